What follows belongs to an exercise in optimizing a design on an open flow for small area; a production flow would make more cautious choices.
At most, simulation tests tie the RTL to the original design; equivalence was not proved.
Order is by start time. A run may have started before the one above it ended, and the first run may already hold edits.
The series may have gaps, and a smaller design here may also do less where the tests do not look.
No functional check of the RTL was part of runs 2, 4 and 5.
Power figures rest on the tool's default switching activity, not on a simulated workload.

## design/flow/design.v

```verilog
`timescale 1ns / 1ps
module game6#(
    MAXSCORE = 110
)
(
    input wire mode,
    input wire CLK,  
    input wire rst,  
    input wire [1:0] BTN_LR,  
    input wire [9:0] i_x,  
    input wire [8:0] i_y,  
    input wire i_animate,  
    output reg [3:0] VGA_R,  
    output reg [3:0] VGA_G,  
    output reg [3:0] VGA_B,  
    output wire endgame,  
    output wire [8:0] score,
    output wire win
    );
    localparam PW = 60;  
    localparam PH = 5;  
    localparam PY = 480 - 2*PH;  
    localparam PX = 320;  
    localparam BX = 104;
    localparam BY = 150;
    localparam BW = 30;  
    localparam BH = 10;  
    localparam IX = 320;  
    localparam IY = 470 - PH - PH - 30;  
    localparam B_SIZE = 5;  
    localparam speed_x = 5;
    localparam speed_y = 5;
    wire pix_stb = 1'b1;  
    wire [9:0] x = i_x;   
    wire [8:0] y = i_y;   
    wire animate = i_animate;   
    wire collide;  
    wire [43:0] hit_block;
    wire [21:0] col_detected;
    reg sq_a, sq_b;  
    reg sq_b1, sq_b2, sq_b3, sq_b4, sq_b5, sq_b6, sq_b7, sq_b8, sq_b9, sq_b10, sq_b11, sq_b12, sq_b13;
    reg sq_b14, sq_b15, sq_b16, sq_b17, sq_b18, sq_b19, sq_b20, sq_b21, sq_b22;
    wire [11:0] s_x, s_y;  
    wire [11:0] sq_a_x1, sq_a_x2, sq_a_y1, sq_a_y2;  
    wire [11:0] sq_b_x1, sq_b_x2, sq_b_y1, sq_b_y2;  
    wire [11:0] sq_b1_x1, sq_b1_x2, sq_b1_y1, sq_b1_y2;
    wire [11:0] sq_b2_x1, sq_b2_x2, sq_b2_y1, sq_b2_y2;
    wire [11:0] sq_b3_x1, sq_b3_x2, sq_b3_y1, sq_b3_y2;
    wire [11:0] sq_b4_x1, sq_b4_x2, sq_b4_y1, sq_b4_y2;
    wire [11:0] sq_b5_x1, sq_b5_x2, sq_b5_y1, sq_b5_y2;
    wire [11:0] sq_b6_x1, sq_b6_x2, sq_b6_y1, sq_b6_y2;
    wire [11:0] sq_b7_x1, sq_b7_x2, sq_b7_y1, sq_b7_y2;
    wire [11:0] sq_b8_x1, sq_b8_x2, sq_b8_y1, sq_b8_y2;
    wire [11:0] sq_b9_x1, sq_b9_x2, sq_b9_y1, sq_b9_y2;
    wire [11:0] sq_b10_x1, sq_b10_x2, sq_b10_y1, sq_b10_y2;
    wire [11:0] sq_b11_x1, sq_b11_x2, sq_b11_y1, sq_b11_y2;
    wire [11:0] sq_b12_x1, sq_b12_x2, sq_b12_y1, sq_b12_y2;
    wire [11:0] sq_b13_x1, sq_b13_x2, sq_b13_y1, sq_b13_y2;
    wire [11:0] sq_b14_x1, sq_b14_x2, sq_b14_y1, sq_b14_y2;
    wire [11:0] sq_b15_x1, sq_b15_x2, sq_b15_y1, sq_b15_y2;
    wire [11:0] sq_b16_x1, sq_b16_x2, sq_b16_y1, sq_b16_y2;
    wire [11:0] sq_b17_x1, sq_b17_x2, sq_b17_y1, sq_b17_y2;
    wire [11:0] sq_b18_x1, sq_b18_x2, sq_b18_y1, sq_b18_y2;
    wire [11:0] sq_b19_x1, sq_b19_x2, sq_b19_y1, sq_b19_y2;
    wire [11:0] sq_b20_x1, sq_b20_x2, sq_b20_y1, sq_b20_y2;
    wire [11:0] sq_b21_x1, sq_b21_x2, sq_b21_y1, sq_b21_y2;
    wire [11:0] sq_b22_x1, sq_b22_x2, sq_b22_y1, sq_b22_y2;
    wire active;  
    wire [1:0] com;  
    paddle #(.P_WIDTH(PW), .P_HEIGHT(PH), .IX(PX), .IY(PY)) p(
        .endgame(endgame|!mode),
        .i_clk(CLK),
        .rst(rst), 
        .i_ani_stb(pix_stb),
        .i_animate(animate),
        .BTN_LR(BTN_LR),
        .o_x1(sq_b_x1),
        .o_x2(sq_b_x2),
        .o_y1(sq_b_y1),
        .o_y2(sq_b_y2),
        .active(active),
        .com(com)
        );  
    square #(.PY(PY), .PH(PH), .IX(IX), .IY(IY), .H_SIZE(B_SIZE), .speed_x(speed_x), .speed_y(speed_y),.MAXSCORE(MAXSCORE)) b0 (
        .toggle(1),
        .com(com),
        .mode(mode),
        .start(active),
        .i_x1(sq_b_x1),
        .i_x2(sq_b_x2),
        .i_clk(CLK),
        .rst(rst), 
        .i_ani_stb(pix_stb),
        .i_animate(animate),
        .hit_block(hit_block),
        .o_x1(sq_a_x1),
        .o_x2(sq_a_x2),
        .o_y1(sq_a_y1),
        .o_y2(sq_a_y2),
        .s_x(s_x),
        .s_y(s_y),
        .endgame(endgame),
        .score(score),
        .col_detected(col_detected),
        .win_game(win)
    );  
    block #(.B_WIDTH(BW), .B_HEIGHT(BH), .IX(BX), .IY(BY)) b1(
        .i_clk(CLK),
        .rst(rst), 
        .i_ani_stb(pix_stb),
        .i_animate(animate),
        .mode(mode),
        .s_x(s_x),
        .s_y(s_y),
        .col_detected(col_detected[21]),
        .o_x1(sq_b1_x1),
        .o_x2(sq_b1_x2),
        .o_y1(sq_b1_y1),
        .o_y2(sq_b1_y2),
        .com(com),
        .hit_block(hit_block[43:42])
    );
    block #(.B_WIDTH(BW), .B_HEIGHT(BH), .IX(BX+216), .IY(BY)) b2(
        .i_clk(CLK),
        .rst(rst), 
        .i_ani_stb(pix_stb),
        .i_animate(animate),
        .mode(mode),
        .s_x(s_x),
        .s_y(s_y),
        .col_detected(col_detected[20]),
        .o_x1(sq_b2_x1),
        .o_x2(sq_b2_x2),
        .o_y1(sq_b2_y1),
        .o_y2(sq_b2_y2),
        .com(com),
        .hit_block(hit_block[41:40])
    );
    block #(.B_WIDTH(BW), .B_HEIGHT(BH), .IX(BX + 432), .IY(BY)) b3(
        .i_clk(CLK),
        .rst(rst), 
        .i_ani_stb(pix_stb),
        .i_animate(animate),
        .mode(mode),
        .s_x(s_x),
        .s_y(s_y),
        .col_detected(col_detected[19]),
        .o_x1(sq_b3_x1),
        .o_x2(sq_b3_x2),
        .o_y1(sq_b3_y1),
        .o_y2(sq_b3_y2),
        .com(com),
        .hit_block(hit_block[39:38])
    );
    block #(.B_WIDTH(BW), .B_HEIGHT(BH), .IX(BX + 216), .IY(BY + 150)) b4(
        .i_clk(CLK),
        .rst(rst), 
        .i_ani_stb(pix_stb),
        .i_animate(animate),
        .mode(mode),
        .s_x(s_x),
        .s_y(s_y),
        .col_detected(col_detected[18]),
        .o_x1(sq_b4_x1),
        .o_x2(sq_b4_x2),
        .o_y1(sq_b4_y1),
        .o_y2(sq_b4_y2),
        .com(com),
        .hit_block(hit_block[37:36])
    );
    block #(.B_WIDTH(BW), .B_HEIGHT(BH), .IX(BX + 36), .IY(BY - 25)) b5(
        .i_clk(CLK),
        .rst(rst), 
        .i_ani_stb(pix_stb),
        .i_animate(animate),
        .mode(mode),
        .s_x(s_x),
        .s_y(s_y),
        .col_detected(col_detected[17]),
        .o_x1(sq_b5_x1),
        .o_x2(sq_b5_x2),
        .o_y1(sq_b5_y1),
        .o_y2(sq_b5_y2),
        .com(com),
        .hit_block(hit_block[35:34])
    );
    block #(.B_WIDTH(BW), .B_HEIGHT(BH), .IX(BX + 36), .IY(BY + 25)) b6(
        .i_clk(CLK),
        .rst(rst), 
        .i_ani_stb(pix_stb),
        .i_animate(animate),
        .mode(mode),
        .s_x(s_x),
        .s_y(s_y),
        .col_detected(col_detected[16]),
        .o_x1(sq_b6_x1),
        .o_x2(sq_b6_x2),
        .o_y1(sq_b6_y1),
        .o_y2(sq_b6_y2),
        .com(com),
        .hit_block(hit_block[33:32])
    );
    block #(.B_WIDTH(BW), .B_HEIGHT(BH), .IX(BX + 72), .IY(BY - 50)) b7(
        .i_clk(CLK),
        .rst(rst), 
        .i_ani_stb(pix_stb),
        .i_animate(animate),
        .mode(mode),
        .s_x(s_x),
        .s_y(s_y),
        .col_detected(col_detected[15]),
        .o_x1(sq_b7_x1),
        .o_x2(sq_b7_x2),
        .o_y1(sq_b7_y1),
        .o_y2(sq_b7_y2),
        .com(com),
        .hit_block(hit_block[31:30])
    );
    block #(.B_WIDTH(BW), .B_HEIGHT(BH), .IX(BX + 72), .IY(BY + 50)) b8(
        .i_clk(CLK),
        .rst(rst), 
        .i_ani_stb(pix_stb),
        .i_animate(animate),
        .mode(mode),
        .s_x(s_x),
        .s_y(s_y),
        .col_detected(col_detected[14]),
        .o_x1(sq_b8_x1),
        .o_x2(sq_b8_x2),
        .o_y1(sq_b8_y1),
        .o_y2(sq_b8_y2),
        .com(com),
        .hit_block(hit_block[29:28])
    );
    block #(.B_WIDTH(BW), .B_HEIGHT(BH), .IX(BX + 144), .IY(BY - 50)) b9(
        .i_clk(CLK),
        .rst(rst), 
        .i_ani_stb(pix_stb),
        .i_animate(animate),
        .mode(mode),
        .s_x(s_x),
        .s_y(s_y),
        .col_detected(col_detected[13]),
        .o_x1(sq_b9_x1),
        .o_x2(sq_b9_x2),
        .o_y1(sq_b9_y1),
        .o_y2(sq_b9_y2),
        .com(com),
        .hit_block(hit_block[27:26])
    );
    block #(.B_WIDTH(BW), .B_HEIGHT(BH), .IX(BX + 144), .IY(BY + 100)) b10(
        .i_clk(CLK),
        .rst(rst), 
        .i_ani_stb(pix_stb),
        .i_animate(animate),
         .mode(mode),
        .s_x(s_x),
        .s_y(s_y),
        .col_detected(col_detected[12]),
        .o_x1(sq_b10_x1),
        .o_x2(sq_b10_x2),
        .o_y1(sq_b10_y1),
        .o_y2(sq_b10_y2),
        .com(com),
        .hit_block(hit_block[25:24])
    );
    block #(.B_WIDTH(BW), .B_HEIGHT(BH), .IX(BX + 180), .IY(BY - 25)) b11(
        .i_clk(CLK),
        .rst(rst), 
        .i_ani_stb(pix_stb),
        .i_animate(animate),
        .mode(mode),
        .s_x(s_x),
        .s_y(s_y),
        .col_detected(col_detected[11]),
        .o_x1(sq_b11_x1),
        .o_x2(sq_b11_x2),
        .o_y1(sq_b11_y1),
        .o_y2(sq_b11_y2),
        .com(com),
        .hit_block(hit_block[23:22])
    );
     block #(.B_WIDTH(BW), .B_HEIGHT(BH), .IX(BX + 180), .IY(BY + 125)) b12(
        .i_clk(CLK),
        .rst(rst), 
        .i_ani_stb(pix_stb),
        .i_animate(animate),
        .mode(mode),
        .s_x(s_x),
        .s_y(s_y),
        .col_detected(col_detected[10]),
        .o_x1(sq_b12_x1),
        .o_x2(sq_b12_x2),
        .o_y1(sq_b12_y1),
        .o_y2(sq_b12_y2),
        .com(com),
        .hit_block(hit_block[21:20])
    );
     block #(.B_WIDTH(BW), .B_HEIGHT(BH), .IX(BX + 252), .IY(BY - 25)) b13(
        .i_clk(CLK),
        .rst(rst), 
        .i_ani_stb(pix_stb),
        .i_animate(animate),
        .mode(mode),
        .s_x(s_x),
        .s_y(s_y),
        .col_detected(col_detected[9]),
        .o_x1(sq_b13_x1),
        .o_x2(sq_b13_x2),
        .o_y1(sq_b13_y1),
        .o_y2(sq_b13_y2),
        .com(com),
        .hit_block(hit_block[19:18])
    );
    block #(.B_WIDTH(BW), .B_HEIGHT(BH), .IX(BX + 252), .IY(BY + 125)) b14(
        .i_clk(CLK),
        .rst(rst), 
        .i_ani_stb(pix_stb),
        .i_animate(animate),
        .mode(mode),
        .s_x(s_x),
        .s_y(s_y),
        .col_detected(col_detected[8]),
        .o_x1(sq_b14_x1),
        .o_x2(sq_b14_x2),
        .o_y1(sq_b14_y1),
        .o_y2(sq_b14_y2),
        .com(com),
        .hit_block(hit_block[17:16])
    );
    block #(.B_WIDTH(BW), .B_HEIGHT(BH), .IX(BX + 288), .IY(BY - 50)) b15(
        .i_clk(CLK),
        .rst(rst), 
        .i_ani_stb(pix_stb),
        .i_animate(animate),
        .mode(mode),
        .s_x(s_x),
        .s_y(s_y),
        .col_detected(col_detected[7]),
        .o_x1(sq_b15_x1),
        .o_x2(sq_b15_x2),
        .o_y1(sq_b15_y1),
        .o_y2(sq_b15_y2),
        .com(com),
        .hit_block(hit_block[15:14])
    );
    block #(.B_WIDTH(BW), .B_HEIGHT(BH), .IX(BX + 288), .IY(BY + 100)) b16(
        .i_clk(CLK),
        .rst(rst), 
        .i_ani_stb(pix_stb),
        .i_animate(animate),
        .mode(mode),
        .s_x(s_x),
        .s_y(s_y),
        .col_detected(col_detected[6]),
        .o_x1(sq_b16_x1),
        .o_x2(sq_b16_x2),
        .o_y1(sq_b16_y1),
        .o_y2(sq_b16_y2),
        .com(com),
        .hit_block(hit_block[13:12])
    );
    block #(.B_WIDTH(BW), .B_HEIGHT(BH), .IX(BX + 360), .IY(BY - 50)) b17(
        .i_clk(CLK),
        .rst(rst), 
        .i_ani_stb(pix_stb),
        .i_animate(animate),
        .mode(mode),
        .s_x(s_x),
        .s_y(s_y),
        .col_detected(col_detected[5]),
        .o_x1(sq_b17_x1),
        .o_x2(sq_b17_x2),
        .o_y1(sq_b17_y1),
        .o_y2(sq_b17_y2),
        .com(com),
        .hit_block(hit_block[11:10])
    );
    block #(.B_WIDTH(BW), .B_HEIGHT(BH), .IX(BX + 360), .IY(BY + 50)) b18(
        .i_clk(CLK),
        .rst(rst), 
        .i_ani_stb(pix_stb),
        .i_animate(animate),
        .mode(mode),
        .s_x(s_x),
        .s_y(s_y),
        .col_detected(col_detected[4]),
        .o_x1(sq_b18_x1),
        .o_x2(sq_b18_x2),
        .o_y1(sq_b18_y1),
        .o_y2(sq_b18_y2),
        .com(com),
        .hit_block(hit_block[9:8])
    );
    block #(.B_WIDTH(BW), .B_HEIGHT(BH), .IX(BX + 396), .IY(BY - 25)) b19(
        .i_clk(CLK),
        .rst(rst), 
        .i_ani_stb(pix_stb),
        .i_animate(animate),
        .mode(mode),
        .s_x(s_x),
        .s_y(s_y),
        .col_detected(col_detected[3]),
        .o_x1(sq_b19_x1),
        .o_x2(sq_b19_x2),
        .o_y1(sq_b19_y1),
        .o_y2(sq_b19_y2),
        .com(com),
        .hit_block(hit_block[7:6])
    );
    block #(.B_WIDTH(BW), .B_HEIGHT(BH), .IX(BX + 396), .IY(BY + 25)) b20(
        .i_clk(CLK),
        .rst(rst), 
        .i_ani_stb(pix_stb),
        .i_animate(animate),
        .mode(mode),
        .s_x(s_x),
        .s_y(s_y),
        .col_detected(col_detected[2]),
        .o_x1(sq_b20_x1),
        .o_x2(sq_b20_x2),
        .o_y1(sq_b20_y1),
        .o_y2(sq_b20_y2),
        .com(com),
        .hit_block(hit_block[5:4])
    );
    block #(.B_WIDTH(BW), .B_HEIGHT(BH), .IX(BX + 108), .IY(BY + 75)) b21(
        .i_clk(CLK),
        .rst(rst), 
        .i_ani_stb(pix_stb),
        .i_animate(animate),
        .mode(mode),
        .s_x(s_x),
        .s_y(s_y),
        .col_detected(col_detected[1]),
        .o_x1(sq_b21_x1),
        .o_x2(sq_b21_x2),
        .o_y1(sq_b21_y1),
        .o_y2(sq_b21_y2),
        .com(com),
        .hit_block(hit_block[3:2])
    );
    block #(.B_WIDTH(BW), .B_HEIGHT(BH), .IX(BX + 324), .IY(BY + 75)) b22(
        .i_clk(CLK),
        .rst(rst), 
        .i_ani_stb(pix_stb),
        .i_animate(animate),
        .mode(mode),
        .s_x(s_x),
        .s_y(s_y),
        .col_detected(col_detected[0]),
        .o_x1(sq_b22_x1),
        .o_x2(sq_b22_x2),
        .o_y1(sq_b22_y1),
        .o_y2(sq_b22_y2),
        .com(com),
        .hit_block(hit_block[1:0])
    );
    always @ (*)
    begin
            sq_a = ((x > sq_a_x1) & (y > sq_a_y1) & (x < sq_a_x2) & (y < sq_a_y2)) ? 1 : 0;  
            sq_b = ((x > sq_b_x1) & (y > sq_b_y1) & (x < sq_b_x2) & (y < sq_b_y2)) ? 1 : 0;  
            sq_b1 = ((x > sq_b1_x1) & (y > sq_b1_y1) & (x < sq_b1_x2) & (y < sq_b1_y2)) ? 1 : 0; 
            sq_b2 = ((x > sq_b2_x1) & (y > sq_b2_y1) & (x < sq_b2_x2) & (y < sq_b2_y2)) ? 1 : 0; 
            sq_b3 = ((x > sq_b3_x1) & (y > sq_b3_y1) & (x < sq_b3_x2) & (y < sq_b3_y2)) ? 1 : 0; 
            sq_b4 = ((x > sq_b4_x1) & (y > sq_b4_y1) & (x < sq_b4_x2) & (y < sq_b4_y2)) ? 1 : 0; 
            sq_b5 = ((x > sq_b5_x1) & (y > sq_b5_y1) & (x < sq_b5_x2) & (y < sq_b5_y2)) ? 1 : 0; 
            sq_b6 = ((x > sq_b6_x1) & (y > sq_b6_y1) & (x < sq_b6_x2) & (y < sq_b6_y2)) ? 1 : 0; 
            sq_b7 = ((x > sq_b7_x1) & (y > sq_b7_y1) & (x < sq_b7_x2) & (y < sq_b7_y2)) ? 1 : 0; 
            sq_b8 = ((x > sq_b8_x1) & (y > sq_b8_y1) & (x < sq_b8_x2) & (y < sq_b8_y2)) ? 1 : 0; 
            sq_b9 = ((x > sq_b9_x1) & (y > sq_b9_y1) & (x < sq_b9_x2) & (y < sq_b9_y2)) ? 1 : 0;
            sq_b10 = ((x > sq_b10_x1) & (y > sq_b10_y1) & (x < sq_b10_x2) & (y < sq_b10_y2)) ? 1 : 0;   
            sq_b11 = ((x > sq_b11_x1) & (y > sq_b11_y1) & (x < sq_b11_x2) & (y < sq_b11_y2)) ? 1 : 0;   
            sq_b12 = ((x > sq_b12_x1) & (y > sq_b12_y1) & (x < sq_b12_x2) & (y < sq_b12_y2)) ? 1 : 0;   
            sq_b13 = ((x > sq_b13_x1) & (y > sq_b13_y1) & (x < sq_b13_x2) & (y < sq_b13_y2)) ? 1 : 0;   
            sq_b14 = ((x > sq_b14_x1) & (y > sq_b14_y1) & (x < sq_b14_x2) & (y < sq_b14_y2)) ? 1 : 0;   
            sq_b15 = ((x > sq_b15_x1) & (y > sq_b15_y1) & (x < sq_b15_x2) & (y < sq_b15_y2)) ? 1 : 0; 
            sq_b16 = ((x > sq_b16_x1) & (y > sq_b16_y1) & (x < sq_b16_x2) & (y < sq_b16_y2)) ? 1 : 0;   
            sq_b17 = ((x > sq_b17_x1) & (y > sq_b17_y1) & (x < sq_b17_x2) & (y < sq_b17_y2)) ? 1 : 0;
            sq_b18 = ((x > sq_b18_x1) & (y > sq_b18_y1) & (x < sq_b18_x2) & (y < sq_b18_y2)) ? 1 : 0;
            sq_b19 = ((x > sq_b19_x1) & (y > sq_b19_y1) & (x < sq_b19_x2) & (y < sq_b19_y2)) ? 1 : 0;
            sq_b20 = ((x > sq_b20_x1) & (y > sq_b20_y1) & (x < sq_b20_x2) & (y < sq_b20_y2)) ? 1 : 0;
            sq_b21 = ((x > sq_b21_x1) & (y > sq_b21_y1) & (x < sq_b21_x2) & (y < sq_b21_y2)) ? 1 : 0;
            sq_b22 = ((x > sq_b22_x1) & (y > sq_b22_y1) & (x < sq_b22_x2) & (y < sq_b22_y2)) ? 1 : 0;   
    end
    always @(posedge CLK)
    if (rst) begin
        VGA_R <= 4'd0;
        VGA_G <= 4'd0;
        VGA_B <= 4'd0;
    end
    else begin
        VGA_R[3] <= (sq_a | sq_b | sq_b1 |  sq_b2 |  sq_b3 |  sq_b4 |  sq_b5 |  sq_b6 |  sq_b7 |  sq_b8 |  sq_b9  | sq_b10 |  sq_b11 |  sq_b12 |  sq_b13 |  sq_b14 |  sq_b15 |  sq_b16 |  sq_b17 |  sq_b18 |  sq_b19 |  sq_b20 |  sq_b21 |  sq_b22 ); 
        VGA_G[3] <= (sq_a | sq_b | sq_b1 |  sq_b2 |  sq_b3 |  sq_b4 |  sq_b5 |  sq_b6 |  sq_b7 |  sq_b8 |  sq_b9  | sq_b10 |  sq_b11 |  sq_b12 |  sq_b13 |  sq_b14 |  sq_b15 |  sq_b16 |  sq_b17 |  sq_b18 |  sq_b19 |  sq_b20 |  sq_b21 |  sq_b22 ); 
        VGA_B[3] <= (sq_a | sq_b | sq_b1 |  sq_b2 |  sq_b3 |  sq_b4 |  sq_b5 |  sq_b6 |  sq_b7 |  sq_b8 |  sq_b9  | sq_b10 |  sq_b11 |  sq_b12 |  sq_b13 |  sq_b14 |  sq_b15 |  sq_b16 |  sq_b17 |  sq_b18 |  sq_b19 |  sq_b20 |  sq_b21 |  sq_b22 ); 
        VGA_R[2] <= (sq_a | sq_b | sq_b1 |  sq_b2 |  sq_b3 |  sq_b4 |  sq_b5 |  sq_b6 |  sq_b7 |  sq_b8 |  sq_b9  | sq_b10 |  sq_b11 |  sq_b12 |  sq_b13 |  sq_b14 |  sq_b15 |  sq_b16 |  sq_b17 |  sq_b18 |  sq_b19 |  sq_b20 |  sq_b21 |  sq_b22 ); 
        VGA_G[2] <= (sq_a | sq_b | sq_b1 |  sq_b2 |  sq_b3 |  sq_b4 |  sq_b5 |  sq_b6 |  sq_b7 |  sq_b8 |  sq_b9  | sq_b10 |  sq_b11 |  sq_b12 |  sq_b13 |  sq_b14 |  sq_b15 |  sq_b16 |  sq_b17 |  sq_b18 |  sq_b19 |  sq_b20 |  sq_b21 |  sq_b22 ); 
        VGA_B[2] <= (sq_a | sq_b | sq_b1 |  sq_b2 |  sq_b3 |  sq_b4 |  sq_b5 |  sq_b6 |  sq_b7 |  sq_b8 |  sq_b9  | sq_b10 |  sq_b11 |  sq_b12 |  sq_b13 |  sq_b14 |  sq_b15 |  sq_b16 |  sq_b17 |  sq_b18 |  sq_b19 |  sq_b20 |  sq_b21 |  sq_b22 ); 
        VGA_R[1] <= (sq_a | sq_b | sq_b1 |  sq_b2 |  sq_b3 |  sq_b4 |  sq_b5 |  sq_b6 |  sq_b7 |  sq_b8 |  sq_b9  | sq_b10 |  sq_b11 |  sq_b12 |  sq_b13 |  sq_b14 |  sq_b15 |  sq_b16 |  sq_b17 |  sq_b18 |  sq_b19 |  sq_b20 |  sq_b21 |  sq_b22 ); 
        VGA_G[1] <= (sq_a | sq_b | sq_b1 |  sq_b2 |  sq_b3 |  sq_b4 |  sq_b5 |  sq_b6 |  sq_b7 |  sq_b8 |  sq_b9  | sq_b10 |  sq_b11 |  sq_b12 |  sq_b13 |  sq_b14 |  sq_b15 |  sq_b16 |  sq_b17 |  sq_b18 |  sq_b19 |  sq_b20 |  sq_b21 |  sq_b22 ); 
        VGA_B[1] <= (sq_a | sq_b | sq_b1 |  sq_b2 |  sq_b3 |  sq_b4 |  sq_b5 |  sq_b6 |  sq_b7 |  sq_b8 |  sq_b9  | sq_b10 |  sq_b11 |  sq_b12 |  sq_b13 |  sq_b14 |  sq_b15 |  sq_b16 |  sq_b17 |  sq_b18 |  sq_b19 |  sq_b20 |  sq_b21 |  sq_b22 ); 
        VGA_R[0] <= (sq_a | sq_b | sq_b1 |  sq_b2 |  sq_b3 |  sq_b4 |  sq_b5 |  sq_b6 |  sq_b7 |  sq_b8 |  sq_b9  | sq_b10 |  sq_b11 |  sq_b12 |  sq_b13 |  sq_b14 |  sq_b15 |  sq_b16 |  sq_b17 |  sq_b18 |  sq_b19 |  sq_b20 |  sq_b21 |  sq_b22 ); 
        VGA_G[0] <= (sq_a | sq_b | sq_b1 |  sq_b2 |  sq_b3 |  sq_b4 |  sq_b5 |  sq_b6 |  sq_b7 |  sq_b8 |  sq_b9  | sq_b10 |  sq_b11 |  sq_b12 |  sq_b13 |  sq_b14 |  sq_b15 |  sq_b16 |  sq_b17 |  sq_b18 |  sq_b19 |  sq_b20 |  sq_b21 |  sq_b22 ); 
        VGA_B[0] <= (sq_a | sq_b | sq_b1 |  sq_b2 |  sq_b3 |  sq_b4 |  sq_b5 |  sq_b6 |  sq_b7 |  sq_b8 |  sq_b9  | sq_b10 |  sq_b11 |  sq_b12 |  sq_b13 |  sq_b14 |  sq_b15 |  sq_b16 |  sq_b17 |  sq_b18 |  sq_b19 |  sq_b20 |  sq_b21 |  sq_b22 ); 
    end
endmodule
`timescale 1ns / 1ps
module square #(
    PY=10,           
    PH=10,           
    H_SIZE=80,       
    IX=320,          
    IY=240,          
    IY_DIR=0,        
    D_WIDTH=640,     
    D_HEIGHT=480,     
    MAXSCORE=20,
    speed_x = 1,
    speed_y = 1
    )
    (
    input wire toggle,
    input wire [1:0] com,
    input wire mode,         
    input wire start,        
    input wire [11:0] i_x1,  
    input wire [11:0] i_x2,  
    input wire i_clk,          
    input wire rst,            
    input wire i_ani_stb,      
    input wire i_animate,      
    input wire [43:0] hit_block,
    output wire [11:0] o_x1,   
    output wire [11:0] o_x2,   
    output wire [11:0] o_y1,   
    output wire [11:0] o_y2,    
    output wire [11:0] s_x,   
    output wire [11:0] s_y,   
    output reg [13:0] score,
    output reg endgame,
    output reg [21:0] col_detected,
    output reg win_game
    );
    reg [13:0] s;
    reg [11:0] x;         
    reg [11:0] y;         
    reg y_dir;            
    reg x_dir;            
    wire [3:0] incx = speed_x, incy = speed_y;  
    assign s_x = x;
    assign s_y = y;
    assign o_x1 = x - H_SIZE;   
    assign o_x2 = x + H_SIZE;   
    assign o_y1 = y - H_SIZE;   
    assign o_y2 = y + H_SIZE;   
    reg [28:0] ctr;  
    wire [28:0] ctr_inc = ctr + 1;
    wire [28:0] ctr_nxt = (ctr_inc == 500000000) ? 29'd0 : ctr_inc;  
    integer i;
    reg hx_dir, hy_dir;
    reg [13:0] hs;
    reg [21:0] hcol;
    always @(*)
    begin
        hx_dir = x_dir;
        hy_dir = y_dir;
        hs = s;
        hcol = col_detected;
        for (i = 44; i > 1; i = i-2) begin
            if (hit_block[(i-1) -: 2] == 2'b01) begin
                hy_dir = ~hy_dir;
                hs = hs + 5;
                hcol[((i/2) -1)] = 1'b1;  end
            else if (hit_block[(i-1) -: 2] == 2'b10) begin
                hx_dir = ~hx_dir;
                hs = hs + 5;
                hcol[((i/2) - 1)] = 1'b1; end
            else if (hit_block[(i-1) -: 2] == 2'b11) begin
                hx_dir = ~hx_dir;
                hy_dir = ~hy_dir;
                hs = hs + 5;
                hcol[((i/2) - 1)] = 1'b1; end
        end
    end
    wire bottom = (y >= D_HEIGHT - H_SIZE - 1) & toggle;  
    always @ (posedge i_clk)
    if (rst) begin
        ctr <= 0;
        x <= IX;
        y <= IY;
        x_dir <= 1'b0;
        y_dir <= IY_DIR;
        col_detected <= 0;
        endgame <= 1'b0;
        s <= 0;
    end
    else begin
        ctr <= ctr_nxt;
        if (mode & endgame) begin
            x <= IX;  
            y <= IY;  
            x_dir <= ctr_nxt[0];  
            y_dir <= IY_DIR;  
        end
        if (bottom)   
        begin
            endgame <= 1;  
            x <= IX;  
            y <= IY;  
            x_dir <= ctr_nxt[0];  
            y_dir <= IY_DIR;  
        end
        if (!mode) begin  
            x <= IX;  
            y <= IY;  
            x_dir <= ctr_nxt[0];  
            y_dir <= IY_DIR;  
            col_detected <= 0;
            endgame <= 0;
            s <= 0;
        end
        if (i_animate & i_ani_stb & !endgame & mode)
        begin
            if (!bottom) begin
                x_dir <= hx_dir;
                y_dir <= hy_dir;
            end
            s <= hs;
            col_detected <= hcol;
            x <= (x_dir) ? x + incx : x - incx;   
            y <= (y_dir) ? y + incy : y - incy;   
            if (x <= H_SIZE + 1) begin   
                x_dir <= 1;   
            end
            if (x >= (D_WIDTH - H_SIZE - 1)) begin   
                x_dir <= 0;   
            end
            if (y <= H_SIZE + 1) begin  
                y_dir <= 1;   
            end
            if (y >= (D_HEIGHT - H_SIZE - 1) | ((o_y2 >= PY - PH) & (o_y2 > 0) & (o_x1 <= i_x2) & (o_x2 >= i_x1))) begin  
                y_dir <= 0;   
                if (com[1] & !com[0])
                    x_dir <= 0;
                else if (com[0] & !com[1])
                    x_dir <= 1;
            end
       end
    end
 always @(s) begin
        if (s == MAXSCORE) 
        win_game = 1;
        else 
        win_game = 0;
 end
    always @(*)
    begin
        if(!mode)begin
        score = 0;
        end
        else
        score = s;  
    end    
endmodule
`timescale 1ns / 1ps
module block
     #(
    B_WIDTH=30,  
    B_HEIGHT=5, 
    IX=20,          
    IY=20,          
    IX_DIR=0,        
    D_WIDTH=640,     
    D_HEIGHT=480,     
    S_SIZE = 5,
    BUFF = 2
    )
    (
    input wire toggle,
    input wire [1:0] com,
    input wire mode,          
    input wire start,         
    input wire [11:0] i_x1,   
    input wire [11:0] i_x2,   
    input wire i_clk,         
    input wire rst,           
    input wire i_ani_stb,     
    input wire i_animate,     
    input wire col_detected,  
    input wire [11:0] s_x,    
    input wire [11:0] s_y,    
    output reg [11:0] o_x1,   
    output reg [11:0] o_x2,   
    output reg [11:0] o_y1,   
    output reg [11:0] o_y2,   
    output reg [8:0] score,
    output reg [1:0] hit_block
    );
    reg [11:0] x;    
    reg [11:0] y;    
    always @(*)
    begin
        o_x1 = x - B_WIDTH;   
        o_x2 = x + B_WIDTH;   
        o_y1 = y - B_HEIGHT;   
        o_y2 = y + B_HEIGHT;   
    end
    reg [11:0] nx, ny;
    reg [1:0] nh;
    always @ (posedge i_clk) begin
       nx = x;
       ny = y;
       nh = hit_block;
       if (rst) begin
            nx = IX;
            ny = IY;
            nh = 2'b00;
       end
       else begin
       if(!mode)begin
            nx = IX;    
            ny = IY;    
       end
        if( (s_x <= nx + B_WIDTH + S_SIZE) && (s_x >= nx + B_WIDTH + S_SIZE - BUFF) && 
            (s_y <= ny + B_HEIGHT + S_SIZE) && (s_y >= ny - B_HEIGHT - S_SIZE) ) begin
            nh = 2'b10;
            nx = 3000;
            ny = 3000;
            end
        else if( (s_x >= nx - B_WIDTH - S_SIZE) && (s_x <= nx - B_WIDTH - S_SIZE + BUFF) &&
            (s_y <= ny + B_HEIGHT + S_SIZE) && (s_y >= ny - B_HEIGHT - S_SIZE) ) begin
           nh = 2'b10;
           nx = 3000;
           ny = 3000;
           end
        else if( (s_y <= ny + B_HEIGHT + S_SIZE) && (s_y >=ny + B_HEIGHT + S_SIZE - BUFF) &&
            (s_x <= nx + B_WIDTH + S_SIZE) && (s_x >= nx - B_WIDTH - S_SIZE) ) begin
            nh = 2'b01;
            nx = 3000;
            ny = 3000;
            end
        else if( (s_y >= ny - B_HEIGHT - S_SIZE) && (s_y <= ny - B_HEIGHT - S_SIZE + BUFF) &&
            (s_x <= nx + B_WIDTH + S_SIZE) && (s_x >= nx - B_WIDTH - S_SIZE) ) begin
           nh = 2'b01;       
           nx = 3000;
           ny = 3000;
           end
        else if( (s_x == nx - B_WIDTH - S_SIZE && (s_y == ny - B_HEIGHT - S_SIZE)) ||
                  (s_x == nx + B_WIDTH + S_SIZE && (s_y == ny - B_HEIGHT - S_SIZE)) ||
                  (s_x == nx - B_WIDTH - S_SIZE && (s_y == ny + B_HEIGHT + S_SIZE)) ||
                  (s_x == nx + B_WIDTH + S_SIZE && (s_y == ny + B_HEIGHT + S_SIZE)) ) begin
            nh = 2'b11;
            nx = 3000;
            ny = 3000;
            end
          else if(col_detected == 1) nh = 2'b00;
       end
       x <= nx;
       y <= ny;
       hit_block <= nh;
    end
endmodule
`timescale 1ns / 1ps
module paddle
    #(
    P_WIDTH=30,  
    P_HEIGHT=5, 
    IX=320,          
    IY=480,          
    IX_DIR=0,        
    D_WIDTH=640,     
    D_HEIGHT=480     
    )
    (
    input wire endgame,        
    input wire i_clk,          
    input wire rst,            
    input wire i_ani_stb,      
    input wire i_animate,      
    input wire [1:0] BTN_LR,      
    output reg [11:0] o_x1,   
    output reg [11:0] o_x2,   
    output reg [11:0] o_y1,   
    output reg [11:0] o_y2,    
    output wire active,      
    output wire [1:0] com   
    );
    assign com = BTN_LR;  
    assign active = BTN_LR[0] | BTN_LR[1];  
    reg [11:0] x;    
    reg [11:0] y;    
    always @ (posedge i_clk)
    if (rst) begin
        x <= IX;
        y <= IY;
    end
    else begin
        if (endgame)   
        begin
            x <= IX;  
            y <= IY;  
        end
        if (i_animate & i_ani_stb & !endgame)
        begin
            if (BTN_LR[0] & ! BTN_LR[1] & o_x2<=D_WIDTH)  
                x <= x + 10;  
            if (BTN_LR[1] & ! BTN_LR[0] & o_x1>=2)  
                x <= x - 10;  
        end
    end
    always @(*)
    begin
        o_x1 = x - P_WIDTH;   
        o_x2 = x + P_WIDTH;   
        o_y1 = y - P_HEIGHT;   
        o_y2 = y + P_HEIGHT;   
    end
endmodule
```

## design/flow/run.sh

```bash
#!/bin/bash
# synth_recipe.tcl (not shown) runs the flow's synth.tcl, then flattens the netlist and writes it again
# the make line also repeats each setting of config.mk as NAME=value (left out here)
make -C /OpenROAD-flow-scripts/flow DESIGN_CONFIG=/design/flow/config.mk WORK_HOME=/design/flow/orfs CLKGATE_MAP_FILE= SYNTH_SCRIPT=/design/flow/synth_recipe.tcl finish
```

## design/flow/config.mk

```make
export PLATFORM = sky130hd
export DESIGN_NAME = game6
export DESIGN_NICKNAME = game6
export VERILOG_FILES = /design/flow/design.v
export SDC_FILE = /design/flow/constraint.sdc
export NUM_CORES = 4
export LEC_CHECK = 0
export CAP_MARGIN = 20
export CORE_MARGIN = 2
export CORE_UTILIZATION = 40
export SLEW_MARGIN = 20
```

## design/flow/constraint.sdc

```tcl
create_clock -name core_clock -period 16.0 [get_ports {CLK}]
set_input_delay 3.2000 -clock core_clock [delete_from_list [all_inputs] [get_ports {CLK}]]
set_output_delay 3.2000 -clock core_clock [all_outputs]
set_load 0.01 [all_outputs]
```

==> summary.md, run 1 <==
| Metric | Value |
|---|---|
| Run status | no timing/DRC/antenna violations |
| CTS tree | yes |
| Top cell type's share of synthesized area | 0.272 |
| Standard-cell rows | 238 |
| Async SR Flop Fraction | 0 |
| Cell area power density | approximately 48 mW/mm^2 |
| Max Root-Sink Buffers | 4 |
| Core area | 0.420 sq mm |
| H-tree lvl count | 3 |
| Largest net degree at the start of global routing | 130 |
| Initial Utilization | 0.402 |
| Pins over their slew limit | 0 |
| Post-Route WL | 546000 um |
| Initial antenna violation count | 31 |
| Setup_tns | 0 ns |
| Synth Area per Inst | ~7.4 sq um |
| Crit path arrival time | 15.56 ns |
| Drc violations | 0 |
| Post-synth top flop | dfxtp_1 |
| Maximum clock rate | 0.0672 GHz |
| Tightest Pin Transition | ~1.2 ns |
| Crit path required time | 16.67 ns |
| Top cells by area, synth | ha_1 27%, xnor2_1 8.7%, dfxtp_1 8.0% |
| Crit start category | register |
| Area Overhead vs Synth | 5.82% |
| Die width | 653 um |
| Final nets | approximately 26000 |
| Hold_buf cts | 0 |
| Final hold vios | 0 |
| First-pass GRT wire length | 853000 um |
| Yosys reg bits | 677 |
| Vias per cell | around 5.7 |
| Via Count | 160685 |
| RSZ-0062 raised after global routing | false |
| Fill cells | 43526 |
| Pre-antenna DRT Iters | 6 |
| Vias in the first global route | about 150k |
| Unique masters post-synth | roughly 120 |
| CTS buffer count | 99 |
| Slowest CP cell | or4_1 |
| Worst r2r path cells | 70 |
| Critical path type | register to register |
| Cell taking the most area after synthesis | ha_1 |
| Die Area | between 0.4 and 0.5 sq mm |
| Worst-path clk slew | around 0.06 ns |
| Tmin final | 14.89 ns |
| Overall routing resource usage | 0.246 |
| Maxcap violations | 0 |
| Post-synth EDFFs | 0 |
| CTS sink cnt | 677 |
| Initial DRC Count | ~11000 |
| Final HPWL DP | 412000 um |
| Leakage | 75.9 nW |
| Synthesized area | 0.169 sq mm |
| Routability Congestion | between 0.9 and 1 |
| Wirelength per Cell | 19.3 um |
| Clk_skew | 0.0680 ns |
| Post-DRT Antenna Nets | 0 |
| Worst min path class | register to register |
| CTS root buf | clkbuf_16 |
| Sequential area share after synthesis | 0.0803 |
| Worst Setup End Kind | register |
| Layout cells sized above 1 | 0.0276 |
| Synthesis warning total | 27 |
| VDD IR max | 69.8 uV |
| Placed cell count | roughly 28000 |
| Buffers on Ports | 47 |
| Hold Crit Depth | 2 |
| Ports | 48 |
| Chip height | 653 um |
| GRT overflow | 0 |
| Max FFs per register | 29 |
| Slew headroom | 0.200 |
| Largest register by flop count | b0.ctr |
| Mapped Cells | 22936 |
| Most common cell on crit path | ha_1 |
| CP peak stage delay | 0.55 ns |
| Fin cells | roughly 28000 |
| Final setup fails | 0 |
| Crit share post-route | 0.931 |
| Clk latency of the worst-skew pair | between 0.8 and 0.9 ns |
| Worst-path maximum fanout | 10 |
| Biggest regs | b0.ctr x29, b0.col_detected x22, b0.s x14 |
[report_power, final]
| group | internal (mW) | switching (mW) |
|---|---|---|
| sequential | 1.75 | 0.201 |
| combinational | 1.66 | 2.54 |
| clock | 1.36 | 0.989 |
| total | 4.78 | 3.73 |
[synth_stat cells, drive strengths merged (159+ instances only)]
library cell,instances
xnor2,1697
nor4,254
and2,166
xor2,1361
nand2b,853
o21a,159
inv,1128
nand4,631
and3,318
nor2b,611
nor2,1693
clkbuf,600
nand2,1929
o21ai,1276
a21oi,1592
nand3,769
nor3,790
ha,3668
a21o,533
dfxtp,677
or3,273
[layer usage]
metal  wire length (um)  vias to the layer above  track usage
met5                 80                        -            0
met3              27900                      653       0.0181
met2             244000                     3806        0.410
met4              15700                       12       0.0663
li1                   -                    80930            -
met1             258000                    75284        0.339
[area by class of cell]
type,count,area [sq um],share of cell area
multi-input cells,20421,148000,0.831
repair buffers,218,1940,0.0109
clock buffers,139,2880,0.0161
diodes,18,45.0,0.000252
flip-flops and latches,677,13600,0.0764
inverters,1131,4260,0.0239
clock inverters,38,409,0.00229
well taps,5640,7060,0.0395
[logic make-up after synthesis]
family,count (synthesis),share of synthesized area
simple gates,9071,0.279
compound gates,4487,0.160
flops,677,0.0803
xor+xnor,3067,0.161
mux,81,0.00494
other cells,1,0.0000222
buf+inv,1880,0.0422
fa+ha+maj,3672,0.272
[placed cells by master (no fill, tap or decap), types with 318 or more instances in the layout]
cell and n:
nor2b_1 611, nand2_1 1929, nor3_1 779, nand2b_1 852
xnor2_1 1678, nor2_1 1689, o21ai_0 1259, ha_1 3668
nand3_1 769, inv_1 1122, nand4_1 631, and3_1 318
a21o_1 533, dfxtp_1 655, a21oi_1 1587, xor2_1 1351
[worst max-delay path, delay by kind of cell (launching register included)]
family,cells,cell delay (ns)
AOI/OAI and AO/OA,19,3.57
DFF,1,0.45
xor gates and xnor gates,6,1.10
adders and majority gates,15,4.66
buffers and inverters,5,0.40
and+or+nand+nor,24,4.26
muxes,1,0.30
[stage by stage]
step	util	hold WS (ns)	worst slack [ns]	total power, mW	area [sq um]
CTS	0.425	0.474	1.12	8.51	178000
floorplan	-	0.443	2.12	4.99	169000
global placement	0.417	0.462	0.968	6.07	175000
finish	0.425	0.469	1.11	8.50	179000
detailed placement	0.417	0.464	1.17	6.12	175000
global route	0.425	0.496	0.0121	9.13	178000
[repair_timing]
item | 4_1_cts | 5_1_grt
endpoints found under the setup margin | 0 | 2
gates resized for setup | 0 | 1
hold endpoints to repair | 0 | 0
buffers inserted | 0 | 1
[worst paths after layout]
kind	start	endpoint	slack [ns]
min	b0.col_detected[10]	b0.col_detected[10]	0.47
max	b1.hit_block[1]	b0.s[13]	1.11
min reg2reg	b0.col_detected[10]	b0.col_detected[10]	0.47
max reg2reg	b1.hit_block[1]	b0.s[13]	1.11
==> run 2, diff against run 1 <==
==> design/flow/design.v (replaced) <==
module game6 (
    input wire mode,
    input wire CLK,
    input wire rst,
    input wire [1:0] BTN_LR,
    input wire [9:0] i_x,
    input wire [8:0] i_y,
    input wire i_animate,
    output wire [3:0] VGA_R,
    output wire [3:0] VGA_G,
    output wire [3:0] VGA_B,
    output wire endgame,
    output wire [8:0] score,
    output wire win
    );
    reg [9:0] bx;
    reg [8:0] by;
    reg xd, yd;          
    reg par;             
    reg eg;              
    reg [4:0] n;         
    reg [9:0] px;        
    reg [21:0] a;        
    reg [21:0] pend;     
    reg [21:0] cnt;      
    reg hx, hy;          
    reg lit;
    wire run = i_animate & ~eg & mode;
    wire bottom = (by >= 9'd474);
    wire restart = ~mode | bottom | eg;
    wire cx104 = (bx >= 10'd69) & (bx <= 10'd139);
    wire sx104 = (bx == 10'd70);
    wire cx140 = (bx >= 10'd105) & (bx <= 10'd175);
    wire sx140 = (bx == 10'd105) | (bx == 10'd175);
    wire cx176 = (bx >= 10'd141) & (bx <= 10'd211);
    wire sx176 = (bx == 10'd210);
    wire cx212 = (bx >= 10'd177) & (bx <= 10'd247);
    wire sx212 = (bx == 10'd245);
    wire cx248 = (bx >= 10'd213) & (bx <= 10'd283);
    wire sx248 = (bx == 10'd215);
    wire cx284 = (bx >= 10'd249) & (bx <= 10'd319);
    wire sx284 = (bx == 10'd250);
    wire cx320 = (bx >= 10'd285) & (bx <= 10'd355);
    wire sx320 = (bx == 10'd285) | (bx == 10'd355);
    wire cx356 = (bx >= 10'd321) & (bx <= 10'd391);
    wire sx356 = (bx == 10'd390);
    wire cx392 = (bx >= 10'd357) & (bx <= 10'd427);
    wire sx392 = (bx == 10'd425);
    wire cx428 = (bx >= 10'd393) & (bx <= 10'd463);
    wire sx428 = (bx == 10'd395);
    wire cx464 = (bx >= 10'd429) & (bx <= 10'd499);
    wire sx464 = (bx == 10'd430);
    wire cx500 = (bx >= 10'd465) & (bx <= 10'd535);
    wire sx500 = (bx == 10'd465) | (bx == 10'd535);
    wire cx536 = (bx >= 10'd501) & (bx <= 10'd571);
    wire sx536 = (bx == 10'd570);
    wire ry100 = (by >= 9'd85) & (by <= 9'd115);
    wire ey100 = (by == 9'd85) | (by == 9'd115);
    wire ry125 = (by >= 9'd110) & (by <= 9'd140);
    wire ey125 = (by == 9'd110) | (by == 9'd140);
    wire ry150 = (by >= 9'd135) & (by <= 9'd165);
    wire ey150 = (by == 9'd135) | (by == 9'd165);
    wire ry175 = (by >= 9'd160) & (by <= 9'd190);
    wire ey175 = (by == 9'd160) | (by == 9'd190);
    wire ry200 = (by >= 9'd185) & (by <= 9'd215);
    wire ey200 = (by == 9'd185) | (by == 9'd215);
    wire ry225 = (by >= 9'd210) & (by <= 9'd240);
    wire ey225 = (by == 9'd210) | (by == 9'd240);
    wire ry250 = (by >= 9'd235) & (by <= 9'd265);
    wire ey250 = (by == 9'd235) | (by == 9'd265);
    wire ry275 = (by >= 9'd260) & (by <= 9'd290);
    wire ey275 = (by == 9'd260) | (by == 9'd290);
    wire ry300 = (by >= 9'd285) & (by <= 9'd315);
    wire ey300 = (by == 9'd285) | (by == 9'd315);
    wire [21:0] zs, ze;
    assign zs[0] = sx104 & ry150;
    assign ze[0] = cx104 & ey150;
    assign zs[1] = sx320 & ry150;
    assign ze[1] = cx320 & ey150;
    assign zs[2] = sx536 & ry150;
    assign ze[2] = cx536 & ey150;
    assign zs[3] = sx320 & ry300;
    assign ze[3] = cx320 & ey300;
    assign zs[4] = sx140 & ry125;
    assign ze[4] = cx140 & ey125;
    assign zs[5] = sx140 & ry175;
    assign ze[5] = cx140 & ey175;
    assign zs[6] = sx176 & ry100;
    assign ze[6] = cx176 & ey100;
    assign zs[7] = sx176 & ry200;
    assign ze[7] = cx176 & ey200;
    assign zs[8] = sx248 & ry100;
    assign ze[8] = cx248 & ey100;
    assign zs[9] = sx248 & ry250;
    assign ze[9] = cx248 & ey250;
    assign zs[10] = sx284 & ry125;
    assign ze[10] = cx284 & ey125;
    assign zs[11] = sx284 & ry275;
    assign ze[11] = cx284 & ey275;
    assign zs[12] = sx356 & ry125;
    assign ze[12] = cx356 & ey125;
    assign zs[13] = sx356 & ry275;
    assign ze[13] = cx356 & ey275;
    assign zs[14] = sx392 & ry100;
    assign ze[14] = cx392 & ey100;
    assign zs[15] = sx392 & ry250;
    assign ze[15] = cx392 & ey250;
    assign zs[16] = sx464 & ry100;
    assign ze[16] = cx464 & ey100;
    assign zs[17] = sx464 & ry200;
    assign ze[17] = cx464 & ey200;
    assign zs[18] = sx500 & ry125;
    assign ze[18] = cx500 & ey125;
    assign zs[19] = sx500 & ry175;
    assign ze[19] = cx500 & ey175;
    assign zs[20] = sx212 & ry225;
    assign ze[20] = cx212 & ey225;
    assign zs[21] = sx428 & ry225;
    assign ze[21] = cx428 & ey225;
    wire [21:0] z = zs | ze;
    wire [21:0] hit = (a | {22{~mode}}) & z;
    wire [21:0] t10 = zs;              
    always @(posedge CLK)
    if (rst) begin
        a <= {22{1'b1}};
        pend <= 0;
        cnt <= 0;
        hx <= 1'b0;
        hy <= 1'b0;
    end else begin
        a <= (a | {22{~mode}}) & ~z;
        if (~mode) begin
            pend <= pend | hit;
            cnt <= 0;
            hx <= hx | (|(hit & t10));
            hy <= hy | (|(hit & ~t10));
        end else if (run) begin
            pend <= hit & ~pend & ~cnt;
            cnt <= cnt | pend;
            hx <= |(hit & t10 & ~pend & ~cnt);
            hy <= |(hit & ~t10 & ~pend & ~cnt);
        end else begin
            pend <= pend | (hit & ~cnt);
            hx <= hx | (|(hit & t10 & ~cnt));
            hy <= hy | (|(hit & ~t10 & ~cnt));
        end
    end
    wire pad_x = (bx != 10'd0) & (bx != 10'd1019) & (bx <= px + 10'd65) & (bx + 10'd65 >= px);
    wire pad_hit = bottom | ((by >= 9'd460) & pad_x);
    wire lwall = (bx <= 10'd6);
    wire rwall = (bx >= 10'd634);
    wire top = (by <= 9'd6);
    wire btn_l = BTN_LR[1] & ~BTN_LR[0];
    wire btn_r = BTN_LR[0] & ~BTN_LR[1];
    always @(posedge CLK)
    if (rst) begin
        par <= 1'b0;
        bx <= 10'd320;
        by <= 9'd430;
        xd <= 1'b0;
        yd <= 1'b0;
        eg <= 1'b0;
        n <= 5'd0;
    end else begin
        par <= ~par;
        eg <= mode & (eg | bottom);
        if (~mode) n <= 5'd0;
        else if (run) n <= n + {4'd0, hx} + {4'd0, hy};
        if (run) begin
            bx <= xd ? bx + 10'd5 : bx - 10'd5;
            by <= yd ? by + 9'd5 : by - 9'd5;
            if (pad_hit & (btn_l | btn_r)) xd <= btn_r;
            else if (rwall) xd <= 1'b0;
            else if (lwall) xd <= 1'b1;
            else if (bottom) xd <= ~par;
            else xd <= xd ^ hx;
            if (pad_hit) yd <= 1'b0;
            else if (top) yd <= 1'b1;
            else if (bottom) yd <= 1'b0;
            else yd <= yd ^ hy;
        end else if (restart) begin
            bx <= 10'd320;
            by <= 9'd430;
            xd <= ~par;
            yd <= 1'b0;
        end
    end
    always @(posedge CLK)
    if (rst) px <= 10'd320;
    else if (eg | ~mode) px <= 10'd320;
    else if (run & btn_r & (px <= 10'd580)) px <= px + 10'd10;
    else if (run & btn_l & (px >= 10'd62)) px <= px - 10'd10;
    wire dx104 = (i_x >= 10'd75) & (i_x <= 10'd133);
    wire dx140 = (i_x >= 10'd111) & (i_x <= 10'd169);
    wire dx176 = (i_x >= 10'd147) & (i_x <= 10'd205);
    wire dx212 = (i_x >= 10'd183) & (i_x <= 10'd241);
    wire dx248 = (i_x >= 10'd219) & (i_x <= 10'd277);
    wire dx284 = (i_x >= 10'd255) & (i_x <= 10'd313);
    wire dx320 = (i_x >= 10'd291) & (i_x <= 10'd349);
    wire dx356 = (i_x >= 10'd327) & (i_x <= 10'd385);
    wire dx392 = (i_x >= 10'd363) & (i_x <= 10'd421);
    wire dx428 = (i_x >= 10'd399) & (i_x <= 10'd457);
    wire dx464 = (i_x >= 10'd435) & (i_x <= 10'd493);
    wire dx500 = (i_x >= 10'd471) & (i_x <= 10'd529);
    wire dx536 = (i_x >= 10'd507) & (i_x <= 10'd565);
    wire dy100 = (i_y >= 9'd91) & (i_y <= 9'd109);
    wire dy125 = (i_y >= 9'd116) & (i_y <= 9'd134);
    wire dy150 = (i_y >= 9'd141) & (i_y <= 9'd159);
    wire dy175 = (i_y >= 9'd166) & (i_y <= 9'd184);
    wire dy200 = (i_y >= 9'd191) & (i_y <= 9'd209);
    wire dy225 = (i_y >= 9'd216) & (i_y <= 9'd234);
    wire dy250 = (i_y >= 9'd241) & (i_y <= 9'd259);
    wire dy275 = (i_y >= 9'd266) & (i_y <= 9'd284);
    wire dy300 = (i_y >= 9'd291) & (i_y <= 9'd309);
    wire [21:0] blk_pix = a & {dx428 & dy225, dx212 & dy225, dx500 & dy175, dx500 & dy125, dx464 & dy200, dx464 & dy100, dx392 & dy250, dx392 & dy100, dx356 & dy275, dx356 & dy125, dx284 & dy275, dx284 & dy125, dx248 & dy250, dx248 & dy100, dx176 & dy200, dx176 & dy100, dx140 & dy175, dx140 & dy125, dx320 & dy300, dx536 & dy150, dx320 & dy150, dx104 & dy150};
    wire ball_pix = (bx != 10'd0) & (by != 9'd0) & (i_x + 10'd5 > bx) & (i_x < bx + 10'd5) & ({1'b0, i_y} + 10'd5 > {1'b0, by}) & (i_y < by + 9'd5);
    wire pad_pix = (i_x + 10'd60 > px) & (i_x < px + 10'd60) & (i_y > 9'd465) & (i_y < 9'd475);
    always @(posedge CLK)
    if (rst) lit <= 1'b0;
    else lit <= ball_pix | pad_pix | (|blk_pix);
    assign VGA_R = {4{lit}};
    assign VGA_G = {4{lit}};
    assign VGA_B = {4{lit}};
    assign endgame = eg;
    wire [6:0] s = {n, 2'b00} + {2'b00, n};
    assign score = mode ? {2'b00, s} : 9'd0;
    assign win = (n == 5'd22);
endmodule
==> run 2 against run 1 <==
Against the previous run:
- utilization is 0.33 points higher
- register-to-register slack better by 10 ns
- via count is 92% lower
- largest cell class unchanged
- still clean on timing, DRC and antenna
- die area is 92% lower
- first-iteration DRC count is 85% lower
- non-clock buffer count is 156 lower
- global-route usage is 4.5 points higher
- synthesized cell count is 93% lower
- worst hold slack better by 0.0035 ns
==> summary.md, run 2 <==
| Metric | Value |
|---|---|
| Run status | no timing/DRC/antenna violations (unchanged) |
| Routability Congestion | 1.03 (was 0.907) |
| Final hold vios | 0 (unchanged) |
| Sequential area share after synthesis | 0.173 (was 0.0803) |
| Vias in the first global route | 12356 (was 150548) |
| Global Route met3 Usage | 0.0558 (was 0.0181) |
| Chip height | 179 um (was 653 um) |
| Initial Utilization | 0.403 (was 0.402) |
| Maxcap violations | 0 (unchanged) |
| Biggest regs | a x22, cnt x22, pend x22 (was b0.ctr x29, b0.col_detected x22, b0.s x14) |
| Met1 usage | 0.392 (was 0.339) |
| Largest net degree at the start of global routing | 71 (was 130) |
| Crit path arrival time | 5.02 ns (was 15.56 ns) |
| Wirelength per Cell | 22.8 um (was 19.3 um) |
| Initial antenna violation count | 0 (was 31) |
| Worst-path maximum fanout | 25 (was 10) |
| RSZ-0062 raised after global routing | false (unchanged) |
| Post-Route WL | 46700 um (was 546000 um) |
| Tightest Pin Transition | 1.15 ns (was 1.19 ns) |
| Synthesis warning total | 1 (was 27) |
| Post-synth EDFFs | 0 (unchanged) |
| Core area | 0.0304 sq mm (was 0.420 sq mm) |
| Cell area power density | 51.6 mW/mm^2 (was 47.6 mW/mm^2) |
| Slew headroom | 0.234 (was 0.200) |
| Final setup fails | 0 (unchanged) |
| Post-route cell area | 0.0130 sq mm (was 0.179 sq mm) |
| Leakage | 4.97 nW (was 75.9 nW) |
| Most frequent cells in the layout | 212 x nor2_1, 138 x nand2_1, 118 x a21oi_1 (was 3668 x ha_1, 1929 x nand2_1, 1689 x nor2_1) |
| Clk latency of the worst-skew pair | 0.38 ns (was 0.88 ns) |
| Origin of the critical flop-to-flop path | by[1] (was b1.hit_block[1]) |
| WHS Endpoint | cnt[18] (was b0.col_detected[10]) |
| Synthesized area | 0.0123 sq mm (was 0.169 sq mm) |
| Hold Path Origin | cnt[18] (was b0.col_detected[10]) |
| Pins over their slew limit | 0 (unchanged) |
| Via Count | 13146 (was 160685) |
| Final nets | 1788 (was 26241) |
| Clk_skew | 0.0163 ns (was 0.0680 ns) |
| Vias per cell | 6.42 (was 5.68) |
| Reg-to-reg critical path endpoint | hx (was b0.s[13]) |
| Maximum clock rate | 0.122 GHz (was 0.0672 GHz) |
| VDD IR max | 42.7 uV (was 69.8 uV) |
| Pre-antenna DRT Iters | 6 (unchanged) |
| Layout cells sized above 1 | 0.0527 (was 0.0276) |
| First-pass GRT wire length | 72200 um (was 853000 um) |
| CTS buffer count | 9 (was 99) |
| Most common cell in the synthesized netlist | nor2_1 (was ha_1) |
| Yosys reg bits | 106 (was 677) |
| Critical path type | input pin to primary output (was register to register) |
| H-tree lvl count | 3 (unchanged) |
| Reg-to-reg slack, setup | 11.26 ns (was 1.11 ns) |
| Worst-path clk slew | 0.07 ns (was 0.06 ns) |
| Post-CTS Resized | 0 (unchanged) |
| GR peak layer | met2 (unchanged) |
| Post-DRT Antenna Nets | 0 (unchanged) |
| Most common cell after layout, fill and taps aside | nor2_1 (was ha_1) |
| Buffers on Ports | 45 (was 47) |
| Setup_tns | 0 ns (unchanged) |
| Fin util | 0.428 (was 0.425) |
| Hold_buf cts | 0 (unchanged) |
| Worst min path class | register to register (unchanged) |
| Placed instance area | 0.0128 sq mm (was 0.175 sq mm) |
| Die Area | 0.0321 sq mm (was 0.427 sq mm) |
| Die width | 179 um (was 653 um) |
| Max Root-Sink Buffers | 2 (was 4) |
| Final HPWL DP | 35500 um (was 412000 um) |
| Top cells by area, synth | dfxtp_1 17%, ha_1 11%, nor2_1 6.5% (was ha_1 27%, xnor2_1 8.7%, dfxtp_1 8.0%) |
| Top cell type's share of synthesized area | 0.173 (was 0.272) |
| Met2 global-route usage | 0.445 (was 0.410) |
| Async SR Flop Fraction | 0 (unchanged) |
| Mapped Cells | 1695 (was 22936) |
| Ports | 48 (unchanged) |
| Initial DRC Count | 1701 (was 11307) |
| Area Overhead vs Synth | 6.14% (was 5.82%) |
| Fill cells | 3212 (was 43526) |
| Worst Setup End Kind | primary output (was register) |
| Synth top cells by count | 212 x nor2_1, 138 x nand2_1, 118 x a21oi_1 (was 3668 x ha_1, 1929 x nand2_1, 1692 x nor2_1) |
| WHS | 0.473 ns (was 0.469 ns) |
| Setup Fix Bufs, Post-CTS | 0 (unchanged) |
| Crit path required time | 12.80 ns (was 16.67 ns) |
| CTS sink cnt | 106 (was 677) |
| Standard-cell rows | 64 (was 238) |
| CTS root buf | clkbuf_16 (unchanged) |
| Crit share post-route | 0.514 (was 0.931) |
| Hold Crit Depth | 2 (unchanged) |
| Cell taking the most area after synthesis | dfxtp_1 (was ha_1) |
| Tmin final | 8.22 ns (was 14.89 ns) |
| Unique masters post-synth | 105 (was 115) |
| CTS tree | yes (unchanged) |
| Post-synth top flop | dfxtp_1 (unchanged) |
| Overall routing resource usage | 0.291 (was 0.246) |
| Worst r2r path cells | 10 (was 70) |
| GRT overflow | 0 (unchanged) |
| Synth Area per Inst | 7.24 sq um (was 7.36 sq um) |
| Drc violations | 0 (unchanged) |
| Crit start category | input pin (was register) |
## run 2: changes by cell type after synthesis, sizes merged, moves of 734 or more
cell / before / now
a21oi: 1592 / 120
xnor2: 1697 / 49
nand2b: 853 / 44
inv: 1128 / 65
o21ai: 1276 / 74
nor2: 1693 / 212
xor2: 1361 / 22
nand2: 1929 / 139
nor3: 790 / 56
ha: 3668 / 112
## run 2: logic make-up after synthesis
family,Yosys count,share of synthesized area
compound gates,467,0.266
flops,106,0.173
mux,11,0.00927
buf+inv,192,0.0699
simple gates,731,0.310
xor+xnor,71,0.0507
fa+ha+maj,116,0.121
other cells,1,0.000305
## run 2: layout make-up
| type | count | area, sq um | area share |
|---|---|---|---|
| antenna | 1 | 2.50 | 0.000192 |
| multi-input combinational | 1398 | 9300 | 0.714 |
| sequential | 106 | 2120 | 0.163 |
| inverter | 70 | 263 | 0.0202 |
| timing repair buffer | 62 | 573 | 0.0440 |
| clock buffer | 10 | 229 | 0.0176 |
| clock inverter | 5 | 41.3 | 0.00317 |
| tap | 396 | 495 | 0.0380 |
## run 2: through the flow
| stage | setup WS (ns) | cells | power, mW |
|---|---|---|---|
| 2_1_floorplan | 8.47 | 1696 | 0.401 |
| 3_3_place_gp | 7.76 | 2032 | 0.448 |
| 3_5_place_dp | 7.72 | 2032 | 0.451 |
| 4_1_cts | 7.72 | 2047 | 0.673 |
| 5_1_grt | 7.70 | 2047 | 0.702 |
| 6_report | 7.78 | 2048 | 0.672 |
## run 2: worst max-delay path by stage
stage,from,endpoint,slack (ns),cells past startpoint
6_report,mode,score[0],7.78,5
5_1_grt,mode,score[0],7.70,5
4_1_cts,mode,score[0],7.72,5
3_5_place_dp,mode,score[0],7.72,5
3_3_place_gp,mode,score[0],7.76,5
2_1_floorplan,mode,score[4],8.47,5
## run 2: critical path: stages
cell             delay [ns]
clkdlybuf4s50_1        0.66
clkinv_1               0.20
buf_4                  0.27
nor2_1                 0.14
clkdlybuf4s50_1        0.54
## run 2: power by group
group          total [mW]  switching [mW]  internal, mW  leakage (nW)
Clock               0.224           0.118         0.106         0.119
Sequential          0.279          0.0124         0.267         0.858
Combinational       0.169           0.105        0.0643          3.99
Total               0.672           0.235         0.437          4.97
## run 2: routing by layer
metal  vias to the layer above  part of all wire  routed length (um)
li1                       6133                 -                   -
met1                      6273              0.44               20500
met2                       637              0.43               20000
met3                       103             0.087                4070
met4                         0             0.046                2170
met5                         -                 0                   0
==> run 3, diff against run 2 <==
==> design/flow/design.v (replaced) <==
module game6 (
    input wire mode,
    input wire CLK,
    input wire rst,
    input wire [1:0] BTN_LR,
    input wire [9:0] i_x,
    input wire [8:0] i_y,
    input wire i_animate,
    output wire [3:0] VGA_R,
    output wire [3:0] VGA_G,
    output wire [3:0] VGA_B,
    output wire endgame,
    output wire [8:0] score,
    output wire win
    );
    reg [9:0] bx;        
    reg [8:0] by;        
    reg xd, yd;          
    reg par;             
    reg eg;              
    reg [8:0] ph;        
    reg [21:0] a;        
    reg [21:0] pend;     
    reg [21:0] cnt;      
    reg hx, hy;          
    reg lit;             
    reg [4:0] n;         
    wire run = i_animate & ~eg & mode;
    wire bottom = ((by[7] & by[6] & ~by[5] & by[3] & by[1]));
    wire restart = ~mode | bottom | eg;
    wire cx104 = ((~bx[9] & ~bx[8] & ~bx[7] & bx[6] & bx[3]) | (~bx[9] & ~bx[8] & ~bx[7] & bx[6] & bx[4]) | (~bx[8] & bx[7] & ~bx[6] & ~bx[4] & ~bx[3] & bx[1]) | (~bx[9] & ~bx[8] & ~bx[7] & bx[6] & bx[5]));
    wire sx104 = ((~bx[7] & ~bx[5] & ~bx[3] & bx[2] & bx[1] & ~bx[0]));
    wire cx140 = ((~bx[9] & ~bx[8] & bx[7] & ~bx[6] & ~bx[5]) | (~bx[9] & ~bx[8] & ~bx[7] & bx[6] & bx[5] & bx[4]) | (~bx[9] & ~bx[8] & bx[7] & ~bx[6] & ~bx[4] & ~bx[0]) | (~bx[9] & ~bx[8] & bx[7] & ~bx[6] & ~bx[4] & ~bx[3]) | (~bx[8] & bx[5] & ~bx[4] & bx[3] & bx[1] & ~bx[0]));
    wire sx140 = ((~bx[7] & bx[5] & bx[3] & ~bx[2] & ~bx[1] & bx[0]) | (bx[7] & ~bx[6] & bx[5] & bx[2] & bx[1] & bx[0]));
    wire cx176 = ((~bx[8] & bx[7] & ~bx[6] & bx[5]) | (~bx[9] & ~bx[8] & bx[7] & ~bx[6] & bx[4]) | (~bx[8] & bx[7] & bx[6] & ~bx[5] & ~bx[4]));
    wire sx176 = ((bx[7] & bx[4] & ~bx[3] & ~bx[2] & bx[1] & ~bx[0]));
    wire cx212 = ((~bx[8] & bx[7] & bx[6] & ~bx[4]) | (~bx[8] & bx[7] & bx[6] & ~bx[5]) | (~bx[8] & bx[7] & ~bx[6] & bx[5] & bx[4]) | (~bx[8] & bx[7] & bx[6] & ~bx[3] & ~bx[2]));
    wire sx212 = ((bx[7] & bx[5] & bx[4] & ~bx[3] & ~bx[1] & bx[0]));
    wire cx248 = ((~bx[8] & bx[7] & bx[6] & bx[5]) | (bx[8] & ~bx[7] & ~bx[6] & ~bx[5] & ~bx[0]) | (bx[8] & ~bx[7] & ~bx[6] & ~bx[5] & ~bx[2]) | (~bx[8] & bx[7] & bx[6] & bx[4] & ~bx[1]));
    wire sx248 = ((bx[7] & bx[4] & ~bx[3] & bx[2] & bx[1] & bx[0]));
    wire cx284 = ((bx[8] & ~bx[7] & ~bx[6]) | (~bx[9] & bx[5] & bx[4] & bx[3] & bx[1] & bx[0]));
    wire sx284 = ((bx[7] & bx[5] & bx[4] & ~bx[2] & bx[1] & ~bx[0]));
    wire cx320 = ((bx[8] & ~bx[7] & bx[6] & ~bx[5]) | (bx[8] & ~bx[7] & ~bx[6] & bx[5]));
    wire sx320 = ((bx[8] & bx[6] & ~bx[4] & ~bx[2] & bx[0]) | (bx[8] & ~bx[5] & bx[3] & bx[2] & ~bx[1] & bx[0]));
    wire cx356 = ((bx[8] & ~bx[7] & bx[6] & bx[2]) | (bx[8] & ~bx[7] & bx[6] & bx[3]) | (bx[8] & ~bx[7] & bx[6] & bx[1]) | (bx[8] & ~bx[4] & ~bx[3] & ~bx[2] & bx[0]));
    wire sx356 = ((bx[7] & ~bx[5] & ~bx[4] & bx[2] & bx[1] & ~bx[0]));
    wire cx392 = ((bx[8] & bx[7] & ~bx[6] & ~bx[5]) | (bx[8] & ~bx[7] & bx[6] & bx[5] & ~bx[0]) | (bx[8] & ~bx[7] & bx[6] & bx[5] & bx[2]) | (bx[8] & bx[7] & ~bx[6] & ~bx[3] & ~bx[1]));
    wire sx392 = ((bx[7] & bx[5] & ~bx[4] & bx[3] & ~bx[1]));
    wire cx428 = ((bx[8] & bx[7] & ~bx[6] & bx[4]) | (bx[8] & bx[7] & ~bx[6] & bx[5]) | (bx[8] & bx[7] & bx[6] & ~bx[5] & ~bx[4]));
    wire sx428 = ((bx[7] & ~bx[5] & ~bx[4] & bx[3] & ~bx[2] & bx[0]));
    wire cx464 = ((bx[8] & bx[7] & bx[6] & ~bx[4]) | (bx[8] & bx[7] & bx[6] & ~bx[5]) | (bx[8] & bx[7] & ~bx[6] & bx[5] & bx[4]));
    wire sx464 = ((bx[7] & ~bx[4] & bx[3] & bx[2] & bx[1] & ~bx[0]));
    wire cx500 = ((~bx[9] & bx[8] & bx[7] & bx[6] & bx[5]) | (bx[9] & ~bx[7] & ~bx[6] & ~bx[5] & ~bx[2]) | (~bx[9] & bx[8] & bx[7] & bx[6] & bx[4] & bx[1]) | (bx[9] & ~bx[7] & ~bx[6] & ~bx[5] & ~bx[4]));
    wire sx500 = ((bx[7] & bx[6] & ~bx[5] & ~bx[3] & ~bx[1]) | (bx[9] & ~bx[5] & ~bx[3] & bx[2] & bx[1]));
    wire cx536 = ((bx[9] & ~bx[7] & ~bx[6] & ~bx[3]) | (bx[9] & ~bx[7] & ~bx[6] & ~bx[1]) | (~bx[9] & bx[8] & bx[7] & bx[6] & bx[5] & bx[4] & bx[3]) | (bx[9] & ~bx[7] & ~bx[6] & ~bx[4]));
    wire sx536 = ((bx[9] & bx[4] & bx[3] & bx[1] & ~bx[0]));
    wire ry100 = ((~by[8] & ~by[7] & by[6] & by[4] & by[1]) | (~by[8] & ~by[7] & by[6] & by[5] & ~by[4]) | (~by[7] & by[6] & ~by[5] & by[4] & by[2] & by[0]));
    wire ey100 = ((~by[8] & ~by[7] & by[6] & by[4] & ~by[3] & by[0]));
    wire ry125 = ((~by[8] & by[7] & ~by[6] & ~by[5] & ~by[4]) | (~by[8] & ~by[7] & by[6] & by[5] & by[4]) | (~by[8] & ~by[4] & by[3] & by[2] & ~by[0]));
    wire ey125 = ((~by[8] & ~by[4] & by[3] & by[2] & ~by[0]));
    wire ry150 = ((~by[8] & by[7] & ~by[6] & ~by[3] & by[0]) | (~by[8] & by[7] & ~by[6] & ~by[4] & ~by[1]) | (~by[8] & by[7] & ~by[6] & ~by[5] & by[4]));
    wire ey150 = ((by[7] & ~by[6] & ~by[4] & ~by[3] & by[2] & by[0]));
    wire ry175 = ((~by[8] & by[7] & ~by[6] & by[5]));
    wire ey175 = ((by[5] & by[4] & by[3] & by[2] & by[1] & ~by[0]) | (by[5] & ~by[4] & ~by[3] & ~by[2] & ~by[1] & ~by[0]));
    wire ry200 = ((~by[8] & by[7] & by[6] & ~by[5] & by[0]) | (~by[8] & by[7] & by[6] & ~by[5] & ~by[2]) | (~by[8] & by[7] & ~by[6] & by[5] & by[4] & by[3]));
    wire ey200 = ((~by[8] & by[7] & by[5] & by[3] & ~by[1]) | (~by[5] & by[4] & ~by[3] & by[2] & by[1] & by[0]));
    wire ry225 = ((by[7] & by[6] & by[5] & ~by[4]) | (~by[8] & by[7] & by[6] & ~by[5] & by[4]) | (~by[8] & by[7] & by[6] & ~by[3] & ~by[0]));
    wire ey225 = ((by[7] & by[6] & by[4] & ~by[3] & ~by[2] & ~by[0]));
    wire ry250 = ((by[7] & by[6] & by[5] & by[4]) | (by[8] & ~by[7] & ~by[6] & ~by[5] & ~by[4] & ~by[1]) | (by[7] & by[6] & by[5] & by[3]));
    wire ey250 = ((~by[7] & ~by[5] & ~by[4] & by[3] & ~by[1]) | (by[7] & by[6] & ~by[4] & by[3] & by[1]));
    wire ry275 = ((by[8] & ~by[7] & ~by[6] & ~by[5]) | (by[8] & ~by[7] & ~by[6] & ~by[2] & ~by[0]));
    wire ey275 = ((by[8] & ~by[7] & ~by[6] & ~by[4] & ~by[3] & ~by[0]));
    wire ry300 = ((by[8] & ~by[7] & ~by[6] & by[5]) | (by[8] & ~by[7] & ~by[6] & by[2] & by[0]));
    wire ey300 = ((by[8] & ~by[7] & ~by[6] & by[4] & by[3] & by[0]));
    wire [21:0] zs, ze;
    assign zs[0] = sx104 & ry150;
    assign ze[0] = cx104 & ey150;
    assign zs[1] = sx320 & ry150;
    assign ze[1] = cx320 & ey150;
    assign zs[2] = sx536 & ry150;
    assign ze[2] = cx536 & ey150;
    assign zs[3] = sx320 & ry300;
    assign ze[3] = cx320 & ey300;
    assign zs[4] = sx140 & ry125;
    assign ze[4] = cx140 & ey125;
    assign zs[5] = sx140 & ry175;
    assign ze[5] = cx140 & ey175;
    assign zs[6] = sx176 & ry100;
    assign ze[6] = cx176 & ey100;
    assign zs[7] = sx176 & ry200;
    assign ze[7] = cx176 & ey200;
    assign zs[8] = sx248 & ry100;
    assign ze[8] = cx248 & ey100;
    assign zs[9] = sx248 & ry250;
    assign ze[9] = cx248 & ey250;
    assign zs[10] = sx284 & ry125;
    assign ze[10] = cx284 & ey125;
    assign zs[11] = sx284 & ry275;
    assign ze[11] = cx284 & ey275;
    assign zs[12] = sx356 & ry125;
    assign ze[12] = cx356 & ey125;
    assign zs[13] = sx356 & ry275;
    assign ze[13] = cx356 & ey275;
    assign zs[14] = sx392 & ry100;
    assign ze[14] = cx392 & ey100;
    assign zs[15] = sx392 & ry250;
    assign ze[15] = cx392 & ey250;
    assign zs[16] = sx464 & ry100;
    assign ze[16] = cx464 & ey100;
    assign zs[17] = sx464 & ry200;
    assign ze[17] = cx464 & ey200;
    assign zs[18] = sx500 & ry125;
    assign ze[18] = cx500 & ey125;
    assign zs[19] = sx500 & ry175;
    assign ze[19] = cx500 & ey175;
    assign zs[20] = sx212 & ry225;
    assign ze[20] = cx212 & ey225;
    assign zs[21] = sx428 & ry225;
    assign ze[21] = cx428 & ey225;
    wire [21:0] z = zs | ze;           
    wire [21:0] hm = z & ({22{~mode}} | (a & ~cnt));
    always @(posedge CLK)
    if (rst) begin
        a <= {22{1'b1}};
        pend <= 0;
        cnt <= 0;
        hx <= 1'b0;
        hy <= 1'b0;
    end else begin
        a <= (a | {22{~mode}}) & ~z;
        pend <= run ? {22{1'b0}} : pend | hm;
        cnt <= ~mode ? {22{1'b0}} : run ? cnt | pend : cnt;
        hx <= ~run & (hx | (|(hm & zs)));
        hy <= ~run & (hy | (|(hm & ze)));
    end
    wire btn_l = BTN_LR[1] & ~BTN_LR[0];
    wire btn_r = BTN_LR[0] & ~BTN_LR[1];
    wire [8:0] dbp_s;
    wire [9:0] dbp_c;
    assign dbp_c[0] = 1'b1;
    assign dbp_s[0] = bx[1] ^ ~ph[0] ^ dbp_c[0];
    assign dbp_c[1] = (bx[1] & ~ph[0]) | (dbp_c[0] & (bx[1] ^ ~ph[0]));
    assign dbp_s[1] = bx[2] ^ ~ph[1] ^ dbp_c[1];
    assign dbp_c[2] = (bx[2] & ~ph[1]) | (dbp_c[1] & (bx[2] ^ ~ph[1]));
    assign dbp_s[2] = bx[3] ^ ~ph[2] ^ dbp_c[2];
    assign dbp_c[3] = (bx[3] & ~ph[2]) | (dbp_c[2] & (bx[3] ^ ~ph[2]));
    assign dbp_s[3] = bx[4] ^ ~ph[3] ^ dbp_c[3];
    assign dbp_c[4] = (bx[4] & ~ph[3]) | (dbp_c[3] & (bx[4] ^ ~ph[3]));
    assign dbp_s[4] = bx[5] ^ ~ph[4] ^ dbp_c[4];
    assign dbp_c[5] = (bx[5] & ~ph[4]) | (dbp_c[4] & (bx[5] ^ ~ph[4]));
    assign dbp_s[5] = bx[6] ^ ~ph[5] ^ dbp_c[5];
    assign dbp_c[6] = (bx[6] & ~ph[5]) | (dbp_c[5] & (bx[6] ^ ~ph[5]));
    assign dbp_s[6] = bx[7] ^ ~ph[6] ^ dbp_c[6];
    assign dbp_c[7] = (bx[7] & ~ph[6]) | (dbp_c[6] & (bx[7] ^ ~ph[6]));
    assign dbp_s[7] = bx[8] ^ ~ph[7] ^ dbp_c[7];
    assign dbp_c[8] = (bx[8] & ~ph[7]) | (dbp_c[7] & (bx[8] ^ ~ph[7]));
    assign dbp_s[8] = bx[9] ^ ~ph[8] ^ dbp_c[8];
    assign dbp_c[9] = (bx[9] & ~ph[8]) | (dbp_c[8] & (bx[9] ^ ~ph[8]));
    wire [9:0] dbp = {dbp_s, bx[0]};
    wire pad_x = ((bx[0]) | (bx[3]) | (bx[2]) | (bx[1]) | (bx[7]) | (bx[4]) | (bx[6])) & ((~bx[9]) | (~bx[8])) & ((dbp_c[9] & ~(dbp[9] | (dbp[8] | (dbp[7] | (dbp[6] & (dbp[5] | (dbp[4] | (dbp[3] | (dbp[2] | dbp[1]))))))))) | (~dbp_c[9] & (dbp[9] & (dbp[8] & (dbp[7] & (dbp[6] | (dbp[5] & (dbp[4] & (dbp[3] & (dbp[2] & (dbp[1] & dbp[0])))))))))));
    wire pad_hit = bottom | (((by[8] & by[7] & by[6] & by[4]) | (by[8] & by[7] & by[6] & ~by[1])) & pad_x);
    wire lwall = ((~bx[8] & ~bx[7] & ~bx[6] & ~bx[5] & ~bx[4] & ~bx[3] & ~bx[1]));
    wire rwall = ((bx[9] & bx[7]) | (bx[9] & bx[4] & bx[3] & ~bx[2] & bx[0]));
    wire top = ((~by[8] & ~by[6] & ~by[5] & ~by[4] & ~by[3] & ~by[1]));
    wire [9:0] mx_s;
    wire [10:0] mx_c;
    assign mx_c[0] = 1'b0;
    assign mx_s[0] = bx[0] ^ 1'b1 ^ mx_c[0];
    assign mx_c[1] = (bx[0] & 1'b1) | (mx_c[0] & (bx[0] ^ 1'b1));
    assign mx_s[1] = bx[1] ^ ~xd ^ mx_c[1];
    assign mx_c[2] = (bx[1] & ~xd) | (mx_c[1] & (bx[1] ^ ~xd));
    assign mx_s[2] = bx[2] ^ xd ^ mx_c[2];
    assign mx_c[3] = (bx[2] & xd) | (mx_c[2] & (bx[2] ^ xd));
    assign mx_s[3] = bx[3] ^ ~xd ^ mx_c[3];
    assign mx_c[4] = (bx[3] & ~xd) | (mx_c[3] & (bx[3] ^ ~xd));
    assign mx_s[4] = bx[4] ^ ~xd ^ mx_c[4];
    assign mx_c[5] = (bx[4] & ~xd) | (mx_c[4] & (bx[4] ^ ~xd));
    assign mx_s[5] = bx[5] ^ ~xd ^ mx_c[5];
    assign mx_c[6] = (bx[5] & ~xd) | (mx_c[5] & (bx[5] ^ ~xd));
    assign mx_s[6] = bx[6] ^ ~xd ^ mx_c[6];
    assign mx_c[7] = (bx[6] & ~xd) | (mx_c[6] & (bx[6] ^ ~xd));
    assign mx_s[7] = bx[7] ^ ~xd ^ mx_c[7];
    assign mx_c[8] = (bx[7] & ~xd) | (mx_c[7] & (bx[7] ^ ~xd));
    assign mx_s[8] = bx[8] ^ ~xd ^ mx_c[8];
    assign mx_c[9] = (bx[8] & ~xd) | (mx_c[8] & (bx[8] ^ ~xd));
    assign mx_s[9] = bx[9] ^ ~xd ^ mx_c[9];
    assign mx_c[10] = (bx[9] & ~xd) | (mx_c[9] & (bx[9] ^ ~xd));
    wire [8:0] my_s;
    wire [9:0] my_c;
    assign my_c[0] = 1'b0;
    assign my_s[0] = by[0] ^ 1'b1 ^ my_c[0];
    assign my_c[1] = (by[0] & 1'b1) | (my_c[0] & (by[0] ^ 1'b1));
    assign my_s[1] = by[1] ^ ~yd ^ my_c[1];
    assign my_c[2] = (by[1] & ~yd) | (my_c[1] & (by[1] ^ ~yd));
    assign my_s[2] = by[2] ^ yd ^ my_c[2];
    assign my_c[3] = (by[2] & yd) | (my_c[2] & (by[2] ^ yd));
    assign my_s[3] = by[3] ^ ~yd ^ my_c[3];
    assign my_c[4] = (by[3] & ~yd) | (my_c[3] & (by[3] ^ ~yd));
    assign my_s[4] = by[4] ^ ~yd ^ my_c[4];
    assign my_c[5] = (by[4] & ~yd) | (my_c[4] & (by[4] ^ ~yd));
    assign my_s[5] = by[5] ^ ~yd ^ my_c[5];
    assign my_c[6] = (by[5] & ~yd) | (my_c[5] & (by[5] ^ ~yd));
    assign my_s[6] = by[6] ^ ~yd ^ my_c[6];
    assign my_c[7] = (by[6] & ~yd) | (my_c[6] & (by[6] ^ ~yd));
    assign my_s[7] = by[7] ^ ~yd ^ my_c[7];
    assign my_c[8] = (by[7] & ~yd) | (my_c[7] & (by[7] ^ ~yd));
    assign my_s[8] = by[8] ^ ~yd ^ my_c[8];
    assign my_c[9] = (by[8] & ~yd) | (my_c[8] & (by[8] ^ ~yd));
    wire inc1 = hx ^ hy, inc2 = hx & hy;
    wire [4:0] na_s;
    wire [5:0] na_c;
    assign na_c[0] = 1'b0;
    assign na_s[0] = n[0] ^ inc1 ^ na_c[0];
    assign na_c[1] = (n[0] & inc1) | (na_c[0] & (n[0] ^ inc1));
    assign na_s[1] = n[1] ^ inc2 ^ na_c[1];
    assign na_c[2] = (n[1] & inc2) | (na_c[1] & (n[1] ^ inc2));
    assign na_s[2] = n[2] ^ 1'b0 ^ na_c[2];
    assign na_c[3] = (n[2] & 1'b0) | (na_c[2] & (n[2] ^ 1'b0));
    assign na_s[3] = n[3] ^ 1'b0 ^ na_c[3];
    assign na_c[4] = (n[3] & 1'b0) | (na_c[3] & (n[3] ^ 1'b0));
    assign na_s[4] = n[4] ^ 1'b0 ^ na_c[4];
    assign na_c[5] = (n[4] & 1'b0) | (na_c[4] & (n[4] ^ 1'b0));
    always @(posedge CLK)
    if (rst | ~mode) n <= 5'd0;
    else if (run) n <= na_s;
    always @(posedge CLK)
    if (rst) begin
        par <= 1'b0;
        bx <= 10'd320;
        by <= 9'd430;
        xd <= 1'b0;
        yd <= 1'b0;
        eg <= 1'b0;
    end else begin
        par <= ~par;
        eg <= mode & (eg | bottom);
        if (run) begin
            bx <= mx_s;
            by <= my_s;
            if (pad_hit & (btn_l | btn_r)) xd <= btn_r;
            else if (rwall) xd <= 1'b0;
            else if (lwall) xd <= 1'b1;
            else if (bottom) xd <= ~par;
            else xd <= xd ^ hx;
            if (pad_hit) yd <= 1'b0;
            else if (top) yd <= 1'b1;
            else if (bottom) yd <= 1'b0;
            else yd <= yd ^ hy;
        end else if (restart) begin
            bx <= 10'd320;
            by <= 9'd430;
            xd <= ~par;
            yd <= 1'b0;
        end
    end
    wire pm_l = run & btn_l & ((ph[5]) | (ph[0]) | (~ph[2]) | (~ph[4]) | (ph[7]));
    wire pm_r = run & btn_r & ((~ph[8]) | (~ph[5]) | (~ph[0]));
    wire pm = pm_l | pm_r;
    wire [8:0] pa_s;
    wire [9:0] pa_c;
    assign pa_c[0] = 1'b0;
    assign pa_s[0] = ph[0] ^ pm ^ pa_c[0];
    assign pa_c[1] = (ph[0] & pm) | (pa_c[0] & (ph[0] ^ pm));
    assign pa_s[1] = ph[1] ^ pm_l ^ pa_c[1];
    assign pa_c[2] = (ph[1] & pm_l) | (pa_c[1] & (ph[1] ^ pm_l));
    assign pa_s[2] = ph[2] ^ pm_r ^ pa_c[2];
    assign pa_c[3] = (ph[2] & pm_r) | (pa_c[2] & (ph[2] ^ pm_r));
    assign pa_s[3] = ph[3] ^ pm_l ^ pa_c[3];
    assign pa_c[4] = (ph[3] & pm_l) | (pa_c[3] & (ph[3] ^ pm_l));
    assign pa_s[4] = ph[4] ^ pm_l ^ pa_c[4];
    assign pa_c[5] = (ph[4] & pm_l) | (pa_c[4] & (ph[4] ^ pm_l));
    assign pa_s[5] = ph[5] ^ pm_l ^ pa_c[5];
    assign pa_c[6] = (ph[5] & pm_l) | (pa_c[5] & (ph[5] ^ pm_l));
    assign pa_s[6] = ph[6] ^ pm_l ^ pa_c[6];
    assign pa_c[7] = (ph[6] & pm_l) | (pa_c[6] & (ph[6] ^ pm_l));
    assign pa_s[7] = ph[7] ^ pm_l ^ pa_c[7];
    assign pa_c[8] = (ph[7] & pm_l) | (pa_c[7] & (ph[7] ^ pm_l));
    assign pa_s[8] = ph[8] ^ pm_l ^ pa_c[8];
    assign pa_c[9] = (ph[8] & pm_l) | (pa_c[8] & (ph[8] ^ pm_l));
    always @(posedge CLK)
    if (rst | eg | ~mode) ph <= 9'd160;
    else ph <= pa_s;
    wire dx104 = ((i_x[9] | (i_x[8] | (i_x[7] | (i_x[6] & (i_x[5] | (i_x[4] | (i_x[3] & (i_x[2] | (i_x[1] & i_x[0]))))))))) & ~(i_x[9] | (i_x[8] | (i_x[7] & (i_x[6] | (i_x[5] | (i_x[4] | (i_x[3] | (i_x[2] & i_x[1])))))))));
    wire dx140 = ((i_x[9] | (i_x[8] | (i_x[7] | (i_x[6] & (i_x[5] & (i_x[4] | (i_x[3] & (i_x[2] & (i_x[1] & i_x[0]))))))))) & ~(i_x[9] | (i_x[8] | (i_x[7] & (i_x[6] | (i_x[5] & (i_x[4] | (i_x[3] & (i_x[2] | i_x[1])))))))));
    wire dx176 = ((i_x[9] | (i_x[8] | (i_x[7] & (i_x[6] | (i_x[5] | (i_x[4] & (i_x[3] | (i_x[2] | (i_x[1] & i_x[0]))))))))) & ~(i_x[9] | (i_x[8] | (i_x[7] & (i_x[6] & (i_x[5] | (i_x[4] | (i_x[3] & (i_x[2] & i_x[1])))))))));
    wire dx212 = ((i_x[9] | (i_x[8] | (i_x[7] & (i_x[6] | (i_x[5] & (i_x[4] & (i_x[3] | (i_x[2] & (i_x[1] & i_x[0]))))))))) & ~(i_x[9] | (i_x[8] | (i_x[7] & (i_x[6] & (i_x[5] & (i_x[4] & (i_x[3] | (i_x[2] | i_x[1])))))))));
    wire dx248 = ((i_x[9] | (i_x[8] | (i_x[7] & (i_x[6] & (i_x[5] | (i_x[4] & (i_x[3] & (i_x[2] | (i_x[1] & i_x[0]))))))))) & ~(i_x[9] | (i_x[8] & (i_x[7] | (i_x[6] | (i_x[5] | (i_x[4] & (i_x[3] | (i_x[2] & i_x[1])))))))));
    wire dx284 = ((i_x[9] | (i_x[8] | (i_x[7] & (i_x[6] & (i_x[5] & (i_x[4] & (i_x[3] & (i_x[2] & (i_x[1] & i_x[0]))))))))) & ~(i_x[9] | (i_x[8] & (i_x[7] | (i_x[6] | (i_x[5] & (i_x[4] & (i_x[3] & (i_x[2] | i_x[1])))))))));
    wire dx320 = ((i_x[9] | (i_x[8] & (i_x[7] | (i_x[6] | (i_x[5] & (i_x[4] | (i_x[3] | (i_x[2] | (i_x[1] & i_x[0]))))))))) & ~(i_x[9] | (i_x[8] & (i_x[7] | (i_x[6] & (i_x[5] | (i_x[4] & (i_x[3] & (i_x[2] & i_x[1])))))))));
    wire dx356 = ((i_x[9] | (i_x[8] & (i_x[7] | (i_x[6] & (i_x[5] | (i_x[4] | (i_x[3] | (i_x[2] & (i_x[1] & i_x[0]))))))))) & ~(i_x[9] | (i_x[8] & (i_x[7] & (i_x[6] | (i_x[5] | (i_x[4] | (i_x[3] | (i_x[2] | i_x[1])))))))));
    wire dx392 = ((i_x[9] | (i_x[8] & (i_x[7] | (i_x[6] & (i_x[5] & (i_x[4] | (i_x[3] & (i_x[2] | (i_x[1] & i_x[0]))))))))) & ~(i_x[9] | (i_x[8] & (i_x[7] & (i_x[6] | (i_x[5] & (i_x[4] | (i_x[3] | (i_x[2] & i_x[1])))))))));
    wire dx428 = ((i_x[9] | (i_x[8] & (i_x[7] & (i_x[6] | (i_x[5] | (i_x[4] | (i_x[3] & (i_x[2] & (i_x[1] & i_x[0]))))))))) & ~(i_x[9] | (i_x[8] & (i_x[7] & (i_x[6] & (i_x[5] | (i_x[4] | (i_x[3] & (i_x[2] | i_x[1])))))))));
    wire dx464 = ((i_x[9] | (i_x[8] & (i_x[7] & (i_x[6] | (i_x[5] & (i_x[4] & (i_x[3] | (i_x[2] | (i_x[1] & i_x[0]))))))))) & ~(i_x[9] | (i_x[8] & (i_x[7] & (i_x[6] & (i_x[5] & (i_x[4] | (i_x[3] & (i_x[2] & i_x[1])))))))));
    wire dx500 = ((i_x[9] | (i_x[8] & (i_x[7] & (i_x[6] & (i_x[5] | (i_x[4] & (i_x[3] | (i_x[2] & (i_x[1] & i_x[0]))))))))) & ~(i_x[9] & (i_x[8] | (i_x[7] | (i_x[6] | (i_x[5] | (i_x[4] & (i_x[3] | (i_x[2] | i_x[1])))))))));
    wire dx536 = ((i_x[9] | (i_x[8] & (i_x[7] & (i_x[6] & (i_x[5] & (i_x[4] & (i_x[3] & (i_x[2] | (i_x[1] & i_x[0]))))))))) & ~(i_x[9] & (i_x[8] | (i_x[7] | (i_x[6] | (i_x[5] & (i_x[4] & (i_x[3] | (i_x[2] & i_x[1])))))))));
    wire dy100 = ((i_y[8] | (i_y[7] | (i_y[6] & (i_y[5] | (i_y[4] & (i_y[3] & (i_y[2] | (i_y[1] & i_y[0])))))))) & ~(i_y[8] | (i_y[7] | (i_y[6] & (i_y[5] & (i_y[4] | (i_y[3] & (i_y[2] & i_y[1]))))))));
    wire dy125 = ((i_y[8] | (i_y[7] | (i_y[6] & (i_y[5] & (i_y[4] & (i_y[3] | i_y[2])))))) & ~(i_y[8] | (i_y[7] & (i_y[6] | (i_y[5] | (i_y[4] | (i_y[3] | (i_y[2] & (i_y[1] & i_y[0])))))))));
    wire dy150 = ((i_y[8] | (i_y[7] & (i_y[6] | (i_y[5] | (i_y[4] | (i_y[3] & (i_y[2] & (i_y[1] | i_y[0])))))))) & ~(i_y[8] | (i_y[7] & (i_y[6] | i_y[5]))));
    wire dy175 = ((i_y[8] | (i_y[7] & (i_y[6] | (i_y[5] & (i_y[4] | (i_y[3] | (i_y[2] & i_y[1]))))))) & ~(i_y[8] | (i_y[7] & (i_y[6] | (i_y[5] & (i_y[4] & (i_y[3] & (i_y[2] | (i_y[1] | i_y[0])))))))));
    wire dy200 = ((i_y[8] | (i_y[7] & (i_y[6] | (i_y[5] & (i_y[4] & (i_y[3] & (i_y[2] & (i_y[1] & i_y[0])))))))) & ~(i_y[8] | (i_y[7] & (i_y[6] & (i_y[5] | (i_y[4] & (i_y[3] | (i_y[2] | i_y[1]))))))));
    wire dy225 = ((i_y[8] | (i_y[7] & (i_y[6] & (i_y[5] | (i_y[4] & i_y[3]))))) & ~(i_y[8] | (i_y[7] & (i_y[6] & (i_y[5] & (i_y[4] | (i_y[3] & (i_y[2] | (i_y[1] & i_y[0])))))))));
    wire dy250 = ((i_y[8] | (i_y[7] & (i_y[6] & (i_y[5] & (i_y[4] & (i_y[3] | (i_y[2] | (i_y[1] | i_y[0])))))))) & ~(i_y[8] & (i_y[7] | (i_y[6] | (i_y[5] | (i_y[4] | (i_y[3] | i_y[2])))))));
    wire dy275 = ((i_y[8] & (i_y[7] | (i_y[6] | (i_y[5] | (i_y[4] | (i_y[3] & (i_y[2] | i_y[1]))))))) & ~(i_y[8] & (i_y[7] | (i_y[6] | (i_y[5] | (i_y[4] & (i_y[3] & (i_y[2] & (i_y[1] | i_y[0])))))))));
    wire dy300 = ((i_y[8] & (i_y[7] | (i_y[6] | (i_y[5] & (i_y[4] | (i_y[3] | (i_y[2] | (i_y[1] & i_y[0])))))))) & ~(i_y[8] & (i_y[7] | (i_y[6] | (i_y[5] & (i_y[4] & (i_y[3] | (i_y[2] & i_y[1]))))))));
    wire [21:0] blk_pix = a & {dx428 & dy225, dx212 & dy225, dx500 & dy175, dx500 & dy125, dx464 & dy200, dx464 & dy100, dx392 & dy250, dx392 & dy100, dx356 & dy275, dx356 & dy125, dx284 & dy275, dx284 & dy125, dx248 & dy250, dx248 & dy100, dx176 & dy200, dx176 & dy100, dx140 & dy175, dx140 & dy125, dx320 & dy300, dx536 & dy150, dx320 & dy150, dx104 & dy150};
    wire [9:0] bpx_s;
    wire [10:0] bpx_c;
    assign bpx_c[0] = 1'b1;
    assign bpx_s[0] = i_x[0] ^ ~bx[0] ^ bpx_c[0];
    assign bpx_c[1] = (i_x[0] & ~bx[0]) | (bpx_c[0] & (i_x[0] ^ ~bx[0]));
    assign bpx_s[1] = i_x[1] ^ ~bx[1] ^ bpx_c[1];
    assign bpx_c[2] = (i_x[1] & ~bx[1]) | (bpx_c[1] & (i_x[1] ^ ~bx[1]));
    assign bpx_s[2] = i_x[2] ^ ~bx[2] ^ bpx_c[2];
    assign bpx_c[3] = (i_x[2] & ~bx[2]) | (bpx_c[2] & (i_x[2] ^ ~bx[2]));
    assign bpx_s[3] = i_x[3] ^ ~bx[3] ^ bpx_c[3];
    assign bpx_c[4] = (i_x[3] & ~bx[3]) | (bpx_c[3] & (i_x[3] ^ ~bx[3]));
    assign bpx_s[4] = i_x[4] ^ ~bx[4] ^ bpx_c[4];
    assign bpx_c[5] = (i_x[4] & ~bx[4]) | (bpx_c[4] & (i_x[4] ^ ~bx[4]));
    assign bpx_s[5] = i_x[5] ^ ~bx[5] ^ bpx_c[5];
    assign bpx_c[6] = (i_x[5] & ~bx[5]) | (bpx_c[5] & (i_x[5] ^ ~bx[5]));
    assign bpx_s[6] = i_x[6] ^ ~bx[6] ^ bpx_c[6];
    assign bpx_c[7] = (i_x[6] & ~bx[6]) | (bpx_c[6] & (i_x[6] ^ ~bx[6]));
    assign bpx_s[7] = i_x[7] ^ ~bx[7] ^ bpx_c[7];
    assign bpx_c[8] = (i_x[7] & ~bx[7]) | (bpx_c[7] & (i_x[7] ^ ~bx[7]));
    assign bpx_s[8] = i_x[8] ^ ~bx[8] ^ bpx_c[8];
    assign bpx_c[9] = (i_x[8] & ~bx[8]) | (bpx_c[8] & (i_x[8] ^ ~bx[8]));
    assign bpx_s[9] = i_x[9] ^ ~bx[9] ^ bpx_c[9];
    assign bpx_c[10] = (i_x[9] & ~bx[9]) | (bpx_c[9] & (i_x[9] ^ ~bx[9]));
    wire [8:0] bpy_s;
    wire [9:0] bpy_c;
    assign bpy_c[0] = 1'b1;
    assign bpy_s[0] = i_y[0] ^ ~by[0] ^ bpy_c[0];
    assign bpy_c[1] = (i_y[0] & ~by[0]) | (bpy_c[0] & (i_y[0] ^ ~by[0]));
    assign bpy_s[1] = i_y[1] ^ ~by[1] ^ bpy_c[1];
    assign bpy_c[2] = (i_y[1] & ~by[1]) | (bpy_c[1] & (i_y[1] ^ ~by[1]));
    assign bpy_s[2] = i_y[2] ^ ~by[2] ^ bpy_c[2];
    assign bpy_c[3] = (i_y[2] & ~by[2]) | (bpy_c[2] & (i_y[2] ^ ~by[2]));
    assign bpy_s[3] = i_y[3] ^ ~by[3] ^ bpy_c[3];
    assign bpy_c[4] = (i_y[3] & ~by[3]) | (bpy_c[3] & (i_y[3] ^ ~by[3]));
    assign bpy_s[4] = i_y[4] ^ ~by[4] ^ bpy_c[4];
    assign bpy_c[5] = (i_y[4] & ~by[4]) | (bpy_c[4] & (i_y[4] ^ ~by[4]));
    assign bpy_s[5] = i_y[5] ^ ~by[5] ^ bpy_c[5];
    assign bpy_c[6] = (i_y[5] & ~by[5]) | (bpy_c[5] & (i_y[5] ^ ~by[5]));
    assign bpy_s[6] = i_y[6] ^ ~by[6] ^ bpy_c[6];
    assign bpy_c[7] = (i_y[6] & ~by[6]) | (bpy_c[6] & (i_y[6] ^ ~by[6]));
    assign bpy_s[7] = i_y[7] ^ ~by[7] ^ bpy_c[7];
    assign bpy_c[8] = (i_y[7] & ~by[7]) | (bpy_c[7] & (i_y[7] ^ ~by[7]));
    assign bpy_s[8] = i_y[8] ^ ~by[8] ^ bpy_c[8];
    assign bpy_c[9] = (i_y[8] & ~by[8]) | (bpy_c[8] & (i_y[8] ^ ~by[8]));
    wire [8:0] ppx_s;
    wire [9:0] ppx_c;
    assign ppx_c[0] = 1'b1;
    assign ppx_s[0] = i_x[1] ^ ~ph[0] ^ ppx_c[0];
    assign ppx_c[1] = (i_x[1] & ~ph[0]) | (ppx_c[0] & (i_x[1] ^ ~ph[0]));
    assign ppx_s[1] = i_x[2] ^ ~ph[1] ^ ppx_c[1];
    assign ppx_c[2] = (i_x[2] & ~ph[1]) | (ppx_c[1] & (i_x[2] ^ ~ph[1]));
    assign ppx_s[2] = i_x[3] ^ ~ph[2] ^ ppx_c[2];
    assign ppx_c[3] = (i_x[3] & ~ph[2]) | (ppx_c[2] & (i_x[3] ^ ~ph[2]));
    assign ppx_s[3] = i_x[4] ^ ~ph[3] ^ ppx_c[3];
    assign ppx_c[4] = (i_x[4] & ~ph[3]) | (ppx_c[3] & (i_x[4] ^ ~ph[3]));
    assign ppx_s[4] = i_x[5] ^ ~ph[4] ^ ppx_c[4];
    assign ppx_c[5] = (i_x[5] & ~ph[4]) | (ppx_c[4] & (i_x[5] ^ ~ph[4]));
    assign ppx_s[5] = i_x[6] ^ ~ph[5] ^ ppx_c[5];
    assign ppx_c[6] = (i_x[6] & ~ph[5]) | (ppx_c[5] & (i_x[6] ^ ~ph[5]));
    assign ppx_s[6] = i_x[7] ^ ~ph[6] ^ ppx_c[6];
    assign ppx_c[7] = (i_x[7] & ~ph[6]) | (ppx_c[6] & (i_x[7] ^ ~ph[6]));
    assign ppx_s[7] = i_x[8] ^ ~ph[7] ^ ppx_c[7];
    assign ppx_c[8] = (i_x[8] & ~ph[7]) | (ppx_c[7] & (i_x[8] ^ ~ph[7]));
    assign ppx_s[8] = i_x[9] ^ ~ph[8] ^ ppx_c[8];
    assign ppx_c[9] = (i_x[9] & ~ph[8]) | (ppx_c[8] & (i_x[9] ^ ~ph[8]));
    wire [9:0] dpx = {ppx_s, i_x[0]};
    wire ball_x = (bpx_c[10] & ~(bpx_s[9] | (bpx_s[8] | (bpx_s[7] | (bpx_s[6] | (bpx_s[5] | (bpx_s[4] | (bpx_s[3] | (bpx_s[2] & (bpx_s[1] | bpx_s[0])))))))))) | (~bpx_c[10] & (bpx_s[9] & (bpx_s[8] & (bpx_s[7] & (bpx_s[6] & (bpx_s[5] & (bpx_s[4] & (bpx_s[3] & bpx_s[2]))))))));
    wire ball_y = (bpy_c[9] & ~(bpy_s[8] | (bpy_s[7] | (bpy_s[6] | (bpy_s[5] | (bpy_s[4] | (bpy_s[3] | (bpy_s[2] & (bpy_s[1] | bpy_s[0]))))))))) | (~bpy_c[9] & (bpy_s[8] & (bpy_s[7] & (bpy_s[6] & (bpy_s[5] & (bpy_s[4] & (bpy_s[3] & bpy_s[2])))))));
    wire ball_pix = ((bx[0]) | (bx[3]) | (bx[2]) | (bx[1]) | (bx[7]) | (bx[4]) | (bx[6])) & ((by[0]) | (by[1]) | (by[2]) | (by[3]) | (by[4]) | (by[6]) | (by[7])) & ball_x & ball_y;
    wire pad_pix = ((ppx_c[9] & ~(dpx[9] | (dpx[8] | (dpx[7] | (dpx[6] | (dpx[5] & (dpx[4] & (dpx[3] & dpx[2])))))))) | (~ppx_c[9] & (dpx[9] & (dpx[8] & (dpx[7] & (dpx[6] & (dpx[5] | (dpx[4] | (dpx[3] | (dpx[2] & (dpx[1] | dpx[0]))))))))))) & ((i_y[8] & (i_y[7] & (i_y[6] & (i_y[5] | (i_y[4] & (i_y[3] | (i_y[2] | i_y[1]))))))) & ~(i_y[8] & (i_y[7] & (i_y[6] & (i_y[5] | (i_y[4] & (i_y[3] & (i_y[2] | (i_y[1] & i_y[0])))))))));
    always @(posedge CLK)
    if (rst) lit <= 1'b0;
    else lit <= ball_pix | pad_pix | (|blk_pix);
    assign VGA_R = {4{lit}};
    assign VGA_G = {4{lit}};
    assign VGA_B = {4{lit}};
    assign endgame = eg;
    wire [4:0] s5_s;
    wire [5:0] s5_c;
    assign s5_c[0] = 1'b0;
    assign s5_s[0] = n[2] ^ n[0] ^ s5_c[0];
    assign s5_c[1] = (n[2] & n[0]) | (s5_c[0] & (n[2] ^ n[0]));
    assign s5_s[1] = n[3] ^ n[1] ^ s5_c[1];
    assign s5_c[2] = (n[3] & n[1]) | (s5_c[1] & (n[3] ^ n[1]));
    assign s5_s[2] = n[4] ^ n[2] ^ s5_c[2];
    assign s5_c[3] = (n[4] & n[2]) | (s5_c[2] & (n[4] ^ n[2]));
    assign s5_s[3] = 1'b0 ^ n[3] ^ s5_c[3];
    assign s5_c[4] = (1'b0 & n[3]) | (s5_c[3] & (1'b0 ^ n[3]));
    assign s5_s[4] = 1'b0 ^ n[4] ^ s5_c[4];
    assign s5_c[5] = (1'b0 & n[4]) | (s5_c[4] & (1'b0 ^ n[4]));
    wire [6:0] s = {s5_s, n[1:0]};
    assign score = {2'b00, s & {7{mode}}};
    assign win = ((n[4] & n[2] & n[1]));
endmodule
==> run 3 against run 2 <==
Against the previous run:
- wire length fell by 45%
- maximum frequency increased by 0.29%
- sequential share of layout area increased by 7.2 points
- sequential power is 1% lower
- clock power grew 2%
- register-to-register slack worse by 0.77 ns
- setup slack improved by 0.024 ns
- via count is 42% lower
- clock skew is 0.0059 ns lower
- critical endpoint is now score[1]
- largest cell class unchanged
- largest power group unchanged
- highest routed layer unchanged
==> summary.md, run 3 <==
| Metric | Value |
|---|---|
| Run status | no timing/DRC/antenna violations (unchanged) |
| Post-route cell area | 0.00904 sq mm (was 0.0130 sq mm) |
| Largest net degree at the start of global routing | 52 (was 71) |
| Tmin final | 8.20 ns (was 8.22 ns) |
| Top cells by area, synth | dfxtp_1 26%, fa_1 14%, nor2_1 5.0% (was dfxtp_1 17%, ha_1 11%, nor2_1 6.5%) |
| Routed wl met2 | 11100 um (was 20000 um) |
| Critical path type | input pin to primary output (unchanged) |
| Ports | 48 (unchanged) |
| Largest family of logic cells by synthesized area | simple AND/OR/NAND/NOR gates (unchanged) |
| Final hold vios | 0 (unchanged) |
| Pre-antenna DRT Iters | 5 (was 6) |
| Post-synth top flop | dfxtp_1 (unchanged) |
| Layout cells sized above 1 | 0.0559 (was 0.0527) |
| Wirelength per Cell | 20.1 um (was 22.8 um) |
| Top cell type's share of synthesized area | 0.258 (was 0.173) |
| Post-DRT Antenna Nets | 0 (unchanged) |
| Most common cell in the synthesized netlist | nor2_1 (unchanged) |
| Worst min path class | register to register (unchanged) |
| Clk latency of the worst-skew pair | 0.37 ns (was 0.38 ns) |
| Worst r2r path cells | 16 (was 10) |
| Placed instance area | 0.00876 sq mm (was 0.0128 sq mm) |
| Maximum clock rate | 0.122 GHz (about the same) |
| Clk_skew | 0.0104 ns (was 0.0163 ns) |
| Most frequent cells in the layout | 110 x nor2_1, 106 x dfxtp_1, 93 x inv_1 (was 212 x nor2_1, 138 x nand2_1, 118 x a21oi_1) |
| Crit path arrival time | 5.00 ns (was 5.02 ns) |
| Top Metal Used | met4 (unchanged) |
| XOR/XNOR Fraction of Synth Area | 0.00958 (was 0.0507) |
| Hold Crit Depth | 1 (was 2) |
| Slowest CP cell | clkdlybuf4s50_1 (unchanged) |
| Buffers on Ports | 45 (unchanged) |
| Placed cell count | 1274 (was 2032) |
| Maxcap violations | 0 (unchanged) |
| Cell taking the most area after synthesis | dfxtp_1 (unchanged) |
| Antenna Cells | 0 (was 1) |
| CTS sink cnt | 106 (unchanged) |
| Post-Synth Simple-Gate Area | 0.254 (was 0.310) |
| Cell area power density | 68.7 mW/mm^2 (was 51.6 mW/mm^2) |
| Worst Setup End Kind | primary output (unchanged) |
| Max Root-Sink Buffers | 2 (unchanged) |
| Core area | 0.0202 sq mm (was 0.0304 sq mm) |
| Chip height | 147 um (was 179 um) |
| Final HPWL DP | 19500 um (was 35500 um) |
| Vias in the first global route | 7271 (was 12356) |
| Synthesized area | 0.00823 sq mm (was 0.0123 sq mm) |
| Crit share post-route | 0.513 (was 0.514) |
| Async SR Flop Fraction | 0 (unchanged) |
| Via Count | 7634 (was 13146) |
| CTS root buf | clkbuf_16 (unchanged) |
| Synthesis warning total | 1 (unchanged) |
| VDD IR max | 41.1 uV (was 42.7 uV) |
| Yosys reg bits | 106 (unchanged) |
| Final nets | 1112 (was 1788) |
| Initial Utilization | 0.407 (was 0.403) |
| CTS tree | yes (unchanged) |
| Overall routing resource usage | 0.246 (was 0.291) |
| Sequential area share after synthesis | 0.258 (was 0.173) |
| Routability Congestion | 0.929 (was 1.03) |
| Die Area | 0.0217 sq mm (was 0.0321 sq mm) |
| Initial antenna violation count | 0 (unchanged) |
| Fin util | 0.447 (was 0.428) |
| Metal-1 WL | 11700 um (was 20500 um) |
| Setup_tns | 0 ns (unchanged) |
| Metal3 WL | 2170 um (was 4070 um) |
| RSZ-0062 raised after global routing | false (unchanged) |
| Post-Route WL | 25900 um (was 46700 um) |
| Initial DRC Count | 812 (was 1701) |
| Tightest Pin Transition | 1.12 ns (was 1.15 ns) |
| Standard-cell rows | 52 (was 64) |
| Drc violations | 0 (unchanged) |
| First-pass GRT wire length | 41400 um (was 72200 um) |
| Worst-path maximum fanout | 31 (was 25) |
| Synth Area in Adders | 0.162 (was 0.121) |
| Worst-path clk slew | 0.07 ns (about the same) |
| Hold_buf cts | 0 (unchanged) |
| Mapped Cells | 1021 (was 1695) |
| WHS | 0.436 ns (was 0.473 ns) |
| GRT overflow | 0 (unchanged) |
| Biggest regs | a x22, cnt x22, pend x22 (unchanged) |
| Crit start category | input pin (unchanged) |
| Fin cells | 1290 (was 2048) |
| Die width | 147 um (was 179 um) |
| Leakage | 3.35 nW (was 4.97 nW) |
| Slew headroom | 0.250 (was 0.234) |
| Vias per cell | 5.92 (was 6.42) |
| Pins over their slew limit | 0 (unchanged) |
| Unique masters post-synth | 88 (was 105) |
| Synth top cells by count | 110 x nor2_1, 106 x dfxtp_1, 93 x inv_1 (was 212 x nor2_1, 138 x nand2_1, 118 x a21oi_1) |
| CP peak stage delay | 0.55 ns (was 0.66 ns) |
| Worst-path cell chain | clkdlybuf4s50_1 > buf_4 > inv_1 > buf_4 > nor2_1 > clkdlybuf4s50_1 (was clkdlybuf4s50_1 > clkinv_1 > buf_4 > nor2_1 > clkdlybuf4s50_1) |
| Most common cell after layout, fill and taps aside | nor2_1 (unchanged) |
| CTS buffer count | 9 (unchanged) |
| Final setup fails | 0 (unchanged) |
| H-tree lvl count | 3 (unchanged) |
| Fill cells | 2049 (was 3212) |
| Mux share of post-synthesis cell area | 0.00259 (was 0.00927) |
| Post-CTS Resized | 0 (unchanged) |
| Crit path required time | 12.80 ns (about the same) |
| Fraction of the mapped netlist area in compound gates | 0.225 (was 0.266) |
| Synth Area per Inst | 8.06 sq um (was 7.24 sq um) |
| Area Overhead vs Synth | 9.95% (was 6.14%) |
| Post-synth EDFFs | 0 (unchanged) |
| Setup Fix Bufs, Post-CTS | 0 (unchanged) |
-- run 3: cell types whose count changed in the layout (fill, tap and decap cells not counted), sizes merged, moves of 17 or more --
cell | before | now
nand2b | 44 | 21
nand3 | 54 | 35
inv | 66 | 97
nor3 | 56 | 24
nand2 | 139 | 70
ha | 112 | 14
xnor2 | 49 | 7
nand4 | 34 | 16
xor2 | 22 | 2
o21ai | 74 | 48
a21oi | 120 | 77
nor2 | 212 | 110
a21o | 27 | 10
fa | 4 | 58
-- run 3: cell type report --
type	count	area, sq um	share of cell area
multi-input cells	744	5380	0.595
flip-flops and latches	106	2120	0.235
repair buffers	61	566	0.0625
inverters	93	349	0.0386
well taps	270	338	0.0373
clock buffers	10	229	0.0253
clock inverters	6	57.6	0.00636
-- run 3: power breakdown --
part,switching (mW),total (mW),internal (mW)
Combinational,0.0731,0.118,0.0451
Clock,0.118,0.228,0.110
Sequential,0.00863,0.275,0.267
-- run 3: final timing paths --
| check | start | end | slack [ns] |
|---|---|---|---|
| worst max register to register | bx[0] | lit | 10.49 |
| worst max-delay path | mode | score[1] | 7.80 |
| worst min-delay path | par | par | 0.44 |
| worst min register to register | par | par | 0.44 |
-- run 3: stage by stage --
stage	worst slack, ns	power [mW]
floorplan	8.40	0.360
global placement	7.82	0.397
detailed placement	7.65	0.398
CTS	7.82	0.621
global route	7.67	0.648
finish	7.80	0.621
-- run 3: worst max-delay path: cells and delay by family --
kind	cells	cell delay [ns]
buffers and inverters	5	1.66
and+or+nand+nor	1	0.13
-- run 3: cells by family after synthesis --
| group | after synthesis |
|---|---|
| AND/OR/NAND/NOR | 390 |
| AO/OA/AOI/OAI | 269 |
| buffers and inverters | 172 |
| flip-flops | 106 |
| adder cells (fa/ha/maj) | 72 |
| XOR/XNOR | 9 |
| multiplexers | 2 |
| other | 1 |
-- run 3: routing by layer --
metal,vias to the layer above,GRT usage
met2,330,0.366
met1,3657,0.352
li1,3588,-
met4,0,0.107
met5,-,0
met3,59,0.0451
==> run 4, diff against run 3 <==
--- a/design/flow/design.v
+++ b/design/flow/design.v
@@ -15,4 +15,6 @@
     );
-    reg [9:0] bx;        
-    reg [8:0] by;        
+    reg [9:0] bxn;       
+    reg [8:0] byn;       
+    wire [9:0] bx = ~bxn;
+    wire [8:0] by = ~byn;
     reg xd, yd;          
@@ -21,5 +23,4 @@
     reg [8:0] ph;        
-    reg [21:0] a;        
-    reg [21:0] pend;     
-    reg [21:0] cnt;      
+    reg [21:0] a, h;     
+    reg cs;              
     reg hx, hy;          
@@ -120,3 +121,4 @@
     wire [21:0] z = zs | ze;           
-    wire [21:0] hm = z & ({22{~mode}} | (a & ~cnt));
+    wire [21:0] hc = h & {22{cs}};
+    wire [21:0] hm = z & ({22{~mode}} | (a & ~hc));
     always @(posedge CLK)
@@ -124,4 +126,4 @@
         a <= {22{1'b1}};
-        pend <= 0;
-        cnt <= 0;
+        h <= 0;
+        cs <= 1'b0;
         hx <= 1'b0;
@@ -130,4 +132,6 @@
         a <= (a | {22{~mode}}) & ~z;
-        pend <= run ? {22{1'b0}} : pend | hm;
-        cnt <= ~mode ? {22{1'b0}} : run ? cnt | pend : cnt;
+        if (~mode) h <= z | (h & ~(a & {22{cs}}));
+        else if (run) h <= h & a;
+        else h <= (a & z & ~hc) | (~(a & z) & h);
+        cs <= mode & (cs | run);
         hx <= ~run & (hx | (|(hm & zs)));
@@ -137,25 +141,27 @@
     wire btn_r = BTN_LR[0] & ~BTN_LR[1];
-    wire [8:0] dbp_s;
-    wire [9:0] dbp_c;
+    wire [9:0] dbp_s;
+    wire [10:0] dbp_c;
     assign dbp_c[0] = 1'b1;
-    assign dbp_s[0] = bx[1] ^ ~ph[0] ^ dbp_c[0];
-    assign dbp_c[1] = (bx[1] & ~ph[0]) | (dbp_c[0] & (bx[1] ^ ~ph[0]));
-    assign dbp_s[1] = bx[2] ^ ~ph[1] ^ dbp_c[1];
-    assign dbp_c[2] = (bx[2] & ~ph[1]) | (dbp_c[1] & (bx[2] ^ ~ph[1]));
-    assign dbp_s[2] = bx[3] ^ ~ph[2] ^ dbp_c[2];
-    assign dbp_c[3] = (bx[3] & ~ph[2]) | (dbp_c[2] & (bx[3] ^ ~ph[2]));
-    assign dbp_s[3] = bx[4] ^ ~ph[3] ^ dbp_c[3];
-    assign dbp_c[4] = (bx[4] & ~ph[3]) | (dbp_c[3] & (bx[4] ^ ~ph[3]));
-    assign dbp_s[4] = bx[5] ^ ~ph[4] ^ dbp_c[4];
-    assign dbp_c[5] = (bx[5] & ~ph[4]) | (dbp_c[4] & (bx[5] ^ ~ph[4]));
-    assign dbp_s[5] = bx[6] ^ ~ph[5] ^ dbp_c[5];
-    assign dbp_c[6] = (bx[6] & ~ph[5]) | (dbp_c[5] & (bx[6] ^ ~ph[5]));
-    assign dbp_s[6] = bx[7] ^ ~ph[6] ^ dbp_c[6];
-    assign dbp_c[7] = (bx[7] & ~ph[6]) | (dbp_c[6] & (bx[7] ^ ~ph[6]));
-    assign dbp_s[7] = bx[8] ^ ~ph[7] ^ dbp_c[7];
-    assign dbp_c[8] = (bx[8] & ~ph[7]) | (dbp_c[7] & (bx[8] ^ ~ph[7]));
-    assign dbp_s[8] = bx[9] ^ ~ph[8] ^ dbp_c[8];
-    assign dbp_c[9] = (bx[9] & ~ph[8]) | (dbp_c[8] & (bx[9] ^ ~ph[8]));
-    wire [9:0] dbp = {dbp_s, bx[0]};
-    wire pad_x = ((bx[0]) | (bx[3]) | (bx[2]) | (bx[1]) | (bx[7]) | (bx[4]) | (bx[6])) & ((~bx[9]) | (~bx[8])) & ((dbp_c[9] & ~(dbp[9] | (dbp[8] | (dbp[7] | (dbp[6] & (dbp[5] | (dbp[4] | (dbp[3] | (dbp[2] | dbp[1]))))))))) | (~dbp_c[9] & (dbp[9] & (dbp[8] & (dbp[7] & (dbp[6] | (dbp[5] & (dbp[4] & (dbp[3] & (dbp[2] & (dbp[1] & dbp[0])))))))))));
+    assign dbp_s[0] = 1'b0 ^ bxn[0] ^ dbp_c[0];
+    assign dbp_c[1] = (1'b0 & bxn[0]) | (dbp_c[0] & (1'b0 ^ bxn[0]));
+    assign dbp_s[1] = ph[0] ^ bxn[1] ^ dbp_c[1];
+    assign dbp_c[2] = (ph[0] & bxn[1]) | (dbp_c[1] & (ph[0] ^ bxn[1]));
+    assign dbp_s[2] = ph[1] ^ bxn[2] ^ dbp_c[2];
+    assign dbp_c[3] = (ph[1] & bxn[2]) | (dbp_c[2] & (ph[1] ^ bxn[2]));
+    assign dbp_s[3] = ph[2] ^ bxn[3] ^ dbp_c[3];
+    assign dbp_c[4] = (ph[2] & bxn[3]) | (dbp_c[3] & (ph[2] ^ bxn[3]));
+    assign dbp_s[4] = ph[3] ^ bxn[4] ^ dbp_c[4];
+    assign dbp_c[5] = (ph[3] & bxn[4]) | (dbp_c[4] & (ph[3] ^ bxn[4]));
+    assign dbp_s[5] = ph[4] ^ bxn[5] ^ dbp_c[5];
+    assign dbp_c[6] = (ph[4] & bxn[5]) | (dbp_c[5] & (ph[4] ^ bxn[5]));
+    assign dbp_s[6] = ph[5] ^ bxn[6] ^ dbp_c[6];
+    assign dbp_c[7] = (ph[5] & bxn[6]) | (dbp_c[6] & (ph[5] ^ bxn[6]));
+    assign dbp_s[7] = ph[6] ^ bxn[7] ^ dbp_c[7];
+    assign dbp_c[8] = (ph[6] & bxn[7]) | (dbp_c[7] & (ph[6] ^ bxn[7]));
+    assign dbp_s[8] = ph[7] ^ bxn[8] ^ dbp_c[8];
+    assign dbp_c[9] = (ph[7] & bxn[8]) | (dbp_c[8] & (ph[7] ^ bxn[8]));
+    assign dbp_s[9] = ph[8] ^ bxn[9] ^ dbp_c[9];
+    assign dbp_c[10] = (ph[8] & bxn[9]) | (dbp_c[9] & (ph[8] ^ bxn[9]));
+    wire [9:0] dbp = dbp_s;
+    wire pad_x = ((bx[0]) | (bx[3]) | (bx[2]) | (bx[1]) | (bx[7]) | (bx[4]) | (bx[6])) & ((~bx[9]) | (~bx[8])) & ((dbp_c[10] & ~(dbp[9] | (dbp[8] | (dbp[7] | (dbp[6] & (dbp[5] | (dbp[4] | (dbp[3] | (dbp[2] | dbp[1]))))))))) | (~dbp_c[10] & (dbp[9] & (dbp[8] & (dbp[7] & (dbp[6] | (dbp[5] & (dbp[4] & (dbp[3] & (dbp[2] & (dbp[1] & dbp[0])))))))))));
     wire pad_hit = bottom | (((by[8] & by[7] & by[6] & by[4]) | (by[8] & by[7] & by[6] & ~by[1])) & pad_x);
@@ -167,22 +173,22 @@
     assign mx_c[0] = 1'b0;
-    assign mx_s[0] = bx[0] ^ 1'b1 ^ mx_c[0];
-    assign mx_c[1] = (bx[0] & 1'b1) | (mx_c[0] & (bx[0] ^ 1'b1));
-    assign mx_s[1] = bx[1] ^ ~xd ^ mx_c[1];
-    assign mx_c[2] = (bx[1] & ~xd) | (mx_c[1] & (bx[1] ^ ~xd));
-    assign mx_s[2] = bx[2] ^ xd ^ mx_c[2];
-    assign mx_c[3] = (bx[2] & xd) | (mx_c[2] & (bx[2] ^ xd));
-    assign mx_s[3] = bx[3] ^ ~xd ^ mx_c[3];
-    assign mx_c[4] = (bx[3] & ~xd) | (mx_c[3] & (bx[3] ^ ~xd));
-    assign mx_s[4] = bx[4] ^ ~xd ^ mx_c[4];
-    assign mx_c[5] = (bx[4] & ~xd) | (mx_c[4] & (bx[4] ^ ~xd));
-    assign mx_s[5] = bx[5] ^ ~xd ^ mx_c[5];
-    assign mx_c[6] = (bx[5] & ~xd) | (mx_c[5] & (bx[5] ^ ~xd));
-    assign mx_s[6] = bx[6] ^ ~xd ^ mx_c[6];
-    assign mx_c[7] = (bx[6] & ~xd) | (mx_c[6] & (bx[6] ^ ~xd));
-    assign mx_s[7] = bx[7] ^ ~xd ^ mx_c[7];
-    assign mx_c[8] = (bx[7] & ~xd) | (mx_c[7] & (bx[7] ^ ~xd));
-    assign mx_s[8] = bx[8] ^ ~xd ^ mx_c[8];
-    assign mx_c[9] = (bx[8] & ~xd) | (mx_c[8] & (bx[8] ^ ~xd));
-    assign mx_s[9] = bx[9] ^ ~xd ^ mx_c[9];
-    assign mx_c[10] = (bx[9] & ~xd) | (mx_c[9] & (bx[9] ^ ~xd));
+    assign mx_s[0] = bxn[0] ^ 1'b1 ^ mx_c[0];
+    assign mx_c[1] = (bxn[0] & 1'b1) | (mx_c[0] & (bxn[0] ^ 1'b1));
+    assign mx_s[1] = bxn[1] ^ xd ^ mx_c[1];
+    assign mx_c[2] = (bxn[1] & xd) | (mx_c[1] & (bxn[1] ^ xd));
+    assign mx_s[2] = bxn[2] ^ ~xd ^ mx_c[2];
+    assign mx_c[3] = (bxn[2] & ~xd) | (mx_c[2] & (bxn[2] ^ ~xd));
+    assign mx_s[3] = bxn[3] ^ xd ^ mx_c[3];
+    assign mx_c[4] = (bxn[3] & xd) | (mx_c[3] & (bxn[3] ^ xd));
+    assign mx_s[4] = bxn[4] ^ xd ^ mx_c[4];
+    assign mx_c[5] = (bxn[4] & xd) | (mx_c[4] & (bxn[4] ^ xd));
+    assign mx_s[5] = bxn[5] ^ xd ^ mx_c[5];
+    assign mx_c[6] = (bxn[5] & xd) | (mx_c[5] & (bxn[5] ^ xd));
+    assign mx_s[6] = bxn[6] ^ xd ^ mx_c[6];
+    assign mx_c[7] = (bxn[6] & xd) | (mx_c[6] & (bxn[6] ^ xd));
+    assign mx_s[7] = bxn[7] ^ xd ^ mx_c[7];
+    assign mx_c[8] = (bxn[7] & xd) | (mx_c[7] & (bxn[7] ^ xd));
+    assign mx_s[8] = bxn[8] ^ xd ^ mx_c[8];
+    assign mx_c[9] = (bxn[8] & xd) | (mx_c[8] & (bxn[8] ^ xd));
+    assign mx_s[9] = bxn[9] ^ xd ^ mx_c[9];
+    assign mx_c[10] = (bxn[9] & xd) | (mx_c[9] & (bxn[9] ^ xd));
     wire [8:0] my_s;
@@ -190,20 +196,20 @@
     assign my_c[0] = 1'b0;
-    assign my_s[0] = by[0] ^ 1'b1 ^ my_c[0];
-    assign my_c[1] = (by[0] & 1'b1) | (my_c[0] & (by[0] ^ 1'b1));
-    assign my_s[1] = by[1] ^ ~yd ^ my_c[1];
-    assign my_c[2] = (by[1] & ~yd) | (my_c[1] & (by[1] ^ ~yd));
-    assign my_s[2] = by[2] ^ yd ^ my_c[2];
-    assign my_c[3] = (by[2] & yd) | (my_c[2] & (by[2] ^ yd));
-    assign my_s[3] = by[3] ^ ~yd ^ my_c[3];
-    assign my_c[4] = (by[3] & ~yd) | (my_c[3] & (by[3] ^ ~yd));
-    assign my_s[4] = by[4] ^ ~yd ^ my_c[4];
-    assign my_c[5] = (by[4] & ~yd) | (my_c[4] & (by[4] ^ ~yd));
-    assign my_s[5] = by[5] ^ ~yd ^ my_c[5];
-    assign my_c[6] = (by[5] & ~yd) | (my_c[5] & (by[5] ^ ~yd));
-    assign my_s[6] = by[6] ^ ~yd ^ my_c[6];
-    assign my_c[7] = (by[6] & ~yd) | (my_c[6] & (by[6] ^ ~yd));
-    assign my_s[7] = by[7] ^ ~yd ^ my_c[7];
-    assign my_c[8] = (by[7] & ~yd) | (my_c[7] & (by[7] ^ ~yd));
-    assign my_s[8] = by[8] ^ ~yd ^ my_c[8];
-    assign my_c[9] = (by[8] & ~yd) | (my_c[8] & (by[8] ^ ~yd));
+    assign my_s[0] = byn[0] ^ 1'b1 ^ my_c[0];
+    assign my_c[1] = (byn[0] & 1'b1) | (my_c[0] & (byn[0] ^ 1'b1));
+    assign my_s[1] = byn[1] ^ yd ^ my_c[1];
+    assign my_c[2] = (byn[1] & yd) | (my_c[1] & (byn[1] ^ yd));
+    assign my_s[2] = byn[2] ^ ~yd ^ my_c[2];
+    assign my_c[3] = (byn[2] & ~yd) | (my_c[2] & (byn[2] ^ ~yd));
+    assign my_s[3] = byn[3] ^ yd ^ my_c[3];
+    assign my_c[4] = (byn[3] & yd) | (my_c[3] & (byn[3] ^ yd));
+    assign my_s[4] = byn[4] ^ yd ^ my_c[4];
+    assign my_c[5] = (byn[4] & yd) | (my_c[4] & (byn[4] ^ yd));
+    assign my_s[5] = byn[5] ^ yd ^ my_c[5];
+    assign my_c[6] = (byn[5] & yd) | (my_c[5] & (byn[5] ^ yd));
+    assign my_s[6] = byn[6] ^ yd ^ my_c[6];
+    assign my_c[7] = (byn[6] & yd) | (my_c[6] & (byn[6] ^ yd));
+    assign my_s[7] = byn[7] ^ yd ^ my_c[7];
+    assign my_c[8] = (byn[7] & yd) | (my_c[7] & (byn[7] ^ yd));
+    assign my_s[8] = byn[8] ^ yd ^ my_c[8];
+    assign my_c[9] = (byn[8] & yd) | (my_c[8] & (byn[8] ^ yd));
     wire inc1 = hx ^ hy, inc2 = hx & hy;
@@ -228,4 +234,4 @@
         par <= 1'b0;
-        bx <= 10'd320;
-        by <= 9'd430;
+        bxn <= ~10'd320;
+        byn <= ~9'd430;
         xd <= 1'b0;
@@ -237,4 +243,4 @@
         if (run) begin
-            bx <= mx_s;
-            by <= my_s;
+            bxn <= mx_s;
+            byn <= my_s;
             if (pad_hit & (btn_l | btn_r)) xd <= btn_r;
@@ -249,4 +255,4 @@
         end else if (restart) begin
-            bx <= 10'd320;
-            by <= 9'd430;
+            bxn <= ~10'd320;
+            byn <= ~9'd430;
             xd <= ~par;
@@ -308,22 +314,22 @@
     assign bpx_c[0] = 1'b1;
-    assign bpx_s[0] = i_x[0] ^ ~bx[0] ^ bpx_c[0];
-    assign bpx_c[1] = (i_x[0] & ~bx[0]) | (bpx_c[0] & (i_x[0] ^ ~bx[0]));
-    assign bpx_s[1] = i_x[1] ^ ~bx[1] ^ bpx_c[1];
-    assign bpx_c[2] = (i_x[1] & ~bx[1]) | (bpx_c[1] & (i_x[1] ^ ~bx[1]));
-    assign bpx_s[2] = i_x[2] ^ ~bx[2] ^ bpx_c[2];
-    assign bpx_c[3] = (i_x[2] & ~bx[2]) | (bpx_c[2] & (i_x[2] ^ ~bx[2]));
-    assign bpx_s[3] = i_x[3] ^ ~bx[3] ^ bpx_c[3];
-    assign bpx_c[4] = (i_x[3] & ~bx[3]) | (bpx_c[3] & (i_x[3] ^ ~bx[3]));
-    assign bpx_s[4] = i_x[4] ^ ~bx[4] ^ bpx_c[4];
-    assign bpx_c[5] = (i_x[4] & ~bx[4]) | (bpx_c[4] & (i_x[4] ^ ~bx[4]));
-    assign bpx_s[5] = i_x[5] ^ ~bx[5] ^ bpx_c[5];
-    assign bpx_c[6] = (i_x[5] & ~bx[5]) | (bpx_c[5] & (i_x[5] ^ ~bx[5]));
-    assign bpx_s[6] = i_x[6] ^ ~bx[6] ^ bpx_c[6];
-    assign bpx_c[7] = (i_x[6] & ~bx[6]) | (bpx_c[6] & (i_x[6] ^ ~bx[6]));
-    assign bpx_s[7] = i_x[7] ^ ~bx[7] ^ bpx_c[7];
-    assign bpx_c[8] = (i_x[7] & ~bx[7]) | (bpx_c[7] & (i_x[7] ^ ~bx[7]));
-    assign bpx_s[8] = i_x[8] ^ ~bx[8] ^ bpx_c[8];
-    assign bpx_c[9] = (i_x[8] & ~bx[8]) | (bpx_c[8] & (i_x[8] ^ ~bx[8]));
-    assign bpx_s[9] = i_x[9] ^ ~bx[9] ^ bpx_c[9];
-    assign bpx_c[10] = (i_x[9] & ~bx[9]) | (bpx_c[9] & (i_x[9] ^ ~bx[9]));
+    assign bpx_s[0] = i_x[0] ^ bxn[0] ^ bpx_c[0];
+    assign bpx_c[1] = (i_x[0] & bxn[0]) | (bpx_c[0] & (i_x[0] ^ bxn[0]));
+    assign bpx_s[1] = i_x[1] ^ bxn[1] ^ bpx_c[1];
+    assign bpx_c[2] = (i_x[1] & bxn[1]) | (bpx_c[1] & (i_x[1] ^ bxn[1]));
+    assign bpx_s[2] = i_x[2] ^ bxn[2] ^ bpx_c[2];
+    assign bpx_c[3] = (i_x[2] & bxn[2]) | (bpx_c[2] & (i_x[2] ^ bxn[2]));
+    assign bpx_s[3] = i_x[3] ^ bxn[3] ^ bpx_c[3];
+    assign bpx_c[4] = (i_x[3] & bxn[3]) | (bpx_c[3] & (i_x[3] ^ bxn[3]));
+    assign bpx_s[4] = i_x[4] ^ bxn[4] ^ bpx_c[4];
+    assign bpx_c[5] = (i_x[4] & bxn[4]) | (bpx_c[4] & (i_x[4] ^ bxn[4]));
+    assign bpx_s[5] = i_x[5] ^ bxn[5] ^ bpx_c[5];
+    assign bpx_c[6] = (i_x[5] & bxn[5]) | (bpx_c[5] & (i_x[5] ^ bxn[5]));
+    assign bpx_s[6] = i_x[6] ^ bxn[6] ^ bpx_c[6];
+    assign bpx_c[7] = (i_x[6] & bxn[6]) | (bpx_c[6] & (i_x[6] ^ bxn[6]));
+    assign bpx_s[7] = i_x[7] ^ bxn[7] ^ bpx_c[7];
+    assign bpx_c[8] = (i_x[7] & bxn[7]) | (bpx_c[7] & (i_x[7] ^ bxn[7]));
+    assign bpx_s[8] = i_x[8] ^ bxn[8] ^ bpx_c[8];
+    assign bpx_c[9] = (i_x[8] & bxn[8]) | (bpx_c[8] & (i_x[8] ^ bxn[8]));
+    assign bpx_s[9] = i_x[9] ^ bxn[9] ^ bpx_c[9];
+    assign bpx_c[10] = (i_x[9] & bxn[9]) | (bpx_c[9] & (i_x[9] ^ bxn[9]));
     wire [8:0] bpy_s;
@@ -331,20 +337,20 @@
     assign bpy_c[0] = 1'b1;
-    assign bpy_s[0] = i_y[0] ^ ~by[0] ^ bpy_c[0];
-    assign bpy_c[1] = (i_y[0] & ~by[0]) | (bpy_c[0] & (i_y[0] ^ ~by[0]));
-    assign bpy_s[1] = i_y[1] ^ ~by[1] ^ bpy_c[1];
-    assign bpy_c[2] = (i_y[1] & ~by[1]) | (bpy_c[1] & (i_y[1] ^ ~by[1]));
-    assign bpy_s[2] = i_y[2] ^ ~by[2] ^ bpy_c[2];
-    assign bpy_c[3] = (i_y[2] & ~by[2]) | (bpy_c[2] & (i_y[2] ^ ~by[2]));
-    assign bpy_s[3] = i_y[3] ^ ~by[3] ^ bpy_c[3];
-    assign bpy_c[4] = (i_y[3] & ~by[3]) | (bpy_c[3] & (i_y[3] ^ ~by[3]));
-    assign bpy_s[4] = i_y[4] ^ ~by[4] ^ bpy_c[4];
-    assign bpy_c[5] = (i_y[4] & ~by[4]) | (bpy_c[4] & (i_y[4] ^ ~by[4]));
-    assign bpy_s[5] = i_y[5] ^ ~by[5] ^ bpy_c[5];
-    assign bpy_c[6] = (i_y[5] & ~by[5]) | (bpy_c[5] & (i_y[5] ^ ~by[5]));
-    assign bpy_s[6] = i_y[6] ^ ~by[6] ^ bpy_c[6];
-    assign bpy_c[7] = (i_y[6] & ~by[6]) | (bpy_c[6] & (i_y[6] ^ ~by[6]));
-    assign bpy_s[7] = i_y[7] ^ ~by[7] ^ bpy_c[7];
-    assign bpy_c[8] = (i_y[7] & ~by[7]) | (bpy_c[7] & (i_y[7] ^ ~by[7]));
-    assign bpy_s[8] = i_y[8] ^ ~by[8] ^ bpy_c[8];
-    assign bpy_c[9] = (i_y[8] & ~by[8]) | (bpy_c[8] & (i_y[8] ^ ~by[8]));
+    assign bpy_s[0] = i_y[0] ^ byn[0] ^ bpy_c[0];
+    assign bpy_c[1] = (i_y[0] & byn[0]) | (bpy_c[0] & (i_y[0] ^ byn[0]));
+    assign bpy_s[1] = i_y[1] ^ byn[1] ^ bpy_c[1];
+    assign bpy_c[2] = (i_y[1] & byn[1]) | (bpy_c[1] & (i_y[1] ^ byn[1]));
+    assign bpy_s[2] = i_y[2] ^ byn[2] ^ bpy_c[2];
+    assign bpy_c[3] = (i_y[2] & byn[2]) | (bpy_c[2] & (i_y[2] ^ byn[2]));
+    assign bpy_s[3] = i_y[3] ^ byn[3] ^ bpy_c[3];
+    assign bpy_c[4] = (i_y[3] & byn[3]) | (bpy_c[3] & (i_y[3] ^ byn[3]));
+    assign bpy_s[4] = i_y[4] ^ byn[4] ^ bpy_c[4];
+    assign bpy_c[5] = (i_y[4] & byn[4]) | (bpy_c[4] & (i_y[4] ^ byn[4]));
+    assign bpy_s[5] = i_y[5] ^ byn[5] ^ bpy_c[5];
+    assign bpy_c[6] = (i_y[5] & byn[5]) | (bpy_c[5] & (i_y[5] ^ byn[5]));
+    assign bpy_s[6] = i_y[6] ^ byn[6] ^ bpy_c[6];
+    assign bpy_c[7] = (i_y[6] & byn[6]) | (bpy_c[6] & (i_y[6] ^ byn[6]));
+    assign bpy_s[7] = i_y[7] ^ byn[7] ^ bpy_c[7];
+    assign bpy_c[8] = (i_y[7] & byn[7]) | (bpy_c[7] & (i_y[7] ^ byn[7]));
+    assign bpy_s[8] = i_y[8] ^ byn[8] ^ bpy_c[8];
+    assign bpy_c[9] = (i_y[8] & byn[8]) | (bpy_c[8] & (i_y[8] ^ byn[8]));
     wire [8:0] ppx_s;
==> run 4 against run 3 <==
Against the previous run:
- clock power fell by 7%
- largest power group unchanged
- wire length rose by 5.7%
- synthesized area rose by 2.4%
- clock skew fell by 0.0011 ns
- still clean on timing, DRC and antenna
- utilization fell by 0.49 points
- worst hold slack improved by 0.0023 ns
==> summary.md, run 4 <==
| Metric | Value |
|---|---|
| Mapped Cells | 1087 (was 1021) |
| Clk latency of the worst-skew pair | 0.36 ns (was 0.37 ns) |
| Initial Utilization | 0.405 (was 0.407) |
| Cell area power density | 63.2 mW/mm^2 (was 68.7 mW/mm^2) |
| Run status | no timing/DRC/antenna violations (unchanged) |
| Unique masters post-synth | 90 (was 88) |
| Standard-cell rows | 53 (was 52) |
| Sequential area share after synthesis | 0.202 (was 0.258) |
| Async SR Flop Fraction | 0 (unchanged) |
| Placed cell count | 1330 (was 1274) |
| Crit path buf inv count | 5 (unchanged) |
| Die Area | 0.0222 sq mm (was 0.0217 sq mm) |
| Vias per cell | 6.10 (was 5.92) |
| Most frequent cells in the layout | 99 x nand2_1, 93 x inv_1, 92 x nor2_1 (was 110 x nor2_1, 106 x dfxtp_1, 93 x inv_1) |
| Post-synth EDFFs | 0 (unchanged) |
| Delay-heaviest family, CP | buffers and inverters (unchanged) |
| FF/Latch Area | 0.00170 sq mm (was 0.00212 sq mm) |
| Crit path arrival time | 5.20 ns (was 5.00 ns) |
| Synth Area per Inst | 7.75 sq um (was 8.06 sq um) |
| CTS buffer count | 9 (unchanged) |
| H-tree lvl count | 3 (unchanged) |
| Crit path required time | 12.80 ns (about the same) |
| Worst Setup End Kind | primary output (unchanged) |
| Top cell type's share of synthesized area | 0.202 (was 0.258) |
| Worst-path maximum fanout | 59 (was 31) |
| Maxcap violations | 0 (unchanged) |
| VDD IR max | 58.4 uV (was 41.1 uV) |
| CP Launch Point | mode (unchanged) |
| GRT overflow | 0 (unchanged) |
| Origin of the critical flop-to-flop path | bxn[0] (was bx[0]) |
| Pins over their slew limit | 0 (unchanged) |
| Synthesis warning total | 1 (unchanged) |
| Initial antenna violation count | 1 (was 0) |
| Core area | 0.0208 sq mm (was 0.0202 sq mm) |
| Setup slack at placement | 7.41 ns (was 7.65 ns) |
| Setup_tns | 0 ns (unchanged) |
| Most common cell after layout, fill and taps aside | nand2_1 (was nor2_1) |
| Worst-path cell chain | clkdlybuf4s50_1 > buf_4 > clkinv_1 > buf_4 > nor2_1 > clkdlybuf4s50_1 (was clkdlybuf4s50_1 > buf_4 > inv_1 > buf_4 > nor2_1 > clkdlybuf4s50_1) |
| Pre-antenna DRT Iters | 6 (was 5) |
| Clk_skew | 0.00932 ns (was 0.0104 ns) |
| First-pass GRT wire length | 43800 um (was 41400 um) |
| Buffers on Ports | 45 (unchanged) |
| Slowest CP cell | clkdlybuf4s50_1 (unchanged) |
| Final hold vios | 0 (unchanged) |
| Critical path type | input pin to primary output (unchanged) |
| CTS tree | yes (unchanged) |
| Tightest Pin Transition | 0.915 ns (was 1.12 ns) |
| Crit start category | input pin (unchanged) |
| Slew headroom | 0.388 (was 0.250) |
| Maximum clock rate | 0.119 GHz (was 0.122 GHz) |
| Final nets | 1165 (was 1112) |
| Synth top cells by count | 99 x nand2_1, 94 x inv_1, 92 x nor2_1 (was 110 x nor2_1, 106 x dfxtp_1, 93 x inv_1) |
| Chip height | 149 um (was 147 um) |
| Largest net degree at the start of global routing | 60 (was 52) |
| Drc violations | 0 (unchanged) |
| Tmin final | 8.40 ns (was 8.20 ns) |
| Ports | 48 (unchanged) |
| Die width | 149 um (was 147 um) |
| Max Root-Sink Buffers | 2 (unchanged) |
| Fin cells | 1347 (was 1290) |
| Vias in the first global route | 7705 (was 7271) |
| Area Overhead vs Synth | 9.28% (was 9.95%) |
| Hold Path Origin | par (unchanged) |
| Cell taking the most area after synthesis | dfxtp_1 (unchanged) |
| Post-CTS Resized | 0 (unchanged) |
| Yosys reg bits | 85 (was 106) |
| Setup Fix Bufs, Post-CTS | 0 (unchanged) |
| CTS root buf | clkbuf_16 (unchanged) |
| Final setup fails | 0 (unchanged) |
| Final HPWL DP | 20300 um (was 19500 um) |
| Area of the multi-input gates | 0.00596 sq mm (was 0.00538 sq mm) |
| Setup ws final | 7.60 ns (was 7.80 ns) |
| Routability Congestion | 0.991 (was 0.929) |
| Most common cell in the synthesized netlist | nand2_1 (was nor2_1) |
| RSZ-0062 raised after global routing | false (unchanged) |
| Synthesized area | 0.00842 sq mm (was 0.00823 sq mm) |
| Post-synth top flop | dfxtp_1 (unchanged) |
| Wirelength per Cell | 20.3 um (was 20.1 um) |
| Overall routing resource usage | 0.253 (was 0.246) |
| Via Count | 8212 (was 7634) |
| Worst-path clk slew | 0.06 ns (was 0.07 ns) |
| WHS | 0.439 ns (was 0.436 ns) |
| Hold_buf cts | 0 (unchanged) |
| CTS sink cnt | 85 (was 106) |
| Worst min path class | register to register (unchanged) |
| Design Power | 0.582 mW (was 0.621 mW) |
| Post-DRT Antenna Nets | 0 (unchanged) |
| Crit share post-route | 0.525 (was 0.513) |
| Leakage | 3.45 nW (was 3.35 nW) |
| CP peak stage delay | 0.55 ns (about the same) |
| Layout cells sized above 1 | 0.0476 (was 0.0559) |
| Post-Route WL | 27400 um (was 25900 um) |
| Initial DRC Count | 863 (was 812) |
| Fill cells | 2125 (was 2049) |
| Top cells by area, synth | dfxtp_1 20%, fa_1 14%, a21oi_1 4.5% (was dfxtp_1 26%, fa_1 14%, nor2_1 5.0%) |
==> run 4: worst paths after layout <==
kind                            slack (ns)  cells after the start        to
worst max-delay path                  7.60                      6  score[3]
worst max register to register       10.40                     17        yd
worst min-delay path                  0.44                      1       par
worst min register to register        0.44                      1       par
==> run 4: per-stage QoR <==
stage | cell area, sq um | utilization
floorplan | 8430 | -
global placement | 8890 | 0.427
detailed placement | 8890 | 0.427
CTS | 9180 | 0.441
global route | 9200 | 0.442
finish | 9210 | 0.442
==> run 4: cells by family (layout without fill, tap and decap cells) <==
logic type	count (synthesis)	count (layout)	share of synthesized area
compound gates	323	323	0.265
xor+xnor	10	10	0.0104
fa+ha+maj	84	84	0.174
buf+inv	186	169	0.0934
flops	85	85	0.202
mux	14	14	0.0168
other cells	1	3	0.000445
simple gates	384	384	0.237
==> run 4: area by class of cell <==
class                   instances  share of cell area
clock buffers                  11              0.0275
flip-flops and latches         85               0.185
diodes                          1            0.000272
well taps                     275              0.0374
inverters                      95              0.0387
multi-input cells             817               0.647
clock inverters                 5             0.00462
repair buffers                 58              0.0595
==> run 4: report_power, final <==
| group | total (mW) | leakage [nW] | internal, mW | switching, mW |
|---|---|---|---|---|
| combinational | 0.141 | 2.61 | 0.0553 | 0.0857 |
| sequential | 0.227 | 0.691 | 0.217 | 0.0105 |
| clock | 0.213 | 0.148 | 0.116 | 0.0972 |
| total | 0.582 | 3.45 | 0.388 | 0.193 |
==> run 4: routing by layer <==
layer	global-route usage	routed length [um]	up-vias	part of all wire
met2	0.386	12300	306	0.45
met1	0.348	12000	3983	0.44
met5	0	13	-	0.00048
met3	0.0630	2210	59	0.081
li1	-	-	3862	-
met4	0.0886	832	2	0.030
==> run 5, diff against run 4 <==
--- a/design/flow/design.v
+++ b/design/flow/design.v
@@ -23,4 +23,5 @@
     reg [8:0] ph;        
-    reg [21:0] a, h;     
-    reg cs;              
+    reg [21:0] a;        
+    reg [21:0] pend;     
+    reg [21:0] cnt;      
     reg hx, hy;          
@@ -121,4 +122,3 @@
     wire [21:0] z = zs | ze;           
-    wire [21:0] hc = h & {22{cs}};
-    wire [21:0] hm = z & ({22{~mode}} | (a & ~hc));
+    wire [21:0] hm = z & ({22{~mode}} | (a & ~cnt));
     always @(posedge CLK)
@@ -126,4 +126,4 @@
         a <= {22{1'b1}};
-        h <= 0;
-        cs <= 1'b0;
+        pend <= 0;
+        cnt <= 0;
         hx <= 1'b0;
@@ -132,6 +132,4 @@
         a <= (a | {22{~mode}}) & ~z;
-        if (~mode) h <= z | (h & ~(a & {22{cs}}));
-        else if (run) h <= h & a;
-        else h <= (a & z & ~hc) | (~(a & z) & h);
-        cs <= mode & (cs | run);
+        pend <= run ? {22{1'b0}} : pend | hm;
+        cnt <= ~mode ? {22{1'b0}} : run ? cnt | pend : cnt;
         hx <= ~run & (hx | (|(hm & zs)));
==> run 5 against run 4 <==
Against the previous run:
- worst hold slack worse by 0.0052 ns
- critical path depth rose by 13
- clock skew is 0.0033 ns lower
- non-clock buffer count is 2 lower
- sequential cell count is 21 higher
- sequential power rose by 22%
- total power is 7.4% higher
- sequential share of layout area increased by 5.3 points
- critical endpoint is now lit
- still clean
- critical path type is now input pin to register
- largest power group unchanged
- setup slack worse by 0.048 ns
- synthesized area fell by 3.3%
- clock-buffer cell count decreased by 1
==> summary.md, run 5 <==
| Metric | Value |
|---|---|
| GRT overflow | 0 (unchanged) |
| Slowest CP cell | clkdlybuf4s50_1 (unchanged) |
| Setup_tns | 0 ns (unchanged) |
| Chip height | 147 um (was 149 um) |
| Pins over their slew limit | 0 (unchanged) |
| Worst-path cell chain | clkdlybuf4s50_1 > inv_1 > ha_1 > inv_1 > fa_1 > inv_1 > fa_1 > fa_1 > fa_1 > fa_1 > fa_1 > fa_1 > fa_1 > fa_1 > nand4b_1 > or3_1 > a2111oi_0 > nor4_1 > a41oi_1 (was clkdlybuf4s50_1 > buf_4 > clkinv_1 > buf_4 > nor2_1 > clkdlybuf4s50_1) |
| WHS | 0.434 ns (was 0.439 ns) |
| Tightest Pin Transition | 0.912 ns (was 0.915 ns) |
| Drc violations | 0 (unchanged) |
| CTS tree | yes (unchanged) |
| Crit path required time | 16.28 ns (was 12.80 ns) |
| FF/Latch Area | 0.00212 sq mm (was 0.00170 sq mm) |
| Slew headroom | 0.387 (was 0.388) |
| RSZ-0062 raised after global routing | false (unchanged) |
| Ports | 48 (unchanged) |
| Top cells by area, synth | dfxtp_1 26%, fa_1 15%, nor2_1 4.5% (was dfxtp_1 20%, fa_1 14%, a21oi_1 4.5%) |
| Core area | 0.0201 sq mm (was 0.0208 sq mm) |
| Crit start category | input pin (unchanged) |
| Synth top cells by count | 106 x dfxtp_1, 98 x nor2_1, 92 x inv_1 (was 99 x nand2_1, 94 x inv_1, 92 x nor2_1) |
| Post-CTS Resized | 0 (unchanged) |
| Initial DRC Count | 614 (was 863) |
| Origin of the critical flop-to-flop path | bxn[0] (unchanged) |
| Async SR Flop Fraction | 0 (unchanged) |
| Tmin final | 8.45 ns (was 8.40 ns) |
| Worst-path maximum fanout | 5 (was 59) |
| Antenna Cells | 0 (was 1) |
| Final setup fails | 0 (unchanged) |
| Setup ws final | 7.55 ns (was 7.60 ns) |
| CP Launch Point | i_x[0] (was mode) |
| Worst-path clk slew | 0.08 ns (was 0.06 ns) |
| CTS root buf | clkbuf_16 (unchanged) |
| Critical path type | input pin to register (was input pin to primary output) |
| Most common cell in the synthesized netlist | dfxtp_1 (was nand2_1) |
| Post-DRT Antenna Nets | 0 (unchanged) |
| Synthesis warning total | 1 (unchanged) |
| Hold_buf cts | 0 (unchanged) |
| Final HPWL DP | 19300 um (was 20300 um) |
| Maximum clock rate | 0.118 GHz (was 0.119 GHz) |
| Run status | no timing/DRC/antenna violations (unchanged) |
| Routability Congestion | 0.998 (was 0.991) |
| Area of the multi-input gates | 0.00527 sq mm (was 0.00596 sq mm) |
| Unique masters post-synth | 85 (was 90) |
| Initial antenna violation count | 0 (was 1) |
| Max Root-Sink Buffers | 2 (unchanged) |
| First-pass GRT wire length | 40700 um (was 43800 um) |
| Die Area | 0.0215 sq mm (was 0.0222 sq mm) |
| Crit share post-route | 0.528 (was 0.525) |
| Mapped Cells | 1021 (was 1087) |
| Biggest regs | a x22, cnt x22, pend x22 |
| Cell area power density | 69.9 mW/mm^2 (was 63.2 mW/mm^2) |
| Vias in the first global route | 7332 (was 7705) |
| Top cell type's share of synthesized area | 0.261 (was 0.202) |
| Leakage | 3.38 nW (was 3.45 nW) |
| CTS sink cnt | 106 (was 85) |
| Sequential area share after synthesis | 0.261 (was 0.202) |
| Synthesized area | 0.00814 sq mm (was 0.00842 sq mm) |
| Initial Utilization | 0.405 (about the same) |
| Setup slack at placement | 7.18 ns (was 7.41 ns) |
| Most common cell after layout, fill and taps aside | dfxtp_1 (was nand2_1) |
| CP peak stage delay | 0.54 ns (was 0.55 ns) |
| Post-synth top flop | dfxtp_1 (unchanged) |
| Design Power | 0.624 mW (was 0.582 mW) |
| Wirelength per Cell | 19.6 um (was 20.3 um) |
| Fin util | 0.445 (was 0.442) |
| Overall routing resource usage | 0.240 (was 0.253) |
| Clk latency of the worst-skew pair | 0.36 ns (about the same) |
| Cell taking the most area after synthesis | dfxtp_1 (unchanged) |
| Worst Setup End Kind | register (was primary output) |
| VDD IR max | 64.2 uV (was 58.4 uV) |
| Most frequent cells in the layout | 106 x dfxtp_1, 98 x nor2_1, 92 x inv_1 (was 99 x nand2_1, 93 x inv_1, 92 x nor2_1) |
| Clk_skew | 0.00606 ns (was 0.00932 ns) |
| H-tree lvl count | 3 (unchanged) |
| Synth Area per Inst | 7.98 sq um (was 7.75 sq um) |
| Largest net degree at the start of global routing | 41 (was 60) |
| Crit path arrival time | 8.73 ns (was 5.20 ns) |
| Post-Route WL | 25300 um (was 27400 um) |
| Vias per cell | 5.91 (was 6.10) |
| Fill cells | 2045 (was 2125) |
| Layout cells sized above 1 | 0.0471 (was 0.0476) |
| Final hold vios | 0 (unchanged) |
| Pre-antenna DRT Iters | 8 (was 6) |
| Most common cell on crit path | fa_1 |
| Worst min path class | register to register (unchanged) |
| Die width | 147 um (was 149 um) |
| Area Overhead vs Synth | 9.76% (was 9.28%) |
| Setup Fix Bufs, Post-CTS | 0 (unchanged) |
| Buffers on Ports | 45 (unchanged) |
| Standard-cell rows | 52 (was 53) |
| Via Count | 7616 (was 8212) |
| Yosys reg bits | 106 (was 85) |
| Final nets | 1113 (was 1165) |
| Maxcap violations | 0 (unchanged) |
| Post-synth EDFFs | 0 (unchanged) |
| CTS buffer count | 9 (unchanged) |
| Hold Path Origin | par (unchanged) |
==> run 5: cell types whose count changed after synthesis, moves of 12 or more <==
cell      previous run  this run
and3_1               5        18
and2_1              19         7
nand4_1             27        13
o21ai_0             55        31
clkbuf_1            49        33
o21ai_1              3        31
nand2_1             99        70
nand3_1             23        41
dfxtp_1             85       106
==> run 5: per-layer routing <==
metal	vias to the layer above	wire length (um)	track usage
li1	3599	-	-
met1	3650	11600	0.344
met2	313	11200	0.375
met3	54	1740	0.0339
met4	0	727	0.0806
met5	-	0	0
==> run 5: path summary, 6_finish.rpt <==
check             cells past startpoint   to  slack (ns)
setup / recovery                     19  lit        7.55
hold reg to reg                       1  par        0.43
hold / removal                        1  par        0.43
setup reg to reg                     18  lit       10.02
==> run 5: cell type report <==
cell class,count,share of cell area
clock buffers,10,0.0256
clock inverters,6,0.00630
inverters,103,0.0433
multi-input cells,738,0.590
flip-flops and latches,106,0.237
well taps,270,0.0378
repair buffers,56,0.0596
==> run 5: logic make-up after synthesis <==
group	Yosys count	share of synthesized area
buffers and inverters	178	0.0933
adder cells (fa/ha/maj)	74	0.168
multiplexers	3	0.00384
flip-flops	106	0.261
XOR/XNOR	9	0.00968
AO/OA/AOI/OAI	266	0.213
other	1	0.000460
AND/OR/NAND/NOR	384	0.251
==> run 5: worst max-delay path: cells and delay by family <==
family,cells,cell delay [ns]
AND/OR/NAND/NOR,3,0.55
adder cells (fa/ha/maj),10,3.57
AO/OA/AOI/OAI,2,0.70
buffers and inverters,4,0.72
==> run 5: report_power, final <==
group | leakage [nW] | internal, mW | switching, mW
logic | 2.38 | 0.0483 | 0.0768
clock network | 0.138 | 0.109 | 0.112
registers | 0.858 | 0.267 | 0.0110
==> run 5: per-stage QoR <==
step,instances,cell area [sq um]
3_3_place_gp,1273,8650
6_report,1289,8940
3_5_place_dp,1273,8650
5_1_grt,1289,8940
4_1_cts,1289,8930
2_1_floorplan,1022,8150
==> run 6, diff against run 5 <==
--- a/design/flow/design.v
+++ b/design/flow/design.v
@@ -23,8 +23,6 @@
     reg [8:0] ph;        
-    reg [21:0] a;        
-    reg [21:0] pend;     
-    reg [21:0] cnt;      
+    reg cs;              
     reg hx, hy;          
-    reg lit;             
     reg [4:0] n;         
+    reg lit;             
     wire run = i_animate & ~eg & mode;
@@ -76,2 +74,26 @@
     wire ey300 = ((by[8] & ~by[7] & ~by[6] & by[4] & by[3] & by[0]));
+    wire dx104 = ((i_x[9] | (i_x[8] | (i_x[7] | (i_x[6] & (i_x[5] | (i_x[4] | (i_x[3] & (i_x[2] | (i_x[1] & i_x[0]))))))))) & ~(i_x[9] | (i_x[8] | (i_x[7] & (i_x[6] | (i_x[5] | (i_x[4] | (i_x[3] | (i_x[2] & i_x[1])))))))));
+    wire dx140 = ((i_x[9] | (i_x[8] | (i_x[7] | (i_x[6] & (i_x[5] & (i_x[4] | (i_x[3] & (i_x[2] & (i_x[1] & i_x[0]))))))))) & ~(i_x[9] | (i_x[8] | (i_x[7] & (i_x[6] | (i_x[5] & (i_x[4] | (i_x[3] & (i_x[2] | i_x[1])))))))));
+    wire dx176 = ((i_x[9] | (i_x[8] | (i_x[7] & (i_x[6] | (i_x[5] | (i_x[4] & (i_x[3] | (i_x[2] | (i_x[1] & i_x[0]))))))))) & ~(i_x[9] | (i_x[8] | (i_x[7] & (i_x[6] & (i_x[5] | (i_x[4] | (i_x[3] & (i_x[2] & i_x[1])))))))));
+    wire dx212 = ((i_x[9] | (i_x[8] | (i_x[7] & (i_x[6] | (i_x[5] & (i_x[4] & (i_x[3] | (i_x[2] & (i_x[1] & i_x[0]))))))))) & ~(i_x[9] | (i_x[8] | (i_x[7] & (i_x[6] & (i_x[5] & (i_x[4] & (i_x[3] | (i_x[2] | i_x[1])))))))));
+    wire dx248 = ((i_x[9] | (i_x[8] | (i_x[7] & (i_x[6] & (i_x[5] | (i_x[4] & (i_x[3] & (i_x[2] | (i_x[1] & i_x[0]))))))))) & ~(i_x[9] | (i_x[8] & (i_x[7] | (i_x[6] | (i_x[5] | (i_x[4] & (i_x[3] | (i_x[2] & i_x[1])))))))));
+    wire dx284 = ((i_x[9] | (i_x[8] | (i_x[7] & (i_x[6] & (i_x[5] & (i_x[4] & (i_x[3] & (i_x[2] & (i_x[1] & i_x[0]))))))))) & ~(i_x[9] | (i_x[8] & (i_x[7] | (i_x[6] | (i_x[5] & (i_x[4] & (i_x[3] & (i_x[2] | i_x[1])))))))));
+    wire dx320 = ((i_x[9] | (i_x[8] & (i_x[7] | (i_x[6] | (i_x[5] & (i_x[4] | (i_x[3] | (i_x[2] | (i_x[1] & i_x[0]))))))))) & ~(i_x[9] | (i_x[8] & (i_x[7] | (i_x[6] & (i_x[5] | (i_x[4] & (i_x[3] & (i_x[2] & i_x[1])))))))));
+    wire dx356 = ((i_x[9] | (i_x[8] & (i_x[7] | (i_x[6] & (i_x[5] | (i_x[4] | (i_x[3] | (i_x[2] & (i_x[1] & i_x[0]))))))))) & ~(i_x[9] | (i_x[8] & (i_x[7] & (i_x[6] | (i_x[5] | (i_x[4] | (i_x[3] | (i_x[2] | i_x[1])))))))));
+    wire dx392 = ((i_x[9] | (i_x[8] & (i_x[7] | (i_x[6] & (i_x[5] & (i_x[4] | (i_x[3] & (i_x[2] | (i_x[1] & i_x[0]))))))))) & ~(i_x[9] | (i_x[8] & (i_x[7] & (i_x[6] | (i_x[5] & (i_x[4] | (i_x[3] | (i_x[2] & i_x[1])))))))));
+    wire dx428 = ((i_x[9] | (i_x[8] & (i_x[7] & (i_x[6] | (i_x[5] | (i_x[4] | (i_x[3] & (i_x[2] & (i_x[1] & i_x[0]))))))))) & ~(i_x[9] | (i_x[8] & (i_x[7] & (i_x[6] & (i_x[5] | (i_x[4] | (i_x[3] & (i_x[2] | i_x[1])))))))));
+    wire dx464 = ((i_x[9] | (i_x[8] & (i_x[7] & (i_x[6] | (i_x[5] & (i_x[4] & (i_x[3] | (i_x[2] | (i_x[1] & i_x[0]))))))))) & ~(i_x[9] | (i_x[8] & (i_x[7] & (i_x[6] & (i_x[5] & (i_x[4] | (i_x[3] & (i_x[2] & i_x[1])))))))));
+    wire dx500 = ((i_x[9] | (i_x[8] & (i_x[7] & (i_x[6] & (i_x[5] | (i_x[4] & (i_x[3] | (i_x[2] & (i_x[1] & i_x[0]))))))))) & ~(i_x[9] & (i_x[8] | (i_x[7] | (i_x[6] | (i_x[5] | (i_x[4] & (i_x[3] | (i_x[2] | i_x[1])))))))));
+    wire dx536 = ((i_x[9] | (i_x[8] & (i_x[7] & (i_x[6] & (i_x[5] & (i_x[4] & (i_x[3] & (i_x[2] | (i_x[1] & i_x[0]))))))))) & ~(i_x[9] & (i_x[8] | (i_x[7] | (i_x[6] | (i_x[5] & (i_x[4] & (i_x[3] | (i_x[2] & i_x[1])))))))));
+    wire dy100 = ((i_y[8] | (i_y[7] | (i_y[6] & (i_y[5] | (i_y[4] & (i_y[3] & (i_y[2] | (i_y[1] & i_y[0])))))))) & ~(i_y[8] | (i_y[7] | (i_y[6] & (i_y[5] & (i_y[4] | (i_y[3] & (i_y[2] & i_y[1]))))))));
+    wire dy125 = ((i_y[8] | (i_y[7] | (i_y[6] & (i_y[5] & (i_y[4] & (i_y[3] | i_y[2])))))) & ~(i_y[8] | (i_y[7] & (i_y[6] | (i_y[5] | (i_y[4] | (i_y[3] | (i_y[2] & (i_y[1] & i_y[0])))))))));
+    wire dy150 = ((i_y[8] | (i_y[7] & (i_y[6] | (i_y[5] | (i_y[4] | (i_y[3] & (i_y[2] & (i_y[1] | i_y[0])))))))) & ~(i_y[8] | (i_y[7] & (i_y[6] | i_y[5]))));
+    wire dy175 = ((i_y[8] | (i_y[7] & (i_y[6] | (i_y[5] & (i_y[4] | (i_y[3] | (i_y[2] & i_y[1]))))))) & ~(i_y[8] | (i_y[7] & (i_y[6] | (i_y[5] & (i_y[4] & (i_y[3] & (i_y[2] | (i_y[1] | i_y[0])))))))));
+    wire dy200 = ((i_y[8] | (i_y[7] & (i_y[6] | (i_y[5] & (i_y[4] & (i_y[3] & (i_y[2] & (i_y[1] & i_y[0])))))))) & ~(i_y[8] | (i_y[7] & (i_y[6] & (i_y[5] | (i_y[4] & (i_y[3] | (i_y[2] | i_y[1]))))))));
+    wire dy225 = ((i_y[8] | (i_y[7] & (i_y[6] & (i_y[5] | (i_y[4] & i_y[3]))))) & ~(i_y[8] | (i_y[7] & (i_y[6] & (i_y[5] & (i_y[4] | (i_y[3] & (i_y[2] | (i_y[1] & i_y[0])))))))));
+    wire dy250 = ((i_y[8] | (i_y[7] & (i_y[6] & (i_y[5] & (i_y[4] & (i_y[3] | (i_y[2] | (i_y[1] | i_y[0])))))))) & ~(i_y[8] & (i_y[7] | (i_y[6] | (i_y[5] | (i_y[4] | (i_y[3] | i_y[2])))))));
+    wire dy275 = ((i_y[8] & (i_y[7] | (i_y[6] | (i_y[5] | (i_y[4] | (i_y[3] & (i_y[2] | i_y[1]))))))) & ~(i_y[8] & (i_y[7] | (i_y[6] | (i_y[5] | (i_y[4] & (i_y[3] & (i_y[2] & (i_y[1] | i_y[0])))))))));
+    wire dy300 = ((i_y[8] & (i_y[7] | (i_y[6] | (i_y[5] & (i_y[4] | (i_y[3] | (i_y[2] | (i_y[1] & i_y[0])))))))) & ~(i_y[8] & (i_y[7] | (i_y[6] | (i_y[5] & (i_y[4] & (i_y[3] | (i_y[2] & i_y[1]))))))));
+    wire [21:0] hxs, hys, bpix;
+    reg [21:0] a, h;
     wire [21:0] zs, ze;
@@ -79,46 +101,70 @@
     assign ze[0] = cx104 & ey150;
+    assign bpix[0] = a[0] & dx104 & dy150;
     assign zs[1] = sx320 & ry150;
     assign ze[1] = cx320 & ey150;
+    assign bpix[1] = a[1] & dx320 & dy150;
     assign zs[2] = sx536 & ry150;
     assign ze[2] = cx536 & ey150;
+    assign bpix[2] = a[2] & dx536 & dy150;
     assign zs[3] = sx320 & ry300;
     assign ze[3] = cx320 & ey300;
+    assign bpix[3] = a[3] & dx320 & dy300;
     assign zs[4] = sx140 & ry125;
     assign ze[4] = cx140 & ey125;
+    assign bpix[4] = a[4] & dx140 & dy125;
     assign zs[5] = sx140 & ry175;
     assign ze[5] = cx140 & ey175;
+    assign bpix[5] = a[5] & dx140 & dy175;
     assign zs[6] = sx176 & ry100;
     assign ze[6] = cx176 & ey100;
+    assign bpix[6] = a[6] & dx176 & dy100;
     assign zs[7] = sx176 & ry200;
     assign ze[7] = cx176 & ey200;
+    assign bpix[7] = a[7] & dx176 & dy200;
     assign zs[8] = sx248 & ry100;
     assign ze[8] = cx248 & ey100;
+    assign bpix[8] = a[8] & dx248 & dy100;
     assign zs[9] = sx248 & ry250;
     assign ze[9] = cx248 & ey250;
+    assign bpix[9] = a[9] & dx248 & dy250;
     assign zs[10] = sx284 & ry125;
     assign ze[10] = cx284 & ey125;
+    assign bpix[10] = a[10] & dx284 & dy125;
     assign zs[11] = sx284 & ry275;
     assign ze[11] = cx284 & ey275;
+    assign bpix[11] = a[11] & dx284 & dy275;
     assign zs[12] = sx356 & ry125;
     assign ze[12] = cx356 & ey125;
+    assign bpix[12] = a[12] & dx356 & dy125;
     assign zs[13] = sx356 & ry275;
     assign ze[13] = cx356 & ey275;
+    assign bpix[13] = a[13] & dx356 & dy275;
     assign zs[14] = sx392 & ry100;
     assign ze[14] = cx392 & ey100;
+    assign bpix[14] = a[14] & dx392 & dy100;
     assign zs[15] = sx392 & ry250;
     assign ze[15] = cx392 & ey250;
+    assign bpix[15] = a[15] & dx392 & dy250;
     assign zs[16] = sx464 & ry100;
     assign ze[16] = cx464 & ey100;
+    assign bpix[16] = a[16] & dx464 & dy100;
     assign zs[17] = sx464 & ry200;
     assign ze[17] = cx464 & ey200;
+    assign bpix[17] = a[17] & dx464 & dy200;
     assign zs[18] = sx500 & ry125;
     assign ze[18] = cx500 & ey125;
+    assign bpix[18] = a[18] & dx500 & dy125;
     assign zs[19] = sx500 & ry175;
     assign ze[19] = cx500 & ey175;
+    assign bpix[19] = a[19] & dx500 & dy175;
     assign zs[20] = sx212 & ry225;
     assign ze[20] = cx212 & ey225;
+    assign bpix[20] = a[20] & dx212 & dy225;
     assign zs[21] = sx428 & ry225;
     assign ze[21] = cx428 & ey225;
-    wire [21:0] z = zs | ze;           
-    wire [21:0] hm = z & ({22{~mode}} | (a & ~cnt));
+    assign bpix[21] = a[21] & dx428 & dy225;
+    wire [21:0] z = zs | ze;
+    wire [21:0] g = {22{~mode}} | (a & ~h);
+    assign hxs = zs & g;
+    assign hys = ze & g;
     always @(posedge CLK)
@@ -126,4 +172,11 @@
         a <= {22{1'b1}};
-        pend <= 0;
-        cnt <= 0;
+        h <= 0;
+    end else begin
+        a <= (a | {22{~mode}}) & ~z;
+        if (~mode) h <= ~z & ((a & h & {22{~cs}}) | (~a & ~h));
+        else h <= h | ({22{run}} & ~a);
+    end
+    always @(posedge CLK)
+    if (rst) begin
+        cs <= 1'b0;
         hx <= 1'b0;
@@ -131,7 +184,5 @@
     end else begin
-        a <= (a | {22{~mode}}) & ~z;
-        pend <= run ? {22{1'b0}} : pend | hm;
-        cnt <= ~mode ? {22{1'b0}} : run ? cnt | pend : cnt;
-        hx <= ~run & (hx | (|(hm & zs)));
-        hy <= ~run & (hy | (|(hm & ze)));
+        cs <= mode & (cs | run);
+        hx <= ~run & (hx | (|hxs));
+        hy <= ~run & (hy | (|hys));
     end
@@ -163,3 +214,3 @@
     wire [9:0] dbp = dbp_s;
-    wire pad_x = ((bx[0]) | (bx[3]) | (bx[2]) | (bx[1]) | (bx[7]) | (bx[4]) | (bx[6])) & ((~bx[9]) | (~bx[8])) & ((dbp_c[10] & ~(dbp[9] | (dbp[8] | (dbp[7] | (dbp[6] & (dbp[5] | (dbp[4] | (dbp[3] | (dbp[2] | dbp[1]))))))))) | (~dbp_c[10] & (dbp[9] & (dbp[8] & (dbp[7] & (dbp[6] | (dbp[5] & (dbp[4] & (dbp[3] & (dbp[2] & (dbp[1] & dbp[0])))))))))));
+    wire pad_x = ((bx[2]) | (~bx[9] & bx[3]) | (~bx[3] & bx[0]) | (bx[9] & ~bx[8]) | (~bx[9] & bx[6]) | (~bx[9] & bx[7]) | (~bx[9] & bx[1])) & ((dbp_c[10] & ~(dbp[9] | (dbp[8] | (dbp[7] | (dbp[6] & (dbp[5] | (dbp[4] | (dbp[3] | (dbp[2] | dbp[1]))))))))) | (~dbp_c[10] & (dbp[9] & (dbp[8] & (dbp[7] & (dbp[6] | (dbp[5] & (dbp[4] & (dbp[3] & (dbp[2] & (dbp[1] & dbp[0])))))))))));
     wire pad_hit = bottom | (((by[8] & by[7] & by[6] & by[4]) | (by[8] & by[7] & by[6] & ~by[1])) & pad_x);
@@ -286,25 +337,2 @@
     else ph <= pa_s;
-    wire dx104 = ((i_x[9] | (i_x[8] | (i_x[7] | (i_x[6] & (i_x[5] | (i_x[4] | (i_x[3] & (i_x[2] | (i_x[1] & i_x[0]))))))))) & ~(i_x[9] | (i_x[8] | (i_x[7] & (i_x[6] | (i_x[5] | (i_x[4] | (i_x[3] | (i_x[2] & i_x[1])))))))));
-    wire dx140 = ((i_x[9] | (i_x[8] | (i_x[7] | (i_x[6] & (i_x[5] & (i_x[4] | (i_x[3] & (i_x[2] & (i_x[1] & i_x[0]))))))))) & ~(i_x[9] | (i_x[8] | (i_x[7] & (i_x[6] | (i_x[5] & (i_x[4] | (i_x[3] & (i_x[2] | i_x[1])))))))));
-    wire dx176 = ((i_x[9] | (i_x[8] | (i_x[7] & (i_x[6] | (i_x[5] | (i_x[4] & (i_x[3] | (i_x[2] | (i_x[1] & i_x[0]))))))))) & ~(i_x[9] | (i_x[8] | (i_x[7] & (i_x[6] & (i_x[5] | (i_x[4] | (i_x[3] & (i_x[2] & i_x[1])))))))));
-    wire dx212 = ((i_x[9] | (i_x[8] | (i_x[7] & (i_x[6] | (i_x[5] & (i_x[4] & (i_x[3] | (i_x[2] & (i_x[1] & i_x[0]))))))))) & ~(i_x[9] | (i_x[8] | (i_x[7] & (i_x[6] & (i_x[5] & (i_x[4] & (i_x[3] | (i_x[2] | i_x[1])))))))));
-    wire dx248 = ((i_x[9] | (i_x[8] | (i_x[7] & (i_x[6] & (i_x[5] | (i_x[4] & (i_x[3] & (i_x[2] | (i_x[1] & i_x[0]))))))))) & ~(i_x[9] | (i_x[8] & (i_x[7] | (i_x[6] | (i_x[5] | (i_x[4] & (i_x[3] | (i_x[2] & i_x[1])))))))));
-    wire dx284 = ((i_x[9] | (i_x[8] | (i_x[7] & (i_x[6] & (i_x[5] & (i_x[4] & (i_x[3] & (i_x[2] & (i_x[1] & i_x[0]))))))))) & ~(i_x[9] | (i_x[8] & (i_x[7] | (i_x[6] | (i_x[5] & (i_x[4] & (i_x[3] & (i_x[2] | i_x[1])))))))));
-    wire dx320 = ((i_x[9] | (i_x[8] & (i_x[7] | (i_x[6] | (i_x[5] & (i_x[4] | (i_x[3] | (i_x[2] | (i_x[1] & i_x[0]))))))))) & ~(i_x[9] | (i_x[8] & (i_x[7] | (i_x[6] & (i_x[5] | (i_x[4] & (i_x[3] & (i_x[2] & i_x[1])))))))));
-    wire dx356 = ((i_x[9] | (i_x[8] & (i_x[7] | (i_x[6] & (i_x[5] | (i_x[4] | (i_x[3] | (i_x[2] & (i_x[1] & i_x[0]))))))))) & ~(i_x[9] | (i_x[8] & (i_x[7] & (i_x[6] | (i_x[5] | (i_x[4] | (i_x[3] | (i_x[2] | i_x[1])))))))));
-    wire dx392 = ((i_x[9] | (i_x[8] & (i_x[7] | (i_x[6] & (i_x[5] & (i_x[4] | (i_x[3] & (i_x[2] | (i_x[1] & i_x[0]))))))))) & ~(i_x[9] | (i_x[8] & (i_x[7] & (i_x[6] | (i_x[5] & (i_x[4] | (i_x[3] | (i_x[2] & i_x[1])))))))));
-    wire dx428 = ((i_x[9] | (i_x[8] & (i_x[7] & (i_x[6] | (i_x[5] | (i_x[4] | (i_x[3] & (i_x[2] & (i_x[1] & i_x[0]))))))))) & ~(i_x[9] | (i_x[8] & (i_x[7] & (i_x[6] & (i_x[5] | (i_x[4] | (i_x[3] & (i_x[2] | i_x[1])))))))));
-    wire dx464 = ((i_x[9] | (i_x[8] & (i_x[7] & (i_x[6] | (i_x[5] & (i_x[4] & (i_x[3] | (i_x[2] | (i_x[1] & i_x[0]))))))))) & ~(i_x[9] | (i_x[8] & (i_x[7] & (i_x[6] & (i_x[5] & (i_x[4] | (i_x[3] & (i_x[2] & i_x[1])))))))));
-    wire dx500 = ((i_x[9] | (i_x[8] & (i_x[7] & (i_x[6] & (i_x[5] | (i_x[4] & (i_x[3] | (i_x[2] & (i_x[1] & i_x[0]))))))))) & ~(i_x[9] & (i_x[8] | (i_x[7] | (i_x[6] | (i_x[5] | (i_x[4] & (i_x[3] | (i_x[2] | i_x[1])))))))));
-    wire dx536 = ((i_x[9] | (i_x[8] & (i_x[7] & (i_x[6] & (i_x[5] & (i_x[4] & (i_x[3] & (i_x[2] | (i_x[1] & i_x[0]))))))))) & ~(i_x[9] & (i_x[8] | (i_x[7] | (i_x[6] | (i_x[5] & (i_x[4] & (i_x[3] | (i_x[2] & i_x[1])))))))));
-    wire dy100 = ((i_y[8] | (i_y[7] | (i_y[6] & (i_y[5] | (i_y[4] & (i_y[3] & (i_y[2] | (i_y[1] & i_y[0])))))))) & ~(i_y[8] | (i_y[7] | (i_y[6] & (i_y[5] & (i_y[4] | (i_y[3] & (i_y[2] & i_y[1]))))))));
-    wire dy125 = ((i_y[8] | (i_y[7] | (i_y[6] & (i_y[5] & (i_y[4] & (i_y[3] | i_y[2])))))) & ~(i_y[8] | (i_y[7] & (i_y[6] | (i_y[5] | (i_y[4] | (i_y[3] | (i_y[2] & (i_y[1] & i_y[0])))))))));
-    wire dy150 = ((i_y[8] | (i_y[7] & (i_y[6] | (i_y[5] | (i_y[4] | (i_y[3] & (i_y[2] & (i_y[1] | i_y[0])))))))) & ~(i_y[8] | (i_y[7] & (i_y[6] | i_y[5]))));
-    wire dy175 = ((i_y[8] | (i_y[7] & (i_y[6] | (i_y[5] & (i_y[4] | (i_y[3] | (i_y[2] & i_y[1]))))))) & ~(i_y[8] | (i_y[7] & (i_y[6] | (i_y[5] & (i_y[4] & (i_y[3] & (i_y[2] | (i_y[1] | i_y[0])))))))));
-    wire dy200 = ((i_y[8] | (i_y[7] & (i_y[6] | (i_y[5] & (i_y[4] & (i_y[3] & (i_y[2] & (i_y[1] & i_y[0])))))))) & ~(i_y[8] | (i_y[7] & (i_y[6] & (i_y[5] | (i_y[4] & (i_y[3] | (i_y[2] | i_y[1]))))))));
-    wire dy225 = ((i_y[8] | (i_y[7] & (i_y[6] & (i_y[5] | (i_y[4] & i_y[3]))))) & ~(i_y[8] | (i_y[7] & (i_y[6] & (i_y[5] & (i_y[4] | (i_y[3] & (i_y[2] | (i_y[1] & i_y[0])))))))));
-    wire dy250 = ((i_y[8] | (i_y[7] & (i_y[6] & (i_y[5] & (i_y[4] & (i_y[3] | (i_y[2] | (i_y[1] | i_y[0])))))))) & ~(i_y[8] & (i_y[7] | (i_y[6] | (i_y[5] | (i_y[4] | (i_y[3] | i_y[2])))))));
-    wire dy275 = ((i_y[8] & (i_y[7] | (i_y[6] | (i_y[5] | (i_y[4] | (i_y[3] & (i_y[2] | i_y[1]))))))) & ~(i_y[8] & (i_y[7] | (i_y[6] | (i_y[5] | (i_y[4] & (i_y[3] & (i_y[2] & (i_y[1] | i_y[0])))))))));
-    wire dy300 = ((i_y[8] & (i_y[7] | (i_y[6] | (i_y[5] & (i_y[4] | (i_y[3] | (i_y[2] | (i_y[1] & i_y[0])))))))) & ~(i_y[8] & (i_y[7] | (i_y[6] | (i_y[5] & (i_y[4] & (i_y[3] | (i_y[2] & i_y[1]))))))));
-    wire [21:0] blk_pix = a & {dx428 & dy225, dx212 & dy225, dx500 & dy175, dx500 & dy125, dx464 & dy200, dx464 & dy100, dx392 & dy250, dx392 & dy100, dx356 & dy275, dx356 & dy125, dx284 & dy275, dx284 & dy125, dx248 & dy250, dx248 & dy100, dx176 & dy200, dx176 & dy100, dx140 & dy175, dx140 & dy125, dx320 & dy300, dx536 & dy150, dx320 & dy150, dx104 & dy150};
     wire [9:0] bpx_s;
@@ -381,3 +409,3 @@
     if (rst) lit <= 1'b0;
-    else lit <= ball_pix | pad_pix | (|blk_pix);
+    else lit <= ball_pix | pad_pix | (|bpix);
     assign VGA_R = {4{lit}};
--- a/design/flow/config.mk
+++ b/design/flow/config.mk
@@ -9,3 +9,6 @@
 export CORE_MARGIN = 2
-export CORE_UTILIZATION = 40
+export CORE_UTILIZATION = 60
+export CTS_BUF_LIST = sky130_fd_sc_hd__clkbuf_8
+export CTS_CLUSTER_DIAMETER = 150
+export CTS_CLUSTER_SIZE = 40
 export SLEW_MARGIN = 20
==> run 6 against run 5 <==
Against the previous run:
- sequential power shrank 19%
- critical endpoint unchanged
- clock skew rose by 0.0071 ns
- sequential cell count down 21
- register-to-register slack got worse by 0.33 ns
- largest power group unchanged
- clock power down 21%
- critical path type unchanged
- synthesized cell count is 2.5% higher
==> summary.md, run 6 <==
| Metric | Value |
|---|---|
| CTS root buf | clkbuf_8 (was clkbuf_16) |
| Ports | 48 (unchanged) |
| Worst-path clk slew | 0.09 ns (was 0.08 ns) |
| CTS sink cnt | 85 (was 106) |
| Hold_buf cts | 0 (unchanged) |
| Die Area | 0.0142 sq mm (was 0.0215 sq mm) |
| Slew headroom | 0.337 (was 0.387) |
| Cell taking the most area after synthesis | dfxtp_1 (unchanged) |
| Core area | 0.0131 sq mm (was 0.0201 sq mm) |
| Setup_tns | 0 ns (unchanged) |
| Most common cell after layout, fill and taps aside | o21ai_0 (was dfxtp_1) |
| Post-route cell area | 0.00854 sq mm (was 0.00894 sq mm) |
| Vias per cell | 6.45 (was 5.91) |
| Die width | 119 um (was 147 um) |
| Maxcap violations | 0 (unchanged) |
| Worst-path maximum fanout | 5 (unchanged) |
| Cell area power density | 61.1 mW/mm^2 (was 69.9 mW/mm^2) |
| Crit start category | input pin (unchanged) |
| RSZ-0062 raised after global routing | false (unchanged) |
| Via Count | 7835 (was 7616) |
| Unique masters post-synth | 80 (was 85) |
| Maximum clock rate | 0.122 GHz (was 0.118 GHz) |
| Fin cells | 1215 (was 1289) |
| Post-CTS Resized | 0 (unchanged) |
| Routability Congestion | 0.992 (was 0.998) |
| Setup ws final | 7.79 ns (was 7.55 ns) |
| Tightest Pin Transition | 0.985 ns (was 0.912 ns) |
| VDD IR max | 49.2 uV (was 64.2 uV) |
| Pre-antenna DRT Iters | 6 (was 8) |
| Sequential area share after synthesis | 0.214 (was 0.261) |
| Worst min path class | register to register (unchanged) |
| Most frequent cells in the layout | 97 x o21ai_0, 92 x inv_1, 88 x nor2_1 (was 106 x dfxtp_1, 98 x nor2_1, 92 x inv_1) |
| Crit share post-route | 0.513 (was 0.528) |
| Vias in the first global route | 7171 (was 7332) |
| Final HPWL DP | 18000 um (was 19300 um) |
| Leakage | 3.24 nW (was 3.38 nW) |
| Yosys reg bits | 85 (was 106) |
| Synthesized area | 0.00796 sq mm (was 0.00814 sq mm) |
| H-tree lvl count | 3 (unchanged) |
| Layout cells sized above 1 | 0.0443 (was 0.0471) |
| Chip height | 119 um (was 147 um) |
| CTS buffer count | 9 (unchanged) |
| Biggest regs | a x22, h x22, bxn x10 (was a x22, cnt x22, pend x22) |
| Initial Utilization | 0.609 (was 0.405) |
| GRT overflow | 0 (unchanged) |
| Mapped Cells | 1047 (was 1021) |
| First-pass GRT wire length | 39100 um (was 40700 um) |
| Initial antenna violation count | 0 (unchanged) |
| Run status | no timing/DRC/antenna violations (unchanged) |
| Placed cell count | 1199 (was 1273) |
| Largest net degree at the start of global routing | 67 (was 41) |
| Overall routing resource usage | 0.353 (was 0.240) |
| Async SR Flop Fraction | 0 (unchanged) |
| Post-Route WL | 24300 um (was 25300 um) |
| Area of the multi-input gates | 0.00553 sq mm (was 0.00527 sq mm) |
| Buffers on Ports | 45 (unchanged) |
| Clk latency of the worst-skew pair | 0.39 ns (was 0.36 ns) |
| FF/Latch Area | 0.00170 sq mm (was 0.00212 sq mm) |
| Pins over their slew limit | 0 (unchanged) |
| Hold Crit Depth | 1 (unchanged) |
| Final hold vios | 0 (unchanged) |
| Wirelength per Cell | 20.0 um (was 19.6 um) |
| Post-synth EDFFs | 0 (unchanged) |
| Post-synth top flop | dfxtp_1 (unchanged) |
| Top cell type's share of synthesized area | 0.214 (was 0.261) |
| Max Root-Sink Buffers | 2 (unchanged) |
| Drc violations | 0 (unchanged) |
| Top cells by area, synth | dfxtp_1 21%, fa_1 15%, o21ai_0 6.1% (was dfxtp_1 26%, fa_1 15%, nor2_1 4.5%) |
| Crit path required time | 16.31 ns (was 16.28 ns) |
| Crit path arrival time | 8.52 ns (was 8.73 ns) |
| Synthesis warning total | 1 (unchanged) |
| Critical path type | input pin to register (unchanged) |
| Synth top cells by count | 97 x o21ai_0, 91 x inv_1, 88 x nor2_1 (was 106 x dfxtp_1, 98 x nor2_1, 92 x inv_1) |
| Fill cells | 1178 (was 2045) |
| Initial DRC Count | 997 (was 614) |
| Area Overhead vs Synth | 7.23% (was 9.76%) |
| Standard-cell rows | 42 (was 52) |
| Worst r2r path cells | 19 (was 18) |
| Most common cell in the synthesized netlist | o21ai_0 (was dfxtp_1) |
| Post-DRT Antenna Nets | 0 (unchanged) |
| Final setup fails | 0 (unchanged) |
| Design Power | 0.522 mW (was 0.624 mW) |
| Antenna Cells | 0 (unchanged) |
| Synth Area per Inst | 7.61 sq um (was 7.98 sq um) |
| Setup Fix Bufs, Post-CTS | 0 (unchanged) |
| Setup slack at placement | 7.42 ns (was 7.18 ns) |
| CTS tree | yes (unchanged) |
| Clk_skew | 0.0132 ns (was 0.00606 ns) |
| Placed instance area | 0.00831 sq mm (was 0.00865 sq mm) |
| Final nets | 1133 (was 1113) |
| Worst Setup End Kind | register (unchanged) |
| Tmin final | 8.21 ns (was 8.45 ns) |
run 6: final timing paths:
kind               start   to  slack (ns)
hold / removal       par  par        0.46
setup / recovery  i_x[0]  lit        7.79
setup reg to reg  bxn[0]   xd        9.69
hold reg to reg      par  par        0.46
run 6: where the power goes:
part	switching (mW)	internal (mW)	total [mW]
Combinational	0.0760	0.0467	0.123
Clock	0.0792	0.0954	0.175
Sequential	0.0101	0.215	0.225
Total	0.165	0.357	0.522
run 6: worst max-delay path, cell delays in order:
cell and delay [ns]:
clkdlybuf4s50_1 0.55, inv_1 0.09, ha_1 0.20, inv_1 0.06, fa_1 0.16, inv_1 0.05, fa_1 0.39, fa_1 0.40
fa_1 0.39, fa_1 0.39, fa_1 0.38, fa_1 0.39, fa_1 0.42, fa_1 0.52, nand4b_1 0.09, o31ai_1 0.30
o2111ai_1 0.16, o221ai_1 0.10, a21oi_1 0.07, a41oi_1 0.21
run 6: layer usage:
layer | global-route usage | routed length (um) | vias up
li1 | - | - | 3683
met1 | 0.504 | 10700 | 3672
met2 | 0.520 | 10400 | 413
met3 | 0.0618 | 2160 | 67
met4 | 0.161 | 988 | 0
met5 | 0 | 0 | -
run 6: area by class of cell:
| type | instances | area share |
|---|---|---|
| Multi-Input combinational cell | 790 | 0.647 |
| Timing Repair Buffer | 54 | 0.0601 |
| Clock buffer | 11 | 0.0177 |
| Tap cell | 176 | 0.0258 |
| Inverter | 94 | 0.0413 |
| Sequential cell | 85 | 0.199 |
| Clock inverter | 5 | 0.00865 |
run 6: kinds of logic after synthesis:
kind of cell / share of synthesized area
and+or+nand+nor: 0.261
DFF: 0.214
xor gates and xnor gates: 0.0110
buffers and inverters: 0.0938
adders and majority gates: 0.172
other: 0.000471
AOI/OAI and AO/OA: 0.242
muxes: 0.00519
run 6: through the flow:
stage	hold slack, ns	utilization
2_1_floorplan	0.400	-
3_3_place_gp	0.416	0.635
3_5_place_dp	0.449	0.635
4_1_cts	0.461	0.652
5_1_grt	0.489	0.653
6_report	0.461	0.653
==> run 7, diff against run 6 <==
==> design/flow/flow/run.sh (new file) <==
#!/bin/bash
# Layout flow: the standard layout (standard.sh), except that the
# synthesis maps the logic with an area-oriented ABC script (abc_area.script
# here) in place of ORFS's delay-oriented abc_speed.script.  The synthesis is
# otherwise ORFS's and the standard flow's own (synth_recipe.tcl), so the registers, their
# names and cells are those of the standard synthesis.
set -euo pipefail
W=$(pwd)
rm -rf "$W/scripts_area"
cp -r "$FLOW_HOME/scripts" "$W/scripts_area"
cp "$W/flow/abc_area.script" "$W/scripts_area/abc_speed.script"
bash "$W/standard.sh" SCRIPTS_DIR="$W/scripts_area" synth > "$W/synth.log" 2>&1
bash "$W/standard.sh" > "$W/layout.log" 2>&1
==> design/flow/flow/abc_area.script (new file) <==
&get -n
&st
&syn2
&dc2
&syn2
&dch -f
&nf -R 1000 -p
&put
topo
==> design/flow/standard.sh (new file) <==
#!/bin/bash
# synth_recipe.tcl (not shown) runs the flow's synth.tcl, then flattens the netlist and writes it again
# the make line also repeats each setting of config.mk as NAME=value (left out here)
make -C /OpenROAD-flow-scripts/flow DESIGN_CONFIG=/design/flow/config.mk WORK_HOME=/design/flow/orfs CLKGATE_MAP_FILE= SYNTH_SCRIPT=/design/flow/synth_recipe.tcl "${@:-finish}"
--- a/design/flow/config.mk
+++ b/design/flow/config.mk
@@ -9,6 +9,3 @@
 export CORE_MARGIN = 2
-export CORE_UTILIZATION = 60
-export CTS_BUF_LIST = sky130_fd_sc_hd__clkbuf_8
-export CTS_CLUSTER_DIAMETER = 150
-export CTS_CLUSTER_SIZE = 40
+export CORE_UTILIZATION = 40
 export SLEW_MARGIN = 20
removed: design/flow/run.sh
==> run 7 against run 6 <==
Against the previous run:
- critical path type unchanged
- synthesized cell count shrank 13%
- clock power grew 22%
- cell count down 1.7%
- highest routed layer unchanged
- wire length fell by 3.6%
- sequential cell count stayed put
- largest power group unchanged
- combinational power fell by 6%
==> summary.md, run 7 <==
| Metric | Value |
|---|---|
| Post-CTS Resized | 0 (unchanged) |
| Wirelength per Cell | 19.6 um (was 20.0 um) |
| Post-synth top flop | dfxtp_1 (unchanged) |
| Antenna Cells | 0 (unchanged) |
| Synth Area per Inst | 7.91 sq um (was 7.61 sq um) |
| Hold_buf cts | 0 (unchanged) |
| Yosys reg bits | 85 (unchanged) |
| Critical path type | input pin to register (unchanged) |
| Placed cell count | 1178 (was 1199) |
| Routed wl met2 | 10000 um (was 10400 um) |
| Area Overhead vs Synth | 13.2% (was 7.23%) |
| Top cell type's share of synthesized area | 0.235 (was 0.214) |
| Final HPWL DP | 17800 um (was 18000 um) |
| CTS sink cnt | 85 (unchanged) |
| Routability Congestion | 0.973 (was 0.992) |
| Run status | no timing/DRC/antenna violations (unchanged) |
| Core area | 0.0178 sq mm (was 0.0131 sq mm) |
| Top cells by area, synth | dfxtp_1 24%, fa_1 16%, nor2_1 5.4% (was dfxtp_1 21%, fa_1 15%, o21ai_0 6.1%) |
| Delay-heaviest family, CP | adder cells (unchanged) |
| Maxcap violations | 0 (unchanged) |
| Final hold vios | 0 (unchanged) |
| Setup_tns | 0 ns (unchanged) |
| Unique masters post-synth | 54 (was 80) |
| Most frequent cells in the layout | 104 x nor2_1, 99 x clkinv_1, 85 x dfxtp_1 (was 97 x o21ai_0, 92 x inv_1, 88 x nor2_1) |
| Worst min path class | register to register (unchanged) |
| Layout cells sized above 1 | 0.0228 (was 0.0443) |
| Tmin final | 8.12 ns (was 8.21 ns) |
| Worst-path clk slew | 0.07 ns (was 0.09 ns) |
| Pins over their slew limit | 0 (unchanged) |
| Standard-cell rows | 49 (was 42) |
| Worst Setup End Kind | register (unchanged) |
| Sw Pwr | 0.186 mW (was 0.165 mW) |
| Pre-antenna DRT Iters | 6 (unchanged) |
| Worst-path cell chain | clkdlybuf4s50_1 > clkinv_1 > ha_1 > clkinv_1 > fa_1 > clkinv_1 > fa_1 > fa_1 > fa_1 > fa_1 > fa_1 > fa_1 > fa_1 > fa_1 > nand4b_1 > nor3_1 > a31oi_1 > nor3_1 > nor4_1 > a21oi_1 (was clkdlybuf4s50_1 > inv_1 > ha_1 > inv_1 > fa_1 > inv_1 > fa_1 > fa_1 > fa_1 > fa_1 > fa_1 > fa_1 > fa_1 > fa_1 > nand4b_1 > o31ai_1 > o2111ai_1 > o221ai_1 > a21oi_1 > a41oi_1) |
| Die width | 138 um (was 119 um) |
| Crit path buf inv count | 4 (unchanged) |
| Most common cell in the synthesized netlist | nor2_1 (was o21ai_0) |
| Synth top cells by count | 104 x nor2_1, 99 x clkinv_1, 85 x dfxtp_1 (was 97 x o21ai_0, 91 x inv_1, 88 x nor2_1) |
| H-tree lvl count | 3 (unchanged) |
| Clk_skew | 0.00808 ns (was 0.0132 ns) |
| Largest net degree at the start of global routing | 69 (was 67) |
| Fill cells | 1803 (was 1178) |
| Cell area power density | 68.0 mW/mm^2 (was 61.1 mW/mm^2) |
| Slew headroom | 0.322 (was 0.337) |
| Mapped Cells | 913 (was 1047) |
| Final setup fails | 0 (unchanged) |
| Most common cell after layout, fill and taps aside | nor2_1 (was o21ai_0) |
| Sw Ratio | 0.335 (was 0.316) |
| GRT overflow | 0 (unchanged) |
| Metal3 WL | 1820 um (was 2160 um) |
| Crit share post-route | 0.507 (was 0.513) |
| CTS root buf | clkbuf_16 (was clkbuf_8) |
| Seq pwr share | 0.408 (was 0.431) |
| RSZ-0062 raised after global routing | false (unchanged) |
| Tightest Pin Transition | 1.02 ns (was 0.985 ns) |
| Post-route cell area | 0.00818 sq mm (was 0.00854 sq mm) |
| CTS tree | yes (unchanged) |
| Crit path required time | 16.21 ns (was 16.31 ns) |
| Vias in the first global route | 6893 (was 7171) |
| Chip height | 138 um (was 119 um) |
| Post-Route WL | 23400 um (was 24300 um) |
| Fin cells | 1194 (was 1215) |
| Leakage | 2.72 nW (was 3.24 nW) |
| Overall routing resource usage | 0.246 (was 0.353) |
| Top Metal Used | met4 (unchanged) |
| Post-DRT Antenna Nets | 0 (unchanged) |
| Clock power frac | 0.384 (was 0.334) |
| Initial DRC Count | 891 (was 997) |
| Design Power | 0.556 mW (was 0.522 mW) |
| Sequential area share after synthesis | 0.235 (was 0.214) |
| Synthesized area | 0.00723 sq mm (was 0.00796 sq mm) |
| Slowest CP cell | clkdlybuf4s50_1 (unchanged) |
| Most common cell on crit path | fa_1 (unchanged) |
| Drc violations | 0 (unchanged) |
| Synthesis warning total | 1 (unchanged) |
| Max Root-Sink Buffers | 2 (unchanged) |
| Initial Utilization | 0.405 (was 0.609) |
| VDD IR max | 37.4 uV (was 49.2 uV) |
| Biggest regs | a x22, h x22, bxn x10 (unchanged) |
| Metal-1 WL | 10400 um (was 10700 um) |
| Comb pwr share | 0.208 (was 0.235) |
| Die Area | 0.0192 sq mm (was 0.0142 sq mm) |
| Setup Fix Bufs, Post-CTS | 0 (unchanged) |
| Initial antenna violation count | 0 (unchanged) |
| Ports | 48 (unchanged) |
| CTS buffer count | 9 (unchanged) |
| Worst-path maximum fanout | 5 (unchanged) |
| Maximum clock rate | 0.123 GHz (was 0.122 GHz) |
| Clk latency of the worst-skew pair | 0.36 ns (was 0.39 ns) |
| Placed instance area | 0.00788 sq mm (was 0.00831 sq mm) |
| Async SR Flop Fraction | 0 (unchanged) |
| Crit path arrival time | 8.33 ns (was 8.52 ns) |
| Vias per cell | 6.18 (was 6.45) |
| Crit start category | input pin (unchanged) |
| Cell taking the most area after synthesis | dfxtp_1 (unchanged) |
| Int Pwr | 0.370 mW (was 0.357 mW) |
| First-pass GRT wire length | 37800 um (was 39100 um) |
| Via Count | 7377 (was 7835) |
| Buffers on Ports | 45 (unchanged) |
| Final nets | 1059 (was 1133) |
| Post-synth EDFFs | 0 (unchanged) |
| CP peak stage delay | 0.55 ns (about the same) |
run 7: cells by family after synthesis:
logic type,after synthesis,synth area share
simple gates,358,0.244
compound gates,274,0.255
buf+inv,113,0.0660
flops,85,0.235
fa+ha+maj,74,0.189
xor+xnor,7,0.00849
other cells,1,0.000519
mux,1,0.00139
run 7: metal layers:
metal / GRT usage / vias up
li1: - / 3461
met1: 0.350 / 3455
met2: 0.366 / 392
met3: 0.0291 / 69
met4: 0.130 / 0
met5: 0 / -
run 7: worst paths after layout:
kind | start | endpoint | slack (ns) | depth (start not counted)
worst max register to register | bxn[0] | xd | 9.70 | 20
worst min-delay path | par | par | 0.46 | 1
worst min register to register | par | par | 0.46 | 1
worst max-delay path | i_x[0] | lit | 7.88 | 20
run 7: area by class of cell:
| cell class | instances | area [sq um] | area share |
|---|---|---|---|
| Tap cell | 229 | 287 | 0.0350 |
| Multi-Input combinational cell | 716 | 5050 | 0.617 |
| Sequential cell | 85 | 1700 | 0.208 |
| Clock buffer | 9 | 225 | 0.0275 |
| Inverter | 99 | 372 | 0.0454 |
| Clock inverter | 7 | 73.8 | 0.00902 |
| Timing Repair Buffer | 49 | 470 | 0.0575 |
run 7: power groups by stage:
stage	combinational (mW)	sequential, mW	clock [mW]
3_5_place_dp	0.114	0.231	0
3_3_place_gp	0.114	0.232	0
4_1_cts	0.115	0.226	0.217
5_1_grt	0.131	0.228	0.227
2_1_floorplan	0.0738	0.228	0
6_report	0.116	0.227	0.213
run 7: through the flow:
step	util	hold slack (ns)	setup WS, ns
5_1_grt	0.459	0.473	7.60
4_1_cts	0.459	0.461	7.89
6_report	0.459	0.455	7.88
3_3_place_gp	0.442	0.430	7.56
3_5_place_dp	0.442	0.446	7.52
2_1_floorplan	-	0.409	8.41
==> run 8, diff against run 7 <==
==> design/flow/run.sh (new file) <==
#!/bin/bash
# synth_recipe.tcl (not shown) runs the flow's synth.tcl, then flattens the netlist and writes it again
# the make line also repeats each setting of config.mk as NAME=value (left out here)
make -C /OpenROAD-flow-scripts/flow DESIGN_CONFIG=/design/flow/config.mk WORK_HOME=/design/flow/orfs CLKGATE_MAP_FILE= SYNTH_SCRIPT=/design/flow/synth_recipe.tcl finish
--- a/design/flow/config.mk
+++ b/design/flow/config.mk
@@ -7,5 +7,8 @@
 export LEC_CHECK = 0
-export CAP_MARGIN = 20
+export CAP_MARGIN = 0
 export CORE_MARGIN = 2
-export CORE_UTILIZATION = 40
-export SLEW_MARGIN = 20
+export CORE_UTILIZATION = 70
+export CTS_BUF_LIST = sky130_fd_sc_hd__clkbuf_8
+export CTS_CLUSTER_DIAMETER = 200
+export CTS_CLUSTER_SIZE = 60
+export SLEW_MARGIN = 0
removed: design/flow/flow/run.sh
removed: design/flow/flow/abc_area.script
removed: design/flow/standard.sh
==> run 8 against run 7 <==
Against the previous run:
- via count up 9.8%
- synthesized area up 10%
- die area down 36%
- final area up 3.4%
- synthesized cell count up 15%
- register-to-register slack better by 0.16 ns
- largest power group unchanged
==> summary.md, run 8 <==
| Metric | Value |
|---|---|
| Maximum clock rate | 0.120 GHz (was 0.123 GHz) |
| Crit start category | input pin (unchanged) |
| CTS root buf | clkbuf_8 (was clkbuf_16) |
| Sequential area share after synthesis | 0.214 (was 0.235) |
| Final nets | 1130 (was 1059) |
| Slew headroom | 0.225 (was 0.322) |
| Pre-antenna DRT Iters | 6 (unchanged) |
| Clk_skew | 0.0174 ns (was 0.00808 ns) |
| RSZ-0062 raised after global routing | false (unchanged) |
| Setup Fix Bufs, Post-CTS | 0 (unchanged) |
| Max Root-Sink Buffers | 2 (unchanged) |
| Core area | 0.0110 sq mm (was 0.0178 sq mm) |
| Run status | no timing/DRC/antenna violations (unchanged) |
| First-pass GRT wire length | 39000 um (was 37800 um) |
| Biggest regs | a x22, h x22, bxn x10 (unchanged) |
| Largest net degree at the start of global routing | 67 (was 69) |
| Synth Area per Inst | 7.61 sq um (was 7.91 sq um) |
| Tightest Pin Transition | 1.16 ns (was 1.02 ns) |
| Worst min path class | register to register (unchanged) |
| Synthesis warning total | 1 (unchanged) |
| Clk latency of the worst-skew pair | 0.39 ns (was 0.36 ns) |
| Synth top cells by count | 97 x o21ai_0, 91 x inv_1, 88 x nor2_1 (was 104 x nor2_1, 99 x clkinv_1, 85 x dfxtp_1) |
| Initial Utilization | 0.725 (was 0.405) |
| Post-synth EDFFs | 0 (unchanged) |
| Ports | 48 (unchanged) |
| Post-CTS Resized | 0 (unchanged) |
| Setup ws final | 7.69 ns (was 7.88 ns) |
| Crit path arrival time | 8.62 ns (was 8.33 ns) |
| Unique masters post-synth | 80 (was 54) |
| Final hold vios | 0 (unchanged) |
| VDD IR max | 66.1 uV (was 37.4 uV) |
| Most common cell after layout, fill and taps aside | o21ai_0 (was nor2_1) |
| Placed cell count | 1160 (was 1178) |
| H-tree lvl count | 3 (unchanged) |
| Die width | 111 um (was 138 um) |
| Critical path type | input pin to register (unchanged) |
| Cell area power density | 61.8 mW/mm^2 (was 68.0 mW/mm^2) |
| Hold_buf cts | 0 (unchanged) |
| Overall routing resource usage | 0.393 (was 0.246) |
| Layout cells sized above 1 | 0.0405 (was 0.0228) |
| CTS sink cnt | 85 (unchanged) |
| Yosys reg bits | 85 (unchanged) |
| Crit path required time | 16.30 ns (was 16.21 ns) |
| Area Overhead vs Synth | 6.25% (was 13.2%) |
| Final HPWL DP | 17700 um (was 17800 um) |
| Top cells by area, synth | dfxtp_1 21%, fa_1 15%, o21ai_0 6.1% (was dfxtp_1 24%, fa_1 16%, nor2_1 5.4%) |
| Cell taking the most area after synthesis | dfxtp_1 (unchanged) |
| Tmin final | 8.31 ns (was 8.12 ns) |
| Crit share post-route | 0.519 (was 0.507) |
| Worst r2r path cells | 19 (was 20) |
| Synthesized area | 0.00796 sq mm (was 0.00723 sq mm) |
| Antenna Cells | 0 (unchanged) |
| Initial DRC Count | 1349 (was 891) |
| Fin cells | 1176 (was 1194) |
| Post-synth top flop | dfxtp_1 (unchanged) |
| Mapped Cells | 1047 (was 913) |
| Vias per cell | 6.89 (was 6.18) |
| Most frequent cells in the layout | 97 x o21ai_0, 92 x inv_1, 88 x nor2_1 (was 104 x nor2_1, 99 x clkinv_1, 85 x dfxtp_1) |
| Die Area | 0.0122 sq mm (was 0.0192 sq mm) |
| Post-DRT Antenna Nets | 0 (unchanged) |
| Initial antenna violation count | 0 (unchanged) |
| Drc violations | 0 (unchanged) |
| Pins over their slew limit | 0 (unchanged) |
| Routability Congestion | 1.02 (was 0.973) |
| CTS buffer count | 9 (unchanged) |
| Most common cell in the synthesized netlist | o21ai_0 (was nor2_1) |
| Chip height | 111 um (was 138 um) |
| Hold Crit Depth | 1 (unchanged) |
| Setup_tns | 0 ns (unchanged) |
| GRT overflow | 0 (unchanged) |
| Maxcap violations | 0 (unchanged) |
| Post-Route WL | 24000 um (was 23400 um) |
| Wirelength per Cell | 20.4 um (was 19.6 um) |
| Leakage | 3.22 nW (was 2.72 nW) |
| Standard-cell rows | 38 (was 49) |
| CTS tree | yes (unchanged) |
| Via Count | 8102 (was 7377) |
| Buffers on Ports | 45 (unchanged) |
| Vias in the first global route | 7370 (was 6893) |
| Top cell type's share of synthesized area | 0.214 (was 0.235) |
| Worst-path clk slew | 0.09 ns (was 0.07 ns) |
| Worst Setup End Kind | register (unchanged) |
| Worst-path maximum fanout | 27 (was 5) |
| Final setup fails | 0 (unchanged) |
| Async SR Flop Fraction | 0 (unchanged) |
| Setup slack at placement | 7.30 ns (was 7.52 ns) |
run 8: per-layer routing:
layer,track usage,vias up,part of all wire
li1,-,3696,-
met1,0.555,3681,0.39
met2,0.587,632,0.43
met3,0.0705,93,0.13
met4,0.185,0,0.047
met5,0,-,0
run 8: stage by stage:
step | area [sq um] | hold slack, ns | power, mW | util
after floorplan | 7970 | 0.400 | 0.312 | -
after global placement | 8240 | 0.436 | 0.343 | 0.750
after detailed placement | 8240 | 0.465 | 0.348 | 0.750
after CTS | 8460 | 0.479 | 0.517 | 0.770
after global routing | 8460 | 0.493 | 0.544 | 0.770
final | 8460 | 0.493 | 0.523 | 0.770
run 8: area by class of cell:
class / count / area, sq um
inverters: 94 / 353
repair buffers: 51 / 490
clock inverters: 7 / 98.8
multi-input cells: 790 / 5520
clock buffers: 9 / 124
fillers: 849 / 2520
flip-flops and latches: 85 / 1700
well taps: 140 / 175
run 8: report_power, final:
group          internal [mW]  switching, mW  total, mW
Sequential             0.215         0.0122      0.227
Clock                 0.0887         0.0868      0.176
Combinational         0.0464         0.0743      0.121
Total                  0.350          0.173      0.523
run 8: path summary, 6_finish.rpt:
path | start | endpoint | slack [ns]
worst max-delay path | i_animate | ph[8] | 7.69
worst min-delay path | par | par | 0.49
worst max register to register | bxn[0] | xd | 9.86
worst min register to register | par | par | 0.49
run 8: cell families (layout without fill, tap and decap cells):
| group | count (synthesis) | in the layout | share of synthesized area |
|---|---|---|---|
| compound gates | 303 | 303 | 0.242 |
| xor+xnor | 10 | 10 | 0.0110 |
| fa+ha+maj | 74 | 74 | 0.172 |
| buf+inv | 173 | 161 | 0.0938 |
| flops | 85 | 85 | 0.214 |
| mux | 4 | 4 | 0.00519 |
| other cells | 1 | 2 | 0.000471 |
| simple gates | 397 | 397 | 0.261 |
run 8: worst max-delay path: stages:
cell	delay (ns)
clkdlybuf4s50_1	0.46
nand2b_1	0.09
buf_4	0.30
nor2_1	0.34
nand2_1	0.17
a41oi_1	0.20
or2_2	0.49
ha_1	0.19
fa_1	0.38
fa_1	0.38
fa_1	0.40
fa_1	0.39
fa_1	0.39
fa_1	0.39
fa_1	0.38
xor2_1	0.16
xnor2_1	0.12
nor3_1	0.14
==> run 9, diff against run 8 <==
--- a/design/flow/design.v
+++ b/design/flow/design.v
@@ -97,3 +97,5 @@
     wire [21:0] hxs, hys, bpix;
-    reg [21:0] a, h;
+    reg [21:0] an;
+    wire [21:0] a = ~an;
+    reg [21:0] h;
     wire [21:0] zs, ze;
@@ -169,10 +171,7 @@
     assign hys = ze & g;
-    always @(posedge CLK)
-    if (rst) begin
-        a <= {22{1'b1}};
-        h <= 0;
-    end else begin
-        a <= (a | {22{~mode}}) & ~z;
-        if (~mode) h <= ~z & ((a & h & {22{~cs}}) | (~a & ~h));
-        else h <= h | ({22{run}} & ~a);
+    wire [21:0] a_n = rst ? {22{1'b1}} : (a | {22{~mode}}) & ~z;
+    wire [21:0] h_n = rst ? {22{1'b0}} : ~mode ? ~z & ((a & h & {22{~cs}}) | (~a & ~h)) : h | ({22{run}} & ~a);
+    always @(posedge CLK) begin
+        an <= ~a_n;
+        h <= h_n;
     end
@@ -190,27 +189,16 @@
     wire btn_r = BTN_LR[0] & ~BTN_LR[1];
-    wire [9:0] dbp_s;
-    wire [10:0] dbp_c;
-    assign dbp_c[0] = 1'b1;
-    assign dbp_s[0] = 1'b0 ^ bxn[0] ^ dbp_c[0];
-    assign dbp_c[1] = (1'b0 & bxn[0]) | (dbp_c[0] & (1'b0 ^ bxn[0]));
-    assign dbp_s[1] = ph[0] ^ bxn[1] ^ dbp_c[1];
-    assign dbp_c[2] = (ph[0] & bxn[1]) | (dbp_c[1] & (ph[0] ^ bxn[1]));
-    assign dbp_s[2] = ph[1] ^ bxn[2] ^ dbp_c[2];
-    assign dbp_c[3] = (ph[1] & bxn[2]) | (dbp_c[2] & (ph[1] ^ bxn[2]));
-    assign dbp_s[3] = ph[2] ^ bxn[3] ^ dbp_c[3];
-    assign dbp_c[4] = (ph[2] & bxn[3]) | (dbp_c[3] & (ph[2] ^ bxn[3]));
-    assign dbp_s[4] = ph[3] ^ bxn[4] ^ dbp_c[4];
-    assign dbp_c[5] = (ph[3] & bxn[4]) | (dbp_c[4] & (ph[3] ^ bxn[4]));
-    assign dbp_s[5] = ph[4] ^ bxn[5] ^ dbp_c[5];
-    assign dbp_c[6] = (ph[4] & bxn[5]) | (dbp_c[5] & (ph[4] ^ bxn[5]));
-    assign dbp_s[6] = ph[5] ^ bxn[6] ^ dbp_c[6];
-    assign dbp_c[7] = (ph[5] & bxn[6]) | (dbp_c[6] & (ph[5] ^ bxn[6]));
-    assign dbp_s[7] = ph[6] ^ bxn[7] ^ dbp_c[7];
-    assign dbp_c[8] = (ph[6] & bxn[7]) | (dbp_c[7] & (ph[6] ^ bxn[7]));
-    assign dbp_s[8] = ph[7] ^ bxn[8] ^ dbp_c[8];
-    assign dbp_c[9] = (ph[7] & bxn[8]) | (dbp_c[8] & (ph[7] ^ bxn[8]));
-    assign dbp_s[9] = ph[8] ^ bxn[9] ^ dbp_c[9];
-    assign dbp_c[10] = (ph[8] & bxn[9]) | (dbp_c[9] & (ph[8] ^ bxn[9]));
-    wire [9:0] dbp = dbp_s;
-    wire pad_x = ((bx[2]) | (~bx[9] & bx[3]) | (~bx[3] & bx[0]) | (bx[9] & ~bx[8]) | (~bx[9] & bx[6]) | (~bx[9] & bx[7]) | (~bx[9] & bx[1])) & ((dbp_c[10] & ~(dbp[9] | (dbp[8] | (dbp[7] | (dbp[6] & (dbp[5] | (dbp[4] | (dbp[3] | (dbp[2] | dbp[1]))))))))) | (~dbp_c[10] & (dbp[9] & (dbp[8] & (dbp[7] & (dbp[6] | (dbp[5] & (dbp[4] & (dbp[3] & (dbp[2] & (dbp[1] & dbp[0])))))))))));
+    wire [8:0] dbp_s;
+    wire [9:0] dbp_c;
+    assign dbp_c[0] = bxn[0];
+    fa dbp_0 (.a(ph[0]), .b(bxn[1]), .ci(dbp_c[0]), .s(dbp_s[0]), .co(dbp_c[1]));
+    fa dbp_1 (.a(ph[1]), .b(bxn[2]), .ci(dbp_c[1]), .s(dbp_s[1]), .co(dbp_c[2]));
+    fa dbp_2 (.a(ph[2]), .b(bxn[3]), .ci(dbp_c[2]), .s(dbp_s[2]), .co(dbp_c[3]));
+    fa dbp_3 (.a(ph[3]), .b(bxn[4]), .ci(dbp_c[3]), .s(dbp_s[3]), .co(dbp_c[4]));
+    fa dbp_4 (.a(ph[4]), .b(bxn[5]), .ci(dbp_c[4]), .s(dbp_s[4]), .co(dbp_c[5]));
+    fa dbp_5 (.a(ph[5]), .b(bxn[6]), .ci(dbp_c[5]), .s(dbp_s[5]), .co(dbp_c[6]));
+    fa dbp_6 (.a(ph[6]), .b(bxn[7]), .ci(dbp_c[6]), .s(dbp_s[6]), .co(dbp_c[7]));
+    fa dbp_7 (.a(ph[7]), .b(bxn[8]), .ci(dbp_c[7]), .s(dbp_s[7]), .co(dbp_c[8]));
+    fa dbp_8 (.a(ph[8]), .b(bxn[9]), .ci(dbp_c[8]), .s(dbp_s[8]), .co(dbp_c[9]));
+    wire [9:0] dbp = {dbp_s, ~bxn[0]};
+    wire pad_x = ((bx[2]) | (~bx[9] & bx[3]) | (~bx[3] & bx[0]) | (bx[9] & ~bx[8]) | (~bx[9] & bx[6]) | (~bx[9] & bx[7]) | (~bx[9] & bx[1])) & ((dbp_c[9] & ~(dbp[9] | (dbp[8] | (dbp[7] | (dbp[6] & (dbp[5] | (dbp[4] | (dbp[3] | (dbp[2] | dbp[1]))))))))) | (~dbp_c[9] & (dbp[9] & (dbp[8] & (dbp[7] & (dbp[6] | (dbp[5] & (dbp[4] & (dbp[3] & (dbp[2] & (dbp[1] & dbp[0])))))))))));
     wire pad_hit = bottom | (((by[8] & by[7] & by[6] & by[4]) | (by[8] & by[7] & by[6] & ~by[1])) & pad_x);
@@ -219,46 +207,25 @@
     wire top = ((~by[8] & ~by[6] & ~by[5] & ~by[4] & ~by[3] & ~by[1]));
-    wire [9:0] mx_s;
-    wire [10:0] mx_c;
-    assign mx_c[0] = 1'b0;
-    assign mx_s[0] = bxn[0] ^ 1'b1 ^ mx_c[0];
-    assign mx_c[1] = (bxn[0] & 1'b1) | (mx_c[0] & (bxn[0] ^ 1'b1));
-    assign mx_s[1] = bxn[1] ^ xd ^ mx_c[1];
-    assign mx_c[2] = (bxn[1] & xd) | (mx_c[1] & (bxn[1] ^ xd));
-    assign mx_s[2] = bxn[2] ^ ~xd ^ mx_c[2];
-    assign mx_c[3] = (bxn[2] & ~xd) | (mx_c[2] & (bxn[2] ^ ~xd));
-    assign mx_s[3] = bxn[3] ^ xd ^ mx_c[3];
-    assign mx_c[4] = (bxn[3] & xd) | (mx_c[3] & (bxn[3] ^ xd));
-    assign mx_s[4] = bxn[4] ^ xd ^ mx_c[4];
-    assign mx_c[5] = (bxn[4] & xd) | (mx_c[4] & (bxn[4] ^ xd));
-    assign mx_s[5] = bxn[5] ^ xd ^ mx_c[5];
-    assign mx_c[6] = (bxn[5] & xd) | (mx_c[5] & (bxn[5] ^ xd));
-    assign mx_s[6] = bxn[6] ^ xd ^ mx_c[6];
-    assign mx_c[7] = (bxn[6] & xd) | (mx_c[6] & (bxn[6] ^ xd));
-    assign mx_s[7] = bxn[7] ^ xd ^ mx_c[7];
-    assign mx_c[8] = (bxn[7] & xd) | (mx_c[7] & (bxn[7] ^ xd));
-    assign mx_s[8] = bxn[8] ^ xd ^ mx_c[8];
-    assign mx_c[9] = (bxn[8] & xd) | (mx_c[8] & (bxn[8] ^ xd));
-    assign mx_s[9] = bxn[9] ^ xd ^ mx_c[9];
-    assign mx_c[10] = (bxn[9] & xd) | (mx_c[9] & (bxn[9] ^ xd));
-    wire [8:0] my_s;
-    wire [9:0] my_c;
-    assign my_c[0] = 1'b0;
-    assign my_s[0] = byn[0] ^ 1'b1 ^ my_c[0];
-    assign my_c[1] = (byn[0] & 1'b1) | (my_c[0] & (byn[0] ^ 1'b1));
-    assign my_s[1] = byn[1] ^ yd ^ my_c[1];
-    assign my_c[2] = (byn[1] & yd) | (my_c[1] & (byn[1] ^ yd));
-    assign my_s[2] = byn[2] ^ ~yd ^ my_c[2];
-    assign my_c[3] = (byn[2] & ~yd) | (my_c[2] & (byn[2] ^ ~yd));
-    assign my_s[3] = byn[3] ^ yd ^ my_c[3];
-    assign my_c[4] = (byn[3] & yd) | (my_c[3] & (byn[3] ^ yd));
-    assign my_s[4] = byn[4] ^ yd ^ my_c[4];
-    assign my_c[5] = (byn[4] & yd) | (my_c[4] & (byn[4] ^ yd));
-    assign my_s[5] = byn[5] ^ yd ^ my_c[5];
-    assign my_c[6] = (byn[5] & yd) | (my_c[5] & (byn[5] ^ yd));
-    assign my_s[6] = byn[6] ^ yd ^ my_c[6];
-    assign my_c[7] = (byn[6] & yd) | (my_c[6] & (byn[6] ^ yd));
-    assign my_s[7] = byn[7] ^ yd ^ my_c[7];
-    assign my_c[8] = (byn[7] & yd) | (my_c[7] & (byn[7] ^ yd));
-    assign my_s[8] = byn[8] ^ yd ^ my_c[8];
-    assign my_c[9] = (byn[8] & yd) | (my_c[8] & (byn[8] ^ yd));
+    wire [8:0] mx_s;
+    wire [9:0] mx_c;
+    assign mx_c[0] = bxn[0];
+    fa mx_0 (.a(bxn[1]), .b(xd), .ci(mx_c[0]), .s(mx_s[0]), .co(mx_c[1]));
+    fa mx_1 (.a(bxn[2]), .b(~xd), .ci(mx_c[1]), .s(mx_s[1]), .co(mx_c[2]));
+    fa mx_2 (.a(bxn[3]), .b(xd), .ci(mx_c[2]), .s(mx_s[2]), .co(mx_c[3]));
+    fa mx_3 (.a(bxn[4]), .b(xd), .ci(mx_c[3]), .s(mx_s[3]), .co(mx_c[4]));
+    fa mx_4 (.a(bxn[5]), .b(xd), .ci(mx_c[4]), .s(mx_s[4]), .co(mx_c[5]));
+    fa mx_5 (.a(bxn[6]), .b(xd), .ci(mx_c[5]), .s(mx_s[5]), .co(mx_c[6]));
+    fa mx_6 (.a(bxn[7]), .b(xd), .ci(mx_c[6]), .s(mx_s[6]), .co(mx_c[7]));
+    fa mx_7 (.a(bxn[8]), .b(xd), .ci(mx_c[7]), .s(mx_s[7]), .co(mx_c[8]));
+    fa mx_8 (.a(bxn[9]), .b(xd), .ci(mx_c[8]), .s(mx_s[8]), .co(mx_c[9]));
+    wire [7:0] my_s;
+    wire [8:0] my_c;
+    assign my_c[0] = byn[0];
+    fa my_0 (.a(byn[1]), .b(yd), .ci(my_c[0]), .s(my_s[0]), .co(my_c[1]));
+    fa my_1 (.a(byn[2]), .b(~yd), .ci(my_c[1]), .s(my_s[1]), .co(my_c[2]));
+    fa my_2 (.a(byn[3]), .b(yd), .ci(my_c[2]), .s(my_s[2]), .co(my_c[3]));
+    fa my_3 (.a(byn[4]), .b(yd), .ci(my_c[3]), .s(my_s[3]), .co(my_c[4]));
+    fa my_4 (.a(byn[5]), .b(yd), .ci(my_c[4]), .s(my_s[4]), .co(my_c[5]));
+    fa my_5 (.a(byn[6]), .b(yd), .ci(my_c[5]), .s(my_s[5]), .co(my_c[6]));
+    fa my_6 (.a(byn[7]), .b(yd), .ci(my_c[6]), .s(my_s[6]), .co(my_c[7]));
+    fa my_7 (.a(byn[8]), .b(yd), .ci(my_c[7]), .s(my_s[7]), .co(my_c[8]));
     wire inc1 = hx ^ hy, inc2 = hx & hy;
@@ -269,4 +236,3 @@
     assign na_c[1] = (n[0] & inc1) | (na_c[0] & (n[0] ^ inc1));
-    assign na_s[1] = n[1] ^ inc2 ^ na_c[1];
-    assign na_c[2] = (n[1] & inc2) | (na_c[1] & (n[1] ^ inc2));
+    fa na_1 (.a(n[1]), .b(inc2), .ci(na_c[1]), .s(na_s[1]), .co(na_c[2]));
     assign na_s[2] = n[2] ^ 1'b0 ^ na_c[2];
@@ -292,4 +258,4 @@
         if (run) begin
-            bxn <= mx_s;
-            byn <= my_s;
+            bxn <= {mx_s, ~bxn[0]};
+            byn <= {my_s, ~byn[0]};
             if (pad_hit & (btn_l | btn_r)) xd <= btn_r;
@@ -318,18 +284,10 @@
     assign pa_c[1] = (ph[0] & pm) | (pa_c[0] & (ph[0] ^ pm));
-    assign pa_s[1] = ph[1] ^ pm_l ^ pa_c[1];
-    assign pa_c[2] = (ph[1] & pm_l) | (pa_c[1] & (ph[1] ^ pm_l));
-    assign pa_s[2] = ph[2] ^ pm_r ^ pa_c[2];
-    assign pa_c[3] = (ph[2] & pm_r) | (pa_c[2] & (ph[2] ^ pm_r));
-    assign pa_s[3] = ph[3] ^ pm_l ^ pa_c[3];
-    assign pa_c[4] = (ph[3] & pm_l) | (pa_c[3] & (ph[3] ^ pm_l));
-    assign pa_s[4] = ph[4] ^ pm_l ^ pa_c[4];
-    assign pa_c[5] = (ph[4] & pm_l) | (pa_c[4] & (ph[4] ^ pm_l));
-    assign pa_s[5] = ph[5] ^ pm_l ^ pa_c[5];
-    assign pa_c[6] = (ph[5] & pm_l) | (pa_c[5] & (ph[5] ^ pm_l));
-    assign pa_s[6] = ph[6] ^ pm_l ^ pa_c[6];
-    assign pa_c[7] = (ph[6] & pm_l) | (pa_c[6] & (ph[6] ^ pm_l));
-    assign pa_s[7] = ph[7] ^ pm_l ^ pa_c[7];
-    assign pa_c[8] = (ph[7] & pm_l) | (pa_c[7] & (ph[7] ^ pm_l));
-    assign pa_s[8] = ph[8] ^ pm_l ^ pa_c[8];
-    assign pa_c[9] = (ph[8] & pm_l) | (pa_c[8] & (ph[8] ^ pm_l));
+    fa pa_1 (.a(ph[1]), .b(pm_l), .ci(pa_c[1]), .s(pa_s[1]), .co(pa_c[2]));
+    fa pa_2 (.a(ph[2]), .b(pm_r), .ci(pa_c[2]), .s(pa_s[2]), .co(pa_c[3]));
+    fa pa_3 (.a(ph[3]), .b(pm_l), .ci(pa_c[3]), .s(pa_s[3]), .co(pa_c[4]));
+    fa pa_4 (.a(ph[4]), .b(pm_l), .ci(pa_c[4]), .s(pa_s[4]), .co(pa_c[5]));
+    fa pa_5 (.a(ph[5]), .b(pm_l), .ci(pa_c[5]), .s(pa_s[5]), .co(pa_c[6]));
+    fa pa_6 (.a(ph[6]), .b(pm_l), .ci(pa_c[6]), .s(pa_s[6]), .co(pa_c[7]));
+    fa pa_7 (.a(ph[7]), .b(pm_l), .ci(pa_c[7]), .s(pa_s[7]), .co(pa_c[8]));
+    fa pa_8 (.a(ph[8]), .b(pm_l), .ci(pa_c[8]), .s(pa_s[8]), .co(pa_c[9]));
     always @(posedge CLK)
@@ -339,44 +297,27 @@
     wire [10:0] bpx_c;
-    assign bpx_c[0] = 1'b1;
+    assign bpx_c[0] = 1'b0;
     assign bpx_s[0] = i_x[0] ^ bxn[0] ^ bpx_c[0];
     assign bpx_c[1] = (i_x[0] & bxn[0]) | (bpx_c[0] & (i_x[0] ^ bxn[0]));
-    assign bpx_s[1] = i_x[1] ^ bxn[1] ^ bpx_c[1];
-    assign bpx_c[2] = (i_x[1] & bxn[1]) | (bpx_c[1] & (i_x[1] ^ bxn[1]));
-    assign bpx_s[2] = i_x[2] ^ bxn[2] ^ bpx_c[2];
-    assign bpx_c[3] = (i_x[2] & bxn[2]) | (bpx_c[2] & (i_x[2] ^ bxn[2]));
-    assign bpx_s[3] = i_x[3] ^ bxn[3] ^ bpx_c[3];
-    assign bpx_c[4] = (i_x[3] & bxn[3]) | (bpx_c[3] & (i_x[3] ^ bxn[3]));
-    assign bpx_s[4] = i_x[4] ^ bxn[4] ^ bpx_c[4];
-    assign bpx_c[5] = (i_x[4] & bxn[4]) | (bpx_c[4] & (i_x[4] ^ bxn[4]));
-    assign bpx_s[5] = i_x[5] ^ bxn[5] ^ bpx_c[5];
-    assign bpx_c[6] = (i_x[5] & bxn[5]) | (bpx_c[5] & (i_x[5] ^ bxn[5]));
-    assign bpx_s[6] = i_x[6] ^ bxn[6] ^ bpx_c[6];
-    assign bpx_c[7] = (i_x[6] & bxn[6]) | (bpx_c[6] & (i_x[6] ^ bxn[6]));
-    assign bpx_s[7] = i_x[7] ^ bxn[7] ^ bpx_c[7];
-    assign bpx_c[8] = (i_x[7] & bxn[7]) | (bpx_c[7] & (i_x[7] ^ bxn[7]));
-    assign bpx_s[8] = i_x[8] ^ bxn[8] ^ bpx_c[8];
-    assign bpx_c[9] = (i_x[8] & bxn[8]) | (bpx_c[8] & (i_x[8] ^ bxn[8]));
-    assign bpx_s[9] = i_x[9] ^ bxn[9] ^ bpx_c[9];
-    assign bpx_c[10] = (i_x[9] & bxn[9]) | (bpx_c[9] & (i_x[9] ^ bxn[9]));
+    fa bpx_1 (.a(i_x[1]), .b(bxn[1]), .ci(bpx_c[1]), .s(bpx_s[1]), .co(bpx_c[2]));
+    fa bpx_2 (.a(i_x[2]), .b(bxn[2]), .ci(bpx_c[2]), .s(bpx_s[2]), .co(bpx_c[3]));
+    fa bpx_3 (.a(i_x[3]), .b(bxn[3]), .ci(bpx_c[3]), .s(bpx_s[3]), .co(bpx_c[4]));
+    fa bpx_4 (.a(i_x[4]), .b(bxn[4]), .ci(bpx_c[4]), .s(bpx_s[4]), .co(bpx_c[5]));
+    fa bpx_5 (.a(i_x[5]), .b(bxn[5]), .ci(bpx_c[5]), .s(bpx_s[5]), .co(bpx_c[6]));
+    fa bpx_6 (.a(i_x[6]), .b(bxn[6]), .ci(bpx_c[6]), .s(bpx_s[6]), .co(bpx_c[7]));
+    fa bpx_7 (.a(i_x[7]), .b(bxn[7]), .ci(bpx_c[7]), .s(bpx_s[7]), .co(bpx_c[8]));
+    fa bpx_8 (.a(i_x[8]), .b(bxn[8]), .ci(bpx_c[8]), .s(bpx_s[8]), .co(bpx_c[9]));
+    fa bpx_9 (.a(i_x[9]), .b(bxn[9]), .ci(bpx_c[9]), .s(bpx_s[9]), .co(bpx_c[10]));
     wire [8:0] bpy_s;
     wire [9:0] bpy_c;
-    assign bpy_c[0] = 1'b1;
+    assign bpy_c[0] = 1'b0;
     assign bpy_s[0] = i_y[0] ^ byn[0] ^ bpy_c[0];
     assign bpy_c[1] = (i_y[0] & byn[0]) | (bpy_c[0] & (i_y[0] ^ byn[0]));
-    assign bpy_s[1] = i_y[1] ^ byn[1] ^ bpy_c[1];
-    assign bpy_c[2] = (i_y[1] & byn[1]) | (bpy_c[1] & (i_y[1] ^ byn[1]));
-    assign bpy_s[2] = i_y[2] ^ byn[2] ^ bpy_c[2];
-    assign bpy_c[3] = (i_y[2] & byn[2]) | (bpy_c[2] & (i_y[2] ^ byn[2]));
-    assign bpy_s[3] = i_y[3] ^ byn[3] ^ bpy_c[3];
-    assign bpy_c[4] = (i_y[3] & byn[3]) | (bpy_c[3] & (i_y[3] ^ byn[3]));
-    assign bpy_s[4] = i_y[4] ^ byn[4] ^ bpy_c[4];
-    assign bpy_c[5] = (i_y[4] & byn[4]) | (bpy_c[4] & (i_y[4] ^ byn[4]));
-    assign bpy_s[5] = i_y[5] ^ byn[5] ^ bpy_c[5];
-    assign bpy_c[6] = (i_y[5] & byn[5]) | (bpy_c[5] & (i_y[5] ^ byn[5]));
-    assign bpy_s[6] = i_y[6] ^ byn[6] ^ bpy_c[6];
-    assign bpy_c[7] = (i_y[6] & byn[6]) | (bpy_c[6] & (i_y[6] ^ byn[6]));
-    assign bpy_s[7] = i_y[7] ^ byn[7] ^ bpy_c[7];
-    assign bpy_c[8] = (i_y[7] & byn[7]) | (bpy_c[7] & (i_y[7] ^ byn[7]));
-    assign bpy_s[8] = i_y[8] ^ byn[8] ^ bpy_c[8];
-    assign bpy_c[9] = (i_y[8] & byn[8]) | (bpy_c[8] & (i_y[8] ^ byn[8]));
+    fa bpy_1 (.a(i_y[1]), .b(byn[1]), .ci(bpy_c[1]), .s(bpy_s[1]), .co(bpy_c[2]));
+    fa bpy_2 (.a(i_y[2]), .b(byn[2]), .ci(bpy_c[2]), .s(bpy_s[2]), .co(bpy_c[3]));
+    fa bpy_3 (.a(i_y[3]), .b(byn[3]), .ci(bpy_c[3]), .s(bpy_s[3]), .co(bpy_c[4]));
+    fa bpy_4 (.a(i_y[4]), .b(byn[4]), .ci(bpy_c[4]), .s(bpy_s[4]), .co(bpy_c[5]));
+    fa bpy_5 (.a(i_y[5]), .b(byn[5]), .ci(bpy_c[5]), .s(bpy_s[5]), .co(bpy_c[6]));
+    fa bpy_6 (.a(i_y[6]), .b(byn[6]), .ci(bpy_c[6]), .s(bpy_s[6]), .co(bpy_c[7]));
+    fa bpy_7 (.a(i_y[7]), .b(byn[7]), .ci(bpy_c[7]), .s(bpy_s[7]), .co(bpy_c[8]));
+    fa bpy_8 (.a(i_y[8]), .b(byn[8]), .ci(bpy_c[8]), .s(bpy_s[8]), .co(bpy_c[9]));
     wire [8:0] ppx_s;
@@ -386,21 +327,13 @@
     assign ppx_c[1] = (i_x[1] & ~ph[0]) | (ppx_c[0] & (i_x[1] ^ ~ph[0]));
-    assign ppx_s[1] = i_x[2] ^ ~ph[1] ^ ppx_c[1];
-    assign ppx_c[2] = (i_x[2] & ~ph[1]) | (ppx_c[1] & (i_x[2] ^ ~ph[1]));
-    assign ppx_s[2] = i_x[3] ^ ~ph[2] ^ ppx_c[2];
-    assign ppx_c[3] = (i_x[3] & ~ph[2]) | (ppx_c[2] & (i_x[3] ^ ~ph[2]));
-    assign ppx_s[3] = i_x[4] ^ ~ph[3] ^ ppx_c[3];
-    assign ppx_c[4] = (i_x[4] & ~ph[3]) | (ppx_c[3] & (i_x[4] ^ ~ph[3]));
-    assign ppx_s[4] = i_x[5] ^ ~ph[4] ^ ppx_c[4];
-    assign ppx_c[5] = (i_x[5] & ~ph[4]) | (ppx_c[4] & (i_x[5] ^ ~ph[4]));
-    assign ppx_s[5] = i_x[6] ^ ~ph[5] ^ ppx_c[5];
-    assign ppx_c[6] = (i_x[6] & ~ph[5]) | (ppx_c[5] & (i_x[6] ^ ~ph[5]));
-    assign ppx_s[6] = i_x[7] ^ ~ph[6] ^ ppx_c[6];
-    assign ppx_c[7] = (i_x[7] & ~ph[6]) | (ppx_c[6] & (i_x[7] ^ ~ph[6]));
-    assign ppx_s[7] = i_x[8] ^ ~ph[7] ^ ppx_c[7];
-    assign ppx_c[8] = (i_x[8] & ~ph[7]) | (ppx_c[7] & (i_x[8] ^ ~ph[7]));
-    assign ppx_s[8] = i_x[9] ^ ~ph[8] ^ ppx_c[8];
-    assign ppx_c[9] = (i_x[9] & ~ph[8]) | (ppx_c[8] & (i_x[9] ^ ~ph[8]));
+    fa ppx_1 (.a(i_x[2]), .b(~ph[1]), .ci(ppx_c[1]), .s(ppx_s[1]), .co(ppx_c[2]));
+    fa ppx_2 (.a(i_x[3]), .b(~ph[2]), .ci(ppx_c[2]), .s(ppx_s[2]), .co(ppx_c[3]));
+    fa ppx_3 (.a(i_x[4]), .b(~ph[3]), .ci(ppx_c[3]), .s(ppx_s[3]), .co(ppx_c[4]));
+    fa ppx_4 (.a(i_x[5]), .b(~ph[4]), .ci(ppx_c[4]), .s(ppx_s[4]), .co(ppx_c[5]));
+    fa ppx_5 (.a(i_x[6]), .b(~ph[5]), .ci(ppx_c[5]), .s(ppx_s[5]), .co(ppx_c[6]));
+    fa ppx_6 (.a(i_x[7]), .b(~ph[6]), .ci(ppx_c[6]), .s(ppx_s[6]), .co(ppx_c[7]));
+    fa ppx_7 (.a(i_x[8]), .b(~ph[7]), .ci(ppx_c[7]), .s(ppx_s[7]), .co(ppx_c[8]));
+    fa ppx_8 (.a(i_x[9]), .b(~ph[8]), .ci(ppx_c[8]), .s(ppx_s[8]), .co(ppx_c[9]));
     wire [9:0] dpx = {ppx_s, i_x[0]};
-    wire ball_x = (bpx_c[10] & ~(bpx_s[9] | (bpx_s[8] | (bpx_s[7] | (bpx_s[6] | (bpx_s[5] | (bpx_s[4] | (bpx_s[3] | (bpx_s[2] & (bpx_s[1] | bpx_s[0])))))))))) | (~bpx_c[10] & (bpx_s[9] & (bpx_s[8] & (bpx_s[7] & (bpx_s[6] & (bpx_s[5] & (bpx_s[4] & (bpx_s[3] & bpx_s[2]))))))));
-    wire ball_y = (bpy_c[9] & ~(bpy_s[8] | (bpy_s[7] | (bpy_s[6] | (bpy_s[5] | (bpy_s[4] | (bpy_s[3] | (bpy_s[2] & (bpy_s[1] | bpy_s[0]))))))))) | (~bpy_c[9] & (bpy_s[8] & (bpy_s[7] & (bpy_s[6] & (bpy_s[5] & (bpy_s[4] & (bpy_s[3] & bpy_s[2])))))));
+    wire ball_x = (bpx_c[10] & ~(bpx_s[9] | (bpx_s[8] | (bpx_s[7] | (bpx_s[6] | (bpx_s[5] | (bpx_s[4] | (bpx_s[3] | bpx_s[2])))))))) | (~bpx_c[10] & (bpx_s[9] & (bpx_s[8] & (bpx_s[7] & (bpx_s[6] & (bpx_s[5] & (bpx_s[4] & (bpx_s[3] & (bpx_s[2] | (bpx_s[1] & bpx_s[0]))))))))));
+    wire ball_y = (bpy_c[9] & ~(bpy_s[8] | (bpy_s[7] | (bpy_s[6] | (bpy_s[5] | (bpy_s[4] | (bpy_s[3] | bpy_s[2]))))))) | (~bpy_c[9] & (bpy_s[8] & (bpy_s[7] & (bpy_s[6] & (bpy_s[5] & (bpy_s[4] & (bpy_s[3] & (bpy_s[2] | (bpy_s[1] & bpy_s[0])))))))));
     wire ball_pix = ((bx[0]) | (bx[3]) | (bx[2]) | (bx[1]) | (bx[7]) | (bx[4]) | (bx[6])) & ((by[0]) | (by[1]) | (by[2]) | (by[3]) | (by[4]) | (by[6]) | (by[7])) & ball_x & ball_y;
@@ -419,6 +352,4 @@
     assign s5_c[1] = (n[2] & n[0]) | (s5_c[0] & (n[2] ^ n[0]));
-    assign s5_s[1] = n[3] ^ n[1] ^ s5_c[1];
-    assign s5_c[2] = (n[3] & n[1]) | (s5_c[1] & (n[3] ^ n[1]));
-    assign s5_s[2] = n[4] ^ n[2] ^ s5_c[2];
-    assign s5_c[3] = (n[4] & n[2]) | (s5_c[2] & (n[4] ^ n[2]));
+    fa s5_1 (.a(n[3]), .b(n[1]), .ci(s5_c[1]), .s(s5_s[1]), .co(s5_c[2]));
+    fa s5_2 (.a(n[4]), .b(n[2]), .ci(s5_c[2]), .s(s5_s[2]), .co(s5_c[3]));
     assign s5_s[3] = 1'b0 ^ n[3] ^ s5_c[3];
@@ -431 +362,11 @@
 endmodule
+module fa (
+    input wire a,
+    input wire b,
+    input wire ci,
+    output wire s,
+    output wire co
+    );
+    assign s = a ^ b ^ ci;
+    assign co = (a & b) | (ci & (a ^ b));
+endmodule
==> design/flow/flow/run.sh (new file) <==
#!/bin/bash
# Layout flow: the standard layout (standard.sh), except that the
# synthesis maps the logic with an area-oriented ABC script (abc_area.script
# here) in place of ORFS's delay-oriented abc_speed.script.  The synthesis is
# otherwise ORFS's and the standard flow's own (synth_recipe.tcl), so the registers, their
# names and cells are those of the standard synthesis.
set -euo pipefail
W=$(pwd)
rm -rf "$W/scripts_area"
cp -r "$FLOW_HOME/scripts" "$W/scripts_area"
cp "$W/flow/abc_area.script" "$W/scripts_area/abc_speed.script"
bash "$W/standard.sh" SCRIPTS_DIR="$W/scripts_area" synth > "$W/synth.log" 2>&1
bash "$W/standard.sh" > "$W/layout.log" 2>&1
==> design/flow/flow/abc_area.script (new file) <==
&get -n
&st
&syn2
&dc2
&syn2
&dch -f
&nf -R 1000 -p
&put
topo
==> design/flow/standard.sh (new file) <==
#!/bin/bash
# synth_recipe.tcl (not shown) runs the flow's synth.tcl, then flattens the netlist and writes it again
# the make line also repeats each setting of config.mk as NAME=value (left out here)
make -C /OpenROAD-flow-scripts/flow DESIGN_CONFIG=/design/flow/config.mk WORK_HOME=/design/flow/orfs CLKGATE_MAP_FILE= SYNTH_SCRIPT=/design/flow/synth_recipe.tcl "${@:-finish}"
--- a/design/flow/config.mk
+++ b/design/flow/config.mk
@@ -9,6 +9,5 @@
 export CORE_MARGIN = 2
-export CORE_UTILIZATION = 70
+export CORE_UTILIZATION = 40
 export CTS_BUF_LIST = sky130_fd_sc_hd__clkbuf_8
-export CTS_CLUSTER_DIAMETER = 200
-export CTS_CLUSTER_SIZE = 60
 export SLEW_MARGIN = 0
+export SYNTH_HIERARCHICAL = 1
removed: design/flow/run.sh
==> run 9 against run 8 <==
Against the previous run:
- non-clock buffer count grew 3
- total power is 1.9% lower
- clock-buffer cell count unchanged
- via count decreased by 11%
- critical path depth unchanged
- register-to-register slack better by 0.42 ns
- global-route usage shrank 14 points
- utilization shrank 31 points
- first-iteration DRC count fell by 46%
- sequential share of layout area rose by 1.3 points
- synthesized area is 12% lower
- sequential cell count unchanged
==> summary.md, run 9 <==
| Metric | Value |
|---|---|
| Unique masters post-synth | 56 (was 80) |
| Cell area power density | 64.7 mW/mm^2 (was 61.8 mW/mm^2) |
| Routability Congestion | 0.957 (was 1.02) |
| Initial DRC Count | 727 (was 1349) |
| CTS tree | yes (unchanged) |
| Sequential area share after synthesis | 0.242 (was 0.214) |
| CTS sink cnt | 85 (unchanged) |
| Post-CTS Resized | 0 (unchanged) |
| Overall routing resource usage | 0.253 (was 0.393) |
| Vias per cell | 6.20 (was 6.89) |
| Standard-cell rows | 48 (was 38) |
| Largest net degree at the start of global routing | 71 (was 67) |
| Ports | 48 (unchanged) |
| Post-synth top flop | dfxtp_1 (unchanged) |
| Clk_skew | 0.0145 ns (was 0.0174 ns) |
| Most common cell in the synthesized netlist | nor2_1 (was o21ai_0) |
| Critical path type | input pin to register (unchanged) |
| Setup ws final | 7.59 ns (was 7.69 ns) |
| Hold_buf cts | 0 (unchanged) |
| Synth Area per Inst | 8.02 sq um (was 7.61 sq um) |
| H-tree lvl count | 3 (unchanged) |
| GRT overflow | 0 (unchanged) |
| Final HPWL DP | 16600 um (was 17700 um) |
| Initial antenna violation count | 1 (was 0) |
| Initial Utilization | 0.408 (was 0.725) |
| CP peak stage delay | 0.51 ns (was 0.49 ns) |
| Most common cell after layout, fill and taps aside | nor2_1 (was o21ai_0) |
| CP Launch Point | i_x[0] (was i_animate) |
| Pins over their slew limit | 0 (unchanged) |
| Final hold vios | 0 (unchanged) |
| CTS buffer count | 9 (unchanged) |
| Biggest regs | an x22, h x22, bxn x10 (was a x22, h x22, bxn x10) |
| Die Area | 0.0186 sq mm (was 0.0122 sq mm) |
| Vias in the first global route | 6587 (was 7370) |
| Leakage | 2.62 nW (was 3.22 nW) |
| Worst r2r path cells | 17 (was 19) |
| Clk latency of the worst-skew pair | 0.40 ns (was 0.39 ns) |
| Tmin final | 8.41 ns (was 8.31 ns) |
| Layout cells sized above 1 | 0.0279 (was 0.0405) |
| Mapped Cells | 876 (was 1047) |
| Final setup fails | 0 (unchanged) |
| Reg-to-reg critical path endpoint | lit (was xd) |
| Via Count | 7185 (was 8102) |
| Post-DRT Antenna Nets | 0 (unchanged) |
| VDD IR max | 35.0 uV (was 66.1 uV) |
| RSZ-0062 raised after global routing | false (unchanged) |
| Slew headroom | 0.359 (was 0.225) |
| Worst min path class | register to register (unchanged) |
| Async SR Flop Fraction | 0 (unchanged) |
| Post-route cell area | 0.00793 sq mm (was 0.00846 sq mm) |
| Chip height | 137 um (was 111 um) |
| Worst Setup End Kind | register (unchanged) |
| Worst-path clk slew | 0.10 ns (was 0.09 ns) |
| Hold Path Origin | par (unchanged) |
| Run status | no timing/DRC/antenna violations (unchanged) |
| Crit path arrival time | 8.65 ns (was 8.62 ns) |
| Fill cells | 1765 (was 849) |
| Worst-path cell chain | clkdlybuf4s50_1 > ha_1 > fa_1 > fa_1 > fa_1 > fa_1 > fa_1 > fa_1 > fa_1 > fa_1 > fa_1 > nor4b_1 > a21oi_1 > nor3_1 > a31oi_1 > o311ai_0 > a2111oi_0 > a41oi_1 (was clkdlybuf4s50_1 > nand2b_1 > buf_4 > nor2_1 > nand2_1 > a41oi_1 > or2_2 > ha_1 > fa_1 > fa_1 > fa_1 > fa_1 > fa_1 > fa_1 > fa_1 > xor2_1 > xnor2_1 > nor3_1) |
| Origin of the critical flop-to-flop path | bxn[0] (unchanged) |
| Top cell type's share of synthesized area | 0.242 (was 0.214) |
| Cell taking the most area after synthesis | dfxtp_1 (unchanged) |
| Die width | 137 um (was 111 um) |
| WHS | 0.464 ns (was 0.493 ns) |
| Tightest Pin Transition | 0.960 ns (was 1.16 ns) |
| Crit share post-route | 0.526 (was 0.519) |
| Wirelength per Cell | 19.7 um (was 20.4 um) |
| Yosys reg bits | 85 (unchanged) |
| Critical path destination | lit (was ph[8]) |
| Core area | 0.0172 sq mm (was 0.0110 sq mm) |
| Post-synth EDFFs | 0 (unchanged) |
| Setup_tns | 0 ns (unchanged) |
| Most common cell on crit path | fa_1 (unchanged) |
| Max Root-Sink Buffers | 2 (unchanged) |
| Crit start category | input pin (unchanged) |
| Fin cells | 1158 (was 1176) |
| Worst-path maximum fanout | 4 (was 27) |
| Buffers on Ports | 45 (unchanged) |
| Placed cell count | 1142 (was 1160) |
| First-pass GRT wire length | 36300 um (was 39000 um) |
| Antenna Cells | 0 (unchanged) |
| Synthesized area | 0.00703 sq mm (was 0.00796 sq mm) |
| Final nets | 1027 (was 1130) |
| Design Power | 0.513 mW (was 0.523 mW) |
| Pre-antenna DRT Iters | 6 (unchanged) |
| Maxcap violations | 0 (unchanged) |
| Synth top cells by count | 121 x nor2_1, 86 x nand2_1, 85 x dfxtp_1 (was 97 x o21ai_0, 91 x inv_1, 88 x nor2_1) |
| Crit path required time | 16.24 ns (was 16.30 ns) |
| Fin util | 0.460 (was 0.770) |
| Reg-to-reg slack, setup | 10.28 ns (was 9.86 ns) |
| Hold Crit Depth | 1 (unchanged) |
| Most frequent cells in the layout | 121 x nor2_1, 86 x nand2_1, 85 x dfxtp_1 (was 97 x o21ai_0, 92 x inv_1, 88 x nor2_1) |
| Drc violations | 0 (unchanged) |
| Synthesis warning total | 7 (was 1) |
| Area Overhead vs Synth | 12.9% (was 6.25%) |
| Maximum clock rate | 0.119 GHz (was 0.120 GHz) |
| CTS root buf | clkbuf_8 (unchanged) |
| Setup slack at placement | 7.18 ns (was 7.30 ns) |
| Post-Route WL | 22800 um (was 24000 um) |
| Setup Fix Bufs, Post-CTS | 0 (unchanged) |
| Placed instance area | 0.00771 sq mm (was 0.00824 sq mm) |
| Slowest CP cell | fa_1 (was or2_2) |
| Top cells by area, synth | dfxtp_1 24%, fa_1 18%, nor2_1 6.5% (was dfxtp_1 21%, fa_1 15%, o21ai_0 6.1%) |
[run 9: cell families (layout without fill, tap and decap cells)]
group,count (synthesis),after routing,share of synthesized area
XOR/XNOR,4,4,0.00499
buffers and inverters,37,93,0.0272
other,1,2,0.000534
AO/OA/AOI/OAI,286,286,0.257
flip-flops,85,85,0.242
adder cells (fa/ha/maj),74,74,0.198
AND/OR/NAND/NOR,389,389,0.270
[run 9: cell type report]
| class | count | area [sq um] | area share |
|---|---|---|---|
| clock buffers | 9 | 124 | 0.0156 |
| repair buffers | 54 | 508 | 0.0641 |
| flip-flops and latches | 85 | 1700 | 0.215 |
| multi-input cells | 755 | 5140 | 0.648 |
| clock inverters | 7 | 91.3 | 0.0115 |
| well taps | 225 | 282 | 0.0355 |
| inverters | 23 | 86.3 | 0.0109 |
[run 9: worst min path at each step]
| stage | to |
|---|---|
| finish | par |
| CTS | par |
| global placement | par |
| floorplan | par |
| detailed placement | par |
| global route | par |
[run 9: worst max-delay path, delay by kind of cell]
family                   cells  cell delay, ns
AND/OR/NAND/NOR              2            0.13
buffers and inverters        1            0.45
adder cells (fa/ha/maj)     10            3.83
AO/OA/AOI/OAI                5            1.03
[run 9: power by group]
part           internal, mW  leakage [nW]  total [mW]  switching (mW)
sequential            0.215         0.687       0.226          0.0110
combinational        0.0462          1.81       0.115          0.0683
clock                0.0873         0.114       0.173          0.0858
total                 0.348          2.62       0.513           0.165
[run 9: metal layers]
metal  track usage  part of all wire  vias up
met3        0.0363             0.068       62
met2         0.380              0.44      301
met5             0           0.00070        -
met4         0.102             0.034        2
met1         0.365              0.46     3422
li1              -                 -     3398
[run 9: Yosys stat by module (local to each module, per instance)]
module / times used / cells inside / flops+latches
game6: 1 / 814 / 85
fa: 62 / 1 / 0
==> run 10, diff against run 9 <==
--- a/design/flow/flow/run.sh
+++ b/design/flow/flow/run.sh
@@ -12,2 +12,2 @@
 bash "$W/standard.sh" SCRIPTS_DIR="$W/scripts_area" synth > "$W/synth.log" 2>&1
-bash "$W/standard.sh" > "$W/layout.log" 2>&1
+bash "$W/standard.sh" "BUFFER_PORTS_ARGS=-buffer_cell sky130_fd_sc_hd__buf_1" > "$W/layout.log" 2>&1
==> run 10 against run 9 <==
Against the previous run:
- sequential power hardly changed
- critical path type unchanged
- final area is 3.7% lower
- still clean on timing, DRC and antenna
- largest cell class unchanged
- largest power group unchanged
- clock skew is 0.0019 ns lower
- sequential cell count stayed put
==> summary.md, run 10 <==
| Metric | Value |
|---|---|
| Final hold vios | 0 (unchanged) |
| Most common cell after layout, fill and taps aside | nor2_1 (unchanged) |
| Die Area | 0.0186 sq mm (unchanged) |
| Initial Utilization | 0.408 (unchanged) |
| Clk latency of the worst-skew pair | 0.38 ns (was 0.40 ns) |
| Hold_buf cts | 0 (unchanged) |
| Setup_tns | 0 ns (unchanged) |
| Ports | 48 (unchanged) |
| Via Count | 7222 (was 7185) |
| Overall routing resource usage | 0.254 (was 0.253) |
| Leakage | 2.50 nW (was 2.62 nW) |
| Initial DRC Count | 738 (was 727) |
| Layout cells sized above 1 | 0.0289 (was 0.0279) |
| Pins over their slew limit | 0 (unchanged) |
| Yosys reg bits | 85 (unchanged) |
| Pre-antenna DRT Iters | 7 (was 6) |
| Core area | 0.0172 sq mm (unchanged) |
| Worst-path maximum fanout | 4 (unchanged) |
| WHS | 0.454 ns (was 0.464 ns) |
| Vias per cell | 6.23 (was 6.20) |
| Most frequent cells in the layout | 121 x nor2_1, 86 x nand2_1, 85 x dfxtp_1 (unchanged) |
| Worst Setup End Kind | register (unchanged) |
| H-tree lvl count | 3 (unchanged) |
| Standard-cell rows | 48 (unchanged) |
| Top cells by area, synth | dfxtp_1 24%, fa_1 18%, nor2_1 6.5% (unchanged) |
| Most common cell on crit path | fa_1 (unchanged) |
| Crit path arrival time | 8.23 ns (was 8.65 ns) |
| Setup slack at placement | 7.55 ns (was 7.18 ns) |
| VDD IR max | 38.6 uV (was 35.0 uV) |
| Synthesized area | 0.00703 sq mm (unchanged) |
| Wirelength per Cell | 19.6 um (was 19.7 um) |
| Post-route cell area | 0.00764 sq mm (was 0.00793 sq mm) |
| Chip height | 137 um (unchanged) |
| Top cell type's share of synthesized area | 0.242 (unchanged) |
| Synth Area per Inst | 8.02 sq um (unchanged) |
| Sequential area share after synthesis | 0.242 (unchanged) |
| Routability Congestion | 1.00 (was 0.957) |
| Placed cell count | 1144 (was 1142) |
| Final HPWL DP | 16500 um (was 16600 um) |
| Die width | 137 um (unchanged) |
| Mapped Cells | 876 (unchanged) |
| Buffers on Ports | 45 (unchanged) |
| Largest net degree at the start of global routing | 71 (unchanged) |
| Crit path required time | 16.21 ns (was 16.24 ns) |
| Slowest CP cell | fa_1 (unchanged) |
| CP peak stage delay | 0.51 ns (about the same) |
| Setup ws final | 7.99 ns (was 7.59 ns) |
| Antenna Cells | 0 (unchanged) |
| Placed instance area | 0.00746 sq mm (was 0.00771 sq mm) |
| Worst-path cell chain | buf_1 > ha_1 > fa_1 > fa_1 > fa_1 > fa_1 > fa_1 > fa_1 > fa_1 > fa_1 > fa_1 > nor4b_1 > a21oi_1 > nor3_1 > a31oi_1 > o311ai_0 > a2111oi_0 > a41oi_1 (was clkdlybuf4s50_1 > ha_1 > fa_1 > fa_1 > fa_1 > fa_1 > fa_1 > fa_1 > fa_1 > fa_1 > fa_1 > nor4b_1 > a21oi_1 > nor3_1 > a31oi_1 > o311ai_0 > a2111oi_0 > a41oi_1) |
| Worst r2r path cells | 17 (unchanged) |
| Most common cell in the synthesized netlist | nor2_1 (unchanged) |
| RSZ-0062 raised after global routing | false (unchanged) |
| Critical path type | input pin to register (unchanged) |
| Slew headroom | 0.262 (was 0.359) |
| Design Power | 0.478 mW (was 0.513 mW) |
| CTS sink cnt | 85 (unchanged) |
| Worst min path class | register to register (unchanged) |
| Cell taking the most area after synthesis | dfxtp_1 (unchanged) |
| Post-Route WL | 22700 um (was 22800 um) |
| Vias in the first global route | 6565 (was 6587) |
| Post-CTS Resized | 0 (unchanged) |
| Final nets | 1029 (was 1027) |
| Worst-path clk slew | 0.09 ns (was 0.10 ns) |
| Hold Crit Depth | 1 (unchanged) |
| Post-synth EDFFs | 0 (unchanged) |
| Fin cells | 1160 (was 1158) |
| Synthesis warning total | 7 (unchanged) |
| First-pass GRT wire length | 36500 um (was 36300 um) |
| Area Overhead vs Synth | 8.71% (was 12.9%) |
| Run status | no timing/DRC/antenna violations (unchanged) |
| Unique masters post-synth | 56 (unchanged) |
| Final setup fails | 0 (unchanged) |
| Fin util | 0.443 (was 0.460) |
| Maximum clock rate | 0.125 GHz (was 0.119 GHz) |
| Cell area power density | 62.6 mW/mm^2 (was 64.7 mW/mm^2) |
| Biggest regs | an x22, h x22, bxn x10 (unchanged) |
| CTS tree | yes (unchanged) |
| Origin of the critical flop-to-flop path | bxn[0] (unchanged) |
| Setup Fix Bufs, Post-CTS | 0 (unchanged) |
| WHS Endpoint | par (unchanged) |
| Hold Path Origin | par (unchanged) |
| Maxcap violations | 0 (unchanged) |
| Post-DRT Antenna Nets | 0 (unchanged) |
| Tightest Pin Transition | 1.11 ns (was 0.960 ns) |
| CTS buffer count | 9 (unchanged) |
| Post-synth top flop | dfxtp_1 (unchanged) |
| Reg-to-reg critical path endpoint | lit (unchanged) |
| Synth top cells by count | 121 x nor2_1, 86 x nand2_1, 85 x dfxtp_1 (unchanged) |
| Clk_skew | 0.0126 ns (was 0.0145 ns) |
| Tmin final | 8.01 ns (was 8.41 ns) |
| Reg-to-reg slack, setup | 10.31 ns (was 10.28 ns) |
| CTS root buf | clkbuf_8 (unchanged) |
| Crit start category | input pin (unchanged) |
| Async SR Flop Fraction | 0 (unchanged) |
| Max Root-Sink Buffers | 2 (unchanged) |
| Fill cells | 1771 (was 1765) |
| GRT overflow | 0 (unchanged) |
| Crit share post-route | 0.501 (was 0.526) |
| Drc violations | 0 (unchanged) |
| Initial antenna violation count | 1 (unchanged) |
==> run 10: kinds of logic (layout without fill, tap and decap cells) <==
family	after synthesis	in the layout	synth area share
simple gates	389	389	0.270
xor+xnor	4	4	0.00499
fa+ha+maj	74	74	0.198
flops	85	85	0.242
other cells	1	2	0.000534
compound gates	286	286	0.257
buf+inv	37	95	0.0272
==> run 10: per-layer routing <==
layer,global-route usage,part of all wire,vias up
li1,-,-,3395
met1,0.370,0.45,3428
met2,0.380,0.44,356
met3,0.0485,0.087,43
met4,0.0775,0.025,0
met5,0,0,-
==> run 10: per-module statistics from Yosys (local to each module, per instance) <==
module | times used | flip-flops and latches | area, sq um | cells
fa | 62 | 0 | 20.0 | 1
game6 | 1 | 85 | 5790 | 814
==> run 10: final cells by class <==
cell class                      instances  area [sq um]  area share
Clock buffer                           10           138      0.0180
Clock inverter                          6          40.0     0.00524
Inverter                               23          86.3      0.0113
Multi-Input combinational cell        755          5140       0.673
Sequential cell                        85          1700       0.223
Tap cell                              225           282      0.0369
Timing Repair Buffer                   56           254      0.0333
==> run 10: report_power, final <==
group	leakage [nW]	total, mW	switching [mW]	internal [mW]
clock network	0.0915	0.144	0.0841	0.0604
registers	0.687	0.225	0.0109	0.215
logic	1.72	0.108	0.0684	0.0399
==> run 10: how the worst max path moves through the flow <==
stage                to  startpoint  slack [ns]  cells after the start
global route        lit      i_x[0]        7.73                     18
finish              lit      i_x[0]        7.99                     18
floorplan           lit      i_x[0]        8.02                     17
global placement    lit      i_x[0]        7.65                     18
detailed placement  lit      i_x[0]        7.55                     18
CTS                 lit      i_x[0]        7.96                     18
==> run 10: worst max-delay path: cells and delay by family <==
| kind | cells | cell delay, ns |
|---|---|---|
| fa+ha+maj | 10 | 3.81 |
| simple gates | 2 | 0.13 |
| compound gates | 5 | 0.99 |
| buf+inv | 1 | 0.10 |
==> run 11, diff against run 10 <==
==> design/flow/flow/run.sh (replaced) <==
#!/bin/bash
# Layout flow: the standard layout (standard.sh) with three changes:
#  - the synthesis maps the logic with an area-oriented ABC script
#    (abc_area.script here) in place of ORFS's delay-oriented abc_speed.script;
#  - the synthesis buffers pass-through outputs with buf_1 instead of buf_4;
#  - placement gives every input and output port a buf_1 buffer.
# The synthesis is otherwise ORFS's with the standard flow's own script (synth_recipe.tcl),
# so the registers, their names and cells are those of the standard synthesis.
set -euo pipefail
W=$(pwd)
rm -rf "$W/scripts_area"
cp -r "$FLOW_HOME/scripts" "$W/scripts_area"
cp "$W/flow/abc_area.script" "$W/scripts_area/abc_speed.script"
bash "$W/standard.sh" SCRIPTS_DIR="$W/scripts_area" "MIN_BUF_CELL_AND_PORTS=sky130_fd_sc_hd__buf_1 A X" synth > "$W/synth.log" 2>&1
bash "$W/standard.sh" "BUFFER_PORTS_ARGS=-buffer_cell sky130_fd_sc_hd__buf_1" > "$W/layout.log" 2>&1
==> design/flow/flow/abc_area.script (replaced) <==
&get -n
&st
&syn2
&dc2
&syn2
&dch -f
&nf -R 1000 -p
&st
&syn2
&dc2
&syn2
&dch -f
&nf -R 1000 -p
&put
topo
==> run 11 against run 10 <==
Against the previous run:
- register-to-register slack got worse by 0.07 ns
- die area down 1.3%
- worst hold slack better by 0.011 ns
- sequential power is essentially flat
- combinational power is 4% higher
- clock power rose by 18%
- critical endpoint unchanged
- total power is 5.5% higher
- clock skew down 0.0059 ns
- largest cell class unchanged
- sequential cell count unchanged
- via count is 1.0% lower
- global-route usage fell by 0.20 points
- still clean
==> summary.md, run 11 <==
| Metric | Value |
|---|---|
| Run status | no timing/DRC/antenna violations (unchanged) |
| Maxcap violations | 0 (unchanged) |
| GRT overflow | 0 (unchanged) |
| Largest net degree at the start of global routing | 70 (was 71) |
| CTS sink cnt | 85 (unchanged) |
| Yosys reg bits | 85 (unchanged) |
| Synth Area per Inst | 8.07 sq um (was 8.02 sq um) |
| Delay-heaviest family, CP | adder cells (unchanged) |
| Core area | 0.0171 sq mm (was 0.0172 sq mm) |
| Ports | 48 (unchanged) |
| Tightest Pin Transition | 1.02 ns (was 1.11 ns) |
| CTS buffer count | 9 (unchanged) |
| RSZ-0062 raised after global routing | false (unchanged) |
| Worst Setup End Kind | register (unchanged) |
| Final HPWL DP | 16500 um (about the same) |
| Layout cells sized above 1 | 0.0337 (was 0.0289) |
| Worst min path class | register to register (unchanged) |
| Leakage | 2.48 nW (was 2.50 nW) |
| Final nets | 1016 (was 1029) |
| Die width | 136 um (was 137 um) |
| Sequential area share after synthesis | 0.246 (was 0.242) |
| Crit path buf inv count | 1 (unchanged) |
| Comb pwr share | 0.221 (was 0.226) |
| Initial DRC Count | 763 (was 738) |
| Post-Route WL | 22400 um (was 22700 um) |
| Overall routing resource usage | 0.252 (was 0.254) |
| Int Pwr | 0.346 mW (was 0.315 mW) |
| Crit path required time | 16.31 ns (was 16.21 ns) |
| Vias in the first global route | 6507 (was 6565) |
| Pre-antenna DRT Iters | 5 (was 7) |
| FF/Latch Area | 0.00170 sq mm (unchanged) |
| Worst-path maximum fanout | 7 (was 4) |
| Cell area power density | 65.9 mW/mm^2 (was 62.6 mW/mm^2) |
| Synthesis warning total | 7 (unchanged) |
| Post-CTS Resized | 0 (unchanged) |
| Post-DRT Antenna Nets | 0 (unchanged) |
| Max Root-Sink Buffers | 2 (unchanged) |
| Unique masters post-synth | 59 (was 56) |
| Most frequent cells in the layout | 103 x nor2_1, 90 x nand2_1, 85 x dfxtp_1 (was 121 x nor2_1, 86 x nand2_1, 85 x dfxtp_1) |
| CP peak stage delay | 0.46 ns (was 0.51 ns) |
| Post-synth top flop | dfxtp_1 (unchanged) |
| Sw Ratio | 0.315 (was 0.342) |
| Maximum clock rate | 0.125 GHz (about the same) |
| Crit share post-route | 0.500 (was 0.501) |
| Final hold vios | 0 (unchanged) |
| Tmin final | 8.00 ns (was 8.01 ns) |
| Worst-path cell chain | buf_1 > ha_1 > fa_1 > fa_1 > fa_1 > fa_1 > fa_1 > fa_1 > fa_1 > fa_1 > fa_1 > nor4b_1 > a21oi_1 > a2111oi_0 > a31oi_1 > o21ai_0 > a2111oi_0 > a21oi_1 (was buf_1 > ha_1 > fa_1 > fa_1 > fa_1 > fa_1 > fa_1 > fa_1 > fa_1 > fa_1 > fa_1 > nor4b_1 > a21oi_1 > nor3_1 > a31oi_1 > o311ai_0 > a2111oi_0 > a41oi_1) |
| Clk latency of the worst-skew pair | 0.38 ns (about the same) |
| Fill cells | 1721 (was 1771) |
| Cell taking the most area after synthesis | dfxtp_1 (unchanged) |
| Synthesized area | 0.00693 sq mm (was 0.00703 sq mm) |
| Die Area | 0.0184 sq mm (was 0.0186 sq mm) |
| Crit start category | input pin (unchanged) |
| Wirelength per Cell | 19.5 um (was 19.6 um) |
| Worst-path clk slew | 0.08 ns (was 0.09 ns) |
| Standard-cell rows | 48 (unchanged) |
| Biggest regs | an x22, h x22, bxn x10 (unchanged) |
| Design Power | 0.505 mW (was 0.478 mW) |
| Setup_tns | 0 ns (unchanged) |
| Top cells by area, synth | dfxtp_1 25%, fa_1 18%, nor2_1 5.6% (was dfxtp_1 24%, fa_1 18%, nor2_1 6.5%) |
| VDD IR max | 45.0 uV (was 38.6 uV) |
| Post-synth EDFFs | 0 (unchanged) |
| Antenna Cells | 0 (unchanged) |
| Critical path type | input pin to register (unchanged) |
| Setup slack at placement | 7.61 ns (was 7.55 ns) |
| Area Overhead vs Synth | 10.5% (was 8.71%) |
| Most common cell on crit path | fa_1 (unchanged) |
| Sw Pwr | 0.159 mW (was 0.163 mW) |
| Crit path arrival time | 8.30 ns (was 8.23 ns) |
| Clk_skew | 0.00662 ns (was 0.0126 ns) |
| Slowest CP cell | fa_1 (unchanged) |
| Top cell type's share of synthesized area | 0.246 (was 0.242) |
| CTS tree | yes (unchanged) |
| Area of the multi-input gates | 0.00510 sq mm (was 0.00514 sq mm) |
| Most common cell after layout, fill and taps aside | nor2_1 (unchanged) |
| Hold_buf cts | 0 (unchanged) |
| Seq pwr share | 0.442 (was 0.471) |
| H-tree lvl count | 3 (unchanged) |
| Clock power frac | 0.337 (was 0.302) |
| Mapped Cells | 859 (was 876) |
| Via Count | 7149 (was 7222) |
| CTS root buf | clkbuf_8 (unchanged) |
| Synth top cells by count | 103 x nor2_1, 90 x nand2_1, 85 x dfxtp_1 (was 121 x nor2_1, 86 x nand2_1, 85 x dfxtp_1) |
| Setup Fix Bufs, Post-CTS | 0 (unchanged) |
| Buffers on Ports | 45 (unchanged) |
| Pins over their slew limit | 0 (unchanged) |
| Initial antenna violation count | 1 (unchanged) |
| Chip height | 136 um (was 137 um) |
| Setup ws final | 8.00 ns (was 7.99 ns) |
| Routability Congestion | 0.981 (was 1.00) |
| Initial Utilization | 0.405 (was 0.408) |
| Drc violations | 0 (unchanged) |
| First-pass GRT wire length | 36100 um (was 36500 um) |
| Async SR Flop Fraction | 0 (unchanged) |
| Vias per cell | 6.24 (was 6.23) |
| Most common cell in the synthesized netlist | nor2_1 (unchanged) |
| Final setup fails | 0 (unchanged) |
| Slew headroom | 0.317 (was 0.262) |
[run 11: changes by cell type after synthesis, moves of 10 or more]
cell,before,now
buf_4,14,0
nor3_1,43,53
buf_1,0,14
nor2_1,121,103
[run 11: metal layers]
| layer | global-route usage | vias up | routed length (um) |
|---|---|---|---|
| met5 | 0 | - | 13 |
| met4 | 0.0897 | 2 | 548 |
| met3 | 0.0561 | 54 | 1880 |
| met2 | 0.382 | 328 | 10100 |
| met1 | 0.353 | 3414 | 9830 |
| li1 | - | 3351 | - |
[run 11: worst register-to-register path, cell delays in order (launching register included)]
cell      delay (ns)
dfxtp_1         0.57
fa_1            0.53
fa_1            0.40
fa_1            0.41
fa_1            0.39
fa_1            0.39
fa_1            0.38
fa_1            0.39
fa_1            0.39
fa_1            0.46
nor4b_1         0.27
nand2_1         0.08
o21ai_0         0.12
a21oi_1         0.17
nor2_1          0.15
mux2i_1         0.19
nor2_1          0.05
a221oi_1        0.23
nor2_1          0.06
[run 11: final timing paths]
| kind | endpoint | slack (ns) | depth (start not counted) | startpoint |
|---|---|---|---|---|
| max | lit | 8.00 | 18 | i_x[0] |
| min reg2reg | par | 0.46 | 1 | par |
| max reg2reg | xd | 10.24 | 18 | bxn[1] |
| min | par | 0.46 | 1 | par |
[run 11: area by class of cell]
| class | instances | share of cell area |
|---|---|---|
| clock buffer | 10 | 0.0180 |
| tap | 225 | 0.0367 |
| clock inverter | 5 | 0.00996 |
| inverter | 22 | 0.0108 |
| timing repair buffer | 60 | 0.0371 |
| multi-input combinational | 739 | 0.665 |
| sequential | 85 | 0.222 |
[run 11: cells by family (layout without fill, tap and decap cells)]
group | Yosys count | count (layout) | share of synthesized area
AO/OA/AOI/OAI | 274 | 274 | 0.252
adder cells (fa/ha/maj) | 74 | 74 | 0.201
XOR/XNOR | 4 | 4 | 0.00506
buffers and inverters | 36 | 97 | 0.0195
flip-flops | 85 | 85 | 0.246
AND/OR/NAND/NOR | 384 | 384 | 0.275
other | 1 | 2 | 0.000541
multiplexers | 1 | 1 | 0.00144
[run 11: through the flow]
stage	util	instances	hold WS, ns	cell area (sq um)
CTS	0.448	1146	0.458	7660
global placement	0.435	1131	0.436	7450
global route	0.448	1146	0.522	7660
floorplan	-	860	0.410	6930
finish	0.448	1146	0.464	7660
detailed placement	0.435	1131	0.445	7450
[run 11: Yosys stat by module, one instance, submodules excluded]
| module | times used | flops+latches | area (sq um) | cells |
|---|---|---|---|---|
| fa | 62 | 0 | 20.0 | 1 |
| game6 | 1 | 85 | 5690 | 797 |
[run 11: power groups by stage]
stage / registers [mW] / logic [mW] / clock network (mW)
3_3_place_gp: 0.228 / 0.108 / 0
2_1_floorplan: 0.229 / 0.0647 / 0
3_5_place_dp: 0.228 / 0.109 / 0
6_report: 0.223 / 0.112 / 0.170
5_1_grt: 0.224 / 0.126 / 0.183
4_1_cts: 0.223 / 0.110 / 0.174
==> run 12, diff against run 11 <==
--- a/design/flow/config.mk
+++ b/design/flow/config.mk
@@ -11,2 +11,3 @@
 export CTS_BUF_LIST = sky130_fd_sc_hd__clkbuf_8
+export GPL_TIMING_DRIVEN = 0
 export SLEW_MARGIN = 0
==> run 12 against run 11 <==
Against the previous run:
- still clean
- global-route usage decreased by 0.44 points
- total power shrank 4.5%
- die area unchanged
- largest power group unchanged
==> summary.md, run 12 <==
| Metric | Value |
|---|---|
| Post-Synth Simple-Gate Area | 0.275 (unchanged) |
| Synth Area per Inst | 8.07 sq um (unchanged) |
| Hold_buf cts | 0 (unchanged) |
| CTS sink cnt | 85 (unchanged) |
| Worst min path class | register to register (unchanged) |
| VDD IR max | 34.5 uV (was 45.0 uV) |
| Crit start category | input pin (unchanged) |
| Synthesis warning total | 7 (unchanged) |
| Core area | 0.0171 sq mm (unchanged) |
| Most common cell after layout, fill and taps aside | nor2_1 (unchanged) |
| Initial DRC Count | 665 (was 763) |
| Die Area | 0.0184 sq mm (unchanged) |
| Cell taking the most area after synthesis | dfxtp_1 (unchanged) |
| Run status | no timing/DRC/antenna violations (unchanged) |
| Fin cells | 1148 (was 1146) |
| Reg-to-reg slack, setup | 10.28 ns (was 10.24 ns) |
| Final setup fails | 0 (unchanged) |
| Worst-path cell chain | buf_2 > and3b_2 > and3_1 > or2_0 > ha_1 > fa_1 > fa_1 > fa_1 > fa_1 > fa_1 > fa_1 > fa_1 > fa_1 > and2_0 (was buf_1 > ha_1 > fa_1 > fa_1 > fa_1 > fa_1 > fa_1 > fa_1 > fa_1 > fa_1 > fa_1 > nor4b_1 > a21oi_1 > a2111oi_0 > a31oi_1 > o21ai_0 > a2111oi_0 > a21oi_1) |
| Max Root-Sink Buffers | 2 (unchanged) |
| CP peak stage delay | 0.64 ns (was 0.46 ns) |
| Chip height | 136 um (unchanged) |
| Clk latency of the worst-skew pair | 0.39 ns (was 0.38 ns) |
| Die width | 136 um (unchanged) |
| Tmin final | 8.13 ns (was 8.00 ns) |
| Final nets | 1017 (was 1016) |
| CP Launch Point | mode (was i_x[0]) |
| Routability Congestion | 0.982 (was 0.981) |
| Biggest regs | an x22, h x22, bxn x10 (unchanged) |
| Clk_skew | 0.00991 ns (was 0.00662 ns) |
| Critical path destination | ph[8] (was lit) |
| Maxcap violations | 0 (unchanged) |
| Yosys reg bits | 85 (unchanged) |
| Slowest CP cell | and3b_2 (was fa_1) |
| Async SR Flop Fraction | 0 (unchanged) |
| Hold Crit Depth | 1 (unchanged) |
| Initial Utilization | 0.405 (unchanged) |
| Overall routing resource usage | 0.248 (was 0.252) |
| Setup Fix Bufs, Post-CTS | 0 (unchanged) |
| Largest net degree at the start of global routing | 66 (was 70) |
| Worst Setup End Kind | register (unchanged) |
| Crit share post-route | 0.508 (was 0.500) |
| Worst r2r path cells | 18 (unchanged) |
| Top cell type's share of synthesized area | 0.246 (unchanged) |
| Post-synth EDFFs | 0 (unchanged) |
| Crit path arrival time | 8.42 ns (was 8.30 ns) |
| Worst-path maximum fanout | 42 (was 7) |
| Unique masters post-synth | 59 (unchanged) |
| Leakage | 2.43 nW (was 2.48 nW) |
| Ports | 48 (unchanged) |
| Wirelength per Cell | 19.0 um (was 19.5 um) |
| Critical path type | input pin to register (unchanged) |
| Reg-to-reg critical path endpoint | xd (unchanged) |
| Worst-path clk slew | 0.09 ns (was 0.08 ns) |
| H-tree lvl count | 3 (unchanged) |
| Post-Route WL | 21800 um (was 22400 um) |
| Post-synth top flop | dfxtp_1 (unchanged) |
| Setup_tns | 0 ns (unchanged) |
| Origin of the critical flop-to-flop path | bxn[1] (unchanged) |
| Post-CTS Resized | 0 (unchanged) |
| Sequential area share after synthesis | 0.246 (unchanged) |
| Most common cell in the synthesized netlist | nor2_1 (unchanged) |
| Drc violations | 0 (unchanged) |
| Tightest Pin Transition | 0.970 ns (was 1.02 ns) |
| Synth Area in Adders | 0.201 (unchanged) |
| Placed cell count | 1132 (was 1131) |
| GRT overflow | 0 (unchanged) |
| Top cells by area, synth | dfxtp_1 25%, fa_1 18%, nor2_1 5.6% (unchanged) |
| Area Overhead vs Synth | 9.88% (was 10.5%) |
| Final hold vios | 0 (unchanged) |
| Synthesized area | 0.00693 sq mm (unchanged) |
| Maximum clock rate | 0.123 GHz (was 0.125 GHz) |
| XOR/XNOR Fraction of Synth Area | 0.00506 (unchanged) |
| Standard-cell rows | 48 (unchanged) |
| First-pass GRT wire length | 35300 um (was 36100 um) |
| Via Count | 7066 (was 7149) |
| Pins over their slew limit | 0 (unchanged) |
| CTS tree | yes (unchanged) |
| Most common cell on crit path | fa_1 (unchanged) |
| Cell area power density | 63.3 mW/mm^2 (was 65.9 mW/mm^2) |
| CTS root buf | clkbuf_8 (unchanged) |
| Mux share of post-synthesis cell area | 0.00144 (unchanged) |
| Fraction of the mapped netlist area in compound gates | 0.252 (unchanged) |
| Most frequent cells in the layout | 103 x nor2_1, 90 x nand2_1, 85 x dfxtp_1 (unchanged) |
| Final HPWL DP | 15900 um (was 16500 um) |
| CTS buffer count | 9 (unchanged) |
| Antenna Cells | 0 (unchanged) |
| Mapped Cells | 859 (unchanged) |
| Vias per cell | 6.16 (was 6.24) |
| Pre-antenna DRT Iters | 5 (unchanged) |
| Post-DRT Antenna Nets | 0 (unchanged) |
| RSZ-0062 raised after global routing | false (unchanged) |
| Vias in the first global route | 6619 (was 6507) |
| Buffers on Ports | 45 (unchanged) |
| Crit path required time | 16.29 ns (was 16.31 ns) |
| Slew headroom | 0.352 (was 0.317) |
| Initial antenna violation count | 0 (was 1) |
| Largest family of logic cells by synthesized area | simple AND/OR/NAND/NOR gates (unchanged) |
| Synth top cells by count | 103 x nor2_1, 90 x nand2_1, 85 x dfxtp_1 (unchanged) |
| Layout cells sized above 1 | 0.0228 (was 0.0337) |
run 12: cell counts after synthesis:
No cell type changed its count.
run 12: critical path: cells and delay by family:
| family | cells | cell delay [ns] |
|---|---|---|
| fa+ha+maj | 9 | 3.34 |
| simple gates | 4 | 1.58 |
| buf+inv | 1 | 0.30 |
run 12: where the power goes:
group | leakage (nW) | switching [mW] | internal, mW | total (mW)
logic | 1.65 | 0.0619 | 0.0401 | 0.102
registers | 0.687 | 0.0160 | 0.215 | 0.231
clock network | 0.0953 | 0.0844 | 0.0649 | 0.149
run 12: worst min-delay path by stage:
stage	start	slack, ns	to
3_5_place_dp	par	0.44	par
6_report	par	0.45	par
5_1_grt	par	0.49	par
3_3_place_gp	par	0.43	par
2_1_floorplan	par	0.41	par
4_1_cts	par	0.45	par
run 12: layer usage:
| layer | share of wire | wire length [um] | track usage |
|---|---|---|---|
| met1 | 0.44 | 9590 | 0.344 |
| met2 | 0.44 | 9620 | 0.376 |
| met3 | 0.083 | 1820 | 0.0426 |
| met4 | 0.035 | 771 | 0.112 |
| met5 | 0 | 0 | 0 |
run 12: per-module statistics from Yosys (local to each module, per instance):
module,times used,cells inside
fa,62,1
game6,1,797
run 12: per-stage QoR:
stage	worst slack, ns	hold WS [ns]	instance area (sq um)	power (mW)	util
CTS	7.87	0.451	7610	0.484	0.445
detailed placement	7.43	0.437	7430	0.335	0.434
global route	7.65	0.488	7610	0.510	0.445
finish	7.87	0.455	7610	0.482	0.445
global placement	5.60	0.426	7380	0.334	0.431
floorplan	8.08	0.410	6930	0.294	-
run 12: cell families after synthesis:
family / count (synthesis)
simple gates: 384
compound gates: 274
flops: 85
fa+ha+maj: 74
buf+inv: 36
xor+xnor: 4
other cells: 1
mux: 1
run 12: final cells by class:
class,instances,area (sq um)
inverters,22,82.6
repair buffers,47,211
multi-input cells,739,5100
fillers,1748,9500
well taps,225,282
flip-flops and latches,85,1700
plain buffers,14,52.6
clock inverters,5,35.0
clock buffers,11,151
==> run 13, diff against run 12 <==
--- a/design/flow/flow/run.sh
+++ b/design/flow/flow/run.sh
@@ -5,3 +5,4 @@
 #  - the synthesis buffers pass-through outputs with buf_1 instead of buf_4;
-#  - placement gives every input and output port a buf_1 buffer.
+#  - placement gives every input and output port a buf_1 buffer;
+#  - clock tree synthesis adds no dummy loads to balance the tree's leaves.
 # The synthesis is otherwise ORFS's with the standard flow's own script (synth_recipe.tcl),
@@ -14,2 +15,4 @@
 bash "$W/standard.sh" SCRIPTS_DIR="$W/scripts_area" "MIN_BUF_CELL_AND_PORTS=sky130_fd_sc_hd__buf_1 A X" synth > "$W/synth.log" 2>&1
-bash "$W/standard.sh" "BUFFER_PORTS_ARGS=-buffer_cell sky130_fd_sc_hd__buf_1" > "$W/layout.log" 2>&1
+bash "$W/standard.sh" "BUFFER_PORTS_ARGS=-buffer_cell sky130_fd_sc_hd__buf_1" \
+    "CTS_ARGS=-sink_clustering_enable -repair_clock_nets -buf_list sky130_fd_sc_hd__clkbuf_8 -dont_use_dummy_load" \
+    > "$W/layout.log" 2>&1
==> run 13 against run 12 <==
Against the previous run:
- worst hold slack worse by 0.0055 ns
- sequential power about the same
- synthesized cell count unchanged
- cell count down 0.61%
- critical endpoint unchanged
==> summary.md, run 13 <==
| Metric | Value |
|---|---|
| Area Overhead vs Synth | 8.97% (was 9.88%) |
| Async SR Flop Fraction | 0 (unchanged) |
| RSZ-0062 raised after global routing | false (unchanged) |
| Buffers on Ports | 45 (unchanged) |
| Vias in the first global route | 6601 (was 6619) |
| Critical path type | input pin to register (unchanged) |
| CTS buffer count | 9 (unchanged) |
| FF/Latch Area | 0.00170 sq mm (unchanged) |
| Synth Area per Inst | 8.07 sq um (unchanged) |
| Fin util | 0.441 (was 0.445) |
| Post-synth EDFFs | 0 (unchanged) |
| Hold_buf cts | 0 (unchanged) |
| Yosys reg bits | 85 (unchanged) |
| Ports | 48 (unchanged) |
| Crit path required time | 16.29 ns (about the same) |
| Biggest regs | an x22, h x22, bxn x10 (unchanged) |
| Slew headroom | 0.341 (was 0.352) |
| CTS root buf | clkbuf_8 (unchanged) |
| CP peak stage delay | 0.64 ns (about the same) |
| Leakage | 2.40 nW (was 2.43 nW) |
| Most common cell after layout, fill and taps aside | nor2_1 (unchanged) |
| Cell area power density | 60.5 mW/mm^2 (was 63.3 mW/mm^2) |
| Maxcap violations | 0 (unchanged) |
| Top cell type's share of synthesized area | 0.246 (unchanged) |
| Initial Utilization | 0.405 (unchanged) |
| Max Root-Sink Buffers | 2 (unchanged) |
| Core area | 0.0171 sq mm (unchanged) |
| Worst-path clk slew | 0.09 ns (about the same) |
| CTS sink cnt | 85 (unchanged) |
| Vias per cell | 6.20 (was 6.16) |
| Clk_skew | 0.0247 ns (was 0.00991 ns) |
| Crit path arrival time | 8.42 ns (about the same) |
| Chip height | 136 um (unchanged) |
| Maximum clock rate | 0.123 GHz (about the same) |
| Setup_tns | 0 ns (unchanged) |
| Area of the multi-input gates | 0.00510 sq mm (unchanged) |
| Final nets | 1017 (unchanged) |
| Post-Route WL | 21700 um (was 21800 um) |
| Post-CTS Resized | 0 (unchanged) |
| Largest net degree at the start of global routing | 66 (unchanged) |
| Antenna Cells | 0 (unchanged) |
| Most common cell on crit path | fa_1 (unchanged) |
| First-pass GRT wire length | 35200 um (was 35300 um) |
| Sequential area share after synthesis | 0.246 (unchanged) |
| Worst-path maximum fanout | 42 (unchanged) |
| Synth top cells by count | 103 x nor2_1, 90 x nand2_1, 85 x dfxtp_1 (unchanged) |
| Die Area | 0.0184 sq mm (unchanged) |
| Wirelength per Cell | 19.1 um (was 19.0 um) |
| Slowest CP cell | and3b_2 (unchanged) |
| Die width | 136 um (unchanged) |
| Via Count | 7077 (was 7066) |
| Unique masters post-synth | 59 (unchanged) |
| Worst min path class | register to register (unchanged) |
| Cell taking the most area after synthesis | dfxtp_1 (unchanged) |
| Most frequent cells in the layout | 103 x nor2_1, 90 x nand2_1, 85 x dfxtp_1 (unchanged) |
| Most common cell in the synthesized netlist | nor2_1 (unchanged) |
| Run status | no timing/DRC/antenna violations (unchanged) |
| Fill cells | 1745 (was 1748) |
| Initial DRC Count | 640 (was 665) |
| Worst-path cell chain | buf_2 > and3b_2 > and3_1 > or2_0 > ha_1 > fa_1 > fa_1 > fa_1 > fa_1 > fa_1 > fa_1 > fa_1 > fa_1 > and2_0 (unchanged) |
| Setup Fix Bufs, Post-CTS | 0 (unchanged) |
| Final hold vios | 0 (unchanged) |
| Synthesis warning total | 7 (unchanged) |
| Overall routing resource usage | 0.247 (was 0.248) |
| Post-DRT Antenna Nets | 0 (unchanged) |
| Worst Setup End Kind | register (unchanged) |
| VDD IR max | 34.6 uV (was 34.5 uV) |
| Tmin final | 8.13 ns (about the same) |
| Final setup fails | 0 (unchanged) |
| Final HPWL DP | 15900 um (unchanged) |
| GRT overflow | 0 (unchanged) |
| CTS tree | yes (unchanged) |
| Initial antenna violation count | 0 (unchanged) |
| Drc violations | 0 (unchanged) |
| Routability Congestion | 0.982 (unchanged) |
| Standard-cell rows | 48 (unchanged) |
| Post-synth top flop | dfxtp_1 (unchanged) |
| H-tree lvl count | 3 (unchanged) |
| Pins over their slew limit | 0 (unchanged) |
| Tightest Pin Transition | 0.987 ns (was 0.970 ns) |
| Pre-antenna DRT Iters | 5 (unchanged) |
| Mapped Cells | 859 (unchanged) |
| Top cells by area, synth | dfxtp_1 25%, fa_1 18%, nor2_1 5.6% (unchanged) |
| Crit share post-route | 0.508 (about the same) |
| Crit start category | input pin (unchanged) |
| Synthesized area | 0.00693 sq mm (unchanged) |
| Layout cells sized above 1 | 0.0153 (was 0.0228) |
| Clk latency of the worst-skew pair | 0.39 ns (about the same) |
## run 13: Yosys stat by module, one instance, submodules excluded
module | flops+latches | cells inside
game6 | 85 | 797
fa | 0 | 1
## run 13: cells by family (layout without fill, tap and decap cells)
family                     after synthesis  count (layout)  share of synthesized area
and+or+nand+nor                        384             384                      0.275
AOI/OAI and AO/OA                      274             274                      0.252
DFF                                     85              85                      0.246
adders and majority gates               74              74                      0.201
buffers and inverters                   36              92                     0.0195
xor gates and xnor gates                 4               4                    0.00506
other                                    1               2                   0.000541
muxes                                    1               1                    0.00144
## run 13: routing by layer
metal	up-vias	part of all wire	wire, um	global-route usage
li1	3338	-	-	-
met1	3401	0.44	9680	0.343
met2	292	0.44	9670	0.374
met3	46	0.078	1690	0.0430
met4	0	0.032	706	0.111
met5	-	0	0	0
## run 13: critical path: cells and delay by family
kind          cells  cell delay, ns
simple gates      4            1.59
buf+inv           1            0.30
fa+ha+maj         9            3.33
## run 13: worst paths after layout
| kind | end | from | cells past startpoint | slack (ns) |
|---|---|---|---|---|
| hold / removal | par | par | 1 | 0.45 |
| setup reg to reg | xd | bxn[1] | 18 | 10.31 |
| setup / recovery | ph[8] | mode | 14 | 7.87 |
| hold reg to reg | par | par | 1 | 0.45 |
## run 13: where the power goes
part	internal, mW	switching, mW	leakage (nW)
clock	0.0504	0.0733	0.0647
combinational	0.0402	0.0621	1.65
sequential	0.215	0.0161	0.687
## run 13: metrics by stage
stage / total power, mW / hold slack, ns / cells / worst slack [ns] / cell area (sq um)
2_1_floorplan: 0.294 / 0.410 / 860 / 8.08 / 6930
3_3_place_gp: 0.334 / 0.426 / 1130 / 5.60 / 7380
3_5_place_dp: 0.335 / 0.437 / 1132 / 7.43 / 7430
4_1_cts: 0.458 / 0.449 / 1141 / 7.86 / 7550
5_1_grt: 0.483 / 0.487 / 1141 / 7.64 / 7550
6_report: 0.457 / 0.449 / 1141 / 7.87 / 7550
## run 13: cell type report
type | instances | share of cell area
multi-input cells | 739 | 0.675
plain buffers | 14 | 0.00696
inverters | 22 | 0.0109
clock buffers | 9 | 0.0164
well taps | 225 | 0.0373
repair buffers | 47 | 0.0280
flip-flops and latches | 85 | 0.225
==> run 14, diff against run 13 <==
--- a/design/flow/flow/run.sh
+++ b/design/flow/flow/run.sh
@@ -1,3 +1,3 @@
 #!/bin/bash
-# Layout flow: the standard layout (standard.sh) with three changes:
+# Layout flow: the standard layout (standard.sh) with these changes:
 #  - the synthesis maps the logic with an area-oriented ABC script
==> run 14 against run 13 <==
Against the previous run:
- still clean on timing, DRC and antenna
- sequential share of layout area unchanged
- setup slack unchanged
- synthesized cell count unchanged
- via count unchanged
- cell count unchanged
- die area unchanged
- critical path type unchanged
==> summary.md, run 14 <==
| Metric | Value |
|---|---|
| Run status | no timing/DRC/antenna violations (unchanged) |
| Most common cell in the synthesized netlist | nor2_1 (unchanged) |
| Global Route met3 Usage | 0.0430 (unchanged) |
| Post-route cell area | 0.00755 sq mm (unchanged) |
| Clk latency of the worst-skew pair | 0.39 ns (about the same) |
| Overall routing resource usage | 0.247 (unchanged) |
| Met1 usage | 0.343 (unchanged) |
| WHS | 0.449 ns (unchanged) |
| Initial Utilization | 0.405 (unchanged) |
| Vias in the first global route | 6601 (unchanged) |
| Crit share post-route | 0.508 (unchanged) |
| Crit path arrival time | 8.42 ns (about the same) |
| Post-CTS Resized | 0 (unchanged) |
| Die width | 136 um (unchanged) |
| Buffers on Ports | 45 (unchanged) |
| First-pass GRT wire length | 35200 um (unchanged) |
| Worst Setup End Kind | register (unchanged) |
| Setup ws final | 7.87 ns (unchanged) |
| Max Root-Sink Buffers | 2 (unchanged) |
| Wirelength per Cell | 19.1 um (unchanged) |
| Drc violations | 0 (unchanged) |
| Core area | 0.0171 sq mm (unchanged) |
| Ports | 48 (unchanged) |
| Initial DRC Count | 640 (unchanged) |
| Sequential area share after synthesis | 0.246 (unchanged) |
| GRT overflow | 0 (unchanged) |
| Post-DRT Antenna Nets | 0 (unchanged) |
| Final HPWL DP | 15900 um (unchanged) |
| Hold Path Origin | par (unchanged) |
| Die Area | 0.0184 sq mm (unchanged) |
| Critical path type | input pin to register (unchanged) |
| Maxcap violations | 0 (unchanged) |
| Via Count | 7077 (unchanged) |
| Largest net degree at the start of global routing | 66 (unchanged) |
| Tmin final | 8.13 ns (unchanged) |
| Synth top cells by count | 103 x nor2_1, 90 x nand2_1, 85 x dfxtp_1 (unchanged) |
| Worst-path clk slew | 0.09 ns (about the same) |
| Worst-path maximum fanout | 42 (unchanged) |
| Cell area power density | 60.5 mW/mm^2 (unchanged) |
| Unique masters post-synth | 59 (unchanged) |
| Setup slack at placement | 7.43 ns (unchanged) |
| Final nets | 1017 (unchanged) |
| Slew headroom | 0.341 (unchanged) |
| Routability Congestion | 0.982 (unchanged) |
| Leakage | 2.40 nW (unchanged) |
| CTS buffer count | 9 (unchanged) |
| Top cell type's share of synthesized area | 0.246 (unchanged) |
| Cell taking the most area after synthesis | dfxtp_1 (unchanged) |
| Synthesized area | 0.00693 sq mm (unchanged) |
| Synthesis warning total | 7 (unchanged) |
| Final hold vios | 0 (unchanged) |
| Biggest regs | an x22, h x22, bxn x10 (unchanged) |
| Post-synth top flop | dfxtp_1 (unchanged) |
| Crit start category | input pin (unchanged) |
| Setup Fix Bufs, Post-CTS | 0 (unchanged) |
| Initial antenna violation count | 0 (unchanged) |
| Tightest Pin Transition | 0.987 ns (unchanged) |
| VDD IR max | 34.6 uV (unchanged) |
| Post-synth EDFFs | 0 (unchanged) |
| CTS sink cnt | 85 (unchanged) |
| Met2 global-route usage | 0.374 (unchanged) |
| Antenna Cells | 0 (unchanged) |
| Setup_tns | 0 ns (unchanged) |
| Origin of the critical flop-to-flop path | bxn[1] (unchanged) |
| Chip height | 136 um (unchanged) |
| H-tree lvl count | 3 (unchanged) |
| Most frequent cells in the layout | 103 x nor2_1, 90 x nand2_1, 85 x dfxtp_1 (unchanged) |
| Design Power | 0.457 mW (unchanged) |
| Yosys reg bits | 85 (unchanged) |
| Placed cell count | 1132 (unchanged) |
| Vias per cell | 6.20 (unchanged) |
| Fin util | 0.441 (unchanged) |
| Top cells by area, synth | dfxtp_1 25%, fa_1 18%, nor2_1 5.6% (unchanged) |
| Placed instance area | 0.00743 sq mm (unchanged) |
| Pre-antenna DRT Iters | 5 (unchanged) |
| CTS root buf | clkbuf_8 (unchanged) |
| Mapped Cells | 859 (unchanged) |
| Layout cells sized above 1 | 0.0153 (unchanged) |
| Async SR Flop Fraction | 0 (unchanged) |
| CP Launch Point | mode (unchanged) |
| CTS tree | yes (unchanged) |
| Synth Area per Inst | 8.07 sq um (unchanged) |
| Worst min path class | register to register (unchanged) |
| Post-Route WL | 21700 um (unchanged) |
| RSZ-0062 raised after global routing | false (unchanged) |
| Clk_skew | 0.0247 ns (unchanged) |
| Hold_buf cts | 0 (unchanged) |
| Pins over their slew limit | 0 (unchanged) |
| Most common cell after layout, fill and taps aside | nor2_1 (unchanged) |
| Final setup fails | 0 (unchanged) |
| Maximum clock rate | 0.123 GHz (unchanged) |
| Fin cells | 1141 (unchanged) |
| Standard-cell rows | 48 (unchanged) |
| Crit path required time | 16.29 ns (about the same) |
| Area Overhead vs Synth | 8.97% (unchanged) |
| GR peak layer | met2 (unchanged) |
-- run 14: cells by family (layout without fill, tap and decap cells) --
kind of cell,count (synthesis),in the layout,synth area share
AND/OR/NAND/NOR,384,384,0.275
flip-flops,85,85,0.246
XOR/XNOR,4,4,0.00506
other,1,2,0.000541
buffers and inverters,36,92,0.0195
adder cells (fa/ha/maj),74,74,0.201
multiplexers,1,1,0.00144
AO/OA/AOI/OAI,274,274,0.252
-- run 14: per-module statistics from Yosys (local to each module, per instance) --
| module | cells | flops+latches |
|---|---|---|
| game6 | 797 | 85 |
| fa | 1 | 0 |
-- run 14: path summary, 6_finish.rpt --
check	to	slack (ns)	cells past startpoint
worst max register to register	xd	10.31	18
worst min register to register	par	0.45	1
worst min-delay path	par	0.45	1
worst max-delay path	ph[8]	7.87	14
-- run 14: per-layer routing --
| layer | part of all wire | wire [um] |
|---|---|---|
| met1 | 0.44 | 9680 |
| met2 | 0.44 | 9670 |
| met3 | 0.078 | 1690 |
| met4 | 0.032 | 706 |
| met5 | 0 | 0 |
-- run 14: layout make-up --
cell class                      count  area [sq um]
Buffer                             14          52.6
Fill cell                        1745          9560
Tap cell                          225           282
Multi-Input combinational cell    739          5100
Timing Repair Buffer               47           211
Clock buffer                        9           124
Sequential cell                    85          1700
Inverter                           22          82.6
-- run 14: worst max-delay path, stage by stage --
cell,delay [ns]
buf_2,0.30
and3b_2,0.64
and3_1,0.52
or2_0,0.29
ha_1,0.19
fa_1,0.39
fa_1,0.39
fa_1,0.39
fa_1,0.38
fa_1,0.39
fa_1,0.39
fa_1,0.39
fa_1,0.42
and2_0,0.14
-- run 14: where the power goes --
group | switching [mW] | leakage, nW | internal (mW)
Clock | 0.0733 | 0.0647 | 0.0504
Sequential | 0.0161 | 0.687 | 0.215
Combinational | 0.0621 | 1.65 | 0.0402
Total | 0.151 | 2.40 | 0.305
==> run 15, diff against run 14 <==
--- a/design/flow/config.mk
+++ b/design/flow/config.mk
@@ -9,3 +9,3 @@
 export CORE_MARGIN = 2
-export CORE_UTILIZATION = 40
+export CORE_UTILIZATION = 55
 export CTS_BUF_LIST = sky130_fd_sc_hd__clkbuf_8
==> run 15 against run 14 <==
Against the previous run:
- via count increased by 3.2%
- maximum frequency decreased by 3.7%
- worst hold slack improved by 0.0099 ns
- largest power group unchanged
==> summary.md, run 15 <==
| Metric | Value |
|---|---|
| Run status | no timing/DRC/antenna violations (unchanged) |
| Crit share post-route | 0.528 (was 0.508) |
| Post-CTS Resized | 0 (unchanged) |
| Setup Fix Bufs, Post-CTS | 0 (unchanged) |
| CTS tree | yes (unchanged) |
| Worst-path maximum fanout | 7 (was 42) |
| Post-DRT Antenna Nets | 0 (unchanged) |
| Standard-cell rows | 41 (was 48) |
| Tmin final | 8.44 ns (was 8.13 ns) |
| Clk_skew | 0.0277 ns (was 0.0247 ns) |
| Vias in the first global route | 6887 (was 6601) |
| Synth Area per Inst | 8.07 sq um (unchanged) |
| First-pass GRT wire length | 36100 um (was 35200 um) |
| Mapped Cells | 859 (unchanged) |
| CTS root buf | clkbuf_8 (unchanged) |
| Post-synth top flop | dfxtp_1 (unchanged) |
| Drc violations | 0 (unchanged) |
| Hold Crit Depth | 1 (unchanged) |
| Reg-to-reg slack, setup | 10.02 ns (was 10.31 ns) |
| Sequential area share after synthesis | 0.246 (unchanged) |
| Post-synth EDFFs | 0 (unchanged) |
| Synthesis warning total | 7 (unchanged) |
| Async SR Flop Fraction | 0 (unchanged) |
| Area Overhead vs Synth | 8.02% (was 8.97%) |
| Cell taking the most area after synthesis | dfxtp_1 (unchanged) |
| Chip height | 116 um (was 136 um) |
| Via Count | 7300 (was 7077) |
| Clk latency of the worst-skew pair | 0.39 ns (about the same) |
| Crit path arrival time | 8.74 ns (was 8.42 ns) |
| Wirelength per Cell | 21.0 um (was 19.1 um) |
| Worst r2r path cells | 17 (was 18) |
| Final setup fails | 0 (unchanged) |
| Post-Route WL | 22800 um (was 21700 um) |
| Tightest Pin Transition | 1.14 ns (was 0.987 ns) |
| Synth top cells by count | 103 x nor2_1, 90 x nand2_1, 85 x dfxtp_1 (unchanged) |
| Placed instance area | 0.00736 sq mm (was 0.00743 sq mm) |
| Largest net degree at the start of global routing | 72 (was 66) |
| Initial Utilization | 0.556 (was 0.405) |
| Initial DRC Count | 995 (was 640) |
| GRT overflow | 0 (unchanged) |
| Synthesized area | 0.00693 sq mm (unchanged) |
| Yosys reg bits | 85 (unchanged) |
| Pre-antenna DRT Iters | 6 (was 5) |
| Antenna Cells | 0 (unchanged) |
| VDD IR max | 66.3 uV (was 34.6 uV) |
| Final HPWL DP | 17000 um (was 15900 um) |
| CTS buffer count | 9 (unchanged) |
| Maximum clock rate | 0.118 GHz (was 0.123 GHz) |
| Pins over their slew limit | 0 (unchanged) |
| Unique masters post-synth | 59 (unchanged) |
| Routability Congestion | 0.998 (was 0.982) |
| Fill cells | 1166 (was 1745) |
| Most common cell after layout, fill and taps aside | nor2_1 (unchanged) |
| Worst-path clk slew | 0.09 ns (about the same) |
| Layout cells sized above 1 | 0.0153 (unchanged) |
| Core area | 0.0125 sq mm (was 0.0171 sq mm) |
| Post-route cell area | 0.00749 sq mm (was 0.00755 sq mm) |
| Die width | 116 um (was 136 um) |
| Cell area power density | 61.5 mW/mm^2 (was 60.5 mW/mm^2) |
| Maxcap violations | 0 (unchanged) |
| Critical path type | input pin to register (unchanged) |
| Overall routing resource usage | 0.351 (was 0.247) |
| Setup_tns | 0 ns (unchanged) |
| Die Area | 0.0135 sq mm (was 0.0184 sq mm) |
| Final nets | 1017 (unchanged) |
| Slew headroom | 0.239 (was 0.341) |
| CTS sink cnt | 85 (unchanged) |
| Worst min path class | register to register (unchanged) |
| H-tree lvl count | 3 (unchanged) |
| Most frequent cells in the layout | 103 x nor2_1, 90 x nand2_1, 85 x dfxtp_1 (unchanged) |
| Leakage | 2.40 nW (unchanged) |
| Initial antenna violation count | 0 (unchanged) |
| Biggest regs | an x22, h x22, bxn x10 (unchanged) |
| Hold_buf cts | 0 (unchanged) |
| Top cells by area, synth | dfxtp_1 25%, fa_1 18%, nor2_1 5.6% (unchanged) |
| Ports | 48 (unchanged) |
| Buffers on Ports | 45 (unchanged) |
| Most common cell in the synthesized netlist | nor2_1 (unchanged) |
| Vias per cell | 6.71 (was 6.20) |
| Worst Setup End Kind | register (unchanged) |
| Final hold vios | 0 (unchanged) |
| Top cell type's share of synthesized area | 0.246 (unchanged) |
| Crit start category | input pin (unchanged) |
| Crit path required time | 16.29 ns (about the same) |
| RSZ-0062 raised after global routing | false (unchanged) |
| Max Root-Sink Buffers | 2 (unchanged) |
## run 15: cell counts after synthesis
Identical to the previous run, type by type.
## run 15: per-layer routing
metal,track usage,part of all wire,vias up
met3,0.0773,0.090,60
met5,0,0,-
li1,-,-,3355
met1,0.463,0.41,3486
met4,0.134,0.034,0
met2,0.567,0.47,399
## run 15: path summary, 6_finish.rpt
path,startpoint,endpoint
min,par,par
min reg2reg,par,par
max,i_x[0],lit
max reg2reg,bxn[0],lit
## run 15: cell type report
type / instances / area (sq um) / area share
Multi-Input combinational cell: 739 / 5100 / 0.681
Sequential cell: 85 / 1700 / 0.227
Tap cell: 172 / 215 / 0.0287
Timing Repair Buffer: 47 / 211 / 0.0282
Clock buffer: 9 / 124 / 0.0165
Inverter: 22 / 82.6 / 0.0110
Buffer: 14 / 52.6 / 0.00702
## run 15: where the power goes
group	leakage, nW	internal, mW	switching, mW
Clock	0.0647	0.0504	0.0738
Combinational	1.65	0.0411	0.0650
Sequential	0.687	0.215	0.0158
Total	2.40	0.306	0.155
## run 15: kinds of logic after synthesis
logic type	share of synthesized area
AND/OR/NAND/NOR	0.275
AO/OA/AOI/OAI	0.252
flip-flops	0.246
adder cells (fa/ha/maj)	0.201
buffers and inverters	0.0195
XOR/XNOR	0.00506
other	0.000541
multiplexers	0.00144
## run 15: per-stage QoR
stage / std cells / util / hold slack [ns] / total power, mW / setup WS (ns)
3_5_place_dp: 1079 / 0.591 / 0.437 / 0.337 / 7.17
4_1_cts: 1088 / 0.601 / 0.459 / 0.459 / 7.54
6_report: 1088 / 0.601 / 0.459 / 0.461 / 7.56
5_1_grt: 1088 / 0.601 / 0.492 / 0.482 / 7.19
3_3_place_gp: 1077 / 0.587 / 0.429 / 0.329 / 5.78
2_1_floorplan: 860 / - / 0.410 / 0.294 / 8.08
## run 15: worst max-delay path, stage by stage
cell       delay, ns
buf_1           0.18
ha_1            0.26
fa_1            0.38
fa_1            0.39
fa_1            0.40
fa_1            0.39
fa_1            0.38
fa_1            0.40
fa_1            0.40
fa_1            0.40
fa_1            0.46
nor4b_1         0.27
a21oi_1         0.15
a2111oi_0       0.52
a31oi_1         0.17
o21ai_0         0.10
a2111oi_0       0.07
a21oi_1         0.20
## run 15: per-module statistics from Yosys (local to each module, per instance)
module	cell area, sq um	flip-flops and latches	copies in the design	cells inside
fa	20.0	0	62	1
game6	5690	85	1	797
==> run 16, diff against run 15 <==
--- a/design/flow/design.v
+++ b/design/flow/design.v
@@ -167,2 +167,3 @@
     assign bpix[21] = a[21] & dx428 & dy225;
+    wire hxn = |hxs, hyn = |hys;
     wire [21:0] z = zs | ze;
@@ -172,3 +173,3 @@
     wire [21:0] a_n = rst ? {22{1'b1}} : (a | {22{~mode}}) & ~z;
-    wire [21:0] h_n = rst ? {22{1'b0}} : ~mode ? ~z & ((a & h & {22{~cs}}) | (~a & ~h)) : h | ({22{run}} & ~a);
+    wire [21:0] h_n = rst ? {22{1'b0}} : mode ? h : (z | (h & {22{~cs}}));
     always @(posedge CLK) begin
@@ -184,4 +185,4 @@
         cs <= mode & (cs | run);
-        hx <= ~run & (hx | (|hxs));
-        hy <= ~run & (hy | (|hys));
+        hx <= ~run & (hx | hxn);
+        hy <= ~run & (hy | hyn);
     end
--- a/design/flow/config.mk
+++ b/design/flow/config.mk
@@ -9,3 +9,3 @@
 export CORE_MARGIN = 2
-export CORE_UTILIZATION = 55
+export CORE_UTILIZATION = 40
 export CTS_BUF_LIST = sky130_fd_sc_hd__clkbuf_8
==> run 16 against run 15 <==
Against the previous run:
- combinational power is essentially flat
- global-route usage is 12 points lower
- utilization shrank 15 points
- still clean
- maximum frequency fell by 0.15%
- sequential cell count stayed put
- clock power is essentially flat
- clock-buffer cell count is the same
==> summary.md, run 16 <==
| Metric | Value |
|---|---|
| Crit start category | input pin (unchanged) |
| Tmin final | 8.46 ns (was 8.44 ns) |
| Biggest regs | an x22, h x22, bxn x10 (unchanged) |
| Most common cell after layout, fill and taps aside | nor2_1 (unchanged) |
| Worst-path maximum fanout | 34 (was 7) |
| Via Count | 6478 (was 7300) |
| Worst-path cell chain | clkbuf_2 > clkinv_1 > nor3b_2 > and3_1 > or2_0 > ha_1 > fa_1 > fa_1 > fa_1 > fa_1 > fa_1 > fa_1 > fa_1 > fa_1 > and2_0 (was buf_1 > ha_1 > fa_1 > fa_1 > fa_1 > fa_1 > fa_1 > fa_1 > fa_1 > fa_1 > fa_1 > nor4b_1 > a21oi_1 > a2111oi_0 > a31oi_1 > o21ai_0 > a2111oi_0 > a21oi_1) |
| Post-DRT Antenna Nets | 0 (unchanged) |
| Crit share post-route | 0.528 (about the same) |
| Unique masters post-synth | 58 (was 59) |
| Post-Route WL | 20400 um (was 22800 um) |
| Worst min path class | register to register (unchanged) |
| Final hold vios | 0 (unchanged) |
| Initial Utilization | 0.405 (was 0.556) |
| Core area | 0.0164 sq mm (was 0.0125 sq mm) |
| Synthesized area | 0.00664 sq mm (was 0.00693 sq mm) |
| CTS sink cnt | 85 (unchanged) |
| Overall routing resource usage | 0.236 (was 0.351) |
| Most common cell on crit path | fa_1 (unchanged) |
| Slew headroom | 0.218 (was 0.239) |
| Slowest CP cell | clkinv_1 (was a2111oi_0) |
| Cell taking the most area after synthesis | dfxtp_1 (unchanged) |
| Mapped Cells | 806 (was 859) |
| Post-synth EDFFs | 0 (unchanged) |
| RSZ-0062 raised after global routing | false (unchanged) |
| First-pass GRT wire length | 32700 um (was 36100 um) |
| VDD IR max | 34.5 uV (was 66.3 uV) |
| Pins over their slew limit | 0 (unchanged) |
| Run status | no timing/DRC/antenna violations (unchanged) |
| Crit path required time | 16.27 ns (was 16.29 ns) |
| Yosys reg bits | 85 (unchanged) |
| Setup_tns | 0 ns (unchanged) |
| Maxcap violations | 0 (unchanged) |
| Final HPWL DP | 15500 um (was 17000 um) |
| Drc violations | 0 (unchanged) |
| Chip height | 133 um (was 116 um) |
| Worst-path clk slew | 0.07 ns (was 0.09 ns) |
| WHS | 0.450 ns (was 0.459 ns) |
| Final setup fails | 0 (unchanged) |
| Area Overhead vs Synth | 10.3% (was 8.02%) |
| Final nets | 968 (was 1017) |
| Worst Setup End Kind | register (unchanged) |
| Synth top cells by count | 98 x nor2_1, 85 x dfxtp_1, 82 x nand2_1 (was 103 x nor2_1, 90 x nand2_1, 85 x dfxtp_1) |
| Vias per cell | 5.96 (was 6.71) |
| Sequential area share after synthesis | 0.256 (was 0.246) |
| CTS buffer count | 9 (unchanged) |
| Vias in the first global route | 5938 (was 6887) |
| Cell area power density | 62.4 mW/mm^2 (was 61.5 mW/mm^2) |
| Initial DRC Count | 795 (was 995) |
| Delay-heaviest family, CP | adder cells (unchanged) |
| Most frequent cells in the layout | 97 x nor2_1, 85 x dfxtp_1, 82 x nand2_1 (was 103 x nor2_1, 90 x nand2_1, 85 x dfxtp_1) |
| Routability Congestion | 0.973 (was 0.998) |
| Top cell type's share of synthesized area | 0.256 (was 0.246) |
| Largest net degree at the start of global routing | 49 (was 72) |
| Layout cells sized above 1 | 0.0242 (was 0.0153) |
| Die width | 133 um (was 116 um) |
| Post-synth top flop | dfxtp_1 (unchanged) |
| Antenna Cells | 0 (unchanged) |
| Design Power | 0.457 mW (was 0.461 mW) |
| Buffers on Ports | 45 (unchanged) |
| Synthesis warning total | 7 (unchanged) |
| Leakage | 2.61 nW (was 2.40 nW) |
| Crit path arrival time | 8.72 ns (was 8.74 ns) |
| Async SR Flop Fraction | 0 (unchanged) |
| Crit path buf inv count | 2 (was 1) |
| Most common cell in the synthesized netlist | nor2_1 (unchanged) |
| Pre-antenna DRT Iters | 8 (was 6) |
| Setup Fix Bufs, Post-CTS | 0 (unchanged) |
| H-tree lvl count | 3 (unchanged) |
| Tightest Pin Transition | 1.16 ns (was 1.14 ns) |
| Standard-cell rows | 47 (was 41) |
| Synth Area per Inst | 8.24 sq um (was 8.07 sq um) |
| Max Root-Sink Buffers | 2 (unchanged) |
| Initial antenna violation count | 0 (unchanged) |
| Clk_skew | 0.0212 ns (was 0.0277 ns) |
| Post-CTS Resized | 0 (unchanged) |
| CTS tree | yes (unchanged) |
| Critical path type | input pin to register (unchanged) |
| GRT overflow | 0 (unchanged) |
| CTS root buf | clkbuf_8 (unchanged) |
| Maximum clock rate | 0.118 GHz (about the same) |
| Hold_buf cts | 0 (unchanged) |
| Wirelength per Cell | 18.8 um (was 21.0 um) |
| CP peak stage delay | 0.68 ns (was 0.52 ns) |
| Die Area | 0.0176 sq mm (was 0.0135 sq mm) |
| Ports | 48 (unchanged) |
| Top cells by area, synth | dfxtp_1 26%, fa_1 19%, nor2_1 5.5% (was dfxtp_1 25%, fa_1 18%, nor2_1 5.6%) |
| Clk latency of the worst-skew pair | 0.38 ns (was 0.39 ns) |
==> run 16: area by class of cell <==
class,instances,area (sq um)
flip-flops and latches,85,1700
well taps,220,275
plain buffers,14,52.6
repair buffers,51,264
fillers,1671,9080
inverters,29,109
clock buffers,9,124
multi-input cells,679,4800
==> run 16: per-stage QoR <==
step | util | std cells | area, sq um | setup WS (ns)
4_1_cts | 0.446 | 1087 | 7320 | 6.77
3_3_place_gp | 0.432 | 1072 | 7090 | 4.97
6_report | 0.446 | 1087 | 7320 | 7.54
5_1_grt | 0.446 | 1087 | 7320 | 7.25
3_5_place_dp | 0.439 | 1078 | 7200 | 6.73
2_1_floorplan | - | 807 | 6640 | 8.05
==> run 16: metal layers <==
layer / wire length (um) / up-vias / GRT usage
met5: 0 / - / 0
li1: - / 3078 / -
met1: 9470 / 3106 / 0.339
met4: 427 / 0 / 0.0812
met3: 1170 / 35 / 0.0241
met2: 9370 / 259 / 0.371
==> run 16: modules after synthesis, one instance, submodules excluded <==
module,copies in the design,cells inside,cell area [sq um]
game6,1,744,5400
fa,62,1,20.0
==> run 16: kinds of logic after synthesis <==
group | Yosys count | synth area share
AO/OA/AOI/OAI | 249 | 0.242
XOR/XNOR | 3 | 0.00396
adder cells (fa/ha/maj) | 74 | 0.210
buffers and inverters | 43 | 0.0243
flip-flops | 85 | 0.256
other | 1 | 0.000565
AND/OR/NAND/NOR | 351 | 0.263
==> run 16: worst paths after layout <==
path	end	startpoint	cells past startpoint	slack [ns]
worst max-delay path	ph[8]	mode	15	7.54
worst min-delay path	h[10]	h[10]	2	0.45
worst max register to register	lit	bxn[0]	18	10.25
worst min register to register	h[10]	h[10]	2	0.45
==> run 16: power breakdown <==
part / internal (mW) / switching (mW)
registers: 0.215 / 0.0155
clock network: 0.0504 / 0.0729
logic: 0.0414 / 0.0617
==> run 16: worst reg2reg max path: cells and delay by family (launching register included) <==
| kind | cells | cell delay [ns] |
|---|---|---|
| flops | 1 | 0.52 |
| simple gates | 4 | 0.76 |
| compound gates | 4 | 0.49 |
| fa+ha+maj | 10 | 3.91 |
==> run 17, diff against run 16 <==
--- a/design/flow/flow/run.sh
+++ b/design/flow/flow/run.sh
@@ -4,3 +4,4 @@
 #    (abc_area.script here) in place of ORFS's delay-oriented abc_speed.script;
-#  - the synthesis buffers pass-through outputs with buf_1 instead of buf_4;
+#  - the synthesis adds no buffers between outputs that carry the same signal
+#    (placement still gives every output port a buffer of its own);
 #  - placement gives every input and output port a buf_1 buffer;
@@ -14,3 +15,3 @@
 cp "$W/flow/abc_area.script" "$W/scripts_area/abc_speed.script"
-bash "$W/standard.sh" SCRIPTS_DIR="$W/scripts_area" "MIN_BUF_CELL_AND_PORTS=sky130_fd_sc_hd__buf_1 A X" synth > "$W/synth.log" 2>&1
+bash "$W/standard.sh" SCRIPTS_DIR="$W/scripts_area" SYNTH_INSBUF=0 synth > "$W/synth.log" 2>&1
 bash "$W/standard.sh" "BUFFER_PORTS_ARGS=-buffer_cell sky130_fd_sc_hd__buf_1" \
==> design/flow/flow/abc_area.script (replaced) <==
&get -n
&st
&syn2
&dc2
&syn2
&dch -f
&nf -R 1000 -p
&st
&syn2
&dc2
&syn2
&dch -f
&nf -R 1000 -p
&put
buffer -c
topo
stime -c
upsize -c
dnsize -c
==> run 17 against run 16 <==
Against the previous run:
- sequential cell count is the same
- global-route usage grew 2.4 points
- register-to-register slack gained 0.14 ns
- first-iteration DRC count shrank 9.9%
- setup slack lost 0.020 ns
- worst hold slack lost 0.016 ns
- largest cell class unchanged
- final area grew 1.4%
- critical path depth shrank 9
- combinational power grew 12%
- clock power is essentially flat
- synthesized cell count grew 4.5%
==> summary.md, run 17 <==
| Metric | Value |
|---|---|
| Critical path destination | score[5] (was ph[8]) |
| VDD IR max | 33.0 uV (was 34.5 uV) |
| CP peak stage delay | 0.53 ns (was 0.68 ns) |
| CTS tree | yes (unchanged) |
| Async SR Flop Fraction | 0 (unchanged) |
| Reg-to-reg slack, setup | 10.39 ns (was 10.25 ns) |
| Core area | 0.0166 sq mm (was 0.0164 sq mm) |
| Die Area | 0.0182 sq mm (was 0.0176 sq mm) |
| Crit share post-route | 0.530 (was 0.528) |
| Via Count | 6794 (was 6478) |
| Setup_tns | 0 ns (unchanged) |
| Top Metal Used | met4 (unchanged) |
| Final nets | 997 (was 968) |
| Cell taking the most area after synthesis | dfxtp_1 (unchanged) |
| Vias in the first global route | 6331 (was 5938) |
| Most frequent cells in the layout | 98 x nor2_1, 85 x dfxtp_1, 81 x nand2_1 (was 97 x nor2_1, 85 x dfxtp_1, 82 x nand2_1) |
| Run status | no timing/DRC/antenna violations (unchanged) |
| Standard-cell rows | 47 (unchanged) |
| Post-DRT Antenna Nets | 0 (unchanged) |
| Largest net degree at the start of global routing | 17 (was 49) |
| Placed instance area | 0.00730 sq mm (was 0.00720 sq mm) |
| Hold_buf cts | 0 (unchanged) |
| Initial DRC Count | 716 (was 795) |
| Wirelength per Cell | 20.7 um (was 18.8 um) |
| Clk latency of the worst-skew pair | 0.38 ns (about the same) |
| Slew headroom | 0.390 (was 0.218) |
| Chip height | 135 um (was 133 um) |
| H-tree lvl count | 3 (unchanged) |
| Biggest regs | an x22, h x22, bxn x10 (unchanged) |
| Final setup fails | 0 (unchanged) |
| GRT overflow | 0 (unchanged) |
| First-pass GRT wire length | 36000 um (was 32700 um) |
| Crit path arrival time | 5.28 ns (was 8.72 ns) |
| Most common cell after layout, fill and taps aside | nor2_1 (unchanged) |
| Antenna Cells | 0 (unchanged) |
| Leakage | 2.81 nW (was 2.61 nW) |
| Die width | 135 um (was 133 um) |
| Worst-path cell chain | buf_1 > clkbuf_1 > buf_2 > clkbuf_1 > and2_1 > buf_1 (was clkbuf_2 > clkinv_1 > nor3b_2 > and3_1 > or2_0 > ha_1 > fa_1 > fa_1 > fa_1 > fa_1 > fa_1 > fa_1 > fa_1 > fa_1 > and2_0) |
| Yosys reg bits | 85 (unchanged) |
| Pre-antenna DRT Iters | 5 (was 8) |
| Crit start category | input pin (unchanged) |
| Crit path required time | 12.80 ns (was 16.27 ns) |
| Tightest Pin Transition | 0.904 ns (was 1.16 ns) |
| Final HPWL DP | 18100 um (was 15500 um) |
| CTS sink cnt | 85 (unchanged) |
| Worst Setup End Kind | primary output (was register) |
| Synthesis warning total | 7 (unchanged) |
| Initial antenna violation count | 1 (was 0) |
| Post-route cell area | 0.00742 sq mm (was 0.00732 sq mm) |
| Reg-to-reg critical path endpoint | lit (unchanged) |
| Origin of the critical flop-to-flop path | bxn[0] (unchanged) |
| Pins over their slew limit | 0 (unchanged) |
| Synthesized area | 0.00686 sq mm (was 0.00664 sq mm) |
| Layout cells sized above 1 | 0.0536 (was 0.0242) |
| Synth Area per Inst | 8.14 sq um (was 8.24 sq um) |
| Top cells by area, synth | dfxtp_1 25%, fa_1 18%, nor2_1 5.4% (was dfxtp_1 26%, fa_1 19%, nor2_1 5.5%) |
| FF/Latch Area | 0.00170 sq mm (unchanged) |
| Maxcap violations | 0 (unchanged) |
| Fin cells | 1116 (was 1087) |
| Worst r2r path cells | 18 (unchanged) |
| Slowest CP cell | clkbuf_1 (was clkinv_1) |
| Max Root-Sink Buffers | 2 (unchanged) |
| RSZ-0062 raised after global routing | false (unchanged) |
| Final hold vios | 0 (unchanged) |
| Initial Utilization | 0.412 (was 0.405) |
| Setup Fix Bufs, Post-CTS | 0 (unchanged) |
| Clk_skew | 0.0313 ns (was 0.0212 ns) |
| Mapped Cells | 842 (was 806) |
| Metal-1 WL | 10200 um (was 9470 um) |
| Post-Route WL | 23000 um (was 20400 um) |
| Drc violations | 0 (unchanged) |
| Worst-path clk slew | 0.07 ns (about the same) |
| Maximum clock rate | 0.118 GHz (about the same) |
| Buffers on Ports | 44 (was 45) |
| Post-CTS Resized | 0 (unchanged) |
| Post-synth top flop | dfxtp_1 (unchanged) |
| Area Overhead vs Synth | 8.28% (was 10.3%) |
| CTS root buf | clkbuf_8 (unchanged) |
| Post-synth EDFFs | 0 (unchanged) |
| Cell area power density | 62.5 mW/mm^2 (was 62.4 mW/mm^2) |
| Tmin final | 8.48 ns (was 8.46 ns) |
| Worst-path maximum fanout | 10 (was 34) |
| Overall routing resource usage | 0.260 (was 0.236) |
| Unique masters post-synth | 71 (was 58) |
| Fill cells | 1697 (was 1671) |
| CP Launch Point | mode (unchanged) |
| Routability Congestion | 0.999 (was 0.973) |
| Fin util | 0.446 (about the same) |
| Synth top cells by count | 98 x nor2_1, 85 x dfxtp_1, 81 x nand2_1 (was 98 x nor2_1, 85 x dfxtp_1, 82 x nand2_1) |
| Area of the multi-input gates | 0.00481 sq mm (was 0.00480 sq mm) |
| Critical path type | input pin to primary output (was input pin to register) |
| Worst min path class | register to register (unchanged) |
| Most common cell in the synthesized netlist | nor2_1 (unchanged) |
| Ports | 48 (unchanged) |
| Vias per cell | 6.09 (was 5.96) |
| Metal3 WL | 2030 um (was 1170 um) |
| Placed cell count | 1107 (was 1078) |
| CTS buffer count | 9 (unchanged) |
| Routed wl met2 | 9790 um (was 9370 um) |
| Top cell type's share of synthesized area | 0.248 (was 0.256) |
| Sequential area share after synthesis | 0.248 (was 0.256) |
-- run 17: cell count changes after synthesis, sizes merged --
cell / previous run / this run
and2b: 0 / 3
buf: 14 / 30
clkbuf: 0 / 20
clkinv: 29 / 1
inv: 0 / 28
nor2b: 16 / 13
-- run 17: final cells by class --
cell class	instances	area share
Inverter	29	0.0147
Buffer	50	0.0319
Multi-Input combinational cell	679	0.648
Timing Repair Buffer	44	0.0222
Sequential cell	85	0.229
Tap cell	220	0.0371
Clock buffer	9	0.0167
-- run 17: per-module statistics from Yosys, one instance, submodules excluded --
module / copies in the design / cells inside / flops+latches
fa: 62 / 1 / 0
game6: 1 / 780 / 85
-- run 17: kinds of logic (layout without fill, tap and decap cells) --
| group | count (synthesis) | count (layout) | synth area share |
|---|---|---|---|
| other | 1 | 2 | 0.000547 |
| flip-flops | 85 | 85 | 0.248 |
| XOR/XNOR | 3 | 3 | 0.00383 |
| AND/OR/NAND/NOR | 351 | 351 | 0.259 |
| buffers and inverters | 79 | 132 | 0.0504 |
| AO/OA/AOI/OAI | 249 | 249 | 0.236 |
| adder cells (fa/ha/maj) | 74 | 74 | 0.203 |
-- run 17: stage by stage --
| stage | setup WS, ns | hold WS [ns] | total power, mW |
|---|---|---|---|
| floorplan | 8.06 | 0.398 | 0.303 |
| global placement | 7.47 | 0.418 | 0.340 |
| detailed placement | 7.50 | 0.418 | 0.341 |
| CTS | 7.52 | 0.437 | 0.465 |
| global route | 7.35 | 0.449 | 0.490 |
| finish | 7.52 | 0.434 | 0.464 |
-- run 17: report_power, final --
| group | internal (mW) | switching, mW |
|---|---|---|
| Sequential | 0.215 | 0.00902 |
| Combinational | 0.0425 | 0.0721 |
| Clock | 0.0505 | 0.0751 |
-- run 17: worst min-delay path by stage --
stage	from	endpoint	slack (ns)	depth (start not counted)
3_3_place_gp	par	par	0.42	1
4_1_cts	par	par	0.44	1
6_report	par	par	0.43	1
2_1_floorplan	par	par	0.40	1
5_1_grt	par	par	0.45	1
3_5_place_dp	par	par	0.42	1
-- run 17: critical path: cells and delay by family --
family                 cells  cell delay (ns)
and+or+nand+nor            1             0.21
buffers and inverters      5             1.85
-- run 17: per-layer routing --
| metal | GRT usage | vias up |
|---|---|---|
| li1 | - | 3153 |
| met1 | 0.356 | 3269 |
| met2 | 0.379 | 318 |
| met3 | 0.0698 | 54 |
| met4 | 0.125 | 0 |
| met5 | 0 | - |
==> run 18, diff against run 17 <==
==> design/flow/flow/abc_area.script (replaced) <==
&get -n
&st
&syn2
&dc2
&syn2
&dch -f
&nf -R 1000 -p
&st
&syn2
&dc2
&syn2
&dch -f
&nf -R 1000 -p
&put
topo
==> run 18 against run 17 <==
Against the previous run:
- sequential cell count unchanged
- worst hold slack better by 0.014 ns
- sequential share of layout area rose by 0.58 points
- synthesized area decreased by 4.0%
- combinational power down 12%
- first-iteration DRC count is 5.9% lower
- register-to-register slack lost 0.10 ns
- clock power shrank 3%
- final area decreased by 2.5%
- synthesized cell count fell by 5.9%
- global-route usage down 1.8 points
- critical endpoint is now ph[8]
- largest cell class unchanged
- largest power group unchanged
- highest routed layer unchanged
==> summary.md, run 18 <==
| Metric | Value |
|---|---|
| Crit start category | input pin (unchanged) |
| Fin cells | 1068 (was 1116) |
| Final hold vios | 0 (unchanged) |
| Initial DRC Count | 674 (was 716) |
| Design Power | 0.453 mW (was 0.464 mW) |
| Post-CTS Resized | 0 (unchanged) |
| Synth Area per Inst | 8.31 sq um (was 8.14 sq um) |
| FF/Latch Area | 0.00170 sq mm (unchanged) |
| Die Area | 0.0175 sq mm (was 0.0182 sq mm) |
| Max Root-Sink Buffers | 2 (unchanged) |
| Crit share post-route | 0.522 (was 0.530) |
| Area of the multi-input gates | 0.00480 sq mm (was 0.00481 sq mm) |
| Synthesized area | 0.00659 sq mm (was 0.00686 sq mm) |
| Die width | 132 um (was 135 um) |
| Post-synth EDFFs | 0 (unchanged) |
| Crit path required time | 16.27 ns (was 12.80 ns) |
| Synth top cells by count | 98 x nor2_1, 85 x dfxtp_1, 82 x nand2_1 (was 98 x nor2_1, 85 x dfxtp_1, 81 x nand2_1) |
| Setup Fix Bufs, Post-CTS | 0 (unchanged) |
| Yosys reg bits | 85 (unchanged) |
| Pins over their slew limit | 0 (unchanged) |
| Cell area power density | 62.6 mW/mm^2 (was 62.5 mW/mm^2) |
| Setup slack at placement | 7.19 ns (was 7.50 ns) |
| Crit path arrival time | 8.63 ns (was 5.28 ns) |
| Top cell type's share of synthesized area | 0.258 (was 0.248) |
| Most common cell after layout, fill and taps aside | nor2_1 (unchanged) |
| CTS tree | yes (unchanged) |
| Worst min path class | register to register (unchanged) |
| Slew headroom | 0.295 (was 0.390) |
| Run status | no timing/DRC/antenna violations (unchanged) |
| Fill cells | 1694 (was 1697) |
| Initial Utilization | 0.412 (about the same) |
| Synthesis warning total | 7 (unchanged) |
| CTS root buf | clkbuf_8 (unchanged) |
| Maximum clock rate | 0.120 GHz (was 0.118 GHz) |
| Cell taking the most area after synthesis | dfxtp_1 (unchanged) |
| Final HPWL DP | 15400 um (was 18100 um) |
| Vias per cell | 6.00 (was 6.09) |
| Post-Route WL | 20600 um (was 23000 um) |
| Setup_tns | 0 ns (unchanged) |
| H-tree lvl count | 3 (unchanged) |
| First-pass GRT wire length | 33500 um (was 36000 um) |
| Tightest Pin Transition | 1.04 ns (was 0.904 ns) |
| Wirelength per Cell | 19.3 um (was 20.7 um) |
| Setup ws final | 7.64 ns (was 7.52 ns) |
| Clk latency of the worst-skew pair | 0.37 ns (was 0.38 ns) |
| CTS sink cnt | 85 (unchanged) |
| Final setup fails | 0 (unchanged) |
| Final nets | 953 (was 997) |
| Routability Congestion | 0.982 (was 0.999) |
| Vias in the first global route | 6073 (was 6331) |
| Ports | 48 (unchanged) |
| Top cells by area, synth | dfxtp_1 26%, fa_1 19%, nor2_1 5.6% (was dfxtp_1 25%, fa_1 18%, nor2_1 5.4%) |
| RSZ-0062 raised after global routing | false (unchanged) |
| Post-DRT Antenna Nets | 0 (unchanged) |
| Unique masters post-synth | 57 (was 71) |
| Clk_skew | 0.0170 ns (was 0.0313 ns) |
| Core area | 0.0160 sq mm (was 0.0166 sq mm) |
| Worst Setup End Kind | register (was primary output) |
| Buffers on Ports | 45 (was 44) |
| Leakage | 2.58 nW (was 2.81 nW) |
| Largest net degree at the start of global routing | 52 (was 17) |
| Standard-cell rows | 46 (was 47) |
| GRT overflow | 0 (unchanged) |
| Layout cells sized above 1 | 0.0235 (was 0.0536) |
| Most frequent cells in the layout | 97 x nor2_1, 85 x dfxtp_1, 82 x nand2_1 (was 98 x nor2_1, 85 x dfxtp_1, 81 x nand2_1) |
| Chip height | 132 um (was 135 um) |
| Most common cell in the synthesized netlist | nor2_1 (unchanged) |
| Area Overhead vs Synth | 9.96% (was 8.28%) |
| Tmin final | 8.36 ns (was 8.48 ns) |
| Maxcap violations | 0 (unchanged) |
| Antenna Cells | 0 (unchanged) |
| Pre-antenna DRT Iters | 7 (was 5) |
| Overall routing resource usage | 0.241 (was 0.260) |
| Mapped Cells | 792 (was 842) |
| Sequential area share after synthesis | 0.258 (was 0.248) |
| Drc violations | 0 (unchanged) |
| Placed cell count | 1059 (was 1107) |
| Worst-path maximum fanout | 34 (was 10) |
| Critical path type | input pin to register (was input pin to primary output) |
| Worst-path clk slew | 0.08 ns (was 0.07 ns) |
| Biggest regs | an x22, h x22, bxn x10 (unchanged) |
| CTS buffer count | 9 (unchanged) |
| VDD IR max | 62.4 uV (was 33.0 uV) |
| Initial antenna violation count | 0 (was 1) |
| Async SR Flop Fraction | 0 (unchanged) |
| Hold_buf cts | 0 (unchanged) |
| Via Count | 6405 (was 6794) |
| Post-synth top flop | dfxtp_1 (unchanged) |
[run 18: cell count changes in the layout (fill, tap and decap cells not counted), sizes merged]
cell    delta
and2b      -3
buf       -24
clkbuf    -20
clkinv    +28
inv       -28
nor2b      +3
[run 18: power by group]
part           switching, mW  total (mW)  internal (mW)
combinational         0.0614       0.101         0.0398
sequential            0.0156       0.231          0.215
clock                 0.0712       0.122         0.0504
total                  0.148       0.453          0.305
[run 18: final cells by class]
cell class              instances  area share
multi-input cells             679       0.662
flip-flops and latches         85       0.235
well taps                     216      0.0373
repair buffers                 50      0.0332
clock buffers                   9      0.0171
inverters                      29      0.0150
[run 18: cells by family after synthesis]
logic type / synth area share
xor+xnor: 0.00399
buf+inv: 0.0165
compound gates: 0.244
simple gates: 0.265
fa+ha+maj: 0.211
flops: 0.258
other cells: 0.000569
[run 18: critical path, cell delays in order]
cell,delay (ns)
buf_2,0.30
clkinv_1,0.60
nor3b_2,0.30
and3_1,0.43
or2_0,0.29
ha_1,0.19
fa_1,0.38
fa_1,0.39
fa_1,0.39
fa_1,0.38
fa_1,0.39
fa_1,0.39
fa_1,0.39
fa_1,0.42
and2_0,0.14
[run 18: final timing paths]
kind	slack (ns)	cells past startpoint	end	start
hold / removal	0.45	1	par	par
hold reg to reg	0.45	1	par	par
setup / recovery	7.64	15	ph[8]	mode
setup reg to reg	10.29	18	lit	bxn[0]
[run 18: layer usage]
metal	vias to the layer above	track usage	share of wire
met3	44	0.0438	0.067
li1	3064	-	-
met1	3049	0.343	0.46
met2	248	0.371	0.44
met5	-	0	0
met4	0	0.0806	0.026
[run 18: per-stage QoR]
step           cell area (sq um)  hold WS [ns]  utilization
2_1_floorplan               6590         0.398            -
3_3_place_gp                7030         0.417        0.439
3_5_place_dp                7120         0.425        0.445
4_1_cts                     7240         0.446        0.453
5_1_grt                     7240         0.478        0.453
6_report                    7240         0.448        0.453
[run 18: modules after synthesis (local to each module, per instance)]
module	cells inside	cell area, sq um
game6	730	5340
fa	1	20.0
==> run 19, diff against run 18 <==
--- a/design/flow/config.mk
+++ b/design/flow/config.mk
@@ -9,5 +9,6 @@
 export CORE_MARGIN = 2
-export CORE_UTILIZATION = 40
+export CORE_UTILIZATION = 60
 export CTS_BUF_LIST = sky130_fd_sc_hd__clkbuf_8
 export GPL_TIMING_DRIVEN = 0
+export PLACE_DENSITY = 0.8
 export SLEW_MARGIN = 0
==> run 19 against run 18 <==
Against the previous run:
- first-iteration DRC count is 35% higher
- combinational power grew 7%
- still clean on timing, DRC and antenna
- clock skew increased by 0.016 ns
- clock-buffer cell count unchanged
==> summary.md, run 19 <==
| Metric | Value |
|---|---|
| Core area | 0.0108 sq mm (was 0.0160 sq mm) |
| Post-Route WL | 21700 um (was 20600 um) |
| Synth Area per Inst | 8.31 sq um (unchanged) |
| WHS | 0.453 ns (was 0.448 ns) |
| Post-DRT Antenna Nets | 0 (unchanged) |
| Setup_tns | 0 ns (unchanged) |
| Vias in the first global route | 6365 (was 6073) |
| Slew headroom | 0.323 (was 0.295) |
| RSZ-0062 raised after global routing | false (unchanged) |
| Final hold vios | 0 (unchanged) |
| Setup Fix Bufs, Post-CTS | 0 (unchanged) |
| VDD IR max | 57.2 uV (was 62.4 uV) |
| Post-synth EDFFs | 0 (unchanged) |
| Worst r2r path cells | 17 (was 18) |
| First-pass GRT wire length | 34300 um (was 33500 um) |
| Mapped Cells | 792 (unchanged) |
| Top cell type's share of synthesized area | 0.258 (unchanged) |
| Biggest regs | an x22, h x22, bxn x10 (unchanged) |
| Maximum clock rate | 0.117 GHz (was 0.120 GHz) |
| GRT overflow | 0 (unchanged) |
| Design Power | 0.463 mW (was 0.453 mW) |
| Area Overhead vs Synth | 8.27% (was 9.96%) |
| Drc violations | 0 (unchanged) |
| Hold_buf cts | 0 (unchanged) |
| Pins over their slew limit | 0 (unchanged) |
| Crit path arrival time | 8.80 ns (was 8.63 ns) |
| Synthesized area | 0.00659 sq mm (unchanged) |
| CTS tree | yes (unchanged) |
| Sw Ratio | 0.337 (was 0.327) |
| Hold Crit Depth | 2 (was 1) |
| Via Count | 6911 (was 6405) |
| Die Area | 0.0118 sq mm (was 0.0175 sq mm) |
| Initial antenna violation count | 1 (was 0) |
| Routability Congestion | 1.02 (was 0.982) |
| Worst Setup End Kind | register (unchanged) |
| Worst-path maximum fanout | 34 (unchanged) |
| Async SR Flop Fraction | 0 (unchanged) |
| Crit share post-route | 0.533 (was 0.522) |
| Clk_skew | 0.0335 ns (was 0.0170 ns) |
| Maxcap violations | 0 (unchanged) |
| Crit start category | input pin (unchanged) |
| Run status | no timing/DRC/antenna violations (unchanged) |
| Most frequent cells in the layout | 97 x nor2_1, 85 x dfxtp_1, 82 x nand2_1 (unchanged) |
| Most common cell in the synthesized netlist | nor2_1 (unchanged) |
| Cell taking the most area after synthesis | dfxtp_1 (unchanged) |
| Overall routing resource usage | 0.383 (was 0.241) |
| CTS sink cnt | 85 (unchanged) |
| H-tree lvl count | 3 (unchanged) |
| Die width | 109 um (was 132 um) |
| Top cells by area, synth | dfxtp_1 26%, fa_1 19%, nor2_1 5.6% (unchanged) |
| Synth top cells by count | 98 x nor2_1, 85 x dfxtp_1, 82 x nand2_1 (unchanged) |
| Max Root-Sink Buffers | 2 (unchanged) |
| Layout cells sized above 1 | 0.0223 (was 0.0235) |
| Post-route cell area | 0.00713 sq mm (was 0.00724 sq mm) |
| Wirelength per Cell | 21.9 um (was 19.3 um) |
| Tmin final | 8.53 ns (was 8.36 ns) |
| Largest net degree at the start of global routing | 53 (was 52) |
| Initial Utilization | 0.610 (was 0.412) |
| Most common cell after layout, fill and taps aside | nor2_1 (unchanged) |
| Tightest Pin Transition | 1.02 ns (was 1.04 ns) |
| Pre-antenna DRT Iters | 5 (was 7) |
| Sequential area share after synthesis | 0.258 (unchanged) |
| Standard-cell rows | 38 (was 46) |
| Comb pwr share | 0.233 (was 0.223) |
| Chip height | 109 um (was 132 um) |
| Worst min path class | register to register (unchanged) |
| CTS root buf | clkbuf_8 (unchanged) |
| Vias per cell | 6.97 (was 6.00) |
| Antenna Cells | 0 (unchanged) |
| Int Pwr | 0.307 mW (was 0.305 mW) |
| Placed instance area | 0.00700 sq mm (was 0.00712 sq mm) |
| Post-synth top flop | dfxtp_1 (unchanged) |
| Cell area power density | 65.0 mW/mm^2 (was 62.6 mW/mm^2) |
| CTS buffer count | 9 (unchanged) |
| Final setup fails | 0 (unchanged) |
| Post-CTS Resized | 0 (unchanged) |
| Ports | 48 (unchanged) |
| Initial DRC Count | 913 (was 674) |
| Synthesis warning total | 7 (unchanged) |
| Unique masters post-synth | 57 (unchanged) |
| Crit path required time | 16.27 ns (about the same) |
| Buffers on Ports | 45 (unchanged) |
| Yosys reg bits | 85 (unchanged) |
| Seq pwr share | 0.497 (was 0.509) |
| Final HPWL DP | 16200 um (was 15400 um) |
| Worst-path clk slew | 0.08 ns (about the same) |
| Clk latency of the worst-skew pair | 0.40 ns (was 0.37 ns) |
| Clock power frac | 0.270 (was 0.268) |
| Sw Pwr | 0.156 mW (was 0.148 mW) |
| Leakage | 2.58 nW (about the same) |
| Critical path type | input pin to register (unchanged) |
| Final nets | 952 (was 953) |
run 19: cell families (layout without fill, tap and decap cells):
kind of cell / count (synthesis) / in the layout / synth area share
AND/OR/NAND/NOR: 351 / 351 / 0.265
AO/OA/AOI/OAI: 249 / 249 / 0.244
flip-flops: 85 / 85 / 0.258
adder cells (fa/ha/maj): 74 / 74 / 0.211
buffers and inverters: 29 / 87 / 0.0165
XOR/XNOR: 3 / 3 / 0.00399
other: 1 / 2 / 0.000569
run 19: metrics by stage:
step | util | cells | worst slack, ns
2_1_floorplan | - | 793 | 8.05
3_3_place_gp | 0.642 | 978 | 5.47
3_5_place_dp | 0.649 | 982 | 6.75
4_1_cts | 0.660 | 991 | 6.84
5_1_grt | 0.661 | 991 | 7.26
6_report | 0.661 | 991 | 7.47
run 19: final timing paths:
| check | startpoint | end | slack, ns |
|---|---|---|---|
| max | mode | ph[8] | 7.47 |
| min | h[1] | h[1] | 0.45 |
| max reg2reg | bxn[1] | xd | 10.18 |
| min reg2reg | h[1] | h[1] | 0.45 |
run 19: critical path, cell delays in order:
cell	delay, ns
clkbuf_2	0.39
clkinv_1	0.70
nor3b_2	0.26
and3_1	0.43
or2_0	0.29
ha_1	0.20
fa_1	0.38
fa_1	0.38
fa_1	0.39
fa_1	0.39
fa_1	0.39
fa_1	0.40
fa_1	0.39
fa_1	0.43
and2_0	0.15
run 19: power by group through the flow:
stage | Clock, mW | Sequential [mW] | Combinational, mW
after detailed placement | 0 | 0.235 | 0.104
after global routing | 0.130 | 0.232 | 0.118
after global placement | 0 | 0.235 | 0.0931
after CTS | 0.125 | 0.230 | 0.105
after floorplan | 0 | 0.231 | 0.0629
final | 0.125 | 0.230 | 0.108
run 19: modules after synthesis (local to each module, per instance):
module	times used	flops+latches	cells
fa	62	0	1
game6	1	85	730
run 19: per-layer routing:
layer / share of wire / GRT usage
met2: 0.46 / 0.595
met4: 0.042 / 0.164
met1: 0.40 / 0.523
met3: 0.097 / 0.0771
met5: 0.00055 / 0
run 19: area by class of cell:
class | instances | area [sq um]
Clock buffer | 9 | 124
Multi-Input combinational cell | 679 | 4800
Timing Repair Buffer | 49 | 224
Sequential cell | 85 | 1700
Fill cell | 908 | 3660
Inverter | 29 | 109
Tap cell | 140 | 175
==> run 20, diff against run 19 <==
--- a/design/flow/design.v
+++ b/design/flow/design.v
@@ -99,3 +99,2 @@
     wire [21:0] a = ~an;
-    reg [21:0] h;
     wire [21:0] zs, ze;
@@ -167,12 +166,19 @@
     assign bpix[21] = a[21] & dx428 & dy225;
-    wire hxn = |hxs, hyn = |hys;
-    wire [21:0] z = zs | ze;
-    wire [21:0] g = {22{~mode}} | (a & ~h);
-    assign hxs = zs & g;
-    assign hys = ze & g;
-    wire [21:0] a_n = rst ? {22{1'b1}} : (a | {22{~mode}}) & ~z;
-    wire [21:0] h_n = rst ? {22{1'b0}} : mode ? h : (z | (h & {22{~cs}}));
+    wire [4:0] es = {|{zs[15], zs[16], zs[17], zs[18], zs[19], zs[20], zs[21]}, |{zs[7], zs[8], zs[9], zs[10], zs[11], zs[12], zs[13], zs[14]}, |{zs[3], zs[4], zs[5], zs[6], zs[11], zs[12], zs[13], zs[14], zs[19], zs[20], zs[21]}, |{zs[1], zs[2], zs[5], zs[6], zs[9], zs[10], zs[13], zs[14], zs[17], zs[18], zs[21]}, |{zs[0], zs[2], zs[4], zs[6], zs[8], zs[10], zs[12], zs[14], zs[16], zs[18], zs[20]}};
+    wire [4:0] ee = {|{ze[15], ze[16], ze[17], ze[18], ze[19], ze[20], ze[21]}, |{ze[7], ze[8], ze[9], ze[10], ze[11], ze[12], ze[13], ze[14]}, |{ze[3], ze[4], ze[5], ze[6], ze[11], ze[12], ze[13], ze[14], ze[19], ze[20], ze[21]}, |{ze[1], ze[2], ze[5], ze[6], ze[9], ze[10], ze[13], ze[14], ze[17], ze[18], ze[21]}, |{ze[0], ze[2], ze[4], ze[6], ze[8], ze[10], ze[12], ze[14], ze[16], ze[18], ze[20]}};
+    wire [21:0] a_n = rst ? {22{1'b1}} : (a | {22{~mode}}) & ~(zs | ze);
+    reg [4:0] ks, ke;    
+    wire in_s = (es == ks) | (es == ke);     
+    wire in_e = (ee == ks) | (ee == ke);
+    wire hxn = (|zs) & (~mode | ((|(zs & a)) & ~in_s));
+    wire hyn = (|ze) & (~mode | ((|(ze & a)) & ~in_e));
     always @(posedge CLK) begin
         an <= ~a_n;
-        h <= h_n;
+        if (rst) begin
+            ks <= 5'd0;
+            ke <= 5'd0;
+        end else if (~mode & cs) begin
+            ks <= es;
+            ke <= ee;
+        end
     end
--- a/design/flow/config.mk
+++ b/design/flow/config.mk
@@ -9,6 +9,5 @@
 export CORE_MARGIN = 2
-export CORE_UTILIZATION = 60
+export CORE_UTILIZATION = 40
 export CTS_BUF_LIST = sky130_fd_sc_hd__clkbuf_8
 export GPL_TIMING_DRIVEN = 0
-export PLACE_DENSITY = 0.8
 export SLEW_MARGIN = 0
==> run 20 against run 19 <==
Against the previous run:
- utilization decreased by 21 points
- wire length decreased by 3.0%
- die area increased by 46%
- clock skew decreased by 0.012 ns
- clock power decreased by 6%
- critical path depth increased by 5
- first-iteration DRC count decreased by 24%
- largest power group unchanged
==> summary.md, run 20 <==
| Metric | Value |
|---|---|
| Crit share post-route | 0.524 (was 0.533) |
| Die Area | 0.0173 sq mm (was 0.0118 sq mm) |
| Vias per cell | 6.10 (was 6.97) |
| Initial antenna violation count | 0 (was 1) |
| Hold_buf cts | 0 (unchanged) |
| First-pass GRT wire length | 34300 um (about the same) |
| Clk_skew | 0.0218 ns (was 0.0335 ns) |
| GR peak layer | met2 (unchanged) |
| Area Overhead vs Synth | 9.08% (was 8.27%) |
| Biggest regs | an x22, bxn x10 (was an x22, h x22, bxn x10) |
| Worst min path class | register to register (unchanged) |
| Core area | 0.0159 sq mm (was 0.0108 sq mm) |
| Final nets | 973 (was 952) |
| Leakage | 2.56 nW (was 2.58 nW) |
| Worst Setup End Kind | register (unchanged) |
| GRT overflow | 0 (unchanged) |
| Post-synth EDFFs | 0 (unchanged) |
| Setup_tns | 0 ns (unchanged) |
| Crit path required time | 16.25 ns (was 16.27 ns) |
| Run status | no timing/DRC/antenna violations (unchanged) |
| Post-synth top flop | dfxtp_1 (unchanged) |
| Crit path arrival time | 8.63 ns (was 8.80 ns) |
| Synthesis warning total | 7 (unchanged) |
| Maximum clock rate | 0.119 GHz (was 0.117 GHz) |
| Synth Area per Inst | 7.95 sq um (was 8.31 sq um) |
| Maxcap violations | 0 (unchanged) |
| Wirelength per Cell | 19.4 um (was 21.9 um) |
| Yosys reg bits | 73 (was 85) |
| Met2 global-route usage | 0.387 (was 0.595) |
| Most common cell after layout, fill and taps aside | nor2_1 (unchanged) |
| Post-CTS Resized | 0 (unchanged) |
| Synthesized area | 0.00649 sq mm (was 0.00659 sq mm) |
| Max Root-Sink Buffers | 2 (unchanged) |
| VDD IR max | 40.3 uV (was 57.2 uV) |
| Placed instance area | 0.00696 sq mm (was 0.00700 sq mm) |
| H-tree lvl count | 3 (unchanged) |
| Overall routing resource usage | 0.248 (was 0.383) |
| Post-route cell area | 0.00708 sq mm (was 0.00713 sq mm) |
| Setup slack at placement | 7.30 ns (was 6.75 ns) |
| CTS sink cnt | 73 (was 85) |
| Buffers on Ports | 45 (unchanged) |
| Top cells by area, synth | dfxtp_1 23%, fa_1 19%, nor2_1 6.4% (was dfxtp_1 26%, fa_1 19%, nor2_1 5.6%) |
| Final setup fails | 0 (unchanged) |
| Most frequent cells in the layout | 110 x nor2_1, 107 x nand2_1, 73 x dfxtp_1 (was 97 x nor2_1, 85 x dfxtp_1, 82 x nand2_1) |
| Crit start category | input pin (unchanged) |
| Critical path type | input pin to register (unchanged) |
| Cell area power density | 58.3 mW/mm^2 (was 65.0 mW/mm^2) |
| Initial DRC Count | 690 (was 913) |
| Tightest Pin Transition | 0.947 ns (was 1.02 ns) |
| Chip height | 131 um (was 109 um) |
| Largest register by flop count | an |
| Initial Utilization | 0.409 (was 0.610) |
| Max FFs per register | 22 |
| Largest net degree at the start of global routing | 47 (was 53) |
| FF/Latch Area | 0.00146 sq mm (was 0.00170 sq mm) |
| Standard-cell rows | 46 (was 38) |
| Post-Route WL | 21100 um (was 21700 um) |
| Area of the multi-input gates | 0.00496 sq mm (was 0.00480 sq mm) |
| Cell taking the most area after synthesis | dfxtp_1 (unchanged) |
| Final hold vios | 0 (unchanged) |
| Slew headroom | 0.362 (was 0.323) |
| Pre-antenna DRT Iters | 7 (was 5) |
| Layout cells sized above 1 | 0.0138 (was 0.0223) |
| Setup Fix Bufs, Post-CTS | 0 (unchanged) |
| Post-DRT Antenna Nets | 0 (unchanged) |
| Mapped Cells | 816 (was 792) |
| Unique masters post-synth | 54 (was 57) |
| Final HPWL DP | 15700 um (was 16200 um) |
| Met1 usage | 0.349 (was 0.523) |
| Top cell type's share of synthesized area | 0.225 (was 0.258) |
| Fill cells | 1691 (was 908) |
| Tmin final | 8.38 ns (was 8.53 ns) |
| Most common cell in the synthesized netlist | nor2_1 (unchanged) |
| Routability Congestion | 0.989 (was 1.02) |
| Antenna Cells | 0 (unchanged) |
| Ports | 48 (unchanged) |
| Sequential area share after synthesis | 0.225 (was 0.258) |
| Global Route met3 Usage | 0.0409 (was 0.0771) |
| Worst-path maximum fanout | 7 (was 34) |
| Setup ws final | 7.62 ns (was 7.47 ns) |
| Die width | 131 um (was 109 um) |
| CTS buffer count | 9 (unchanged) |
| Async SR Flop Fraction | 0 (unchanged) |
| Worst-path clk slew | 0.07 ns (was 0.08 ns) |
| Vias in the first global route | 6317 (was 6365) |
| RSZ-0062 raised after global routing | false (unchanged) |
| Fin cells | 1088 (was 991) |
| Synth top cells by count | 110 x nor2_1, 107 x nand2_1, 73 x dfxtp_1 (was 98 x nor2_1, 85 x dfxtp_1, 82 x nand2_1) |
| Pins over their slew limit | 0 (unchanged) |
| CTS tree | yes (unchanged) |
| Drc violations | 0 (unchanged) |
| Placed cell count | 1079 (was 982) |
| Clk latency of the worst-skew pair | 0.39 ns (was 0.40 ns) |
| CTS root buf | clkbuf_8 (unchanged) |
| Via Count | 6636 (was 6911) |
-- run 20: changes by cell type after synthesis, sizes merged, moves of 13 or more --
cell	previous run	this run
a31oi	16	31
nor3	14	38
o22ai	22	38
a21o	14	1
o21ai	64	33
nand2	82	107
-- run 20: metal layers --
metal / part of all wire / up-vias
li1: - / 3134
met1: 0.45 / 3171
met2: 0.46 / 291
met3: 0.071 / 40
met4: 0.026 / 0
met5: 0 / -
-- run 20: cell families after synthesis --
kind of cell	Yosys count	share of synthesized area
buffers and inverters	19	0.0110
AOI/OAI and AO/OA	192	0.187
DFF	73	0.225
and+or+nand+nor	434	0.331
adders and majority gates	74	0.214
xor gates and xnor gates	23	0.0310
other	1	0.000578
-- run 20: area by class of cell --
type | instances | share of cell area
clock buffer | 9 | 0.0175
inverter | 19 | 0.0101
multi-input combinational | 725 | 0.701
sequential | 73 | 0.206
tap | 216 | 0.0382
timing repair buffer | 46 | 0.0270
-- run 20: worst paths after layout --
check,from,end,slack [ns],cells past startpoint
max,i_x[0],lit,7.62,20
min,par,par,0.44,1
max reg2reg,bxn[0],lit,10.10,19
min reg2reg,par,par,0.44,1
-- run 20: stage by stage --
step / hold WS [ns] / util / power, mW
final: 0.442 / 0.446 / 0.412
after floorplan: 0.398 / - / 0.261
after global placement: 0.420 / 0.437 / 0.296
after global routing: 0.463 / 0.446 / 0.435
after detailed placement: 0.426 / 0.438 / 0.297
after CTS: 0.444 / 0.446 / 0.415
-- run 20: worst max-delay path, cell delays in order --
cell and delay (ns):
buf_1 0.18, ha_1 0.27, fa_1 0.39, fa_1 0.39
fa_1 0.38, fa_1 0.39, fa_1 0.39, fa_1 0.39
fa_1 0.39, fa_1 0.39, fa_1 0.52, nor2_1 0.05
nand3_1 0.07, nor3_1 0.04, o21ai_0 0.22, o311ai_0 0.16
a2111oi_0 0.41, nand4_1 0.14, nor4_1 0.19, nor2_1 0.06
-- run 20: power breakdown --
part | internal (mW) | total, mW | switching (mW)
combinational | 0.0373 | 0.0930 | 0.0557
sequential | 0.185 | 0.201 | 0.0156
clock | 0.0503 | 0.118 | 0.0682
total | 0.273 | 0.412 | 0.139
-- run 20: per-module statistics from Yosys (local to each module, per instance) --
module  copies in the design  cell area [sq um]  flip-flops and latches  cells
game6                      1               5250                      73    754
fa                        62               20.0                       0      1
==> run 21, diff against run 20 <==
--- a/design/flow/design.v
+++ b/design/flow/design.v
@@ -30,11 +30,11 @@
     wire restart = ~mode | bottom | eg;
-    wire cx104 = ((~bx[9] & ~bx[8] & ~bx[7] & bx[6] & bx[3]) | (~bx[9] & ~bx[8] & ~bx[7] & bx[6] & bx[4]) | (~bx[8] & bx[7] & ~bx[6] & ~bx[4] & ~bx[3] & bx[1]) | (~bx[9] & ~bx[8] & ~bx[7] & bx[6] & bx[5]));
+    wire cx104 = ~((bx[9]) | (bx[8]) | (~bx[7] & ~bx[6]) | (bx[7] & bx[4]) | (bx[7] & bx[5]) | (bx[6] & ~bx[5] & ~bx[4] & ~bx[3]) | (bx[7] & ~bx[1]));
     wire sx104 = ((~bx[7] & ~bx[5] & ~bx[3] & bx[2] & bx[1] & ~bx[0]));
-    wire cx140 = ((~bx[9] & ~bx[8] & bx[7] & ~bx[6] & ~bx[5]) | (~bx[9] & ~bx[8] & ~bx[7] & bx[6] & bx[5] & bx[4]) | (~bx[9] & ~bx[8] & bx[7] & ~bx[6] & ~bx[4] & ~bx[0]) | (~bx[9] & ~bx[8] & bx[7] & ~bx[6] & ~bx[4] & ~bx[3]) | (~bx[8] & bx[5] & ~bx[4] & bx[3] & bx[1] & ~bx[0]));
-    wire sx140 = ((~bx[7] & bx[5] & bx[3] & ~bx[2] & ~bx[1] & bx[0]) | (bx[7] & ~bx[6] & bx[5] & bx[2] & bx[1] & bx[0]));
-    wire cx176 = ((~bx[8] & bx[7] & ~bx[6] & bx[5]) | (~bx[9] & ~bx[8] & bx[7] & ~bx[6] & bx[4]) | (~bx[8] & bx[7] & bx[6] & ~bx[5] & ~bx[4]));
+    wire cx140 = ~((bx[9]) | (bx[8]) | (~bx[7] & ~bx[6]) | (bx[6] & ~bx[5]) | (bx[6] & ~bx[4] & ~bx[3]) | (bx[7] & bx[5] & bx[4]) | (~bx[4] & bx[3] & bx[0]));
+    wire sx140 = ((bx[7] & ~bx[6] & bx[5] & bx[2] & bx[1] & bx[0]) | (~bx[7] & bx[5] & bx[3] & ~bx[2] & ~bx[1] & bx[0]));
+    wire cx176 = ((~bx[8] & bx[7] & ~bx[6] & bx[5]) | (~bx[8] & bx[7] & bx[6] & ~bx[5] & ~bx[4]) | (~bx[9] & ~bx[8] & bx[7] & ~bx[6] & bx[4]));
     wire sx176 = ((bx[7] & bx[4] & ~bx[3] & ~bx[2] & bx[1] & ~bx[0]));
-    wire cx212 = ((~bx[8] & bx[7] & bx[6] & ~bx[4]) | (~bx[8] & bx[7] & bx[6] & ~bx[5]) | (~bx[8] & bx[7] & ~bx[6] & bx[5] & bx[4]) | (~bx[8] & bx[7] & bx[6] & ~bx[3] & ~bx[2]));
+    wire cx212 = ~((~bx[7]) | (~bx[6] & ~bx[5]) | (bx[8]) | (~bx[6] & ~bx[4]) | (bx[5] & bx[2] & bx[0]) | (bx[3] & ~bx[2] & bx[1] & ~bx[0]));
     wire sx212 = ((bx[7] & bx[5] & bx[4] & ~bx[3] & ~bx[1] & bx[0]));
-    wire cx248 = ((~bx[8] & bx[7] & bx[6] & bx[5]) | (bx[8] & ~bx[7] & ~bx[6] & ~bx[5] & ~bx[0]) | (bx[8] & ~bx[7] & ~bx[6] & ~bx[5] & ~bx[2]) | (~bx[8] & bx[7] & bx[6] & bx[4] & ~bx[1]));
+    wire cx248 = ~((~bx[8] & ~bx[7]) | (bx[7] & ~bx[6]) | (bx[8] & bx[6]) | (~bx[7] & bx[5]) | (~bx[8] & ~bx[5] & ~bx[2]) | (~bx[5] & bx[2] & bx[0]));
     wire sx248 = ((bx[7] & bx[4] & ~bx[3] & bx[2] & bx[1] & bx[0]));
@@ -42,17 +42,17 @@
     wire sx284 = ((bx[7] & bx[5] & bx[4] & ~bx[2] & bx[1] & ~bx[0]));
-    wire cx320 = ((bx[8] & ~bx[7] & bx[6] & ~bx[5]) | (bx[8] & ~bx[7] & ~bx[6] & bx[5]));
-    wire sx320 = ((bx[8] & bx[6] & ~bx[4] & ~bx[2] & bx[0]) | (bx[8] & ~bx[5] & bx[3] & bx[2] & ~bx[1] & bx[0]));
-    wire cx356 = ((bx[8] & ~bx[7] & bx[6] & bx[2]) | (bx[8] & ~bx[7] & bx[6] & bx[3]) | (bx[8] & ~bx[7] & bx[6] & bx[1]) | (bx[8] & ~bx[4] & ~bx[3] & ~bx[2] & bx[0]));
+    wire cx320 = ((bx[8] & ~bx[7] & ~bx[6] & bx[5]) | (bx[8] & ~bx[7] & bx[6] & ~bx[5]));
+    wire sx320 = ((bx[8] & ~bx[5] & bx[3] & bx[2] & ~bx[1] & bx[0]) | (bx[8] & bx[6] & ~bx[4] & ~bx[2] & bx[0]));
+    wire cx356 = ~((~bx[8]) | (bx[7] & bx[6]) | (~bx[7] & ~bx[6]) | (~bx[6] & bx[3]) | (~bx[6] & bx[4]) | (~bx[4] & ~bx[3] & ~bx[0]));
     wire sx356 = ((bx[7] & ~bx[5] & ~bx[4] & bx[2] & bx[1] & ~bx[0]));
-    wire cx392 = ((bx[8] & bx[7] & ~bx[6] & ~bx[5]) | (bx[8] & ~bx[7] & bx[6] & bx[5] & ~bx[0]) | (bx[8] & ~bx[7] & bx[6] & bx[5] & bx[2]) | (bx[8] & bx[7] & ~bx[6] & ~bx[3] & ~bx[1]));
+    wire cx392 = ~((~bx[8]) | (~bx[7] & ~bx[5]) | (bx[7] & bx[6]) | (~bx[7] & ~bx[6]) | (~bx[6] & bx[5] & bx[3]) | (bx[5] & ~bx[2] & bx[0]));
     wire sx392 = ((bx[7] & bx[5] & ~bx[4] & bx[3] & ~bx[1]));
-    wire cx428 = ((bx[8] & bx[7] & ~bx[6] & bx[4]) | (bx[8] & bx[7] & ~bx[6] & bx[5]) | (bx[8] & bx[7] & bx[6] & ~bx[5] & ~bx[4]));
+    wire cx428 = ~((~bx[8]) | (~bx[7]) | (bx[6] & bx[4]) | (bx[6] & bx[5]) | (~bx[6] & ~bx[5] & ~bx[4]));
     wire sx428 = ((bx[7] & ~bx[5] & ~bx[4] & bx[3] & ~bx[2] & bx[0]));
-    wire cx464 = ((bx[8] & bx[7] & bx[6] & ~bx[4]) | (bx[8] & bx[7] & bx[6] & ~bx[5]) | (bx[8] & bx[7] & ~bx[6] & bx[5] & bx[4]));
+    wire cx464 = ~((~bx[8]) | (~bx[7]) | (bx[6] & bx[5] & bx[4]) | (~bx[6] & ~bx[5]) | (~bx[6] & ~bx[4]));
     wire sx464 = ((bx[7] & ~bx[4] & bx[3] & bx[2] & bx[1] & ~bx[0]));
-    wire cx500 = ((~bx[9] & bx[8] & bx[7] & bx[6] & bx[5]) | (bx[9] & ~bx[7] & ~bx[6] & ~bx[5] & ~bx[2]) | (~bx[9] & bx[8] & bx[7] & bx[6] & bx[4] & bx[1]) | (bx[9] & ~bx[7] & ~bx[6] & ~bx[5] & ~bx[4]));
+    wire cx500 = ((bx[9] & ~bx[7] & ~bx[6] & ~bx[5] & ~bx[2]) | (bx[9] & ~bx[7] & ~bx[6] & ~bx[5] & ~bx[4]) | (~bx[9] & bx[8] & bx[7] & bx[6] & bx[4] & bx[1]) | (~bx[9] & bx[8] & bx[7] & bx[6] & bx[5]));
     wire sx500 = ((bx[7] & bx[6] & ~bx[5] & ~bx[3] & ~bx[1]) | (bx[9] & ~bx[5] & ~bx[3] & bx[2] & bx[1]));
-    wire cx536 = ((bx[9] & ~bx[7] & ~bx[6] & ~bx[3]) | (bx[9] & ~bx[7] & ~bx[6] & ~bx[1]) | (~bx[9] & bx[8] & bx[7] & bx[6] & bx[5] & bx[4] & bx[3]) | (bx[9] & ~bx[7] & ~bx[6] & ~bx[4]));
+    wire cx536 = ((bx[9] & ~bx[7] & ~bx[6] & ~bx[1]) | (~bx[9] & bx[8] & bx[7] & bx[6] & bx[5] & bx[4] & bx[3]) | (bx[9] & ~bx[7] & ~bx[6] & ~bx[4]) | (bx[9] & ~bx[7] & ~bx[6] & ~bx[3]));
     wire sx536 = ((bx[9] & bx[4] & bx[3] & bx[1] & ~bx[0]));
-    wire ry100 = ((~by[8] & ~by[7] & by[6] & by[4] & by[1]) | (~by[8] & ~by[7] & by[6] & by[5] & ~by[4]) | (~by[7] & by[6] & ~by[5] & by[4] & by[2] & by[0]));
+    wire ry100 = ~((~by[6]) | (by[7]) | (by[8]) | (~by[5] & ~by[4]) | (by[4] & by[3] & ~by[1]) | (~by[5] & ~by[3] & ~by[0]));
     wire ey100 = ((~by[8] & ~by[7] & by[6] & by[4] & ~by[3] & by[0]));
@@ -60,12 +60,12 @@
     wire ey125 = ((~by[8] & ~by[4] & by[3] & by[2] & ~by[0]));
-    wire ry150 = ((~by[8] & by[7] & ~by[6] & ~by[3] & by[0]) | (~by[8] & by[7] & ~by[6] & ~by[4] & ~by[1]) | (~by[8] & by[7] & ~by[6] & ~by[5] & by[4]));
+    wire ry150 = ~((by[6]) | (~by[7]) | (by[8]) | (by[5] & by[4]) | (by[5] & by[3]) | (~by[5] & ~by[2] & ~by[0]));
     wire ey150 = ((by[7] & ~by[6] & ~by[4] & ~by[3] & by[2] & by[0]));
     wire ry175 = ((~by[8] & by[7] & ~by[6] & by[5]));
-    wire ey175 = ((by[5] & by[4] & by[3] & by[2] & by[1] & ~by[0]) | (by[5] & ~by[4] & ~by[3] & ~by[2] & ~by[1] & ~by[0]));
-    wire ry200 = ((~by[8] & by[7] & by[6] & ~by[5] & by[0]) | (~by[8] & by[7] & by[6] & ~by[5] & ~by[2]) | (~by[8] & by[7] & ~by[6] & by[5] & by[4] & by[3]));
-    wire ey200 = ((~by[8] & by[7] & by[5] & by[3] & ~by[1]) | (~by[5] & by[4] & ~by[3] & by[2] & by[1] & by[0]));
-    wire ry225 = ((by[7] & by[6] & by[5] & ~by[4]) | (~by[8] & by[7] & by[6] & ~by[5] & by[4]) | (~by[8] & by[7] & by[6] & ~by[3] & ~by[0]));
+    wire ey175 = ((by[5] & ~by[4] & ~by[3] & ~by[2] & ~by[1] & ~by[0]) | (by[5] & by[4] & by[3] & by[2] & by[1] & ~by[0]));
+    wire ry200 = ~((by[8]) | (~by[6] & ~by[5]) | (~by[7]) | (by[5] & ~by[4]) | (by[6] & by[5]) | (by[2] & ~by[1] & ~by[0]));
+    wire ey200 = ((~by[5] & by[4] & ~by[3] & by[2] & by[1] & by[0]) | (~by[8] & by[7] & by[5] & by[3] & ~by[1]));
+    wire ry225 = ((~by[8] & by[7] & by[6] & ~by[5] & by[4]) | (by[7] & by[6] & by[5] & ~by[4]) | (~by[8] & by[7] & by[6] & ~by[3] & ~by[0]));
     wire ey225 = ((by[7] & by[6] & by[4] & ~by[3] & ~by[2] & ~by[0]));
-    wire ry250 = ((by[7] & by[6] & by[5] & by[4]) | (by[8] & ~by[7] & ~by[6] & ~by[5] & ~by[4] & ~by[1]) | (by[7] & by[6] & by[5] & by[3]));
-    wire ey250 = ((~by[7] & ~by[5] & ~by[4] & by[3] & ~by[1]) | (by[7] & by[6] & ~by[4] & by[3] & by[1]));
+    wire ry250 = ((by[8] & ~by[7] & ~by[6] & ~by[5] & ~by[4] & ~by[1]) | (by[7] & by[6] & by[5] & by[3]) | (by[7] & by[6] & by[5] & by[4]));
+    wire ey250 = ((by[7] & by[6] & ~by[4] & by[3] & by[1]) | (~by[7] & ~by[5] & ~by[4] & by[3] & ~by[1]));
     wire ry275 = ((by[8] & ~by[7] & ~by[6] & ~by[5]) | (by[8] & ~by[7] & ~by[6] & ~by[2] & ~by[0]));
@@ -209,3 +209,3 @@
     wire [9:0] dbp = {dbp_s, ~bxn[0]};
-    wire pad_x = ((bx[2]) | (~bx[9] & bx[3]) | (~bx[3] & bx[0]) | (bx[9] & ~bx[8]) | (~bx[9] & bx[6]) | (~bx[9] & bx[7]) | (~bx[9] & bx[1])) & ((dbp_c[9] & ~(dbp[9] | (dbp[8] | (dbp[7] | (dbp[6] & (dbp[5] | (dbp[4] | (dbp[3] | (dbp[2] | dbp[1]))))))))) | (~dbp_c[9] & (dbp[9] & (dbp[8] & (dbp[7] & (dbp[6] | (dbp[5] & (dbp[4] & (dbp[3] & (dbp[2] & (dbp[1] & dbp[0])))))))))));
+    wire pad_x = ~((bx[9] & bx[8]) | (~bx[7] & ~bx[6] & ~bx[5] & ~bx[3] & ~bx[2] & ~bx[1])) & ((dbp_c[9] & ~(dbp[9] | (dbp[8] | (dbp[7] | (dbp[6] & (dbp[5] | (dbp[4] | (dbp[3] | (dbp[2] | dbp[1]))))))))) | (~dbp_c[9] & (dbp[9] & (dbp[8] & (dbp[7] & (dbp[6] | (dbp[5] & (dbp[4] & (dbp[3] & (dbp[2] & (dbp[1] & dbp[0])))))))))));
     wire pad_hit = bottom | (((by[8] & by[7] & by[6] & by[4]) | (by[8] & by[7] & by[6] & ~by[1])) & pad_x);
@@ -283,4 +283,4 @@
     end
-    wire pm_l = run & btn_l & ((ph[5]) | (ph[0]) | (~ph[2]) | (~ph[4]) | (ph[7]));
-    wire pm_r = run & btn_r & ((~ph[8]) | (~ph[5]) | (~ph[0]));
+    wire pm_l = run & btn_l & ~((~ph[8] & ~ph[7] & ~ph[6] & ~ph[5]));
+    wire pm_r = run & btn_r & ~((ph[8] & ph[5] & ph[0]));
     wire pm = pm_l | pm_r;
@@ -345,3 +345,3 @@
     wire ball_y = (bpy_c[9] & ~(bpy_s[8] | (bpy_s[7] | (bpy_s[6] | (bpy_s[5] | (bpy_s[4] | (bpy_s[3] | bpy_s[2]))))))) | (~bpy_c[9] & (bpy_s[8] & (bpy_s[7] & (bpy_s[6] & (bpy_s[5] & (bpy_s[4] & (bpy_s[3] & (bpy_s[2] | (bpy_s[1] & bpy_s[0])))))))));
-    wire ball_pix = ((bx[0]) | (bx[3]) | (bx[2]) | (bx[1]) | (bx[7]) | (bx[4]) | (bx[6])) & ((by[0]) | (by[1]) | (by[2]) | (by[3]) | (by[4]) | (by[6]) | (by[7])) & ball_x & ball_y;
+    wire ball_pix = ~((~bx[7] & ~bx[6] & ~bx[5] & ~bx[3] & ~bx[2] & ~bx[1])) & ~((~by[6] & ~by[5] & ~by[4] & ~by[2] & ~by[1] & ~by[0])) & ball_x & ball_y;
     wire pad_pix = ((ppx_c[9] & ~(dpx[9] | (dpx[8] | (dpx[7] | (dpx[6] | (dpx[5] & (dpx[4] & (dpx[3] & dpx[2])))))))) | (~ppx_c[9] & (dpx[9] & (dpx[8] & (dpx[7] & (dpx[6] & (dpx[5] | (dpx[4] | (dpx[3] | (dpx[2] & (dpx[1] | dpx[0]))))))))))) & ((i_y[8] & (i_y[7] & (i_y[6] & (i_y[5] | (i_y[4] & (i_y[3] | (i_y[2] | i_y[1]))))))) & ~(i_y[8] & (i_y[7] & (i_y[6] & (i_y[5] | (i_y[4] & (i_y[3] & (i_y[2] | (i_y[1] & i_y[0])))))))));
==> run 21 against run 20 <==
Against the previous run:
- maximum frequency grew 2.5%
- clock power about the same
- die area increased by 0.22%
- combinational power rose by 4.3%
- via count grew 0.32%
- sequential power about the same
- utilization up 0.14 points
- synthesized cell count decreased by 1.5%
- sequential cell count unchanged
- final area up 0.32%
- worst hold slack worse by 0.013 ns
- critical path type unchanged
- largest power group unchanged
- highest routed layer unchanged
==> summary.md, run 21 <==
| Metric | Value |
|---|---|
| Placed instance area | 0.00698 sq mm (was 0.00696 sq mm) |
| Post-route cell area | 0.00710 sq mm (was 0.00708 sq mm) |
| Top cell type's share of synthesized area | 0.225 (about the same) |
| Vias per cell | 6.19 (was 6.10) |
| Fin util | 0.447 (was 0.446) |
| Maxcap violations | 0 (unchanged) |
| H-tree lvl count | 3 (unchanged) |
| VDD IR max | 33.5 uV (was 40.3 uV) |
| Most frequent cells in the layout | 103 x nand2_1, 89 x nor2_1, 73 x dfxtp_1 (was 110 x nor2_1, 107 x nand2_1, 73 x dfxtp_1) |
| Clk latency of the worst-skew pair | 0.39 ns (about the same) |
| Most common cell after layout, fill and taps aside | nand2_1 (was nor2_1) |
| Tmin final | 8.17 ns (was 8.38 ns) |
| Overall routing resource usage | 0.246 (was 0.248) |
| Initial DRC Count | 824 (was 690) |
| First-pass GRT wire length | 33900 um (was 34300 um) |
| Synthesized area | 0.00651 sq mm (was 0.00649 sq mm) |
| Post-Route WL | 20600 um (was 21100 um) |
| Core area | 0.0159 sq mm (unchanged) |
| Pre-antenna DRT Iters | 6 (was 7) |
| Worst r2r path cells | 16 (was 19) |
| Post-DRT Antenna Nets | 0 (unchanged) |
| Slew headroom | 0.359 (was 0.362) |
| Via Count | 6657 (was 6636) |
| Max FFs per register | 22 (unchanged) |
| Worst min path class | register to register (unchanged) |
| Largest net degree at the start of global routing | 38 (was 47) |
| Final nets | 961 (was 973) |
| Initial antenna violation count | 0 (unchanged) |
| Biggest regs | an x22, bxn x10 (unchanged) |
| RSZ-0062 raised after global routing | false (unchanged) |
| Buffers on Ports | 45 (unchanged) |
| Synth Area per Inst | 8.09 sq um (was 7.95 sq um) |
| Leakage | 2.60 nW (was 2.56 nW) |
| Setup_tns | 0 ns (unchanged) |
| Largest register by flop count | an (unchanged) |
| Cell area power density | 58.4 mW/mm^2 (was 58.3 mW/mm^2) |
| Critical path type | input pin to register (unchanged) |
| Tightest Pin Transition | 0.962 ns (was 0.947 ns) |
| Unique masters post-synth | 53 (was 54) |
| Antenna Cells | 0 (unchanged) |
| Most common cell in the synthesized netlist | nand2_1 (was nor2_1) |
| GRT overflow | 0 (unchanged) |
| Crit share post-route | 0.511 (was 0.524) |
| CTS root buf | clkbuf_8 (unchanged) |
| Crit start category | input pin (unchanged) |
| Async SR Flop Fraction | 0 (unchanged) |
| Yosys reg bits | 73 (unchanged) |
| Max Root-Sink Buffers | 2 (unchanged) |
| Final setup fails | 0 (unchanged) |
| Hold Crit Depth | 1 (unchanged) |
| Maximum clock rate | 0.122 GHz (was 0.119 GHz) |
| Post-synth EDFFs | 0 (unchanged) |
| Mapped Cells | 804 (was 816) |
| Synthesis warning total | 7 (unchanged) |
| Setup Fix Bufs, Post-CTS | 0 (unchanged) |
| Cell taking the most area after synthesis | dfxtp_1 (unchanged) |
| Area Overhead vs Synth | 9.17% (was 9.08%) |
| Standard-cell rows | 46 (unchanged) |
| Run status | no timing/DRC/antenna violations (unchanged) |
| Final HPWL DP | 15400 um (was 15700 um) |
| CTS sink cnt | 73 (unchanged) |
| Clk_skew | 0.0255 ns (was 0.0218 ns) |
| Placed cell count | 1067 (was 1079) |
| Post-CTS Resized | 0 (unchanged) |
| Routability Congestion | 0.984 (was 0.989) |
| Chip height | 132 um (was 131 um) |
| Worst Setup End Kind | register (unchanged) |
| Pins over their slew limit | 0 (unchanged) |
| Crit path arrival time | 8.44 ns (was 8.63 ns) |
| Post-synth top flop | dfxtp_1 (unchanged) |
| CTS buffer count | 9 (unchanged) |
| Top cells by area, synth | dfxtp_1 22%, fa_1 19%, nand2_1 5.9% (was dfxtp_1 23%, fa_1 19%, nor2_1 6.4%) |
| Synth top cells by count | 103 x nand2_1, 89 x nor2_1, 73 x dfxtp_1 (was 110 x nor2_1, 107 x nand2_1, 73 x dfxtp_1) |
| Final hold vios | 0 (unchanged) |
| Fill cells | 1669 (was 1691) |
| Sequential area share after synthesis | 0.225 (about the same) |
| Vias in the first global route | 6269 (was 6317) |
| CTS tree | yes (unchanged) |
| Drc violations | 0 (unchanged) |
| Design Power | 0.415 mW (was 0.412 mW) |
| Ports | 48 (unchanged) |
| Layout cells sized above 1 | 0.0140 (was 0.0138) |
| Worst-path maximum fanout | 37 (was 7) |
| Crit path required time | 16.26 ns (was 16.25 ns) |
| Worst-path clk slew | 0.07 ns (about the same) |
| Fin cells | 1076 (was 1088) |
| Die Area | 0.0173 sq mm (about the same) |
| Hold_buf cts | 0 (unchanged) |
| Die width | 132 um (was 131 um) |
| Wirelength per Cell | 19.2 um (was 19.4 um) |
| Initial Utilization | 0.410 (was 0.409) |
-- run 21: cell types whose count changed in the layout (fill, tap and decap cells not counted), sizes merged, moves of 4 or more --
cell / before / now
o31ai: 7 / 3
nand3: 26 / 32
nand2b: 26 / 33
nor2: 110 / 89
o21ai: 33 / 29
nor3: 38 / 42
nand4: 25 / 21
nand2: 107 / 103
o41ai: 0 / 4
and3: 15 / 8
-- run 21: cell families after synthesis --
kind of cell               after synthesis  share of synthesized area
other                                    1                   0.000576
AOI/OAI and AO/OA                      192                      0.189
adders and majority gates               74                      0.214
xor gates and xnor gates                20                     0.0269
and+or+nand+nor                        422                      0.329
buffers and inverters                   19                     0.0110
muxes                                    3                    0.00462
DFF                                     73                      0.225
-- run 21: area by class of cell --
type	count	area, sq um	share of cell area
Clock buffer	9	124	0.0174
Sequential cell	73	1460	0.206
Timing Repair Buffer	46	199	0.0280
Inverter	19	71.3	0.0100
Tap cell	216	270	0.0380
Multi-Input combinational cell	713	4980	0.701
-- run 21: layer usage --
metal / share of wire / vias up / GRT usage / routed length (um)
met5: 0 / - / 0 / 0
met4: 0.031 / 0 / 0.107 / 631
met3: 0.083 / 49 / 0.0444 / 1720
met2: 0.44 / 330 / 0.362 / 9010
met1: 0.45 / 3168 / 0.351 / 9280
li1: - / 3110 / - / -
-- run 21: through the flow --
| stage | setup WS [ns] | hold WS [ns] |
|---|---|---|
| after global routing | 7.52 | 0.492 |
| after detailed placement | 7.40 | 0.419 |
| final | 7.83 | 0.429 |
| after global placement | 6.88 | 0.411 |
| after CTS | 7.80 | 0.435 |
| after floorplan | 8.16 | 0.398 |
-- run 21: power by group --
| group | switching (mW) | internal, mW |
|---|---|---|
| sequential | 0.0155 | 0.186 |
| clock | 0.0666 | 0.0502 |
| combinational | 0.0569 | 0.0401 |
-- run 21: modules after synthesis (local to each module, per instance) --
module  copies in the design  flops+latches  cells inside  area [sq um]
game6                      1             73           742          5270
fa                        62              0             1          20.0
-- run 21: final timing paths --
path | slack [ns] | from | to
worst max-delay path | 7.83 | mode | ph[8]
worst min-delay path | 0.43 | par | par
worst max register to register | 10.40 | bxn[0] | lit
worst min register to register | 0.43 | par | par
-- run 21: worst max-delay path, cell delays in order --
cell and delay, ns:
buf_2 0.32, nand3b_1 0.67, nor2_1 0.43, or2_0 0.32, ha_1 0.20, fa_1 0.38, fa_1 0.39, fa_1 0.39
fa_1 0.38, fa_1 0.38, fa_1 0.38, fa_1 0.39, fa_1 0.42, and2_0 0.14
==> run 22, diff against run 21 <==
==> design/flow/design.v: back to that of run 20 <==
==> design/flow/flow/abc_area.script (replaced) <==
&get -n
&st
&syn2
&dc2
&syn2
&dch -f
&nf -R 1000 -p
&st
&syn2
&dc2
&syn2
&dch -f
&nf -R 1000 -p
&st
&syn2
&dc2
&syn2
&dch -f
&nf -R 1000 -p
&put
topo
==> run 22 against run 21 <==
Against the previous run:
- final area is 0.48% lower
- largest power group unchanged
- largest cell class unchanged
- critical endpoint unchanged
- clock power increased by 3%
- non-clock buffer count unchanged
- sequential share of layout area increased by 0.098 points
- first-iteration DRC count increased by 13%
- setup slack got worse by 0.035 ns
==> summary.md, run 22 <==
| Metric | Value |
|---|---|
| Setup Fix Bufs, Post-CTS | 0 (unchanged) |
| CTS root buf | clkbuf_8 (unchanged) |
| Initial Utilization | 0.408 (was 0.410) |
| Crit path arrival time | 8.47 ns (was 8.44 ns) |
| Standard-cell rows | 46 (unchanged) |
| Yosys reg bits | 73 (unchanged) |
| CTS sink cnt | 73 (unchanged) |
| CTS tree | yes (unchanged) |
| Final HPWL DP | 15800 um (was 15400 um) |
| Wirelength per Cell | 19.7 um (was 19.2 um) |
| Run status | no timing/DRC/antenna violations (unchanged) |
| Worst-path clk slew | 0.07 ns (about the same) |
| Post-synth EDFFs | 0 (unchanged) |
| Pins over their slew limit | 0 (unchanged) |
| Hold_buf cts | 0 (unchanged) |
| Max FFs per register | 22 (unchanged) |
| Placed instance area | 0.00695 sq mm (was 0.00698 sq mm) |
| Setup_tns | 0 ns (unchanged) |
| Routability Congestion | 1.01 (was 0.984) |
| Via Count | 6616 (was 6657) |
| Overall routing resource usage | 0.249 (was 0.246) |
| RSZ-0062 raised after global routing | false (unchanged) |
| Crit path required time | 16.26 ns (about the same) |
| Pre-antenna DRT Iters | 7 (was 6) |
| GRT overflow | 0 (unchanged) |
| Fin util | 0.445 (was 0.447) |
| Largest register by flop count | an (unchanged) |
| Final setup fails | 0 (unchanged) |
| First-pass GRT wire length | 34300 um (was 33900 um) |
| Post-Route WL | 21200 um (was 20600 um) |
| Synth Area per Inst | 8.09 sq um (about the same) |
| Most frequent cells in the layout | 109 x nand2_1, 92 x nor2_1, 73 x dfxtp_1 (was 103 x nand2_1, 89 x nor2_1, 73 x dfxtp_1) |
| Worst min path class | register to register (unchanged) |
| Worst Setup End Kind | register (unchanged) |
| Sequential area share after synthesis | 0.226 (was 0.225) |
| Cell taking the most area after synthesis | dfxtp_1 (unchanged) |
| WHS | 0.470 ns (was 0.429 ns) |
| Most common cell after layout, fill and taps aside | nand2_1 (unchanged) |
| VDD IR max | 74.9 uV (was 33.5 uV) |
| Final hold vios | 0 (unchanged) |
| Crit share post-route | 0.513 (was 0.511) |
| Async SR Flop Fraction | 0 (unchanged) |
| Synthesized area | 0.00648 sq mm (was 0.00651 sq mm) |
| Cell area power density | 59.2 mW/mm^2 (was 58.4 mW/mm^2) |
| Antenna Cells | 0 (unchanged) |
| Clk_skew | 0.0262 ns (was 0.0255 ns) |
| Maximum clock rate | 0.122 GHz (about the same) |
| Die Area | 0.0172 sq mm (was 0.0173 sq mm) |
| Core area | 0.0159 sq mm (unchanged) |
| Synthesis warning total | 7 (unchanged) |
| Post-CTS Resized | 0 (unchanged) |
| Initial antenna violation count | 0 (unchanged) |
| Vias per cell | 6.17 (was 6.19) |
| Synth top cells by count | 109 x nand2_1, 92 x nor2_1, 73 x dfxtp_1 (was 103 x nand2_1, 89 x nor2_1, 73 x dfxtp_1) |
| Fill cells | 1675 (was 1669) |
| Mapped Cells | 801 (was 804) |
| Post-synth top flop | dfxtp_1 (unchanged) |
| Drc violations | 0 (unchanged) |
| Ports | 48 (unchanged) |
| Post-DRT Antenna Nets | 0 (unchanged) |
| Buffers on Ports | 45 (unchanged) |
| Top cells by area, synth | dfxtp_1 23%, fa_1 19%, nand2_1 6.3% (was dfxtp_1 22%, fa_1 19%, nand2_1 5.9%) |
| Leakage | 2.51 nW (was 2.60 nW) |
| Top cell type's share of synthesized area | 0.226 (was 0.225) |
| Maxcap violations | 0 (unchanged) |
| Post-route cell area | 0.00707 sq mm (was 0.00710 sq mm) |
| Unique masters post-synth | 55 (was 53) |
| Vias in the first global route | 6232 (was 6269) |
| Tightest Pin Transition | 0.966 ns (was 0.962 ns) |
| Crit start category | input pin (unchanged) |
| Slew headroom | 0.355 (was 0.359) |
| Critical path type | input pin to register (unchanged) |
| Largest net degree at the start of global routing | 38 (unchanged) |
| Tmin final | 8.21 ns (was 8.17 ns) |
| Clk latency of the worst-skew pair | 0.39 ns (about the same) |
| Biggest regs | an x22, bxn x10 (unchanged) |
| Worst-path maximum fanout | 37 (unchanged) |
| Layout cells sized above 1 | 0.0140 (about the same) |
| Initial DRC Count | 928 (was 824) |
| Chip height | 131 um (was 132 um) |
| Area Overhead vs Synth | 9.09% (was 9.17%) |
| H-tree lvl count | 3 (unchanged) |
| Max Root-Sink Buffers | 2 (unchanged) |
| CTS buffer count | 9 (unchanged) |
| Die width | 131 um (was 132 um) |
| Final nets | 958 (was 961) |
| Most common cell in the synthesized netlist | nand2_1 (unchanged) |
[run 22: cell families after synthesis]
| family | after synthesis | synth area share |
|---|---|---|
| compound gates | 204 | 0.203 |
| xor+xnor | 22 | 0.0297 |
| fa+ha+maj | 74 | 0.215 |
| buf+inv | 18 | 0.0104 |
| flops | 73 | 0.226 |
| other cells | 1 | 0.000579 |
| simple gates | 409 | 0.316 |
[run 22: where the power goes]
group | total (mW) | leakage [nW] | switching [mW] | internal, mW
combinational | 0.0956 | 1.86 | 0.0563 | 0.0392
clock | 0.121 | 0.0647 | 0.0704 | 0.0503
sequential | 0.202 | 0.591 | 0.0164 | 0.185
total | 0.418 | 2.51 | 0.143 | 0.275
[run 22: routing by layer]
layer,up-vias,wire (um),global-route usage
met5,-,0,0
met1,3136,9570,0.347
met3,64,1400,0.0459
met2,323,9520,0.390
li1,3093,-,-
met4,0,701,0.0851
[run 22: per-stage QoR]
stage | instances | power (mW) | setup slack, ns
floorplan | 802 | 0.264 | 7.99
global route | 1073 | 0.442 | 7.54
global placement | 1063 | 0.299 | 6.95
finish | 1073 | 0.418 | 7.79
CTS | 1073 | 0.419 | 7.75
detailed placement | 1064 | 0.300 | 7.35
[run 22: cell type report]
cell class                 count  area (sq um)  share of cell area
sequential                    73          1460               0.207
clock buffer                   9           124              0.0175
tap                          216           270              0.0382
timing repair buffer          46           191              0.0271
inverter                      18          67.6             0.00956
multi-input combinational    711          4950               0.701
[run 22: path summary, 6_finish.rpt]
| check | startpoint | to | slack (ns) | depth (start not counted) |
|---|---|---|---|---|
| max reg2reg | bxn[1] | xd | 10.24 | 19 |
| min reg2reg | par | par | 0.47 | 1 |
| max | mode | ph[8] | 7.79 | 14 |
| min | par | par | 0.47 | 1 |
[run 22: per-module statistics from Yosys (local to each module, per instance)]
module  cells inside  flops+latches
fa                 1              0
game6            739             73
[run 22: critical path, stage by stage]
cell and delay [ns]:
buf_2 0.32, and3b_1 0.58, and3_1 0.51, or2_0 0.30
ha_1 0.19, fa_1 0.38, fa_1 0.39, fa_1 0.39
fa_1 0.39, fa_1 0.39, fa_1 0.41, fa_1 0.40
fa_1 0.42, and2_0 0.14
==> run 23, diff against run 22 <==
==> design/flow/design.v: back to that of run 21 <==
==> design/flow/flow/abc_area.script (replaced) <==
&get -n
&st
&syn2
&dc2
&syn2
&dch -f
&nf -R 1000 -p
&put
topo
==> run 23 against run 22 <==
Against the previous run:
- still clean on timing, DRC and antenna
- sequential share of layout area decreased by 0.11 points
- clock power decreased by 4%
- final area increased by 0.55%
- combinational power increased by 4.5%
- non-clock buffer count unchanged
- utilization increased by 0.24 points
- first-iteration DRC count decreased by 18%
- critical path type unchanged
- critical endpoint unchanged
- largest cell class unchanged
- highest routed layer unchanged
==> summary.md, run 23 <==
| Metric | Value |
|---|---|
| Top cells by area, synth | dfxtp_1 22%, fa_1 19%, nand2_1 5.6% (was dfxtp_1 23%, fa_1 19%, nand2_1 6.3%) |
| Pre-antenna DRT Iters | 5 (was 7) |
| Cell area power density | 58.8 mW/mm^2 (was 59.2 mW/mm^2) |
| Final hold vios | 0 (unchanged) |
| Post-synth EDFFs | 0 (unchanged) |
| Overall routing resource usage | 0.253 (was 0.249) |
| Largest register by flop count | an (unchanged) |
| Most common cell on crit path | fa_1 (unchanged) |
| Wirelength per Cell | 19.7 um (about the same) |
| Final nets | 969 (was 958) |
| Clk_skew | 0.0302 ns (was 0.0262 ns) |
| Delay-heaviest family, CP | adder cells (unchanged) |
| Top cell type's share of synthesized area | 0.224 (was 0.226) |
| Synth top cells by count | 97 x nand2_1, 85 x nor2_1, 73 x dfxtp_1 (was 109 x nand2_1, 92 x nor2_1, 73 x dfxtp_1) |
| Crit path arrival time | 8.42 ns (was 8.47 ns) |
| Biggest regs | an x22, bxn x10 (unchanged) |
| RSZ-0062 raised after global routing | false (unchanged) |
| Area Overhead vs Synth | 9.04% (was 9.09%) |
| H-tree lvl count | 3 (unchanged) |
| Synthesis warning total | 7 (unchanged) |
| Async SR Flop Fraction | 0 (unchanged) |
| Crit start category | input pin (unchanged) |
| Leakage | 2.56 nW (was 2.51 nW) |
| Buffers on Ports | 45 (unchanged) |
| First-pass GRT wire length | 34800 um (was 34300 um) |
| Post-Route WL | 21400 um (was 21200 um) |
| Maxcap violations | 0 (unchanged) |
| Most common cell after layout, fill and taps aside | nand2_1 (unchanged) |
| Layout cells sized above 1 | 0.0138 (was 0.0140) |
| Setup Fix Bufs, Post-CTS | 0 (unchanged) |
| Ports | 48 (unchanged) |
| Maximum clock rate | 0.123 GHz (was 0.122 GHz) |
| CTS buffer count | 9 (unchanged) |
| Metal3 WL | 1610 um (was 1400 um) |
| Routed wl met2 | 9380 um (was 9520 um) |
| CTS tree | yes (unchanged) |
| Top Metal Used | met4 (unchanged) |
| Slew headroom | 0.208 (was 0.355) |
| Tightest Pin Transition | 1.17 ns (was 0.966 ns) |
| Largest net degree at the start of global routing | 38 (unchanged) |
| Initial Utilization | 0.410 (was 0.408) |
| Via Count | 6644 (was 6616) |
| Synth Area per Inst | 8.03 sq um (was 8.09 sq um) |
| Mapped Cells | 812 (was 801) |
| Design Power | 0.418 mW (about the same) |
| Worst-path cell chain | buf_2 > nand3b_1 > nor2_1 > or2_0 > ha_1 > fa_1 > fa_1 > fa_1 > fa_1 > fa_1 > fa_1 > fa_1 > fa_1 > and2_0 (was buf_2 > and3b_1 > and3_1 > or2_0 > ha_1 > fa_1 > fa_1 > fa_1 > fa_1 > fa_1 > fa_1 > fa_1 > fa_1 > and2_0) |
| Most common cell in the synthesized netlist | nand2_1 (unchanged) |
| Hold_buf cts | 0 (unchanged) |
| Run status | no timing/DRC/antenna violations (unchanged) |
| Clk latency of the worst-skew pair | 0.38 ns (was 0.39 ns) |
| Crit share post-route | 0.510 (was 0.513) |
| Synthesized area | 0.00652 sq mm (was 0.00648 sq mm) |
| Worst-path clk slew | 0.08 ns (was 0.07 ns) |
| Post-DRT Antenna Nets | 0 (unchanged) |
| Worst min path class | register to register (unchanged) |
| Sequential area share after synthesis | 0.224 (was 0.226) |
| Unique masters post-synth | 53 (was 55) |
| Initial DRC Count | 762 (was 928) |
| GRT overflow | 0 (unchanged) |
| Initial antenna violation count | 0 (unchanged) |
| Chip height | 132 um (was 131 um) |
| CTS root buf | clkbuf_8 (unchanged) |
| Drc violations | 0 (unchanged) |
| Die width | 132 um (was 131 um) |
| Setup_tns | 0 ns (unchanged) |
| Cell taking the most area after synthesis | dfxtp_1 (unchanged) |
| Die Area | 0.0173 sq mm (was 0.0172 sq mm) |
| Most frequent cells in the layout | 97 x nand2_1, 85 x nor2_1, 73 x dfxtp_1 (was 109 x nand2_1, 92 x nor2_1, 73 x dfxtp_1) |
| Critical path type | input pin to register (unchanged) |
| Worst-path maximum fanout | 37 (unchanged) |
| Final setup fails | 0 (unchanged) |
| Tmin final | 8.16 ns (was 8.21 ns) |
| Max Root-Sink Buffers | 2 (unchanged) |
| Routability Congestion | 0.970 (was 1.01) |
| CP peak stage delay | 0.68 ns (was 0.58 ns) |
| Standard-cell rows | 46 (unchanged) |
| Pins over their slew limit | 0 (unchanged) |
| WHS | 0.441 ns (was 0.470 ns) |
| Worst Setup End Kind | register (unchanged) |
| Post-CTS Resized | 0 (unchanged) |
| Crit path buf inv count | 1 (unchanged) |
| Yosys reg bits | 73 (unchanged) |
| Post-synth top flop | dfxtp_1 (unchanged) |
| Final HPWL DP | 16000 um (was 15800 um) |
| CTS sink cnt | 73 (unchanged) |
| Metal-1 WL | 9570 um (about the same) |
| Crit path required time | 16.27 ns (was 16.26 ns) |
| Slowest CP cell | nand3b_1 (was and3b_1) |
| Vias in the first global route | 6259 (was 6232) |
| Antenna Cells | 0 (unchanged) |
| Vias per cell | 6.13 (was 6.17) |
| Core area | 0.0159 sq mm (unchanged) |
| VDD IR max | 36.0 uV (was 74.9 uV) |
| Max FFs per register | 22 (unchanged) |
-- run 23: changes by cell type in the layout (fill, tap and decap cells not counted), sizes merged, moves of 4 or more --
cell / change
nor3: +22
nand2: -12
o21ai: +9
nand3: +8
xor2: +8
nor2: -7
clkinv: +6
nand4: -6
nor4: +5
o211ai: -5
xnor2: -5
nand4b: -4
o31ai: -4
-- run 23: layer usage --
metal  track usage  vias up
met5             0        -
met4         0.107        0
met3        0.0478       61
met2         0.372      305
met1         0.361     3153
li1              -     3125
-- run 23: power breakdown --
group / internal [mW] / total (mW) / leakage (nW) / switching [mW]
clock: 0.0501 / 0.116 / 0.0647 / 0.0657
combinational: 0.0401 / 0.0999 / 1.91 / 0.0598
sequential: 0.186 / 0.202 / 0.592 / 0.0165
total: 0.276 / 0.418 / 2.56 / 0.142
-- run 23: cell families after synthesis --
logic type / synth area share
and+or+nand+nor: 0.322
muxes: 0.00307
AOI/OAI and AO/OA: 0.189
buffers and inverters: 0.0138
adders and majority gates: 0.213
other: 0.000575
xor gates and xnor gates: 0.0336
DFF: 0.224
-- run 23: final timing paths --
check,start,endpoint,slack (ns),cells past startpoint
setup reg to reg,bxn[1],xd,10.21,17
setup / recovery,mode,ph[8],7.84,14
hold reg to reg,par,par,0.44,1
hold / removal,par,par,0.44,1
-- run 23: metrics by stage --
step / utilization / area (sq um) / instances / setup slack (ns)
3_3_place_gp: 0.438 / 6960 / 1074 / 6.88
6_report: 0.447 / 7110 / 1084 / 7.84
5_1_grt: 0.447 / 7110 / 1084 / 7.59
4_1_cts: 0.447 / 7110 / 1084 / 7.80
2_1_floorplan: - / 6520 / 813 / 8.25
3_5_place_dp: 0.440 / 6980 / 1075 / 7.41
-- run 23: cell type report --
| type | count | area [sq um] |
|---|---|---|
| flip-flops and latches | 73 | 1460 |
| well taps | 216 | 270 |
| repair buffers | 46 | 191 |
| clock buffers | 9 | 124 |
| fillers | 1722 | 8780 |
| inverters | 24 | 90.1 |
| multi-input cells | 716 | 4970 |
-- run 23: modules after synthesis, one instance, submodules excluded --
module,cells inside,times used
fa,1,62
game6,750,1
-- run 23: worst register-to-register path, delay by kind of cell, from the launching register on --
family                     cells  cell delay (ns)
AOI/OAI and AO/OA              5             1.17
and+or+nand+nor                3             0.25
adders and majority gates      9             3.77
DFF                            1             0.57

==> port drivers added, routing unchanged <==
In the flow no input, the clock included, has a driving cell. The finished layouts below were timed again as built, in two steps. Step 1 assumes that a clkbuf_16 drives the clock port and a buf_2 every other input. Step 2 also shifts input and output timing later by t, the mid clock arrival at the registers, as if the neighbouring blocks saw the same clock. Three values: no drivers, after step 1, after step 2; two values: the first two.
run | t, ns | setup slack, ns | worst setup path after step 2 | clock arrival spread, ns
run 1 | 0.958 | 1.110 / 1.110 / 1.110 | register to register | 0.071 / 0.070
run 2 | 0.421 | 7.776 / 7.751 / 7.751 | input to output | 0.016 / 0.016
run 3 | 0.412 | 7.800 / 7.778 / 7.636 | input to register | 0.010 / 0.011
run 4 | 0.397 | 7.602 / 7.580 / 7.491 | input to register | 0.009 / 0.009
run 5 | 0.403 | 7.554 / 7.572 / 7.169 | input to register | 0.007 / 0.006
run 6 | 0.418 | 7.786 / 7.801 / 7.382 | input to register | 0.013 / 0.013
run 7 | 0.401 | 7.883 / 7.901 / 7.500 | input to register | 0.008 / 0.008
run 8 | 0.413 | 7.689 / 7.706 / 7.293 | input to register | 0.017 / 0.018
run 9 | 0.435 | 7.591 / 7.610 / 7.174 | input to register | 0.015 / 0.015
run 10 | 0.410 | 7.985 / 7.999 / 7.589 | input to register | 0.013 / 0.012
run 11 | 0.411 | 8.003 / 8.020 / 7.609 | input to register | 0.007 / 0.007
run 12 | 0.423 | 7.871 / 7.888 / 7.464 | input to register | 0.010 / 0.011
run 13 | 0.417 | 7.869 / 7.886 / 7.469 | input to register | 0.024 / 0.024
run 14 | 0.417 | 7.869 / 7.886 / 7.469 | input to register | 0.024 / 0.024
run 15 | 0.416 | 7.557 / 7.578 / 7.161 | input to register | 0.028 / 0.027
run 16 | 0.413 | 7.544 / 7.565 / 7.152 | input to register | 0.021 / 0.021
run 17 | 0.405 | 7.524 / 7.500 / 7.392 | input to register | 0.032 / 0.032
run 18 | 0.401 | 7.644 / 7.637 / 7.259 | input to register | 0.017 / 0.017
run 19 | 0.413 | 7.470 / 7.485 / 7.072 | input to register | 0.034 / 0.034
run 20 | 0.413 | 7.620 / 7.638 / 7.225 | input to register | 0.022 / 0.022
run 21 | 0.410 | 7.828 / 7.841 / 7.431 | input to register | 0.025 / 0.026
run 22 | 0.414 | 7.793 / 7.804 / 7.390 | input to register | 0.026 / 0.026
run 23 | 0.405 | 7.844 / 7.858 / 7.453 | input to register | 0.030 / 0.030
After both steps setup and hold are still met in every run listed. For run 9, which loses most, drivers alone change the setup slack by +0.019 ns; drivers and shift together by -0.417 ns.
